What follows belongs to an exercise in optimizing a design on an open flow for small area and a short achievable clock period; a production flow would make more cautious choices. The RTL was checked by simulation tests, not by an equivalence proof against the original design. Order is by start time. A run may have started before the one above it ended, and the first run may already hold edits. Some runs may be left out. An edit can pass the tests and still lose a function that they never use.

===== design/flow/config.mk =====
export PLATFORM = sky130hd
export DESIGN_NAME = buck_cv_pi
export DESIGN_NICKNAME = buck_cv_pi
export VERILOG_FILES = /design/flow/design.v
export SDC_FILE = /design/flow/constraint.sdc
export NUM_CORES = 4
export LEC_CHECK = 0
export CAP_MARGIN = 20
export CORE_MARGIN = 2
export CORE_UTILIZATION = 40
export SLEW_MARGIN = 20

===== design/flow/constraint.sdc =====
create_clock -name core_clock -period 175.0 [get_ports {clk_sample}]
set_input_delay 35.0000 -clock core_clock [delete_from_list [all_inputs] [get_ports {clk_sample}]]
set_output_delay 35.0000 -clock core_clock [all_outputs]
set_load 0.01 [all_outputs]

===== design/flow/design.v =====
module buck_cv_pi(clk_sample,rst,Vout_from_buck,Time_on);
input clk_sample;
input rst;                           
input [15:0] Vout_from_buck;
output [9:0] Time_on;
localparam [36:0] DMAX  = 37'd109951162777;    
localparam [37:0] DMAX1 = 38'd109951162778;
reg [15:0] vp;
reg [36:0] d;
reg rf;
wire [15:0] V = Vout_from_buck;
wire [16:0] u = V + vp;
wire [17:0] w = u + ((u + 17'd1) >> 1);
wire big = u > 17'd5000;
wire [17:0] x = w + (big ? 18'd36 : 18'd19);
wire [15:0] y = x[17:2];
reg [15:0] q;
reg [2:0] rm;
reg [3:0] t5;
integer i;
always @* begin
  rm = 3'd0;
  for (i = 15; i >= 0; i = i - 1) begin
    t5 = {rm, y[i]};
    q[i] = (t5 >= 4'd5);
    rm = q[i] ? (t5 - 4'd5) : t5[2:0];
  end
end
wire le7  = (rm <= 3'd1);    
wire le11 = (rm <= 3'd2);    
wire [37:0] v = {22'b0, vp} - {22'b0, V};
wire [37:0] Kc = big ? 38'd110327 : 38'd375;
wire [37:0] Z = {1'b0, d} + v * 38'd800 + Kc - {22'b0, q};
wire neg = Z[37];
wire [37:0] Dadd = Z + {1'b0, DMAX} + {37'b0, le11};
wire [37:0] Dsub = Z + {37'b0, le7} - DMAX1;
wire over = ~Dsub[37];
wire [36:0] Dn = neg ? Dadd[36:0] : (over ? Dsub[36:0] : Z[36:0]);
always @(posedge clk_sample) begin
  if (rst) begin
    vp <= 16'd2500;
    d  <= 37'd0;
    rf <= 1'b1;
  end else begin
    vp <= V;
    d  <= Dn;
    rf <= 1'b0;
  end
end
wire [38:0] d3 = {d, 1'b0} + {2'b0, d};
wire lt = d3 > {d[31:0], 7'b0};
wire [4:0] k = d[36:32] - {4'b0, lt};
reg [1:0] m;
reg [2:0] s3;
integer j;
always @* begin
  m = 2'd0;
  for (j = 0; j < 17; j = j + 1) begin
    s3 = m + d[3+2*j +: 2];
    m = (s3 >= 3'd6) ? s3 - 3'd6 : (s3 >= 3'd3) ? s3 - 3'd3 : s3[1:0];
  end
end
wire [12:0] tv = {m, 10'b0} - {m, 4'b0} - {m, 3'b0} + d[2:0] * 8'd125 + k * 7'd112;
wire tb = tv >= 13'd3000;
wire [9:0] T = d[12:3] * 10'd683 + k * 10'd30 + {9'b0, tb} - m * 10'd683;
assign Time_on = rf ? 10'd200 : T;
endmodule

===== design/flow/run.sh =====
#!/bin/bash
# synth_recipe.tcl (not shown) runs the flow's synth.tcl, then flattens the netlist and writes it again
# the make line also repeats each setting of config.mk as NAME=value (left out here)
make -C /OpenROAD-flow-scripts/flow DESIGN_CONFIG=/design/flow/config.mk WORK_HOME=/design/flow/orfs CLKGATE_MAP_FILE= SYNTH_SCRIPT=/design/flow/synth_recipe.tcl finish

==> impl_results.md, run 1 <==
- Final antenna-violating net count: 0
- DRC marker count from the first detailed-route iteration: approximately 800
- Number of I/O port buffers: 27
- Master cell of the clock root buffer: sky130_fd_sc_hd__clkbuf_16
- Highest clock rate: 14.9 MHz
- Post CTS Setup Buffer Count: 0
- Post-layout minimum cycle time: 67.05 ns
- Std-Cell Core Area: around 47000 µm²
- Pins over their slew limit: 0
- Number of H-tree levels: 2
- Fraction of registers with async set/reset: 0%
- Maximum single-stage delay on the critical path: 0.57 ns
- Finish-stage setup viols: 0
- Tightest Pin Transition: 1.10 ns
- Clock insertion delay at the later pin of the skew report: between 0.3 and 0.4 ns
- Worst slew margin: around 27%
- Antenna Cells: 0
- Max-cap check violation count: 0
- Area of the die: 49200 µm²
- Count of distinct cell types in the synthesized netlist: ~120
- Synth Cell Area: 19000 µm²
- Sequential Area: 1080 µm²
- Signed area change from the synthesized netlist to the final layout: 5.93%
- Detailed-route DRC error count: 0
- Net count of the mapped netlist: a little under 3000
- Maximum number of pins on one net before global-route repair: 55
- Via count: around 16000
- Flops & latches, synth: 54
- Post-synth top area share: between 20% and 30%
- Tcrit/Tclk final: a little under two fifths
- Filler cell count in the final layout: ~4700
- Number of synthesized flops with an enable pin: 0
- Layout cells sized above 1: between 4 and 5%
- CTS tree: yes
- Cells after Synth: ~2300
- Data arrival time of the critical path: 32.05 ns
- Top_reg_cell synth: sky130_fd_sc_hd__dfxtp_1
- Resize count post-CTS: 0
- Ranking of synthesized cells by area: sky130_fd_sc_hd__ha_1 28%, sky130_fd_sc_hd__fa_1 12%, sky130_fd_sc_hd__inv_1 7.7%, sky130_fd_sc_hd__xnor2_1 6.6%, sky130_fd_sc_hd__dfxtp_1 5.7%
- Number of detailed-routing iterations run before antenna repair: 5
- Endpoint kind of the worst setup timing path: output port
- Worst path most repeated cell: sky130_fd_sc_hd__ha_1
- Worst-case clock buffer depth: 2
- Post-detail-place hpwl: around 38000 µm
- Final nets: roughly 2900
- Overall die width: around 220 µm
- RSZ-0062 raised after global routing: false
- Sum of routed wire length over all layers: 43700 µm
- Final routed wire length divided by cell count: approximately 15 µm
- Setup tns final: 0 ns
- Slowest stage cell on the critical path: sky130_fd_sc_hd__fa_1
- Initial Utilization: 40.7%
- CTS clk-pin slew, worst paths: approximately 0.09 ns
- Via count of the first global-routing pass: ~16000
- Setup Crit Path Kind: register to output port
- Nature of the critical path startpoint: register
- Outcome: no timing/DRC/antenna violations
- Biggest fanout along the worst timing path: 10
- Global Route Usage Sum: between 10% and 20%
- # rows: approximately 80
- Number of antenna violations at the first check in global routing: 0
- HP Class: register to register
- Height of the die: between 200 and 250 µm
- Data required time of the worst path: between 100 and 150 ns
- Average footprint of a synthesized cell: about 8.1 µm²
- Total congestion overflow: 0
- Count leader, synth: sky130_fd_sc_hd__ha_1
- Share of the core filled with cells: a little over two fifths
- Proportion of synthesized chip area in sequential cells: between 5 and 6%
- Count of hold-fix buffers inserted at cts: 0
- Global-route wire length before repair: ~75000 µm
- I/O pin total: 28
- Area of all placed cells without fillers: roughly 20000 µm²
- Commonest cells in the netlist: 424 x sky130_fd_sc_hd__ha_1, 388 x sky130_fd_sc_hd__inv_1, 152 x sky130_fd_sc_hd__a21oi_1
- Via-to-Cell Ratio: between 5 and 6
- CTS sink count: 54
- YS warnings: 1
- Cell taking the most area after synthesis: sky130_fd_sc_hd__ha_1
- Worst clock skew: approximately 0.016 ns
- Final hold viol count: 0
- Inserted Clock Buffers: 5
- Post-DP Area: 20000 µm²
- Area occupied by multi-input gates: 16300 µm²
- Global placement routability congestion: around 0.85
-- metal layers --
layer,vias to the layer above,wire [µm],track usage [%]
met2,214,20900,32.3
li1,8091,-,-
met4,0,869,3.86
met3,40,1130,1.50
met5,-,0,0
met1,7445,20900,23.5
-- cell type report --
cell class / count / share of cell area, %
Clock inverter: 3 / 0.143
Sequential cell: 54 / 5.38
Inverter: 390 / 7.28
Tap cell: 607 / 3.78
Timing Repair Buffer: 33 / 1.54
Multi-Input combinational cell: 1869 / 81.3
Clock buffer: 5 / 0.622
-- layout by cell type, fill, tap and decap left out, types with 46 or more instances in the layout --
master                    instances
sky130_fd_sc_hd__o21ai_0        123
sky130_fd_sc_hd__ha_1           424
sky130_fd_sc_hd__nor2_1         137
sky130_fd_sc_hd__a21o_1          69
sky130_fd_sc_hd__xor2_1          63
sky130_fd_sc_hd__nand2_1         94
sky130_fd_sc_hd__nor2b_1         46
sky130_fd_sc_hd__inv_1          388
sky130_fd_sc_hd__a21oi_1        151
sky130_fd_sc_hd__fa_1           114
sky130_fd_sc_hd__xnor2_1        144
sky130_fd_sc_hd__dfxtp_1         54
-- path summary, 6_finish.rpt --
check,start,to,slack [ns],depth (start not counted)
worst max register to register,vp[0]$_SDFF_PP0_,d[20]$_SDFF_PP0_,144.47,133
worst max-delay path,d[4]$_SDFF_PP0_,Time_on[9],107.95,170
worst min register to register,d[0]$_SDFF_PP0_,d[0]$_SDFF_PP0_,1.13,4
worst min-delay path,d[0]$_SDFF_PP0_,d[0]$_SDFF_PP0_,1.13,4
-- registers in the layout, indices dropped and copies added (netlist names) --
| register | flops |
|---|---|
| d | 37 |
| vp | 16 |
| rf | 1 |
-- through the flow --
step	worst slack, ns	std cells	hold slack, ns
4_1_cts	107.95	2961	1.14
6_report	107.95	2961	1.13
3_3_place_gp	109.93	2953	1.10
3_5_place_dp	108.35	2953	1.13
5_1_grt	105.14	2961	1.22
2_1_floorplan	110.93	2338	0.981
-- cell families after synthesis --
group	synth area share (%)
adders and majority gates	40.0
muxes	1.33
buffers and inverters	8.28
xor gates and xnor gates	9.77
AOI/OAI and AO/OA	20.0
and+or+nand+nor	14.9
DFF	5.69
-- worst max-delay path: cells and delay by family, from the launching register on --
kind | cells | cell delay (ns)
adder cells (fa/ha/maj) | 60 | 17.95
flip-flops | 1 | 0.41
multiplexers | 1 | 0.14
XOR/XNOR | 2 | 0.24
buffers and inverters | 41 | 3.54
AO/OA/AOI/OAI | 42 | 6.29
AND/OR/NAND/NOR | 24 | 3.16
Power of run 1 is not shown: default switching activity piles up to over one toggle a cycle in this logic, so the estimate is an artifact.
==> run 2, diff against run 1 <==
==> design/flow/design.v (replaced) <==
module buck_cv_pi(clk_sample,rst,Vout_from_buck,Time_on);
input clk_sample;
input rst;                           
input [15:0] Vout_from_buck;
output [9:0] Time_on;
reg [40:0] A;
reg [15:0] vp;
reg rf;
wire [15:0] V = Vout_from_buck;
wire n0, n1;
ha_m un0(.a(V[0]), .b(vp[0]), .s(n0), .co(n1));
wire n2, n3;
fa_m un2(.a(V[1]), .b(vp[1]), .c(n1), .s(n2), .co(n3));
wire n4, n5;
fa_m un4(.a(V[2]), .b(vp[2]), .c(n3), .s(n4), .co(n5));
wire n6, n7;
fa_m un6(.a(V[3]), .b(vp[3]), .c(n5), .s(n6), .co(n7));
wire n8, n9;
fa_m un8(.a(V[4]), .b(vp[4]), .c(n7), .s(n8), .co(n9));
wire n10, n11;
fa_m un10(.a(V[5]), .b(vp[5]), .c(n9), .s(n10), .co(n11));
wire n12, n13;
fa_m un12(.a(V[6]), .b(vp[6]), .c(n11), .s(n12), .co(n13));
wire n14, n15;
fa_m un14(.a(V[7]), .b(vp[7]), .c(n13), .s(n14), .co(n15));
wire n16, n17;
fa_m un16(.a(V[8]), .b(vp[8]), .c(n15), .s(n16), .co(n17));
wire n18, n19;
fa_m un18(.a(V[9]), .b(vp[9]), .c(n17), .s(n18), .co(n19));
wire n20, n21;
fa_m un20(.a(V[10]), .b(vp[10]), .c(n19), .s(n20), .co(n21));
wire n22, n23;
fa_m un22(.a(V[11]), .b(vp[11]), .c(n21), .s(n22), .co(n23));
wire n24, n25;
fa_m un24(.a(V[12]), .b(vp[12]), .c(n23), .s(n24), .co(n25));
wire n26, n27;
fa_m un26(.a(V[13]), .b(vp[13]), .c(n25), .s(n26), .co(n27));
wire n28, n29;
fa_m un28(.a(V[14]), .b(vp[14]), .c(n27), .s(n28), .co(n29));
wire n30, n31;
fa_m un30(.a(V[15]), .b(vp[15]), .c(n29), .s(n30), .co(n31));
wire [16:0] u = {n31, n30, n28, n26, n24, n22, n20, n18, n16, n14, n12, n10, n8, n6, n4, n2, n0};
wire n32, n33;
ha_m un32(.a(~vp[0]), .b(V[0]), .s(n32), .co(n33));
wire n34, n35;
fa_m un34(.a(~vp[1]), .b(V[1]), .c(n33), .s(n34), .co(n35));
wire n36, n37;
fa_m un36(.a(~vp[2]), .b(V[2]), .c(n35), .s(n36), .co(n37));
wire n38, n39;
fa_m un38(.a(~vp[3]), .b(V[3]), .c(n37), .s(n38), .co(n39));
wire n40, n41;
fa_m un40(.a(~vp[4]), .b(V[4]), .c(n39), .s(n40), .co(n41));
wire n42, n43;
fa_m un42(.a(~vp[5]), .b(V[5]), .c(n41), .s(n42), .co(n43));
wire n44, n45;
fa_m un44(.a(~vp[6]), .b(V[6]), .c(n43), .s(n44), .co(n45));
wire n46, n47;
fa_m un46(.a(~vp[7]), .b(V[7]), .c(n45), .s(n46), .co(n47));
wire n48, n49;
fa_m un48(.a(~vp[8]), .b(V[8]), .c(n47), .s(n48), .co(n49));
wire n50, n51;
fa_m un50(.a(~vp[9]), .b(V[9]), .c(n49), .s(n50), .co(n51));
wire n52, n53;
fa_m un52(.a(~vp[10]), .b(V[10]), .c(n51), .s(n52), .co(n53));
wire n54, n55;
fa_m un54(.a(~vp[11]), .b(V[11]), .c(n53), .s(n54), .co(n55));
wire n56, n57;
fa_m un56(.a(~vp[12]), .b(V[12]), .c(n55), .s(n56), .co(n57));
wire n58, n59;
fa_m un58(.a(~vp[13]), .b(V[13]), .c(n57), .s(n58), .co(n59));
wire n60, n61;
fa_m un60(.a(~vp[14]), .b(V[14]), .c(n59), .s(n60), .co(n61));
wire n62, n63;
fa_m un62(.a(~vp[15]), .b(V[15]), .c(n61), .s(n62), .co(n63));
wire [16:0] v = {n63, ~n62, ~n60, ~n58, ~n56, ~n54, ~n52, ~n50, ~n48, ~n46, ~n44, ~n42, ~n40, ~n38, ~n36, ~n34, ~n32};
wire big = u > 17'd5000;
wire n64, n65;
fa_m un64(.a(u[0]), .b(u[0]), .c(u[1]), .s(n64), .co(n65));
wire n66, n67;
fa_m un66(.a(u[1]), .b(u[2]), .c(n65), .s(n66), .co(n67));
wire n68, n69;
ha_m un68(.a(~A[2]), .b(m5[0]), .s(n68), .co(n69));
wire n70, n71;
fa_m un70(.a(n68), .b(u[2]), .c(u[3]), .s(n70), .co(n71));
wire n72, n73;
fa_m un72(.a(n67), .b(n70), .c(big), .s(n72), .co(n73));
wire n74, n75;
ha_m un74(.a(~A[3]), .b(m5[1]), .s(n74), .co(n75));
wire n76, n77;
fa_m un76(.a(n69), .b(n74), .c(u[3]), .s(n76), .co(n77));
wire n78, n79;
fa_m un78(.a(u[4]), .b(n71), .c(n76), .s(n78), .co(n79));
wire n80, n81;
fa_m un80(.a(~A[4]), .b(m5[2]), .c(n75), .s(n80), .co(n81));
wire n82, n83;
fa_m un82(.a(n80), .b(u[4]), .c(n77), .s(n82), .co(n83));
wire n84, n85;
fa_m un84(.a(u[5]), .b(n79), .c(n82), .s(n84), .co(n85));
wire n86, n87;
ha_m un86(.a(~A[5]), .b(n81), .s(n86), .co(n87));
wire n88, n89;
fa_m un88(.a(n86), .b(u[5]), .c(n83), .s(n88), .co(n89));
wire n90, n91;
fa_m un90(.a(u[6]), .b(n85), .c(n88), .s(n90), .co(n91));
wire n92, n93;
ha_m un92(.a(~A[6]), .b(n87), .s(n92), .co(n93));
wire n94, n95;
fa_m un94(.a(n92), .b(u[6]), .c(n89), .s(n94), .co(n95));
wire n96, n97;
fa_m un96(.a(u[7]), .b(n91), .c(n94), .s(n96), .co(n97));
wire n98, n99;
fa_m un98(.a(~A[7]), .b(n93), .c(v[0]), .s(n98), .co(n99));
wire n100, n101;
fa_m un100(.a(n98), .b(u[7]), .c(n95), .s(n100), .co(n101));
wire n102, n103;
fa_m un102(.a(u[8]), .b(n97), .c(n100), .s(n102), .co(n103));
wire n104, n105;
fa_m un104(.a(~A[8]), .b(v[0]), .c(n99), .s(n104), .co(n105));
wire n106, n107;
fa_m un106(.a(v[1]), .b(n104), .c(u[8]), .s(n106), .co(n107));
wire n108, n109;
fa_m un108(.a(n101), .b(u[9]), .c(n103), .s(n108), .co(n109));
wire n110, n111;
ha_m un110(.a(~A[9]), .b(v[1]), .s(n110), .co(n111));
wire n112, n113;
fa_m un112(.a(n110), .b(n105), .c(v[2]), .s(n112), .co(n113));
wire n114, n115;
fa_m un114(.a(n112), .b(u[9]), .c(n107), .s(n114), .co(n115));
wire n116, n117;
fa_m un116(.a(u[10]), .b(n109), .c(n114), .s(n116), .co(n117));
wire n118, n119;
fa_m un118(.a(~A[10]), .b(n111), .c(v[2]), .s(n118), .co(n119));
wire n120, n121;
fa_m un120(.a(v[3]), .b(n113), .c(n118), .s(n120), .co(n121));
wire n122, n123;
fa_m un122(.a(n120), .b(u[10]), .c(n115), .s(n122), .co(n123));
wire n124, n125;
fa_m un124(.a(u[11]), .b(n117), .c(n122), .s(n124), .co(n125));
wire n126, n127;
ha_m un126(.a(~A[11]), .b(v[3]), .s(n126), .co(n127));
wire n128, n129;
fa_m un128(.a(n119), .b(n126), .c(v[4]), .s(n128), .co(n129));
wire n130, n131;
fa_m un130(.a(n121), .b(n128), .c(u[11]), .s(n130), .co(n131));
wire n132, n133;
fa_m un132(.a(n123), .b(u[12]), .c(n125), .s(n132), .co(n133));
wire n134, n135;
fa_m un134(.a(~A[12]), .b(n127), .c(v[4]), .s(n134), .co(n135));
wire n136, n137;
fa_m un136(.a(v[5]), .b(n129), .c(n134), .s(n136), .co(n137));
wire n138, n139;
fa_m un138(.a(n136), .b(u[12]), .c(n131), .s(n138), .co(n139));
wire n140, n141;
fa_m un140(.a(u[13]), .b(n133), .c(n138), .s(n140), .co(n141));
wire n142, n143;
fa_m un142(.a(~A[13]), .b(v[5]), .c(n135), .s(n142), .co(n143));
wire n144, n145;
fa_m un144(.a(v[6]), .b(n137), .c(n142), .s(n144), .co(n145));
wire n146, n147;
fa_m un146(.a(n144), .b(u[13]), .c(n139), .s(n146), .co(n147));
wire n148, n149;
fa_m un148(.a(u[14]), .b(n141), .c(n146), .s(n148), .co(n149));
wire n150, n151;
fa_m un150(.a(A[14]), .b(v[0]), .c(~v[6]), .s(n150), .co(n151));
wire n152, n153;
fa_m un152(.a(n143), .b(v[7]), .c(~n150), .s(n152), .co(n153));
wire n154, n155;
fa_m un154(.a(n145), .b(n152), .c(u[14]), .s(n154), .co(n155));
wire n156, n157;
fa_m un156(.a(n147), .b(u[15]), .c(n149), .s(n156), .co(n157));
wire n158, n159;
fa_m un158(.a(A[15]), .b(v[1]), .c(n151), .s(n158), .co(n159));
wire n160, n161;
fa_m un160(.a(v[7]), .b(v[8]), .c(~n158), .s(n160), .co(n161));
wire n162, n163;
fa_m un162(.a(n153), .b(n160), .c(u[16]), .s(n162), .co(n163));
wire n164, n165;
fa_m un164(.a(u[15]), .b(n155), .c(n162), .s(n164), .co(n165));
wire n166, n167;
fa_m un166(.a(~big), .b(n157), .c(n164), .s(n166), .co(n167));
wire n168 = A[16] ^ v[2];
wire n169 = A[16] | v[2];
wire n170, n171;
fa_m un170(.a(n168), .b(~n159), .c(v[8]), .s(n170), .co(n171));
wire n172, n173;
fa_m un172(.a(v[9]), .b(n161), .c(n170), .s(n172), .co(n173));
wire n174, n175;
fa_m un174(.a(n172), .b(u[16]), .c(n163), .s(n174), .co(n175));
wire n176, n177;
fa_m un176(.a(~big), .b(n165), .c(n174), .s(n176), .co(n177));
wire n178, n179;
fa_m un178(.a(A[17]), .b(n169), .c(v[3]), .s(n178), .co(n179));
wire n180, n181;
fa_m un180(.a(~n178), .b(v[9]), .c(n171), .s(n180), .co(n181));
wire n182, n183;
fa_m un182(.a(v[10]), .b(n173), .c(n180), .s(n182), .co(n183));
wire n184, n185;
fa_m un184(.a(n182), .b(n175), .c(n177), .s(n184), .co(n185));
wire n186 = A[18] ^ v[4];
wire n187 = A[18] | v[4];
wire n188, n189;
fa_m un188(.a(~n179), .b(n186), .c(v[10]), .s(n188), .co(n189));
wire n190, n191;
fa_m un190(.a(n181), .b(v[11]), .c(n188), .s(n190), .co(n191));
wire n192, n193;
fa_m un192(.a(n183), .b(n190), .c(n185), .s(n192), .co(n193));
wire n194 = A[19] ^ n187;
wire n195 = A[19] | n187;
wire n196, n197;
fa_m un196(.a(~v[5]), .b(n194), .c(v[11]), .s(n196), .co(n197));
wire n198, n199;
fa_m un198(.a(n189), .b(v[12]), .c(n191), .s(n198), .co(n199));
wire n200, n201;
fa_m un200(.a(n196), .b(n198), .c(n193), .s(n200), .co(n201));
wire n202 = A[20] ^ n195;
wire n203 = A[20] | n195;
wire n204, n205;
fa_m un204(.a(~v[6]), .b(n202), .c(v[12]), .s(n204), .co(n205));
wire n206, n207;
fa_m un206(.a(n197), .b(v[13]), .c(n199), .s(n206), .co(n207));
wire n208, n209;
fa_m un208(.a(n204), .b(n206), .c(n201), .s(n208), .co(n209));
wire n210 = A[21] ^ n203;
wire n211 = A[21] | n203;
wire n212, n213;
fa_m un212(.a(n210), .b(~v[7]), .c(v[13]), .s(n212), .co(n213));
wire n214, n215;
fa_m un214(.a(n205), .b(v[14]), .c(n207), .s(n214), .co(n215));
wire n216, n217;
fa_m un216(.a(n212), .b(n214), .c(~big), .s(n216), .co(n217));
wire n218 = A[22] ^ n211;
wire n219 = A[22] | n211;
wire n220, n221;
fa_m un220(.a(n218), .b(~v[8]), .c(v[14]), .s(n220), .co(n221));
wire n222, n223;
fa_m un222(.a(n213), .b(v[15]), .c(n215), .s(n222), .co(n223));
wire n224, n225;
fa_m un224(.a(n220), .b(n222), .c(n217), .s(n224), .co(n225));
wire n226, n227;
fa_m un226(.a(A[23]), .b(n219), .c(v[9]), .s(n226), .co(n227));
wire n228, n229;
fa_m un228(.a(n226), .b(v[16]), .c(~v[15]), .s(n228), .co(n229));
wire n230, n231;
fa_m un230(.a(n221), .b(~n228), .c(n223), .s(n230), .co(n231));
wire n232, n233;
fa_m un232(.a(A[24]), .b(v[10]), .c(n227), .s(n232), .co(n233));
wire n234, n235;
fa_m un234(.a(n232), .b(v[16]), .c(n229), .s(n234), .co(n235));
wire n236 = A[25] ^ v[11];
wire n237 = A[25] | v[11];
wire n238, n239;
fa_m un238(.a(n233), .b(~n236), .c(n235), .s(n238), .co(n239));
wire n240 = A[26] ^ n237;
wire n241 = A[26] | n237;
wire n242, n243;
fa_m un242(.a(v[12]), .b(~n240), .c(n239), .s(n242), .co(n243));
wire n244 = A[27] ^ n241;
wire n245 = A[27] | n241;
wire n246, n247;
fa_m un246(.a(v[13]), .b(~n244), .c(n243), .s(n246), .co(n247));
wire n248 = A[28] ^ n245;
wire n249 = A[28] | n245;
wire n250, n251;
fa_m un250(.a(~n248), .b(v[14]), .c(n247), .s(n250), .co(n251));
wire n252 = A[29] ^ n249;
wire n253 = A[29] | n249;
wire n254, n255;
fa_m un254(.a(~n252), .b(v[15]), .c(n251), .s(n254), .co(n255));
wire n256, n257;
fa_m un256(.a(A[30]), .b(n253), .c(~v[16]), .s(n256), .co(n257));
wire n258 = A[31] ^ n257;
wire n259 = A[31] | n257;
wire n260 = A[32] ^ n259;
wire n261 = A[32] | n259;
wire n262 = A[33] ^ n261;
wire n263 = A[33] | n261;
wire n264 = A[34] ^ n263;
wire n265 = A[34] | n263;
wire n266 = A[35] ^ n265;
wire n267 = A[35] | n265;
wire n268 = A[36] ^ n267;
wire n269 = A[36] | n267;
wire n270 = A[37] ^ n269;
wire n271 = A[37] | n269;
wire n272 = A[38] ^ n271;
wire n273 = A[38] | n271;
wire n274 = A[39] ^ n273;
wire n275 = A[39] | n273;
wire n276 = A[40] ^ n275;
wire n277 = A[40] | n275;
wire n278, n279;
ha_m un278(.a(big), .b(~n64), .s(n278), .co(n279));
wire n280, n281;
ha_m un280(.a(big), .b(~n66), .s(n280), .co(n281));
wire n282 = n73 ^ n78;
wire n283 = n73 | n78;
wire n284, n285;
ha_m un284(.a(big), .b(~n84), .s(n284), .co(n285));
wire n286, n287;
ha_m un286(.a(big), .b(~n90), .s(n286), .co(n287));
wire n288 = big ^ n96;
wire n289 = big | n96;
wire n290 = n106 ^ n108;
wire n291 = n106 | n108;
wire n292, n293;
ha_m un292(.a(big), .b(~n116), .s(n292), .co(n293));
wire n294 = big ^ n124;
wire n295 = big | n124;
wire n296 = n130 ^ n132;
wire n297 = n130 | n132;
wire n298 = big ^ n140;
wire n299 = big | n140;
wire n300, n301;
ha_m un300(.a(big), .b(~n148), .s(n300), .co(n301));
wire n302 = n154 ^ n156;
wire n303 = n154 | n156;
wire n304 = n167 ^ n176;
wire n305 = n167 | n176;
wire n306 = n209 ^ n216;
wire n307 = n209 | n216;
wire n308 = n225 ^ n230;
wire n309 = n225 | n230;
wire n310, n311;
ha_m un310(.a(~n231), .b(n234), .s(n310), .co(n311));
wire n312, n313;
ha_m un312(.a(n255), .b(n256), .s(n312), .co(n313));
wire n314 = n279 | (n278 & 1'b1);
wire n315 = n281 | (n280 & n314);
wire n316 = n280 & n278;
wire n317 = ~n283 | (n282 & 1'b0);
wire n318 = n282 & ~n72;
wire n319 = n287 | (n286 & n285);
wire n320 = n286 & n284;
wire n321 = 1'b0 | (~n102 & ~n289);
wire n322 = ~n102 & n288;
wire n323 = n293 | (n292 & ~n291);
wire n324 = n292 & n290;
wire n325 = ~n297 | (n296 & ~n295);
wire n326 = n296 & n294;
wire n327 = n301 | (n300 & ~n299);
wire n328 = n300 & n298;
wire n329 = 1'b0 | (~n166 & ~n303);
wire n330 = ~n166 & n302;
wire n331 = 1'b0 | (~n184 & ~n305);
wire n332 = ~n184 & n304;
wire n333 = 1'b0 | (~n200 & 1'b0);
wire n334 = ~n200 & ~n192;
wire n335 = ~n307 | (n306 & 1'b0);
wire n336 = n306 & ~n208;
wire n337 = ~n309 | (n308 & 1'b0);
wire n338 = n308 & ~n224;
wire n339 = 1'b0 | (n238 & n311);
wire n340 = n238 & n310;
wire n341 = 1'b0 | (n246 & 1'b0);
wire n342 = n246 & n242;
wire n343 = 1'b0 | (n254 & 1'b0);
wire n344 = n254 & n250;
wire n345 = 1'b0 | (~n258 & n313);
wire n346 = ~n258 & n312;
wire n347 = 1'b0 | (~n262 & 1'b0);
wire n348 = ~n262 & ~n260;
wire n349 = 1'b0 | (~n266 & 1'b0);
wire n350 = ~n266 & ~n264;
wire n351 = 1'b0 | (~n270 & 1'b0);
wire n352 = ~n270 & ~n268;
wire n353 = 1'b0 | (~n274 & 1'b0);
wire n354 = ~n274 & ~n272;
wire n355 = n317 | (n318 & n315);
wire n356 = n318 & n316;
wire n357 = n321 | (n322 & n319);
wire n358 = n322 & n320;
wire n359 = n325 | (n326 & n323);
wire n360 = n326 & n324;
wire n361 = n329 | (n330 & n327);
wire n362 = n330 & n328;
wire n363 = n333 | (n334 & n331);
wire n364 = n334 & n332;
wire n365 = n337 | (n338 & n335);
wire n366 = n338 & n336;
wire n367 = n341 | (n342 & n339);
wire n368 = n342 & n340;
wire n369 = n345 | (n346 & n343);
wire n370 = n346 & n344;
wire n371 = n349 | (n350 & n347);
wire n372 = n350 & n348;
wire n373 = n353 | (n354 & n351);
wire n374 = n354 & n352;
wire n375 = n357 | (n358 & n355);
wire n376 = n358 & n356;
wire n377 = n361 | (n362 & n359);
wire n378 = n362 & n360;
wire n379 = n365 | (n366 & n363);
wire n380 = n366 & n364;
wire n381 = n369 | (n370 & n367);
wire n382 = n370 & n368;
wire n383 = n373 | (n374 & n371);
wire n384 = n374 & n372;
wire n385 = n377 | (n378 & n375);
wire n386 = n378 & n376;
wire n387 = n381 | (n382 & n379);
wire n388 = n382 & n380;
wire n389 = n387 | (n388 & n385);
wire n390 = n388 & n386;
wire n391 = n379 | (n380 & n385);
wire n392 = n380 & n386;
wire n393 = n383 | (n384 & n389);
wire n394 = n384 & n390;
wire n395 = n359 | (n360 & n375);
wire n396 = n360 & n376;
wire n397 = n363 | (n364 & n385);
wire n398 = n364 & n386;
wire n399 = n367 | (n368 & n391);
wire n400 = n368 & n392;
wire n401 = n371 | (n372 & n389);
wire n402 = n372 & n390;
wire n403 = n319 | (n320 & n355);
wire n404 = n320 & n356;
wire n405 = n323 | (n324 & n375);
wire n406 = n324 & n376;
wire n407 = n327 | (n328 & n395);
wire n408 = n328 & n396;
wire n409 = n331 | (n332 & n385);
wire n410 = n332 & n386;
wire n411 = n335 | (n336 & n397);
wire n412 = n336 & n398;
wire n413 = n339 | (n340 & n391);
wire n414 = n340 & n392;
wire n415 = n343 | (n344 & n399);
wire n416 = n344 & n400;
wire n417 = n347 | (n348 & n389);
wire n418 = n348 & n390;
wire n419 = n351 | (n352 & n401);
wire n420 = n352 & n402;
wire n421 = 1'b0 | (~n72 & n315);
wire n422 = ~n72 & n316;
wire n423 = n285 | (n284 & n355);
wire n424 = n284 & n356;
wire n425 = ~n289 | (n288 & n403);
wire n426 = n288 & n404;
wire n427 = ~n291 | (n290 & n375);
wire n428 = n290 & n376;
wire n429 = ~n295 | (n294 & n405);
wire n430 = n294 & n406;
wire n431 = ~n299 | (n298 & n395);
wire n432 = n298 & n396;
wire n433 = ~n303 | (n302 & n407);
wire n434 = n302 & n408;
wire n435 = ~n305 | (n304 & n385);
wire n436 = n304 & n386;
wire n437 = 1'b0 | (~n192 & n409);
wire n438 = ~n192 & n410;
wire n439 = 1'b0 | (~n208 & n397);
wire n440 = ~n208 & n398;
wire n441 = 1'b0 | (~n224 & n411);
wire n442 = ~n224 & n412;
wire n443 = n311 | (n310 & n391);
wire n444 = n310 & n392;
wire n445 = 1'b0 | (n242 & n413);
wire n446 = n242 & n414;
wire n447 = 1'b0 | (n250 & n399);
wire n448 = n250 & n400;
wire n449 = n313 | (n312 & n415);
wire n450 = n312 & n416;
wire n451 = 1'b0 | (~n260 & n389);
wire n452 = ~n260 & n390;
wire n453 = 1'b0 | (~n264 & n417);
wire n454 = ~n264 & n418;
wire n455 = 1'b0 | (~n268 & n401);
wire n456 = ~n268 & n402;
wire n457 = 1'b0 | (~n272 & n419);
wire n458 = ~n272 & n420;
wire n459 = 1'b0 | (~n276 & n393);
wire n460 = ~n276 & n394;
wire n461 = n278 ^ 1'b1;
wire n462 = n280 ^ n314;
wire n463 = ~n72 ^ n315;
wire n464 = n282 ^ n421;
wire n465 = n284 ^ n355;
wire n466 = n286 ^ n423;
wire n467 = n288 ^ n403;
wire n468 = ~n102 ^ n425;
wire n469 = n290 ^ n375;
wire n470 = n292 ^ n427;
wire n471 = n294 ^ n405;
wire n472 = n296 ^ n429;
wire n473 = n298 ^ n395;
wire n474 = n300 ^ n431;
wire n475 = n302 ^ n407;
wire n476 = ~n166 ^ n433;
wire n477 = n304 ^ n385;
wire n478 = ~n184 ^ n435;
wire n479 = ~n192 ^ n409;
wire n480 = ~n200 ^ n437;
wire n481 = ~n208 ^ n397;
wire n482 = n306 ^ n439;
wire n483 = ~n224 ^ n411;
wire n484 = n308 ^ n441;
wire n485 = n310 ^ n391;
wire n486 = n238 ^ n443;
wire n487 = n242 ^ n413;
wire n488 = n246 ^ n445;
wire n489 = n250 ^ n399;
wire n490 = n254 ^ n447;
wire n491 = n312 ^ n415;
wire n492 = ~n258 ^ n449;
wire n493 = ~n260 ^ n389;
wire n494 = ~n262 ^ n451;
wire n495 = ~n264 ^ n417;
wire n496 = ~n266 ^ n453;
wire n497 = ~n268 ^ n401;
wire n498 = ~n270 ^ n455;
wire n499 = ~n272 ^ n419;
wire n500 = ~n274 ^ n457;
wire n501 = ~n276 ^ n393;
wire [40:0] S = {n501, n500, n499, n498, n497, n496, n495, n494, n493, n492, n491, n490, n489, n488, n487, n486, n485, n484, n483, n482, n481, n480, n479, n478, n477, n476, n475, n474, n473, n472, n471, n470, n469, n468, n467, n466, n465, n464, n463, n462, n461};
wire n502, n503;
fa_m un502(.a(A[5]), .b(A[9]), .c(A[13]), .s(n502), .co(n503));
wire n504, n505;
fa_m un504(.a(A[17]), .b(A[21]), .c(A[25]), .s(n504), .co(n505));
wire n506, n507;
fa_m un506(.a(A[29]), .b(A[33]), .c(A[37]), .s(n506), .co(n507));
wire n508, n509;
fa_m un508(.a(n502), .b(n504), .c(n506), .s(n508), .co(n509));
wire n510, n511;
fa_m un510(.a(A[6]), .b(A[10]), .c(A[14]), .s(n510), .co(n511));
wire n512, n513;
fa_m un512(.a(A[18]), .b(A[22]), .c(A[26]), .s(n512), .co(n513));
wire n514, n515;
fa_m un514(.a(A[30]), .b(A[34]), .c(A[38]), .s(n514), .co(n515));
wire n516, n517;
fa_m un516(.a(n503), .b(n505), .c(n507), .s(n516), .co(n517));
wire n518, n519;
fa_m un518(.a(n510), .b(n512), .c(n514), .s(n518), .co(n519));
wire n520, n521;
fa_m un520(.a(n509), .b(n516), .c(n518), .s(n520), .co(n521));
wire n522, n523;
fa_m un522(.a(A[7]), .b(A[11]), .c(A[15]), .s(n522), .co(n523));
wire n524, n525;
fa_m un524(.a(A[19]), .b(A[23]), .c(A[27]), .s(n524), .co(n525));
wire n526, n527;
fa_m un526(.a(A[31]), .b(A[35]), .c(A[39]), .s(n526), .co(n527));
wire n528, n529;
fa_m un528(.a(n511), .b(n513), .c(n515), .s(n528), .co(n529));
wire n530, n531;
fa_m un530(.a(n522), .b(n524), .c(n526), .s(n530), .co(n531));
wire n532, n533;
fa_m un532(.a(n517), .b(n519), .c(n528), .s(n532), .co(n533));
wire n534, n535;
fa_m un534(.a(n530), .b(n521), .c(n532), .s(n534), .co(n535));
wire n536, n537;
fa_m un536(.a(A[8]), .b(A[12]), .c(A[16]), .s(n536), .co(n537));
wire n538, n539;
fa_m un538(.a(A[20]), .b(A[24]), .c(A[28]), .s(n538), .co(n539));
wire n540, n541;
fa_m un540(.a(A[32]), .b(A[36]), .c(A[40]), .s(n540), .co(n541));
wire n542, n543;
fa_m un542(.a(n523), .b(n525), .c(n527), .s(n542), .co(n543));
wire n544, n545;
fa_m un544(.a(n536), .b(n538), .c(n540), .s(n544), .co(n545));
wire n546, n547;
fa_m un546(.a(n529), .b(n531), .c(n542), .s(n546), .co(n547));
wire n548, n549;
fa_m un548(.a(n544), .b(n533), .c(n546), .s(n548), .co(n549));
wire n550, n551;
fa_m un550(.a(n537), .b(n539), .c(n541), .s(n550), .co(n551));
wire n552, n553;
fa_m un552(.a(n543), .b(n545), .c(n550), .s(n552), .co(n553));
wire n554, n555;
fa_m un554(.a(n508), .b(n547), .c(n552), .s(n554), .co(n555));
wire n556, n557;
fa_m un556(.a(n551), .b(n553), .c(n520), .s(n556), .co(n557));
wire n558, n559;
ha_m un558(.a(n549), .b(n554), .s(n558), .co(n559));
wire n560, n561;
fa_m un560(.a(n555), .b(n556), .c(n559), .s(n560), .co(n561));
wire n562, n563;
fa_m un562(.a(n534), .b(n557), .c(n561), .s(n562), .co(n563));
wire n564, n565;
fa_m un564(.a(n535), .b(n548), .c(n563), .s(n564), .co(n565));
wire [4:0] rs = {n565, n564, n562, n560, n558};
wire [3:0] rho;
localparam [31:0] RHO_T0 = 32'b10010101010101010010101010101010;
assign rho[0] = RHO_T0[rs];
localparam [31:0] RHO_T1 = 32'b00100110011001100100110011001100;
assign rho[1] = RHO_T1[rs];
localparam [31:0] RHO_T2 = 32'b00111000011110000111000011110000;
assign rho[2] = RHO_T2[rs];
localparam [31:0] RHO_T3 = 32'b00111111100000000111111100000000;
assign rho[3] = RHO_T3[rs];
wire [2:0] m5;
localparam [127:0] M5_T0 = 128'b00000000010100101001010010100101001010010100101001010010100101001010010100101001010010100101001010010100101001010010100101001010;
assign m5[0] = M5_T0[{rho, A[4:2]}];
localparam [127:0] M5_T1 = 128'b00000000011000110001100011000110001100011000110001100011000110001100011000110001100011000110001100011000110001100011000110001100;
assign m5[1] = M5_T1[{rho, A[4:2]}];
localparam [127:0] M5_T2 = 128'b00000000100001000010000100001000010000100001000010000100001000010000100001000010000100001000010000100001000010000100001000010000;
assign m5[2] = M5_T2[{rho, A[4:2]}];
wire [4:0] dm24;
localparam [127:0] DM24_T0 = 128'b00000000111110000011111000001111100000111110000011111000001111100000111110000011111000001111100000111110000011111000001111100000;
assign dm24[0] = DM24_T0[{rho, A[4:2]}];
localparam [127:0] DM24_T1 = 128'b00000000111111111100000000001111111111000000000011111111110000000000111111111100000000001111111111000000000011111111110000000000;
assign dm24[1] = DM24_T1[{rho, A[4:2]}];
localparam [127:0] DM24_T2 = 128'b00000000111111111111111111110000000000000000000011111111111111111111000000000000000000001111111111111111111100000000000000000000;
assign dm24[2] = DM24_T2[{rho, A[4:2]}];
localparam [127:0] DM24_T3 = 128'b00000000000000000000000000000000000000000000000011111111111111111111111111111111111111110000000000000000000000000000000000000000;
assign dm24[3] = DM24_T3[{rho, A[4:2]}];
localparam [127:0] DM24_T4 = 128'b00000000111111111111111111111111111111111111111100000000000000000000000000000000000000000000000000000000000000000000000000000000;
assign dm24[4] = DM24_T4[{rho, A[4:2]}];
wire [0:0] hs;
localparam [31:0] HS_T0 = 32'b01110111101110111101110111101110;
assign hs[0] = HS_T0[A[40:36]];
wire [33:0] cc;
localparam [31:0] CC_T0 = 32'b01010011001010010100010010100100;
assign cc[0] = CC_T0[A[40:36]];
localparam [31:0] CC_T1 = 32'b01000111000110001100000110001100;
assign cc[1] = CC_T1[A[40:36]];
localparam [31:0] CC_T2 = 32'b01100100001010101000010011001000;
assign cc[2] = CC_T2[A[40:36]];
localparam [31:0] CC_T3 = 32'b00100011000110011001110001000100;
assign cc[3] = CC_T3[A[40:36]];
localparam [31:0] CC_T4 = 32'b01000101100100010001010101100110;
assign cc[4] = CC_T4[A[40:36]];
localparam [31:0] CC_T5 = 32'b00100011001100110101000100100010;
assign cc[5] = CC_T5[A[40:36]];
localparam [31:0] CC_T6 = 32'b00010111000010110000110100001110;
assign cc[6] = CC_T6[A[40:36]];
localparam [31:0] CC_T7 = 32'b00000000101110110000000011101110;
assign cc[7] = CC_T7[A[40:36]];
localparam [31:0] CC_T8 = 32'b00000000000000001101110111101110;
assign cc[8] = CC_T8[A[40:36]];
localparam [31:0] CC_T9 = 32'b01010010100100101001010010100100;
assign cc[9] = CC_T9[A[40:36]];
localparam [31:0] CC_T10 = 32'b01100011000110001100010100101000;
assign cc[10] = CC_T10[A[40:36]];
localparam [31:0] CC_T11 = 32'b01110100000110110000010111000000;
assign cc[11] = CC_T11[A[40:36]];
localparam [31:0] CC_T12 = 32'b00100101001100101001000101001010;
assign cc[12] = CC_T12[A[40:36]];
localparam [31:0] CC_T13 = 32'b01000110001000110001100110001100;
assign cc[13] = CC_T13[A[40:36]];
localparam [31:0] CC_T14 = 32'b00100010101010101000100010101010;
assign cc[14] = CC_T14[A[40:36]];
localparam [31:0] CC_T15 = 32'b01000100100010001100110011001100;
assign cc[15] = CC_T15[A[40:36]];
localparam [31:0] CC_T16 = 32'b01110000101100001101000011100000;
assign cc[16] = CC_T16[A[40:36]];
localparam [31:0] CC_T17 = 32'b01110111000000001101110100000000;
assign cc[17] = CC_T17[A[40:36]];
localparam [31:0] CC_T18 = 32'b01110111101110110000000000000000;
assign cc[18] = CC_T18[A[40:36]];
localparam [31:0] CC_T19 = 32'b00100101001010010100100101001010;
assign cc[19] = CC_T19[A[40:36]];
localparam [31:0] CC_T20 = 32'b00010100101000110001100011000110;
assign cc[20] = CC_T20[A[40:36]];
localparam [31:0] CC_T21 = 32'b00000011101000001101100000101110;
assign cc[21] = CC_T21[A[40:36]];
localparam [31:0] CC_T22 = 32'b01010010100010010100110010100100;
assign cc[22] = CC_T22[A[40:36]];
localparam [31:0] CC_T23 = 32'b00110001100110001100010001100010;
assign cc[23] = CC_T23[A[40:36]];
localparam [31:0] CC_T24 = 32'b01010101000100010101010101000100;
assign cc[24] = CC_T24[A[40:36]];
localparam [31:0] CC_T25 = 32'b00110011001100110001000100100010;
assign cc[25] = CC_T25[A[40:36]];
localparam [31:0] CC_T26 = 32'b00000111000010110000110100001110;
assign cc[26] = CC_T26[A[40:36]];
localparam [31:0] CC_T27 = 32'b00000000101110110000000011101110;
assign cc[27] = CC_T27[A[40:36]];
localparam [31:0] CC_T28 = 32'b00000000000000001101110111101110;
assign cc[28] = CC_T28[A[40:36]];
localparam [31:0] CC_T29 = 32'b01010010100100101001010010100100;
assign cc[29] = CC_T29[A[40:36]];
localparam [31:0] CC_T30 = 32'b01100011000110001100010100101000;
assign cc[30] = CC_T30[A[40:36]];
localparam [31:0] CC_T31 = 32'b01110100000110110000010111000000;
assign cc[31] = CC_T31[A[40:36]];
localparam [31:0] CC_T32 = 32'b00100101001100101001000101001010;
assign cc[32] = CC_T32[A[40:36]];
localparam [31:0] CC_T33 = 32'b01000110001000110001100110001100;
assign cc[33] = CC_T33[A[40:36]];
wire [9:0] k30;
localparam [31:0] K30_T0 = 32'b00000000000000000000000000000000;
assign k30[0] = K30_T0[A[40:36]];
localparam [31:0] K30_T1 = 32'b01011010110100101001011010110100;
assign k30[1] = K30_T1[A[40:36]];
localparam [31:0] K30_T2 = 32'b00111001110011100111000110001100;
assign k30[2] = K30_T2[A[40:36]];
localparam [31:0] K30_T3 = 32'b00000111110000011111000001111100;
assign k30[3] = K30_T3[A[40:36]];
localparam [31:0] K30_T4 = 32'b11111111110000000000111111111100;
assign k30[4] = K30_T4[A[40:36]];
localparam [31:0] K30_T5 = 32'b01011010111011010110100101001000;
assign k30[5] = K30_T5[A[40:36]];
localparam [31:0] K30_T6 = 32'b10011100111100011000111001110000;
assign k30[6] = K30_T6[A[40:36]];
localparam [31:0] K30_T7 = 32'b11100000111111100000111110000000;
assign k30[7] = K30_T7[A[40:36]];
localparam [31:0] K30_T8 = 32'b00000000111111111111000000000000;
assign k30[8] = K30_T8[A[40:36]];
localparam [31:0] K30_T9 = 32'b11111111000000000000000000000000;
assign k30[9] = K30_T9[A[40:36]];
wire [4:0] th0;
localparam [31:0] TH0_T0 = 32'b10100110110100101000100101001000;
assign th0[0] = TH0_T0[A[40:36]];
localparam [31:0] TH0_T1 = 32'b10011110001100011000011100111000;
assign th0[1] = TH0_T1[A[40:36]];
localparam [31:0] TH0_T2 = 32'b01111110000011111000000011111000;
assign th0[2] = TH0_T2[A[40:36]];
localparam [31:0] TH0_T3 = 32'b00000001111111111000000000000111;
assign th0[3] = TH0_T3[A[40:36]];
localparam [31:0] TH0_T4 = 32'b00000000000000000111111111111111;
assign th0[4] = TH0_T4[A[40:36]];
wire [4:0] th1;
localparam [31:0] TH1_T0 = 32'b01011011001011010110011010110100;
assign th1[0] = TH1_T0[A[40:36]];
localparam [31:0] TH1_T1 = 32'b11000111000111001110000110001100;
assign th1[1] = TH1_T1[A[40:36]];
localparam [31:0] TH1_T2 = 32'b00111111000000111110000001111100;
assign th1[2] = TH1_T2[A[40:36]];
localparam [31:0] TH1_T3 = 32'b00000000111111111110000000000011;
assign th1[3] = TH1_T3[A[40:36]];
localparam [31:0] TH1_T4 = 32'b00000000000000000001111111111111;
assign th1[4] = TH1_T4[A[40:36]];
wire gx0 = A[2] & 1'b1;
wire gy0 = A[2] | 1'b1;
wire ge1 = cc[0] ? gx0 : gy0;
wire gx1 = A[3] & ge1;
wire gy1 = A[3] | ge1;
wire ge2 = cc[1] ? gx1 : gy1;
wire gx2 = A[4] & ge2;
wire gy2 = A[4] | ge2;
wire ge3 = cc[2] ? gx2 : gy2;
wire gx3 = A[5] & ge3;
wire gy3 = A[5] | ge3;
wire ge4 = cc[3] ? gx3 : gy3;
wire gx4 = A[6] & ge4;
wire gy4 = A[6] | ge4;
wire ge5 = cc[4] ? gx4 : gy4;
wire gx5 = A[7] & ge5;
wire gy5 = A[7] | ge5;
wire ge6 = cc[5] ? gx5 : gy5;
wire gx6 = A[8] & ge6;
wire gy6 = A[8] | ge6;
wire ge7 = cc[6] ? gx6 : gy6;
wire gx7 = A[9] & ge7;
wire gy7 = A[9] | ge7;
wire ge8 = cc[7] ? gx7 : gy7;
wire gx8 = A[10] & ge8;
wire gy8 = A[10] | ge8;
wire ge9 = cc[8] ? gx8 : gy8;
wire gx9 = A[11] & ge9;
wire gy9 = A[11] | ge9;
wire ge10 = cc[9] ? gx9 : gy9;
wire gx10 = A[12] & ge10;
wire gy10 = A[12] | ge10;
wire ge11 = cc[10] ? gx10 : gy10;
wire gx11 = A[13] & ge11;
wire gy11 = A[13] | ge11;
wire ge12 = cc[11] ? gx11 : gy11;
wire gx12 = A[14] & ge12;
wire gy12 = A[14] | ge12;
wire ge13 = cc[12] ? gx12 : gy12;
wire gx13 = A[15] & ge13;
wire gy13 = A[15] | ge13;
wire ge14 = cc[13] ? gx13 : gy13;
wire gx14 = A[16] & ge14;
wire gy14 = A[16] | ge14;
wire ge15 = cc[14] ? gx14 : gy14;
wire gx15 = A[17] & ge15;
wire gy15 = A[17] | ge15;
wire ge16 = cc[15] ? gx15 : gy15;
wire gx16 = A[18] & ge16;
wire gy16 = A[18] | ge16;
wire ge17 = cc[16] ? gx16 : gy16;
wire gx17 = A[19] & ge17;
wire gy17 = A[19] | ge17;
wire ge18 = cc[17] ? gx17 : gy17;
wire gx18 = A[20] & ge18;
wire gy18 = A[20] | ge18;
wire ge19 = cc[18] ? gx18 : gy18;
wire gx19 = A[21] & ge19;
wire gy19 = A[21] | ge19;
wire ge20 = cc[19] ? gx19 : gy19;
wire gx20 = A[22] & ge20;
wire gy20 = A[22] | ge20;
wire ge21 = cc[20] ? gx20 : gy20;
wire gx21 = A[23] & ge21;
wire gy21 = A[23] | ge21;
wire ge22 = cc[21] ? gx21 : gy21;
wire gx22 = A[24] & ge22;
wire gy22 = A[24] | ge22;
wire ge23 = cc[22] ? gx22 : gy22;
wire gx23 = A[25] & ge23;
wire gy23 = A[25] | ge23;
wire ge24 = cc[23] ? gx23 : gy23;
wire gx24 = A[26] & ge24;
wire gy24 = A[26] | ge24;
wire ge25 = cc[24] ? gx24 : gy24;
wire gx25 = A[27] & ge25;
wire gy25 = A[27] | ge25;
wire ge26 = cc[25] ? gx25 : gy25;
wire gx26 = A[28] & ge26;
wire gy26 = A[28] | ge26;
wire ge27 = cc[26] ? gx26 : gy26;
wire gx27 = A[29] & ge27;
wire gy27 = A[29] | ge27;
wire ge28 = cc[27] ? gx27 : gy27;
wire gx28 = A[30] & ge28;
wire gy28 = A[30] | ge28;
wire ge29 = cc[28] ? gx28 : gy28;
wire gx29 = A[31] & ge29;
wire gy29 = A[31] | ge29;
wire ge30 = cc[29] ? gx29 : gy29;
wire gx30 = A[32] & ge30;
wire gy30 = A[32] | ge30;
wire ge31 = cc[30] ? gx30 : gy30;
wire gx31 = A[33] & ge31;
wire gy31 = A[33] | ge31;
wire ge32 = cc[31] ? gx31 : gy31;
wire gx32 = A[34] & ge32;
wire gy32 = A[34] | ge32;
wire ge33 = cc[32] ? gx32 : gy32;
wire gx33 = A[35] & ge33;
wire gy33 = A[35] | ge33;
wire ge = cc[33] ? gx33 : gy33;
wire g = hs[0] & ge;
wire t = dm24 >= (g ? th1 : th0);
wire n566, n567;
fa_m un566(.a(rho[0]), .b(k30[0]), .c(t), .s(n566), .co(n567));
wire n568, n569;
fa_m un568(.a(rho[1]), .b(k30[1]), .c(g), .s(n568), .co(n569));
wire n570, n571;
fa_m un570(.a(n567), .b(~A[6]), .c(n568), .s(n570), .co(n571));
wire n572, n573;
fa_m un572(.a(rho[2]), .b(k30[2]), .c(g), .s(n572), .co(n573));
wire n574, n575;
fa_m un574(.a(n569), .b(~A[7]), .c(n572), .s(n574), .co(n575));
wire n576, n577;
fa_m un576(.a(rho[3]), .b(k30[3]), .c(g), .s(n576), .co(n577));
wire n578, n579;
fa_m un578(.a(n573), .b(~A[8]), .c(n576), .s(n578), .co(n579));
wire n580 = rho[0] ^ k30[4];
wire n581 = rho[0] | k30[4];
wire n582, n583;
fa_m un582(.a(g), .b(~n580), .c(n577), .s(n582), .co(n583));
wire n584, n585;
fa_m un584(.a(A[9]), .b(A[5]), .c(~n579), .s(n584), .co(n585));
wire n586, n587;
fa_m un586(.a(rho[1]), .b(k30[5]), .c(n581), .s(n586), .co(n587));
wire n588, n589;
fa_m un588(.a(A[10]), .b(A[6]), .c(~n586), .s(n588), .co(n589));
wire n590, n591;
fa_m un590(.a(~n583), .b(n588), .c(n585), .s(n590), .co(n591));
wire n592, n593;
fa_m un592(.a(rho[2]), .b(k30[6]), .c(~A[11]), .s(n592), .co(n593));
wire n594, n595;
fa_m un594(.a(~A[7]), .b(n587), .c(n592), .s(n594), .co(n595));
wire n596, n597;
fa_m un596(.a(n589), .b(~n594), .c(n591), .s(n596), .co(n597));
wire n598, n599;
fa_m un598(.a(rho[3]), .b(k30[7]), .c(~A[12]), .s(n598), .co(n599));
wire n600, n601;
fa_m un600(.a(~A[8]), .b(n593), .c(n598), .s(n600), .co(n601));
wire n602, n603;
fa_m un602(.a(n595), .b(n600), .c(~n597), .s(n602), .co(n603));
wire n604 = rho[0] ^ k30[8];
wire n605 = rho[0] | k30[8];
wire n606, n607;
fa_m un606(.a(n604), .b(A[13]), .c(A[9]), .s(n606), .co(n607));
wire n608, n609;
fa_m un608(.a(A[5]), .b(~n599), .c(n606), .s(n608), .co(n609));
wire n610, n611;
fa_m un610(.a(n601), .b(~n608), .c(n603), .s(n610), .co(n611));
wire n612, n613;
fa_m un612(.a(rho[1]), .b(k30[9]), .c(n605), .s(n612), .co(n613));
wire n614, n615;
fa_m un614(.a(A[14]), .b(A[10]), .c(A[6]), .s(n614), .co(n615));
wire n616, n617;
fa_m un616(.a(~n612), .b(n607), .c(n614), .s(n616), .co(n617));
wire n618, n619;
fa_m un618(.a(n609), .b(n616), .c(~n611), .s(n618), .co(n619));
wire n620, n621;
ha_m un620(.a(A[5]), .b(~n566), .s(n620), .co(n621));
wire n622, n623;
ha_m un622(.a(n570), .b(~n621), .s(n622), .co(n623));
wire n624, n625;
fa_m un624(.a(n571), .b(n574), .c(n623), .s(n624), .co(n625));
wire n626, n627;
fa_m un626(.a(n575), .b(n578), .c(n625), .s(n626), .co(n627));
wire n628, n629;
fa_m un628(.a(n582), .b(~n584), .c(n627), .s(n628), .co(n629));
wire n630, n631;
ha_m un630(.a(~n590), .b(n629), .s(n630), .co(n631));
wire n632, n633;
ha_m un632(.a(~n596), .b(n631), .s(n632), .co(n633));
wire n634, n635;
ha_m un634(.a(n602), .b(n633), .s(n634), .co(n635));
wire n636, n637;
ha_m un636(.a(n610), .b(n635), .s(n636), .co(n637));
wire n638, n639;
ha_m un638(.a(~n618), .b(n637), .s(n638), .co(n639));
wire [9:0] T = {n638, n636, n634, n632, n630, n628, n626, n624, n622, ~n620};
assign Time_on = rf ? 10'd200 : T;
always @(posedge clk_sample) begin
  if (rst) begin
    A  <= 41'd0;
    vp <= 16'd2500;
    rf <= 1'b1;
  end else begin
    A  <= S;
    vp <= V;
    rf <= 1'b0;
  end
end
endmodule
module fa_m(input a, input b, input c, output s, output co);
assign s = a ^ b ^ c;
assign co = (a & b) | (a & c) | (b & c);
endmodule
module ha_m(input a, input b, output s, output co);
assign s = a ^ b;
assign co = a & b;
endmodule
--- a/design/flow/config.mk
+++ b/design/flow/config.mk
@@ -6,6 +6,8 @@
 export NUM_CORES = 4
 export LEC_CHECK = 0
+export ABC_AREA = 1
 export CAP_MARGIN = 20
 export CORE_MARGIN = 2
-export CORE_UTILIZATION = 40
+export CORE_UTILIZATION = 50
 export SLEW_MARGIN = 20
+export SYNTH_HIERARCHICAL = 1
==> run 2 against run 1 <==
Via count fell by 49%. Fmax rose by 43%. Global-route usage rose by 7.1 points. Synthesized area fell by 46%. Setup slack improved by 20 ns. Final cell count fell by 48%. Sequential share of layout area rose by 5.0 points. Hold slack got worse by 0.33 ns. Clock skew fell by 0.010 ns. Critical path depth fell by 134. Register-to-register slack improved by 15 ns. Critical path type unchanged. Critical endpoint unchanged. Highest routed layer unchanged.
==> impl_results.md, run 2 <==
- End of the worst register-to-register path: A[39]$_SDFF_PP0_
- Sum of routed wire length over all layers: 25300 µm (-42%)
- Critical path endpoint: Time_on[9]
- Highest clock rate: 21.3 MHz (+43%)
- Top Registers: A: 39 flops, vp: 16 flops, rf: 1 flops
- Area of the die: 21500 µm² (-56%)
- Worst-case clock buffer depth: 2 (unchanged)
- Flops & latches, synth: 56 (+3.7%)
- Via count of the first global-routing pass: 8198 (-48%)
- Final antenna-violating net count: 0 (unchanged)
- Maximum single-stage delay on the critical path: 0.77 ns (+0.20 ns)
- Maximum number of pins on one net before global-route repair: 57 (+3.6%)
- Final hold viol count: 0 (unchanged)
- Net count of the mapped netlist: 1557 (-46%)
- Data arrival time of the critical path: 11.88 ns (-20.17 ns)
- Endpoint kind of the worst setup timing path: output port
- Setup tns final: 0 ns (unchanged)
- Post-detail-place hpwl: 21300 µm (-44%)
- Global-route wire length before repair: 42800 µm (-43%)
- Tcrit/Tclk final: 26.8% (-12 points)
- Count of distinct cell types in the synthesized netlist: 60 (-48%)
- Inserted Clock Buffers: 5 (unchanged)
- Worst reg2reg startpoint: A[36]$_SDFF_PP0_
- Setup Crit Path Kind: register to output port
- Area of all placed cells without fillers: 10800 µm² (-46%)
- Number of I/O port buffers: 27 (unchanged)
- Final cell count without fillers: 1545 (-48%)
- Commonest cells after routing, fill and taps aside: 250 x sky130_fd_sc_hd__inv_1, 225 x sky130_fd_sc_hd__nand2_1, 176 x sky130_fd_sc_hd__fa_1, 119 x sky130_fd_sc_hd__nor2_1, 97 x sky130_fd_sc_hd__ha_1
- Std-Cell Core Area: 20100 µm² (-57%)
- Nature of the critical path startpoint: register
- CTS tree: yes
- Minimum setup slack among reg-to-reg paths: 159.45 ns (+14.98 ns)
- RSZ-0062 raised after global routing: false
- YS warnings: 7 (+6)
- Detailed-route DRC error count: 0 (unchanged)
- Share of the core filled with cells: 53.9% (+11 points)
- Post-DP Area: 10600 µm² (-47%)
- Pins over their slew limit: 0 (unchanged)
- Global placement routability congestion: 0.968 (+14%)
- Commonest cells in the netlist: 250 x sky130_fd_sc_hd__inv_1, 225 x sky130_fd_sc_hd__nand2_1, 176 x sky130_fd_sc_hd__fa_1
- DRC marker count from the first detailed-route iteration: 609 (-22%)
- Post-synth top area share: 34.6% (+6.7 points)
- Number of detailed-routing iterations run before antenna repair: 5 (unchanged)
- Height of the die: 147 µm (-34%)
- Outcome: no timing/DRC/antenna violations
- Fraction of registers with async set/reset: 0% (unchanged)
- Final nets: 1565 (-46%)
- Antenna Cells: 0 (unchanged)
- Via count: 8078 (-49%)
- Cells after Synth: 1266 (-46%)
- CP startpoint: A[36]$_SDFF_PP0_
- Ranking of synthesized cells by area: sky130_fd_sc_hd__fa_1 35%, sky130_fd_sc_hd__ha_1 12%, sky130_fd_sc_hd__dfxtp_1 11%, sky130_fd_sc_hd__inv_1 9.2%, sky130_fd_sc_hd__nand2_1 8.3%
- Worst slew margin: 41.7% (+15 points)
- Post CTS Setup Buffer Count: 0 (unchanged)
- Overall die width: 147 µm (-34%)
- Cell count after placement: 1537 (-48%)
- Layout cells sized above 1: 6.04% (+1.7 points)
- Top_reg_cell synth: sky130_fd_sc_hd__dfxtp_1
- Number of H-tree levels: 2 (unchanged)
- Resize count post-CTS: 0 (unchanged)
- Proportion of synthesized chip area in sequential cells: 11.0% (+5.3 points)
- Biggest fanout along the worst timing path: 27 (+17)
- Cell taking the most area after synthesis: sky130_fd_sc_hd__fa_1
- Final routed wire length divided by cell count: 16.4 µm (+11%)
- Tightest Pin Transition: 0.872 ns (-0.226 ns)
- Max-cap check violation count: 0 (unchanged)
- Post-layout minimum cycle time: 46.88 ns (-20.17 ns)
- Initial Utilization: 50.6% (+9.9 points)
- Count of cells along the worst register-to-register path: 53 (-60%)
- Slowest stage cell on the critical path: sky130_fd_sc_hd__dfxtp_1
- Worst path most repeated cell: sky130_fd_sc_hd__fa_1
- HP Class: register to register
- Via-to-Cell Ratio: 5.23 (-2.0%)
- Largest register FFs: 39 (+5.4%)
- # rows: 52 (-34%)
- Signed area change from the synthesized netlist to the final layout: 6.42%
- Worst clock skew: 0.00583 ns (-0.0102 ns)
- Synth Cell Area: 10200 µm² (-46%)
- Top register by number of flip-flops: A
- Data required time of the worst path: 140.00 ns (about the same)
- Average footprint of a synthesized cell: 8.04 µm² (-0.98%)
- Global Route Usage Sum: 25.1% (+7.1 points)
- Total congestion overflow: 0 (unchanged)
- CTS sink count: 56 (+3.7%)
- CTS clk-pin slew, worst paths: 0.07 ns (-0.02 ns)
- Finish-stage setup viols: 0 (unchanged)
- Number of antenna violations at the first check in global routing: 0 (unchanged)
- Number of synthesized flops with an enable pin: 0 (unchanged)
- Most frequent standard cell in the layout excluding fill and tap cells: sky130_fd_sc_hd__inv_1
- Count leader, synth: sky130_fd_sc_hd__inv_1
- Clock insertion delay at the later pin of the skew report: 0.30 ns (-0.03 ns)
- Master cell of the clock root buffer: sky130_fd_sc_hd__clkbuf_16
- Count of hold-fix buffers inserted at cts: 0 (unchanged)
- I/O pin total: 28 (unchanged)
[run 2: changes by cell type after synthesis, moves of 69 or more]
cell | before | now
sky130_fd_sc_hd__a21oi_1 | 152 | 44
sky130_fd_sc_hd__a21o_1 | 69 | 0
sky130_fd_sc_hd__inv_1 | 388 | 250
sky130_fd_sc_hd__nand2_1 | 94 | 225
sky130_fd_sc_hd__xnor2_1 | 144 | 9
sky130_fd_sc_hd__ha_1 | 424 | 97
[run 2: cell type report]
class                           instances  area [µm²]
Inverter                              268        1010
Sequential cell                        56        1120
Multi-Input combinational cell        909        7860
Timing Repair Buffer                   34         320
Clock buffer                            7         153
Tap cell                              270         338
Fill cell                            1919        9270
Clock inverter                          1        30.0
[run 2: how the worst min path moves through the flow]
stage,start,endpoint,slack (ns),cells after the start
floorplan,A[35]$_SDFF_PP0_,A[35]$_SDFF_PP0_,0.69,4
global placement,A[35]$_SDFF_PP0_,A[35]$_SDFF_PP0_,0.78,4
detailed placement,A[35]$_SDFF_PP0_,A[35]$_SDFF_PP0_,0.78,4
CTS,A[35]$_SDFF_PP0_,A[35]$_SDFF_PP0_,0.80,4
global route,A[35]$_SDFF_PP0_,A[35]$_SDFF_PP0_,0.86,4
finish,A[33]$_SDFF_PP0_,A[33]$_SDFF_PP0_,0.79,4
[run 2: kinds of logic (layout without fill, tap and decap cells)]
group | Yosys count | after routing | share of synthesized area [%]
adders and majority gates | 273 | 273 | 46.5
DFF | 56 | 56 | 11.0
and+or+nand+nor | 419 | 419 | 17.3
other | 1 | 1 | 0.0368
xor gates and xnor gates | 16 | 16 | 1.38
AOI/OAI and AO/OA | 200 | 200 | 12.0
buffers and inverters | 301 | 310 | 11.7
[run 2: metrics by stage]
stage	setup WS, ns	hold WS (ns)
after floorplan	128.39	0.688
after global placement	128.01	0.775
after CTS	128.12	0.802
after detailed placement	127.81	0.784
after global routing	127.45	0.858
final	128.12	0.792
[run 2: routing by layer]
| layer | vias to the layer above | wire (µm) | track usage (%) |
|---|---|---|---|
| li1 | 3938 | - | - |
| met1 | 3855 | 11300 | 35.2 |
| met2 | 242 | 12300 | 41.8 |
| met3 | 43 | 1130 | 1.84 |
| met4 | 0 | 681 | 7.77 |
| met5 | - | 0 | 0 |
[run 2: critical path, delay by kind of cell (launching register included)]
family | cells | cell delay [ns]
AO/OA/AOI/OAI | 9 | 1.62
adder cells (fa/ha/maj) | 20 | 7.03
buffers and inverters | 4 | 1.36
flip-flops | 1 | 0.77
AND/OR/NAND/NOR | 3 | 0.79
[run 2: per-module statistics from Yosys, one instance, submodules excluded]
module,flip-flops and latches,cells,cell area (µm²)
ha_m,0,1,12.5
fa_m,0,1,20.0
buck_cv_pi,56,1073,6490
Power of run 2 is left out for the same reason.
==> run 3, diff against run 2 <==
==> design/flow/design.v (replaced) <==
module buck_cv_pi(clk_sample,rst,Vout_from_buck,Time_on);
input clk_sample;
input rst;                           
input [15:0] Vout_from_buck;
output [9:0] Time_on;
reg [40:0] A;
reg [15:0] vp;
reg rf;
wire [15:0] V = Vout_from_buck;
wire n0, n1;
ha_m un0(.a(V[0]), .b(vp[0]), .s(n0), .co(n1));
wire n2, n3;
ha_m un2(.a(V[1]), .b(vp[1]), .s(n2), .co(n3));
wire n4, n5;
ha_m un4(.a(V[2]), .b(vp[2]), .s(n4), .co(n5));
wire n6, n7;
ha_m un6(.a(V[3]), .b(vp[3]), .s(n6), .co(n7));
wire n8, n9;
ha_m un8(.a(V[4]), .b(vp[4]), .s(n8), .co(n9));
wire n10, n11;
ha_m un10(.a(V[5]), .b(vp[5]), .s(n10), .co(n11));
wire n12, n13;
ha_m un12(.a(V[6]), .b(vp[6]), .s(n12), .co(n13));
wire n14, n15;
ha_m un14(.a(V[7]), .b(vp[7]), .s(n14), .co(n15));
wire n16, n17;
ha_m un16(.a(V[8]), .b(vp[8]), .s(n16), .co(n17));
wire n18, n19;
ha_m un18(.a(V[9]), .b(vp[9]), .s(n18), .co(n19));
wire n20, n21;
ha_m un20(.a(V[10]), .b(vp[10]), .s(n20), .co(n21));
wire n22, n23;
ha_m un22(.a(V[11]), .b(vp[11]), .s(n22), .co(n23));
wire n24, n25;
ha_m un24(.a(V[12]), .b(vp[12]), .s(n24), .co(n25));
wire n26, n27;
ha_m un26(.a(V[13]), .b(vp[13]), .s(n26), .co(n27));
wire n28, n29;
ha_m un28(.a(V[14]), .b(vp[14]), .s(n28), .co(n29));
wire n30, n31;
ha_m un30(.a(V[15]), .b(vp[15]), .s(n30), .co(n31));
wire n32 = n3 | (n2 & n1);
wire n33 = n2 & n0;
wire n34 = n7 | (n6 & n5);
wire n35 = n6 & n4;
wire n36 = n11 | (n10 & n9);
wire n37 = n10 & n8;
wire n38 = n15 | (n14 & n13);
wire n39 = n14 & n12;
wire n40 = n19 | (n18 & n17);
wire n41 = n18 & n16;
wire n42 = n23 | (n22 & n21);
wire n43 = n22 & n20;
wire n44 = n27 | (n26 & n25);
wire n45 = n26 & n24;
wire n46 = n31 | (n30 & n29);
wire n47 = n30 & n28;
wire n48 = n34 | (n35 & n32);
wire n49 = n35 & n33;
wire n50 = n38 | (n39 & n36);
wire n51 = n39 & n37;
wire n52 = n42 | (n43 & n40);
wire n53 = n43 & n41;
wire n54 = n46 | (n47 & n44);
wire n55 = n47 & n45;
wire n56 = n50 | (n51 & n48);
wire n57 = n51 & n49;
wire n58 = n54 | (n55 & n52);
wire n59 = n55 & n53;
wire n60 = n58 | (n59 & n56);
wire n61 = n59 & n57;
wire n62 = n52 | (n53 & n56);
wire n63 = n53 & n57;
wire n64 = n36 | (n37 & n48);
wire n65 = n37 & n49;
wire n66 = n40 | (n41 & n56);
wire n67 = n41 & n57;
wire n68 = n44 | (n45 & n62);
wire n69 = n45 & n63;
wire n70 = n5 | (n4 & n32);
wire n71 = n4 & n33;
wire n72 = n9 | (n8 & n48);
wire n73 = n8 & n49;
wire n74 = n13 | (n12 & n64);
wire n75 = n12 & n65;
wire n76 = n17 | (n16 & n56);
wire n77 = n16 & n57;
wire n78 = n21 | (n20 & n66);
wire n79 = n20 & n67;
wire n80 = n25 | (n24 & n62);
wire n81 = n24 & n63;
wire n82 = n29 | (n28 & n68);
wire n83 = n28 & n69;
wire n84 = 1'b0 | (1'b0 & n60);
wire n85 = 1'b0 & n61;
wire n86 = n0 ^ 1'b0;
wire n87 = n2 ^ n1;
wire n88 = n4 ^ n32;
wire n89 = n6 ^ n70;
wire n90 = n8 ^ n48;
wire n91 = n10 ^ n72;
wire n92 = n12 ^ n64;
wire n93 = n14 ^ n74;
wire n94 = n16 ^ n56;
wire n95 = n18 ^ n76;
wire n96 = n20 ^ n66;
wire n97 = n22 ^ n78;
wire n98 = n24 ^ n62;
wire n99 = n26 ^ n80;
wire n100 = n28 ^ n68;
wire n101 = n30 ^ n82;
wire n102 = 1'b0 ^ n60;
wire [16:0] u = {n102, n101, n100, n99, n98, n97, n96, n95, n94, n93, n92, n91, n90, n89, n88, n87, n86};
wire n103, n104;
ha_m un103(.a(vp[0]), .b(~V[0]), .s(n103), .co(n104));
wire n105, n106;
ha_m un105(.a(vp[1]), .b(~V[1]), .s(n105), .co(n106));
wire n107, n108;
ha_m un107(.a(vp[2]), .b(~V[2]), .s(n107), .co(n108));
wire n109, n110;
ha_m un109(.a(vp[3]), .b(~V[3]), .s(n109), .co(n110));
wire n111, n112;
ha_m un111(.a(vp[4]), .b(~V[4]), .s(n111), .co(n112));
wire n113, n114;
ha_m un113(.a(vp[5]), .b(~V[5]), .s(n113), .co(n114));
wire n115, n116;
ha_m un115(.a(vp[6]), .b(~V[6]), .s(n115), .co(n116));
wire n117, n118;
ha_m un117(.a(vp[7]), .b(~V[7]), .s(n117), .co(n118));
wire n119, n120;
ha_m un119(.a(vp[8]), .b(~V[8]), .s(n119), .co(n120));
wire n121, n122;
ha_m un121(.a(vp[9]), .b(~V[9]), .s(n121), .co(n122));
wire n123, n124;
ha_m un123(.a(vp[10]), .b(~V[10]), .s(n123), .co(n124));
wire n125, n126;
ha_m un125(.a(vp[11]), .b(~V[11]), .s(n125), .co(n126));
wire n127, n128;
ha_m un127(.a(vp[12]), .b(~V[12]), .s(n127), .co(n128));
wire n129, n130;
ha_m un129(.a(vp[13]), .b(~V[13]), .s(n129), .co(n130));
wire n131, n132;
ha_m un131(.a(vp[14]), .b(~V[14]), .s(n131), .co(n132));
wire n133, n134;
ha_m un133(.a(vp[15]), .b(~V[15]), .s(n133), .co(n134));
wire n135 = n104 | (n103 & 1'b1);
wire n136 = n106 | (n105 & n135);
wire n137 = n105 & n103;
wire n138 = n110 | (n109 & n108);
wire n139 = n109 & n107;
wire n140 = n114 | (n113 & n112);
wire n141 = n113 & n111;
wire n142 = n118 | (n117 & n116);
wire n143 = n117 & n115;
wire n144 = n122 | (n121 & n120);
wire n145 = n121 & n119;
wire n146 = n126 | (n125 & n124);
wire n147 = n125 & n123;
wire n148 = n130 | (n129 & n128);
wire n149 = n129 & n127;
wire n150 = n134 | (n133 & n132);
wire n151 = n133 & n131;
wire n152 = n138 | (n139 & n136);
wire n153 = n139 & n137;
wire n154 = n142 | (n143 & n140);
wire n155 = n143 & n141;
wire n156 = n146 | (n147 & n144);
wire n157 = n147 & n145;
wire n158 = n150 | (n151 & n148);
wire n159 = n151 & n149;
wire n160 = n154 | (n155 & n152);
wire n161 = n155 & n153;
wire n162 = n158 | (n159 & n156);
wire n163 = n159 & n157;
wire n164 = n162 | (n163 & n160);
wire n165 = n163 & n161;
wire n166 = n156 | (n157 & n160);
wire n167 = n157 & n161;
wire n168 = n140 | (n141 & n152);
wire n169 = n141 & n153;
wire n170 = n144 | (n145 & n160);
wire n171 = n145 & n161;
wire n172 = n148 | (n149 & n166);
wire n173 = n149 & n167;
wire n174 = n108 | (n107 & n136);
wire n175 = n107 & n137;
wire n176 = n112 | (n111 & n152);
wire n177 = n111 & n153;
wire n178 = n116 | (n115 & n168);
wire n179 = n115 & n169;
wire n180 = n120 | (n119 & n160);
wire n181 = n119 & n161;
wire n182 = n124 | (n123 & n170);
wire n183 = n123 & n171;
wire n184 = n128 | (n127 & n166);
wire n185 = n127 & n167;
wire n186 = n132 | (n131 & n172);
wire n187 = n131 & n173;
wire n188 = 1'b0 | (1'b1 & n164);
wire n189 = 1'b1 & n165;
wire n190 = n103 ^ 1'b1;
wire n191 = n105 ^ n135;
wire n192 = n107 ^ n136;
wire n193 = n109 ^ n174;
wire n194 = n111 ^ n152;
wire n195 = n113 ^ n176;
wire n196 = n115 ^ n168;
wire n197 = n117 ^ n178;
wire n198 = n119 ^ n160;
wire n199 = n121 ^ n180;
wire n200 = n123 ^ n170;
wire n201 = n125 ^ n182;
wire n202 = n127 ^ n166;
wire n203 = n129 ^ n184;
wire n204 = n131 ^ n172;
wire n205 = n133 ^ n186;
wire n206 = 1'b1 ^ n164;
wire [16:0] v = {n206, n205, n204, n203, n202, n201, n200, n199, n198, n197, n196, n195, n194, n193, n192, n191, n190};
wire big = u > 17'd5000;
wire n207, n208;
fa_m un207(.a(u[0]), .b(u[1]), .c(u[0]), .s(n207), .co(n208));
wire n209, n210;
fa_m un209(.a(u[1]), .b(u[2]), .c(n208), .s(n209), .co(n210));
wire n211, n212;
ha_m un211(.a(~A[2]), .b(m5[0]), .s(n211), .co(n212));
wire n213, n214;
fa_m un213(.a(n211), .b(u[2]), .c(u[3]), .s(n213), .co(n214));
wire n215, n216;
fa_m un215(.a(n210), .b(n213), .c(big), .s(n215), .co(n216));
wire n217, n218;
ha_m un217(.a(~A[3]), .b(m5[1]), .s(n217), .co(n218));
wire n219, n220;
fa_m un219(.a(n212), .b(n217), .c(u[3]), .s(n219), .co(n220));
wire n221, n222;
fa_m un221(.a(u[4]), .b(n214), .c(n219), .s(n221), .co(n222));
wire n223, n224;
fa_m un223(.a(~A[4]), .b(m5[2]), .c(n218), .s(n223), .co(n224));
wire n225, n226;
fa_m un225(.a(n223), .b(u[4]), .c(u[5]), .s(n225), .co(n226));
wire n227, n228;
fa_m un227(.a(n220), .b(n225), .c(n222), .s(n227), .co(n228));
wire n229, n230;
ha_m un229(.a(~A[5]), .b(n224), .s(n229), .co(n230));
wire n231, n232;
fa_m un231(.a(n229), .b(u[5]), .c(u[6]), .s(n231), .co(n232));
wire n233, n234;
fa_m un233(.a(n226), .b(n231), .c(~big), .s(n233), .co(n234));
wire n235, n236;
ha_m un235(.a(~A[6]), .b(n230), .s(n235), .co(n236));
wire n237, n238;
fa_m un237(.a(n235), .b(u[6]), .c(u[7]), .s(n237), .co(n238));
wire n239, n240;
fa_m un239(.a(n232), .b(n237), .c(big), .s(n239), .co(n240));
wire n241, n242;
fa_m un241(.a(~A[7]), .b(n236), .c(v[0]), .s(n241), .co(n242));
wire n243, n244;
fa_m un243(.a(u[8]), .b(u[7]), .c(n241), .s(n243), .co(n244));
wire n245, n246;
fa_m un245(.a(n238), .b(n243), .c(n240), .s(n245), .co(n246));
wire n247, n248;
fa_m un247(.a(~A[8]), .b(v[0]), .c(v[1]), .s(n247), .co(n248));
wire n249, n250;
fa_m un249(.a(u[8]), .b(u[9]), .c(n242), .s(n249), .co(n250));
wire n251, n252;
fa_m un251(.a(n247), .b(n244), .c(n249), .s(n251), .co(n252));
wire n253, n254;
ha_m un253(.a(~A[9]), .b(v[1]), .s(n253), .co(n254));
wire n255, n256;
fa_m un255(.a(v[2]), .b(n253), .c(u[9]), .s(n255), .co(n256));
wire n257, n258;
fa_m un257(.a(u[10]), .b(n248), .c(n250), .s(n257), .co(n258));
wire n259, n260;
fa_m un259(.a(n255), .b(~big), .c(n252), .s(n259), .co(n260));
wire n261, n262;
fa_m un261(.a(~A[10]), .b(v[2]), .c(n254), .s(n261), .co(n262));
wire n263, n264;
fa_m un263(.a(v[3]), .b(u[10]), .c(u[11]), .s(n263), .co(n264));
wire n265, n266;
fa_m un265(.a(n261), .b(n256), .c(n263), .s(n265), .co(n266));
wire n267, n268;
fa_m un267(.a(big), .b(n258), .c(n265), .s(n267), .co(n268));
wire n269, n270;
ha_m un269(.a(~A[11]), .b(v[3]), .s(n269), .co(n270));
wire n271, n272;
fa_m un271(.a(v[4]), .b(u[12]), .c(u[11]), .s(n271), .co(n272));
wire n273, n274;
fa_m un273(.a(n269), .b(n262), .c(n264), .s(n273), .co(n274));
wire n275, n276;
fa_m un275(.a(n271), .b(n266), .c(n273), .s(n275), .co(n276));
wire n277, n278;
fa_m un277(.a(~A[12]), .b(v[4]), .c(u[12]), .s(n277), .co(n278));
wire n279, n280;
fa_m un279(.a(v[5]), .b(n270), .c(u[13]), .s(n279), .co(n280));
wire n281, n282;
fa_m un281(.a(n277), .b(n272), .c(n279), .s(n281), .co(n282));
wire n283, n284;
fa_m un283(.a(big), .b(n274), .c(n281), .s(n283), .co(n284));
wire n285, n286;
fa_m un285(.a(~A[13]), .b(v[5]), .c(v[6]), .s(n285), .co(n286));
wire n287, n288;
fa_m un287(.a(u[13]), .b(u[14]), .c(n278), .s(n287), .co(n288));
wire n289, n290;
fa_m un289(.a(n280), .b(n285), .c(~big), .s(n289), .co(n290));
wire n291, n292;
fa_m un291(.a(n287), .b(n282), .c(n289), .s(n291), .co(n292));
wire n293, n294;
fa_m un293(.a(A[14]), .b(v[0]), .c(~v[6]), .s(n293), .co(n294));
wire n295, n296;
fa_m un295(.a(u[14]), .b(v[7]), .c(u[15]), .s(n295), .co(n296));
wire n297, n298;
fa_m un297(.a(n286), .b(~n293), .c(n288), .s(n297), .co(n298));
wire n299, n300;
fa_m un299(.a(n295), .b(n290), .c(n297), .s(n299), .co(n300));
wire n301, n302;
fa_m un301(.a(A[15]), .b(v[1]), .c(~u[16]), .s(n301), .co(n302));
wire n303, n304;
fa_m un303(.a(v[8]), .b(v[7]), .c(u[15]), .s(n303), .co(n304));
wire n305, n306;
fa_m un305(.a(n294), .b(n301), .c(~n296), .s(n305), .co(n306));
wire n307, n308;
fa_m un307(.a(~big), .b(n303), .c(n298), .s(n307), .co(n308));
wire n309, n310;
fa_m un309(.a(~n305), .b(n300), .c(n307), .s(n309), .co(n310));
wire n311 = A[16] ^ v[2];
wire n312 = A[16] | v[2];
wire n313, n314;
fa_m un313(.a(u[16]), .b(v[8]), .c(n311), .s(n313), .co(n314));
wire n315, n316;
fa_m un315(.a(v[9]), .b(~n302), .c(n313), .s(n315), .co(n316));
wire n317, n318;
fa_m un317(.a(~n304), .b(big), .c(n306), .s(n317), .co(n318));
wire n319, n320;
fa_m un319(.a(n315), .b(n308), .c(~n317), .s(n319), .co(n320));
wire n321, n322;
fa_m un321(.a(A[17]), .b(v[3]), .c(n312), .s(n321), .co(n322));
wire n323, n324;
fa_m un323(.a(v[9]), .b(v[10]), .c(~n321), .s(n323), .co(n324));
wire n325, n326;
fa_m un325(.a(n314), .b(n316), .c(n323), .s(n325), .co(n326));
wire n327, n328;
fa_m un327(.a(~n318), .b(n325), .c(n320), .s(n327), .co(n328));
wire n329 = A[18] ^ v[4];
wire n330 = A[18] | v[4];
wire n331, n332;
fa_m un331(.a(v[10]), .b(n329), .c(v[11]), .s(n331), .co(n332));
wire n333, n334;
fa_m un333(.a(~n322), .b(n331), .c(n324), .s(n333), .co(n334));
wire n335, n336;
fa_m un335(.a(n326), .b(n333), .c(n328), .s(n335), .co(n336));
wire n337 = A[19] ^ v[5];
wire n338 = A[19] | v[5];
wire n339, n340;
fa_m un339(.a(~n330), .b(v[12]), .c(v[11]), .s(n339), .co(n340));
wire n341, n342;
fa_m un341(.a(n337), .b(n332), .c(n339), .s(n341), .co(n342));
wire n343, n344;
fa_m un343(.a(n341), .b(n334), .c(n336), .s(n343), .co(n344));
wire n345 = A[20] ^ v[6];
wire n346 = A[20] | v[6];
wire n347, n348;
fa_m un347(.a(v[12]), .b(~n338), .c(v[13]), .s(n347), .co(n348));
wire n349, n350;
fa_m un349(.a(n345), .b(n340), .c(n347), .s(n349), .co(n350));
wire n351, n352;
fa_m un351(.a(n342), .b(n349), .c(n344), .s(n351), .co(n352));
wire n353 = A[21] ^ v[7];
wire n354 = A[21] | v[7];
wire n355, n356;
fa_m un355(.a(~n346), .b(v[13]), .c(v[14]), .s(n355), .co(n356));
wire n357, n358;
fa_m un357(.a(n353), .b(~big), .c(n348), .s(n357), .co(n358));
wire n359, n360;
fa_m un359(.a(n355), .b(n350), .c(n357), .s(n359), .co(n360));
wire n361 = A[22] ^ v[8];
wire n362 = A[22] | v[8];
wire n363, n364;
fa_m un363(.a(v[14]), .b(n361), .c(~n354), .s(n363), .co(n364));
wire n365, n366;
fa_m un365(.a(v[15]), .b(n356), .c(n363), .s(n365), .co(n366));
wire n367, n368;
fa_m un367(.a(n358), .b(n365), .c(n360), .s(n367), .co(n368));
wire n369, n370;
fa_m un369(.a(A[23]), .b(v[9]), .c(v[16]), .s(n369), .co(n370));
wire n371, n372;
fa_m un371(.a(n362), .b(~v[15]), .c(n369), .s(n371), .co(n372));
wire n373, n374;
fa_m un373(.a(n364), .b(~n371), .c(n366), .s(n373), .co(n374));
wire n375, n376;
fa_m un375(.a(A[24]), .b(v[10]), .c(v[16]), .s(n375), .co(n376));
wire n377, n378;
fa_m un377(.a(n370), .b(n375), .c(n372), .s(n377), .co(n378));
wire n379 = A[25] ^ v[11];
wire n380 = A[25] | v[11];
wire n381, n382;
fa_m un381(.a(n376), .b(~n379), .c(n378), .s(n381), .co(n382));
wire n383 = A[26] ^ v[12];
wire n384 = A[26] | v[12];
wire n385, n386;
fa_m un385(.a(~n383), .b(n380), .c(n382), .s(n385), .co(n386));
wire n387 = A[27] ^ v[13];
wire n388 = A[27] | v[13];
wire n389, n390;
fa_m un389(.a(n384), .b(~n387), .c(n386), .s(n389), .co(n390));
wire n391 = A[28] ^ v[14];
wire n392 = A[28] | v[14];
wire n393, n394;
fa_m un393(.a(n388), .b(~n391), .c(n390), .s(n393), .co(n394));
wire n395 = A[29] ^ v[15];
wire n396 = A[29] | v[15];
wire n397, n398;
fa_m un397(.a(n392), .b(~n395), .c(n394), .s(n397), .co(n398));
wire n399, n400;
fa_m un399(.a(A[30]), .b(~v[16]), .c(n396), .s(n399), .co(n400));
wire n401 = A[31] ^ n400;
wire n402 = A[31] | n400;
wire n403 = A[32] ^ n402;
wire n404 = A[32] | n402;
wire n405 = A[33] ^ n404;
wire n406 = A[33] | n404;
wire n407 = A[34] ^ n406;
wire n408 = A[34] | n406;
wire n409 = A[35] ^ n408;
wire n410 = A[35] | n408;
wire n411 = A[36] ^ n410;
wire n412 = A[36] | n410;
wire n413 = A[37] ^ n412;
wire n414 = A[37] | n412;
wire n415 = A[38] ^ n414;
wire n416 = A[38] | n414;
wire n417 = A[39] ^ n416;
wire n418 = A[39] | n416;
wire n419 = A[40] ^ n418;
wire n420 = A[40] | n418;
wire n421, n422;
ha_m un421(.a(big), .b(~n207), .s(n421), .co(n422));
wire n423, n424;
ha_m un423(.a(big), .b(~n209), .s(n423), .co(n424));
wire n425 = n216 ^ n221;
wire n426 = n216 | n221;
wire n427, n428;
ha_m un427(.a(big), .b(~n227), .s(n427), .co(n428));
wire n429 = n228 ^ n233;
wire n430 = n228 | n233;
wire n431 = n234 ^ n239;
wire n432 = n234 | n239;
wire n433 = n246 ^ n251;
wire n434 = n246 | n251;
wire n435 = n257 ^ n259;
wire n436 = n257 | n259;
wire n437 = n260 ^ n267;
wire n438 = n260 | n267;
wire n439 = n268 ^ n275;
wire n440 = n268 | n275;
wire n441 = n276 ^ n283;
wire n442 = n276 | n283;
wire n443 = n284 ^ n291;
wire n444 = n284 | n291;
wire n445 = n292 ^ n299;
wire n446 = n292 | n299;
wire n447 = n310 ^ n319;
wire n448 = n310 | n319;
wire n449 = n352 ^ n359;
wire n450 = n352 | n359;
wire n451 = n368 ^ n373;
wire n452 = n368 | n373;
wire n453, n454;
ha_m un453(.a(~n374), .b(n377), .s(n453), .co(n454));
wire n455, n456;
ha_m un455(.a(n398), .b(n399), .s(n455), .co(n456));
wire n457 = n422 | (n421 & 1'b1);
wire n458 = n424 | (n423 & n457);
wire n459 = n423 & n421;
wire n460 = ~n426 | (n425 & 1'b0);
wire n461 = n425 & ~n215;
wire n462 = ~n430 | (n429 & n428);
wire n463 = n429 & n427;
wire n464 = 1'b0 | (~n245 & ~n432);
wire n465 = ~n245 & n431;
wire n466 = ~n436 | (n435 & ~n434);
wire n467 = n435 & n433;
wire n468 = ~n440 | (n439 & ~n438);
wire n469 = n439 & n437;
wire n470 = ~n444 | (n443 & ~n442);
wire n471 = n443 & n441;
wire n472 = 1'b0 | (~n309 & ~n446);
wire n473 = ~n309 & n445;
wire n474 = 1'b0 | (~n327 & ~n448);
wire n475 = ~n327 & n447;
wire n476 = 1'b0 | (~n343 & 1'b0);
wire n477 = ~n343 & ~n335;
wire n478 = ~n450 | (n449 & 1'b0);
wire n479 = n449 & ~n351;
wire n480 = ~n452 | (n451 & 1'b0);
wire n481 = n451 & ~n367;
wire n482 = 1'b0 | (n381 & n454);
wire n483 = n381 & n453;
wire n484 = 1'b0 | (n389 & 1'b0);
wire n485 = n389 & n385;
wire n486 = 1'b0 | (n397 & 1'b0);
wire n487 = n397 & n393;
wire n488 = 1'b0 | (~n401 & n456);
wire n489 = ~n401 & n455;
wire n490 = 1'b0 | (~n405 & 1'b0);
wire n491 = ~n405 & ~n403;
wire n492 = 1'b0 | (~n409 & 1'b0);
wire n493 = ~n409 & ~n407;
wire n494 = 1'b0 | (~n413 & 1'b0);
wire n495 = ~n413 & ~n411;
wire n496 = 1'b0 | (~n417 & 1'b0);
wire n497 = ~n417 & ~n415;
wire n498 = n460 | (n461 & n458);
wire n499 = n461 & n459;
wire n500 = n464 | (n465 & n462);
wire n501 = n465 & n463;
wire n502 = n468 | (n469 & n466);
wire n503 = n469 & n467;
wire n504 = n472 | (n473 & n470);
wire n505 = n473 & n471;
wire n506 = n476 | (n477 & n474);
wire n507 = n477 & n475;
wire n508 = n480 | (n481 & n478);
wire n509 = n481 & n479;
wire n510 = n484 | (n485 & n482);
wire n511 = n485 & n483;
wire n512 = n488 | (n489 & n486);
wire n513 = n489 & n487;
wire n514 = n492 | (n493 & n490);
wire n515 = n493 & n491;
wire n516 = n496 | (n497 & n494);
wire n517 = n497 & n495;
wire n518 = n500 | (n501 & n498);
wire n519 = n501 & n499;
wire n520 = n504 | (n505 & n502);
wire n521 = n505 & n503;
wire n522 = n508 | (n509 & n506);
wire n523 = n509 & n507;
wire n524 = n512 | (n513 & n510);
wire n525 = n513 & n511;
wire n526 = n516 | (n517 & n514);
wire n527 = n517 & n515;
wire n528 = n520 | (n521 & n518);
wire n529 = n521 & n519;
wire n530 = n524 | (n525 & n522);
wire n531 = n525 & n523;
wire n532 = n530 | (n531 & n528);
wire n533 = n531 & n529;
wire n534 = n522 | (n523 & n528);
wire n535 = n523 & n529;
wire n536 = n526 | (n527 & n532);
wire n537 = n527 & n533;
wire n538 = n502 | (n503 & n518);
wire n539 = n503 & n519;
wire n540 = n506 | (n507 & n528);
wire n541 = n507 & n529;
wire n542 = n510 | (n511 & n534);
wire n543 = n511 & n535;
wire n544 = n514 | (n515 & n532);
wire n545 = n515 & n533;
wire n546 = n462 | (n463 & n498);
wire n547 = n463 & n499;
wire n548 = n466 | (n467 & n518);
wire n549 = n467 & n519;
wire n550 = n470 | (n471 & n538);
wire n551 = n471 & n539;
wire n552 = n474 | (n475 & n528);
wire n553 = n475 & n529;
wire n554 = n478 | (n479 & n540);
wire n555 = n479 & n541;
wire n556 = n482 | (n483 & n534);
wire n557 = n483 & n535;
wire n558 = n486 | (n487 & n542);
wire n559 = n487 & n543;
wire n560 = n490 | (n491 & n532);
wire n561 = n491 & n533;
wire n562 = n494 | (n495 & n544);
wire n563 = n495 & n545;
wire n564 = 1'b0 | (~n215 & n458);
wire n565 = ~n215 & n459;
wire n566 = n428 | (n427 & n498);
wire n567 = n427 & n499;
wire n568 = ~n432 | (n431 & n546);
wire n569 = n431 & n547;
wire n570 = ~n434 | (n433 & n518);
wire n571 = n433 & n519;
wire n572 = ~n438 | (n437 & n548);
wire n573 = n437 & n549;
wire n574 = ~n442 | (n441 & n538);
wire n575 = n441 & n539;
wire n576 = ~n446 | (n445 & n550);
wire n577 = n445 & n551;
wire n578 = ~n448 | (n447 & n528);
wire n579 = n447 & n529;
wire n580 = 1'b0 | (~n335 & n552);
wire n581 = ~n335 & n553;
wire n582 = 1'b0 | (~n351 & n540);
wire n583 = ~n351 & n541;
wire n584 = 1'b0 | (~n367 & n554);
wire n585 = ~n367 & n555;
wire n586 = n454 | (n453 & n534);
wire n587 = n453 & n535;
wire n588 = 1'b0 | (n385 & n556);
wire n589 = n385 & n557;
wire n590 = 1'b0 | (n393 & n542);
wire n591 = n393 & n543;
wire n592 = n456 | (n455 & n558);
wire n593 = n455 & n559;
wire n594 = 1'b0 | (~n403 & n532);
wire n595 = ~n403 & n533;
wire n596 = 1'b0 | (~n407 & n560);
wire n597 = ~n407 & n561;
wire n598 = 1'b0 | (~n411 & n544);
wire n599 = ~n411 & n545;
wire n600 = 1'b0 | (~n415 & n562);
wire n601 = ~n415 & n563;
wire n602 = 1'b0 | (~n419 & n536);
wire n603 = ~n419 & n537;
wire n604 = n421 ^ 1'b1;
wire n605 = n423 ^ n457;
wire n606 = ~n215 ^ n458;
wire n607 = n425 ^ n564;
wire n608 = n427 ^ n498;
wire n609 = n429 ^ n566;
wire n610 = n431 ^ n546;
wire n611 = ~n245 ^ n568;
wire n612 = n433 ^ n518;
wire n613 = n435 ^ n570;
wire n614 = n437 ^ n548;
wire n615 = n439 ^ n572;
wire n616 = n441 ^ n538;
wire n617 = n443 ^ n574;
wire n618 = n445 ^ n550;
wire n619 = ~n309 ^ n576;
wire n620 = n447 ^ n528;
wire n621 = ~n327 ^ n578;
wire n622 = ~n335 ^ n552;
wire n623 = ~n343 ^ n580;
wire n624 = ~n351 ^ n540;
wire n625 = n449 ^ n582;
wire n626 = ~n367 ^ n554;
wire n627 = n451 ^ n584;
wire n628 = n453 ^ n534;
wire n629 = n381 ^ n586;
wire n630 = n385 ^ n556;
wire n631 = n389 ^ n588;
wire n632 = n393 ^ n542;
wire n633 = n397 ^ n590;
wire n634 = n455 ^ n558;
wire n635 = ~n401 ^ n592;
wire n636 = ~n403 ^ n532;
wire n637 = ~n405 ^ n594;
wire n638 = ~n407 ^ n560;
wire n639 = ~n409 ^ n596;
wire n640 = ~n411 ^ n544;
wire n641 = ~n413 ^ n598;
wire n642 = ~n415 ^ n562;
wire n643 = ~n417 ^ n600;
wire n644 = ~n419 ^ n536;
wire [40:0] S = {n644, n643, n642, n641, n640, n639, n638, n637, n636, n635, n634, n633, n632, n631, n630, n629, n628, n627, n626, n625, n624, n623, n622, n621, n620, n619, n618, n617, n616, n615, n614, n613, n612, n611, n610, n609, n608, n607, n606, n605, n604};
wire n645, n646;
fa_m un645(.a(A[5]), .b(A[9]), .c(A[13]), .s(n645), .co(n646));
wire n647, n648;
fa_m un647(.a(A[17]), .b(A[21]), .c(A[25]), .s(n647), .co(n648));
wire n649, n650;
fa_m un649(.a(A[29]), .b(A[33]), .c(A[37]), .s(n649), .co(n650));
wire n651, n652;
fa_m un651(.a(n645), .b(n647), .c(n649), .s(n651), .co(n652));
wire n653, n654;
fa_m un653(.a(A[6]), .b(A[10]), .c(A[14]), .s(n653), .co(n654));
wire n655, n656;
fa_m un655(.a(A[18]), .b(A[22]), .c(A[26]), .s(n655), .co(n656));
wire n657, n658;
fa_m un657(.a(A[30]), .b(A[34]), .c(A[38]), .s(n657), .co(n658));
wire n659, n660;
fa_m un659(.a(n646), .b(n648), .c(n650), .s(n659), .co(n660));
wire n661, n662;
fa_m un661(.a(n653), .b(n655), .c(n657), .s(n661), .co(n662));
wire n663, n664;
fa_m un663(.a(n652), .b(n659), .c(n661), .s(n663), .co(n664));
wire n665, n666;
fa_m un665(.a(A[7]), .b(A[11]), .c(A[15]), .s(n665), .co(n666));
wire n667, n668;
fa_m un667(.a(A[19]), .b(A[23]), .c(A[27]), .s(n667), .co(n668));
wire n669, n670;
fa_m un669(.a(A[31]), .b(A[35]), .c(A[39]), .s(n669), .co(n670));
wire n671, n672;
fa_m un671(.a(n654), .b(n656), .c(n658), .s(n671), .co(n672));
wire n673, n674;
fa_m un673(.a(n665), .b(n667), .c(n669), .s(n673), .co(n674));
wire n675, n676;
fa_m un675(.a(n660), .b(n662), .c(n671), .s(n675), .co(n676));
wire n677, n678;
fa_m un677(.a(n673), .b(n664), .c(n675), .s(n677), .co(n678));
wire n679, n680;
fa_m un679(.a(A[8]), .b(A[12]), .c(A[16]), .s(n679), .co(n680));
wire n681, n682;
fa_m un681(.a(A[20]), .b(A[24]), .c(A[28]), .s(n681), .co(n682));
wire n683, n684;
fa_m un683(.a(A[32]), .b(A[36]), .c(A[40]), .s(n683), .co(n684));
wire n685, n686;
fa_m un685(.a(n666), .b(n668), .c(n670), .s(n685), .co(n686));
wire n687, n688;
fa_m un687(.a(n679), .b(n681), .c(n683), .s(n687), .co(n688));
wire n689, n690;
fa_m un689(.a(n672), .b(n674), .c(n685), .s(n689), .co(n690));
wire n691, n692;
fa_m un691(.a(n687), .b(n676), .c(n689), .s(n691), .co(n692));
wire n693, n694;
fa_m un693(.a(n680), .b(n682), .c(n684), .s(n693), .co(n694));
wire n695, n696;
fa_m un695(.a(n686), .b(n688), .c(n693), .s(n695), .co(n696));
wire n697, n698;
fa_m un697(.a(n651), .b(n690), .c(n695), .s(n697), .co(n698));
wire n699, n700;
fa_m un699(.a(n694), .b(n696), .c(n663), .s(n699), .co(n700));
wire n701, n702;
ha_m un701(.a(n692), .b(n697), .s(n701), .co(n702));
wire n703, n704;
fa_m un703(.a(n698), .b(n699), .c(n702), .s(n703), .co(n704));
wire n705, n706;
fa_m un705(.a(n677), .b(n700), .c(n704), .s(n705), .co(n706));
wire n707, n708;
fa_m un707(.a(n678), .b(n691), .c(n706), .s(n707), .co(n708));
wire [4:0] rs = {n708, n707, n705, n703, n701};
wire [3:0] rho;
localparam [31:0] RHO_T0 = 32'b10010101010101010010101010101010;
assign rho[0] = RHO_T0[rs];
localparam [31:0] RHO_T1 = 32'b00100110011001100100110011001100;
assign rho[1] = RHO_T1[rs];
localparam [31:0] RHO_T2 = 32'b00111000011110000111000011110000;
assign rho[2] = RHO_T2[rs];
localparam [31:0] RHO_T3 = 32'b00111111100000000111111100000000;
assign rho[3] = RHO_T3[rs];
wire [2:0] m5;
localparam [127:0] M5_T0 = 128'b00000000010100101001010010100101001010010100101001010010100101001010010100101001010010100101001010010100101001010010100101001010;
assign m5[0] = M5_T0[{rho, A[4:2]}];
localparam [127:0] M5_T1 = 128'b00000000011000110001100011000110001100011000110001100011000110001100011000110001100011000110001100011000110001100011000110001100;
assign m5[1] = M5_T1[{rho, A[4:2]}];
localparam [127:0] M5_T2 = 128'b00000000100001000010000100001000010000100001000010000100001000010000100001000010000100001000010000100001000010000100001000010000;
assign m5[2] = M5_T2[{rho, A[4:2]}];
wire [4:0] dm24;
localparam [127:0] DM24_T0 = 128'b00000000111110000011111000001111100000111110000011111000001111100000111110000011111000001111100000111110000011111000001111100000;
assign dm24[0] = DM24_T0[{rho, A[4:2]}];
localparam [127:0] DM24_T1 = 128'b00000000111111111100000000001111111111000000000011111111110000000000111111111100000000001111111111000000000011111111110000000000;
assign dm24[1] = DM24_T1[{rho, A[4:2]}];
localparam [127:0] DM24_T2 = 128'b00000000111111111111111111110000000000000000000011111111111111111111000000000000000000001111111111111111111100000000000000000000;
assign dm24[2] = DM24_T2[{rho, A[4:2]}];
localparam [127:0] DM24_T3 = 128'b00000000000000000000000000000000000000000000000011111111111111111111111111111111111111110000000000000000000000000000000000000000;
assign dm24[3] = DM24_T3[{rho, A[4:2]}];
localparam [127:0] DM24_T4 = 128'b00000000111111111111111111111111111111111111111100000000000000000000000000000000000000000000000000000000000000000000000000000000;
assign dm24[4] = DM24_T4[{rho, A[4:2]}];
wire [0:0] hs;
localparam [31:0] HS_T0 = 32'b01110111101110111101110111101110;
assign hs[0] = HS_T0[A[40:36]];
wire [33:0] cc;
localparam [31:0] CC_T0 = 32'b01010011001010010100010010100100;
assign cc[0] = CC_T0[A[40:36]];
localparam [31:0] CC_T1 = 32'b01000111000110001100000110001100;
assign cc[1] = CC_T1[A[40:36]];
localparam [31:0] CC_T2 = 32'b01100100001010101000010011001000;
assign cc[2] = CC_T2[A[40:36]];
localparam [31:0] CC_T3 = 32'b00100011000110011001110001000100;
assign cc[3] = CC_T3[A[40:36]];
localparam [31:0] CC_T4 = 32'b01000101100100010001010101100110;
assign cc[4] = CC_T4[A[40:36]];
localparam [31:0] CC_T5 = 32'b00100011001100110101000100100010;
assign cc[5] = CC_T5[A[40:36]];
localparam [31:0] CC_T6 = 32'b00010111000010110000110100001110;
assign cc[6] = CC_T6[A[40:36]];
localparam [31:0] CC_T7 = 32'b00000000101110110000000011101110;
assign cc[7] = CC_T7[A[40:36]];
localparam [31:0] CC_T8 = 32'b00000000000000001101110111101110;
assign cc[8] = CC_T8[A[40:36]];
localparam [31:0] CC_T9 = 32'b01010010100100101001010010100100;
assign cc[9] = CC_T9[A[40:36]];
localparam [31:0] CC_T10 = 32'b01100011000110001100010100101000;
assign cc[10] = CC_T10[A[40:36]];
localparam [31:0] CC_T11 = 32'b01110100000110110000010111000000;
assign cc[11] = CC_T11[A[40:36]];
localparam [31:0] CC_T12 = 32'b00100101001100101001000101001010;
assign cc[12] = CC_T12[A[40:36]];
localparam [31:0] CC_T13 = 32'b01000110001000110001100110001100;
assign cc[13] = CC_T13[A[40:36]];
localparam [31:0] CC_T14 = 32'b00100010101010101000100010101010;
assign cc[14] = CC_T14[A[40:36]];
localparam [31:0] CC_T15 = 32'b01000100100010001100110011001100;
assign cc[15] = CC_T15[A[40:36]];
localparam [31:0] CC_T16 = 32'b01110000101100001101000011100000;
assign cc[16] = CC_T16[A[40:36]];
localparam [31:0] CC_T17 = 32'b01110111000000001101110100000000;
assign cc[17] = CC_T17[A[40:36]];
localparam [31:0] CC_T18 = 32'b01110111101110110000000000000000;
assign cc[18] = CC_T18[A[40:36]];
localparam [31:0] CC_T19 = 32'b00100101001010010100100101001010;
assign cc[19] = CC_T19[A[40:36]];
localparam [31:0] CC_T20 = 32'b00010100101000110001100011000110;
assign cc[20] = CC_T20[A[40:36]];
localparam [31:0] CC_T21 = 32'b00000011101000001101100000101110;
assign cc[21] = CC_T21[A[40:36]];
localparam [31:0] CC_T22 = 32'b01010010100010010100110010100100;
assign cc[22] = CC_T22[A[40:36]];
localparam [31:0] CC_T23 = 32'b00110001100110001100010001100010;
assign cc[23] = CC_T23[A[40:36]];
localparam [31:0] CC_T24 = 32'b01010101000100010101010101000100;
assign cc[24] = CC_T24[A[40:36]];
localparam [31:0] CC_T25 = 32'b00110011001100110001000100100010;
assign cc[25] = CC_T25[A[40:36]];
localparam [31:0] CC_T26 = 32'b00000111000010110000110100001110;
assign cc[26] = CC_T26[A[40:36]];
localparam [31:0] CC_T27 = 32'b00000000101110110000000011101110;
assign cc[27] = CC_T27[A[40:36]];
localparam [31:0] CC_T28 = 32'b00000000000000001101110111101110;
assign cc[28] = CC_T28[A[40:36]];
localparam [31:0] CC_T29 = 32'b01010010100100101001010010100100;
assign cc[29] = CC_T29[A[40:36]];
localparam [31:0] CC_T30 = 32'b01100011000110001100010100101000;
assign cc[30] = CC_T30[A[40:36]];
localparam [31:0] CC_T31 = 32'b01110100000110110000010111000000;
assign cc[31] = CC_T31[A[40:36]];
localparam [31:0] CC_T32 = 32'b00100101001100101001000101001010;
assign cc[32] = CC_T32[A[40:36]];
localparam [31:0] CC_T33 = 32'b01000110001000110001100110001100;
assign cc[33] = CC_T33[A[40:36]];
wire [9:0] k30;
localparam [31:0] K30_T0 = 32'b00000000000000000000000000000000;
assign k30[0] = K30_T0[A[40:36]];
localparam [31:0] K30_T1 = 32'b01011010110100101001011010110100;
assign k30[1] = K30_T1[A[40:36]];
localparam [31:0] K30_T2 = 32'b00111001110011100111000110001100;
assign k30[2] = K30_T2[A[40:36]];
localparam [31:0] K30_T3 = 32'b00000111110000011111000001111100;
assign k30[3] = K30_T3[A[40:36]];
localparam [31:0] K30_T4 = 32'b11111111110000000000111111111100;
assign k30[4] = K30_T4[A[40:36]];
localparam [31:0] K30_T5 = 32'b01011010111011010110100101001000;
assign k30[5] = K30_T5[A[40:36]];
localparam [31:0] K30_T6 = 32'b10011100111100011000111001110000;
assign k30[6] = K30_T6[A[40:36]];
localparam [31:0] K30_T7 = 32'b11100000111111100000111110000000;
assign k30[7] = K30_T7[A[40:36]];
localparam [31:0] K30_T8 = 32'b00000000111111111111000000000000;
assign k30[8] = K30_T8[A[40:36]];
localparam [31:0] K30_T9 = 32'b11111111000000000000000000000000;
assign k30[9] = K30_T9[A[40:36]];
wire [4:0] th0;
localparam [31:0] TH0_T0 = 32'b10100110110100101000100101001000;
assign th0[0] = TH0_T0[A[40:36]];
localparam [31:0] TH0_T1 = 32'b10011110001100011000011100111000;
assign th0[1] = TH0_T1[A[40:36]];
localparam [31:0] TH0_T2 = 32'b01111110000011111000000011111000;
assign th0[2] = TH0_T2[A[40:36]];
localparam [31:0] TH0_T3 = 32'b00000001111111111000000000000111;
assign th0[3] = TH0_T3[A[40:36]];
localparam [31:0] TH0_T4 = 32'b00000000000000000111111111111111;
assign th0[4] = TH0_T4[A[40:36]];
wire [4:0] th1;
localparam [31:0] TH1_T0 = 32'b01011011001011010110011010110100;
assign th1[0] = TH1_T0[A[40:36]];
localparam [31:0] TH1_T1 = 32'b11000111000111001110000110001100;
assign th1[1] = TH1_T1[A[40:36]];
localparam [31:0] TH1_T2 = 32'b00111111000000111110000001111100;
assign th1[2] = TH1_T2[A[40:36]];
localparam [31:0] TH1_T3 = 32'b00000000111111111110000000000011;
assign th1[3] = TH1_T3[A[40:36]];
localparam [31:0] TH1_T4 = 32'b00000000000000000001111111111111;
assign th1[4] = TH1_T4[A[40:36]];
wire gx0 = A[2] & 1'b1;
wire gy0 = A[2] | 1'b1;
wire ge1 = cc[0] ? gx0 : gy0;
wire gx1 = A[3] & ge1;
wire gy1 = A[3] | ge1;
wire ge2 = cc[1] ? gx1 : gy1;
wire gx2 = A[4] & ge2;
wire gy2 = A[4] | ge2;
wire ge3 = cc[2] ? gx2 : gy2;
wire gx3 = A[5] & ge3;
wire gy3 = A[5] | ge3;
wire ge4 = cc[3] ? gx3 : gy3;
wire gx4 = A[6] & ge4;
wire gy4 = A[6] | ge4;
wire ge5 = cc[4] ? gx4 : gy4;
wire gx5 = A[7] & ge5;
wire gy5 = A[7] | ge5;
wire ge6 = cc[5] ? gx5 : gy5;
wire gx6 = A[8] & ge6;
wire gy6 = A[8] | ge6;
wire ge7 = cc[6] ? gx6 : gy6;
wire gx7 = A[9] & ge7;
wire gy7 = A[9] | ge7;
wire ge8 = cc[7] ? gx7 : gy7;
wire gx8 = A[10] & ge8;
wire gy8 = A[10] | ge8;
wire ge9 = cc[8] ? gx8 : gy8;
wire gx9 = A[11] & ge9;
wire gy9 = A[11] | ge9;
wire ge10 = cc[9] ? gx9 : gy9;
wire gx10 = A[12] & ge10;
wire gy10 = A[12] | ge10;
wire ge11 = cc[10] ? gx10 : gy10;
wire gx11 = A[13] & ge11;
wire gy11 = A[13] | ge11;
wire ge12 = cc[11] ? gx11 : gy11;
wire gx12 = A[14] & ge12;
wire gy12 = A[14] | ge12;
wire ge13 = cc[12] ? gx12 : gy12;
wire gx13 = A[15] & ge13;
wire gy13 = A[15] | ge13;
wire ge14 = cc[13] ? gx13 : gy13;
wire gx14 = A[16] & ge14;
wire gy14 = A[16] | ge14;
wire ge15 = cc[14] ? gx14 : gy14;
wire gx15 = A[17] & ge15;
wire gy15 = A[17] | ge15;
wire ge16 = cc[15] ? gx15 : gy15;
wire gx16 = A[18] & ge16;
wire gy16 = A[18] | ge16;
wire ge17 = cc[16] ? gx16 : gy16;
wire gx17 = A[19] & ge17;
wire gy17 = A[19] | ge17;
wire ge18 = cc[17] ? gx17 : gy17;
wire gx18 = A[20] & ge18;
wire gy18 = A[20] | ge18;
wire ge19 = cc[18] ? gx18 : gy18;
wire gx19 = A[21] & ge19;
wire gy19 = A[21] | ge19;
wire ge20 = cc[19] ? gx19 : gy19;
wire gx20 = A[22] & ge20;
wire gy20 = A[22] | ge20;
wire ge21 = cc[20] ? gx20 : gy20;
wire gx21 = A[23] & ge21;
wire gy21 = A[23] | ge21;
wire ge22 = cc[21] ? gx21 : gy21;
wire gx22 = A[24] & ge22;
wire gy22 = A[24] | ge22;
wire ge23 = cc[22] ? gx22 : gy22;
wire gx23 = A[25] & ge23;
wire gy23 = A[25] | ge23;
wire ge24 = cc[23] ? gx23 : gy23;
wire gx24 = A[26] & ge24;
wire gy24 = A[26] | ge24;
wire ge25 = cc[24] ? gx24 : gy24;
wire gx25 = A[27] & ge25;
wire gy25 = A[27] | ge25;
wire ge26 = cc[25] ? gx25 : gy25;
wire gx26 = A[28] & ge26;
wire gy26 = A[28] | ge26;
wire ge27 = cc[26] ? gx26 : gy26;
wire gx27 = A[29] & ge27;
wire gy27 = A[29] | ge27;
wire ge28 = cc[27] ? gx27 : gy27;
wire gx28 = A[30] & ge28;
wire gy28 = A[30] | ge28;
wire ge29 = cc[28] ? gx28 : gy28;
wire gx29 = A[31] & ge29;
wire gy29 = A[31] | ge29;
wire ge30 = cc[29] ? gx29 : gy29;
wire gx30 = A[32] & ge30;
wire gy30 = A[32] | ge30;
wire ge31 = cc[30] ? gx30 : gy30;
wire gx31 = A[33] & ge31;
wire gy31 = A[33] | ge31;
wire ge32 = cc[31] ? gx31 : gy31;
wire gx32 = A[34] & ge32;
wire gy32 = A[34] | ge32;
wire ge33 = cc[32] ? gx32 : gy32;
wire gx33 = A[35] & ge33;
wire gy33 = A[35] | ge33;
wire ge = cc[33] ? gx33 : gy33;
wire g = hs[0] & ge;
wire t = dm24 >= (g ? th1 : th0);
wire n709, n710;
fa_m un709(.a(~A[5]), .b(k30[0]), .c(rho[0]), .s(n709), .co(n710));
wire n711, n712;
fa_m un711(.a(~A[6]), .b(k30[1]), .c(rho[1]), .s(n711), .co(n712));
wire n713, n714;
fa_m un713(.a(n710), .b(n711), .c(g), .s(n713), .co(n714));
wire n715, n716;
fa_m un715(.a(~A[7]), .b(k30[2]), .c(rho[2]), .s(n715), .co(n716));
wire n717, n718;
fa_m un717(.a(n712), .b(n715), .c(g), .s(n717), .co(n718));
wire n719, n720;
fa_m un719(.a(~A[8]), .b(k30[3]), .c(rho[3]), .s(n719), .co(n720));
wire n721, n722;
fa_m un721(.a(n716), .b(n719), .c(g), .s(n721), .co(n722));
wire n723, n724;
ha_m un723(.a(A[9]), .b(A[5]), .s(n723), .co(n724));
wire n725, n726;
fa_m un725(.a(~n723), .b(k30[4]), .c(rho[0]), .s(n725), .co(n726));
wire n727, n728;
fa_m un727(.a(n720), .b(n725), .c(g), .s(n727), .co(n728));
wire n729, n730;
fa_m un729(.a(A[10]), .b(A[6]), .c(n724), .s(n729), .co(n730));
wire n731, n732;
fa_m un731(.a(~n729), .b(k30[5]), .c(rho[1]), .s(n731), .co(n732));
wire n733, n734;
fa_m un733(.a(n726), .b(n731), .c(n728), .s(n733), .co(n734));
wire n735, n736;
fa_m un735(.a(A[11]), .b(A[7]), .c(n730), .s(n735), .co(n736));
wire n737, n738;
fa_m un737(.a(k30[6]), .b(~n735), .c(rho[2]), .s(n737), .co(n738));
wire n739, n740;
fa_m un739(.a(n732), .b(n737), .c(n734), .s(n739), .co(n740));
wire n741, n742;
fa_m un741(.a(A[12]), .b(A[8]), .c(~k30[7]), .s(n741), .co(n742));
wire n743, n744;
fa_m un743(.a(n736), .b(n741), .c(~rho[3]), .s(n743), .co(n744));
wire n745, n746;
fa_m un745(.a(n738), .b(~n743), .c(n740), .s(n745), .co(n746));
wire n747, n748;
ha_m un747(.a(A[13]), .b(A[9]), .s(n747), .co(n748));
wire n749, n750;
fa_m un749(.a(A[5]), .b(n747), .c(~k30[8]), .s(n749), .co(n750));
wire n751, n752;
fa_m un751(.a(n742), .b(n749), .c(~rho[0]), .s(n751), .co(n752));
wire n753, n754;
fa_m un753(.a(n744), .b(n751), .c(~n746), .s(n753), .co(n754));
wire n755, n756;
fa_m un755(.a(A[14]), .b(A[10]), .c(A[6]), .s(n755), .co(n756));
wire n757, n758;
fa_m un757(.a(n748), .b(n755), .c(~k30[9]), .s(n757), .co(n758));
wire n759, n760;
fa_m un759(.a(n750), .b(n757), .c(~rho[1]), .s(n759), .co(n760));
wire n761, n762;
fa_m un761(.a(n752), .b(n759), .c(n754), .s(n761), .co(n762));
wire n763, n764;
ha_m un763(.a(t), .b(n709), .s(n763), .co(n764));
wire n765, n766;
ha_m un765(.a(n714), .b(n717), .s(n765), .co(n766));
wire n767, n768;
ha_m un767(.a(n718), .b(n721), .s(n767), .co(n768));
wire n769, n770;
ha_m un769(.a(n722), .b(n727), .s(n769), .co(n770));
wire n771 = n764 | (n763 & 1'b1);
wire n772 = 1'b0 | (n713 & n771);
wire n773 = n713 & n763;
wire n774 = n768 | (n767 & n766);
wire n775 = n767 & n765;
wire n776 = 1'b0 | (n733 & n770);
wire n777 = n733 & n769;
wire n778 = 1'b0 | (n745 & 1'b0);
wire n779 = n745 & n739;
wire n780 = 1'b0 | (~n761 & 1'b0);
wire n781 = ~n761 & ~n753;
wire n782 = n774 | (n775 & n772);
wire n783 = n775 & n773;
wire n784 = n778 | (n779 & n776);
wire n785 = n779 & n777;
wire n786 = n784 | (n785 & n782);
wire n787 = n785 & n783;
wire n788 = n776 | (n777 & n782);
wire n789 = n777 & n783;
wire n790 = n780 | (n781 & n786);
wire n791 = n781 & n787;
wire n792 = n766 | (n765 & n772);
wire n793 = n765 & n773;
wire n794 = n770 | (n769 & n782);
wire n795 = n769 & n783;
wire n796 = 1'b0 | (n739 & n788);
wire n797 = n739 & n789;
wire n798 = 1'b0 | (~n753 & n786);
wire n799 = ~n753 & n787;
wire n800 = n763 ^ 1'b1;
wire n801 = n713 ^ n771;
wire n802 = n765 ^ n772;
wire n803 = n767 ^ n792;
wire n804 = n769 ^ n782;
wire n805 = n733 ^ n794;
wire n806 = n739 ^ n788;
wire n807 = n745 ^ n796;
wire n808 = ~n753 ^ n786;
wire n809 = ~n761 ^ n798;
wire [9:0] T = {n809, n808, n807, n806, n805, n804, n803, n802, n801, n800};
assign Time_on = rf ? 10'd200 : T;
always @(posedge clk_sample) begin
  if (rst) begin
    A  <= 41'd0;
    vp <= 16'd2500;
    rf <= 1'b1;
  end else begin
    A  <= S;
    vp <= V;
    rf <= 1'b0;
  end
end
endmodule
module fa_m(input a, input b, input c, output s, output co);
assign s = a ^ b ^ c;
assign co = (a & b) | (a & c) | (b & c);
endmodule
module ha_m(input a, input b, output s, output co);
assign s = a ^ b;
assign co = a & b;
endmodule
==> run 3 against run 2 <==
Still clean on timing, DRC and antenna. Non-clock buffer count increased by 3. Count of clock-buffer cells in the layout down 1. Synthesized cell count is 6.6% higher. Setup slack improved by 2.2 ns. Sequential share of layout area shrank 0.24 points. Global-route usage about the same. Hold slack lost 0.015 ns. Final cell count is 5.4% higher. Utilization increased by 0.56 points. Final area increased by 2.3%. Fmax is 5.0% higher. Die area rose by 2.4%. Critical path type unchanged.
==> impl_results.md, run 3 <==
- Outcome: no timing/DRC/antenna violations
- Post-detail-place hpwl: 22200 µm (+4.3%)
- Number of antenna violations at the first check in global routing: 0 (unchanged)
- Average footprint of a synthesized cell: 7.73 µm² (-3.8%)
- Worst clock skew: 0.0101 ns (+0.00423 ns)
- Via count of the first global-routing pass: 8395 (+2.4%)
- Finish-stage setup viols: 0 (unchanged)
- Biggest fanout along the worst timing path: 21 (-22%)
- Net count of the mapped netlist: 1651 (+6.0%)
- Final antenna-violating net count: 0 (unchanged)
- Commonest cells after routing, fill and taps aside: 259 x sky130_fd_sc_hd__inv_1, 223 x sky130_fd_sc_hd__nand2_1, 143 x sky130_fd_sc_hd__nor2_1, 143 x sky130_fd_sc_hd__fa_1, 141 x sky130_fd_sc_hd__ha_1
- Number of H-tree levels: 2 (unchanged)
- End of the worst register-to-register path: A[39]$_SDFF_PP0_
- Dominant delay contributor by cell family on the critical path: adder cells
- Sequential Area: 1120 µm² (unchanged)
- Antenna Cells: 0 (unchanged)
- Count of cells along the worst register-to-register path: 50 (-5.7%)
- Nature of the critical path startpoint: register
- Max-cap check violation count: 0 (unchanged)
- Via-to-Cell Ratio: 5.29 (+1.2%)
- Origin of the worst min-delay path: A[35]$_SDFF_PP0_
- Count of distinct cell types in the synthesized netlist: 62 (+3.3%)
- Proportion of synthesized chip area in sequential cells: 10.7% (-0.27 points)
- Data required time of the worst path: 140.00 ns (about the same)
- Cells on Worst Hold Path: 4 (unchanged)
- Count leader, synth: sky130_fd_sc_hd__inv_1
- Resize count post-CTS: 0 (unchanged)
- Worst Hold Endpoint: A[35]$_SDFF_PP0_
- CTS sink count: 56 (unchanged)
- Total congestion overflow: 0 (unchanged)
- Inserted Clock Buffers: 5 (unchanged)
- Commonest cells in the netlist: 259 x sky130_fd_sc_hd__inv_1, 223 x sky130_fd_sc_hd__nand2_1, 143 x sky130_fd_sc_hd__fa_1, 143 x sky130_fd_sc_hd__nor2_1, 141 x sky130_fd_sc_hd__ha_1
- Worst slew margin: 45.1% (+3.3 points)
- Via count: 8623 (+6.7%)
- Maximum single-stage delay on the critical path: 0.69 ns (-0.08 ns)
- YS warnings: 7 (unchanged)
- Tcrit/Tclk final: 25.5% (-1.3 points)
- Std-Cell Core Area: 20400 µm² (+1.3%)
- Flops & latches, synth: 56 (unchanged)
- Count of buffer and inverter cells on the critical path: 4 (unchanged)
- Top register by number of flip-flops: A
- Cell taking the most area after synthesis: sky130_fd_sc_hd__fa_1
- DRC marker count from the first detailed-route iteration: 620 (+1.8%)
- Layout cells sized above 1: 3.61% (-2.4 points)
- Post-synth top area share: 27.4% (-7.2 points)
- Setup tns final: 0 ns (unchanged)
- Worst reg2reg startpoint: A[36]$_SDFF_PP0_
- Ranking of synthesized cells by area: sky130_fd_sc_hd__fa_1 27%, sky130_fd_sc_hd__ha_1 17%, sky130_fd_sc_hd__dfxtp_1 11%, sky130_fd_sc_hd__inv_1 9.3%, sky130_fd_sc_hd__nand2_1 8.0%
- Signed area change from the synthesized netlist to the final layout: 6.27%
- Slowest stage cell on the critical path: sky130_fd_sc_hd__dfxtp_1
- Top_reg_cell synth: sky130_fd_sc_hd__dfxtp_1
- Global Route Usage Sum: 25.1% (about the same)
- CTS clk-pin slew, worst paths: 0.08 ns (about the same)
- Number of detailed-routing iterations run before antenna repair: 5 (unchanged)
- Worst path most repeated cell: sky130_fd_sc_hd__fa_1
- Sum of routed wire length over all layers: 26400 µm (+4.1%)
- Minimum setup slack among reg-to-reg paths: 162.87 ns (+3.42 ns)
- Worst-case clock buffer depth: 2 (unchanged)
- Synth Cell Area: 10400 µm² (+2.5%)
- Post CTS Setup Buffer Count: 0 (unchanged)
- Clock insertion delay at the later pin of the skew report: 0.31 ns (about the same)
- Number of synthesized flops with an enable pin: 0 (unchanged)
- Master cell of the clock root buffer: sky130_fd_sc_hd__clkbuf_16
- Post-layout minimum cycle time: 44.65 ns (-2.23 ns)
- Fraction of registers with async set/reset: 0% (unchanged)
- I/O pin total: 28 (unchanged)
- Final nets: 1660 (+6.1%)
- Tightest Pin Transition: 0.818 ns (-0.0538 ns)
- Final hold viol count: 0 (unchanged)
- Final routed wire length divided by cell count: 16.2 µm (-1.3%)
- HP Class: register to register
- Area of the die: 22000 µm² (+2.4%)
- Filler cell count in the final layout: 2052 (+6.9%)
- Cells after Synth: 1349 (+6.6%)
- CTS tree: yes
- Global-route wire length before repair: 43600 µm (+1.8%)
- Largest register FFs: 39 (unchanged)
- Endpoint kind of the worst setup timing path: output port
- Highest clock rate: 22.4 MHz (+5.0%)
- Setup Crit Path Kind: register to output port
- Count of hold-fix buffers inserted at cts: 0 (unchanged)
- Pins over their slew limit: 0 (unchanged)
- Most frequent standard cell in the layout excluding fill and tap cells: sky130_fd_sc_hd__inv_1
- Initial Utilization: 51.2% (+0.59 points)
- Overall die width: 148 µm (+1.2%)
- Number of I/O port buffers: 27 (unchanged)
- Maximum number of pins on one net before global-route repair: 51 (-11%)
- Data arrival time of the critical path: 9.65 ns (-2.23 ns)
- Height of the die: 148 µm (+1.2%)
- Global placement routability congestion: 0.960 (-0.85%)
- # rows: 52 (unchanged)
- Area occupied by multi-input gates: 8130 µm² (+3.3%)
- RSZ-0062 raised after global routing: false
- Top Registers: A: 39 flops, vp: 16 flops, rf: 1 flops
- Detailed-route DRC error count: 0 (unchanged)
==> run 3: per-stage QoR <==
step / hold slack (ns) / util, % / setup slack, ns / std cells / area (µm²)
2_1_floorplan: 0.688 / - / 132.30 / 1349 / 10400
3_3_place_gp: 0.751 / 53.6 / 130.84 / 1620 / 10900
3_5_place_dp: 0.767 / 53.6 / 130.71 / 1620 / 10900
4_1_cts: 0.785 / 54.4 / 130.34 / 1628 / 11100
5_1_grt: 0.833 / 54.4 / 129.56 / 1629 / 11100
6_report: 0.777 / 54.4 / 130.35 / 1629 / 11100
==> run 3: cell type report <==
cell class / count / share of cell area [%]
Clock buffer: 6 / 1.16
Clock inverter: 2 / 0.316
Inverter: 264 / 9.01
Multi-Input combinational cell: 994 / 73.3
Sequential cell: 56 / 10.1
Tap cell: 270 / 3.05
Timing Repair Buffer: 37 / 3.05
==> run 3: kinds of logic (layout without fill, tap and decap cells) <==
kind of cell	after synthesis	after routing	synth area share, %
adder cells (fa/ha/maj)	284	284	44.4
buffers and inverters	299	309	11.3
AO/OA/AOI/OAI	227	227	13.0
other	1	1	0.0359
AND/OR/NAND/NOR	451	451	17.9
flip-flops	56	56	10.7
XOR/XNOR	31	31	2.60
==> run 3: per-layer routing <==
metal  wire [µm]  global-route usage [%]
met5           0                       0
met4         565                    5.95
met3        1160                    2.61
met2       12600                    42.4
met1       12000                    35.0
==> run 3: worst reg2reg max path, delay by kind of cell, from the launching register on <==
family / cells / cell delay, ns
xor gates and xnor gates: 1 / 0.15
AOI/OAI and AO/OA: 11 / 2.01
DFF: 1 / 0.69
adders and majority gates: 17 / 6.51
and+or+nand+nor: 15 / 1.74
buffers and inverters: 6 / 0.88
==> run 3: worst max-delay path by stage <==
stage | start | to | slack, ns | depth (start not counted)
floorplan | A[36]$_SDFF_PP0_ | Time_on[9] | 132.30 | 39
finish | A[36]$_SDFF_PP0_ | Time_on[9] | 130.35 | 40
global placement | A[36]$_SDFF_PP0_ | Time_on[9] | 130.84 | 40
global route | A[36]$_SDFF_PP0_ | Time_on[9] | 129.56 | 86
CTS | A[36]$_SDFF_PP0_ | Time_on[9] | 130.34 | 40
detailed placement | A[36]$_SDFF_PP0_ | Time_on[9] | 130.71 | 40
==> run 3: per-module statistics from Yosys (local to each module, per instance) <==
| module | cells inside | cell area (µm²) | copies in the design |
|---|---|---|---|
| buck_cv_pi | 1163 | 7080 | 1 |
| ha_m | 1 | 12.5 | 50 |
| fa_m | 1 | 20.0 | 136 |
Power of run 3 is left out for the same reason.
==> run 4, diff against run 3 <==
--- a/design/flow/config.mk
+++ b/design/flow/config.mk
@@ -6,5 +6,5 @@
 export NUM_CORES = 4
 export LEC_CHECK = 0
-export ABC_AREA = 1
+export ABC_AREA = 0
 export CAP_MARGIN = 20
 export CORE_MARGIN = 2
==> run 4 against run 3 <==
Synthesized cell count decreased by 7.6%. Utilization decreased by 0.99 points. Critical path type unchanged. Synthesized area increased by 5.9%. Die area increased by 5.7%. Via count increased by 1.9%. Sequential cell count unchanged. Routed wire length increased by 3.6%. Highest routed layer unchanged. Critical path depth decreased by 4. Fmax decreased by 1.7%. First-iteration DRC count decreased by 0.16%.
==> impl_results.md, run 4 <==
- Count of distinct cell types in the synthesized netlist: 86 (+39%)
- Data required time of the worst path: 140.00 ns (about the same)
- Cell taking the most area after synthesis: sky130_fd_sc_hd__fa_1
- Count of buffer and inverter cells on the critical path: 3 (-1)
- Overall die width: 153 µm (+2.8%)
- Number of detailed-routing iterations run before antenna repair: 5 (unchanged)
- Number of antenna violations at the first check in global routing: 0 (unchanged)
- Via-to-Cell Ratio: 5.82 (+10%)
- YS warnings: 7 (unchanged)
- Count of hold-fix buffers inserted at cts: 0 (unchanged)
- Top_reg_cell synth: sky130_fd_sc_hd__dfxtp_1
- Slowest stage cell on the critical path: sky130_fd_sc_hd__fa_1
- Std-Cell Core Area: 21800 µm² (+6.8%)
- Net count of the mapped netlist: 1549 (-6.2%)
- Post-detail-place hpwl: 21900 µm (-1.5%)
- Tightest Pin Transition: 0.829 ns (+0.0106 ns)
- Final nets: 1530 (-7.8%)
- Setup tns final: 0 ns (unchanged)
- Flops & latches, synth: 56 (unchanged)
- Maximum number of pins on one net before global-route repair: 70 (+37%)
- Post-synth top area share: 25.9% (-1.5 points)
- Area of all placed cells without fillers: 11600 µm² (+4.9%)
- Post-DP Area: 11400 µm² (+4.8%)
- Ranking of synthesized cells by area: sky130_fd_sc_hd__fa_1 26%, sky130_fd_sc_hd__ha_1 16%, sky130_fd_sc_hd__dfxtp_1 10%, sky130_fd_sc_hd__inv_1 5.1%, sky130_fd_sc_hd__nor2_1 3.7%
- Global placement routability congestion: 0.887 (-7.6%)
- # rows: 54 (+3.8%)
- Detailed-route DRC error count: 0 (unchanged)
- Final hold viol count: 0 (unchanged)
- Most frequent standard cell in the layout excluding fill and tap cells: sky130_fd_sc_hd__inv_1
- CTS tree: yes
- Area occupied by multi-input gates: 9070 µm² (+12%)
- Dominant delay contributor by cell family on the critical path: adder cells
- Worst slew margin: 44.6% (-0.52 points)
- RSZ-0062 raised after global routing: false
- Filler cell count in the final layout: 2056 (+0.19%)
- Worst clock skew: 0.0105 ns (+0.000436 ns)
- I/O pin total: 28 (unchanged)
- Nature of the critical path startpoint: register
- Count leader, synth: sky130_fd_sc_hd__inv_1
- Final cell count without fillers: 1508 (-7.4%)
- Tcrit/Tclk final: 25.9% (+0.44 points)
- Max-cap check violation count: 0 (unchanged)
- DRC marker count from the first detailed-route iteration: 619 (-0.16%)
- Worst-case clock buffer depth: 2 (unchanged)
- Finish-stage setup viols: 0 (unchanged)
- Final antenna-violating net count: 0 (unchanged)
- Top register by number of flip-flops: A
- Cell count after placement: 1501 (-7.3%)
- Antenna Cells: 0 (unchanged)
- Via count: 8783 (+1.9%)
- CTS clk-pin slew, worst paths: 0.07 ns (about the same)
- Highest clock rate: 22.0 MHz (-1.7%)
- Area of the die: 23300 µm² (+5.7%)
- Setup Crit Path Kind: register to output port
- Clock insertion delay at the later pin of the skew report: 0.30 ns (about the same)
- Final routed wire length divided by cell count: 18.1 µm (+12%)
- CTS sink count: 56 (unchanged)
- Inserted Clock Buffers: 5 (unchanged)
- HP Class: register to register
- Commonest cells after routing, fill and taps aside: 150 x sky130_fd_sc_hd__inv_1, 143 x sky130_fd_sc_hd__fa_1, 141 x sky130_fd_sc_hd__ha_1, 109 x sky130_fd_sc_hd__nor2_1, 66 x sky130_fd_sc_hd__a21oi_1
- Fraction of registers with async set/reset: 0% (unchanged)
- Via count of the first global-routing pass: 8854 (+5.5%)
- Post CTS Setup Buffer Count: 0 (unchanged)
- Signed area change from the synthesized netlist to the final layout: 5.28%
- Master cell of the clock root buffer: sky130_fd_sc_hd__clkbuf_16
- Sequential Area: 1120 µm² (+0.33%)
- Largest register FFs: 39 (unchanged)
- Endpoint kind of the worst setup timing path: output port
- Total congestion overflow: 0 (unchanged)
- Resize count post-CTS: 0 (unchanged)
- Synth Cell Area: 11000 µm² (+5.9%)
- Commonest cells in the netlist: 150 x sky130_fd_sc_hd__inv_1, 143 x sky130_fd_sc_hd__fa_1, 141 x sky130_fd_sc_hd__ha_1
- Proportion of synthesized chip area in sequential cells: 10.1% (-0.60 points)
- Pins over their slew limit: 0 (unchanged)
- Worst path most repeated cell: sky130_fd_sc_hd__fa_1
- Global Route Usage Sum: 24.2% (-0.91 points)
- Initial Utilization: 50.8% (-0.45 points)
- Height of the die: 153 µm (+2.8%)
- Sum of routed wire length over all layers: 27300 µm (+3.6%)
- Global-route wire length before repair: 46100 µm (+5.7%)
- Outcome: no timing/DRC/antenna violations
- Number of H-tree levels: 2 (unchanged)
- Biggest fanout along the worst timing path: 67 (+220%)
- Top Registers: A: 39 flops, vp: 16 flops, rf: 1 flops
- Data arrival time of the critical path: 10.41 ns (+0.76 ns)
- Post-layout minimum cycle time: 45.41 ns (+0.763 ns)
- Maximum single-stage delay on the critical path: 0.58 ns (-0.11 ns)
- Post-route worst hold slack: 0.810 ns (+0.0325 ns)
- Average footprint of a synthesized cell: 8.86 µm² (+15%)
- Number of I/O port buffers: 27 (unchanged)
- Number of synthesized flops with an enable pin: 0 (unchanged)
- Cells after Synth: 1247 (-7.6%)
- Layout cells sized above 1: 6.03% (+2.4 points)
-- run 4: cell count changes after synthesis, sizes merged, moves of 9 or more --
| cell | change |
|---|---|
| nor2b | +40 |
| nor2 | -34 |
| mux2i | +13 |
| a211oi | +18 |
| o21ai | -20 |
| mux4 | +11 |
| nand3 | -34 |
| a21o | +23 |
| nor3 | +9 |
| buf | +13 |
| clkbuf | +12 |
| nand2b | +17 |
| nand2 | -161 |
| inv | -110 |
-- run 4: kinds of logic (layout without fill, tap and decap cells) --
group                    count (synthesis)  after routing  share of synthesized area [%]
multiplexers                            30             30                           4.07
XOR/XNOR                                38             38                           3.01
flip-flops                              56             56                           10.1
buffers and inverters                  214            195                           7.74
AND/OR/NAND/NOR                        322            322                           14.2
AO/OA/AOI/OAI                          300            300                           18.7
other                                    1              1                         0.0340
adder cells (fa/ha/maj)                286            286                           42.1
-- run 4: per-layer routing --
metal,vias to the layer above,track usage (%),wire length (µm)
met4,0,6.22,568
met5,-,0,0
met2,253,40.6,13000
met3,36,2.28,1260
li1,4266,-,-
met1,4228,33.9,12500
-- run 4: worst paths after layout --
kind | startpoint | to | slack [ns] | depth (start not counted)
worst max-delay path | A[38]$_SDFF_PP0_ | Time_on[9] | 129.59 | 36
worst min-delay path | A[33]$_SDFF_PP0_ | A[33]$_SDFF_PP0_ | 0.81 | 4
worst max register to register | A[38]$_SDFF_PP0_ | A[38]$_SDFF_PP0_ | 161.95 | 42
worst min register to register | A[33]$_SDFF_PP0_ | A[33]$_SDFF_PP0_ | 0.81 | 4
-- run 4: area by class of cell --
cell class | instances | share of cell area [%]
Clock buffer | 5 | 1.08
Timing Repair Buffer | 34 | 2.75
Sequential cell | 56 | 9.67
Inverter | 154 | 4.97
Clock inverter | 2 | 0.516
Tap cell | 280 | 3.01
Multi-Input combinational cell | 977 | 78.0
-- run 4: metrics by stage --
step	setup WS (ns)	util [%]
floorplan	131.21	-
CTS	129.66	53.4
detailed placement	130.00	52.6
global placement	130.14	52.6
finish	129.59	53.5
global route	128.99	53.5
-- run 4: per-module statistics from Yosys (local to each module, per instance) --
module / flip-flops and latches / copies in the design / area [µm²]
ha_m: 0 / 50 / 12.5
buck_cv_pi: 56 / 1 / 7700
fa_m: 0 / 136 / 20.0
-- run 4: worst register-to-register path, delay by kind of cell, from the launching register on --
kind                     cells  cell delay [ns]
multiplexers                 1             0.49
AND/OR/NAND/NOR              7             1.57
AO/OA/AOI/OAI               13             2.91
buffers and inverters        3             1.15
adder cells (fa/ha/maj)     18             6.50
flip-flops                   1             0.32
Power of run 4 is left out for the same reason.
==> run 5, diff against run 4 <==
--- a/design/flow/config.mk
+++ b/design/flow/config.mk
@@ -6,8 +6,9 @@
 export NUM_CORES = 4
 export LEC_CHECK = 0
-export ABC_AREA = 0
+export ABC_AREA = 1
 export CAP_MARGIN = 20
 export CORE_MARGIN = 2
-export CORE_UTILIZATION = 50
+export CORE_UTILIZATION = 70
+export PLACE_DENSITY = 0.75
 export SLEW_MARGIN = 20
 export SYNTH_HIERARCHICAL = 1
==> run 5 against run 4 <==
Non-clock buffer count up 1. Hold slack worse by 0.022 ns. First-iteration DRC count up 73%. Synthesized cell count up 8.2%. Register-to-register slack better by 0.71 ns. Critical path type unchanged. Critical endpoint unchanged.
==> impl_results.md, run 5 <==
- Outcome: no timing/DRC/antenna violations
- Nature of the critical path startpoint: register
- Count leader, synth: sky130_fd_sc_hd__inv_1
- Signed area change from the synthesized netlist to the final layout: 5.16%
- Final antenna-violating net count: 0 (unchanged)
- Average footprint of a synthesized cell: 7.73 µm² (-13%)
- Largest register FFs: 39 (unchanged)
- CTS tree: yes
- Number of synthesized flops with an enable pin: 0 (unchanged)
- Via-to-Cell Ratio: 5.94 (+2.0%)
- Maximum single-stage delay on the critical path: 0.86 ns (+0.28 ns)
- Clock insertion delay at the later pin of the skew report: 0.30 ns (about the same)
- Data required time of the worst path: 140.00 ns (about the same)
- Highest clock rate: 22.3 MHz (+1.4%)
- Number of detailed-routing iterations run before antenna repair: 6 (+1)
- Top_reg_cell synth: sky130_fd_sc_hd__dfxtp_1
- Ranking of synthesized cells by area: sky130_fd_sc_hd__fa_1 27%, sky130_fd_sc_hd__ha_1 17%, sky130_fd_sc_hd__dfxtp_1 11%, sky130_fd_sc_hd__inv_1 9.3%, sky130_fd_sc_hd__nand2_1 8.0%
- Overall die width: 126 µm (-17%)
- Worst-case clock buffer depth: 2 (unchanged)
- Global-route wire length before repair: 44400 µm (-3.5%)
- Inserted Clock Buffers: 5 (unchanged)
- Post-layout minimum cycle time: 44.80 ns (-0.607 ns)
- Net count of the mapped netlist: 1651 (+6.6%)
- Detailed-route DRC error count: 0 (unchanged)
- Biggest fanout along the worst timing path: 21 (-69%)
- Sum of routed wire length over all layers: 27100 µm (-0.81%)
- Worst slew margin: 19.6% (-25 points)
- Post CTS Setup Buffer Count: 0 (unchanged)
- Pins over their slew limit: 0 (unchanged)
- Commonest cells after routing, fill and taps aside: 259 x sky130_fd_sc_hd__inv_1, 223 x sky130_fd_sc_hd__nand2_1, 143 x sky130_fd_sc_hd__nor2_1, 143 x sky130_fd_sc_hd__fa_1, 141 x sky130_fd_sc_hd__ha_1
- I/O pin total: 28 (unchanged)
- Initial Utilization: 71.8% (+21 points)
- Antenna Cells: 0 (unchanged)
- RSZ-0062 raised after global routing: false
- Resize count post-CTS: 0 (unchanged)
- Layout cells sized above 1: 3.54% (-2.5 points)
- Cells after Synth: 1349 (+8.2%)
- Commonest cells in the netlist: 259 x sky130_fd_sc_hd__inv_1, 223 x sky130_fd_sc_hd__nand2_1, 143 x sky130_fd_sc_hd__fa_1, 143 x sky130_fd_sc_hd__nor2_1, 141 x sky130_fd_sc_hd__ha_1
- Most frequent standard cell in the layout excluding fill and tap cells: sky130_fd_sc_hd__inv_1
- Count of distinct cell types in the synthesized netlist: 62 (-28%)
- Global placement routability congestion: 1.01 (+14%)
- Count of hold-fix buffers inserted at cts: 0 (unchanged)
- Count of buffer and inverter cells on the critical path: 4 (+1)
- Final routed wire length divided by cell count: 17.6 µm (-2.9%)
- Post-synth top area share: 27.4% (+1.5 points)
- Finish-stage setup viols: 0 (unchanged)
- DRC marker count from the first detailed-route iteration: 1069 (+73%)
- Worst path most repeated cell: sky130_fd_sc_hd__fa_1
- Max-cap check violation count: 0 (unchanged)
- Total congestion overflow: 0 (unchanged)
- Top Registers: A: 39 flops, vp: 16 flops, rf: 1 flops
- Master cell of the clock root buffer: sky130_fd_sc_hd__clkbuf_16
- Flops & latches, synth: 56 (unchanged)
- Tightest Pin Transition: 1.19 ns (+0.362 ns)
- Share of the core filled with cells: 75.5% (+22 points)
- Number of H-tree levels: 2 (unchanged)
- Setup tns final: 0 ns (unchanged)
- Maximum number of pins on one net before global-route repair: 51 (-27%)
- Filler cell count in the final layout: 1116 (-46%)
- Final hold viol count: 0 (unchanged)
- Setup Crit Path Kind: register to output port
- Tcrit/Tclk final: 25.6% (-0.35 points)
- Post-detail-place hpwl: 22100 µm (+1.0%)
- Dominant delay contributor by cell family on the critical path: adder cells
- # rows: 44 (-19%)
- Top register by number of flip-flops: A
- YS warnings: 7 (unchanged)
- CTS sink count: 56 (unchanged)
- Number of antenna violations at the first check in global routing: 0 (unchanged)
- Fraction of registers with async set/reset: 0% (unchanged)
- Cell taking the most area after synthesis: sky130_fd_sc_hd__fa_1
- Proportion of synthesized chip area in sequential cells: 10.7% (+0.60 points)
- Height of the die: 126 µm (-17%)
- Slowest stage cell on the critical path: sky130_fd_sc_hd__dfxtp_1
- CTS clk-pin slew, worst paths: 0.08 ns (about the same)
- HP Class: register to register
- Endpoint kind of the worst setup timing path: output port
- Global Route Usage Sum: 34.9% (+11 points)
- Std-Cell Core Area: 14500 µm² (-33%)
- Via count of the first global-routing pass: 9188 (+3.8%)
- Number of I/O port buffers: 27 (unchanged)
- Area of the die: 15900 µm² (-32%)
- Synth Cell Area: 10400 µm² (-5.6%)
- Final nets: 1658 (+8.4%)
- Data arrival time of the critical path: 9.80 ns (-0.61 ns)
- Worst clock skew: 0.00451 ns (-0.00599 ns)
- Via count: 9158 (+4.3%)
-- run 5: cell count changes in the layout (fill, tap and decap cells not counted), moves of 9 or more --
cell	previous run	this run
sky130_fd_sc_hd__nand2_1	65	223
sky130_fd_sc_hd__inv_1	150	259
sky130_fd_sc_hd__nor2b_1	39	0
sky130_fd_sc_hd__nor2_1	109	143
sky130_fd_sc_hd__nand3_1	17	48
sky130_fd_sc_hd__a21o_1	23	0
sky130_fd_sc_hd__a211oi_1	19	1
sky130_fd_sc_hd__nand2b_1	17	0
sky130_fd_sc_hd__o21ai_0	59	75
sky130_fd_sc_hd__mux2i_1	12	0
sky130_fd_sc_hd__mux4_2	11	0
sky130_fd_sc_hd__nor3_1	20	10
sky130_fd_sc_hd__or2_2	15	6
-- run 5: layout make-up --
type                       instances  area [µm²]  area share (%)
multi-input combinational        994        8130            74.1
clock inverter                     3        42.5           0.388
clock buffer                       5         125            1.14
tap                              184         230            2.10
inverter                         264         998            9.10
sequential                        56        1120            10.2
timing repair buffer              35         325            2.97
-- run 5: worst reg2reg max path: cells and delay by family (launching register included) --
kind | cells | cell delay (ns)
AOI/OAI and AO/OA | 11 | 2.02
xor gates and xnor gates | 1 | 0.14
adders and majority gates | 16 | 6.48
buffers and inverters | 6 | 0.91
DFF | 1 | 0.86
and+or+nand+nor | 15 | 1.80
-- run 5: metrics by stage --
step	instance area (µm²)	cells	setup slack, ns	hold slack [ns]
after floorplan	10400	1349	132.30	0.688
after CTS	11000	1541	130.31	0.790
after global placement	10800	1533	130.86	0.745
after detailed placement	10800	1533	130.65	0.766
after global routing	11000	1541	129.43	0.806
final	11000	1541	130.20	0.788
-- run 5: Yosys stat by module, one instance, submodules excluded --
module      cells  flops+latches
fa_m            1              0
buck_cv_pi   1163             56
ha_m            1              0
-- run 5: cells by family (layout without fill, tap and decap cells) --
logic type                 Yosys count  after routing  synth area share, %
xor gates and xnor gates            31             31                 2.60
buffers and inverters              299            307                 11.3
DFF                                 56             56                 10.7
adders and majority gates          284            284                 44.4
and+or+nand+nor                    451            451                 17.9
AOI/OAI and AO/OA                  227            227                 13.0
other                                1              1               0.0359
-- run 5: final timing paths --
check,start,endpoint,slack (ns),cells past startpoint
max,A[37]$_SDFF_PP0_,Time_on[9],130.20,39
min,A[35]$_SDFF_PP0_,A[35]$_SDFF_PP0_,0.79,4
max reg2reg,A[37]$_SDFF_PP0_,A[39]$_SDFF_PP0_,162.66,49
min reg2reg,A[35]$_SDFF_PP0_,A[35]$_SDFF_PP0_,0.79,4
-- run 5: metal layers --
layer	global-route usage, %	wire [µm]	up-vias	part of all wire, %
met2	60.4	13300	444	49
met3	3.57	1860	84	6.9
met4	13.5	1040	0	3.8
li1	-	-	4314	-
met1	45.5	10900	4316	40
met5	0	0	-	0
Power of run 5 is left out for the same reason.
==> run 6, diff against run 5 <==
--- a/design/flow/design.v
+++ b/design/flow/design.v
@@ -229,9 +229,9 @@
 fa_m un215(.a(n210), .b(n213), .c(big), .s(n215), .co(n216));
 wire n217, n218;
-ha_m un217(.a(~A[3]), .b(m5[1]), .s(n217), .co(n218));
+ha_m un217(.a(m5[1]), .b(n212), .s(n217), .co(n218));
 wire n219, n220;
-fa_m un219(.a(n212), .b(n217), .c(u[3]), .s(n219), .co(n220));
+fa_m un219(.a(n217), .b(u[3]), .c(u[4]), .s(n219), .co(n220));
 wire n221, n222;
-fa_m un221(.a(u[4]), .b(n214), .c(n219), .s(n221), .co(n222));
+fa_m un221(.a(~A[3]), .b(n214), .c(n219), .s(n221), .co(n222));
 wire n223, n224;
 fa_m un223(.a(~A[4]), .b(m5[2]), .c(n218), .s(n223), .co(n224));
@@ -265,31 +265,31 @@
 fa_m un251(.a(n247), .b(n244), .c(n249), .s(n251), .co(n252));
 wire n253, n254;
-ha_m un253(.a(~A[9]), .b(v[1]), .s(n253), .co(n254));
+ha_m un253(.a(v[1]), .b(v[2]), .s(n253), .co(n254));
 wire n255, n256;
-fa_m un255(.a(v[2]), .b(n253), .c(u[9]), .s(n255), .co(n256));
+fa_m un255(.a(u[9]), .b(u[10]), .c(n248), .s(n255), .co(n256));
 wire n257, n258;
-fa_m un257(.a(u[10]), .b(n248), .c(n250), .s(n257), .co(n258));
+fa_m un257(.a(n253), .b(n250), .c(n255), .s(n257), .co(n258));
 wire n259, n260;
-fa_m un259(.a(n255), .b(~big), .c(n252), .s(n259), .co(n260));
+fa_m un259(.a(A[9]), .b(big), .c(~n252), .s(n259), .co(n260));
 wire n261, n262;
-fa_m un261(.a(~A[10]), .b(v[2]), .c(n254), .s(n261), .co(n262));
+fa_m un261(.a(v[2]), .b(v[3]), .c(n254), .s(n261), .co(n262));
 wire n263, n264;
-fa_m un263(.a(v[3]), .b(u[10]), .c(u[11]), .s(n263), .co(n264));
+fa_m un263(.a(~A[10]), .b(u[10]), .c(u[11]), .s(n263), .co(n264));
 wire n265, n266;
-fa_m un265(.a(n261), .b(n256), .c(n263), .s(n265), .co(n266));
+fa_m un265(.a(n256), .b(n261), .c(n263), .s(n265), .co(n266));
 wire n267, n268;
 fa_m un267(.a(big), .b(n258), .c(n265), .s(n267), .co(n268));
 wire n269, n270;
-ha_m un269(.a(~A[11]), .b(v[3]), .s(n269), .co(n270));
+ha_m un269(.a(v[3]), .b(v[4]), .s(n269), .co(n270));
 wire n271, n272;
-fa_m un271(.a(v[4]), .b(u[12]), .c(u[11]), .s(n271), .co(n272));
+fa_m un271(.a(u[12]), .b(u[11]), .c(n269), .s(n271), .co(n272));
 wire n273, n274;
-fa_m un273(.a(n269), .b(n262), .c(n264), .s(n273), .co(n274));
+fa_m un273(.a(n262), .b(n264), .c(n271), .s(n273), .co(n274));
 wire n275, n276;
-fa_m un275(.a(n271), .b(n266), .c(n273), .s(n275), .co(n276));
+fa_m un275(.a(~A[11]), .b(n266), .c(n273), .s(n275), .co(n276));
 wire n277, n278;
-fa_m un277(.a(~A[12]), .b(v[4]), .c(u[12]), .s(n277), .co(n278));
+fa_m un277(.a(v[4]), .b(u[12]), .c(v[5]), .s(n277), .co(n278));
 wire n279, n280;
-fa_m un279(.a(v[5]), .b(n270), .c(u[13]), .s(n279), .co(n280));
+fa_m un279(.a(~A[12]), .b(n270), .c(u[13]), .s(n279), .co(n280));
 wire n281, n282;
 fa_m un281(.a(n277), .b(n272), .c(n279), .s(n281), .co(n282));
@@ -297,29 +297,29 @@
 fa_m un283(.a(big), .b(n274), .c(n281), .s(n283), .co(n284));
 wire n285, n286;
-fa_m un285(.a(~A[13]), .b(v[5]), .c(v[6]), .s(n285), .co(n286));
+fa_m un285(.a(v[5]), .b(v[6]), .c(u[13]), .s(n285), .co(n286));
 wire n287, n288;
-fa_m un287(.a(u[13]), .b(u[14]), .c(n278), .s(n287), .co(n288));
+fa_m un287(.a(u[14]), .b(n278), .c(n280), .s(n287), .co(n288));
 wire n289, n290;
-fa_m un289(.a(n280), .b(n285), .c(~big), .s(n289), .co(n290));
+fa_m un289(.a(A[13]), .b(~n285), .c(big), .s(n289), .co(n290));
 wire n291, n292;
-fa_m un291(.a(n287), .b(n282), .c(n289), .s(n291), .co(n292));
+fa_m un291(.a(n282), .b(n287), .c(~n289), .s(n291), .co(n292));
 wire n293, n294;
-fa_m un293(.a(A[14]), .b(v[0]), .c(~v[6]), .s(n293), .co(n294));
+fa_m un293(.a(v[6]), .b(u[14]), .c(v[7]), .s(n293), .co(n294));
 wire n295, n296;
-fa_m un295(.a(u[14]), .b(v[7]), .c(u[15]), .s(n295), .co(n296));
+fa_m un295(.a(A[14]), .b(v[0]), .c(~u[15]), .s(n295), .co(n296));
 wire n297, n298;
-fa_m un297(.a(n286), .b(~n293), .c(n288), .s(n297), .co(n298));
+fa_m un297(.a(n286), .b(n293), .c(n288), .s(n297), .co(n298));
 wire n299, n300;
-fa_m un299(.a(n295), .b(n290), .c(n297), .s(n299), .co(n300));
+fa_m un299(.a(n295), .b(n290), .c(~n297), .s(n299), .co(n300));
 wire n301, n302;
-fa_m un301(.a(A[15]), .b(v[1]), .c(~u[16]), .s(n301), .co(n302));
+fa_m un301(.a(u[16]), .b(v[8]), .c(v[7]), .s(n301), .co(n302));
 wire n303, n304;
-fa_m un303(.a(v[8]), .b(v[7]), .c(u[15]), .s(n303), .co(n304));
+fa_m un303(.a(A[15]), .b(v[1]), .c(~u[15]), .s(n303), .co(n304));
 wire n305, n306;
-fa_m un305(.a(n294), .b(n301), .c(~n296), .s(n305), .co(n306));
+fa_m un305(.a(n296), .b(big), .c(n303), .s(n305), .co(n306));
 wire n307, n308;
-fa_m un307(.a(~big), .b(n303), .c(n298), .s(n307), .co(n308));
+fa_m un307(.a(n294), .b(n301), .c(n298), .s(n307), .co(n308));
 wire n309, n310;
-fa_m un309(.a(~n305), .b(n300), .c(n307), .s(n309), .co(n310));
+fa_m un309(.a(n305), .b(n300), .c(~n307), .s(n309), .co(n310));
 wire n311 = A[16] ^ v[2];
 wire n312 = A[16] | v[2];
@@ -327,17 +327,17 @@
 fa_m un313(.a(u[16]), .b(v[8]), .c(n311), .s(n313), .co(n314));
 wire n315, n316;
-fa_m un315(.a(v[9]), .b(~n302), .c(n313), .s(n315), .co(n316));
+fa_m un315(.a(v[9]), .b(n302), .c(n313), .s(n315), .co(n316));
 wire n317, n318;
-fa_m un317(.a(~n304), .b(big), .c(n306), .s(n317), .co(n318));
+fa_m un317(.a(n304), .b(big), .c(n306), .s(n317), .co(n318));
 wire n319, n320;
-fa_m un319(.a(n315), .b(n308), .c(~n317), .s(n319), .co(n320));
+fa_m un319(.a(n315), .b(~n317), .c(n308), .s(n319), .co(n320));
 wire n321, n322;
 fa_m un321(.a(A[17]), .b(v[3]), .c(n312), .s(n321), .co(n322));
 wire n323, n324;
-fa_m un323(.a(v[9]), .b(v[10]), .c(~n321), .s(n323), .co(n324));
+fa_m un323(.a(v[9]), .b(v[10]), .c(n314), .s(n323), .co(n324));
 wire n325, n326;
-fa_m un325(.a(n314), .b(n316), .c(n323), .s(n325), .co(n326));
+fa_m un325(.a(~n321), .b(n316), .c(n323), .s(n325), .co(n326));
 wire n327, n328;
-fa_m un327(.a(~n318), .b(n325), .c(n320), .s(n327), .co(n328));
+fa_m un327(.a(n325), .b(~n318), .c(n320), .s(n327), .co(n328));
 wire n329 = A[18] ^ v[4];
 wire n330 = A[18] | v[4];
@@ -351,15 +351,15 @@
 wire n338 = A[19] | v[5];
 wire n339, n340;
-fa_m un339(.a(~n330), .b(v[12]), .c(v[11]), .s(n339), .co(n340));
+fa_m un339(.a(v[12]), .b(v[11]), .c(n337), .s(n339), .co(n340));
 wire n341, n342;
-fa_m un341(.a(n337), .b(n332), .c(n339), .s(n341), .co(n342));
+fa_m un341(.a(~n330), .b(n332), .c(n339), .s(n341), .co(n342));
 wire n343, n344;
-fa_m un343(.a(n341), .b(n334), .c(n336), .s(n343), .co(n344));
+fa_m un343(.a(n334), .b(n341), .c(n336), .s(n343), .co(n344));
 wire n345 = A[20] ^ v[6];
 wire n346 = A[20] | v[6];
 wire n347, n348;
-fa_m un347(.a(v[12]), .b(~n338), .c(v[13]), .s(n347), .co(n348));
+fa_m un347(.a(v[12]), .b(v[13]), .c(n345), .s(n347), .co(n348));
 wire n349, n350;
-fa_m un349(.a(n345), .b(n340), .c(n347), .s(n349), .co(n350));
+fa_m un349(.a(~n338), .b(n340), .c(n347), .s(n349), .co(n350));
 wire n351, n352;
 fa_m un351(.a(n342), .b(n349), .c(n344), .s(n351), .co(n352));
@@ -367,17 +367,17 @@
 wire n354 = A[21] | v[7];
 wire n355, n356;
-fa_m un355(.a(~n346), .b(v[13]), .c(v[14]), .s(n355), .co(n356));
+fa_m un355(.a(v[13]), .b(v[14]), .c(n353), .s(n355), .co(n356));
 wire n357, n358;
-fa_m un357(.a(n353), .b(~big), .c(n348), .s(n357), .co(n358));
+fa_m un357(.a(n346), .b(big), .c(~n348), .s(n357), .co(n358));
 wire n359, n360;
-fa_m un359(.a(n355), .b(n350), .c(n357), .s(n359), .co(n360));
+fa_m un359(.a(n355), .b(~n357), .c(n350), .s(n359), .co(n360));
 wire n361 = A[22] ^ v[8];
 wire n362 = A[22] | v[8];
 wire n363, n364;
-fa_m un363(.a(v[14]), .b(n361), .c(~n354), .s(n363), .co(n364));
+fa_m un363(.a(v[14]), .b(n361), .c(v[15]), .s(n363), .co(n364));
 wire n365, n366;
-fa_m un365(.a(v[15]), .b(n356), .c(n363), .s(n365), .co(n366));
+fa_m un365(.a(~n354), .b(n356), .c(n363), .s(n365), .co(n366));
 wire n367, n368;
-fa_m un367(.a(n358), .b(n365), .c(n360), .s(n367), .co(n368));
+fa_m un367(.a(~n358), .b(n365), .c(n360), .s(n367), .co(n368));
 wire n369, n370;
 fa_m un369(.a(A[23]), .b(v[9]), .c(v[16]), .s(n369), .co(n370));
@@ -433,293 +433,265 @@
 wire n420 = A[40] | n418;
 wire n421, n422;
-ha_m un421(.a(big), .b(~n207), .s(n421), .co(n422));
+ha_m un421(.a(~big), .b(n207), .s(n421), .co(n422));
 wire n423, n424;
-ha_m un423(.a(big), .b(~n209), .s(n423), .co(n424));
-wire n425 = n216 ^ n221;
-wire n426 = n216 | n221;
+fa_m un423(.a(~big), .b(n209), .c(n422), .s(n423), .co(n424));
+wire n425 = n215 ^ n424;
+wire n426 = n215 | n424;
 wire n427, n428;
-ha_m un427(.a(big), .b(~n227), .s(n427), .co(n428));
-wire n429 = n228 ^ n233;
-wire n430 = n228 | n233;
-wire n431 = n234 ^ n239;
-wire n432 = n234 | n239;
-wire n433 = n246 ^ n251;
-wire n434 = n246 | n251;
-wire n435 = n257 ^ n259;
-wire n436 = n257 | n259;
-wire n437 = n260 ^ n267;
-wire n438 = n260 | n267;
-wire n439 = n268 ^ n275;
-wire n440 = n268 | n275;
-wire n441 = n276 ^ n283;
-wire n442 = n276 | n283;
-wire n443 = n284 ^ n291;
-wire n444 = n284 | n291;
-wire n445 = n292 ^ n299;
-wire n446 = n292 | n299;
-wire n447 = n310 ^ n319;
-wire n448 = n310 | n319;
-wire n449 = n352 ^ n359;
-wire n450 = n352 | n359;
-wire n451 = n368 ^ n373;
-wire n452 = n368 | n373;
-wire n453, n454;
-ha_m un453(.a(~n374), .b(n377), .s(n453), .co(n454));
+fa_m un427(.a(n216), .b(n221), .c(n426), .s(n427), .co(n428));
+wire n429, n430;
+fa_m un429(.a(~big), .b(n227), .c(n428), .s(n429), .co(n430));
+wire n431, n432;
+fa_m un431(.a(n228), .b(n233), .c(n430), .s(n431), .co(n432));
+wire n433 = n234 ^ n239;
+wire n434 = n234 | n239;
+wire n435 = n246 ^ n251;
+wire n436 = n246 | n251;
+wire n437, n438;
+ha_m un437(.a(~n257), .b(n259), .s(n437), .co(n438));
+wire n439, n440;
+ha_m un439(.a(n260), .b(~n267), .s(n439), .co(n440));
+wire n441 = n268 ^ n275;
+wire n442 = n268 | n275;
+wire n443 = n276 ^ n283;
+wire n444 = n276 | n283;
+wire n445 = n284 ^ n291;
+wire n446 = n284 | n291;
+wire n447, n448;
+ha_m un447(.a(~n292), .b(n299), .s(n447), .co(n448));
+wire n449, n450;
+ha_m un449(.a(n310), .b(~n319), .s(n449), .co(n450));
+wire n451 = n352 ^ n359;
+wire n452 = n352 | n359;
+wire n453 = n368 ^ n373;
+wire n454 = n368 | n373;
 wire n455, n456;
-ha_m un455(.a(n398), .b(n399), .s(n455), .co(n456));
-wire n457 = n422 | (n421 & 1'b1);
-wire n458 = n424 | (n423 & n457);
-wire n459 = n423 & n421;
-wire n460 = ~n426 | (n425 & 1'b0);
-wire n461 = n425 & ~n215;
-wire n462 = ~n430 | (n429 & n428);
-wire n463 = n429 & n427;
-wire n464 = 1'b0 | (~n245 & ~n432);
-wire n465 = ~n245 & n431;
-wire n466 = ~n436 | (n435 & ~n434);
-wire n467 = n435 & n433;
-wire n468 = ~n440 | (n439 & ~n438);
-wire n469 = n439 & n437;
-wire n470 = ~n444 | (n443 & ~n442);
-wire n471 = n443 & n441;
-wire n472 = 1'b0 | (~n309 & ~n446);
-wire n473 = ~n309 & n445;
-wire n474 = 1'b0 | (~n327 & ~n448);
-wire n475 = ~n327 & n447;
-wire n476 = 1'b0 | (~n343 & 1'b0);
-wire n477 = ~n343 & ~n335;
-wire n478 = ~n450 | (n449 & 1'b0);
-wire n479 = n449 & ~n351;
-wire n480 = ~n452 | (n451 & 1'b0);
-wire n481 = n451 & ~n367;
-wire n482 = 1'b0 | (n381 & n454);
-wire n483 = n381 & n453;
-wire n484 = 1'b0 | (n389 & 1'b0);
-wire n485 = n389 & n385;
-wire n486 = 1'b0 | (n397 & 1'b0);
-wire n487 = n397 & n393;
-wire n488 = 1'b0 | (~n401 & n456);
-wire n489 = ~n401 & n455;
-wire n490 = 1'b0 | (~n405 & 1'b0);
-wire n491 = ~n405 & ~n403;
-wire n492 = 1'b0 | (~n409 & 1'b0);
-wire n493 = ~n409 & ~n407;
-wire n494 = 1'b0 | (~n413 & 1'b0);
-wire n495 = ~n413 & ~n411;
-wire n496 = 1'b0 | (~n417 & 1'b0);
-wire n497 = ~n417 & ~n415;
-wire n498 = n460 | (n461 & n458);
-wire n499 = n461 & n459;
-wire n500 = n464 | (n465 & n462);
-wire n501 = n465 & n463;
-wire n502 = n468 | (n469 & n466);
-wire n503 = n469 & n467;
-wire n504 = n472 | (n473 & n470);
-wire n505 = n473 & n471;
-wire n506 = n476 | (n477 & n474);
-wire n507 = n477 & n475;
-wire n508 = n480 | (n481 & n478);
-wire n509 = n481 & n479;
-wire n510 = n484 | (n485 & n482);
-wire n511 = n485 & n483;
-wire n512 = n488 | (n489 & n486);
-wire n513 = n489 & n487;
-wire n514 = n492 | (n493 & n490);
-wire n515 = n493 & n491;
-wire n516 = n496 | (n497 & n494);
-wire n517 = n497 & n495;
-wire n518 = n500 | (n501 & n498);
-wire n519 = n501 & n499;
-wire n520 = n504 | (n505 & n502);
-wire n521 = n505 & n503;
-wire n522 = n508 | (n509 & n506);
-wire n523 = n509 & n507;
-wire n524 = n512 | (n513 & n510);
-wire n525 = n513 & n511;
-wire n526 = n516 | (n517 & n514);
-wire n527 = n517 & n515;
-wire n528 = n520 | (n521 & n518);
-wire n529 = n521 & n519;
-wire n530 = n524 | (n525 & n522);
-wire n531 = n525 & n523;
-wire n532 = n530 | (n531 & n528);
-wire n533 = n531 & n529;
-wire n534 = n522 | (n523 & n528);
-wire n535 = n523 & n529;
-wire n536 = n526 | (n527 & n532);
-wire n537 = n527 & n533;
-wire n538 = n502 | (n503 & n518);
-wire n539 = n503 & n519;
-wire n540 = n506 | (n507 & n528);
-wire n541 = n507 & n529;
-wire n542 = n510 | (n511 & n534);
-wire n543 = n511 & n535;
-wire n544 = n514 | (n515 & n532);
-wire n545 = n515 & n533;
-wire n546 = n462 | (n463 & n498);
-wire n547 = n463 & n499;
-wire n548 = n466 | (n467 & n518);
-wire n549 = n467 & n519;
-wire n550 = n470 | (n471 & n538);
-wire n551 = n471 & n539;
-wire n552 = n474 | (n475 & n528);
-wire n553 = n475 & n529;
-wire n554 = n478 | (n479 & n540);
-wire n555 = n479 & n541;
-wire n556 = n482 | (n483 & n534);
-wire n557 = n483 & n535;
-wire n558 = n486 | (n487 & n542);
-wire n559 = n487 & n543;
-wire n560 = n490 | (n491 & n532);
-wire n561 = n491 & n533;
-wire n562 = n494 | (n495 & n544);
-wire n563 = n495 & n545;
-wire n564 = 1'b0 | (~n215 & n458);
-wire n565 = ~n215 & n459;
-wire n566 = n428 | (n427 & n498);
-wire n567 = n427 & n499;
-wire n568 = ~n432 | (n431 & n546);
-wire n569 = n431 & n547;
-wire n570 = ~n434 | (n433 & n518);
-wire n571 = n433 & n519;
-wire n572 = ~n438 | (n437 & n548);
-wire n573 = n437 & n549;
-wire n574 = ~n442 | (n441 & n538);
-wire n575 = n441 & n539;
-wire n576 = ~n446 | (n445 & n550);
-wire n577 = n445 & n551;
-wire n578 = ~n448 | (n447 & n528);
-wire n579 = n447 & n529;
-wire n580 = 1'b0 | (~n335 & n552);
-wire n581 = ~n335 & n553;
-wire n582 = 1'b0 | (~n351 & n540);
-wire n583 = ~n351 & n541;
-wire n584 = 1'b0 | (~n367 & n554);
-wire n585 = ~n367 & n555;
-wire n586 = n454 | (n453 & n534);
-wire n587 = n453 & n535;
-wire n588 = 1'b0 | (n385 & n556);
-wire n589 = n385 & n557;
-wire n590 = 1'b0 | (n393 & n542);
-wire n591 = n393 & n543;
-wire n592 = n456 | (n455 & n558);
-wire n593 = n455 & n559;
-wire n594 = 1'b0 | (~n403 & n532);
-wire n595 = ~n403 & n533;
-wire n596 = 1'b0 | (~n407 & n560);
-wire n597 = ~n407 & n561;
-wire n598 = 1'b0 | (~n411 & n544);
-wire n599 = ~n411 & n545;
-wire n600 = 1'b0 | (~n415 & n562);
-wire n601 = ~n415 & n563;
-wire n602 = 1'b0 | (~n419 & n536);
-wire n603 = ~n419 & n537;
-wire n604 = n421 ^ 1'b1;
-wire n605 = n423 ^ n457;
-wire n606 = ~n215 ^ n458;
-wire n607 = n425 ^ n564;
-wire n608 = n427 ^ n498;
-wire n609 = n429 ^ n566;
-wire n610 = n431 ^ n546;
-wire n611 = ~n245 ^ n568;
-wire n612 = n433 ^ n518;
-wire n613 = n435 ^ n570;
-wire n614 = n437 ^ n548;
-wire n615 = n439 ^ n572;
-wire n616 = n441 ^ n538;
-wire n617 = n443 ^ n574;
-wire n618 = n445 ^ n550;
-wire n619 = ~n309 ^ n576;
-wire n620 = n447 ^ n528;
-wire n621 = ~n327 ^ n578;
-wire n622 = ~n335 ^ n552;
-wire n623 = ~n343 ^ n580;
-wire n624 = ~n351 ^ n540;
-wire n625 = n449 ^ n582;
-wire n626 = ~n367 ^ n554;
-wire n627 = n451 ^ n584;
-wire n628 = n453 ^ n534;
-wire n629 = n381 ^ n586;
-wire n630 = n385 ^ n556;
-wire n631 = n389 ^ n588;
-wire n632 = n393 ^ n542;
-wire n633 = n397 ^ n590;
-wire n634 = n455 ^ n558;
-wire n635 = ~n401 ^ n592;
-wire n636 = ~n403 ^ n532;
-wire n637 = ~n405 ^ n594;
-wire n638 = ~n407 ^ n560;
-wire n639 = ~n409 ^ n596;
-wire n640 = ~n411 ^ n544;
-wire n641 = ~n413 ^ n598;
-wire n642 = ~n415 ^ n562;
-wire n643 = ~n417 ^ n600;
-wire n644 = ~n419 ^ n536;
-wire [40:0] S = {n644, n643, n642, n641, n640, n639, n638, n637, n636, n635, n634, n633, n632, n631, n630, n629, n628, n627, n626, n625, n624, n623, n622, n621, n620, n619, n618, n617, n616, n615, n614, n613, n612, n611, n610, n609, n608, n607, n606, n605, n604};
+ha_m un455(.a(~n374), .b(n377), .s(n455), .co(n456));
+wire n457, n458;
+ha_m un457(.a(n398), .b(n399), .s(n457), .co(n458));
+wire n459 = ~n434 | (n433 & ~n432);
+wire n460 = 1'b0 | (~n245 & n459);
+wire n461 = ~n245 & n433;
+wire n462 = n438 | (n437 & ~n436);
+wire n463 = n437 & n435;
+wire n464 = ~n442 | (n441 & n440);
+wire n465 = n441 & n439;
+wire n466 = ~n446 | (n445 & ~n444);
+wire n467 = n445 & n443;
+wire n468 = 1'b0 | (n309 & n448);
+wire n469 = n309 & n447;
+wire n470 = 1'b0 | (~n327 & n450);
+wire n471 = ~n327 & n449;
+wire n472 = 1'b0 | (~n343 & 1'b0);
+wire n473 = ~n343 & ~n335;
+wire n474 = ~n452 | (n451 & 1'b0);
+wire n475 = n451 & ~n351;
+wire n476 = ~n454 | (n453 & 1'b0);
+wire n477 = n453 & ~n367;
+wire n478 = 1'b0 | (n381 & n456);
+wire n479 = n381 & n455;
+wire n480 = 1'b0 | (n389 & 1'b0);
+wire n481 = n389 & n385;
+wire n482 = 1'b0 | (n397 & 1'b0);
+wire n483 = n397 & n393;
+wire n484 = 1'b0 | (~n401 & n458);
+wire n485 = ~n401 & n457;
+wire n486 = 1'b0 | (~n405 & 1'b0);
+wire n487 = ~n405 & ~n403;
+wire n488 = 1'b0 | (~n409 & 1'b0);
+wire n489 = ~n409 & ~n407;
+wire n490 = 1'b0 | (~n413 & 1'b0);
+wire n491 = ~n413 & ~n411;
+wire n492 = 1'b0 | (~n417 & 1'b0);
+wire n493 = ~n417 & ~n415;
+wire n494 = n462 | (n463 & n460);
+wire n495 = n463 & n461;
+wire n496 = n466 | (n467 & n464);
+wire n497 = n467 & n465;
+wire n498 = n470 | (n471 & n468);
+wire n499 = n471 & n469;
+wire n500 = n474 | (n475 & n472);
+wire n501 = n475 & n473;
+wire n502 = n478 | (n479 & n476);
+wire n503 = n479 & n477;
+wire n504 = n482 | (n483 & n480);
+wire n505 = n483 & n481;
+wire n506 = n486 | (n487 & n484);
+wire n507 = n487 & n485;
+wire n508 = n490 | (n491 & n488);
+wire n509 = n491 & n489;
+wire n510 = n496 | (n497 & n494);
+wire n511 = n497 & n495;
+wire n512 = n500 | (n501 & n498);
+wire n513 = n501 & n499;
+wire n514 = n504 | (n505 & n502);
+wire n515 = n505 & n503;
+wire n516 = n508 | (n509 & n506);
+wire n517 = n509 & n507;
+wire n518 = n512 | (n513 & n510);
+wire n519 = n513 & n511;
+wire n520 = n516 | (n517 & n514);
+wire n521 = n517 & n515;
+wire n522 = n520 | (n521 & n518);
+wire n523 = n521 & n519;
+wire n524 = n514 | (n515 & n518);
+wire n525 = n515 & n519;
+wire n526 = n498 | (n499 & n510);
+wire n527 = n499 & n511;
+wire n528 = n502 | (n503 & n518);
+wire n529 = n503 & n519;
+wire n530 = n506 | (n507 & n524);
+wire n531 = n507 & n525;
+wire n532 = n464 | (n465 & n494);
+wire n533 = n465 & n495;
+wire n534 = n468 | (n469 & n510);
+wire n535 = n469 & n511;
+wire n536 = n472 | (n473 & n526);
+wire n537 = n473 & n527;
+wire n538 = n476 | (n477 & n518);
+wire n539 = n477 & n519;
+wire n540 = n480 | (n481 & n528);
+wire n541 = n481 & n529;
+wire n542 = n484 | (n485 & n524);
+wire n543 = n485 & n525;
+wire n544 = n488 | (n489 & n530);
+wire n545 = n489 & n531;
+wire n546 = n492 | (n493 & n522);
+wire n547 = n493 & n523;
+wire n548 = ~n436 | (n435 & n460);
+wire n549 = n435 & n461;
+wire n550 = n440 | (n439 & n494);
+wire n551 = n439 & n495;
+wire n552 = ~n444 | (n443 & n532);
+wire n553 = n443 & n533;
+wire n554 = n448 | (n447 & n510);
+wire n555 = n447 & n511;
+wire n556 = n450 | (n449 & n534);
+wire n557 = n449 & n535;
+wire n558 = 1'b0 | (~n335 & n526);
+wire n559 = ~n335 & n527;
+wire n560 = 1'b0 | (~n351 & n536);
+wire n561 = ~n351 & n537;
+wire n562 = 1'b0 | (~n367 & n518);
+wire n563 = ~n367 & n519;
+wire n564 = n456 | (n455 & n538);
+wire n565 = n455 & n539;
+wire n566 = 1'b0 | (n385 & n528);
+wire n567 = n385 & n529;
+wire n568 = 1'b0 | (n393 & n540);
+wire n569 = n393 & n541;
+wire n570 = n458 | (n457 & n524);
+wire n571 = n457 & n525;
+wire n572 = 1'b0 | (~n403 & n542);
+wire n573 = ~n403 & n543;
+wire n574 = 1'b0 | (~n407 & n530);
+wire n575 = ~n407 & n531;
+wire n576 = 1'b0 | (~n411 & n544);
+wire n577 = ~n411 & n545;
+wire n578 = 1'b0 | (~n415 & n522);
+wire n579 = ~n415 & n523;
+wire n580 = 1'b0 | (~n419 & n546);
+wire n581 = ~n419 & n547;
+wire n582 = n433 ^ ~n432;
+wire n583 = ~n245 ^ n459;
+wire n584 = n435 ^ n460;
+wire n585 = n437 ^ n548;
+wire n586 = n439 ^ n494;
+wire n587 = n441 ^ n550;
+wire n588 = n443 ^ n532;
+wire n589 = n445 ^ n552;
+wire n590 = n447 ^ n510;
+wire n591 = n309 ^ n554;
+wire n592 = n449 ^ n534;
+wire n593 = ~n327 ^ n556;
+wire n594 = ~n335 ^ n526;
+wire n595 = ~n343 ^ n558;
+wire n596 = ~n351 ^ n536;
+wire n597 = n451 ^ n560;
+wire n598 = ~n367 ^ n518;
+wire n599 = n453 ^ n562;
+wire n600 = n455 ^ n538;
+wire n601 = n381 ^ n564;
+wire n602 = n385 ^ n528;
+wire n603 = n389 ^ n566;
+wire n604 = n393 ^ n540;
+wire n605 = n397 ^ n568;
+wire n606 = n457 ^ n524;
+wire n607 = ~n401 ^ n570;
+wire n608 = ~n403 ^ n542;
+wire n609 = ~n405 ^ n572;
+wire n610 = ~n407 ^ n530;
+wire n611 = ~n409 ^ n574;
+wire n612 = ~n411 ^ n544;
+wire n613 = ~n413 ^ n576;
+wire n614 = ~n415 ^ n522;
+wire n615 = ~n417 ^ n578;
+wire n616 = ~n419 ^ n546;
+wire [40:0] S = {n616, n615, n614, n613, n612, n611, n610, n609, n608, n607, n606, n605, n604, n603, n602, n601, n600, n599, n598, n597, n596, n595, n594, n593, n592, n591, n590, n589, n588, n587, n586, n585, n584, n583, n582, ~n431, ~n429, ~n427, n425, ~n423, ~n421};
+wire n617, n618;
+fa_m un617(.a(A[5]), .b(A[9]), .c(A[13]), .s(n617), .co(n618));
+wire n619, n620;
+fa_m un619(.a(A[17]), .b(A[21]), .c(A[25]), .s(n619), .co(n620));
+wire n621, n622;
+fa_m un621(.a(A[29]), .b(A[33]), .c(A[37]), .s(n621), .co(n622));
+wire n623, n624;
+fa_m un623(.a(n617), .b(n619), .c(n621), .s(n623), .co(n624));
+wire n625, n626;
+fa_m un625(.a(A[6]), .b(A[10]), .c(A[14]), .s(n625), .co(n626));
+wire n627, n628;
+fa_m un627(.a(A[18]), .b(A[22]), .c(A[26]), .s(n627), .co(n628));
+wire n629, n630;
+fa_m un629(.a(A[30]), .b(A[34]), .c(A[38]), .s(n629), .co(n630));
+wire n631, n632;
+fa_m un631(.a(n618), .b(n620), .c(n622), .s(n631), .co(n632));
+wire n633, n634;
+fa_m un633(.a(n625), .b(n627), .c(n629), .s(n633), .co(n634));
+wire n635, n636;
+fa_m un635(.a(n624), .b(n631), .c(n633), .s(n635), .co(n636));
+wire n637, n638;
+fa_m un637(.a(A[7]), .b(A[11]), .c(A[15]), .s(n637), .co(n638));
+wire n639, n640;
+fa_m un639(.a(A[19]), .b(A[23]), .c(A[27]), .s(n639), .co(n640));
+wire n641, n642;
+fa_m un641(.a(A[31]), .b(A[35]), .c(A[39]), .s(n641), .co(n642));
+wire n643, n644;
+fa_m un643(.a(n626), .b(n628), .c(n630), .s(n643), .co(n644));
 wire n645, n646;
-fa_m un645(.a(A[5]), .b(A[9]), .c(A[13]), .s(n645), .co(n646));
+fa_m un645(.a(n637), .b(n639), .c(n641), .s(n645), .co(n646));
 wire n647, n648;
-fa_m un647(.a(A[17]), .b(A[21]), .c(A[25]), .s(n647), .co(n648));
+fa_m un647(.a(n632), .b(n634), .c(n643), .s(n647), .co(n648));
 wire n649, n650;
-fa_m un649(.a(A[29]), .b(A[33]), .c(A[37]), .s(n649), .co(n650));
+fa_m un649(.a(n645), .b(n636), .c(n647), .s(n649), .co(n650));
 wire n651, n652;
-fa_m un651(.a(n645), .b(n647), .c(n649), .s(n651), .co(n652));
+fa_m un651(.a(A[8]), .b(A[12]), .c(A[16]), .s(n651), .co(n652));
 wire n653, n654;
-fa_m un653(.a(A[6]), .b(A[10]), .c(A[14]), .s(n653), .co(n654));
+fa_m un653(.a(A[20]), .b(A[24]), .c(A[28]), .s(n653), .co(n654));
 wire n655, n656;
-fa_m un655(.a(A[18]), .b(A[22]), .c(A[26]), .s(n655), .co(n656));
+fa_m un655(.a(A[32]), .b(A[36]), .c(A[40]), .s(n655), .co(n656));
 wire n657, n658;
-fa_m un657(.a(A[30]), .b(A[34]), .c(A[38]), .s(n657), .co(n658));
+fa_m un657(.a(n638), .b(n640), .c(n642), .s(n657), .co(n658));
 wire n659, n660;
-fa_m un659(.a(n646), .b(n648), .c(n650), .s(n659), .co(n660));
+fa_m un659(.a(n651), .b(n653), .c(n655), .s(n659), .co(n660));
 wire n661, n662;
-fa_m un661(.a(n653), .b(n655), .c(n657), .s(n661), .co(n662));
+fa_m un661(.a(n644), .b(n646), .c(n657), .s(n661), .co(n662));
 wire n663, n664;
-fa_m un663(.a(n652), .b(n659), .c(n661), .s(n663), .co(n664));
+fa_m un663(.a(n659), .b(n648), .c(n661), .s(n663), .co(n664));
 wire n665, n666;
-fa_m un665(.a(A[7]), .b(A[11]), .c(A[15]), .s(n665), .co(n666));
+fa_m un665(.a(n652), .b(n654), .c(n656), .s(n665), .co(n666));
 wire n667, n668;
-fa_m un667(.a(A[19]), .b(A[23]), .c(A[27]), .s(n667), .co(n668));
+fa_m un667(.a(n658), .b(n660), .c(n665), .s(n667), .co(n668));
 wire n669, n670;
-fa_m un669(.a(A[31]), .b(A[35]), .c(A[39]), .s(n669), .co(n670));
+fa_m un669(.a(n623), .b(n662), .c(n667), .s(n669), .co(n670));
 wire n671, n672;
-fa_m un671(.a(n654), .b(n656), .c(n658), .s(n671), .co(n672));
+fa_m un671(.a(n666), .b(n668), .c(n635), .s(n671), .co(n672));
 wire n673, n674;
-fa_m un673(.a(n665), .b(n667), .c(n669), .s(n673), .co(n674));
+ha_m un673(.a(n664), .b(n669), .s(n673), .co(n674));
 wire n675, n676;
-fa_m un675(.a(n660), .b(n662), .c(n671), .s(n675), .co(n676));
+fa_m un675(.a(n670), .b(n671), .c(n674), .s(n675), .co(n676));
 wire n677, n678;
-fa_m un677(.a(n673), .b(n664), .c(n675), .s(n677), .co(n678));
+fa_m un677(.a(n649), .b(n672), .c(n676), .s(n677), .co(n678));
 wire n679, n680;
-fa_m un679(.a(A[8]), .b(A[12]), .c(A[16]), .s(n679), .co(n680));
-wire n681, n682;
-fa_m un681(.a(A[20]), .b(A[24]), .c(A[28]), .s(n681), .co(n682));
-wire n683, n684;
-fa_m un683(.a(A[32]), .b(A[36]), .c(A[40]), .s(n683), .co(n684));
-wire n685, n686;
-fa_m un685(.a(n666), .b(n668), .c(n670), .s(n685), .co(n686));
-wire n687, n688;
-fa_m un687(.a(n679), .b(n681), .c(n683), .s(n687), .co(n688));
-wire n689, n690;
-fa_m un689(.a(n672), .b(n674), .c(n685), .s(n689), .co(n690));
-wire n691, n692;
-fa_m un691(.a(n687), .b(n676), .c(n689), .s(n691), .co(n692));
-wire n693, n694;
-fa_m un693(.a(n680), .b(n682), .c(n684), .s(n693), .co(n694));
-wire n695, n696;
-fa_m un695(.a(n686), .b(n688), .c(n693), .s(n695), .co(n696));
-wire n697, n698;
-fa_m un697(.a(n651), .b(n690), .c(n695), .s(n697), .co(n698));
-wire n699, n700;
-fa_m un699(.a(n694), .b(n696), .c(n663), .s(n699), .co(n700));
-wire n701, n702;
-ha_m un701(.a(n692), .b(n697), .s(n701), .co(n702));
-wire n703, n704;
-fa_m un703(.a(n698), .b(n699), .c(n702), .s(n703), .co(n704));
-wire n705, n706;
-fa_m un705(.a(n677), .b(n700), .c(n704), .s(n705), .co(n706));
-wire n707, n708;
-fa_m un707(.a(n678), .b(n691), .c(n706), .s(n707), .co(n708));
-wire [4:0] rs = {n708, n707, n705, n703, n701};
+fa_m un679(.a(n650), .b(n663), .c(n678), .s(n679), .co(n680));
+wire [4:0] rs = {n680, n679, n677, n675, n673};
 wire [3:0] rho;
 localparam [31:0] RHO_T0 = 32'b10010101010101010010101010101010;
@@ -968,106 +940,106 @@
 wire g = hs[0] & ge;
 wire t = dm24 >= (g ? th1 : th0);
+wire n681, n682;
+fa_m un681(.a(~A[5]), .b(k30[0]), .c(rho[0]), .s(n681), .co(n682));
+wire n683, n684;
+fa_m un683(.a(~A[6]), .b(k30[1]), .c(rho[1]), .s(n683), .co(n684));
+wire n685, n686;
+fa_m un685(.a(n682), .b(n683), .c(g), .s(n685), .co(n686));
+wire n687, n688;
+fa_m un687(.a(~A[7]), .b(k30[2]), .c(rho[2]), .s(n687), .co(n688));
+wire n689, n690;
+fa_m un689(.a(n684), .b(n687), .c(g), .s(n689), .co(n690));
+wire n691, n692;
+fa_m un691(.a(~A[8]), .b(k30[3]), .c(rho[3]), .s(n691), .co(n692));
+wire n693, n694;
+fa_m un693(.a(n688), .b(n691), .c(g), .s(n693), .co(n694));
+wire n695, n696;
+ha_m un695(.a(A[9]), .b(A[5]), .s(n695), .co(n696));
+wire n697, n698;
+fa_m un697(.a(~n695), .b(k30[4]), .c(rho[0]), .s(n697), .co(n698));
+wire n699, n700;
+fa_m un699(.a(n692), .b(n697), .c(g), .s(n699), .co(n700));
+wire n701, n702;
+fa_m un701(.a(A[10]), .b(A[6]), .c(n696), .s(n701), .co(n702));
+wire n703, n704;
+fa_m un703(.a(~n701), .b(k30[5]), .c(rho[1]), .s(n703), .co(n704));
+wire n705, n706;
+fa_m un705(.a(n698), .b(n703), .c(n700), .s(n705), .co(n706));
+wire n707, n708;
+fa_m un707(.a(A[11]), .b(A[7]), .c(n702), .s(n707), .co(n708));
 wire n709, n710;
-fa_m un709(.a(~A[5]), .b(k30[0]), .c(rho[0]), .s(n709), .co(n710));
+fa_m un709(.a(k30[6]), .b(~n707), .c(rho[2]), .s(n709), .co(n710));
 wire n711, n712;
-fa_m un711(.a(~A[6]), .b(k30[1]), .c(rho[1]), .s(n711), .co(n712));
+fa_m un711(.a(n704), .b(n709), .c(n706), .s(n711), .co(n712));
 wire n713, n714;
-fa_m un713(.a(n710), .b(n711), .c(g), .s(n713), .co(n714));
+fa_m un713(.a(A[12]), .b(A[8]), .c(n708), .s(n713), .co(n714));
 wire n715, n716;
-fa_m un715(.a(~A[7]), .b(k30[2]), .c(rho[2]), .s(n715), .co(n716));
+fa_m un715(.a(k30[7]), .b(~n713), .c(rho[3]), .s(n715), .co(n716));
 wire n717, n718;
-fa_m un717(.a(n712), .b(n715), .c(g), .s(n717), .co(n718));
+fa_m un717(.a(n710), .b(n715), .c(n712), .s(n717), .co(n718));
 wire n719, n720;
-fa_m un719(.a(~A[8]), .b(k30[3]), .c(rho[3]), .s(n719), .co(n720));
+ha_m un719(.a(A[13]), .b(A[9]), .s(n719), .co(n720));
 wire n721, n722;
-fa_m un721(.a(n716), .b(n719), .c(g), .s(n721), .co(n722));
+fa_m un721(.a(A[5]), .b(n719), .c(~k30[8]), .s(n721), .co(n722));
 wire n723, n724;
-ha_m un723(.a(A[9]), .b(A[5]), .s(n723), .co(n724));
+fa_m un723(.a(n714), .b(n721), .c(~rho[0]), .s(n723), .co(n724));
 wire n725, n726;
-fa_m un725(.a(~n723), .b(k30[4]), .c(rho[0]), .s(n725), .co(n726));
+fa_m un725(.a(n716), .b(~n723), .c(n718), .s(n725), .co(n726));
 wire n727, n728;
-fa_m un727(.a(n720), .b(n725), .c(g), .s(n727), .co(n728));
+fa_m un727(.a(A[14]), .b(A[10]), .c(A[6]), .s(n727), .co(n728));
 wire n729, n730;
-fa_m un729(.a(A[10]), .b(A[6]), .c(n724), .s(n729), .co(n730));
+fa_m un729(.a(n720), .b(n727), .c(~k30[9]), .s(n729), .co(n730));
 wire n731, n732;
-fa_m un731(.a(~n729), .b(k30[5]), .c(rho[1]), .s(n731), .co(n732));
+fa_m un731(.a(n722), .b(n729), .c(~rho[1]), .s(n731), .co(n732));
 wire n733, n734;
-fa_m un733(.a(n726), .b(n731), .c(n728), .s(n733), .co(n734));
+fa_m un733(.a(n724), .b(n731), .c(~n726), .s(n733), .co(n734));
 wire n735, n736;
-fa_m un735(.a(A[11]), .b(A[7]), .c(n730), .s(n735), .co(n736));
+ha_m un735(.a(t), .b(n681), .s(n735), .co(n736));
 wire n737, n738;
-fa_m un737(.a(k30[6]), .b(~n735), .c(rho[2]), .s(n737), .co(n738));
+ha_m un737(.a(n686), .b(n689), .s(n737), .co(n738));
 wire n739, n740;
-fa_m un739(.a(n732), .b(n737), .c(n734), .s(n739), .co(n740));
+ha_m un739(.a(n690), .b(n693), .s(n739), .co(n740));
 wire n741, n742;
-fa_m un741(.a(A[12]), .b(A[8]), .c(~k30[7]), .s(n741), .co(n742));
-wire n743, n744;
-fa_m un743(.a(n736), .b(n741), .c(~rho[3]), .s(n743), .co(n744));
-wire n745, n746;
-fa_m un745(.a(n738), .b(~n743), .c(n740), .s(n745), .co(n746));
-wire n747, n748;
-ha_m un747(.a(A[13]), .b(A[9]), .s(n747), .co(n748));
-wire n749, n750;
-fa_m un749(.a(A[5]), .b(n747), .c(~k30[8]), .s(n749), .co(n750));
-wire n751, n752;
-fa_m un751(.a(n742), .b(n749), .c(~rho[0]), .s(n751), .co(n752));
-wire n753, n754;
-fa_m un753(.a(n744), .b(n751), .c(~n746), .s(n753), .co(n754));
-wire n755, n756;
-fa_m un755(.a(A[14]), .b(A[10]), .c(A[6]), .s(n755), .co(n756));
-wire n757, n758;
-fa_m un757(.a(n748), .b(n755), .c(~k30[9]), .s(n757), .co(n758));
-wire n759, n760;
-fa_m un759(.a(n750), .b(n757), .c(~rho[1]), .s(n759), .co(n760));
-wire n761, n762;
-fa_m un761(.a(n752), .b(n759), .c(n754), .s(n761), .co(n762));
-wire n763, n764;
-ha_m un763(.a(t), .b(n709), .s(n763), .co(n764));
-wire n765, n766;
-ha_m un765(.a(n714), .b(n717), .s(n765), .co(n766));
-wire n767, n768;
-ha_m un767(.a(n718), .b(n721), .s(n767), .co(n768));
-wire n769, n770;
-ha_m un769(.a(n722), .b(n727), .s(n769), .co(n770));
-wire n771 = n764 | (n763 & 1'b1);
-wire n772 = 1'b0 | (n713 & n771);
-wire n773 = n713 & n763;
-wire n774 = n768 | (n767 & n766);
-wire n775 = n767 & n765;
-wire n776 = 1'b0 | (n733 & n770);
-wire n777 = n733 & n769;
-wire n778 = 1'b0 | (n745 & 1'b0);
-wire n779 = n745 & n739;
-wire n780 = 1'b0 | (~n761 & 1'b0);
-wire n781 = ~n761 & ~n753;
-wire n782 = n774 | (n775 & n772);
-wire n783 = n775 & n773;
-wire n784 = n778 | (n779 & n776);
-wire n785 = n779 & n777;
-wire n786 = n784 | (n785 & n782);
-wire n787 = n785 & n783;
-wire n788 = n776 | (n777 & n782);
-wire n789 = n777 & n783;
-wire n790 = n780 | (n781 & n786);
-wire n791 = n781 & n787;
-wire n792 = n766 | (n765 & n772);
-wire n793 = n765 & n773;
-wire n794 = n770 | (n769 & n782);
-wire n795 = n769 & n783;
-wire n796 = 1'b0 | (n739 & n788);
-wire n797 = n739 & n789;
-wire n798 = 1'b0 | (~n753 & n786);
-wire n799 = ~n753 & n787;
-wire n800 = n763 ^ 1'b1;
-wire n801 = n713 ^ n771;
-wire n802 = n765 ^ n772;
-wire n803 = n767 ^ n792;
-wire n804 = n769 ^ n782;
-wire n805 = n733 ^ n794;
-wire n806 = n739 ^ n788;
-wire n807 = n745 ^ n796;
-wire n808 = ~n753 ^ n786;
-wire n809 = ~n761 ^ n798;
-wire [9:0] T = {n809, n808, n807, n806, n805, n804, n803, n802, n801, n800};
+ha_m un741(.a(n694), .b(n699), .s(n741), .co(n742));
+wire n743 = n736 | (n735 & 1'b1);
+wire n744 = 1'b0 | (n685 & n743);
+wire n745 = n685 & n735;
+wire n746 = n740 | (n739 & n738);
+wire n747 = n739 & n737;
+wire n748 = 1'b0 | (n705 & n742);
+wire n749 = n705 & n741;
+wire n750 = 1'b0 | (n717 & 1'b0);
+wire n751 = n717 & n711;
+wire n752 = 1'b0 | (~n733 & 1'b0);
+wire n753 = ~n733 & n725;
+wire n754 = n746 | (n747 & n744);
+wire n755 = n747 & n745;
+wire n756 = n750 | (n751 & n748);
+wire n757 = n751 & n749;
+wire n758 = n756 | (n757 & n754);
+wire n759 = n757 & n755;
+wire n760 = n748 | (n749 & n754);
+wire n761 = n749 & n755;
+wire n762 = n752 | (n753 & n758);
+wire n763 = n753 & n759;
+wire n764 = n738 | (n737 & n744);
+wire n765 = n737 & n745;
+wire n766 = n742 | (n741 & n754);
+wire n767 = n741 & n755;
+wire n768 = 1'b0 | (n711 & n760);
+wire n769 = n711 & n761;
+wire n770 = 1'b0 | (n725 & n758);
+wire n771 = n725 & n759;
+wire n772 = n735 ^ 1'b1;
+wire n773 = n685 ^ n743;
+wire n774 = n737 ^ n744;
+wire n775 = n739 ^ n764;
+wire n776 = n741 ^ n754;
+wire n777 = n705 ^ n766;
+wire n778 = n711 ^ n760;
+wire n779 = n717 ^ n768;
+wire n780 = n725 ^ n758;
+wire n781 = ~n733 ^ n770;
+wire [9:0] T = {n781, n780, n779, n778, n777, n776, n775, n774, n773, n772};
 assign Time_on = rf ? 10'd200 : T;
 always @(posedge clk_sample) begin
--- a/design/flow/config.mk
+++ b/design/flow/config.mk
@@ -9,6 +9,5 @@
 export CAP_MARGIN = 20
 export CORE_MARGIN = 2
-export CORE_UTILIZATION = 70
-export PLACE_DENSITY = 0.75
+export CORE_UTILIZATION = 50
 export SLEW_MARGIN = 20
 export SYNTH_HIERARCHICAL = 1
==> run 6 against run 5 <==
Final cell count up 3.9%. Non-clock buffer count increased by 1. Synthesized cell count decreased by 2.3%. Final area decreased by 0.35%. Hold slack got worse by 0.024 ns. Routed wire length is 3.0% lower. Synthesized area decreased by 1.9%. Sequential cell count unchanged. Die area grew 36%. Global-route usage is 9.7 points lower. Clock skew rose by 0.0079 ns.
==> impl_results.md, run 6 <==
- Count of hold-fix buffers inserted at cts: 0 (unchanged)
- Worst-case clock buffer depth: 2 (unchanged)
- Endpoint kind of the worst setup timing path: output port
- Count leader, synth: sky130_fd_sc_hd__inv_1
- Worst path most repeated cell: sky130_fd_sc_hd__fa_1
- DRC marker count from the first detailed-route iteration: 629 (-41%)
- Via count of the first global-routing pass: 8523 (-7.2%)
- Maximum single-stage delay on the critical path: 0.53 ns (-0.33 ns)
- Setup Crit Path Kind: register to output port
- Clock insertion delay at the later pin of the skew report: 0.31 ns (about the same)
- Post-route worst hold slack: 0.764 ns (-0.0240 ns)
- Finish-stage setup viols: 0 (unchanged)
- Number of I/O port buffers: 27 (unchanged)
- Global-route wire length before repair: 43700 µm (-1.7%)
- Top_reg_cell synth: sky130_fd_sc_hd__dfxtp_1
- Data arrival time of the critical path: 9.75 ns (-0.05 ns)
- Number of detailed-routing iterations run before antenna repair: 7 (+1)
- Area of the die: 21600 µm² (+36%)
- Max-cap check violation count: 0 (unchanged)
- Flops & latches, synth: 56 (unchanged)
- Net count of the mapped netlist: 1620 (-1.9%)
- Biggest fanout along the worst timing path: 42 (+100%)
- Antenna Cells: 0 (unchanged)
- Detailed-route DRC error count: 0 (unchanged)
- Synth Cell Area: 10200 µm² (-1.9%)
- Cells after Synth: 1318 (-2.3%)
- Commonest cells after routing, fill and taps aside: 246 x sky130_fd_sc_hd__inv_1, 213 x sky130_fd_sc_hd__nand2_1, 149 x sky130_fd_sc_hd__nor2_1, 144 x sky130_fd_sc_hd__fa_1, 140 x sky130_fd_sc_hd__ha_1
- Initial Utilization: 50.8% (-21 points)
- Data required time of the worst path: 140.00 ns (about the same)
- Top register by number of flip-flops: A
- Post-synth top area share: 28.2% (+0.72 points)
- Resize count post-CTS: 0 (unchanged)
- Global placement routability congestion: 0.944 (-6.8%)
- Average footprint of a synthesized cell: 7.77 µm² (+0.45%)
- Pins over their slew limit: 0 (unchanged)
- Nature of the critical path startpoint: register
- Ranking of synthesized cells by area: sky130_fd_sc_hd__fa_1 28%, sky130_fd_sc_hd__ha_1 17%, sky130_fd_sc_hd__dfxtp_1 11%, sky130_fd_sc_hd__inv_1 9.0%, sky130_fd_sc_hd__nand2_1 7.8%
- CTS tree: yes
- Setup tns final: 0 ns (unchanged)
- # rows: 52 (+18%)
- Std-Cell Core Area: 20200 µm² (+39%)
- HP Class: register to register
- Via count: 8619 (-5.9%)
- Final nets: 1632 (-1.6%)
- Sum of routed wire length over all layers: 26300 µm (-3.0%)
- RSZ-0062 raised after global routing: false
- Master cell of the clock root buffer: sky130_fd_sc_hd__clkbuf_16
- Most frequent standard cell in the layout excluding fill and tap cells: sky130_fd_sc_hd__inv_1
- Worst clock skew: 0.0124 ns (+0.00791 ns)
- Post-layout minimum cycle time: 44.75 ns (-0.0560 ns)
- Final hold viol count: 0 (unchanged)
- Worst slew margin: 49.3% (+30 points)
- Final routed wire length divided by cell count: 16.4 µm (-6.6%)
- CTS sink count: 56 (unchanged)
- Highest clock rate: 22.3 MHz (+0.12%)
- Fraction of registers with async set/reset: 0% (unchanged)
- Maximum number of pins on one net before global-route repair: 51 (unchanged)
- Count of distinct cell types in the synthesized netlist: 55 (-11%)
- Global Route Usage Sum: 25.3% (-9.7 points)
- Cell taking the most area after synthesis: sky130_fd_sc_hd__fa_1
- Met2 wire len: 12500 µm (-5.8%)
- Cell count after placement: 1593 (+3.9%)
- Routed met3 length: 1470 µm (-21%)
- Layout cells sized above 1: 3.31% (-0.23 points)
- Number of antenna violations at the first check in global routing: 0 (unchanged)
- Outcome: no timing/DRC/antenna violations
- Final cell count without fillers: 1601 (+3.9%)
- Wire length the detailed router placed on met1: 11700 µm (+7.0%)
- Post CTS Setup Buffer Count: 0 (unchanged)
- Proportion of synthesized chip area in sequential cells: 11.0% (+0.20 points)
- YS warnings: 7 (unchanged)
- Tightest Pin Transition: 0.755 ns (-0.436 ns)
- Number of H-tree levels: 2 (unchanged)
- Height of the die: 147 µm (+17%)
- Via-to-Cell Ratio: 5.38 (-9.4%)
- Final antenna-violating net count: 0 (unchanged)
- Slowest stage cell on the critical path: sky130_fd_sc_hd__fa_1
- Overall die width: 147 µm (+17%)
- Commonest cells in the netlist: 246 x sky130_fd_sc_hd__inv_1, 213 x sky130_fd_sc_hd__nand2_1, 149 x sky130_fd_sc_hd__nor2_1
- Top Registers: A: 39 flops, vp: 16 flops, rf: 1 flops
- Number of synthesized flops with an enable pin: 0 (unchanged)
- Largest register FFs: 39 (unchanged)
- Tcrit/Tclk final: 25.6% (-0.032 points)
- Inserted Clock Buffers: 5 (unchanged)
- CTS clk-pin slew, worst paths: 0.07 ns (about the same)
- Signed area change from the synthesized netlist to the final layout: 6.77%
- Total congestion overflow: 0 (unchanged)
- Post-detail-place hpwl: 21900 µm (-0.86%)
- I/O pin total: 28 (unchanged)
- Top routing layer in use: met4
==> run 6: modules after synthesis (local to each module, per instance) <==
module      cells  flip-flops and latches  cell area (µm²)
fa_m            1                       0             20.0
buck_cv_pi   1126                      56             6780
ha_m            1                       0             12.5
==> run 6: critical path, delay by kind of cell (launching register included) <==
family	cells	cell delay [ns]
buffers and inverters	8	2.00
XOR/XNOR	1	0.15
AO/OA/AOI/OAI	10	1.25
flip-flops	1	0.31
AND/OR/NAND/NOR	12	1.41
adder cells (fa/ha/maj)	12	4.31
==> run 6: cells by family after synthesis <==
family	after synthesis	share of synthesized area [%]
AO/OA/AOI/OAI	218	12.8
flip-flops	56	11.0
adder cells (fa/ha/maj)	284	45.3
other	1	0.0366
AND/OR/NAND/NOR	449	18.0
buffers and inverters	283	10.6
XOR/XNOR	27	2.31
==> run 6: area by class of cell <==
| cell class | count | area [µm²] |
|---|---|---|
| repair buffers | 36 | 333 |
| well taps | 270 | 338 |
| clock inverters | 2 | 13.8 |
| multi-input cells | 979 | 8040 |
| clock buffers | 6 | 139 |
| inverters | 252 | 946 |
| fillers | 2007 | 9240 |
| flip-flops and latches | 56 | 1120 |
==> run 6: per-layer routing <==
layer	vias to the layer above	track usage [%]
met3	48	2.89
met5	-	0
met2	291	43.0
li1	4231	-
met1	4049	34.4
met4	0	6.78
==> run 6: path summary, 6_finish.rpt <==
check,startpoint,endpoint,slack (ns),cells past startpoint
hold reg to reg,A[33]$_SDFF_PP0_,A[33]$_SDFF_PP0_,0.76,4
hold / removal,A[33]$_SDFF_PP0_,A[33]$_SDFF_PP0_,0.76,4
setup reg to reg,A[40]$_SDFF_PP0_,A[39]$_SDFF_PP0_,162.12,60
setup / recovery,A[40]$_SDFF_PP0_,Time_on[9],130.25,43
==> run 6: metrics by stage <==
stage | setup WS (ns) | area (µm²) | utilization [%]
final | 130.25 | 10900 | 54.2
after global routing | 129.55 | 10900 | 54.2
after CTS | 130.12 | 10900 | 54.2
after detailed placement | 130.45 | 10800 | 53.4
after global placement | 130.64 | 10800 | 53.4
after floorplan | 131.79 | 10200 | -
Power of run 6 is left out for the same reason.
==> run 7, diff against run 6 <==
--- a/design/flow/design.v
+++ b/design/flow/design.v
@@ -695,145 +695,78 @@
 wire [4:0] rs = {n680, n679, n677, n675, n673};
 wire [3:0] rho;
-localparam [31:0] RHO_T0 = 32'b10010101010101010010101010101010;
-assign rho[0] = RHO_T0[rs];
-localparam [31:0] RHO_T1 = 32'b00100110011001100100110011001100;
-assign rho[1] = RHO_T1[rs];
-localparam [31:0] RHO_T2 = 32'b00111000011110000111000011110000;
-assign rho[2] = RHO_T2[rs];
-localparam [31:0] RHO_T3 = 32'b00111111100000000111111100000000;
-assign rho[3] = RHO_T3[rs];
+assign rho[0] = (rs[0] & ~rs[1] & ~rs[4]) | (~rs[0] & ~rs[2] & rs[4]) | (rs[0] & ~rs[2] & ~rs[4]) | (~rs[0] & ~rs[3] & rs[4]) | (rs[0] & ~rs[3] & ~rs[4]) | (~rs[0] & ~rs[1] & rs[4]);
+assign rho[1] = (rs[1] & ~rs[2] & ~rs[4]) | (rs[0] & ~rs[1] & rs[4]) | (~rs[0] & rs[1] & ~rs[3]) | (~rs[0] & rs[1] & ~rs[4]) | (rs[1] & ~rs[3] & ~rs[4]) | (~rs[0] & rs[1] & ~rs[2]);
+assign rho[2] = (~rs[1] & rs[2]) | (rs[2] & ~rs[3] & ~rs[4]) | (rs[0] & rs[1] & ~rs[2] & rs[4]) | (~rs[0] & rs[2] & ~rs[4]) | (~rs[0] & rs[2] & ~rs[3]);
+assign rho[3] = (~rs[2] & rs[3]) | (~rs[1] & rs[3]) | (~rs[0] & rs[3] & ~rs[4]) | (rs[0] & rs[1] & rs[2] & rs[4]);
 wire [2:0] m5;
-localparam [127:0] M5_T0 = 128'b00000000010100101001010010100101001010010100101001010010100101001010010100101001010010100101001010010100101001010010100101001010;
-assign m5[0] = M5_T0[{rho, A[4:2]}];
-localparam [127:0] M5_T1 = 128'b00000000011000110001100011000110001100011000110001100011000110001100011000110001100011000110001100011000110001100011000110001100;
-assign m5[1] = M5_T1[{rho, A[4:2]}];
-localparam [127:0] M5_T2 = 128'b00000000100001000010000100001000010000100001000010000100001000010000100001000010000100001000010000100001000010000100001000010000;
-assign m5[2] = M5_T2[{rho, A[4:2]}];
+assign m5[0] = (A[2] & A[4] & rho[0] & rho[1] & rho[2]) | (~A[2] & ~A[4] & rho[0] & rho[1] & rho[2]) | (~A[2] & A[4] & rho[1] & rho[2] & rho[3]) | (A[2] & A[3] & A[4] & ~rho[0] & ~rho[1] & rho[3]) | (~A[2] & ~A[3] & ~A[4] & ~rho[0] & rho[1] & ~rho[3]) | (~A[2] & ~A[3] & A[4] & ~rho[1] & ~rho[2] & rho[3]) | (A[2] & ~A[3] & ~A[4] & ~rho[1] & rho[2] & ~rho[3]) | (A[2] & ~A[4] & ~rho[0] & rho[1] & ~rho[2] & rho[3]) | (~A[2] & A[3] & ~A[4] & ~rho[0] & ~rho[1] & rho[3]) | (A[2] & A[3] & ~A[4] & rho[0] & ~rho[1] & ~rho[3]) | (~A[2] & A[3] & A[4] & ~rho[0] & ~rho[1] & ~rho[3]) | (A[2] & ~A[4] & ~rho[0] & ~rho[1] & ~rho[2] & ~rho[3]) | (A[2] & A[4] & ~rho[0] & rho[1] & ~rho[2] & ~rho[3]) | (~A[2] & A[3] & ~A[4] & rho[1] & ~rho[2] & ~rho[3]) | (A[2] & A[3] & A[4] & rho[0] & rho[2] & rho[3]) | (A[2] & A[3] & A[4] & rho[0] & rho[1] & ~rho[3]) | (~A[2] & A[3] & A[4] & ~rho[0] & rho[1] & rho[3]) | (A[2] & A[4] & ~rho[0] & ~rho[1] & rho[2] & rho[3]) | (A[2] & ~A[3] & A[4] & rho[1] & rho[2] & ~rho[3]) | (~A[2] & ~A[3] & ~A[4] & rho[0] & rho[1] & rho[3]) | (~A[2] & A[3] & ~A[4] & rho[0] & rho[2] & rho[3]) | (A[2] & ~A[3] & ~A[4] & ~rho[0] & rho[1] & rho[3]) | (A[2] & A[3] & ~A[4] & rho[1] & ~rho[2] & rho[3]) | (~A[2] & ~A[4] & ~rho[0] & ~rho[1] & rho[2] & rho[3]) | (~A[2] & A[4] & rho[0] & ~rho[1] & ~rho[2] & rho[3]) | (~A[2] & ~A[3] & A[4] & rho[0] & rho[2] & rho[3]) | (~A[2] & A[4] & ~rho[0] & ~rho[1] & rho[2] & ~rho[3]) | (A[2] & ~A[3] & A[4] & rho[0] & rho[1] & rho[3]) | (~A[2] & A[3] & A[4] & ~rho[1] & rho[2] & ~rho[3]) | (~A[2] & ~A[3] & A[4] & rho[0] & rho[1] & ~rho[2] & ~rho[3]) | (~A[2] & ~A[3] & ~A[4] & rho[0] & ~rho[1] & ~rho[2] & ~rho[3]) | (A[2] & A[3] & ~A[4] & ~rho[0] & rho[1] & rho[2] & ~rho[3]) | (A[2] & ~A[3] & ~A[4] & rho[0] & ~rho[1] & ~rho[2] & rho[3]) | (A[2] & ~A[3] & A[4] & rho[0] & ~rho[1] & ~rho[2] & ~rho[3]);
+assign m5[1] = (~A[2] & ~A[3] & rho[0] & rho[1] & rho[3]) | (~A[2] & A[3] & rho[0] & rho[1] & rho[2]) | (A[2] & ~A[3] & rho[1] & rho[2] & rho[3]) | (~A[3] & A[4] & rho[0] & ~rho[1] & ~rho[2] & ~rho[3]) | (A[3] & A[4] & ~rho[0] & ~rho[1] & rho[2] & rho[3]) | (A[2] & A[3] & ~rho[0] & ~rho[1] & ~rho[2] & ~rho[3]) | (A[2] & A[3] & ~A[4] & ~rho[0] & ~rho[2] & rho[3]) | (A[2] & A[3] & A[4] & rho[0] & rho[2] & ~rho[3]) | (~A[2] & ~A[3] & ~A[4] & rho[0] & ~rho[1] & ~rho[2]) | (A[2] & A[3] & ~A[4] & rho[0] & ~rho[1] & rho[2]) | (~A[2] & A[3] & ~rho[0] & rho[1] & ~rho[2] & ~rho[3]) | (A[2] & ~A[3] & rho[0] & ~rho[1] & ~rho[2] & rho[3]) | (A[2] & A[3] & A[4] & ~rho[0] & rho[1] & ~rho[2]) | (A[2] & ~A[3] & ~rho[0] & ~rho[1] & rho[2] & ~rho[3]) | (~A[2] & ~A[3] & ~rho[0] & rho[1] & rho[2] & ~rho[3]) | (~A[3] & A[4] & rho[0] & rho[1] & rho[3]) | (~A[3] & ~A[4] & rho[1] & rho[2] & rho[3]) | (~A[2] & ~A[3] & A[4] & rho[0] & ~rho[2] & ~rho[3]) | (~A[2] & A[3] & A[4] & ~rho[0] & rho[2] & rho[3]) | (A[3] & ~A[4] & ~rho[0] & rho[1] & ~rho[2] & rho[3]) | (A[2] & ~A[3] & ~A[4] & ~rho[0] & rho[2] & rho[3]) | (A[3] & ~A[4] & rho[0] & ~rho[1] & rho[2] & ~rho[3]) | (~A[2] & ~A[3] & A[4] & rho[0] & rho[2] & rho[3]) | (A[3] & ~A[4] & ~rho[0] & ~rho[1] & ~rho[2] & ~rho[3]) | (~A[2] & A[3] & A[4] & ~rho[0] & ~rho[1] & rho[2]) | (A[2] & ~A[3] & A[4] & ~rho[0] & rho[1] & rho[2]) | (~A[3] & ~A[4] & ~rho[0] & ~rho[1] & rho[2] & ~rho[3]) | (~A[2] & A[3] & ~rho[0] & ~rho[1] & rho[2] & rho[3]) | (A[2] & ~A[3] & ~A[4] & rho[0] & rho[1] & rho[2]) | (A[2] & ~A[3] & ~A[4] & ~rho[0] & rho[1] & ~rho[2] & ~rho[3]) | (~A[2] & A[3] & A[4] & rho[0] & ~rho[1] & ~rho[2] & rho[3]) | (A[2] & A[3] & ~A[4] & rho[0] & rho[1] & ~rho[2] & ~rho[3]) | (~A[2] & ~A[3] & A[4] & ~rho[0] & ~rho[1] & ~rho[2] & rho[3]);
+assign m5[2] = (A[2] & A[3] & A[4] & rho[1] & rho[2] & rho[3]) | (A[2] & ~A[3] & A[4] & rho[0] & rho[2] & rho[3]) | (A[2] & A[3] & ~A[4] & rho[0] & rho[1] & rho[2]) | (~A[2] & A[3] & A[4] & rho[0] & rho[1] & rho[3]) | (~A[2] & A[3] & ~A[4] & rho[1] & rho[2] & rho[3]) | (~A[2] & ~A[3] & ~A[4] & rho[0] & rho[2] & rho[3]) | (A[2] & ~A[3] & ~A[4] & rho[0] & rho[1] & rho[3]) | (~A[2] & ~A[3] & A[4] & ~rho[0] & ~rho[1] & ~rho[2] & ~rho[3]) | (A[2] & ~A[3] & ~A[4] & ~rho[0] & rho[1] & rho[2] & ~rho[3]) | (A[2] & ~A[3] & A[4] & rho[0] & rho[1] & ~rho[2] & ~rho[3]) | (A[2] & A[3] & ~A[4] & ~rho[0] & rho[1] & ~rho[2] & ~rho[3]) | (~A[2] & ~A[3] & A[4] & ~rho[0] & rho[1] & ~rho[2] & rho[3]) | (~A[2] & A[3] & ~A[4] & rho[0] & ~rho[1] & ~rho[2] & rho[3]) | (~A[2] & ~A[3] & ~A[4] & ~rho[0] & ~rho[1] & ~rho[2] & rho[3]) | (A[2] & ~A[3] & ~A[4] & rho[0] & ~rho[1] & ~rho[2] & ~rho[3]) | (~A[2] & A[3] & A[4] & ~rho[0] & rho[1] & rho[2] & ~rho[3]) | (~A[2] & ~A[3] & A[4] & rho[0] & ~rho[1] & rho[2] & ~rho[3]) | (A[2] & A[3] & ~A[4] & ~rho[0] & ~rho[1] & rho[2] & rho[3]) | (~A[2] & A[3] & ~A[4] & ~rho[0] & ~rho[1] & rho[2] & ~rho[3]) | (~A[2] & ~A[3] & ~A[4] & rho[0] & rho[1] & ~rho[2] & ~rho[3]) | (~A[2] & A[3] & A[4] & rho[0] & ~rho[1] & ~rho[2] & ~rho[3]) | (A[2] & A[3] & A[4] & rho[0] & ~rho[1] & ~rho[2] & rho[3]) | (A[2] & ~A[3] & A[4] & ~rho[0] & ~rho[1] & ~rho[2] & rho[3]) | (A[2] & A[3] & A[4] & ~rho[0] & ~rho[1] & rho[2] & ~rho[3]);
 wire [4:0] dm24;
-localparam [127:0] DM24_T0 = 128'b00000000111110000011111000001111100000111110000011111000001111100000111110000011111000001111100000111110000011111000001111100000;
-assign dm24[0] = DM24_T0[{rho, A[4:2]}];
-localparam [127:0] DM24_T1 = 128'b00000000111111111100000000001111111111000000000011111111110000000000111111111100000000001111111111000000000011111111110000000000;
-assign dm24[1] = DM24_T1[{rho, A[4:2]}];
-localparam [127:0] DM24_T2 = 128'b00000000111111111111111111110000000000000000000011111111111111111111000000000000000000001111111111111111111100000000000000000000;
-assign dm24[2] = DM24_T2[{rho, A[4:2]}];
-localparam [127:0] DM24_T3 = 128'b00000000000000000000000000000000000000000000000011111111111111111111111111111111111111110000000000000000000000000000000000000000;
-assign dm24[3] = DM24_T3[{rho, A[4:2]}];
-localparam [127:0] DM24_T4 = 128'b00000000111111111111111111111111111111111111111100000000000000000000000000000000000000000000000000000000000000000000000000000000;
-assign dm24[4] = DM24_T4[{rho, A[4:2]}];
+assign dm24[0] = (~A[4] & rho[0] & rho[1] & rho[2]) | (A[4] & rho[1] & rho[2] & rho[3]) | (A[3] & ~A[4] & ~rho[0] & ~rho[1] & rho[3]) | (A[3] & A[4] & ~rho[0] & ~rho[1] & ~rho[3]) | (A[4] & rho[0] & ~rho[1] & ~rho[2] & rho[3]) | (~A[4] & ~rho[0] & rho[1] & ~rho[2] & ~rho[3]) | (A[2] & ~A[4] & ~rho[1] & rho[2] & rho[3]) | (A[2] & A[4] & ~rho[1] & rho[2] & ~rho[3]) | (~A[3] & ~A[4] & rho[0] & rho[1] & rho[3]) | (A[3] & ~A[4] & rho[0] & rho[1] & ~rho[3]) | (A[2] & A[3] & A[4] & rho[1] & rho[3]) | (~A[3] & A[4] & rho[0] & rho[2] & rho[3]) | (~A[3] & ~A[4] & ~rho[0] & rho[1] & ~rho[3]) | (~A[3] & A[4] & ~rho[1] & ~rho[2] & rho[3]) | (A[2] & ~A[3] & rho[0] & rho[1] & ~rho[2] & ~rho[3]) | (~A[3] & ~A[4] & rho[0] & ~rho[1] & ~rho[2] & ~rho[3]) | (A[3] & ~A[4] & rho[0] & rho[2] & rho[3]) | (~A[4] & ~rho[0] & ~rho[1] & rho[2] & rho[3]) | (A[2] & A[3] & ~A[4] & ~rho[1] & rho[3]) | (A[2] & A[4] & ~rho[0] & ~rho[1] & ~rho[3]) | (A[4] & ~rho[0] & ~rho[1] & rho[2] & ~rho[3]) | (A[2] & A[3] & A[4] & ~rho[1] & ~rho[3]) | (A[3] & A[4] & ~rho[1] & rho[2] & ~rho[3]) | (A[2] & A[3] & rho[1] & rho[2] & rho[3]) | (A[3] & A[4] & ~rho[0] & rho[1] & rho[3]) | (A[2] & A[4] & ~rho[0] & rho[1] & rho[3]) | (A[2] & ~A[4] & ~rho[0] & ~rho[1] & rho[3]) | (A[2] & A[3] & ~rho[0] & ~rho[1] & rho[2] & ~rho[3]) | (A[2] & A[3] & A[4] & ~rho[0] & rho[2] & ~rho[3]) | (~A[3] & A[4] & rho[0] & rho[1] & ~rho[2] & ~rho[3]);
+assign dm24[1] = (rho[1] & rho[2] & rho[3]) | (A[3] & rho[0] & ~rho[1] & ~rho[2]) | (A[4] & ~rho[0] & rho[2] & ~rho[3]) | (~A[4] & ~rho[0] & ~rho[1] & rho[2]) | (A[4] & rho[0] & ~rho[2] & rho[3]) | (A[3] & ~A[4] & rho[1] & rho[2]) | (~A[4] & ~rho[0] & rho[1] & ~rho[2] & ~rho[3]) | (rho[0] & ~rho[1] & ~rho[2] & rho[3]) | (A[3] & rho[0] & rho[1] & rho[3]) | (A[3] & A[4] & rho[0] & rho[3]) | (A[3] & A[4] & rho[0] & ~rho[2]) | (A[4] & rho[0] & ~rho[1] & ~rho[2]) | (~A[4] & rho[0] & rho[1] & rho[2]) | (A[3] & A[4] & ~rho[1] & ~rho[2] & rho[3]);
+assign dm24[2] = (A[4] & ~rho[1] & rho[3]) | (rho[0] & ~rho[1] & rho[3]) | (rho[1] & rho[2] & rho[3]) | (A[4] & rho[1] & ~rho[2] & ~rho[3]) | (~rho[0] & ~rho[1] & rho[2] & ~rho[3]) | (~rho[1] & ~rho[2] & rho[3]) | (rho[0] & rho[1] & ~rho[2] & ~rho[3]) | (A[4] & rho[0] & rho[1] & ~rho[3]);
+assign dm24[3] = (~rho[1] & ~rho[2] & rho[3]) | (rho[1] & rho[2] & ~rho[3]) | (rho[0] & rho[2] & ~rho[3]);
+assign dm24[4] = (rho[1] & rho[3]) | (rho[2] & rho[3]);
 wire [0:0] hs;
-localparam [31:0] HS_T0 = 32'b01110111101110111101110111101110;
-assign hs[0] = HS_T0[A[40:36]];
+assign hs[0] = (~A[37] & A[40]) | (A[37] & ~A[40]) | (~A[36] & A[39]) | (A[36] & ~A[39]);
 wire [33:0] cc;
-localparam [31:0] CC_T0 = 32'b01010011001010010100010010100100;
-assign cc[0] = CC_T0[A[40:36]];
-localparam [31:0] CC_T1 = 32'b01000111000110001100000110001100;
-assign cc[1] = CC_T1[A[40:36]];
-localparam [31:0] CC_T2 = 32'b01100100001010101000010011001000;
-assign cc[2] = CC_T2[A[40:36]];
-localparam [31:0] CC_T3 = 32'b00100011000110011001110001000100;
-assign cc[3] = CC_T3[A[40:36]];
-localparam [31:0] CC_T4 = 32'b01000101100100010001010101100110;
-assign cc[4] = CC_T4[A[40:36]];
-localparam [31:0] CC_T5 = 32'b00100011001100110101000100100010;
-assign cc[5] = CC_T5[A[40:36]];
-localparam [31:0] CC_T6 = 32'b00010111000010110000110100001110;
-assign cc[6] = CC_T6[A[40:36]];
-localparam [31:0] CC_T7 = 32'b00000000101110110000000011101110;
-assign cc[7] = CC_T7[A[40:36]];
-localparam [31:0] CC_T8 = 32'b00000000000000001101110111101110;
-assign cc[8] = CC_T8[A[40:36]];
-localparam [31:0] CC_T9 = 32'b01010010100100101001010010100100;
-assign cc[9] = CC_T9[A[40:36]];
-localparam [31:0] CC_T10 = 32'b01100011000110001100010100101000;
-assign cc[10] = CC_T10[A[40:36]];
-localparam [31:0] CC_T11 = 32'b01110100000110110000010111000000;
-assign cc[11] = CC_T11[A[40:36]];
-localparam [31:0] CC_T12 = 32'b00100101001100101001000101001010;
-assign cc[12] = CC_T12[A[40:36]];
-localparam [31:0] CC_T13 = 32'b01000110001000110001100110001100;
-assign cc[13] = CC_T13[A[40:36]];
-localparam [31:0] CC_T14 = 32'b00100010101010101000100010101010;
-assign cc[14] = CC_T14[A[40:36]];
-localparam [31:0] CC_T15 = 32'b01000100100010001100110011001100;
-assign cc[15] = CC_T15[A[40:36]];
-localparam [31:0] CC_T16 = 32'b01110000101100001101000011100000;
-assign cc[16] = CC_T16[A[40:36]];
-localparam [31:0] CC_T17 = 32'b01110111000000001101110100000000;
-assign cc[17] = CC_T17[A[40:36]];
-localparam [31:0] CC_T18 = 32'b01110111101110110000000000000000;
-assign cc[18] = CC_T18[A[40:36]];
-localparam [31:0] CC_T19 = 32'b00100101001010010100100101001010;
-assign cc[19] = CC_T19[A[40:36]];
-localparam [31:0] CC_T20 = 32'b00010100101000110001100011000110;
-assign cc[20] = CC_T20[A[40:36]];
-localparam [31:0] CC_T21 = 32'b00000011101000001101100000101110;
-assign cc[21] = CC_T21[A[40:36]];
-localparam [31:0] CC_T22 = 32'b01010010100010010100110010100100;
-assign cc[22] = CC_T22[A[40:36]];
-localparam [31:0] CC_T23 = 32'b00110001100110001100010001100010;
-assign cc[23] = CC_T23[A[40:36]];
-localparam [31:0] CC_T24 = 32'b01010101000100010101010101000100;
-assign cc[24] = CC_T24[A[40:36]];
-localparam [31:0] CC_T25 = 32'b00110011001100110001000100100010;
-assign cc[25] = CC_T25[A[40:36]];
-localparam [31:0] CC_T26 = 32'b00000111000010110000110100001110;
-assign cc[26] = CC_T26[A[40:36]];
-localparam [31:0] CC_T27 = 32'b00000000101110110000000011101110;
-assign cc[27] = CC_T27[A[40:36]];
-localparam [31:0] CC_T28 = 32'b00000000000000001101110111101110;
-assign cc[28] = CC_T28[A[40:36]];
-localparam [31:0] CC_T29 = 32'b01010010100100101001010010100100;
-assign cc[29] = CC_T29[A[40:36]];
-localparam [31:0] CC_T30 = 32'b01100011000110001100010100101000;
-assign cc[30] = CC_T30[A[40:36]];
-localparam [31:0] CC_T31 = 32'b01110100000110110000010111000000;
-assign cc[31] = CC_T31[A[40:36]];
-localparam [31:0] CC_T32 = 32'b00100101001100101001000101001010;
-assign cc[32] = CC_T32[A[40:36]];
-localparam [31:0] CC_T33 = 32'b01000110001000110001100110001100;
-assign cc[33] = CC_T33[A[40:36]];
+assign cc[0] = (~A[36] & ~A[38] & ~A[39]) | (~A[36] & ~A[37] & A[39] & A[40]) | (~A[36] & A[37] & A[38] & A[39]) | (A[36] & ~A[37] & A[38] & ~A[39]) | (A[36] & ~A[37] & ~A[38] & A[39]) | (A[36] & A[37] & ~A[38] & A[40]) | (~A[36] & A[37] & ~A[38] & ~A[40]) | (A[36] & A[38] & ~A[39] & ~A[40]);
+assign cc[1] = (A[37] & ~A[38] & ~A[39]) | (~A[37] & ~A[38] & A[39]) | (A[37] & A[38] & A[39]) | (A[37] & A[39] & A[40]) | (~A[36] & ~A[37] & A[38] & ~A[39]) | (A[36] & A[37] & ~A[39] & ~A[40]);
+assign cc[2] = (A[37] & A[39] & A[40]) | (A[36] & A[38] & A[39]) | (A[36] & A[37] & ~A[39] & ~A[40]) | (A[36] & ~A[37] & ~A[39] & A[40]) | (A[37] & ~A[38] & A[40]) | (A[37] & A[38] & ~A[39] & ~A[40]) | (~A[36] & A[37] & ~A[38] & A[39]);
+assign cc[3] = (A[36] & A[39]) | (~A[36] & ~A[39]) | (A[36] & A[37] & ~A[38] & A[40]) | (~A[37] & A[38] & A[39] & ~A[40]) | (~A[37] & ~A[38] & A[39] & A[40]) | (A[37] & ~A[38] & A[39] & ~A[40]);
+assign cc[4] = (~A[36] & ~A[38]) | (~A[37] & ~A[40]) | (~A[36] & ~A[39]) | (A[37] & A[38] & A[40]);
+assign cc[5] = (A[36] & ~A[37]) | (~A[37] & ~A[38]) | (~A[36] & A[38] & A[39] & ~A[40]) | (~A[37] & ~A[39]);
+assign cc[6] = (~A[38]) | (~A[36] & ~A[37] & A[39] & A[40]);
+assign cc[7] = (~A[39]);
+assign cc[8] = (~A[40]);
+assign cc[9] = (~A[36] & A[38] & A[40]) | (A[36] & A[38] & ~A[40]) | (A[36] & ~A[37] & ~A[38] & A[40]) | (~A[36] & A[37] & ~A[38] & ~A[40]) | (~A[37] & A[38] & ~A[40]) | (A[37] & A[38] & A[40]);
+assign cc[10] = (~A[37] & ~A[38] & A[39]) | (A[37] & A[38] & A[39]) | (A[36] & A[37] & ~A[38] & ~A[39]) | (A[36] & A[39] & A[40]) | (~A[36] & ~A[37] & A[38] & ~A[39]) | (A[36] & ~A[37] & A[38] & ~A[40]) | (~A[36] & A[37] & A[39] & ~A[40]);
+assign cc[11] = (~A[38] & ~A[39] & A[40]) | (A[38] & A[39] & A[40]) | (~A[36] & A[38] & ~A[39]) | (~A[36] & A[37] & ~A[38] & A[39]) | (A[37] & A[38] & ~A[39] & ~A[40]) | (~A[36] & ~A[37] & ~A[38] & ~A[40]);
+assign cc[12] = (A[36] & A[38] & A[39]) | (~A[37] & ~A[38] & ~A[40]) | (~A[36] & A[38] & ~A[39]) | (~A[36] & ~A[38] & A[39] & A[40]) | (A[36] & ~A[37] & ~A[39] & A[40]) | (~A[36] & ~A[37] & ~A[40]) | (A[36] & ~A[38] & ~A[39] & ~A[40]);
+assign cc[13] = (A[37] & A[39] & A[40]) | (~A[36] & ~A[37] & ~A[40]) | (A[36] & ~A[38] & A[39]) | (~A[36] & ~A[38] & ~A[39]) | (A[36] & A[37] & ~A[39] & ~A[40]) | (A[36] & ~A[37] & ~A[39] & A[40]);
+assign cc[14] = (A[36]);
+assign cc[15] = (A[37]);
+assign cc[16] = (A[38]);
+assign cc[17] = (A[39]);
+assign cc[18] = (A[40]);
+assign cc[19] = (A[36] & A[37] & ~A[38]) | (~A[36] & ~A[38] & A[40]) | (~A[37] & ~A[38] & ~A[40]) | (~A[36] & A[37] & A[38] & ~A[40]) | (A[36] & ~A[37] & A[38] & A[40]);
+assign cc[20] = (A[37] & A[38] & ~A[39]) | (~A[37] & ~A[38] & ~A[39]) | (~A[36] & ~A[37] & A[38] & A[39]) | (~A[36] & A[37] & ~A[39]) | (A[37] & ~A[38] & A[39] & A[40]) | (A[36] & A[37] & ~A[38] & A[39]) | (A[36] & A[38] & ~A[39] & A[40]);
+assign cc[21] = (~A[38] & ~A[39] & ~A[40]) | (A[38] & A[39] & ~A[40]) | (A[36] & ~A[38] & A[39]) | (A[36] & A[38] & ~A[39] & A[40]) | (~A[37] & A[38] & ~A[40]) | (~A[37] & ~A[38] & A[39] & A[40]);
+assign cc[22] = (A[36] & ~A[38] & A[39]) | (A[36] & A[37] & A[40]) | (~A[36] & ~A[38] & ~A[39]) | (~A[36] & A[37] & A[39] & ~A[40]) | (A[36] & A[38] & ~A[39] & ~A[40]) | (~A[36] & A[38] & A[39] & A[40]);
+assign cc[23] = (A[36] & ~A[37] & ~A[40]) | (A[36] & A[38] & A[39]) | (~A[36] & A[38] & ~A[39]) | (A[36] & A[37] & A[40]) | (~A[36] & ~A[37] & A[39] & A[40]) | (~A[36] & A[37] & A[39] & ~A[40]);
+assign cc[24] = (~A[36]);
+assign cc[25] = (~A[37]);
+assign cc[26] = (~A[38]);
+assign cc[27] = (~A[39]);
+assign cc[28] = (~A[40]);
+assign cc[29] = (~A[36] & A[38] & A[40]) | (A[36] & A[38] & ~A[40]) | (A[36] & ~A[37] & ~A[38] & A[40]) | (~A[36] & A[37] & ~A[38] & ~A[40]) | (~A[37] & A[38] & ~A[40]) | (A[37] & A[38] & A[40]);
+assign cc[30] = (~A[37] & ~A[38] & A[39]) | (A[37] & A[38] & A[39]) | (A[36] & A[37] & ~A[38] & ~A[39]) | (A[36] & A[39] & A[40]) | (~A[36] & ~A[37] & A[38] & ~A[39]) | (A[36] & ~A[37] & A[38] & ~A[40]) | (~A[36] & A[37] & A[39] & ~A[40]);
+assign cc[31] = (~A[38] & ~A[39] & A[40]) | (A[38] & A[39] & A[40]) | (~A[36] & A[38] & ~A[39]) | (~A[36] & A[37] & ~A[38] & A[39]) | (A[37] & A[38] & ~A[39] & ~A[40]) | (~A[36] & ~A[37] & ~A[38] & ~A[40]);
+assign cc[32] = (A[36] & A[38] & A[39]) | (~A[37] & ~A[38] & ~A[40]) | (~A[36] & A[38] & ~A[39]) | (~A[36] & ~A[38] & A[39] & A[40]) | (A[36] & ~A[37] & ~A[39] & A[40]) | (~A[36] & ~A[37] & ~A[40]) | (A[36] & ~A[38] & ~A[39] & ~A[40]);
+assign cc[33] = (A[37] & A[39] & A[40]) | (~A[36] & ~A[37] & ~A[40]) | (A[36] & ~A[38] & A[39]) | (~A[36] & ~A[38] & ~A[39]) | (A[36] & A[37] & ~A[39] & ~A[40]) | (A[36] & ~A[37] & ~A[39] & A[40]);
 wire [9:0] k30;
-localparam [31:0] K30_T0 = 32'b00000000000000000000000000000000;
-assign k30[0] = K30_T0[A[40:36]];
-localparam [31:0] K30_T1 = 32'b01011010110100101001011010110100;
-assign k30[1] = K30_T1[A[40:36]];
-localparam [31:0] K30_T2 = 32'b00111001110011100111000110001100;
-assign k30[2] = K30_T2[A[40:36]];
-localparam [31:0] K30_T3 = 32'b00000111110000011111000001111100;
-assign k30[3] = K30_T3[A[40:36]];
-localparam [31:0] K30_T4 = 32'b11111111110000000000111111111100;
-assign k30[4] = K30_T4[A[40:36]];
-localparam [31:0] K30_T5 = 32'b01011010111011010110100101001000;
-assign k30[5] = K30_T5[A[40:36]];
-localparam [31:0] K30_T6 = 32'b10011100111100011000111001110000;
-assign k30[6] = K30_T6[A[40:36]];
-localparam [31:0] K30_T7 = 32'b11100000111111100000111110000000;
-assign k30[7] = K30_T7[A[40:36]];
-localparam [31:0] K30_T8 = 32'b00000000111111111111000000000000;
-assign k30[8] = K30_T8[A[40:36]];
-localparam [31:0] K30_T9 = 32'b11111111000000000000000000000000;
-assign k30[9] = K30_T9[A[40:36]];
+assign k30[0] = 1'b0;
+assign k30[1] = (~A[36] & A[38] & A[40]) | (~A[36] & ~A[37] & A[38]) | (A[36] & ~A[37] & ~A[38] & A[39]) | (~A[36] & A[37] & ~A[38] & ~A[40]) | (A[36] & A[37] & A[38] & ~A[39]) | (A[36] & ~A[38] & A[39] & A[40]) | (A[36] & ~A[37] & ~A[38] & A[40]) | (~A[37] & A[38] & ~A[39] & ~A[40]) | (A[36] & A[37] & A[38] & ~A[40]);
+assign k30[2] = (~A[37] & A[38] & A[39]) | (A[37] & ~A[38] & ~A[39]) | (~A[36] & ~A[37] & A[39]) | (A[36] & A[37] & ~A[39]) | (A[37] & ~A[39] & A[40]) | (A[36] & A[37] & ~A[38] & A[40]) | (A[36] & ~A[38] & ~A[39] & A[40]) | (~A[36] & A[38] & A[39] & ~A[40]);
+assign k30[3] = (~A[36] & A[38] & ~A[40]) | (~A[37] & A[38] & ~A[40]) | (A[37] & ~A[38] & ~A[39] & ~A[40]) | (~A[37] & ~A[38] & A[39] & A[40]) | (A[37] & A[38] & ~A[39] & A[40]) | (A[38] & A[39] & ~A[40]) | (~A[36] & ~A[38] & A[39] & A[40]) | (~A[36] & ~A[37] & ~A[38] & A[40]);
+assign k30[4] = (~A[38] & A[39]) | (A[39] & A[40]) | (A[38] & ~A[39] & ~A[40]) | (A[37] & ~A[38] & ~A[40]) | (A[37] & A[38] & A[40]);
+assign k30[5] = (A[36] & A[37] & ~A[38]) | (~A[36] & A[37] & A[38]) | (A[37] & ~A[39] & A[40]) | (A[36] & ~A[38] & A[39] & A[40]) | (A[36] & A[38] & ~A[39] & A[40]) | (~A[36] & ~A[38] & ~A[39] & A[40]) | (~A[36] & A[38] & A[39] & A[40]) | (A[36] & ~A[37] & A[38] & A[39] & ~A[40]) | (~A[36] & ~A[37] & ~A[38] & A[39] & ~A[40]);
+assign k30[6] = (A[36] & A[37] & A[39]) | (~A[36] & A[38] & ~A[39]) | (A[37] & ~A[38] & A[39]) | (A[38] & ~A[39] & A[40]) | (~A[37] & A[38] & ~A[39]) | (~A[36] & ~A[37] & A[38] & A[40]) | (A[36] & ~A[38] & A[39] & ~A[40]) | (~A[36] & ~A[37] & ~A[39] & A[40]);
+assign k30[7] = (A[36] & ~A[39] & A[40]) | (~A[38] & A[39] & ~A[40]) | (A[37] & A[38] & A[40]) | (A[36] & A[38] & A[40]) | (A[38] & ~A[39] & A[40]) | (A[37] & ~A[39] & A[40]) | (A[36] & A[37] & A[38] & ~A[39]);
+assign k30[8] = (~A[39] & A[40]) | (A[38] & A[39] & ~A[40]);
+assign k30[9] = (A[39] & A[40]);
 wire [4:0] th0;
-localparam [31:0] TH0_T0 = 32'b10100110110100101000100101001000;
-assign th0[0] = TH0_T0[A[40:36]];
-localparam [31:0] TH0_T1 = 32'b10011110001100011000011100111000;
-assign th0[1] = TH0_T1[A[40:36]];
-localparam [31:0] TH0_T2 = 32'b01111110000011111000000011111000;
-assign th0[2] = TH0_T2[A[40:36]];
-localparam [31:0] TH0_T3 = 32'b00000001111111111000000000000111;
-assign th0[3] = TH0_T3[A[40:36]];
-localparam [31:0] TH0_T4 = 32'b00000000000000000111111111111111;
-assign th0[4] = TH0_T4[A[40:36]];
+assign th0[0] = (A[36] & A[37] & ~A[38] & ~A[40]) | (A[37] & A[38] & ~A[39] & A[40]) | (A[36] & A[37] & A[38] & A[39]) | (A[36] & ~A[37] & ~A[38] & A[40]) | (~A[36] & A[38] & ~A[39] & A[40]) | (~A[36] & A[37] & A[38] & ~A[39]) | (A[36] & A[38] & A[39] & A[40]) | (~A[36] & ~A[37] & ~A[38] & A[39] & ~A[40]) | (~A[36] & A[37] & ~A[38] & A[39] & A[40]);
+assign th0[1] = (~A[37] & A[38] & ~A[39]) | (A[36] & ~A[37] & ~A[38] & A[39]) | (A[37] & ~A[38] & A[39] & A[40]) | (A[36] & A[37] & A[38] & A[39]) | (~A[36] & ~A[38] & A[39] & ~A[40]) | (~A[36] & ~A[37] & A[38] & A[40]) | (~A[36] & ~A[37] & ~A[39] & A[40]) | (A[36] & A[37] & ~A[38] & ~A[39] & ~A[40]);
+assign th0[2] = (A[38] & ~A[39] & ~A[40]) | (A[36] & ~A[38] & A[40]) | (~A[38] & ~A[39] & A[40]) | (~A[37] & A[38] & A[39] & A[40]) | (~A[36] & A[37] & A[39] & A[40]) | (A[36] & A[37] & ~A[39] & ~A[40]) | (A[36] & A[37] & A[38] & ~A[40]);
+assign th0[3] = (~A[39] & A[40]) | (~A[36] & ~A[38] & ~A[39]) | (~A[37] & ~A[38] & ~A[39]) | (~A[36] & ~A[37] & ~A[38] & A[40]) | (A[36] & A[37] & A[38] & A[39] & ~A[40]);
+assign th0[4] = (~A[37] & ~A[40]) | (~A[39] & ~A[40]) | (~A[36] & ~A[40]) | (~A[38] & ~A[40]);
 wire [4:0] th1;
-localparam [31:0] TH1_T0 = 32'b01011011001011010110011010110100;
-assign th1[0] = TH1_T0[A[40:36]];
-localparam [31:0] TH1_T1 = 32'b11000111000111001110000110001100;
-assign th1[1] = TH1_T1[A[40:36]];
-localparam [31:0] TH1_T2 = 32'b00111111000000111110000001111100;
-assign th1[2] = TH1_T2[A[40:36]];
-localparam [31:0] TH1_T3 = 32'b00000000111111111110000000000011;
-assign th1[3] = TH1_T3[A[40:36]];
-localparam [31:0] TH1_T4 = 32'b00000000000000000001111111111111;
-assign th1[4] = TH1_T4[A[40:36]];
+assign th1[0] = (~A[36] & ~A[38] & ~A[39]) | (~A[36] & ~A[37] & A[39] & A[40]) | (~A[36] & A[37] & A[38] & A[39]) | (A[36] & ~A[37] & A[38] & ~A[39]) | (A[36] & ~A[37] & ~A[38] & A[39]) | (A[36] & A[37] & ~A[38] & A[40]) | (~A[36] & A[37] & ~A[38] & ~A[40]) | (A[36] & A[38] & ~A[39] & ~A[40]);
+assign th1[1] = (A[37] & ~A[38] & ~A[39]) | (~A[37] & ~A[38] & A[39]) | (A[37] & A[38] & A[39]) | (A[37] & A[39] & A[40]) | (~A[36] & ~A[37] & A[38] & ~A[39]) | (A[36] & A[37] & ~A[39] & ~A[40]);
+assign th1[2] = (~A[37] & A[39] & A[40]) | (~A[36] & ~A[38] & A[40]) | (~A[36] & A[37] & ~A[39]) | (A[37] & A[38] & A[39] & ~A[40]) | (~A[37] & ~A[38] & A[40]) | (A[37] & ~A[38] & ~A[39] & ~A[40]) | (A[36] & ~A[37] & A[38] & ~A[40]);
+assign th1[3] = (~A[39] & A[40]) | (A[37] & A[38] & A[39] & ~A[40]) | (~A[37] & ~A[38] & ~A[39]);
+assign th1[4] = (~A[39] & ~A[40]) | (~A[38] & ~A[40]) | (~A[37] & ~A[40]);
 wire gx0 = A[2] & 1'b1;
 wire gy0 = A[2] | 1'b1;
==> run 7 against run 6 <==
Critical endpoint unchanged. Non-clock buffer count decreased by 2. Largest cell class unchanged. Global-route usage increased by 0.82 points. Clock skew decreased by 0.0029 ns.
==> impl_results.md, run 7 <==
- # rows: 52 (unchanged)
- Final cell count without fillers: 1595 (-0.37%)
- Commonest cells in the netlist: 264 x sky130_fd_sc_hd__inv_1, 204 x sky130_fd_sc_hd__nand2_1, 182 x sky130_fd_sc_hd__nor2_1
- Area of the die: 21400 µm² (-1.2%)
- Final antenna-violating net count: 0 (unchanged)
- Final hold viol count: 0 (unchanged)
- Via count of the first global-routing pass: 8587 (+0.75%)
- Number of antenna violations at the first check in global routing: 0 (unchanged)
- Data arrival time of the critical path: 10.20 ns (+0.45 ns)
- Top_reg_cell synth: sky130_fd_sc_hd__dfxtp_1
- CTS clk-pin slew, worst paths: 0.08 ns (about the same)
- Initial Utilization: 50.4% (-0.33 points)
- Max-cap check violation count: 0 (unchanged)
- Inserted Clock Buffers: 5 (unchanged)
- Cell count after placement: 1587 (-0.38%)
- Post CTS Setup Buffer Count: 0 (unchanged)
- Layout cells sized above 1: 2.94% (-0.36 points)
- Cells on Worst Hold Path: 4 (unchanged)
- Resize count post-CTS: 0 (unchanged)
- Number of H-tree levels: 2 (unchanged)
- Worst setup slack after placement: 130.30 ns (-0.153 ns)
- Cells after Synth: 1316 (-0.15%)
- Final nets: 1610 (-1.3%)
- Nature of the critical path startpoint: register
- Minimum setup slack among reg-to-reg paths: 161.75 ns (-0.37 ns)
- Highest clock rate: 22.1 MHz (-1.0%)
- Outcome: no timing/DRC/antenna violations
- Biggest fanout along the worst timing path: 17 (-60%)
- Count of cells along the worst register-to-register path: 58 (-3.3%)
- Maximum single-stage delay on the critical path: 0.77 ns (+0.24 ns)
- Via count: 8660 (+0.48%)
- Average footprint of a synthesized cell: 7.68 µm² (-1.1%)
- Post-synth top area share: 28.3% (+0.17 points)
- HP Class: register to register
- Commonest cells after routing, fill and taps aside: 264 x sky130_fd_sc_hd__inv_1, 204 x sky130_fd_sc_hd__nand2_1, 182 x sky130_fd_sc_hd__nor2_1, 143 x sky130_fd_sc_hd__fa_1, 125 x sky130_fd_sc_hd__ha_1
- Endpoint kind of the worst setup timing path: output port
- Height of the die: 146 µm (-0.63%)
- Worst clock skew: 0.00949 ns (-0.00293 ns)
- Overall die width: 146 µm (-0.63%)
- Maximum number of pins on one net before global-route repair: 51 (unchanged)
- Cell taking the most area after synthesis: sky130_fd_sc_hd__fa_1
- End of the worst register-to-register path: A[39]$_SDFF_PP0_
- Antenna Cells: 0 (unchanged)
- Global-route wire length before repair: 44600 µm (+2.0%)
- Worst Hold Endpoint: A[33]$_SDFF_PP0_
- Post-detail-place hpwl: 22500 µm (+2.7%)
- RSZ-0062 raised after global routing: false
- Largest register FFs: 39 (unchanged)
- Data required time of the worst path: 140.00 ns (about the same)
- Clock insertion delay at the later pin of the skew report: 0.30 ns (about the same)
- Slowest stage cell on the critical path: sky130_fd_sc_hd__dfxtp_1
- Synth Cell Area: 10100 µm² (-1.3%)
- CTS tree: yes
- Worst path most repeated cell: sky130_fd_sc_hd__nor2_1
- I/O pin total: 28 (unchanged)
- Most frequent standard cell in the layout excluding fill and tap cells: sky130_fd_sc_hd__inv_1
- Worst-case clock buffer depth: 2 (unchanged)
- Number of I/O port buffers: 27 (unchanged)
- Master cell of the clock root buffer: sky130_fd_sc_hd__clkbuf_16
- Top register by number of flip-flops: A
- Detailed-route DRC error count: 0 (unchanged)
- Number of detailed-routing iterations run before antenna repair: 5 (-2)
- Post-route worst hold slack: 0.791 ns (+0.0270 ns)
- Number of synthesized flops with an enable pin: 0 (unchanged)
- Setup Crit Path Kind: register to output port
- Ranking of synthesized cells by area: sky130_fd_sc_hd__fa_1 28%, sky130_fd_sc_hd__ha_1 15%, sky130_fd_sc_hd__dfxtp_1 11%, sky130_fd_sc_hd__inv_1 9.8%, sky130_fd_sc_hd__nand2_1 7.6%
- Final routed wire length divided by cell count: 17.0 µm (+3.4%)
- Via-to-Cell Ratio: 5.43 (+0.85%)
- Net count of the mapped netlist: 1602 (-1.1%)
- Origin of the worst min-delay path: A[33]$_SDFF_PP0_
- Top Registers: A: 39 flops, vp: 16 flops, rf: 1 flops
- Pins over their slew limit: 0 (unchanged)
- Fraction of registers with async set/reset: 0% (unchanged)
- Sum of routed wire length over all layers: 27100 µm (+3.0%)
- Count of hold-fix buffers inserted at cts: 0 (unchanged)
- Flops & latches, synth: 56 (unchanged)
- Global Route Usage Sum: 26.1% (+0.82 points)
- DRC marker count from the first detailed-route iteration: 757 (+20%)
- Signed area change from the synthesized netlist to the final layout: 6.54%
- Worst slew margin: 46.0% (-3.3 points)
- Least setup slack across all paths after layout: 129.80 ns (-0.453 ns)
- YS warnings: 7 (unchanged)
- Tightest Pin Transition: 0.789 ns (+0.0340 ns)
- Total congestion overflow: 0 (unchanged)
- Global placement routability congestion: 0.981 (+3.9%)
- Proportion of synthesized chip area in sequential cells: 11.1% (+0.14 points)
- Std-Cell Core Area: 20000 µm² (-0.65%)
- Setup tns final: 0 ns (unchanged)
- Count of distinct cell types in the synthesized netlist: 54 (-1.8%)
- CTS sink count: 56 (unchanged)
- Tcrit/Tclk final: 25.8% (+0.26 points)
- Finish-stage setup viols: 0 (unchanged)
- Worst reg2reg startpoint: A[36]$_SDFF_PP0_
- Post-layout minimum cycle time: 45.20 ns (+0.453 ns)
- Count leader, synth: sky130_fd_sc_hd__inv_1
-- run 7: cell types whose count changed after synthesis, moves of 4 or more --
cell and delta:
sky130_fd_sc_hd__nand4_1 +14, sky130_fd_sc_hd__nor4_1 +6, sky130_fd_sc_hd__inv_1 +18, sky130_fd_sc_hd__nand2_1 -9, sky130_fd_sc_hd__a21oi_1 -8, sky130_fd_sc_hd__nor2_1 +33
sky130_fd_sc_hd__o2111ai_1 +7, sky130_fd_sc_hd__o211ai_1 -11, sky130_fd_sc_hd__o21ai_0 -29, sky130_fd_sc_hd__clkbuf_1 -5, sky130_fd_sc_hd__a31oi_1 +4, sky130_fd_sc_hd__nand3_1 -5
sky130_fd_sc_hd__ha_1 -15, sky130_fd_sc_hd__or2_2 -4
-- run 7: kinds of logic after synthesis --
logic type | count (synthesis) | synth area share (%)
and+or+nand+nor | 487 | 20.3
buffers and inverters | 301 | 11.6
adders and majority gates | 268 | 43.8
AOI/OAI and AO/OA | 177 | 11.0
DFF | 56 | 11.1
xor gates and xnor gates | 26 | 2.25
other | 1 | 0.0371
-- run 7: cell type report --
class | count | area [µm²]
Sequential cell | 56 | 1120
Fill cell | 1952 | 9270
Tap cell | 270 | 338
Clock buffer | 5 | 125
Multi-Input combinational cell | 959 | 7820
Timing Repair Buffer | 34 | 318
Clock inverter | 3 | 42.5
Inverter | 268 | 1010
-- run 7: worst max-delay path: cells and delay by family, from the launching register on --
kind,cells,cell delay (ns)
AND/OR/NAND/NOR,14,1.88
buffers and inverters,6,1.62
AO/OA/AOI/OAI,10,1.19
XOR/XNOR,1,0.15
adder cells (fa/ha/maj),12,4.27
flip-flops,1,0.77
-- run 7: layer usage --
| metal | vias to the layer above | part of all wire [%] | global-route usage (%) | routed length [µm] |
|---|---|---|---|---|
| met1 | 4028 | 44 | 36.0 | 11900 |
| met3 | 66 | 6.2 | 2.13 | 1670 |
| met4 | 0 | 2.6 | 7.67 | 696 |
| li1 | 4205 | - | - | - |
| met2 | 361 | 47 | 44.2 | 12800 |
| met5 | - | 0 | 0 | 0 |
-- run 7: worst max path at each step --
stage | start | endpoint | slack, ns
finish | A[36]$_SDFF_PP0_ | Time_on[9] | 129.80
CTS | A[36]$_SDFF_PP0_ | Time_on[9] | 129.93
detailed placement | A[36]$_SDFF_PP0_ | Time_on[9] | 130.30
floorplan | Vout_from_buck[1] | A[39]$_SDFF_PP0_ | 132.21
global route | A[36]$_SDFF_PP0_ | Time_on[9] | 129.24
global placement | A[36]$_SDFF_PP0_ | Time_on[9] | 130.40
-- run 7: stage by stage --
stage / cell area (µm²) / utilization (%)
2_1_floorplan: 10100 / -
3_5_place_dp: 10600 / 52.9
4_1_cts: 10800 / 53.7
3_3_place_gp: 10600 / 52.9
6_report: 10800 / 53.7
5_1_grt: 10800 / 53.7
-- run 7: modules after synthesis (local to each module, per instance) --
module / flops+latches / cells
fa_m: 0 / 1
buck_cv_pi: 56 / 1124
ha_m: 0 / 1
Power of run 7 is left out for the same reason.
## Run 8: large edit since run 7, in outline
design/flow/design.v: 997 -> 1000 lines; modules unchanged: 2
  buck_cv_pi: edited, 989 -> 992 lines, shown in part
==> module buck_cv_pi, changes in run 8, first 40 of 493 lines <==
@@ -3,8 +3,8 @@
 input rst;                           
 input [15:0] Vout_from_buck;
-output [9:0] Time_on;
+output reg [9:0] Time_on;
 reg [40:0] A;
 reg [15:0] vp;
-reg rf;
+reg [2:0] m5r;           
 wire [15:0] V = Vout_from_buck;
 wire n0, n1;
@@ -223,5 +223,5 @@
 fa_m un209(.a(u[1]), .b(u[2]), .c(n208), .s(n209), .co(n210));
 wire n211, n212;
-ha_m un211(.a(~A[2]), .b(m5[0]), .s(n211), .co(n212));
+ha_m un211(.a(~A[2]), .b(m5r[0]), .s(n211), .co(n212));
 wire n213, n214;
 fa_m un213(.a(n211), .b(u[2]), .c(u[3]), .s(n213), .co(n214));
@@ -229,11 +229,11 @@
 fa_m un215(.a(n210), .b(n213), .c(big), .s(n215), .co(n216));
 wire n217, n218;
-ha_m un217(.a(m5[1]), .b(n212), .s(n217), .co(n218));
+ha_m un217(.a(~A[3]), .b(m5r[1]), .s(n217), .co(n218));
 wire n219, n220;
-fa_m un219(.a(n217), .b(u[3]), .c(u[4]), .s(n219), .co(n220));
+fa_m un219(.a(n212), .b(n217), .c(u[3]), .s(n219), .co(n220));
 wire n221, n222;
-fa_m un221(.a(~A[3]), .b(n214), .c(n219), .s(n221), .co(n222));
+fa_m un221(.a(u[4]), .b(n214), .c(n219), .s(n221), .co(n222));
 wire n223, n224;
-fa_m un223(.a(~A[4]), .b(m5[2]), .c(n218), .s(n223), .co(n224));
+fa_m un223(.a(~A[4]), .b(m5r[2]), .c(n218), .s(n223), .co(n224));
 wire n225, n226;
 fa_m un225(.a(n223), .b(u[4]), .c(u[5]), .s(n225), .co(n226));
@@ -630,17 +630,17 @@
 wire [40:0] S = {n616, n615, n614, n613, n612, n611, n610, n609, n608, n607, n606, n605, n604, n603, n602, n601, n600, n599, n598, n597, n596, n595, n594, n593, n592, n591, n590, n589, n588, n587, n586, n585, n584, n583, n582, ~n431, ~n429, ~n427, n425, ~n423, ~n421};
 wire n617, n618;
-fa_m un617(.a(A[5]), .b(A[9]), .c(A[13]), .s(n617), .co(n618));
+fa_m un617(.a(S[5]), .b(S[9]), .c(S[13]), .s(n617), .co(n618));
 wire n619, n620;
==> run 8 against run 7 <==
Still clean. Sequential cell count is 12 higher. Count of clock-buffer cells in the layout is 5 higher. Setup slack worse by 8.0 ns. Critical path depth is 37 higher. Sequential share of layout area increased by 1.6 points. Register-to-register slack worse by 5.1 ns. Global-route usage is 0.91 points higher.
==> impl_results.md, run 8 <==
- Resize count post-CTS: 0 (unchanged)
- Total congestion overflow: 0 (unchanged)
- Final routed wire length divided by cell count: 17.4 µm (+2.2%)
- Final antenna-violating net count: 0 (unchanged)
- Max-cap check violation count: 0 (unchanged)
- Std-Cell Core Area: 20900 µm² (+4.2%)
- Synth Cell Area: 10600 µm² (+4.7%)
- Area of the die: 22400 µm² (+4.6%)
- Count of hold-fix buffers inserted at cts: 0 (unchanged)
- Post-detail-place hpwl: 23300 µm (+3.8%)
- Overall die width: 150 µm (+2.3%)
- Endpoint kind of the worst setup timing path: register
- Number of I/O port buffers: 27 (unchanged)
- Average footprint of a synthesized cell: 7.71 µm² (+0.39%)
- Slowest stage cell on the critical path: sky130_fd_sc_hd__inv_1
- Pins over their slew limit: 0 (unchanged)
- Antenna Cells: 0 (unchanged)
- Highest clock rate: 18.8 MHz (-15%)
- Data required time of the worst path: 175.20 ns (+35.20 ns)
- Global Route Usage Sum: 27.0% (+0.91 points)
- I/O pin total: 28 (unchanged)
- CTS sink count: 68 (+21%)
- Signed area change from the synthesized netlist to the final layout: 7.48%
- Post-synth top area share: 27.0% (-1.3 points)
- Via-to-Cell Ratio: 5.38 (-0.97%)
- Count of distinct cell types in the synthesized netlist: 53 (-1.9%)
- Post CTS Setup Buffer Count: 0 (unchanged)
- Post-layout minimum cycle time: 53.15 ns (+7.95 ns)
- Net count of the mapped netlist: 1663 (+3.8%)
- Minimum setup slack among reg-to-reg paths: 156.63 ns (-5.12 ns)
- Sum of routed wire length over all layers: 28900 µm (+6.6%)
- Proportion of synthesized chip area in sequential cells: 12.9% (+1.8 points)
- Top_reg_cell synth: sky130_fd_sc_hd__dfxtp_1
- Worst clock skew: 0.0113 ns (+0.00183 ns)
- Final hold viol count: 0 (unchanged)
- RSZ-0062 raised after global routing: false
- Share of the core filled with cells: 54.5% (+0.74 points)
- Ranking of synthesized cells by area: sky130_fd_sc_hd__fa_1 27%, sky130_fd_sc_hd__ha_1 15%, sky130_fd_sc_hd__dfxtp_1 13%, sky130_fd_sc_hd__inv_1 9.9%, sky130_fd_sc_hd__nor2_1 7.4%
- Number of antenna violations at the first check in global routing: 1 (+1)
- Commonest cells after routing, fill and taps aside: 278 x sky130_fd_sc_hd__inv_1, 208 x sky130_fd_sc_hd__nor2_1, 195 x sky130_fd_sc_hd__nand2_1, 143 x sky130_fd_sc_hd__fa_1, 129 x sky130_fd_sc_hd__ha_1
- Maximum number of pins on one net before global-route repair: 63 (+24%)
- Global-route wire length before repair: 46500 µm (+4.3%)
- Cells after Synth: 1373 (+4.3%)
- Layout cells sized above 1: 3.89% (+0.94 points)
- Largest register FFs: 39 (unchanged)
- Flops & latches, synth: 68 (+21%)
- Height of the die: 150 µm (+2.3%)
- Worst slew margin: 38.6% (-7.4 points)
- Final nets: 1674 (+4.0%)
- Inserted Clock Buffers: 9 (+4)
- Biggest fanout along the worst timing path: 24 (+7)
- Via count of the first global-routing pass: 8808 (+2.6%)
- Cell taking the most area after synthesis: sky130_fd_sc_hd__fa_1
- CTS tree: yes
- Detailed-route DRC error count: 0 (unchanged)
- Data arrival time of the critical path: 53.36 ns (+43.16 ns)
- Count leader, synth: sky130_fd_sc_hd__inv_1
- Top register by number of flip-flops: A
- Worst path most repeated cell: sky130_fd_sc_hd__fa_1
- Number of detailed-routing iterations run before antenna repair: 6 (+1)
- CTS clk-pin slew, worst paths: 0.06 ns (-0.02 ns)
- # rows: 53 (+1.9%)
- Worst-case clock buffer depth: 2 (unchanged)
- Fraction of registers with async set/reset: 0% (unchanged)
- Tightest Pin Transition: 0.918 ns (+0.129 ns)
- Most frequent standard cell in the layout excluding fill and tap cells: sky130_fd_sc_hd__inv_1
- Number of H-tree levels: 3 (+1)
- DRC marker count from the first detailed-route iteration: 705 (-6.9%)
- Commonest cells in the netlist: 278 x sky130_fd_sc_hd__inv_1, 208 x sky130_fd_sc_hd__nor2_1, 195 x sky130_fd_sc_hd__nand2_1
- Clock insertion delay at the later pin of the skew report: 0.35 ns (+0.05 ns)
- Outcome: no timing/DRC/antenna violations
- Master cell of the clock root buffer: sky130_fd_sc_hd__clkbuf_16
- Nature of the critical path startpoint: input port
- Number of synthesized flops with an enable pin: 0 (unchanged)
- Setup Crit Path Kind: input port to register
- Finish-stage setup viols: 0 (unchanged)
- Global placement routability congestion: 0.971 (-1.1%)
- Initial Utilization: 50.7% (+0.24 points)
- Setup tns final: 0 ns (unchanged)
- Top Registers: A: 39 flops, vp: 16 flops, Time_on: 10 flops
- Via count: 8947 (+3.3%)
- YS warnings: 7 (unchanged)
- Maximum single-stage delay on the critical path: 0.70 ns (-0.07 ns)
- Tcrit/Tclk final: 30.4% (+4.5 points)
- HP Class: register to register
==> run 8: cell types whose count changed in the layout (fill, tap and decap cells not counted), sizes merged, moves of 5 or more <==
cell and delta:
nor2 +27, a21oi -22, inv +19, nand4 -13
dfxtp +12, a22oi +10, nor3 +10, a2111oi +6
a211oi +5, clkbuf +5, o2111ai +5, xor2 +5
==> run 8: final timing paths <==
path / from / endpoint / depth (start not counted)
min reg2reg: A[35]$_SDFF_PP0_ / A[35]$_SDFF_PP0_ / 4
max reg2reg: vp[1]$_SDFF_PP0_ / Time_on[9]$_SDFF_PP0_ / 79
min: A[35]$_SDFF_PP0_ / A[35]$_SDFF_PP0_ / 4
max: Vout_from_buck[1] / Time_on[9]$_SDFF_PP0_ / 80
==> run 8: routing by layer <==
metal  vias to the layer above  wire [µm]  global-route usage, %
li1                       4368          -                      -
met1                      4219      13000                   38.1
met2                       319      13300                   43.4
met3                        39       2060                   4.79
met4                         2        459                   6.43
met5                         -         16                      0
==> run 8: cells by family (layout without fill, tap and decap cells) <==
kind of cell	count (synthesis)	after routing	synth area share, %
flops	68	68	12.9
fa+ha+maj	272	272	42.3
compound gates	173	173	10.6
simple gates	507	507	20.0
buf+inv	320	336	11.5
xor+xnor	32	32	2.65
other cells	1	1	0.0354
==> run 8: critical path, delay by kind of cell <==
family / cells / cell delay, ns
simple gates: 25 / 4.11
buf+inv: 10 / 1.70
compound gates: 21 / 3.59
xor+xnor: 1 / 0.15
fa+ha+maj: 23 / 8.77
==> run 8: Yosys stat by module, one instance, submodules excluded <==
module / times used / flops+latches / cells
buck_cv_pi: 1 / 68 / 1181
ha_m: 52 / 0 / 1
fa_m: 140 / 0 / 1
==> run 8: cell type report <==
| class | count | area, µm² |
|---|---|---|
| tap | 275 | 344 |
| multi-input combinational | 985 | 8010 |
| clock buffer | 10 | 239 |
| fill | 2037 | 9510 |
| timing repair buffer | 31 | 295 |
| clock inverter | 6 | 47.5 |
| sequential | 68 | 1360 |
| inverter | 289 | 1080 |
==> run 8: per-stage QoR <==
stage / worst slack (ns) / cell area (µm²) / std cells / hold WS [ns]
after floorplan: 123.75 / 10600 / 1373 / 0.670
after global placement: 121.90 / 11100 / 1648 / 0.774
after detailed placement: 121.61 / 11100 / 1648 / 0.811
after CTS: 121.90 / 11400 / 1664 / 0.825
after global routing: 120.25 / 11400 / 1664 / 0.878
final: 121.85 / 11400 / 1664 / 0.798
Power of run 8 is left out for the same reason.
==> run 9, diff against run 8 <==
==> design/flow/design.v: back to that of run 7 <==
--- a/design/flow/config.mk
+++ b/design/flow/config.mk
@@ -10,4 +10,5 @@
 export CORE_MARGIN = 2
 export CORE_UTILIZATION = 50
+export CTS_BUF_LIST = sky130_fd_sc_hd__clkbuf_4 sky130_fd_sc_hd__clkbuf_8
 export SLEW_MARGIN = 20
 export SYNTH_HIERARCHICAL = 1
==> run 9 against run 8 <==
Sequential share of layout area decreased by 1.5 points. Final area shrank 5.9%. Count of clock-buffer cells in the layout shrank 5. Still clean on timing, DRC and antenna. Critical path depth is 37 lower. First-iteration DRC count down 1.8%. Fmax is 18% higher. Register-to-register slack improved by 5.2 ns.
==> impl_results.md, run 9 <==
- Setup tns final: 0 ns (unchanged)
- Commonest cells after routing, fill and taps aside: 264 x sky130_fd_sc_hd__inv_1, 204 x sky130_fd_sc_hd__nand2_1, 182 x sky130_fd_sc_hd__nor2_1, 143 x sky130_fd_sc_hd__fa_1, 125 x sky130_fd_sc_hd__ha_1
- Count leader, synth: sky130_fd_sc_hd__inv_1
- Largest register FFs: 39 (unchanged)
- Count of hold-fix buffers inserted at cts: 0 (unchanged)
- HP Class: register to register
- Ranking of synthesized cells by area: sky130_fd_sc_hd__fa_1 28%, sky130_fd_sc_hd__ha_1 15%, sky130_fd_sc_hd__dfxtp_1 11%, sky130_fd_sc_hd__inv_1 9.8%, sky130_fd_sc_hd__nand2_1 7.6%
- Number of antenna violations at the first check in global routing: 0 (-1)
- Global-route wire length before repair: 44600 µm (-4.0%)
- Worst clock skew: 0.0124 ns (+0.00104 ns)
- Top Registers: A: 39 flops, vp: 16 flops, rf: 1 flops
- Maximum single-stage delay on the critical path: 0.76 ns (+0.06 ns)
- Outcome: no timing/DRC/antenna violations
- Worst-case clock buffer depth: 2 (unchanged)
- Via count: 8665 (-3.2%)
- Post-layout minimum cycle time: 45.17 ns (-7.99 ns)
- Pins over their slew limit: 0 (unchanged)
- Highest clock rate: 22.1 MHz (+18%)
- Synth Cell Area: 10100 µm² (-4.5%)
- Via-to-Cell Ratio: 5.43 (+1.0%)
- Detailed-route DRC error count: 0 (unchanged)
- Clock insertion delay at the later pin of the skew report: 0.33 ns (-0.02 ns)
- Data arrival time of the critical path: 10.17 ns (-43.19 ns)
- Setup Crit Path Kind: register to output port
- Commonest cells in the netlist: 264 x sky130_fd_sc_hd__inv_1, 204 x sky130_fd_sc_hd__nand2_1, 182 x sky130_fd_sc_hd__nor2_1
- Count of distinct cell types in the synthesized netlist: 54 (+1.9%)
- Data required time of the worst path: 140.00 ns (-35.20 ns)
- Number of synthesized flops with an enable pin: 0 (unchanged)
- Post-synth top area share: 28.3% (+1.3 points)
- Master cell of the clock root buffer: sky130_fd_sc_hd__clkbuf_8
- Filler cell count in the final layout: 1959 (-3.8%)
- Number of H-tree levels: 2 (-1)
- Std-Cell Core Area: 20000 µm² (-4.1%)
- Worst slew margin: 49.3% (+11 points)
- DRC marker count from the first detailed-route iteration: 692 (-1.8%)
- Maximum number of pins on one net before global-route repair: 51 (-19%)
- Layout cells sized above 1: 2.94% (-0.94 points)
- Antenna Cells: 0 (unchanged)
- Final nets: 1610 (-3.8%)
- Inserted Clock Buffers: 5 (-4)
- Height of the die: 146 µm (-2.2%)
- RSZ-0062 raised after global routing: false
- Slowest stage cell on the critical path: sky130_fd_sc_hd__dfxtp_1
- Top register by number of flip-flops: A
- Resize count post-CTS: 0 (unchanged)
- CTS tree: yes
- # rows: 52 (-1.9%)
- Endpoint kind of the worst setup timing path: output port
- Total congestion overflow: 0 (unchanged)
- Worst path most repeated cell: sky130_fd_sc_hd__nor2_1
- I/O pin total: 28 (unchanged)
- Finish-stage setup viols: 0 (unchanged)
- Tightest Pin Transition: 0.742 ns (-0.177 ns)
- Number of I/O port buffers: 27 (unchanged)
- Tcrit/Tclk final: 25.8% (-4.6 points)
- Area of the die: 21400 µm² (-4.4%)
- Via count of the first global-routing pass: 8592 (-2.5%)
- Overall die width: 146 µm (-2.2%)
- Fraction of registers with async set/reset: 0% (unchanged)
- CTS sink count: 56 (-18%)
- Top_reg_cell synth: sky130_fd_sc_hd__dfxtp_1
- Final hold viol count: 0 (unchanged)
- Post-detail-place hpwl: 22500 µm (-3.7%)
- CTS clk-pin slew, worst paths: 0.12 ns (+0.06 ns)
- Flops & latches, synth: 56 (-18%)
- Signed area change from the synthesized netlist to the final layout: 5.98%
- Global Route Usage Sum: 26.1% (-0.87 points)
- Max-cap check violation count: 0 (unchanged)
- Number of detailed-routing iterations run before antenna repair: 5 (-1)
- YS warnings: 7 (unchanged)
- Initial Utilization: 50.4% (-0.24 points)
- Final routed wire length divided by cell count: 16.9 µm (-2.5%)
- Biggest fanout along the worst timing path: 17 (-29%)
- Final antenna-violating net count: 0 (unchanged)
- Post CTS Setup Buffer Count: 0 (unchanged)
- Cell taking the most area after synthesis: sky130_fd_sc_hd__fa_1
- Most frequent standard cell in the layout excluding fill and tap cells: sky130_fd_sc_hd__inv_1
- Nature of the critical path startpoint: register
- Sum of routed wire length over all layers: 27000 µm (-6.5%)
- Cells after Synth: 1316 (-4.2%)
- Proportion of synthesized chip area in sequential cells: 11.1% (-1.8 points)
- Global placement routability congestion: 0.981 (+1.1%)
- Net count of the mapped netlist: 1602 (-3.7%)
- Average footprint of a synthesized cell: 7.68 µm² (-0.39%)
==> run 9: per-module statistics from Yosys (local to each module, per instance) <==
| module | times used | cell area [µm²] | cells inside |
|---|---|---|---|
| buck_cv_pi | 1 | 6650 | 1124 |
| fa_m | 140 | 20.0 | 1 |
| ha_m | 52 | 12.5 | 1 |
==> run 9: path summary, 6_finish.rpt <==
kind	startpoint	end	slack, ns	cells past startpoint
hold reg to reg	A[35]$_SDFF_PP0_	A[35]$_SDFF_PP0_	0.80	4
setup reg to reg	A[36]$_SDFF_PP0_	A[39]$_SDFF_PP0_	161.81	58
hold / removal	A[35]$_SDFF_PP0_	A[35]$_SDFF_PP0_	0.80	4
setup / recovery	A[36]$_SDFF_PP0_	Time_on[9]	129.83	43
==> run 9: through the flow <==
step	hold WS (ns)	setup slack (ns)	instances	cell area, µm²	util, %
after global routing	0.846	129.19	1595	10700	53.4
after floorplan	0.679	132.21	1316	10100	-
after CTS	0.803	129.88	1595	10700	53.4
final	0.799	129.83	1595	10700	53.4
after global placement	0.759	130.40	1587	10600	52.9
after detailed placement	0.775	130.30	1587	10600	52.9
==> run 9: kinds of logic (layout without fill, tap and decap cells) <==
| family | after synthesis | count (layout) | share of synthesized area, % |
|---|---|---|---|
| simple gates | 487 | 487 | 20.3 |
| buf+inv | 301 | 310 | 11.6 |
| fa+ha+maj | 268 | 268 | 43.8 |
| compound gates | 177 | 177 | 11.0 |
| flops | 56 | 56 | 11.1 |
| xor+xnor | 26 | 26 | 2.25 |
| other cells | 1 | 1 | 0.0371 |
==> run 9: worst max-delay path: cells and delay by family (launching register included) <==
kind	cells	cell delay (ns)
fa+ha+maj	12	4.26
simple gates	14	1.88
buf+inv	6	1.59
compound gates	10	1.19
flops	1	0.76
xor+xnor	1	0.15
==> run 9: area by class of cell <==
cell class	count	area (µm²)	share of cell area, %
timing repair buffer	34	318	2.97
multi-input combinational	959	7820	73.0
sequential	56	1120	10.5
clock inverter	3	42.5	0.397
tap	270	338	3.15
clock buffer	5	68.8	0.643
inverter	268	1010	9.39
==> run 9: layer usage <==
layer / part of all wire (%) / wire, µm / global-route usage (%)
met1: 44 / 11800 / 36.0
met2: 48 / 12900 / 44.2
met3: 6.1 / 1660 / 2.22
met4: 2.4 / 637 / 7.82
met5: 0 / 0 / 0
Power of run 9 is left out for the same reason.
==> run 10, diff against run 9 <==
--- a/design/flow/design.v
+++ b/design/flow/design.v
@@ -219,479 +219,471 @@
 wire big = u > 17'd5000;
 wire n207, n208;
-fa_m un207(.a(u[0]), .b(u[1]), .c(u[0]), .s(n207), .co(n208));
+fa_m un207(.a(u[1]), .b(u[0]), .c(big), .s(n207), .co(n208));
 wire n209, n210;
 fa_m un209(.a(u[1]), .b(u[2]), .c(n208), .s(n209), .co(n210));
 wire n211, n212;
-ha_m un211(.a(~A[2]), .b(m5[0]), .s(n211), .co(n212));
+fa_m un211(.a(m5[0]), .b(u[2]), .c(u[3]), .s(n211), .co(n212));
 wire n213, n214;
-fa_m un213(.a(n211), .b(u[2]), .c(u[3]), .s(n213), .co(n214));
+fa_m un213(.a(~A[2]), .b(n211), .c(n210), .s(n213), .co(n214));
 wire n215, n216;
-fa_m un215(.a(n210), .b(n213), .c(big), .s(n215), .co(n216));
+fa_m un215(.a(m5[1]), .b(u[3]), .c(u[4]), .s(n215), .co(n216));
 wire n217, n218;
-ha_m un217(.a(m5[1]), .b(n212), .s(n217), .co(n218));
+fa_m un217(.a(~A[3]), .b(n212), .c(n215), .s(n217), .co(n218));
 wire n219, n220;
-fa_m un219(.a(n217), .b(u[3]), .c(u[4]), .s(n219), .co(n220));
+fa_m un219(.a(m5[2]), .b(u[4]), .c(u[5]), .s(n219), .co(n220));
 wire n221, n222;
-fa_m un221(.a(~A[3]), .b(n214), .c(n219), .s(n221), .co(n222));
+fa_m un221(.a(~A[4]), .b(n216), .c(n219), .s(n221), .co(n222));
 wire n223, n224;
-fa_m un223(.a(~A[4]), .b(m5[2]), .c(n218), .s(n223), .co(n224));
+fa_m un223(.a(n218), .b(big), .c(n221), .s(n223), .co(n224));
 wire n225, n226;
-fa_m un225(.a(n223), .b(u[4]), .c(u[5]), .s(n225), .co(n226));
+ha_m un225(.a(u[5]), .b(u[6]), .s(n225), .co(n226));
 wire n227, n228;
-fa_m un227(.a(n220), .b(n225), .c(n222), .s(n227), .co(n228));
+fa_m un227(.a(~A[5]), .b(n225), .c(n220), .s(n227), .co(n228));
 wire n229, n230;
-ha_m un229(.a(~A[5]), .b(n224), .s(n229), .co(n230));
+fa_m un229(.a(n222), .b(n227), .c(n224), .s(n229), .co(n230));
 wire n231, n232;
-fa_m un231(.a(n229), .b(u[5]), .c(u[6]), .s(n231), .co(n232));
+fa_m un231(.a(u[6]), .b(u[7]), .c(n226), .s(n231), .co(n232));
 wire n233, n234;
-fa_m un233(.a(n226), .b(n231), .c(~big), .s(n233), .co(n234));
+fa_m un233(.a(~A[6]), .b(n231), .c(n228), .s(n233), .co(n234));
 wire n235, n236;
-ha_m un235(.a(~A[6]), .b(n230), .s(n235), .co(n236));
+ha_m un235(.a(~A[7]), .b(v[0]), .s(n235), .co(n236));
 wire n237, n238;
-fa_m un237(.a(n235), .b(u[6]), .c(u[7]), .s(n237), .co(n238));
+fa_m un237(.a(u[8]), .b(n235), .c(u[7]), .s(n237), .co(n238));
 wire n239, n240;
-fa_m un239(.a(n232), .b(n237), .c(big), .s(n239), .co(n240));
+fa_m un239(.a(n232), .b(n237), .c(n234), .s(n239), .co(n240));
 wire n241, n242;
-fa_m un241(.a(~A[7]), .b(n236), .c(v[0]), .s(n241), .co(n242));
+fa_m un241(.a(v[0]), .b(v[1]), .c(n236), .s(n241), .co(n242));
 wire n243, n244;
-fa_m un243(.a(u[8]), .b(u[7]), .c(n241), .s(n243), .co(n244));
+fa_m un243(.a(~A[8]), .b(u[8]), .c(u[9]), .s(n243), .co(n244));
 wire n245, n246;
-fa_m un245(.a(n238), .b(n243), .c(n240), .s(n245), .co(n246));
+fa_m un245(.a(n241), .b(n238), .c(n243), .s(n245), .co(n246));
 wire n247, n248;
-fa_m un247(.a(~A[8]), .b(v[0]), .c(v[1]), .s(n247), .co(n248));
+fa_m un247(.a(~A[9]), .b(v[1]), .c(v[2]), .s(n247), .co(n248));
 wire n249, n250;
-fa_m un249(.a(u[8]), .b(u[9]), .c(n242), .s(n249), .co(n250));
+fa_m un249(.a(u[9]), .b(u[10]), .c(n242), .s(n249), .co(n250));
 wire n251, n252;
 fa_m un251(.a(n247), .b(n244), .c(n249), .s(n251), .co(n252));
 wire n253, n254;
-ha_m un253(.a(v[1]), .b(v[2]), .s(n253), .co(n254));
+fa_m un253(.a(big), .b(n246), .c(n251), .s(n253), .co(n254));
 wire n255, n256;
-fa_m un255(.a(u[9]), .b(u[10]), .c(n248), .s(n255), .co(n256));
+ha_m un255(.a(v[2]), .b(v[3]), .s(n255), .co(n256));
 wire n257, n258;
-fa_m un257(.a(n253), .b(n250), .c(n255), .s(n257), .co(n258));
+fa_m un257(.a(u[10]), .b(u[11]), .c(n248), .s(n257), .co(n258));
 wire n259, n260;
-fa_m un259(.a(A[9]), .b(big), .c(~n252), .s(n259), .co(n260));
+fa_m un259(.a(n255), .b(n250), .c(n257), .s(n259), .co(n260));
 wire n261, n262;
-fa_m un261(.a(v[2]), .b(v[3]), .c(n254), .s(n261), .co(n262));
+fa_m un261(.a(~A[10]), .b(n252), .c(n259), .s(n261), .co(n262));
 wire n263, n264;
-fa_m un263(.a(~A[10]), .b(u[10]), .c(u[11]), .s(n263), .co(n264));
+ha_m un263(.a(v[3]), .b(v[4]), .s(n263), .co(n264));
 wire n265, n266;
-fa_m un265(.a(n256), .b(n261), .c(n263), .s(n265), .co(n266));
+fa_m un265(.a(u[12]), .b(n256), .c(u[11]), .s(n265), .co(n266));
 wire n267, n268;
-fa_m un267(.a(big), .b(n258), .c(n265), .s(n267), .co(n268));
+fa_m un267(.a(n263), .b(n258), .c(n265), .s(n267), .co(n268));
 wire n269, n270;
-ha_m un269(.a(v[3]), .b(v[4]), .s(n269), .co(n270));
+fa_m un269(.a(~A[11]), .b(n260), .c(n267), .s(n269), .co(n270));
 wire n271, n272;
-fa_m un271(.a(u[12]), .b(u[11]), .c(n269), .s(n271), .co(n272));
+ha_m un271(.a(v[4]), .b(u[12]), .s(n271), .co(n272));
 wire n273, n274;
-fa_m un273(.a(n262), .b(n264), .c(n271), .s(n273), .co(n274));
+fa_m un273(.a(v[5]), .b(n264), .c(u[13]), .s(n273), .co(n274));
 wire n275, n276;
-fa_m un275(.a(~A[11]), .b(n266), .c(n273), .s(n275), .co(n276));
+fa_m un275(.a(n271), .b(n266), .c(n273), .s(n275), .co(n276));
 wire n277, n278;
-fa_m un277(.a(v[4]), .b(u[12]), .c(v[5]), .s(n277), .co(n278));
+fa_m un277(.a(A[12]), .b(big), .c(~n268), .s(n277), .co(n278));
 wire n279, n280;
-fa_m un279(.a(~A[12]), .b(n270), .c(u[13]), .s(n279), .co(n280));
+fa_m un279(.a(n275), .b(~n277), .c(n270), .s(n279), .co(n280));
 wire n281, n282;
-fa_m un281(.a(n277), .b(n272), .c(n279), .s(n281), .co(n282));
+fa_m un281(.a(v[5]), .b(v[6]), .c(u[13]), .s(n281), .co(n282));
 wire n283, n284;
-fa_m un283(.a(big), .b(n274), .c(n281), .s(n283), .co(n284));
+fa_m un283(.a(~A[13]), .b(u[14]), .c(n272), .s(n283), .co(n284));
 wire n285, n286;
-fa_m un285(.a(v[5]), .b(v[6]), .c(u[13]), .s(n285), .co(n286));
+fa_m un285(.a(n274), .b(n281), .c(n283), .s(n285), .co(n286));
 wire n287, n288;
-fa_m un287(.a(u[14]), .b(n278), .c(n280), .s(n287), .co(n288));
+fa_m un287(.a(n276), .b(n285), .c(~n278), .s(n287), .co(n288));
 wire n289, n290;
-fa_m un289(.a(A[13]), .b(~n285), .c(big), .s(n289), .co(n290));
+fa_m un289(.a(v[6]), .b(u[14]), .c(v[7]), .s(n289), .co(n290));
 wire n291, n292;
-fa_m un291(.a(n282), .b(n287), .c(~n289), .s(n291), .co(n292));
+fa_m un291(.a(A[14]), .b(v[0]), .c(~u[15]), .s(n291), .co(n292));
 wire n293, n294;
-fa_m un293(.a(v[6]), .b(u[14]), .c(v[7]), .s(n293), .co(n294));
+fa_m un293(.a(n282), .b(n284), .c(n289), .s(n293), .co(n294));
 wire n295, n296;
-fa_m un295(.a(A[14]), .b(v[0]), .c(~u[15]), .s(n295), .co(n296));
-wire n297, n298;
-fa_m un297(.a(n286), .b(n293), .c(n288), .s(n297), .co(n298));
+fa_m un295(.a(~n291), .b(n286), .c(n293), .s(n295), .co(n296));
+wire n297 = A[15] ^ v[1];
+wire n298 = A[15] | v[1];
 wire n299, n300;
-fa_m un299(.a(n295), .b(n290), .c(~n297), .s(n299), .co(n300));
+fa_m un299(.a(n297), .b(u[16]), .c(v[8]), .s(n299), .co(n300));
 wire n301, n302;
-fa_m un301(.a(u[16]), .b(v[8]), .c(v[7]), .s(n301), .co(n302));
+fa_m un301(.a(v[7]), .b(u[15]), .c(n299), .s(n301), .co(n302));
 wire n303, n304;
-fa_m un303(.a(A[15]), .b(v[1]), .c(~u[15]), .s(n303), .co(n304));
+fa_m un303(.a(n290), .b(~n292), .c(big), .s(n303), .co(n304));
 wire n305, n306;
-fa_m un305(.a(n296), .b(big), .c(n303), .s(n305), .co(n306));
+fa_m un305(.a(n301), .b(n294), .c(n303), .s(n305), .co(n306));
 wire n307, n308;
-fa_m un307(.a(n294), .b(n301), .c(n298), .s(n307), .co(n308));
+fa_m un307(.a(A[16]), .b(v[2]), .c(n298), .s(n307), .co(n308));
 wire n309, n310;
-fa_m un309(.a(n305), .b(n300), .c(~n307), .s(n309), .co(n310));
-wire n311 = A[16] ^ v[2];
-wire n312 = A[16] | v[2];
+fa_m un309(.a(u[16]), .b(v[8]), .c(v[9]), .s(n309), .co(n310));
+wire n311, n312;
+fa_m un311(.a(~n307), .b(n300), .c(n309), .s(n311), .co(n312));
 wire n313, n314;
-fa_m un313(.a(u[16]), .b(v[8]), .c(n311), .s(n313), .co(n314));
+fa_m un313(.a(n302), .b(n304), .c(n311), .s(n313), .co(n314));
 wire n315, n316;
-fa_m un315(.a(v[9]), .b(n302), .c(n313), .s(n315), .co(n316));
+fa_m un315(.a(A[17]), .b(v[3]), .c(n308), .s(n315), .co(n316));
 wire n317, n318;
-fa_m un317(.a(n304), .b(big), .c(n306), .s(n317), .co(n318));
+fa_m un317(.a(v[9]), .b(v[10]), .c(n310), .s(n317), .co(n318));
 wire n319, n320;
-fa_m un319(.a(n315), .b(~n317), .c(n308), .s(n319), .co(n320));
+fa_m un319(.a(big), .b(n315), .c(~n312), .s(n319), .co(n320));
 wire n321, n322;
-fa_m un321(.a(A[17]), .b(v[3]), .c(n312), .s(n321), .co(n322));
-wire n323, n324;
-fa_m un323(.a(v[9]), .b(v[10]), .c(n314), .s(n323), .co(n324));
+fa_m un321(.a(n317), .b(~n319), .c(n314), .s(n321), .co(n322));
+wire n323 = A[18] ^ v[4];
+wire n324 = A[18] | v[4];
 wire n325, n326;
-fa_m un325(.a(~n321), .b(n316), .c(n323), .s(n325), .co(n326));
+fa_m un325(.a(v[10]), .b(n323), .c(v[11]), .s(n325), .co(n326));
 wire n327, n328;
-fa_m un327(.a(n325), .b(~n318), .c(n320), .s(n327), .co(n328));
-wire n329 = A[18] ^ v[4];
-wire n330 = A[18] | v[4];
-wire n331, n332;
-fa_m un331(.a(v[10]), .b(n329), .c(v[11]), .s(n331), .co(n332));
+fa_m un327(.a(~n316), .b(n325), .c(n318), .s(n327), .co(n328));
+wire n329, n330;
+fa_m un329(.a(~n320), .b(n327), .c(n322), .s(n329), .co(n330));
+wire n331 = A[19] ^ v[5];
+wire n332 = A[19] | v[5];
 wire n333, n334;
-fa_m un333(.a(~n322), .b(n331), .c(n324), .s(n333), .co(n334));
+fa_m un333(.a(v[12]), .b(v[11]), .c(n331), .s(n333), .co(n334));
 wire n335, n336;
-fa_m un335(.a(n326), .b(n333), .c(n328), .s(n335), .co(n336));
-wire n337 = A[19] ^ v[5];
-wire n338 = A[19] | v[5];
-wire n339, n340;
-fa_m un339(.a(v[12]), .b(v[11]), .c(n337), .s(n339), .co(n340));
+fa_m un335(.a(~n324), .b(n326), .c(n333), .s(n335), .co(n336));
+wire n337, n338;
+fa_m un337(.a(n328), .b(n335), .c(n330), .s(n337), .co(n338));
+wire n339 = A[20] ^ v[6];
+wire n340 = A[20] | v[6];
 wire n341, n342;
-fa_m un341(.a(~n330), .b(n332), .c(n339), .s(n341), .co(n342));
+fa_m un341(.a(v[12]), .b(v[13]), .c(n339), .s(n341), .co(n342));
 wire n343, n344;
-fa_m un343(.a(n334), .b(n341), .c(n336), .s(n343), .co(n344));
-wire n345 = A[20] ^ v[6];
-wire n346 = A[20] | v[6];
-wire n347, n348;
-fa_m un347(.a(v[12]), .b(v[13]), .c(n345), .s(n347), .co(n348));
+fa_m un343(.a(~n332), .b(n334), .c(n341), .s(n343), .co(n344));
+wire n345, n346;
+fa_m un345(.a(n336), .b(n343), .c(n338), .s(n345), .co(n346));
+wire n347 = A[21] ^ v[7];
+wire n348 = A[21] | v[7];
 wire n349, n350;
-fa_m un349(.a(~n338), .b(n340), .c(n347), .s(n349), .co(n350));
+fa_m un349(.a(v[13]), .b(v[14]), .c(n347), .s(n349), .co(n350));
 wire n351, n352;
-fa_m un351(.a(n342), .b(n349), .c(n344), .s(n351), .co(n352));
-wire n353 = A[21] ^ v[7];
-wire n354 = A[21] | v[7];
-wire n355, n356;
-fa_m un355(.a(v[13]), .b(v[14]), .c(n353), .s(n355), .co(n356));
+fa_m un351(.a(n340), .b(big), .c(~n342), .s(n351), .co(n352));
+wire n353, n354;
+fa_m un353(.a(n349), .b(~n351), .c(n344), .s(n353), .co(n354));
+wire n355 = A[22] ^ v[8];
+wire n356 = A[22] | v[8];
 wire n357, n358;
-fa_m un357(.a(n346), .b(big), .c(~n348), .s(n357), .co(n358));
+fa_m un357(.a(v[14]), .b(n355), .c(v[15]), .s(n357), .co(n358));
 wire n359, n360;
-fa_m un359(.a(n355), .b(~n357), .c(n350), .s(n359), .co(n360));
-wire n361 = A[22] ^ v[8];
-wire n362 = A[22] | v[8];
+fa_m un359(.a(~n348), .b(n350), .c(n357), .s(n359), .co(n360));
+wire n361, n362;
+fa_m un361(.a(~n352), .b(n359), .c(n354), .s(n361), .co(n362));
 wire n363, n364;
-fa_m un363(.a(v[14]), .b(n361), .c(v[15]), .s(n363), .co(n364));
+fa_m un363(.a(A[23]), .b(v[9]), .c(v[16]), .s(n363), .co(n364));
 wire n365, n366;
-fa_m un365(.a(~n354), .b(n356), .c(n363), .s(n365), .co(n366));
+fa_m un365(.a(n356), .b(~v[15]), .c(n363), .s(n365), .co(n366));
 wire n367, n368;
-fa_m un367(.a(~n358), .b(n365), .c(n360), .s(n367), .co(n368));
+fa_m un367(.a(n358), .b(~n365), .c(n360), .s(n367), .co(n368));
 wire n369, n370;
-fa_m un369(.a(A[23]), .b(v[9]), .c(v[16]), .s(n369), .co(n370));
+fa_m un369(.a(A[24]), .b(v[10]), .c(v[16]), .s(n369), .co(n370));
 wire n371, n372;
-fa_m un371(.a(n362), .b(~v[15]), .c(n369), .s(n371), .co(n372));
-wire n373, n374;
-fa_m un373(.a(n364), .b(~n371), .c(n366), .s(n373), .co(n374));
+fa_m un371(.a(n364), .b(n369), .c(n366), .s(n371), .co(n372));
+wire n373 = A[25] ^ v[11];
+wire n374 = A[25] | v[11];
 wire n375, n376;
-fa_m un375(.a(A[24]), .b(v[10]), .c(v[16]), .s(n375), .co(n376));
-wire n377, n378;
-fa_m un377(.a(n370), .b(n375), .c(n372), .s(n377), .co(n378));
-wire n379 = A[25] ^ v[11];
-wire n380 = A[25] | v[11];
-wire n381, n382;
-fa_m un381(.a(n376), .b(~n379), .c(n378), .s(n381), .co(n382));
-wire n383 = A[26] ^ v[12];
-wire n384 = A[26] | v[12];
-wire n385, n386;
-fa_m un385(.a(~n383), .b(n380), .c(n382), .s(n385), .co(n386));
-wire n387 = A[27] ^ v[13];
-wire n388 = A[27] | v[13];
-wire n389, n390;
-fa_m un389(.a(n384), .b(~n387), .c(n386), .s(n389), .co(n390));
-wire n391 = A[28] ^ v[14];
-wire n392 = A[28] | v[14];
+fa_m un375(.a(n370), .b(~n373), .c(n372), .s(n375), .co(n376));
+wire n377 = A[26] ^ v[12];
+wire n378 = A[26] | v[12];
+wire n379, n380;
+fa_m un379(.a(~n377), .b(n374), .c(n376), .s(n379), .co(n380));
+wire n381 = A[27] ^ v[13];
+wire n382 = A[27] | v[13];
+wire n383, n384;
+fa_m un383(.a(n378), .b(~n381), .c(n380), .s(n383), .co(n384));
+wire n385 = A[28] ^ v[14];
+wire n386 = A[28] | v[14];
+wire n387, n388;
+fa_m un387(.a(n382), .b(~n385), .c(n384), .s(n387), .co(n388));
+wire n389 = A[29] ^ v[15];
+wire n390 = A[29] | v[15];
+wire n391, n392;
+fa_m un391(.a(n386), .b(~n389), .c(n388), .s(n391), .co(n392));
 wire n393, n394;
-fa_m un393(.a(n388), .b(~n391), .c(n390), .s(n393), .co(n394));
-wire n395 = A[29] ^ v[15];
-wire n396 = A[29] | v[15];
-wire n397, n398;
-fa_m un397(.a(n392), .b(~n395), .c(n394), .s(n397), .co(n398));
-wire n399, n400;
-fa_m un399(.a(A[30]), .b(~v[16]), .c(n396), .s(n399), .co(n400));
-wire n401 = A[31] ^ n400;
-wire n402 = A[31] | n400;
-wire n403 = A[32] ^ n402;
-wire n404 = A[32] | n402;
-wire n405 = A[33] ^ n404;
-wire n406 = A[33] | n404;
-wire n407 = A[34] ^ n406;
-wire n408 = A[34] | n406;
-wire n409 = A[35] ^ n408;
-wire n410 = A[35] | n408;
-wire n411 = A[36] ^ n410;
-wire n412 = A[36] | n410;
-wire n413 = A[37] ^ n412;
-wire n414 = A[37] | n412;
-wire n415 = A[38] ^ n414;
-wire n416 = A[38] | n414;
-wire n417 = A[39] ^ n416;
-wire n418 = A[39] | n416;
-wire n419 = A[40] ^ n418;
-wire n420 = A[40] | n418;
+fa_m un393(.a(A[30]), .b(~v[16]), .c(n390), .s(n393), .co(n394));
+wire n395 = A[31] ^ n394;
+wire n396 = A[31] | n394;
+wire n397 = A[32] ^ n396;
+wire n398 = A[32] | n396;
+wire n399 = A[33] ^ n398;
+wire n400 = A[33] | n398;
+wire n401 = A[34] ^ n400;
+wire n402 = A[34] | n400;
+wire n403 = A[35] ^ n402;
+wire n404 = A[35] | n402;
+wire n405 = A[36] ^ n404;
+wire n406 = A[36] | n404;
+wire n407 = A[37] ^ n406;
+wire n408 = A[37] | n406;
+wire n409 = A[38] ^ n408;
+wire n410 = A[38] | n408;
+wire n411 = A[39] ^ n410;
+wire n412 = A[39] | n410;
+wire n413 = A[40] ^ n412;
+wire n414 = A[40] | n412;
+wire n415 = n207 ^ u[0];
+wire n416 = n207 | u[0];
+wire n417 = n209 ^ n416;
+wire n418 = n209 | n416;
+wire n419 = n213 ^ n418;
+wire n420 = n213 | n418;
 wire n421, n422;
-ha_m un421(.a(~big), .b(n207), .s(n421), .co(n422));
-wire n423, n424;
-fa_m un423(.a(~big), .b(n209), .c(n422), .s(n423), .co(n424));
-wire n425 = n215 ^ n424;
-wire n426 = n215 | n424;
-wire n427, n428;
-fa_m un427(.a(n216), .b(n221), .c(n426), .s(n427), .co(n428));
-wire n429, n430;
-fa_m un429(.a(~big), .b(n227), .c(n428), .s(n429), .co(n430));
-wire n431, n432;
-fa_m un431(.a(n228), .b(n233), .c(n430), .s(n431), .co(n432));
-wire n433 = n234 ^ n239;
-wire n434 = n234 | n239;
-wire n435 = n246 ^ n251;
-wire n436 = n246 | n251;
-wire n437, n438;
-ha_m un437(.a(~n257), .b(n259), .s(n437), .co(n438));
-wire n439, n440;
-ha_m un439(.a(n260), .b(~n267), .s(n439), .co(n440));
-wire n441 = n268 ^ n275;
-wire n442 = n268 | n275;
-wire n443 = n276 ^ n283;
-wire n444 = n276 | n283;
-wire n445 = n284 ^ n291;
-wire n446 = n284 | n291;
+fa_m un421(.a(n214), .b(n217), .c(n420), .s(n421), .co(n422));
+wire n423 = n223 ^ n422;
+wire n424 = n223 | n422;
+wire n425 = n229 ^ n424;
+wire n426 = n229 | n424;
+wire n427 = n230 ^ n233;
+wire n428 = n230 | n233;
+wire n429 = n240 ^ n245;
+wire n430 = n240 | n245;
+wire n431 = n254 ^ n261;
+wire n432 = n254 | n261;
+wire n433 = n262 ^ n269;
+wire n434 = n262 | n269;
+wire n435 = n280 ^ n287;
+wire n436 = n280 | n287;
+wire n437 = n288 ^ n295;
+wire n438 = n288 | n295;
+wire n439 = n296 ^ n305;
+wire n440 = n296 | n305;
+wire n441 = n306 ^ n313;
+wire n442 = n306 | n313;
+wire n443 = n346 ^ n353;
+wire n444 = n346 | n353;
+wire n445 = n362 ^ n367;
+wire n446 = n362 | n367;
 wire n447, n448;
-ha_m un447(.a(~n292), .b(n299), .s(n447), .co(n448));
+ha_m un447(.a(~n368), .b(n371), .s(n447), .co(n448));
 wire n449, n450;
-ha_m un449(.a(n310), .b(~n319), .s(n449), .co(n450));
-wire n451 = n352 ^ n359;
-wire n452 = n352 | n359;
-wire n453 = n368 ^ n373;
-wire n454 = n368 | n373;
-wire n455, n456;
-ha_m un455(.a(~n374), .b(n377), .s(n455), .co(n456));
-wire n457, n458;
-ha_m un457(.a(n398), .b(n399), .s(n457), .co(n458));
-wire n459 = ~n434 | (n433 & ~n432);
-wire n460 = 1'b0 | (~n245 & n459);
-wire n461 = ~n245 & n433;
-wire n462 = n438 | (n437 & ~n436);
-wire n463 = n437 & n435;
-wire n464 = ~n442 | (n441 & n440);
-wire n465 = n441 & n439;
-wire n466 = ~n446 | (n445 & ~n444);
-wire n467 = n445 & n443;
-wire n468 = 1'b0 | (n309 & n448);
-wire n469 = n309 & n447;
-wire n470 = 1'b0 | (~n327 & n450);
-wire n471 = ~n327 & n449;
-wire n472 = 1'b0 | (~n343 & 1'b0);
-wire n473 = ~n343 & ~n335;
-wire n474 = ~n452 | (n451 & 1'b0);
-wire n475 = n451 & ~n351;
-wire n476 = ~n454 | (n453 & 1'b0);
-wire n477 = n453 & ~n367;
-wire n478 = 1'b0 | (n381 & n456);
-wire n479 = n381 & n455;
-wire n480 = 1'b0 | (n389 & 1'b0);
-wire n481 = n389 & n385;
-wire n482 = 1'b0 | (n397 & 1'b0);
-wire n483 = n397 & n393;
-wire n484 = 1'b0 | (~n401 & n458);
-wire n485 = ~n401 & n457;
-wire n486 = 1'b0 | (~n405 & 1'b0);
-wire n487 = ~n405 & ~n403;
-wire n488 = 1'b0 | (~n409 & 1'b0);
-wire n489 = ~n409 & ~n407;
-wire n490 = 1'b0 | (~n413 & 1'b0);
-wire n491 = ~n413 & ~n411;
-wire n492 = 1'b0 | (~n417 & 1'b0);
-wire n493 = ~n417 & ~n415;
-wire n494 = n462 | (n463 & n460);
-wire n495 = n463 & n461;
-wire n496 = n466 | (n467 & n464);
-wire n497 = n467 & n465;
-wire n498 = n470 | (n471 & n468);
-wire n499 = n471 & n469;
-wire n500 = n474 | (n475 & n472);
-wire n501 = n475 & n473;
-wire n502 = n478 | (n479 & n476);
-wire n503 = n479 & n477;
-wire n504 = n482 | (n483 & n480);
-wire n505 = n483 & n481;
-wire n506 = n486 | (n487 & n484);
-wire n507 = n487 & n485;
-wire n508 = n490 | (n491 & n488);
-wire n509 = n491 & n489;
-wire n510 = n496 | (n497 & n494);
-wire n511 = n497 & n495;
-wire n512 = n500 | (n501 & n498);
-wire n513 = n501 & n499;
-wire n514 = n504 | (n505 & n502);
-wire n515 = n505 & n503;
-wire n516 = n508 | (n509 & n506);
-wire n517 = n509 & n507;
-wire n518 = n512 | (n513 & n510);
-wire n519 = n513 & n511;
-wire n520 = n516 | (n517 & n514);
-wire n521 = n517 & n515;
-wire n522 = n520 | (n521 & n518);
-wire n523 = n521 & n519;
-wire n524 = n514 | (n515 & n518);
-wire n525 = n515 & n519;
-wire n526 = n498 | (n499 & n510);
-wire n527 = n499 & n511;
-wire n528 = n502 | (n503 & n518);
-wire n529 = n503 & n519;
-wire n530 = n506 | (n507 & n524);
-wire n531 = n507 & n525;
-wire n532 = n464 | (n465 & n494);
-wire n533 = n465 & n495;
-wire n534 = n468 | (n469 & n510);
-wire n535 = n469 & n511;
-wire n536 = n472 | (n473 & n526);
-wire n537 = n473 & n527;
-wire n538 = n476 | (n477 & n518);
-wire n539 = n477 & n519;
-wire n540 = n480 | (n481 & n528);
-wire n541 = n481 & n529;
-wire n542 = n484 | (n485 & n524);
-wire n543 = n485 & n525;
-wire n544 = n488 | (n489 & n530);
-wire n545 = n489 & n531;
-wire n546 = n492 | (n493 & n522);
-wire n547 = n493 & n523;
-wire n548 = ~n436 | (n435 & n460);
-wire n549 = n435 & n461;
-wire n550 = n440 | (n439 & n494);
-wire n551 = n439 & n495;
-wire n552 = ~n444 | (n443 & n532);
-wire n553 = n443 & n533;
-wire n554 = n448 | (n447 & n510);
-wire n555 = n447 & n511;
-wire n556 = n450 | (n449 & n534);
-wire n557 = n449 & n535;
-wire n558 = 1'b0 | (~n335 & n526);
-wire n559 = ~n335 & n527;
-wire n560 = 1'b0 | (~n351 & n536);
-wire n561 = ~n351 & n537;
-wire n562 = 1'b0 | (~n367 & n518);
-wire n563 = ~n367 & n519;
-wire n564 = n456 | (n455 & n538);
-wire n565 = n455 & n539;
-wire n566 = 1'b0 | (n385 & n528);
-wire n567 = n385 & n529;
-wire n568 = 1'b0 | (n393 & n540);
-wire n569 = n393 & n541;
-wire n570 = n458 | (n457 & n524);
-wire n571 = n457 & n525;
-wire n572 = 1'b0 | (~n403 & n542);
-wire n573 = ~n403 & n543;
-wire n574 = 1'b0 | (~n407 & n530);
-wire n575 = ~n407 & n531;
-wire n576 = 1'b0 | (~n411 & n544);
-wire n577 = ~n411 & n545;
-wire n578 = 1'b0 | (~n415 & n522);
-wire n579 = ~n415 & n523;
-wire n580 = 1'b0 | (~n419 & n546);
-wire n581 = ~n419 & n547;
-wire n582 = n433 ^ ~n432;
-wire n583 = ~n245 ^ n459;
-wire n584 = n435 ^ n460;
-wire n585 = n437 ^ n548;
-wire n586 = n439 ^ n494;
-wire n587 = n441 ^ n550;
-wire n588 = n443 ^ n532;
-wire n589 = n445 ^ n552;
-wire n590 = n447 ^ n510;
-wire n591 = n309 ^ n554;
-wire n592 = n449 ^ n534;
-wire n593 = ~n327 ^ n556;
-wire n594 = ~n335 ^ n526;
-wire n595 = ~n343 ^ n558;
-wire n596 = ~n351 ^ n536;
-wire n597 = n451 ^ n560;
-wire n598 = ~n367 ^ n518;
-wire n599 = n453 ^ n562;
-wire n600 = n455 ^ n538;
-wire n601 = n381 ^ n564;
-wire n602 = n385 ^ n528;
-wire n603 = n389 ^ n566;
-wire n604 = n393 ^ n540;
-wire n605 = n397 ^ n568;
-wire n606 = n457 ^ n524;
-wire n607 = ~n401 ^ n570;
-wire n608 = ~n403 ^ n542;
-wire n609 = ~n405 ^ n572;
-wire n610 = ~n407 ^ n530;
-wire n611 = ~n409 ^ n574;
-wire n612 = ~n411 ^ n544;
-wire n613 = ~n413 ^ n576;
-wire n614 = ~n415 ^ n522;
-wire n615 = ~n417 ^ n578;
-wire n616 = ~n419 ^ n546;
-wire [40:0] S = {n616, n615, n614, n613, n612, n611, n610, n609, n608, n607, n606, n605, n604, n603, n602, n601, n600, n599, n598, n597, n596, n595, n594, n593, n592, n591, n590, n589, n588, n587, n586, n585, n584, n583, n582, ~n431, ~n429, ~n427, n425, ~n423, ~n421};
+ha_m un449(.a(n392), .b(n393), .s(n449), .co(n450));
+wire n451 = ~n428 | (n427 & ~n426);
+wire n452 = 1'b0 | (~n239 & n451);
+wire n453 = ~n239 & n427;
+wire n454 = 1'b0 | (~n253 & ~n430);
+wire n455 = ~n253 & n429;
+wire n456 = ~n434 | (n433 & ~n432);
+wire n457 = n433 & n431;
+wire n458 = ~n436 | (n435 & 1'b0);
+wire n459 = n435 & ~n279;
+wire n460 = ~n440 | (n439 & ~n438);
+wire n461 = n439 & n437;
+wire n462 = 1'b0 | (~n321 & ~n442);
+wire n463 = ~n321 & n441;
+wire n464 = 1'b0 | (~n337 & 1'b0);
+wire n465 = ~n337 & ~n329;
+wire n466 = ~n444 | (n443 & 1'b0);
+wire n467 = n443 & ~n345;
+wire n468 = ~n446 | (n445 & 1'b0);
+wire n469 = n445 & ~n361;
+wire n470 = 1'b0 | (n375 & n448);
+wire n471 = n375 & n447;
+wire n472 = 1'b0 | (n383 & 1'b0);
+wire n473 = n383 & n379;
+wire n474 = 1'b0 | (n391 & 1'b0);
+wire n475 = n391 & n387;
+wire n476 = 1'b0 | (~n395 & n450);
+wire n477 = ~n395 & n449;
+wire n478 = 1'b0 | (~n399 & 1'b0);
+wire n479 = ~n399 & ~n397;
+wire n480 = 1'b0 | (~n403 & 1'b0);
+wire n481 = ~n403 & ~n401;
+wire n482 = 1'b0 | (~n407 & 1'b0);
+wire n483 = ~n407 & ~n405;
+wire n484 = 1'b0 | (~n411 & 1'b0);
+wire n485 = ~n411 & ~n409;
+wire n486 = n454 | (n455 & n452);
+wire n487 = n455 & n453;
+wire n488 = n458 | (n459 & n456);
+wire n489 = n459 & n457;
+wire n490 = n462 | (n463 & n460);
+wire n491 = n463 & n461;
+wire n492 = n466 | (n467 & n464);
+wire n493 = n467 & n465;
+wire n494 = n470 | (n471 & n468);
+wire n495 = n471 & n469;
+wire n496 = n474 | (n475 & n472);
+wire n497 = n475 & n473;
+wire n498 = n478 | (n479 & n476);
+wire n499 = n479 & n477;
+wire n500 = n482 | (n483 & n480);
+wire n501 = n483 & n481;
+wire n502 = n488 | (n489 & n486);
+wire n503 = n489 & n487;
+wire n504 = n492 | (n493 & n490);
+wire n505 = n493 & n491;
+wire n506 = n496 | (n497 & n494);
+wire n507 = n497 & n495;
+wire n508 = n500 | (n501 & n498);
+wire n509 = n501 & n499;
+wire n510 = n504 | (n505 & n502);
+wire n511 = n505 & n503;
+wire n512 = n508 | (n509 & n506);
+wire n513 = n509 & n507;
+wire n514 = n512 | (n513 & n510);
+wire n515 = n513 & n511;
+wire n516 = n506 | (n507 & n510);
+wire n517 = n507 & n511;
+wire n518 = n490 | (n491 & n502);
+wire n519 = n491 & n503;
+wire n520 = n494 | (n495 & n510);
+wire n521 = n495 & n511;
+wire n522 = n498 | (n499 & n516);
+wire n523 = n499 & n517;
+wire n524 = n456 | (n457 & n486);
+wire n525 = n457 & n487;
+wire n526 = n460 | (n461 & n502);
+wire n527 = n461 & n503;
+wire n528 = n464 | (n465 & n518);
+wire n529 = n465 & n519;
+wire n530 = n468 | (n469 & n510);
+wire n531 = n469 & n511;
+wire n532 = n472 | (n473 & n520);
+wire n533 = n473 & n521;
+wire n534 = n476 | (n477 & n516);
+wire n535 = n477 & n517;
+wire n536 = n480 | (n481 & n522);
+wire n537 = n481 & n523;
+wire n538 = n484 | (n485 & n514);
+wire n539 = n485 & n515;
+wire n540 = ~n430 | (n429 & n452);
+wire n541 = n429 & n453;
+wire n542 = ~n432 | (n431 & n486);
+wire n543 = n431 & n487;
+wire n544 = 1'b0 | (~n279 & n524);
+wire n545 = ~n279 & n525;
+wire n546 = ~n438 | (n437 & n502);
+wire n547 = n437 & n503;
+wire n548 = ~n442 | (n441 & n526);
+wire n549 = n441 & n527;
+wire n550 = 1'b0 | (~n329 & n518);
+wire n551 = ~n329 & n519;
+wire n552 = 1'b0 | (~n345 & n528);
+wire n553 = ~n345 & n529;
+wire n554 = 1'b0 | (~n361 & n510);
+wire n555 = ~n361 & n511;
+wire n556 = n448 | (n447 & n530);
+wire n557 = n447 & n531;
+wire n558 = 1'b0 | (n379 & n520);
+wire n559 = n379 & n521;
+wire n560 = 1'b0 | (n387 & n532);
+wire n561 = n387 & n533;
+wire n562 = n450 | (n449 & n516);
+wire n563 = n449 & n517;
+wire n564 = 1'b0 | (~n397 & n534);
+wire n565 = ~n397 & n535;
+wire n566 = 1'b0 | (~n401 & n522);
+wire n567 = ~n401 & n523;
+wire n568 = 1'b0 | (~n405 & n536);
+wire n569 = ~n405 & n537;
+wire n570 = 1'b0 | (~n409 & n514);
+wire n571 = ~n409 & n515;
+wire n572 = 1'b0 | (~n413 & n538);
+wire n573 = ~n413 & n539;
+wire n574 = n427 ^ ~n426;
+wire n575 = ~n239 ^ n451;
+wire n576 = n429 ^ n452;
+wire n577 = ~n253 ^ n540;
+wire n578 = n431 ^ n486;
+wire n579 = n433 ^ n542;
+wire n580 = ~n279 ^ n524;
+wire n581 = n435 ^ n544;
+wire n582 = n437 ^ n502;
+wire n583 = n439 ^ n546;
+wire n584 = n441 ^ n526;
+wire n585 = ~n321 ^ n548;
+wire n586 = ~n329 ^ n518;
+wire n587 = ~n337 ^ n550;
+wire n588 = ~n345 ^ n528;
+wire n589 = n443 ^ n552;
+wire n590 = ~n361 ^ n510;
+wire n591 = n445 ^ n554;
+wire n592 = n447 ^ n530;
+wire n593 = n375 ^ n556;
+wire n594 = n379 ^ n520;
+wire n595 = n383 ^ n558;
+wire n596 = n387 ^ n532;
+wire n597 = n391 ^ n560;
+wire n598 = n449 ^ n516;
+wire n599 = ~n395 ^ n562;
+wire n600 = ~n397 ^ n534;
+wire n601 = ~n399 ^ n564;
+wire n602 = ~n401 ^ n522;
+wire n603 = ~n403 ^ n566;
+wire n604 = ~n405 ^ n536;
+wire n605 = ~n407 ^ n568;
+wire n606 = ~n409 ^ n514;
+wire n607 = ~n411 ^ n570;
+wire n608 = ~n413 ^ n538;
+wire [40:0] S = {n608, n607, n606, n605, n604, n603, n602, n601, n600, n599, n598, n597, n596, n595, n594, n593, n592, n591, n590, n589, n588, n587, n586, n585, n584, n583, n582, n581, n580, n579, n578, n577, n576, n575, n574, n425, n423, ~n421, n419, n417, n415};
+wire n609, n610;
+fa_m un609(.a(A[5]), .b(A[9]), .c(A[13]), .s(n609), .co(n610));
+wire n611, n612;
+fa_m un611(.a(A[17]), .b(A[21]), .c(A[25]), .s(n611), .co(n612));
+wire n613, n614;
+fa_m un613(.a(A[29]), .b(A[33]), .c(A[37]), .s(n613), .co(n614));
+wire n615, n616;
+fa_m un615(.a(n609), .b(n611), .c(n613), .s(n615), .co(n616));
 wire n617, n618;
-fa_m un617(.a(A[5]), .b(A[9]), .c(A[13]), .s(n617), .co(n618));
+fa_m un617(.a(A[6]), .b(A[10]), .c(A[14]), .s(n617), .co(n618));
 wire n619, n620;
-fa_m un619(.a(A[17]), .b(A[21]), .c(A[25]), .s(n619), .co(n620));
+fa_m un619(.a(A[18]), .b(A[22]), .c(A[26]), .s(n619), .co(n620));
 wire n621, n622;
-fa_m un621(.a(A[29]), .b(A[33]), .c(A[37]), .s(n621), .co(n622));
+fa_m un621(.a(A[30]), .b(A[34]), .c(A[38]), .s(n621), .co(n622));
 wire n623, n624;
-fa_m un623(.a(n617), .b(n619), .c(n621), .s(n623), .co(n624));
+fa_m un623(.a(n610), .b(n612), .c(n614), .s(n623), .co(n624));
 wire n625, n626;
-fa_m un625(.a(A[6]), .b(A[10]), .c(A[14]), .s(n625), .co(n626));
+fa_m un625(.a(n617), .b(n619), .c(n621), .s(n625), .co(n626));
 wire n627, n628;
-fa_m un627(.a(A[18]), .b(A[22]), .c(A[26]), .s(n627), .co(n628));
+fa_m un627(.a(n616), .b(n623), .c(n625), .s(n627), .co(n628));
 wire n629, n630;
-fa_m un629(.a(A[30]), .b(A[34]), .c(A[38]), .s(n629), .co(n630));
+fa_m un629(.a(A[7]), .b(A[11]), .c(A[15]), .s(n629), .co(n630));
 wire n631, n632;
-fa_m un631(.a(n618), .b(n620), .c(n622), .s(n631), .co(n632));
+fa_m un631(.a(A[19]), .b(A[23]), .c(A[27]), .s(n631), .co(n632));
 wire n633, n634;
-fa_m un633(.a(n625), .b(n627), .c(n629), .s(n633), .co(n634));
+fa_m un633(.a(A[31]), .b(A[35]), .c(A[39]), .s(n633), .co(n634));
 wire n635, n636;
-fa_m un635(.a(n624), .b(n631), .c(n633), .s(n635), .co(n636));
+fa_m un635(.a(n618), .b(n620), .c(n622), .s(n635), .co(n636));
 wire n637, n638;
-fa_m un637(.a(A[7]), .b(A[11]), .c(A[15]), .s(n637), .co(n638));
+fa_m un637(.a(n629), .b(n631), .c(n633), .s(n637), .co(n638));
 wire n639, n640;
-fa_m un639(.a(A[19]), .b(A[23]), .c(A[27]), .s(n639), .co(n640));
+fa_m un639(.a(n624), .b(n626), .c(n635), .s(n639), .co(n640));
 wire n641, n642;
-fa_m un641(.a(A[31]), .b(A[35]), .c(A[39]), .s(n641), .co(n642));
+fa_m un641(.a(n637), .b(n628), .c(n639), .s(n641), .co(n642));
 wire n643, n644;
-fa_m un643(.a(n626), .b(n628), .c(n630), .s(n643), .co(n644));
+fa_m un643(.a(A[8]), .b(A[12]), .c(A[16]), .s(n643), .co(n644));
 wire n645, n646;
-fa_m un645(.a(n637), .b(n639), .c(n641), .s(n645), .co(n646));
+fa_m un645(.a(A[20]), .b(A[24]), .c(A[28]), .s(n645), .co(n646));
 wire n647, n648;
-fa_m un647(.a(n632), .b(n634), .c(n643), .s(n647), .co(n648));
+fa_m un647(.a(A[32]), .b(A[36]), .c(A[40]), .s(n647), .co(n648));
 wire n649, n650;
-fa_m un649(.a(n645), .b(n636), .c(n647), .s(n649), .co(n650));
+fa_m un649(.a(n630), .b(n632), .c(n634), .s(n649), .co(n650));
 wire n651, n652;
-fa_m un651(.a(A[8]), .b(A[12]), .c(A[16]), .s(n651), .co(n652));
+fa_m un651(.a(n643), .b(n645), .c(n647), .s(n651), .co(n652));
 wire n653, n654;
-fa_m un653(.a(A[20]), .b(A[24]), .c(A[28]), .s(n653), .co(n654));
+fa_m un653(.a(n636), .b(n638), .c(n649), .s(n653), .co(n654));
 wire n655, n656;
-fa_m un655(.a(A[32]), .b(A[36]), .c(A[40]), .s(n655), .co(n656));
+fa_m un655(.a(n651), .b(n640), .c(n653), .s(n655), .co(n656));
 wire n657, n658;
-fa_m un657(.a(n638), .b(n640), .c(n642), .s(n657), .co(n658));
+fa_m un657(.a(n644), .b(n646), .c(n648), .s(n657), .co(n658));
 wire n659, n660;
-fa_m un659(.a(n651), .b(n653), .c(n655), .s(n659), .co(n660));
+fa_m un659(.a(n650), .b(n652), .c(n657), .s(n659), .co(n660));
 wire n661, n662;
-fa_m un661(.a(n644), .b(n646), .c(n657), .s(n661), .co(n662));
+fa_m un661(.a(n615), .b(n654), .c(n659), .s(n661), .co(n662));
 wire n663, n664;
-fa_m un663(.a(n659), .b(n648), .c(n661), .s(n663), .co(n664));
+fa_m un663(.a(n658), .b(n660), .c(n627), .s(n663), .co(n664));
 wire n665, n666;
-fa_m un665(.a(n652), .b(n654), .c(n656), .s(n665), .co(n666));
+ha_m un665(.a(n656), .b(n661), .s(n665), .co(n666));
 wire n667, n668;
-fa_m un667(.a(n658), .b(n660), .c(n665), .s(n667), .co(n668));
+fa_m un667(.a(n662), .b(n663), .c(n666), .s(n667), .co(n668));
 wire n669, n670;
-fa_m un669(.a(n623), .b(n662), .c(n667), .s(n669), .co(n670));
+fa_m un669(.a(n641), .b(n664), .c(n668), .s(n669), .co(n670));
 wire n671, n672;
-fa_m un671(.a(n666), .b(n668), .c(n635), .s(n671), .co(n672));
-wire n673, n674;
-ha_m un673(.a(n664), .b(n669), .s(n673), .co(n674));
-wire n675, n676;
-fa_m un675(.a(n670), .b(n671), .c(n674), .s(n675), .co(n676));
-wire n677, n678;
-fa_m un677(.a(n649), .b(n672), .c(n676), .s(n677), .co(n678));
-wire n679, n680;
-fa_m un679(.a(n650), .b(n663), .c(n678), .s(n679), .co(n680));
-wire [4:0] rs = {n680, n679, n677, n675, n673};
+fa_m un671(.a(n642), .b(n655), .c(n670), .s(n671), .co(n672));
+wire [4:0] rs = {n672, n671, n669, n667, n665};
 wire [3:0] rho;
 assign rho[0] = (rs[0] & ~rs[1] & ~rs[4]) | (~rs[0] & ~rs[2] & rs[4]) | (rs[0] & ~rs[2] & ~rs[4]) | (~rs[0] & ~rs[3] & rs[4]) | (rs[0] & ~rs[3] & ~rs[4]) | (~rs[0] & ~rs[1] & rs[4]);
@@ -873,106 +865,106 @@
 wire g = hs[0] & ge;
 wire t = dm24 >= (g ? th1 : th0);
+wire n673, n674;
+fa_m un673(.a(~A[5]), .b(k30[0]), .c(rho[0]), .s(n673), .co(n674));
+wire n675, n676;
+fa_m un675(.a(~A[6]), .b(k30[1]), .c(rho[1]), .s(n675), .co(n676));
+wire n677, n678;
+fa_m un677(.a(n674), .b(n675), .c(g), .s(n677), .co(n678));
+wire n679, n680;
+fa_m un679(.a(~A[7]), .b(k30[2]), .c(rho[2]), .s(n679), .co(n680));
 wire n681, n682;
-fa_m un681(.a(~A[5]), .b(k30[0]), .c(rho[0]), .s(n681), .co(n682));
+fa_m un681(.a(n676), .b(n679), .c(g), .s(n681), .co(n682));
 wire n683, n684;
-fa_m un683(.a(~A[6]), .b(k30[1]), .c(rho[1]), .s(n683), .co(n684));
+fa_m un683(.a(~A[8]), .b(k30[3]), .c(rho[3]), .s(n683), .co(n684));
 wire n685, n686;
-fa_m un685(.a(n682), .b(n683), .c(g), .s(n685), .co(n686));
+fa_m un685(.a(n680), .b(n683), .c(g), .s(n685), .co(n686));
 wire n687, n688;
-fa_m un687(.a(~A[7]), .b(k30[2]), .c(rho[2]), .s(n687), .co(n688));
+ha_m un687(.a(A[9]), .b(A[5]), .s(n687), .co(n688));
 wire n689, n690;
-fa_m un689(.a(n684), .b(n687), .c(g), .s(n689), .co(n690));
+fa_m un689(.a(~n687), .b(k30[4]), .c(rho[0]), .s(n689), .co(n690));
 wire n691, n692;
-fa_m un691(.a(~A[8]), .b(k30[3]), .c(rho[3]), .s(n691), .co(n692));
+fa_m un691(.a(n684), .b(n689), .c(g), .s(n691), .co(n692));
 wire n693, n694;
-fa_m un693(.a(n688), .b(n691), .c(g), .s(n693), .co(n694));
+fa_m un693(.a(A[10]), .b(A[6]), .c(n688), .s(n693), .co(n694));
 wire n695, n696;
-ha_m un695(.a(A[9]), .b(A[5]), .s(n695), .co(n696));
+fa_m un695(.a(~n693), .b(k30[5]), .c(rho[1]), .s(n695), .co(n696));
 wire n697, n698;
-fa_m un697(.a(~n695), .b(k30[4]), .c(rho[0]), .s(n697), .co(n698));
+fa_m un697(.a(n690), .b(n695), .c(n692), .s(n697), .co(n698));
 wire n699, n700;
-fa_m un699(.a(n692), .b(n697), .c(g), .s(n699), .co(n700));
+fa_m un699(.a(A[11]), .b(A[7]), .c(n694), .s(n699), .co(n700));
 wire n701, n702;
-fa_m un701(.a(A[10]), .b(A[6]), .c(n696), .s(n701), .co(n702));
+fa_m un701(.a(k30[6]), .b(~n699), .c(rho[2]), .s(n701), .co(n702));
 wire n703, n704;
-fa_m un703(.a(~n701), .b(k30[5]), .c(rho[1]), .s(n703), .co(n704));
+fa_m un703(.a(n696), .b(n701), .c(n698), .s(n703), .co(n704));
 wire n705, n706;
-fa_m un705(.a(n698), .b(n703), .c(n700), .s(n705), .co(n706));
+fa_m un705(.a(A[12]), .b(A[8]), .c(n700), .s(n705), .co(n706));
 wire n707, n708;
-fa_m un707(.a(A[11]), .b(A[7]), .c(n702), .s(n707), .co(n708));
+fa_m un707(.a(k30[7]), .b(~n705), .c(rho[3]), .s(n707), .co(n708));
 wire n709, n710;
-fa_m un709(.a(k30[6]), .b(~n707), .c(rho[2]), .s(n709), .co(n710));
+fa_m un709(.a(n702), .b(n707), .c(n704), .s(n709), .co(n710));
 wire n711, n712;
-fa_m un711(.a(n704), .b(n709), .c(n706), .s(n711), .co(n712));
+ha_m un711(.a(A[13]), .b(A[9]), .s(n711), .co(n712));
 wire n713, n714;
-fa_m un713(.a(A[12]), .b(A[8]), .c(n708), .s(n713), .co(n714));
+fa_m un713(.a(A[5]), .b(n711), .c(~k30[8]), .s(n713), .co(n714));
 wire n715, n716;
-fa_m un715(.a(k30[7]), .b(~n713), .c(rho[3]), .s(n715), .co(n716));
+fa_m un715(.a(n706), .b(n713), .c(~rho[0]), .s(n715), .co(n716));
 wire n717, n718;
-fa_m un717(.a(n710), .b(n715), .c(n712), .s(n717), .co(n718));
+fa_m un717(.a(n708), .b(~n715), .c(n710), .s(n717), .co(n718));
 wire n719, n720;
-ha_m un719(.a(A[13]), .b(A[9]), .s(n719), .co(n720));
+fa_m un719(.a(A[14]), .b(A[10]), .c(A[6]), .s(n719), .co(n720));
 wire n721, n722;
-fa_m un721(.a(A[5]), .b(n719), .c(~k30[8]), .s(n721), .co(n722));
+fa_m un721(.a(n712), .b(n719), .c(~k30[9]), .s(n721), .co(n722));
 wire n723, n724;
-fa_m un723(.a(n714), .b(n721), .c(~rho[0]), .s(n723), .co(n724));
+fa_m un723(.a(n714), .b(n721), .c(~rho[1]), .s(n723), .co(n724));
 wire n725, n726;
-fa_m un725(.a(n716), .b(~n723), .c(n718), .s(n725), .co(n726));
+fa_m un725(.a(n716), .b(n723), .c(~n718), .s(n725), .co(n726));
 wire n727, n728;
-fa_m un727(.a(A[14]), .b(A[10]), .c(A[6]), .s(n727), .co(n728));
+ha_m un727(.a(t), .b(n673), .s(n727), .co(n728));
 wire n729, n730;
-fa_m un729(.a(n720), .b(n727), .c(~k30[9]), .s(n729), .co(n730));
+ha_m un729(.a(n678), .b(n681), .s(n729), .co(n730));
 wire n731, n732;
-fa_m un731(.a(n722), .b(n729), .c(~rho[1]), .s(n731), .co(n732));
+ha_m un731(.a(n682), .b(n685), .s(n731), .co(n732));
 wire n733, n734;
-fa_m un733(.a(n724), .b(n731), .c(~n726), .s(n733), .co(n734));
-wire n735, n736;
-ha_m un735(.a(t), .b(n681), .s(n735), .co(n736));
-wire n737, n738;
-ha_m un737(.a(n686), .b(n689), .s(n737), .co(n738));
-wire n739, n740;
-ha_m un739(.a(n690), .b(n693), .s(n739), .co(n740));
-wire n741, n742;
-ha_m un741(.a(n694), .b(n699), .s(n741), .co(n742));
-wire n743 = n736 | (n735 & 1'b1);
-wire n744 = 1'b0 | (n685 & n743);
-wire n745 = n685 & n735;
-wire n746 = n740 | (n739 & n738);
+ha_m un733(.a(n686), .b(n691), .s(n733), .co(n734));
+wire n735 = n728 | (n727 & 1'b1);
+wire n736 = 1'b0 | (n677 & n735);
+wire n737 = n677 & n727;
+wire n738 = n732 | (n731 & n730);
+wire n739 = n731 & n729;
+wire n740 = 1'b0 | (n697 & n734);
+wire n741 = n697 & n733;
+wire n742 = 1'b0 | (n709 & 1'b0);
+wire n743 = n709 & n703;
+wire n744 = 1'b0 | (~n725 & 1'b0);
+wire n745 = ~n725 & n717;
+wire n746 = n738 | (n739 & n736);
 wire n747 = n739 & n737;
-wire n748 = 1'b0 | (n705 & n742);
-wire n749 = n705 & n741;
-wire n750 = 1'b0 | (n717 & 1'b0);
-wire n751 = n717 & n711;
-wire n752 = 1'b0 | (~n733 & 1'b0);
-wire n753 = ~n733 & n725;
-wire n754 = n746 | (n747 & n744);
-wire n755 = n747 & n745;
-wire n756 = n750 | (n751 & n748);
-wire n757 = n751 & n749;
-wire n758 = n756 | (n757 & n754);
-wire n759 = n757 & n755;
-wire n760 = n748 | (n749 & n754);
-wire n761 = n749 & n755;
-wire n762 = n752 | (n753 & n758);
-wire n763 = n753 & n759;
-wire n764 = n738 | (n737 & n744);
-wire n765 = n737 & n745;
-wire n766 = n742 | (n741 & n754);
-wire n767 = n741 & n755;
-wire n768 = 1'b0 | (n711 & n760);
-wire n769 = n711 & n761;
-wire n770 = 1'b0 | (n725 & n758);
-wire n771 = n725 & n759;
-wire n772 = n735 ^ 1'b1;
-wire n773 = n685 ^ n743;
-wire n774 = n737 ^ n744;
-wire n775 = n739 ^ n764;
-wire n776 = n741 ^ n754;
-wire n777 = n705 ^ n766;
-wire n778 = n711 ^ n760;
-wire n779 = n717 ^ n768;
-wire n780 = n725 ^ n758;
-wire n781 = ~n733 ^ n770;
-wire [9:0] T = {n781, n780, n779, n778, n777, n776, n775, n774, n773, n772};
+wire n748 = n742 | (n743 & n740);
+wire n749 = n743 & n741;
+wire n750 = n748 | (n749 & n746);
+wire n751 = n749 & n747;
+wire n752 = n740 | (n741 & n746);
+wire n753 = n741 & n747;
+wire n754 = n744 | (n745 & n750);
+wire n755 = n745 & n751;
+wire n756 = n730 | (n729 & n736);
+wire n757 = n729 & n737;
+wire n758 = n734 | (n733 & n746);
+wire n759 = n733 & n747;
+wire n760 = 1'b0 | (n703 & n752);
+wire n761 = n703 & n753;
+wire n762 = 1'b0 | (n717 & n750);
+wire n763 = n717 & n751;
+wire n764 = n727 ^ 1'b1;
+wire n765 = n677 ^ n735;
+wire n766 = n729 ^ n736;
+wire n767 = n731 ^ n756;
+wire n768 = n733 ^ n746;
+wire n769 = n697 ^ n758;
+wire n770 = n703 ^ n752;
+wire n771 = n709 ^ n760;
+wire n772 = n717 ^ n750;
+wire n773 = ~n725 ^ n762;
+wire [9:0] T = {n773, n772, n771, n770, n769, n768, n767, n766, n765, n764};
 assign Time_on = rf ? 10'd200 : T;
 always @(posedge clk_sample) begin
--- a/design/flow/config.mk
+++ b/design/flow/config.mk
@@ -10,5 +10,4 @@
 export CORE_MARGIN = 2
 export CORE_UTILIZATION = 50
-export CTS_BUF_LIST = sky130_fd_sc_hd__clkbuf_4 sky130_fd_sc_hd__clkbuf_8
 export SLEW_MARGIN = 20
 export SYNTH_HIERARCHICAL = 1
==> run 10 against run 9 <==
Synthesized area is 0.24% lower. Global-route usage is 0.18 points higher. Final area is 0.23% lower. Non-clock buffer count unchanged. Setup slack lost 0.49 ns. Die area is 0.23% lower. Critical path type unchanged. Highest routed layer unchanged.
==> impl_results.md, run 10 <==
- Outcome: no timing/DRC/antenna violations
- Top register by number of flip-flops: A
- Height of the die: 146 µm (-0.12%)
- CTS tree: yes
- Least setup slack across all paths after layout: 129.34 ns (-0.493 ns)
- Worst-case clock buffer depth: 2 (unchanged)
- Ranking of synthesized cells by area: sky130_fd_sc_hd__fa_1 28%, sky130_fd_sc_hd__ha_1 15%, sky130_fd_sc_hd__dfxtp_1 11%, sky130_fd_sc_hd__inv_1 9.3%, sky130_fd_sc_hd__nand2_1 7.6%
- Endpoint kind of the worst setup timing path: output port
- Worst clock skew: 0.00725 ns (-0.00512 ns)
- Synth Cell Area: 10100 µm² (-0.24%)
- Proportion of synthesized chip area in sequential cells: 11.1% (+0.026 points)
- Global placement routability congestion: 0.965 (-1.6%)
- Maximum single-stage delay on the critical path: 0.97 ns (+0.21 ns)
- Net count of the mapped netlist: 1580 (-1.4%)
- RSZ-0062 raised after global routing: false
- Worst slew margin: 34.2% (-15 points)
- Commonest cells after routing, fill and taps aside: 249 x sky130_fd_sc_hd__inv_1, 205 x sky130_fd_sc_hd__nand2_1, 173 x sky130_fd_sc_hd__nor2_1, 140 x sky130_fd_sc_hd__fa_1, 122 x sky130_fd_sc_hd__ha_1
- Worst setup slack after placement: 129.80 ns (-0.502 ns)
- Post-synth top area share: 27.8% (-0.53 points)
- Overall die width: 146 µm (-0.12%)
- Post-detail-place hpwl: 22800 µm (+1.3%)
- Global-route wire length before repair: 44500 µm (-0.18%)
- Via count of the first global-routing pass: 8531 (-0.71%)
- Antenna Cells: 0 (unchanged)
- Finish-stage setup viols: 0 (unchanged)
- Tightest Pin Transition: 0.962 ns (+0.220 ns)
- Layout cells sized above 1: 4.34% (+1.4 points)
- Fraction of registers with async set/reset: 0% (unchanged)
- Global Route Usage Sum: 26.3% (+0.18 points)
- Top Registers: A: 39 flops, vp: 16 flops, rf: 1 flops
- Post CTS Setup Buffer Count: 0 (unchanged)
- Detailed-route DRC error count: 0 (unchanged)
- Data arrival time of the critical path: 10.66 ns (+0.49 ns)
- Number of H-tree levels: 2 (unchanged)
- Number of I/O port buffers: 27 (unchanged)
- Final antenna-violating net count: 0 (unchanged)
- Count leader, synth: sky130_fd_sc_hd__inv_1
- Resize count post-CTS: 0 (unchanged)
- Count of hold-fix buffers inserted at cts: 0 (unchanged)
- Maximum number of pins on one net before global-route repair: 51 (unchanged)
- Total congestion overflow: 0 (unchanged)
- Via count: 8673 (+0.092%)
- Final nets: 1592 (-1.1%)
- Area of the die: 21300 µm² (-0.23%)
- Slowest stage cell on the critical path: sky130_fd_sc_hd__dfxtp_1
- Most frequent standard cell in the layout excluding fill and tap cells: sky130_fd_sc_hd__inv_1
- Via-to-Cell Ratio: 5.50 (+1.2%)
- Biggest fanout along the worst timing path: 19 (+2)
- Number of synthesized flops with an enable pin: 0 (unchanged)
- HP Class: register to register
- Max-cap check violation count: 0 (unchanged)
- I/O pin total: 28 (unchanged)
- Cell count after placement: 1570 (-1.1%)
- Final routed wire length divided by cell count: 17.3 µm (+2.3%)
- Commonest cells in the netlist: 249 x sky130_fd_sc_hd__inv_1, 205 x sky130_fd_sc_hd__nand2_1, 173 x sky130_fd_sc_hd__nor2_1
- Std-Cell Core Area: 19700 µm² (-1.9%)
- Final cell count without fillers: 1577 (-1.1%)
- CTS clk-pin slew, worst paths: 0.07 ns (-0.05 ns)
- Final hold viol count: 0 (unchanged)
- Flops & latches, synth: 56 (unchanged)
- Initial Utilization: 51.3% (+0.87 points)
- Number of detailed-routing iterations run before antenna repair: 8 (+3)
- Pins over their slew limit: 0 (unchanged)
- Average footprint of a synthesized cell: 7.76 µm² (+0.99%)
- Cell taking the most area after synthesis: sky130_fd_sc_hd__fa_1
- Highest clock rate: 21.9 MHz (-1.1%)
- Clock insertion delay at the later pin of the skew report: 0.30 ns (-0.03 ns)
- Count of distinct cell types in the synthesized netlist: 58 (+7.4%)
- Cells after Synth: 1300 (-1.2%)
- Data required time of the worst path: 140.00 ns (about the same)
- Post-layout minimum cycle time: 45.66 ns (+0.493 ns)
- Top_reg_cell synth: sky130_fd_sc_hd__dfxtp_1
- Largest register FFs: 39 (unchanged)
- DRC marker count from the first detailed-route iteration: 610 (-12%)
- Nature of the critical path startpoint: register
- Inserted Clock Buffers: 5 (unchanged)
- Sum of routed wire length over all layers: 27300 µm (+1.2%)
- Signed area change from the synthesized netlist to the final layout: 5.98% (about the same)
- Setup tns final: 0 ns (unchanged)
- Master cell of the clock root buffer: sky130_fd_sc_hd__clkbuf_16
- # rows: 51 (-1.9%)
- Tcrit/Tclk final: 26.1% (+0.28 points)
- CTS sink count: 56 (unchanged)
- Setup Crit Path Kind: register to output port
- YS warnings: 7 (unchanged)
- Number of antenna violations at the first check in global routing: 0 (unchanged)
## run 10: cell count changes after synthesis, moves of 5 or more
cell and delta:
sky130_fd_sc_hd__a2111oi_0 +7, sky130_fd_sc_hd__inv_2 +6, sky130_fd_sc_hd__o21ai_0 -5, sky130_fd_sc_hd__nor2_1 -9, sky130_fd_sc_hd__nand4_1 -6, sky130_fd_sc_hd__inv_1 -15
sky130_fd_sc_hd__a21oi_1 -8, sky130_fd_sc_hd__buf_6 +6, sky130_fd_sc_hd__nand3_1 -5, sky130_fd_sc_hd__nor2_2 +6
## run 10: cells by family after synthesis
group,share of synthesized area (%)
xor gates and xnor gates,2.52
AOI/OAI and AO/OA,11.1
and+or+nand+nor,20.6
other,0.0372
adders and majority gates,42.9
buffers and inverters,11.7
DFF,11.1
## run 10: critical path, delay by kind of cell (launching register included)
family	cells	cell delay (ns)
AO/OA/AOI/OAI	11	1.68
XOR/XNOR	1	0.15
adder cells (fa/ha/maj)	12	4.40
buffers and inverters	5	1.51
flip-flops	1	0.97
AND/OR/NAND/NOR	12	1.64
## run 10: layout make-up
cell class	instances	area [µm²]
repair buffers	34	318
flip-flops and latches	56	1120
fillers	1972	8970
clock inverters	1	5.00
clock buffers	6	129
multi-input cells	951	7780
inverters	264	1000
well taps	265	332
## run 10: Yosys stat by module, one instance, submodules excluded
module | area (µm²) | times used
buck_cv_pi | 6800 | 1
ha_m | 12.5 | 46
fa_m | 20.0 | 135
## run 10: routing by layer
metal	up-vias	routed length, µm	global-route usage (%)
li1	4173	-	-
met1	4063	11900	35.9
met2	366	12900	44.7
met3	71	1720	2.29
met4	0	818	8.06
met5	-	0	0
## run 10: worst paths after layout
kind              cells after the start          endpoint  slack, ns             start
hold reg to reg                       4  A[35]$_SDFF_PP0_       0.78  A[35]$_SDFF_PP0_
setup / recovery                     41        Time_on[9]     129.34  A[39]$_SDFF_PP0_
hold / removal                        4  A[35]$_SDFF_PP0_       0.78  A[35]$_SDFF_PP0_
setup reg to reg                     52  A[39]$_SDFF_PP0_     162.04  A[39]$_SDFF_PP0_
## run 10: stage by stage
step	area [µm²]	util, %	hold WS [ns]
after floorplan	10100	-	0.687
after global placement	10600	53.7	0.763
after detailed placement	10600	53.7	0.774
after CTS	10700	54.4	0.792
after global routing	10700	54.4	0.856
final	10700	54.4	0.775
Power of run 10 is left out for the same reason.
==> run 11, diff against run 10 <==
==> design/flow/flow/run.sh (new file) <==
#!/bin/bash
# Standard layout, except that the port buffers inserted before global
# placement use buf_2 cells instead of the default choice.
set -e
export BUFFER_PORTS_ARGS="-buffer_cell sky130_fd_sc_hd__buf_2"
bash standard.sh > standard.log 2>&1
==> design/flow/standard.sh (new file) <==
#!/bin/bash
# synth_recipe.tcl (not shown) runs the flow's synth.tcl, then flattens the netlist and writes it again
# the make line also repeats each setting of config.mk as NAME=value (left out here)
make -C /OpenROAD-flow-scripts/flow DESIGN_CONFIG=/design/flow/config.mk WORK_HOME=/design/flow/orfs CLKGATE_MAP_FILE= SYNTH_SCRIPT=/design/flow/synth_recipe.tcl "${@:-finish}"
removed: design/flow/run.sh
==> run 11 against run 10 <==
Final area fell by 1.2%. Routed wire length rose by 0.28%. Register-to-register slack worse by 0.31 ns. Count of clock-buffer cells in the layout grew 1. Synthesized area did not move. First-iteration DRC count up 24%. Synthesized cell count did not move. Global-route usage is 0.050 points lower. Hold slack better by 0.0063 ns. Fmax grew 1.0%. Clock skew grew 0.0046 ns. Via count decreased by 0.44%. Critical path type unchanged. Critical endpoint is now Time_on[6].
==> impl_results.md, run 11 <==
- Height of the die: 146 µm (unchanged)
- Nature of the critical path startpoint: register
- Number of H-tree levels: 2 (unchanged)
- Data required time of the worst path: 140.00 ns (about the same)
- Tightest Pin Transition: 1.00 ns (+0.0430 ns)
- Maximum number of pins on one net before global-route repair: 39 (-24%)
- Clock insertion delay at the later pin of the skew report: 0.30 ns (about the same)
- Pins over their slew limit: 0 (unchanged)
- Cell taking the most area after synthesis: sky130_fd_sc_hd__fa_1
- Final cell count without fillers: 1575 (-0.13%)
- Data arrival time of the critical path: 10.19 ns (-0.47 ns)
- Worst clock skew: 0.0118 ns (+0.00456 ns)
- Finish-stage setup viols: 0 (unchanged)
- Endpoint kind of the worst setup timing path: output port
- Proportion of synthesized chip area in sequential cells: 11.1% (unchanged)
- HP Class: register to register
- Max-cap check violation count: 0 (unchanged)
- RSZ-0062 raised after global routing: false
- Setup tns final: 0 ns (unchanged)
- Worst path most repeated cell: sky130_fd_sc_hd__fa_1
- Global Route Usage Sum: 26.3% (-0.050 points)
- Setup Crit Path Kind: register to output port
- Count of distinct cell types in the synthesized netlist: 58 (unchanged)
- Fraction of registers with async set/reset: 0% (unchanged)
- Via count of the first global-routing pass: 8572 (+0.48%)
- Count of buffer and inverter cells on the critical path: 7 (+2)
- Slowest stage cell on the critical path: sky130_fd_sc_hd__dfxtp_1
- Post CTS Setup Buffer Count: 0 (unchanged)
- Number of synthesized flops with an enable pin: 0 (unchanged)
- Most frequent standard cell in the layout excluding fill and tap cells: sky130_fd_sc_hd__inv_1
- Via-to-Cell Ratio: 5.48 (-0.31%)
- Top_reg_cell synth: sky130_fd_sc_hd__dfxtp_1
- Worst slew margin: 31.3% (-2.9 points)
- Commonest cells in the netlist: 249 x sky130_fd_sc_hd__inv_1, 205 x sky130_fd_sc_hd__nand2_1, 173 x sky130_fd_sc_hd__nor2_1
- Cells after Synth: 1300 (unchanged)
- Commonest cells after routing, fill and taps aside: 249 x sky130_fd_sc_hd__inv_1, 205 x sky130_fd_sc_hd__nand2_1, 173 x sky130_fd_sc_hd__nor2_1, 140 x sky130_fd_sc_hd__fa_1, 122 x sky130_fd_sc_hd__ha_1
- Dominant delay contributor by cell family on the critical path: adder cells
- Largest register FFs: 39 (unchanged)
- Count of hold-fix buffers inserted at cts: 0 (unchanged)
- CTS clk-pin slew, worst paths: 0.08 ns (about the same)
- Number of I/O port buffers: 27 (unchanged)
- Signed area change from the synthesized netlist to the final layout: 4.73%
- Layout cells sized above 1: 6.26% (+1.9 points)
- Post-detail-place hpwl: 22800 µm (+0.33%)
- Resize count post-CTS: 0 (unchanged)
- Initial Utilization: 51.3% (unchanged)
- CTS sink count: 56 (unchanged)
- Top register by number of flip-flops: A
- Final routed wire length divided by cell count: 17.4 µm (+0.41%)
- Final antenna-violating net count: 0 (unchanged)
- Cell count after placement: 1568 (-0.13%)
- Number of detailed-routing iterations run before antenna repair: 8 (unchanged)
- Tcrit/Tclk final: 25.8% (-0.27 points)
- I/O pin total: 28 (unchanged)
- Antenna Cells: 0 (unchanged)
- # rows: 51 (unchanged)
- Total congestion overflow: 0 (unchanged)
- Area of the die: 21300 µm² (unchanged)
- Master cell of the clock root buffer: sky130_fd_sc_hd__clkbuf_16
- Sum of routed wire length over all layers: 27400 µm (+0.28%)
- Post-synth top area share: 27.8% (unchanged)
- Inserted Clock Buffers: 5 (unchanged)
- Ranking of synthesized cells by area: sky130_fd_sc_hd__fa_1 28%, sky130_fd_sc_hd__ha_1 15%, sky130_fd_sc_hd__dfxtp_1 11%, sky130_fd_sc_hd__inv_1 9.3%, sky130_fd_sc_hd__nand2_1 7.6%
- Worst-case clock buffer depth: 2 (unchanged)
- Highest clock rate: 22.1 MHz (+1.0%)
- Overall die width: 146 µm (unchanged)
- Count leader, synth: sky130_fd_sc_hd__inv_1
- Flops & latches, synth: 56 (unchanged)
- Top Registers: A: 39 flops, vp: 16 flops, rf: 1 flops
- Final hold viol count: 0 (unchanged)
- Std-Cell Core Area: 19700 µm² (unchanged)
- Outcome: no timing/DRC/antenna violations
- Detailed-route DRC error count: 0 (unchanged)
- Post-layout minimum cycle time: 45.19 ns (-0.468 ns)
- CTS tree: yes
- DRC marker count from the first detailed-route iteration: 759 (+24%)
- Final nets: 1590 (-0.13%)
- Synth Cell Area: 10100 µm² (unchanged)
- Biggest fanout along the worst timing path: 17 (-2)
- Net count of the mapped netlist: 1580 (unchanged)
- Maximum single-stage delay on the critical path: 0.89 ns (-0.08 ns)
- Number of antenna violations at the first check in global routing: 0 (unchanged)
- Average footprint of a synthesized cell: 7.76 µm² (unchanged)
- Global-route wire length before repair: 44700 µm (+0.39%)
- Global placement routability congestion: 0.954 (-1.1%)
- YS warnings: 7 (unchanged)
- Via count: 8635 (-0.44%)
run 11: cell counts after synthesis:
Identical to the previous run, type by type.
run 11: final cells by class:
| class | instances | area [µm²] |
|---|---|---|
| Multi-Input combinational cell | 951 | 7780 |
| Tap cell | 265 | 332 |
| Clock buffer | 7 | 153 |
| Fill cell | 1988 | 9090 |
| Inverter | 264 | 1000 |
| Sequential cell | 56 | 1120 |
| Timing Repair Buffer | 32 | 173 |
run 11: worst reg2reg max path, delay by kind of cell, from the launching register on:
kind	cells	cell delay (ns)
AO/OA/AOI/OAI	11	2.60
XOR/XNOR	1	0.14
adder cells (fa/ha/maj)	15	5.90
buffers and inverters	9	1.47
flip-flops	1	0.89
AND/OR/NAND/NOR	16	2.17
run 11: path summary, 6_finish.rpt:
path,startpoint,endpoint,slack [ns],depth (start not counted)
setup / recovery,A[37]$_SDFF_PP0_,Time_on[6],129.81,38
hold / removal,A[35]$_SDFF_PP0_,A[35]$_SDFF_PP0_,0.78,4
setup reg to reg,A[37]$_SDFF_PP0_,A[39]$_SDFF_PP0_,161.73,52
hold reg to reg,A[35]$_SDFF_PP0_,A[35]$_SDFF_PP0_,0.78,4
run 11: cells by family after synthesis:
group,synth area share [%]
AND/OR/NAND/NOR,20.6
other,0.0372
adder cells (fa/ha/maj),42.9
buffers and inverters,11.7
AO/OA/AOI/OAI,11.1
flip-flops,11.1
XOR/XNOR,2.52
run 11: layer usage:
metal	vias to the layer above	share of wire (%)	wire (µm)	global-route usage, %
met1	4020	44	12000	35.4
li1	4178	-	-	-
met3	65	6.8	1860	3.20
met4	0	2.9	803	9.03
met5	-	0	0	0
met2	372	47	12800	44.0
run 11: per-stage QoR:
| step | setup WS [ns] | hold WS [ns] | area, µm² | util [%] |
|---|---|---|---|---|
| after floorplan | 131.81 | 0.687 | 10100 | - |
| after detailed placement | 130.23 | 0.773 | 10400 | 52.9 |
| after CTS | 129.87 | 0.791 | 10600 | 53.7 |
| final | 129.81 | 0.782 | 10600 | 53.7 |
| after global placement | 130.34 | 0.745 | 10400 | 52.9 |
| after global routing | 129.26 | 0.853 | 10600 | 53.7 |
run 11: modules after synthesis (local to each module, per instance):
module	flip-flops and latches	cell area, µm²	times used	cells inside
fa_m	0	20.0	135	1
ha_m	0	12.5	46	1
buck_cv_pi	56	6800	1	1119
Power of run 11 is left out for the same reason.
==> run 12, diff against run 11 <==
--- a/design/flow/config.mk
+++ b/design/flow/config.mk
@@ -10,4 +10,5 @@
 export CORE_MARGIN = 2
 export CORE_UTILIZATION = 50
+export CTS_BUF_LIST = sky130_fd_sc_hd__clkbuf_8
 export SLEW_MARGIN = 20
 export SYNTH_HIERARCHICAL = 1
==> run 12 against run 11 <==
Die area did not move. Utilization fell by 0.29 points. Sequential cell count did not move. Fmax fell by 0.17%. Synthesized area did not move. Global-route usage barely moved. Critical path depth did not move. Setup slack got worse by 0.079 ns. Via count did not move. Register-to-register slack got worse by 0.07 ns. Final area fell by 0.53%.
==> impl_results.md, run 12 <==
- Filler cell count in the final layout: 1996 (+0.40%)
- Total congestion overflow: 0 (unchanged)
- Final routed wire length divided by cell count: 17.4 µm (+0.20%)
- Global Route Usage Sum: 26.3% (about the same)
- Global placement routability congestion: 0.954 (unchanged)
- Worst slew margin: 26.7% (-4.6 points)
- Most frequent standard cell in the layout excluding fill and tap cells: sky130_fd_sc_hd__inv_1
- Global-route wire length before repair: 44600 µm (-0.12%)
- Max-cap check violation count: 0 (unchanged)
- Top_reg_cell synth: sky130_fd_sc_hd__dfxtp_1
- Maximum single-stage delay on the critical path: 0.90 ns (about the same)
- Setup tns final: 0 ns (unchanged)
- Std-Cell Core Area: 19700 µm² (unchanged)
- Endpoint kind of the worst setup timing path: output port
- Number of I/O port buffers: 27 (unchanged)
- CTS sink count: 56 (unchanged)
- Commonest cells in the netlist: 249 x sky130_fd_sc_hd__inv_1, 205 x sky130_fd_sc_hd__nand2_1, 173 x sky130_fd_sc_hd__nor2_1
- Worst path most repeated cell: sky130_fd_sc_hd__fa_1
- # rows: 51 (unchanged)
- Height of the die: 146 µm (unchanged)
- Worst setup slack after placement: 130.23 ns (unchanged)
- I/O pin total: 28 (unchanged)
- Number of antenna violations at the first check in global routing: 0 (unchanged)
- Proportion of synthesized chip area in sequential cells: 11.1% (unchanged)
- Number of H-tree levels: 2 (unchanged)
- Data required time of the worst path: 140.00 ns (about the same)
- Final nets: 1590 (unchanged)
- Final antenna-violating net count: 0 (unchanged)
- HP Class: register to register
- Master cell of the clock root buffer: sky130_fd_sc_hd__clkbuf_8
- Area of the die: 21300 µm² (unchanged)
- Setup Crit Path Kind: register to output port
- Slowest stage cell on the critical path: sky130_fd_sc_hd__dfxtp_1
- Ranking of synthesized cells by area: sky130_fd_sc_hd__fa_1 28%, sky130_fd_sc_hd__ha_1 15%, sky130_fd_sc_hd__dfxtp_1 11%, sky130_fd_sc_hd__inv_1 9.3%, sky130_fd_sc_hd__nand2_1 7.6%
- Worst-case clock buffer depth: 2 (unchanged)
- Post-layout minimum cycle time: 45.27 ns (+0.0790 ns)
- Sum of routed wire length over all layers: 27500 µm (+0.20%)
- Count of distinct cell types in the synthesized netlist: 58 (unchanged)
- Tightest Pin Transition: 1.07 ns (+0.0671 ns)
- Top register by number of flip-flops: A
- Worst clock skew: 0.0183 ns (+0.00648 ns)
- Largest register FFs: 39 (unchanged)
- Biggest fanout along the worst timing path: 17 (unchanged)
- Outcome: no timing/DRC/antenna violations
- Tcrit/Tclk final: 25.9% (+0.045 points)
- Via count: 8635 (unchanged)
- Highest clock rate: 22.1 MHz (-0.17%)
- Antenna Cells: 0 (unchanged)
- Finish-stage setup viols: 0 (unchanged)
- Synth Cell Area: 10100 µm² (unchanged)
- Maximum number of pins on one net before global-route repair: 39 (unchanged)
- Via count of the first global-routing pass: 8576 (+0.047%)
- Signed area change from the synthesized netlist to the final layout: 4.17%
- Post-synth top area share: 27.8% (unchanged)
- Top Registers: A: 39 flops, vp: 16 flops, rf: 1 flops
- Count leader, synth: sky130_fd_sc_hd__inv_1
- Initial Utilization: 51.3% (unchanged)
- Flops & latches, synth: 56 (unchanged)
- Post CTS Setup Buffer Count: 0 (unchanged)
- Detailed-route DRC error count: 0 (unchanged)
- YS warnings: 7 (unchanged)
- Resize count post-CTS: 0 (unchanged)
- Commonest cells after routing, fill and taps aside: 249 x sky130_fd_sc_hd__inv_1, 205 x sky130_fd_sc_hd__nand2_1, 173 x sky130_fd_sc_hd__nor2_1, 140 x sky130_fd_sc_hd__fa_1, 122 x sky130_fd_sc_hd__ha_1
- CTS tree: yes
- Average footprint of a synthesized cell: 7.76 µm² (unchanged)
- Via-to-Cell Ratio: 5.48 (unchanged)
- Area of all placed cells without fillers: 10500 µm² (-0.53%)
- Cell taking the most area after synthesis: sky130_fd_sc_hd__fa_1
- Final hold viol count: 0 (unchanged)
- DRC marker count from the first detailed-route iteration: 770 (+1.4%)
- Net count of the mapped netlist: 1580 (unchanged)
- Pins over their slew limit: 0 (unchanged)
- Least setup slack across all paths after layout: 129.73 ns (-0.0790 ns)
- Data arrival time of the critical path: 10.27 ns (+0.08 ns)
- Fraction of registers with async set/reset: 0% (unchanged)
- Cells after Synth: 1300 (unchanged)
- Clock insertion delay at the later pin of the skew report: 0.33 ns (+0.03 ns)
- Nature of the critical path startpoint: register
- RSZ-0062 raised after global routing: false
- Overall die width: 146 µm (unchanged)
- Layout cells sized above 1: 6.26% (unchanged)
- Count of hold-fix buffers inserted at cts: 0 (unchanged)
- Inserted Clock Buffers: 5 (unchanged)
- Post-DP Area: 10400 µm² (unchanged)
- CTS clk-pin slew, worst paths: 0.12 ns (+0.04 ns)
- Post-detail-place hpwl: 22800 µm (unchanged)
- Number of synthesized flops with an enable pin: 0 (unchanged)
- Number of detailed-routing iterations run before antenna repair: 5 (-3)
-- run 12: changes by cell type in the layout (fill, tap and decap cells not counted) --
cell / delta
sky130_fd_sc_hd__clkbuf_8: +5
sky130_fd_sc_hd__clkbuf_16: -5
-- run 12: worst paths after layout --
path	slack [ns]	endpoint	startpoint	cells past startpoint
worst max-delay path	129.73	Time_on[6]	A[37]$_SDFF_PP0_	38
worst min-delay path	0.80	A[35]$_SDFF_PP0_	A[35]$_SDFF_PP0_	4
worst max register to register	161.66	A[39]$_SDFF_PP0_	A[37]$_SDFF_PP0_	52
worst min register to register	0.80	A[35]$_SDFF_PP0_	A[35]$_SDFF_PP0_	4
-- run 12: kinds of logic after synthesis --
logic type               Yosys count  share of synthesized area [%]
XOR/XNOR                          29                           2.52
buffers and inverters            293                           11.7
flip-flops                        56                           11.1
other                              1                         0.0372
adder cells (fa/ha/maj)          262                           42.9
AND/OR/NAND/NOR                  485                           20.6
AO/OA/AOI/OAI                    174                           11.1
-- run 12: routing by layer --
metal	vias up	share of wire, %	global-route usage, %
met5	-	0	0
met3	74	6.7	3.20
met2	382	46	44.1
li1	4177	-	-
met1	4002	44	35.3
met4	0	3.3	9.03
-- run 12: stage by stage --
step | hold WS (ns) | utilization, % | cells
2_1_floorplan | 0.687 | - | 1300
3_3_place_gp | 0.745 | 52.9 | 1568
5_1_grt | 0.862 | 53.4 | 1575
4_1_cts | 0.800 | 53.4 | 1575
3_5_place_dp | 0.773 | 52.9 | 1568
6_report | 0.796 | 53.4 | 1575
-- run 12: final cells by class --
class                   instances  area, µm²  area share [%]
flip-flops and latches         56       1120            10.7
clock buffers                   7       96.3           0.917
inverters                     264       1000            9.53
well taps                     265        332            3.16
multi-input cells             951       7780            74.1
repair buffers                 32        173            1.64
-- run 12: worst max-delay path, delay by kind of cell, from the launching register on --
family	cells	cell delay, ns
buffers and inverters	7	1.36
adder cells (fa/ha/maj)	11	4.26
flip-flops	1	0.90
AND/OR/NAND/NOR	11	1.84
AO/OA/AOI/OAI	9	1.53
-- run 12: per-module statistics from Yosys (local to each module, per instance) --
module | area (µm²) | flops+latches | times used
buck_cv_pi | 6800 | 56 | 1
fa_m | 20.0 | 0 | 135
ha_m | 12.5 | 0 | 46
Power of run 12 is left out for the same reason.
==> run 13, diff against run 12 <==
--- a/design/flow/design.v
+++ b/design/flow/design.v
@@ -866,105 +866,116 @@
 wire t = dm24 >= (g ? th1 : th0);
 wire n673, n674;
-fa_m un673(.a(~A[5]), .b(k30[0]), .c(rho[0]), .s(n673), .co(n674));
-wire n675, n676;
-fa_m un675(.a(~A[6]), .b(k30[1]), .c(rho[1]), .s(n675), .co(n676));
-wire n677, n678;
-fa_m un677(.a(n674), .b(n675), .c(g), .s(n677), .co(n678));
-wire n679, n680;
-fa_m un679(.a(~A[7]), .b(k30[2]), .c(rho[2]), .s(n679), .co(n680));
+ha_m un673(.a(A[9]), .b(A[5]), .s(n673), .co(n674));
+wire n675 = A[10] ^ A[6];
+wire n676 = A[10] | A[6];
+wire n677 = A[11] ^ A[7];
+wire n678 = A[11] | A[7];
+wire n679 = A[12] ^ A[8];
+wire n680 = A[12] | A[8];
 wire n681, n682;
-fa_m un681(.a(n676), .b(n679), .c(g), .s(n681), .co(n682));
+ha_m un681(.a(A[13]), .b(A[9]), .s(n681), .co(n682));
 wire n683, n684;
-fa_m un683(.a(~A[8]), .b(k30[3]), .c(rho[3]), .s(n683), .co(n684));
+ha_m un683(.a(~A[5]), .b(k30[8]), .s(n683), .co(n684));
 wire n685, n686;
-fa_m un685(.a(n680), .b(n683), .c(g), .s(n685), .co(n686));
+fa_m un685(.a(A[14]), .b(A[10]), .c(A[6]), .s(n685), .co(n686));
 wire n687, n688;
-ha_m un687(.a(A[9]), .b(A[5]), .s(n687), .co(n688));
+ha_m un687(.a(k30[9]), .b(rho[1]), .s(n687), .co(n688));
 wire n689, n690;
-fa_m un689(.a(~n687), .b(k30[4]), .c(rho[0]), .s(n689), .co(n690));
+fa_m un689(.a(~A[6]), .b(k30[1]), .c(rho[1]), .s(n689), .co(n690));
 wire n691, n692;
-fa_m un691(.a(n684), .b(n689), .c(g), .s(n691), .co(n692));
+fa_m un691(.a(~A[7]), .b(k30[2]), .c(rho[2]), .s(n691), .co(n692));
 wire n693, n694;
-fa_m un693(.a(A[10]), .b(A[6]), .c(n688), .s(n693), .co(n694));
+fa_m un693(.a(~A[8]), .b(k30[3]), .c(rho[3]), .s(n693), .co(n694));
 wire n695, n696;
-fa_m un695(.a(~n693), .b(k30[5]), .c(rho[1]), .s(n695), .co(n696));
+fa_m un695(.a(~n673), .b(k30[4]), .c(rho[0]), .s(n695), .co(n696));
 wire n697, n698;
-fa_m un697(.a(n690), .b(n695), .c(n692), .s(n697), .co(n698));
+fa_m un697(.a(~n674), .b(n675), .c(k30[5]), .s(n697), .co(n698));
 wire n699, n700;
-fa_m un699(.a(A[11]), .b(A[7]), .c(n694), .s(n699), .co(n700));
+fa_m un699(.a(~n676), .b(n677), .c(k30[6]), .s(n699), .co(n700));
 wire n701, n702;
-fa_m un701(.a(k30[6]), .b(~n699), .c(rho[2]), .s(n701), .co(n702));
+fa_m un701(.a(~n678), .b(n679), .c(k30[7]), .s(n701), .co(n702));
 wire n703, n704;
-fa_m un703(.a(n696), .b(n701), .c(n698), .s(n703), .co(n704));
+fa_m un703(.a(n680), .b(n681), .c(~n683), .s(n703), .co(n704));
 wire n705, n706;
-fa_m un705(.a(A[12]), .b(A[8]), .c(n700), .s(n705), .co(n706));
+fa_m un705(.a(n682), .b(n685), .c(~n684), .s(n705), .co(n706));
 wire n707, n708;
-fa_m un707(.a(k30[7]), .b(~n705), .c(rho[3]), .s(n707), .co(n708));
+ha_m un707(.a(A[5]), .b(k30[0]), .s(n707), .co(n708));
 wire n709, n710;
-fa_m un709(.a(n702), .b(n707), .c(n704), .s(n709), .co(n710));
+fa_m un709(.a(~A[5]), .b(n689), .c(g), .s(n709), .co(n710));
 wire n711, n712;
-ha_m un711(.a(A[13]), .b(A[9]), .s(n711), .co(n712));
+fa_m un711(.a(n690), .b(n691), .c(g), .s(n711), .co(n712));
 wire n713, n714;
-fa_m un713(.a(A[5]), .b(n711), .c(~k30[8]), .s(n713), .co(n714));
+fa_m un713(.a(n692), .b(n693), .c(g), .s(n713), .co(n714));
 wire n715, n716;
-fa_m un715(.a(n706), .b(n713), .c(~rho[0]), .s(n715), .co(n716));
+fa_m un715(.a(n694), .b(n695), .c(g), .s(n715), .co(n716));
 wire n717, n718;
-fa_m un717(.a(n708), .b(~n715), .c(n710), .s(n717), .co(n718));
+fa_m un717(.a(n697), .b(rho[1]), .c(n696), .s(n717), .co(n718));
 wire n719, n720;
-fa_m un719(.a(A[14]), .b(A[10]), .c(A[6]), .s(n719), .co(n720));
+fa_m un719(.a(n698), .b(n699), .c(rho[2]), .s(n719), .co(n720));
 wire n721, n722;
-fa_m un721(.a(n712), .b(n719), .c(~k30[9]), .s(n721), .co(n722));
+fa_m un721(.a(n700), .b(n701), .c(rho[3]), .s(n721), .co(n722));
 wire n723, n724;
-fa_m un723(.a(n714), .b(n721), .c(~rho[1]), .s(n723), .co(n724));
+fa_m un723(.a(n702), .b(~n703), .c(rho[0]), .s(n723), .co(n724));
 wire n725, n726;
-fa_m un725(.a(n716), .b(n723), .c(~n718), .s(n725), .co(n726));
+fa_m un725(.a(n704), .b(n705), .c(~n687), .s(n725), .co(n726));
 wire n727, n728;
-ha_m un727(.a(t), .b(n673), .s(n727), .co(n728));
+ha_m un727(.a(n707), .b(rho[0]), .s(n727), .co(n728));
 wire n729, n730;
-ha_m un729(.a(n678), .b(n681), .s(n729), .co(n730));
+ha_m un729(.a(n709), .b(n708), .s(n729), .co(n730));
 wire n731, n732;
-ha_m un731(.a(n682), .b(n685), .s(n731), .co(n732));
+ha_m un731(.a(n711), .b(n710), .s(n731), .co(n732));
 wire n733, n734;
-ha_m un733(.a(n686), .b(n691), .s(n733), .co(n734));
-wire n735 = n728 | (n727 & 1'b1);
-wire n736 = 1'b0 | (n677 & n735);
-wire n737 = n677 & n727;
-wire n738 = n732 | (n731 & n730);
-wire n739 = n731 & n729;
-wire n740 = 1'b0 | (n697 & n734);
-wire n741 = n697 & n733;
-wire n742 = 1'b0 | (n709 & 1'b0);
-wire n743 = n709 & n703;
-wire n744 = 1'b0 | (~n725 & 1'b0);
-wire n745 = ~n725 & n717;
-wire n746 = n738 | (n739 & n736);
-wire n747 = n739 & n737;
-wire n748 = n742 | (n743 & n740);
-wire n749 = n743 & n741;
-wire n750 = n748 | (n749 & n746);
-wire n751 = n749 & n747;
-wire n752 = n740 | (n741 & n746);
-wire n753 = n741 & n747;
-wire n754 = n744 | (n745 & n750);
-wire n755 = n745 & n751;
-wire n756 = n730 | (n729 & n736);
-wire n757 = n729 & n737;
-wire n758 = n734 | (n733 & n746);
-wire n759 = n733 & n747;
-wire n760 = 1'b0 | (n703 & n752);
-wire n761 = n703 & n753;
-wire n762 = 1'b0 | (n717 & n750);
-wire n763 = n717 & n751;
-wire n764 = n727 ^ 1'b1;
-wire n765 = n677 ^ n735;
-wire n766 = n729 ^ n736;
-wire n767 = n731 ^ n756;
-wire n768 = n733 ^ n746;
-wire n769 = n697 ^ n758;
-wire n770 = n703 ^ n752;
-wire n771 = n709 ^ n760;
-wire n772 = n717 ^ n750;
-wire n773 = ~n725 ^ n762;
-wire [9:0] T = {n773, n772, n771, n770, n769, n768, n767, n766, n765, n764};
+ha_m un733(.a(n713), .b(n712), .s(n733), .co(n734));
+wire n735, n736;
+ha_m un735(.a(n715), .b(n714), .s(n735), .co(n736));
+wire n737, n738;
+ha_m un737(.a(n717), .b(n716), .s(n737), .co(n738));
+wire n739, n740;
+ha_m un739(.a(n719), .b(n718), .s(n739), .co(n740));
+wire n741, n742;
+ha_m un741(.a(n721), .b(n720), .s(n741), .co(n742));
+wire n743, n744;
+ha_m un743(.a(n723), .b(n722), .s(n743), .co(n744));
+wire n745, n746;
+ha_m un745(.a(~n725), .b(n724), .s(n745), .co(n746));
+wire n747 = n730 | (n729 & n728);
+wire n748 = n729 & n727;
+wire n749 = n734 | (n733 & n732);
+wire n750 = n733 & n731;
+wire n751 = n738 | (n737 & n736);
+wire n752 = n737 & n735;
+wire n753 = n742 | (n741 & n740);
+wire n754 = n741 & n739;
+wire n755 = n746 | (n745 & n744);
+wire n756 = n745 & n743;
+wire n757 = n749 | (n750 & n747);
+wire n758 = n750 & n748;
+wire n759 = n753 | (n754 & n751);
+wire n760 = n754 & n752;
+wire n761 = n759 | (n760 & n757);
+wire n762 = n760 & n758;
+wire n763 = n751 | (n752 & n757);
+wire n764 = n752 & n758;
+wire n765 = n755 | (n756 & n761);
+wire n766 = n756 & n762;
+wire n767 = n732 | (n731 & n747);
+wire n768 = n731 & n748;
+wire n769 = n736 | (n735 & n757);
+wire n770 = n735 & n758;
+wire n771 = n740 | (n739 & n763);
+wire n772 = n739 & n764;
+wire n773 = n744 | (n743 & n761);
+wire n774 = n743 & n762;
+wire n775 = n727 ^ t;
+wire n776 = n729 ^ (n728 | (n727 & t));
+wire n777 = n731 ^ (n747 | (n748 & t));
+wire n778 = n733 ^ (n767 | (n768 & t));
+wire n779 = n735 ^ (n757 | (n758 & t));
+wire n780 = n737 ^ (n769 | (n770 & t));
+wire n781 = n739 ^ (n763 | (n764 & t));
+wire n782 = n741 ^ (n771 | (n772 & t));
+wire n783 = n743 ^ (n761 | (n762 & t));
+wire n784 = n745 ^ (n773 | (n774 & t));
+wire [9:0] T = {n784, n783, n782, n781, n780, n779, n778, n777, n776, n775};
 assign Time_on = rf ? 10'd200 : T;
 always @(posedge clk_sample) begin
--- a/design/flow/config.mk
+++ b/design/flow/config.mk
@@ -10,5 +10,4 @@
 export CORE_MARGIN = 2
 export CORE_UTILIZATION = 50
-export CTS_BUF_LIST = sky130_fd_sc_hd__clkbuf_8
 export SLEW_MARGIN = 20
 export SYNTH_HIERARCHICAL = 1
==> run 13 against run 12 <==
Final area is essentially flat. Via count is 0.57% lower. First-iteration DRC count is 4.0% lower. Final cell count is essentially flat. Routed wire length decreased by 1.1%. Sequential cell count is the same. Clock skew fell by 0.012 ns. Register-to-register slack improved by 0.57 ns. Hold slack got worse by 0.037 ns. Fmax is 0.72% higher. Highest routed layer unchanged. Die area shrank 1.2%. Critical path type unchanged.
==> impl_results.md, run 13 <==
- Outcome: no timing/DRC/antenna violations
- Via count of the first global-routing pass: 8642 (+0.77%)
- Global Route Usage Sum: 26.5% (+0.21 points)
- Number of H-tree levels: 2 (unchanged)
- Final routed wire length divided by cell count: 17.3 µm (-1.0%)
- Average footprint of a synthesized cell: 7.69 µm² (-0.89%)
- HP Class: register to register
- RSZ-0062 raised after global routing: false
- Flops & latches, synth: 56 (unchanged)
- Final nets: 1589 (-0.063%)
- Number of synthesized flops with an enable pin: 0 (unchanged)
- Worst reg2reg startpoint: A[36]$_SDFF_PP0_
- Via count: 8586 (-0.57%)
- Post CTS Setup Buffer Count: 0 (unchanged)
- Master cell of the clock root buffer: sky130_fd_sc_hd__clkbuf_16
- CTS clk-pin slew, worst paths: 0.07 ns (-0.05 ns)
- Inserted Clock Buffers: 5 (unchanged)
- Final hold viol count: 0 (unchanged)
- Fraction of registers with async set/reset: 0% (unchanged)
- Worst path most repeated cell: sky130_fd_sc_hd__nand2_1
- Number of I/O port buffers: 27 (unchanged)
- Pins over their slew limit: 0 (unchanged)
- Std-Cell Core Area: 19500 µm² (-0.65%)
- Post-layout minimum cycle time: 44.95 ns (-0.324 ns)
- Data required time of the worst path: 140.00 ns (about the same)
- Height of the die: 145 µm (-0.58%)
- Tightest Pin Transition: 0.894 ns (-0.178 ns)
- Nature of the critical path startpoint: register
- Cell taking the most area after synthesis: sky130_fd_sc_hd__fa_1
- Setup Crit Path Kind: register to output port
- Combinational family with the most area after synthesis: adder cells
- Antenna Cells: 0 (unchanged)
- CTS sink count: 56 (unchanged)
- Synth Cell Area: 9960 µm² (-1.2%)
- Maximum single-stage delay on the critical path: 0.68 ns (-0.22 ns)
- Post-detail-place hpwl: 22600 µm (-1.3%)
- Largest register FFs: 39 (unchanged)
- Data arrival time of the critical path: 9.95 ns (-0.32 ns)
- Layout cells sized above 1: 5.50% (-0.76 points)
- CTS tree: yes
- Signed area change from the synthesized netlist to the final layout: 5.34%
- Total congestion overflow: 0 (unchanged)
- Commonest cells after routing, fill and taps aside: 251 x sky130_fd_sc_hd__inv_1, 192 x sky130_fd_sc_hd__nand2_1, 168 x sky130_fd_sc_hd__nor2_1, 134 x sky130_fd_sc_hd__fa_1, 129 x sky130_fd_sc_hd__ha_1
- Sum of routed wire length over all layers: 27200 µm (-1.1%)
- # rows: 51 (unchanged)
- Global-route wire length before repair: 44800 µm (+0.40%)
- Via-to-Cell Ratio: 5.45 (-0.50%)
- Area of all placed cells without fillers: 10500 µm² (about the same)
- Worst clock skew: 0.00641 ns (-0.0119 ns)
- End of the worst register-to-register path: A[39]$_SDFF_PP0_
- Proportion of synthesized chip area in sequential cells: 11.3% (+0.13 points)
- Number of antenna violations at the first check in global routing: 0 (unchanged)
- Clock insertion delay at the later pin of the skew report: 0.30 ns (-0.03 ns)
- DRC marker count from the first detailed-route iteration: 739 (-4.0%)
- I/O pin total: 28 (unchanged)
- Post-DP Area: 10300 µm² (-0.73%)
- Endpoint kind of the worst setup timing path: output port
- Post-synthesis compound-gate area fraction: 11.7% (+0.60 points)
- Share of synthesized cell area in and, or, nand and nor gates: 19.9% (-0.71 points)
- Post-synth top area share: 26.9% (-0.87 points)
- Net count of the mapped netlist: 1577 (-0.19%)
- Detailed-route DRC error count: 0 (unchanged)
- Number of detailed-routing iterations run before antenna repair: 6 (+1)
- Maximum number of pins on one net before global-route repair: 51 (+31%)
- Count of cells along the worst register-to-register path: 53 (+1.9%)
- Top_reg_cell synth: sky130_fd_sc_hd__dfxtp_1
- Multiplexer share of the synthesized area: 0% (unchanged)
- Cells after Synth: 1296 (-0.31%)
- Initial Utilization: 51.0% (-0.28 points)
- Commonest cells in the netlist: 251 x sky130_fd_sc_hd__inv_1, 192 x sky130_fd_sc_hd__nand2_1, 168 x sky130_fd_sc_hd__nor2_1
- Synthesized-area fraction occupied by xor and xnor cells: 2.55% (+0.030 points)
- Overall die width: 145 µm (-0.58%)
- Count of hold-fix buffers inserted at cts: 0 (unchanged)
- Ranking of synthesized cells by area: sky130_fd_sc_hd__fa_1 27%, sky130_fd_sc_hd__ha_1 16%, sky130_fd_sc_hd__dfxtp_1 11%, sky130_fd_sc_hd__inv_1 9.5%, sky130_fd_sc_hd__nand2_1 7.2%
- Critical path endpoint: Time_on[9]
- Max-cap check violation count: 0 (unchanged)
- Biggest fanout along the worst timing path: 21 (+4)
- Adder-Cell Fraction of Synth Area: 43.1% (+0.19 points)
- CP startpoint: A[36]$_SDFF_PP0_
- Finish-stage setup viols: 0 (unchanged)
- Slowest stage cell on the critical path: sky130_fd_sc_hd__dfxtp_1
- Count leader, synth: sky130_fd_sc_hd__inv_1
- Worst slew margin: 40.2% (+14 points)
- Global placement routability congestion: 0.964 (+1.0%)
- Minimum setup slack among reg-to-reg paths: 162.23 ns (+0.57 ns)
- Count of distinct cell types in the synthesized netlist: 56 (-3.4%)
- Resize count post-CTS: 0 (unchanged)
- Area of the die: 21100 µm² (-1.2%)
- Setup tns final: 0 ns (unchanged)
- Worst-case clock buffer depth: 2 (unchanged)
- Tcrit/Tclk final: 25.7% (-0.19 points)
- Top register by number of flip-flops: A
- Final antenna-violating net count: 0 (unchanged)
- Most frequent standard cell in the layout excluding fill and tap cells: sky130_fd_sc_hd__inv_1
- Highest clock rate: 22.2 MHz (+0.72%)
- Top Registers: A: 39 flops, vp: 16 flops, rf: 1 flops
- YS warnings: 7 (unchanged)
-- run 13: final cells by class --
type,instances,area (µm²)
inverters,264,991
multi-input cells,947,7700
well taps,265,332
flip-flops and latches,56,1120
fillers,1973,9030
repair buffers,34,188
clock inverters,2,35.0
clock buffers,6,129
-- run 13: logic make-up (layout without fill, tap and decap cells) --
kind of cell	count (synthesis)	after routing
other cells	1	1
fa+ha+maj	263	263
buf+inv	293	306
flops	56	56
xor+xnor	29	29
simple gates	469	469
compound gates	185	185
-- run 13: how the worst min path moves through the flow --
stage | startpoint | to | slack [ns] | cells after the start
finish | A[35]$_SDFF_PP0_ | A[35]$_SDFF_PP0_ | 0.76 | 4
floorplan | A[35]$_SDFF_PP0_ | A[35]$_SDFF_PP0_ | 0.69 | 4
global route | A[35]$_SDFF_PP0_ | A[35]$_SDFF_PP0_ | 0.85 | 4
CTS | A[35]$_SDFF_PP0_ | A[35]$_SDFF_PP0_ | 0.76 | 4
detailed placement | A[35]$_SDFF_PP0_ | A[35]$_SDFF_PP0_ | 0.75 | 4
global placement | A[35]$_SDFF_PP0_ | A[35]$_SDFF_PP0_ | 0.74 | 4
-- run 13: metal layers --
metal  track usage [%]  vias up  part of all wire (%)
li1                  -     4172                     -
met1              36.2     4037                    44
met2              45.4      333                    48
met3              2.52       44                   6.0
met4              6.62        0                   1.9
met5                 0        -                     0
-- run 13: per-stage QoR --
stage / hold WS, ns / util, % / std cells / worst slack, ns
CTS: 0.764 / 53.7 / 1574 / 130.20
finish: 0.759 / 53.7 / 1574 / 130.05
global route: 0.851 / 53.7 / 1574 / 129.13
global placement: 0.742 / 52.9 / 1566 / 130.63
floorplan: 0.687 / - / 1296 / 131.67
detailed placement: 0.748 / 52.9 / 1566 / 130.41
-- run 13: modules after synthesis (local to each module, per instance) --
module      copies in the design  area [µm²]  flops+latches
buck_cv_pi                     1        6690             56
fa_m                         129        20.0              0
ha_m                          55        12.5              0
-- run 13: critical path, delay by kind of cell, from the launching register on --
kind,cells,cell delay [ns]
adders and majority gates,9,3.54
and+or+nand+nor,14,2.16
AOI/OAI and AO/OA,13,1.92
buffers and inverters,9,1.30
DFF,1,0.68
Power of run 13 is left out for the same reason.
==> run 14, diff against run 13 <==
==> design/flow/design.v: back to that of run 8 <==
==> run 14 against run 13 <==
Critical path depth rose by 35. Count of clock-buffer cells in the layout rose by 4. Via count rose by 5.0%. Sequential cell count rose by 12. Non-clock buffer count fell by 2. First-iteration DRC count rose by 4.6%. Critical path type is now input port to register. Critical endpoint is now Time_on[9]$_SDFF_PP0_. Highest routed layer unchanged.
==> impl_results.md, run 14 <==
- Outcome: no timing/DRC/antenna violations
- Dominant delay contributor by cell family on the critical path: adder cells
- Post-synth top area share: 27.0% (+0.12 points)
- Worst slew margin: 46.9% (+6.7 points)
- Commonest cells in the netlist: 278 x sky130_fd_sc_hd__inv_1, 208 x sky130_fd_sc_hd__nor2_1, 195 x sky130_fd_sc_hd__nand2_1
- Tightest Pin Transition: 0.794 ns (-0.101 ns)
- Finish-stage setup viols: 0 (unchanged)
- Layout cells sized above 1: 5.83% (+0.33 points)
- Clock insertion delay at the later pin of the skew report: 0.35 ns (+0.05 ns)
- Sum of routed wire length over all layers: 28100 µm (+3.6%)
- Post-layout minimum cycle time: 52.73 ns (+7.79 ns)
- Data required time of the worst path: 175.20 ns (+35.20 ns)
- Ranking of synthesized cells by area: sky130_fd_sc_hd__fa_1 27%, sky130_fd_sc_hd__ha_1 15%, sky130_fd_sc_hd__dfxtp_1 13%, sky130_fd_sc_hd__inv_1 9.9%, sky130_fd_sc_hd__nor2_1 7.4%
- Setup Crit Path Kind: input port to register
- Area of all placed cells without fillers: 11300 µm² (+7.2%)
- Post-detail-place hpwl: 22700 µm (+0.86%)
- Antenna Cells: 0 (unchanged)
- Total congestion overflow: 0 (unchanged)
- Commonest cells after routing, fill and taps aside: 278 x sky130_fd_sc_hd__inv_1, 208 x sky130_fd_sc_hd__nor2_1, 195 x sky130_fd_sc_hd__nand2_1, 143 x sky130_fd_sc_hd__fa_1, 129 x sky130_fd_sc_hd__ha_1
- Top Registers: A: 39 flops, vp: 16 flops, Time_on: 10 flops
- Data arrival time of the critical path: 52.93 ns (+42.98 ns)
- Number of synthesized flops with an enable pin: 0 (unchanged)
- Endpoint kind of the worst setup timing path: register
- Top_reg_cell synth: sky130_fd_sc_hd__dfxtp_1
- Cell taking the most area after synthesis: sky130_fd_sc_hd__fa_1
- Final nets: 1675 (+5.4%)
- DRC marker count from the first detailed-route iteration: 773 (+4.6%)
- Final hold viol count: 0 (unchanged)
- Nature of the critical path startpoint: input port
- Area occupied by multi-input gates: 8010 µm² (+4.0%)
- Setup tns final: 0 ns (unchanged)
- Slowest stage cell on the critical path: sky130_fd_sc_hd__clkinv_1
- Worst clock skew: 0.0110 ns (+0.00456 ns)
- Signed area change from the synthesized netlist to the final layout: 6.31%
- Sequential Area: 1360 µm² (+21%)
- Master cell of the clock root buffer: sky130_fd_sc_hd__clkbuf_16
- CTS tree: yes
- Via-to-Cell Ratio: 5.42 (-0.70%)
- Net count of the mapped netlist: 1663 (+5.5%)
- Flops & latches, synth: 68 (+21%)
- I/O pin total: 28 (unchanged)
- Global placement routability congestion: 1.04 (+8.1%)
- Final cell count without fillers: 1665 (+5.8%)
- Initial Utilization: 50.7% (-0.34 points)
- Post CTS Setup Buffer Count: 0 (unchanged)
- Count of distinct cell types in the synthesized netlist: 53 (-5.4%)
- Cell count after placement: 1649 (+5.3%)
- Count of buffer and inverter cells on the critical path: 9 (unchanged)
- Most frequent standard cell in the layout excluding fill and tap cells: sky130_fd_sc_hd__inv_1
- Detailed-route DRC error count: 0 (unchanged)
- Proportion of synthesized chip area in sequential cells: 12.9% (+1.6 points)
- Largest register FFs: 39 (unchanged)
- Overall die width: 150 µm (+3.0%)
- Resize count post-CTS: 0 (unchanged)
- HP Class: register to register
- Filler cell count in the final layout: 2043 (+3.5%)
- Fraction of registers with async set/reset: 0% (unchanged)
- Final routed wire length divided by cell count: 16.9 µm (-2.1%)
- Via count: 9019 (+5.0%)
- Maximum single-stage delay on the critical path: 0.68 ns (about the same)
- Tcrit/Tclk final: 30.1% (+4.5 points)
- Inserted Clock Buffers: 9 (+4)
- Count of hold-fix buffers inserted at cts: 0 (unchanged)
- RSZ-0062 raised after global routing: false
- YS warnings: 7 (unchanged)
- Number of antenna violations at the first check in global routing: 0 (unchanged)
- Biggest fanout along the worst timing path: 19 (-9.5%)
- Synth Cell Area: 10600 µm² (+6.3%)
- Top register by number of flip-flops: A
- Cells after Synth: 1373 (+5.9%)
- Highest clock rate: 19.0 MHz (-15%)
- CTS clk-pin slew, worst paths: 0.06 ns (about the same)
- Worst-case clock buffer depth: 2 (unchanged)
- Number of detailed-routing iterations run before antenna repair: 6 (unchanged)
- Max-cap check violation count: 0 (unchanged)
- Count leader, synth: sky130_fd_sc_hd__inv_1
- Post-DP Area: 11000 µm² (+6.2%)
- Maximum number of pins on one net before global-route repair: 63 (+24%)
- Area of the die: 22400 µm² (+6.1%)
- CTS sink count: 68 (+21%)
- Number of H-tree levels: 3 (+1)
- # rows: 53 (+3.9%)
- Number of I/O port buffers: 27 (unchanged)
- Global Route Usage Sum: 27.0% (+0.50 points)
- Via count of the first global-routing pass: 8918 (+3.2%)
- Post-route worst hold slack: 0.788 ns (+0.0289 ns)
- Std-Cell Core Area: 20900 µm² (+7.0%)
- Pins over their slew limit: 0 (unchanged)
- Final antenna-violating net count: 0 (unchanged)
- Global-route wire length before repair: 46800 µm (+4.6%)
- Worst path most repeated cell: sky130_fd_sc_hd__fa_1
- Average footprint of a synthesized cell: 7.71 µm² (+0.30%)
- Height of the die: 150 µm (+3.0%)
## run 14: area by class of cell
class / instances / area share [%]
Multi-Input combinational cell: 985 / 71.1
Sequential cell: 68 / 12.1
Inverter: 289 / 9.64
Tap cell: 275 / 3.06
Clock buffer: 10 / 2.12
Timing Repair Buffer: 32 / 1.53
Clock inverter: 6 / 0.411
## run 14: routing by layer
| layer | GRT usage (%) | share of wire, % | vias up |
|---|---|---|---|
| li1 | - | - | 4358 |
| met1 | 38.6 | 46 | 4245 |
| met2 | 43.4 | 46 | 357 |
| met3 | 3.11 | 5.8 | 59 |
| met4 | 7.33 | 2.3 | 0 |
| met5 | 0 | 0 | - |
## run 14: metrics by stage
step	worst slack, ns	util [%]
3_5_place_dp	121.87	52.5
2_1_floorplan	123.75	-
3_3_place_gp	122.42	52.5
6_report	122.27	53.9
5_1_grt	120.79	53.9
4_1_cts	122.22	53.9
## run 14: Yosys stat by module, one instance, submodules excluded
module / cell area (µm²) / times used
fa_m: 20.0 / 140
buck_cv_pi: 7130 / 1
ha_m: 12.5 / 52
## run 14: tightest hold or removal path: stages (launching register included)
cell,delay [ns]
sky130_fd_sc_hd__dfxtp_1,0.29
sky130_fd_sc_hd__inv_1,0.04
sky130_fd_sc_hd__ha_1,0.16
sky130_fd_sc_hd__xor2_1,0.16
sky130_fd_sc_hd__nor2_1,0.10
## run 14: final timing paths
kind                           from                    end  slack [ns]  cells after the start
setup reg to reg   vp[1]$_SDFF_PP0_  Time_on[9]$_SDFF_PP0_      156.72                     79
hold reg to reg    A[35]$_SDFF_PP0_       A[35]$_SDFF_PP0_        0.79                      4
hold / removal     A[35]$_SDFF_PP0_       A[35]$_SDFF_PP0_        0.79                      4
setup / recovery  Vout_from_buck[1]  Time_on[9]$_SDFF_PP0_      122.27                     80
## run 14: kinds of logic after synthesis
group	after synthesis	synth area share [%]
adder cells (fa/ha/maj)	272	42.3
flip-flops	68	12.9
buffers and inverters	320	11.5
AO/OA/AOI/OAI	173	10.6
XOR/XNOR	32	2.65
AND/OR/NAND/NOR	507	20.0
other	1	0.0354
Power of run 14 is left out for the same reason.
## Run 15: large edit since run 14, in outline
design/flow/design.v: 1000 -> 994 lines; modules unchanged: 2
  buck_cv_pi: edited, 992 -> 986 lines, shown in part
==> module buck_cv_pi, changes in run 15, first 44 of 1357 lines <==
@@ -3,8 +3,8 @@
 input rst;                           
 input [15:0] Vout_from_buck;
-output reg [9:0] Time_on;
+output [9:0] Time_on;
 reg [40:0] A;
 reg [15:0] vp;
-reg [2:0] m5r;           
+reg rf;
 wire [15:0] V = Vout_from_buck;
 wire n0, n1;
@@ -219,479 +219,465 @@
 wire big = u > 17'd5000;
 wire n207, n208;
-fa_m un207(.a(u[0]), .b(u[1]), .c(u[0]), .s(n207), .co(n208));
+fa_m un207(.a(u[1]), .b(u[0]), .c(big), .s(n207), .co(n208));
 wire n209, n210;
 fa_m un209(.a(u[1]), .b(u[2]), .c(n208), .s(n209), .co(n210));
 wire n211, n212;
-ha_m un211(.a(~A[2]), .b(m5r[0]), .s(n211), .co(n212));
+fa_m un211(.a(m5[0]), .b(u[2]), .c(u[3]), .s(n211), .co(n212));
 wire n213, n214;
-fa_m un213(.a(n211), .b(u[2]), .c(u[3]), .s(n213), .co(n214));
+fa_m un213(.a(~A[2]), .b(n211), .c(n210), .s(n213), .co(n214));
 wire n215, n216;
-fa_m un215(.a(n210), .b(n213), .c(big), .s(n215), .co(n216));
+fa_m un215(.a(m5[1]), .b(u[3]), .c(u[4]), .s(n215), .co(n216));
 wire n217, n218;
-ha_m un217(.a(~A[3]), .b(m5r[1]), .s(n217), .co(n218));
+fa_m un217(.a(~A[3]), .b(n212), .c(n215), .s(n217), .co(n218));
 wire n219, n220;
-fa_m un219(.a(n212), .b(n217), .c(u[3]), .s(n219), .co(n220));
+fa_m un219(.a(m5[2]), .b(u[4]), .c(u[5]), .s(n219), .co(n220));
 wire n221, n222;
-fa_m un221(.a(u[4]), .b(n214), .c(n219), .s(n221), .co(n222));
+fa_m un221(.a(~A[4]), .b(n216), .c(n219), .s(n221), .co(n222));
 wire n223, n224;
-fa_m un223(.a(~A[4]), .b(m5r[2]), .c(n218), .s(n223), .co(n224));
+fa_m un223(.a(n218), .b(big), .c(n221), .s(n223), .co(n224));
 wire n225, n226;
-fa_m un225(.a(n223), .b(u[4]), .c(u[5]), .s(n225), .co(n226));
+ha_m un225(.a(u[5]), .b(u[6]), .s(n225), .co(n226));
 wire n227, n228;
-fa_m un227(.a(n220), .b(n225), .c(n222), .s(n227), .co(n228));
==> run 15 against run 14 <==
Global-route usage shrank 0.78 points. Critical path depth decreased by 32. Hold slack got worse by 0.00098 ns. Setup slack improved by 7.5 ns. First-iteration DRC count fell by 10%. Via count decreased by 4.8%. Utilization shrank 0.14 points. Die area is 4.9% lower. Non-clock buffer count is the same. Critical endpoint is now Time_on[9].
==> impl_results.md, run 15 <==
- Area occupied by multi-input gates: 7720 µm² (-3.5%)
- Number of synthesized flops with an enable pin: 0 (unchanged)
- Tcrit/Tclk final: 25.9% (-4.3 points)
- Slowest stage cell on the critical path: sky130_fd_sc_hd__dfxtp_1
- Outcome: no timing/DRC/antenna violations
- Data required time of the worst path: 140.00 ns (-35.20 ns)
- Post-synthesis compound-gate area fraction: 11.6% (+1.0 points)
- Commonest cells in the netlist: 260 x sky130_fd_sc_hd__inv_1, 183 x sky130_fd_sc_hd__nand2_1, 168 x sky130_fd_sc_hd__nor2_1
- Top register by number of flip-flops: A
- CTS clk-pin slew, worst paths: 0.08 ns (+0.02 ns)
- Signed area change from the synthesized netlist to the final layout: 4.76%
- Resize count post-CTS: 0 (unchanged)
- Total congestion overflow: 0 (unchanged)
- Synth Cell Area: 10000 µm² (-5.1%)
- Final routed wire length divided by cell count: 17.2 µm (+1.6%)
- Sum of routed wire length over all layers: 27200 µm (-3.3%)
- Maximum single-stage delay on the critical path: 0.84 ns (+0.16 ns)
- Largest register FFs: 39 (unchanged)
- Cells after Synth: 1310 (-4.6%)
- Cell taking the most area after synthesis: sky130_fd_sc_hd__fa_1
- Top Registers: A: 39 flops, vp: 16 flops, rf: 1 flops
- Number of I/O port buffers: 27 (unchanged)
- Global placement routability congestion: 0.925 (-11%)
- Most frequent standard cell in the layout excluding fill and tap cells: sky130_fd_sc_hd__inv_1
- Nature of the critical path startpoint: register
- Pins over their slew limit: 0 (unchanged)
- I/O pin total: 28 (unchanged)
- Data arrival time of the critical path: 10.25 ns (-42.68 ns)
- Detailed-route DRC error count: 0 (unchanged)
- Via count: 8582 (-4.8%)
- Biggest fanout along the worst timing path: 20 (+1)
- Number of antenna violations at the first check in global routing: 0 (unchanged)
- Via count of the first global-routing pass: 8481 (-4.9%)
- Worst slew margin: 21.6% (-25 points)
- Finish-stage setup viols: 0 (unchanged)
- RSZ-0062 raised after global routing: false
- Final hold viol count: 0 (unchanged)
- Number of detailed-routing iterations run before antenna repair: 5 (-1)
- Master cell of the clock root buffer: sky130_fd_sc_hd__clkbuf_16
- Filler cell count in the final layout: 1902 (-6.9%)
- Sequential Area: 1120 µm² (-18%)
- Count leader, synth: sky130_fd_sc_hd__inv_1
- Global-route wire length before repair: 44400 µm (-5.2%)
- Area of the die: 21200 µm² (-4.9%)
- Share of synthesized cell area in and, or, nand and nor gates: 20.0% (about the same)
- CTS tree: yes
- Post-synth top area share: 26.7% (-0.35 points)
- # rows: 51 (-3.8%)
- CTS sink count: 56 (-18%)
- Post-route worst hold slack: 0.787 ns (-0.000978 ns)
- Flops & latches, synth: 56 (-18%)
- Tightest Pin Transition: 1.15 ns (+0.352 ns)
- Worst path most repeated cell: sky130_fd_sc_hd__nand2_1
- Endpoint kind of the worst setup timing path: output port
- Final antenna-violating net count: 0 (unchanged)
- Proportion of synthesized chip area in sequential cells: 11.2% (-1.7 points)
- Net count of the mapped netlist: 1591 (-4.3%)
- Post-detail-place hpwl: 22600 µm (-0.71%)
- YS warnings: 7 (unchanged)
- Overall die width: 146 µm (-2.5%)
- Combinational family with the most area after synthesis: adder cells
- Count of hold-fix buffers inserted at cts: 0 (unchanged)
- Inserted Clock Buffers: 5 (-4)
- Top_reg_cell synth: sky130_fd_sc_hd__dfxtp_1
- Post-layout minimum cycle time: 45.25 ns (-7.49 ns)
- Multiplexer share of the synthesized area: 0% (unchanged)
- Final nets: 1600 (-4.5%)
- Setup Crit Path Kind: register to output port
- Setup tns final: 0 ns (unchanged)
- DRC marker count from the first detailed-route iteration: 695 (-10%)
- Height of the die: 146 µm (-2.5%)
- Average footprint of a synthesized cell: 7.67 µm² (-0.51%)
- Maximum number of pins on one net before global-route repair: 50 (-21%)
- Adder-Cell Fraction of Synth Area: 42.8% (+0.47 points)
- Worst-case clock buffer depth: 2 (unchanged)
- Post CTS Setup Buffer Count: 0 (unchanged)
- Worst clock skew: 0.0114 ns (+0.000455 ns)
- Initial Utilization: 51.3% (+0.62 points)
- Fraction of registers with async set/reset: 0% (unchanged)
- Max-cap check violation count: 0 (unchanged)
- Commonest cells after routing, fill and taps aside: 260 x sky130_fd_sc_hd__inv_1, 183 x sky130_fd_sc_hd__nand2_1, 168 x sky130_fd_sc_hd__nor2_1, 134 x sky130_fd_sc_hd__fa_1, 129 x sky130_fd_sc_hd__ha_1
- Global Route Usage Sum: 26.2% (-0.78 points)
- Via-to-Cell Ratio: 5.41 (about the same)
- Ranking of synthesized cells by area: sky130_fd_sc_hd__fa_1 27%, sky130_fd_sc_hd__ha_1 16%, sky130_fd_sc_hd__dfxtp_1 11%, sky130_fd_sc_hd__inv_1 9.7%, sky130_fd_sc_hd__nand2_1 6.8%
- Layout cells sized above 1: 6.14% (+0.31 points)
- HP Class: register to register
- Std-Cell Core Area: 19600 µm² (-6.2%)
- Number of H-tree levels: 2 (-1)
- Clock insertion delay at the later pin of the skew report: 0.31 ns (-0.04 ns)
- Count of distinct cell types in the synthesized netlist: 50 (-5.7%)
- Synthesized-area fraction occupied by xor and xnor cells: 2.35% (-0.29 points)
- Antenna Cells: 0 (unchanged)
- Highest clock rate: 22.1 MHz (+17%)
## run 15: cell count changes after synthesis, sizes merged, moves of 9 or more
cell,delta
nand2,-15
clkbuf,-9
dfxtp,-12
o2111ai,-9
fa,-9
a21oi,+13
nor2,-30
o21ai,+16
inv,-14
## run 15: final cells by class
type	instances	share of cell area, %
multi-input cells	950	73.4
flip-flops and latches	56	10.7
well taps	265	3.15
clock buffers	6	1.32
clock inverters	2	0.0951
repair buffers	32	1.64
inverters	274	9.79
## run 15: kinds of logic (layout without fill, tap and decap cells)
kind of cell	Yosys count	count (layout)
AND/OR/NAND/NOR	469	469
buffers and inverters	304	314
adder cells (fa/ha/maj)	263	263
AO/OA/AOI/OAI	190	190
flip-flops	56	56
XOR/XNOR	27	27
other	1	1
## run 15: final timing paths
kind / start / endpoint / slack (ns) / cells past startpoint
hold reg to reg: A[35]$_SDFF_PP0_ / A[35]$_SDFF_PP0_ / 0.79 / 4
setup reg to reg: A[40]$_SDFF_PP0_ / A[39]$_SDFF_PP0_ / 162.09 / 52
setup / recovery: A[40]$_SDFF_PP0_ / Time_on[9] / 129.75 / 48
hold / removal: A[35]$_SDFF_PP0_ / A[35]$_SDFF_PP0_ / 0.79 / 4
## run 15: per-module statistics from Yosys, one instance, submodules excluded
module / flops+latches / times used / cells / area, µm²
buck_cv_pi: 56 / 1 / 1125 / 6760
fa_m: 0 / 130 / 1 / 20.0
ha_m: 0 / 55 / 1 / 12.5
## run 15: worst max-delay path: cells and delay by family, from the launching register on
kind,cells,cell delay [ns]
adders and majority gates,9,3.70
AOI/OAI and AO/OA,14,2.39
and+or+nand+nor,15,1.78
buffers and inverters,10,1.23
DFF,1,0.84
## run 15: per-layer routing
metal / track usage, % / vias up / wire, µm
li1: - / 4199 / -
met1: 36.4 / 4032 / 12400
met2: 43.9 / 303 / 12700
met3: 2.41 / 48 / 1420
met4: 7.21 / 0 / 620
met5: 0 / - / 0
## run 15: metrics by stage
stage | cells | utilization (%) | setup WS [ns] | instance area (µm²)
2_1_floorplan | 1310 | - | 131.77 | 10000
3_3_place_gp | 1577 | 53.0 | 130.20 | 10400
3_5_place_dp | 1577 | 53.0 | 130.12 | 10400
4_1_cts | 1585 | 53.7 | 129.75 | 10500
5_1_grt | 1585 | 53.7 | 128.95 | 10500
6_report | 1585 | 53.7 | 129.75 | 10500
Power of run 15 is left out for the same reason.

-- afterwards: timing with drivers on the ports --
No port has a modelled driver above. Below, the same layouts with a new extraction and two added sets of constraints. Step 1, drivers: a clkbuf_16 drives clk_sample and a buf_2 each remaining input, both assumed. Step 2 moves the port delays by t, midway between the first and last clock arrival at a register: inputs arrive t later, outputs are due t later. That takes back most of the time a late clock gives input paths. Slacks: no drivers / after step 1 / after step 2; pairs: no drivers / after step 1.
| run | t, ns | setup slack, ns | worst setup path at the end | worst slew at a driven data input, ns |
|---|---|---|---|---|
| run 1 | 0.368 | 107.949 / 107.903 / 108.271 | register to output | 0.04 |
| run 2 | 0.339 | 128.124 / 128.084 / 127.937 | input to register | 0.03 |
| run 3 | 0.352 | 130.353 / 130.310 / 130.662 | register to output | 0.03 |
| run 4 | 0.333 | 129.590 / 129.552 / 129.885 | register to output | 0.03 |
| run 5 | 0.343 | 130.197 / 130.157 / 130.500 | register to output | 0.05 |
| run 6 | 0.344 | 130.253 / 130.211 / 130.555 | register to output | 0.04 |
| run 7 | 0.340 | 129.800 / 129.758 / 130.098 | register to output | 0.03 |
| run 8 | 0.394 | 121.847 / 121.876 / 121.483 | input to register | 0.03 |
| run 9 | 0.359 | 129.834 / 129.795 / 130.155 | register to output | 0.03 |
| run 10 | 0.342 | 129.341 / 129.297 / 129.639 | register to output | 0.03 |
| run 11 | 0.343 | 129.809 / 129.762 / 130.105 | register to output | 0.03 |
| run 12 | 0.363 | 129.730 / 129.689 / 130.052 | register to output | 0.03 |
| run 13 | 0.340 | 130.054 / 130.013 / 130.353 | register to output | 0.03 |
| run 14 | 0.395 | 122.266 / 122.297 / 121.903 | input to register | 0.03 |
| run 15 | 0.346 | 129.752 / 129.707 / 130.053 | register to output | 0.04 |
After both steps every run listed still meets setup and hold. The setup slack of run 8, which loses most, moves by +0.029 ns with the drivers and by -0.364 ns with both steps.
